Context: an optimization exercise on an open-source flow, tuned for small area, a short achievable clock period and few clock cycles per item. The choices shown serve that exercise and are no tape-out recipe.
At most, simulation tests tie the RTL to the original design; equivalence was not proved.
Runs are listed by start time; runs that overlapped did not see each other's results, and the first one shown may already differ from the original design.
Some runs may be left out. An edit can pass the tests and still lose a function that they never use.
Function not checked in runs 1 to 3, 9 to 11 and 15 to 17: the RTL went through the layout flow alone.
No activity file was given, so power comes from the tool's default toggle rates.

==> design/flow/constraint.sdc <==
create_clock -name core_clock -period 4.0 [get_ports {clk}]
set_input_delay 0.8000 -clock core_clock [delete_from_list [all_inputs] [get_ports {clk}]]
set_output_delay 0.8000 -clock core_clock [all_outputs]
set_load 0.01 [all_outputs]
==> design/flow/run.sh <==
#!/bin/bash
# synth_recipe.tcl (not shown) runs the flow's synth.tcl, then flattens the netlist and writes it again
# the make line also repeats each setting of config.mk as NAME=value (left out here)
make -C /OpenROAD-flow-scripts/flow DESIGN_CONFIG=/design/flow/config.mk WORK_HOME=/design/flow/orfs CLKGATE_MAP_FILE= SYNTH_SCRIPT=/design/flow/synth_recipe.tcl finish
==> design/flow/design.v <==
module adder_df(sum, a, b);
    input [63:0]a;
    input [64:0]b;
    output [64:0]sum;
    assign sum = {1'd0,a} + b;
endmodule
module control(clk, reset, start, data_in, ready, wr, initial_wr, sh_right);
    input clk, reset, start;
    input data_in;
    output wr;
    output initial_wr;
    output sh_right;
    output ready;
    wire wr_check;
    wire initial_wr_check;
    wire sh_right_check;
    wire ready_check;
    reg [1:0] state;
    reg [9:0] counter;
    always @(posedge clk) begin
        if (reset) begin
            state <= 2'd0;
            counter <= 10'd0;
        end
        else begin
            case (state)
                2'b00: begin  
                    if (start == 1) state <= 2'b01;
                end
                2'b01: begin  
                    counter <= 0;
                    state <= 2'b10;
                end
                2'b10: begin  
                    if (counter == 63) state <= 2'b00;
                    counter <= counter+1;
                end
            endcase
        end
    end
    assign wr_check = (state == 2'b10) && data_in;
    assign wr = wr_check?1:0;
    assign initial_wr_check = (state == 2'b01);
    assign initial_wr = initial_wr_check?1:0;
    assign sh_right_check = (state == 2'b10);
    assign sh_right = sh_right_check?1:0;
    assign ready_check = (state == 2'b00);
    assign ready = ready_check?1:0;
endmodule
module multiplier_register(data_out, data_in, clk, reset);
    input [63:0]data_in;
    input clk, reset;
    output [63:0]data_out;
    reg [63:0]mul_reg;
    always @(posedge clk) begin  
        if (reset) mul_reg <= 64'd0;
        else mul_reg <= data_in;
    end
    assign data_out = mul_reg;
endmodule
module product_register(clk, reset, data_in, wr, initial_data_in, initial_wr, sh_right, data_out);
    input [64:0] data_in;
    input [63:0] initial_data_in;
    input clk, reset, wr, initial_wr, sh_right;
    output [128:0] data_out;
    reg [128:0] prod_reg;
    always @(posedge clk) begin
        if (reset) prod_reg <= 129'd0;
        else begin
            if (initial_wr == 1) prod_reg <= {65'd0, initial_data_in};
            else begin
                if (wr == 1) prod_reg <= {1'd0, data_in, data_out[63:1]};         
                else if (sh_right == 1) prod_reg <= {1'd0, data_out[128:1]};
            end
        end
    end
    assign data_out = prod_reg;
endmodule
module multiplication_top(a_in, b_in, result, clk, reset, start, ready);
    input [63:0] a_in, b_in;
    input clk, reset, start;
    output ready;
    output [128:0] result;
    wire [63:0]multiplier_out;
    wire [64:0]adder_out;
    wire [128:0]product_out;
    wire control_wr;
    wire control_initial_wr;
    wire control_sh_right;
    multiplier_register mru1(
        .data_out(multiplier_out), 
        .data_in(b_in), 
        .clk(clk), 
        .reset(reset));
    adder_df addu1(
        .sum(adder_out), 
        .a(multiplier_out), 
        .b(product_out[128:64]));
    product_register pru1(
        .clk(clk), 
        .reset(reset), 
        .data_in(adder_out), 
        .wr(control_wr), 
        .initial_data_in(a_in), 
        .initial_wr(control_initial_wr), 
        .data_out(product_out),
        .sh_right(control_sh_right));
    control cu1(
        .clk(clk), 
        .reset(reset), 
        .start(start), 
        .data_in(product_out[0]), 
        .ready(ready), 
        .wr(control_wr), 
        .initial_wr(control_initial_wr),
        .sh_right(control_sh_right));
    assign result = product_out;
endmodule
==> design/flow/config.mk <==
export PLATFORM = sky130hd
export DESIGN_NAME = multiplication_top
export DESIGN_NICKNAME = multiplication_top
export VERILOG_FILES = /design/flow/design.v
export SDC_FILE = /design/flow/constraint.sdc
export NUM_CORES = 4
export LEC_CHECK = 0
export CAP_MARGIN = 20
export CORE_MARGIN = 2
export CORE_UTILIZATION = 40
export SLEW_MARGIN = 20
==> impl.org, run 1 <==
** Outcome
- Run status :: finished clean

** Timing
- The number of hold-slack violations in the final timing report is 0.
- Setup skew after layout :: 0.0170 ns
- Static timing analysis puts the maximum clock frequency at 0.288 GHz.
- The worst pin sits at a relative slew slack of 30.7%.
- Min Clock Period, post-route :: 3.47 ns
- Final-layout setup total negative slack :: 0 ns
- Unrepaired setup endpoints after global routing :: false
- The number of pins with negative max-slew slack in the final report was 0.
- Setup violations remaining at the end of the flow were counted as 0.
- Dividing the final minimum period by the clock period gives 86.7%.
- Worst hold margin :: 0.498 ns
- Setup slack of the critical path after layout :: 0.531 ns
- Worst slew pin tran :: 1.04 ns

** Routing
- In this run the remaining antenna-violating nets after routing total 0.
- Wire per inst :: 17.9 um
- Summed over all layers, the routed wires come to 35.4 mm.
- Detailed router's first-iteration violation count :: 608
- After detailed routing, the number of vias per cell comes to 5.41.
- Number of optimization iterations in the first detailed-route pass :: 5
- Final routed DRC violation total :: 0
- Count of vias placed by the detailed router :: 10700

** Finish
- Flip-flop count of the largest register, all copies and words added :: 128
- Counting the fill cells in the layout gives 2722.
- Fin cells :: 1978
- The area growth from synthesis to layout is 30.3%.
- In the final layout, the share of cells above drive strength 1 is 4.71%.
- Diode insertion count for antenna repair :: 0
- For this run, the post-layout net count is 1778.

** Clock network
- TritonCTS built the clock tree.
- Clock slew seen by the registers of the worst setup and hold paths :: 0.06 ns
- Clock tree synthesis inserted a total of 25 buffers.
- Root cell of the clock tree :: sky130_fd_sc_hd__clkbuf_16
- Buffer depth of the longest clock path :: 3
- Hold repair after CTS inserted 0 buffers.
- In this run, post-CTS repair resized a total of 0 instances.
- CTS Sinks :: 204
- CTS built an H-tree with a depth of 1.
- Number of buffers added for setup after CTS :: 0
- Worst skew pair latency :: 0.54 ns

** Placement
- Prior to clock tree synthesis, the placed netlist has a worst setup slack of 0.606 ns.
- HPWL reported at the end of detailed placement :: 25.6 mm
- Input and output buffers added on the ports amount to 259.
- After detailed placement, the design holds a cell count of 1934.
- GP Congestion :: 0.884

** Global routing
- In the global route stage, met1 resource usage came out at 29.7%.
- Across every metal layer, demand over resource in global routing totals 22.3%.
- The initial antenna violation count came to 2.
- First-pass GRT wire length :: 56.3 mm
- Congestion Overflow GR :: 0
- GR peak layer :: met2
- For this run, global-route usage on met2 was measured as 35.8%.
- Entering global routing, the biggest net connects 105 pins.
- The number of global-route vias before repair was 10600.
- Met3 Resource Use GR :: 6.69%

** Floorplanning
- In this run the vertical extent of the chip is 176 um.
- Number of rows in the core area :: 62
- The floorplan step set the die width to 176 um.
- The die covers 0.0309 mm^2.
- In this run the count of I/O pins placed on the die edge is 261.
- Core outline area :: 0.0289 mm^2
- Starting Density :: 40.9%

** Worst setup path
- The worst setup path is of the reg2reg kind.
- Crit Path Max Fanout :: 5
- Depth of the worst register-to-register path :: 12
- At the worst endpoint, the arrival time is 3.88 ns.
- CP Capture Point :: pru1.prod_reg[127]
- Reg2Reg Setup Slack :: 0.53 ns
- Req. time, crit path :: 4.41 ns
- For this run, the slowest stage of the critical path takes 0.43 ns.
- Worst r2r src :: pru1.prod_reg[64]
- Most frequent cell on the critical path :: sky130_fd_sc_hd__o21ai_1
- CP Capture Type :: flip-flop
- Crit path launch :: pru1.prod_reg[64]
- The worst register-to-register path ends at pru1.prod_reg[127].
- Setup crit start kind :: flip-flop
- The signal on the critical path passes through ha_1 > fa_1 > a211oi_1 > nor2_1 > o211ai_1 > a2111oi_4 > o21ai_1 > o211ai_2 > a21oi_1 > o21ai_1 > a221oi_1 > o22ai_1.
- Standard cell with the maximum stage delay on the critical path :: sky130_fd_sc_hd__fa_1

** Yosys
- The synthesized design contains 0 enable-type register cells.
- The most used flip-flop cell after synthesis is sky130_fd_sc_hd__dfxtp_1.
- Post-synthesis sequential area ratio :: 34.6%
- Of all flip-flops after synthesis, the portion carrying an async set or reset was 0%.
- Synth Warn # :: 3
- Number of distinct standard cells referenced by the synthesized netlist :: 69
- Mean Syn Cell Area :: 8.53 um^2
- Synth Cell Area :: 0.0118 mm^2
- Syn nets :: 1585
- Flip-flop and latch count after synthesis :: 204
- Mapped Cells :: 1384

** Power and ir drop
- IR analysis of the VDD net gives a maximum drop of 0.000552 V.
- Dividing total power by cell area gives a power density of 620 mW/mm^2.
- Leakage Power :: 5.89 nW

** Worst hold path
- Hold WC Path Type :: reg2reg

** Run
- Max-cap violations in this run came to 0.
[critical path, delay by kind of cell, from the launching register on]
family          cells  cell delay [ns]
compound gates      9             2.21
fa+ha+maj           2             0.66
flops               1             0.33
simple gates        1             0.13
[cells by family after synthesis]
logic type	Yosys count	share of synthesized area (%)
AO/OA/AOI/OAI	417	23.5
XOR/XNOR	64	4.75
adder cells (fa/ha/maj)	70	7.48
buffers and inverters	125	4.33
flip-flops	204	34.6
multiplexers	107	9.09
other	1	0.0318
AND/OR/NAND/NOR	396	16.2
[cells in the final DEF, fill, tap and decap left out, types with 57 or more instances in the layout]
cell type / instances
sky130_fd_sc_hd__a21oi_1: 118
sky130_fd_sc_hd__nand2_1: 76
sky130_fd_sc_hd__a211oi_1: 90
sky130_fd_sc_hd__o21ai_0: 57
sky130_fd_sc_hd__nor2_1: 149
sky130_fd_sc_hd__dfxtp_1: 203
sky130_fd_sc_hd__nor2b_1: 74
sky130_fd_sc_hd__mux2i_1: 105
sky130_fd_sc_hd__clkdlybuf4s50_1: 258
sky130_fd_sc_hd__ha_1: 66
[stage by stage]
step,util [%],instance area (um^2),total power [mW]
floorplan,-,11800,5.64
global placement,50.5,14600,7.28
detailed placement,50.5,14600,7.31
CTS,53.3,15400,9.62
global route,53.3,15400,10.2
finish,53.3,15400,9.54
[synth_stat cells (2+ instances only)]
| cell | instances | share of area [%] |
|---|---|---|
| sky130_fd_sc_hd__a221o_1 | 2 | 0.17 |
| sky130_fd_sc_hd__a2bb2oi_1 | 2 | 0.15 |
| sky130_fd_sc_hd__o22ai_1 | 6 | 0.32 |
| sky130_fd_sc_hd__xor2_1 | 27 | 2.0 |
| sky130_fd_sc_hd__and3_1 | 10 | 0.53 |
| sky130_fd_sc_hd__o21ai_0 | 57 | 2.4 |
| sky130_fd_sc_hd__o2111ai_1 | 2 | 0.15 |
| sky130_fd_sc_hd__nand3_1 | 10 | 0.42 |
| sky130_fd_sc_hd__mux2i_1 | 105 | 8.9 |
| sky130_fd_sc_hd__o211ai_1 | 14 | 0.89 |
| sky130_fd_sc_hd__o211ai_2 | 2 | 0.21 |
| sky130_fd_sc_hd__a21oi_4 | 3 | 0.41 |
| sky130_fd_sc_hd__nor3_1 | 14 | 0.59 |
| sky130_fd_sc_hd__nand2b_1 | 5 | 0.26 |
| sky130_fd_sc_hd__nor2_1 | 150 | 4.8 |
| sky130_fd_sc_hd__a21oi_1 | 118 | 5.0 |
| sky130_fd_sc_hd__buf_1 | 14 | 0.45 |
| sky130_fd_sc_hd__buf_4 | 3 | 0.19 |
| sky130_fd_sc_hd__ha_1 | 69 | 7.3 |
| sky130_fd_sc_hd__nor2b_1 | 74 | 3.9 |
| sky130_fd_sc_hd__buf_2 | 12 | 0.51 |
| sky130_fd_sc_hd__a21o_1 | 47 | 3.0 |
| sky130_fd_sc_hd__o31ai_1 | 8 | 0.51 |
| sky130_fd_sc_hd__o21bai_1 | 15 | 0.95 |
| sky130_fd_sc_hd__nor3b_1 | 2 | 0.13 |
| sky130_fd_sc_hd__xnor2_1 | 37 | 2.7 |
| sky130_fd_sc_hd__a221oi_1 | 7 | 0.52 |
| sky130_fd_sc_hd__o21a_1 | 4 | 0.25 |
| sky130_fd_sc_hd__buf_6 | 2 | 0.19 |
| sky130_fd_sc_hd__clkbuf_1 | 71 | 2.3 |
| sky130_fd_sc_hd__nor4_1 | 4 | 0.21 |
| sky130_fd_sc_hd__nand4_1 | 28 | 1.5 |
| sky130_fd_sc_hd__a21boi_0 | 6 | 0.38 |
| sky130_fd_sc_hd__or3_1 | 12 | 0.64 |
| sky130_fd_sc_hd__or2_2 | 3 | 0.16 |
| sky130_fd_sc_hd__and4_1 | 2 | 0.15 |
| sky130_fd_sc_hd__inv_1 | 22 | 0.70 |
| sky130_fd_sc_hd__o21ai_1 | 8 | 0.34 |
| sky130_fd_sc_hd__dfxtp_1 | 204 | 35 |
| sky130_fd_sc_hd__a31oi_1 | 8 | 0.42 |
| sky130_fd_sc_hd__nand2_1 | 76 | 2.4 |
| sky130_fd_sc_hd__a31o_2 | 3 | 0.22 |
| sky130_fd_sc_hd__a211oi_1 | 90 | 5.7 |
[routing by layer]
| metal | wire, um | part of all wire [%] | up-vias |
|---|---|---|---|
| li1 | - | - | 5372 |
| met2 | 15400 | 44 | 354 |
| met3 | 3190 | 9.0 | 43 |
| met5 | 31 | 0.087 | - |
| met1 | 16200 | 46 | 4926 |
| met4 | 533 | 1.5 | 4 |
[layout make-up]
type                       instances  area [um^2]  share of cell area (%)
sequential                       204         4090                    26.6
timing repair buffer             269         2670                    17.3
tap                              384          480                    3.12
clock inverter                     5         57.6                   0.374
inverter                          22         82.6                   0.537
multi-input combinational       1055         7250                    47.1
clock buffer                      39          758                    4.93
[how the worst min path moves through the flow]
stage / end / cells after the start / slack (ns) / start
final: pru1.prod_reg[33] / 2 / 0.50 / pru1.prod_reg[33]
after global routing: pru1.prod_reg[52] / 2 / 0.51 / pru1.prod_reg[52]
after CTS: pru1.prod_reg[11] / 2 / 0.50 / pru1.prod_reg[11]
after detailed placement: pru1.prod_reg[52] / 2 / 0.49 / pru1.prod_reg[52]
after global placement: cu1.counter[1] / 2 / 0.48 / cu1.counter[1]
after floorplan: cu1.counter[1] / 2 / 0.46 / cu1.counter[1]
[power breakdown]
part	switching [mW]	internal, mW	total, mW
sequential	0.441	2.53	2.97
combinational	2.30	2.03	4.33
clock	0.884	1.36	2.24
==> run 2, diff against run 1 <==
==> design/flow/design.v (replaced) <==
module multiplication_top(a_in, b_in, result, clk, reset, start, ready);
    input [63:0] a_in, b_in;
    input clk, reset, start;
    output ready;
    output [128:0] result;
    reg rdy_q;
    reg [2:0] cnt_q;
    reg [63:0] b_q;               
    reg [69:0] lo_q;              
    reg [64:0] s_q, c_q;          
    reg [13:0] sr_q, cr_q;         
    reg [6:0] nr_q;              
    reg ca_q, cb_q;               
    reg [6:0] one_q, two_q, neg_q;
    wire last = (cnt_q == 3'd5);
    wire first = (cnt_q == 3'd0);
    wire [2:0] idx = rdy_q ? 3'd0 : cnt_q[2:0] + 3'd1;
    reg [14:0] ach;
    always @(*) begin
        case (idx)
            3'd0: ach = {a_in[13], a_in[12], a_in[11], a_in[10], a_in[9], a_in[8], a_in[7], a_in[6], a_in[5], a_in[4], a_in[3], a_in[2], a_in[1], a_in[0], 1'b0};
            3'd1: ach = {a_in[27], a_in[26], a_in[25], a_in[24], a_in[23], a_in[22], a_in[21], a_in[20], a_in[19], a_in[18], a_in[17], a_in[16], a_in[15], a_in[14], a_in[13]};
            3'd2: ach = {a_in[41], a_in[40], a_in[39], a_in[38], a_in[37], a_in[36], a_in[35], a_in[34], a_in[33], a_in[32], a_in[31], a_in[30], a_in[29], a_in[28], a_in[27]};
            3'd3: ach = {a_in[55], a_in[54], a_in[53], a_in[52], a_in[51], a_in[50], a_in[49], a_in[48], a_in[47], a_in[46], a_in[45], a_in[44], a_in[43], a_in[42], a_in[41]};
            3'd4: ach = {1'b0, 1'b0, 1'b0, 1'b0, 1'b0, 1'b0, a_in[63], a_in[62], a_in[61], a_in[60], a_in[59], a_in[58], a_in[57], a_in[56], a_in[55]};
            default: ach = 15'd0;
        endcase
    end
    wire [6:0] one_d, two_d, neg_d;
    genvar g;
    generate for (g = 0; g < 7; g = g + 1) begin : enc
        wire x0 = ach[2*g], x1 = ach[2*g+1], x2 = ach[2*g+2];
        assign one_d[g] = x1 ^ x0;
        assign two_d[g] = (x2 & ~x1 & ~x0) | (~x2 & x1 & x0);
        assign neg_d[g] = x2;
    end endgenerate
    wire [63:0] pp0 = ({64{one_q[0]}} & b_q | {64{two_q[0]}} & {b_q[62:0], 1'b0}) ^ {64{neg_q[0]}};
    wire py0 = two_q[0] & b_q[63];
    wire px0 = py0 ^ neg_q[0];
    wire pz0 = py0 & ~neg_q[0];
    wire [63:0] pp1 = ({64{one_q[1]}} & b_q | {64{two_q[1]}} & {b_q[62:0], 1'b0}) ^ {64{neg_q[1]}};
    wire py1 = two_q[1] & b_q[63];
    wire px1 = py1 ^ neg_q[1];
    wire pz1 = py1 & ~neg_q[1];
    wire [63:0] pp2 = ({64{one_q[2]}} & b_q | {64{two_q[2]}} & {b_q[62:0], 1'b0}) ^ {64{neg_q[2]}};
    wire py2 = two_q[2] & b_q[63];
    wire px2 = py2 ^ neg_q[2];
    wire pz2 = py2 & ~neg_q[2];
    wire [63:0] pp3 = ({64{one_q[3]}} & b_q | {64{two_q[3]}} & {b_q[62:0], 1'b0}) ^ {64{neg_q[3]}};
    wire py3 = two_q[3] & b_q[63];
    wire px3 = py3 ^ neg_q[3];
    wire pz3 = py3 & ~neg_q[3];
    wire [63:0] pp4 = ({64{one_q[4]}} & b_q | {64{two_q[4]}} & {b_q[62:0], 1'b0}) ^ {64{neg_q[4]}};
    wire py4 = two_q[4] & b_q[63];
    wire px4 = py4 ^ neg_q[4];
    wire pz4 = py4 & ~neg_q[4];
    wire [63:0] pp5 = ({64{one_q[5]}} & b_q | {64{two_q[5]}} & {b_q[62:0], 1'b0}) ^ {64{neg_q[5]}};
    wire py5 = two_q[5] & b_q[63];
    wire px5 = py5 ^ neg_q[5];
    wire pz5 = py5 & ~neg_q[5];
    wire [63:0] pp6 = ({64{one_q[6]}} & b_q | {64{two_q[6]}} & {b_q[62:0], 1'b0}) ^ {64{neg_q[6]}};
    wire py6 = two_q[6] & b_q[63];
    wire px6 = py6 ^ neg_q[6];
    wire pz6 = py6 & ~neg_q[6];
    wire fs1;
    wire fc2;
    wire hs3;
    wire hc4;
    wire fs5;
    wire fc6;
    wire fs7;
    wire fc8;
    wire hs9;
    wire hc10;
    wire fs11;
    wire fc12;
    wire fs13;
    wire fc14;
    wire fs15;
    wire fc16;
    wire fs17;
    wire fc18;
    wire hs19;
    wire hc20;
    wire fs21;
    wire fc22;
    wire fs23;
    wire fc24;
    wire fs25;
    wire fc26;
    wire fs27;
    wire fc28;
    wire fs29;
    wire fc30;
    wire fs31;
    wire fc32;
    wire fs33;
    wire fc34;
    wire fs35;
    wire fc36;
    wire fs37;
    wire fc38;
    wire fs39;
    wire fc40;
    wire fs41;
    wire fc42;
    wire fs43;
    wire fc44;
    wire fs45;
    wire fc46;
    wire fs47;
    wire fc48;
    wire fs49;
    wire fc50;
    wire fs51;
    wire fc52;
    wire fs53;
    wire fc54;
    wire fs55;
    wire fc56;
    wire fs57;
    wire fc58;
    wire fs59;
    wire fc60;
    wire fs61;
    wire fc62;
    wire fs63;
    wire fc64;
    wire fs65;
    wire fc66;
    wire fs67;
    wire fc68;
    wire fs69;
    wire fc70;
    wire fs71;
    wire fc72;
    wire fs73;
    wire fc74;
    wire fs75;
    wire fc76;
    wire fs77;
    wire fc78;
    wire fs79;
    wire fc80;
    wire fs81;
    wire fc82;
    wire fs83;
    wire fc84;
    wire fs85;
    wire fc86;
    wire fs87;
    wire fc88;
    wire fs89;
    wire fc90;
    wire fs91;
    wire fc92;
    wire fs93;
    wire fc94;
    wire fs95;
    wire fc96;
    wire fs97;
    wire fc98;
    wire fs99;
    wire fc100;
    wire fs101;
    wire fc102;
    wire fs103;
    wire fc104;
    wire fs105;
    wire fc106;
    wire fs107;
    wire fc108;
    wire fs109;
    wire fc110;
    wire fs111;
    wire fc112;
    wire fs113;
    wire fc114;
    wire fs115;
    wire fc116;
    wire fs117;
    wire fc118;
    wire fs119;
    wire fc120;
    wire fs121;
    wire fc122;
    wire fs123;
    wire fc124;
    wire fs125;
    wire fc126;
    wire fs127;
    wire fc128;
    wire fs129;
    wire fc130;
    wire fs131;
    wire fc132;
    wire fs133;
    wire fc134;
    wire fs135;
    wire fc136;
    wire fs137;
    wire fc138;
    wire fs139;
    wire fc140;
    wire fs141;
    wire fc142;
    wire fs143;
    wire fc144;
    wire fs145;
    wire fc146;
    wire fs147;
    wire fc148;
    wire fs149;
    wire fc150;
    wire fs151;
    wire fc152;
    wire fs153;
    wire fc154;
    wire fs155;
    wire fc156;
    wire fs157;
    wire fc158;
    wire fs159;
    wire fc160;
    wire fs161;
    wire fc162;
    wire fs163;
    wire fc164;
    wire fs165;
    wire fc166;
    wire fs167;
    wire fc168;
    wire fs169;
    wire fc170;
    wire fs171;
    wire fc172;
    wire fs173;
    wire fc174;
    wire fs175;
    wire fc176;
    wire fs177;
    wire fc178;
    wire fs179;
    wire fc180;
    wire fs181;
    wire fc182;
    wire fs183;
    wire fc184;
    wire fs185;
    wire fc186;
    wire fs187;
    wire fc188;
    wire fs189;
    wire fc190;
    wire fs191;
    wire fc192;
    wire fs193;
    wire fc194;
    wire fs195;
    wire fc196;
    wire fs197;
    wire fc198;
    wire fs199;
    wire fc200;
    wire fs201;
    wire fc202;
    wire fs203;
    wire fc204;
    wire fs205;
    wire fc206;
    wire fs207;
    wire fc208;
    wire fs209;
    wire fc210;
    wire fs211;
    wire fc212;
    wire fs213;
    wire fc214;
    wire fs215;
    wire fc216;
    wire fs217;
    wire fc218;
    wire fs219;
    wire fc220;
    wire fs221;
    wire fc222;
    wire fs223;
    wire fc224;
    wire fs225;
    wire fc226;
    wire fs227;
    wire fc228;
    wire fs229;
    wire fc230;
    wire fs231;
    wire fc232;
    wire fs233;
    wire fc234;
    wire fs235;
    wire fc236;
    wire fs237;
    wire fc238;
    wire fs239;
    wire fc240;
    wire fs241;
    wire fc242;
    wire fs243;
    wire fc244;
    wire fs245;
    wire fc246;
    wire fs247;
    wire fc248;
    wire fs249;
    wire fc250;
    wire fs251;
    wire fc252;
    wire fs253;
    wire fc254;
    wire fs255;
    wire fc256;
    wire fs257;
    wire fc258;
    wire fs259;
    wire fc260;
    wire fs261;
    wire fc262;
    wire fs263;
    wire fc264;
    wire fs265;
    wire fc266;
    wire fs267;
    wire fc268;
    wire fs269;
    wire fc270;
    wire fs271;
    wire fc272;
    wire fs273;
    wire fc274;
    wire fs275;
    wire fc276;
    wire fs277;
    wire fc278;
    wire fs279;
    wire fc280;
    wire fs281;
    wire fc282;
    wire fs283;
    wire fc284;
    wire fs285;
    wire fc286;
    wire fs287;
    wire fc288;
    wire fs289;
    wire fc290;
    wire fs291;
    wire fc292;
    wire fs293;
    wire fc294;
    wire fs295;
    wire fc296;
    wire fs297;
    wire fc298;
    wire fs299;
    wire fc300;
    wire fs301;
    wire fc302;
    wire fs303;
    wire fc304;
    wire fs305;
    wire fc306;
    wire fs307;
    wire fc308;
    wire fs309;
    wire fc310;
    wire fs311;
    wire fc312;
    wire fs313;
    wire fc314;
    wire fs315;
    wire fc316;
    wire fs317;
    wire fc318;
    wire fs319;
    wire fc320;
    wire fs321;
    wire fc322;
    wire fs323;
    wire fc324;
    wire fs325;
    wire fc326;
    wire fs327;
    wire fc328;
    wire fs329;
    wire fc330;
    wire fs331;
    wire fc332;
    wire fs333;
    wire fc334;
    wire fs335;
    wire fc336;
    wire fs337;
    wire fc338;
    wire hs339;
    wire hc340;
    wire fs341;
    wire fc342;
    wire hs343;
    wire hc344;
    wire hs345;
    wire hc346;
    wire fs347;
    wire fc348;
    wire fs349;
    wire fc350;
    wire hs351;
    wire hc352;
    wire fs353;
    wire fc354;
    wire fs355;
    wire fc356;
    wire fs357;
    wire fc358;
    wire fs359;
    wire fc360;
    wire fs361;
    wire fc362;
    wire fs363;
    wire fc364;
    wire fs365;
    wire fc366;
    wire fs367;
    wire fc368;
    wire fs369;
    wire fc370;
    wire fs371;
    wire fc372;
    wire fs373;
    wire fc374;
    wire fs375;
    wire fc376;
    wire fs377;
    wire fc378;
    wire fs379;
    wire fc380;
    wire fs381;
    wire fc382;
    wire fs383;
    wire fc384;
    wire fs385;
    wire fc386;
    wire fs387;
    wire fc388;
    wire fs389;
    wire fc390;
    wire fs391;
    wire fc392;
    wire fs393;
    wire fc394;
    wire fs395;
    wire fc396;
    wire fs397;
    wire fc398;
    wire fs399;
    wire fc400;
    wire fs401;
    wire fc402;
    wire fs403;
    wire fc404;
    wire fs405;
    wire fc406;
    wire fs407;
    wire fc408;
    wire fs409;
    wire fc410;
    wire fs411;
    wire fc412;
    wire fs413;
    wire fc414;
    wire fs415;
    wire fc416;
    wire fs417;
    wire fc418;
    wire fs419;
    wire fc420;
    wire fs421;
    wire fc422;
    wire fs423;
    wire fc424;
    wire fs425;
    wire fc426;
    wire fs427;
    wire fc428;
    wire fs429;
    wire fc430;
    wire fs431;
    wire fc432;
    wire fs433;
    wire fc434;
    wire fs435;
    wire fc436;
    wire fs437;
    wire fc438;
    wire fs439;
    wire fc440;
    wire fs441;
    wire fc442;
    wire fs443;
    wire fc444;
    wire fs445;
    wire fc446;
    wire fs447;
    wire fc448;
    wire fs449;
    wire fc450;
    wire fs451;
    wire fc452;
    wire fs453;
    wire fc454;
    wire fs455;
    wire fc456;
    wire fs457;
    wire fc458;
    wire fs459;
    wire fc460;
    wire fs461;
    wire fc462;
    wire fs463;
    wire fc464;
    wire fs465;
    wire fc466;
    wire fs467;
    wire fc468;
    wire fs469;
    wire fc470;
    wire fs471;
    wire fc472;
    wire fs473;
    wire fc474;
    wire fs475;
    wire fc476;
    wire fs477;
    wire fc478;
    wire fs479;
    wire fc480;
    wire fs481;
    wire fc482;
    wire fs483;
    wire fc484;
    wire fs485;
    wire fc486;
    wire fs487;
    wire fc488;
    wire fs489;
    wire fc490;
    wire fs491;
    wire fc492;
    wire fs493;
    wire fc494;
    wire fs495;
    wire fc496;
    wire fs497;
    wire fc498;
    wire fs499;
    wire fc500;
    wire fs501;
    wire fc502;
    wire fs503;
    wire fc504;
    wire fs505;
    wire fc506;
    wire fs507;
    wire fc508;
    wire fs509;
    wire fc510;
    wire fs511;
    wire fc512;
    wire fs513;
    wire fc514;
    wire fs515;
    wire fc516;
    wire fs517;
    wire fc518;
    wire fs519;
    wire fc520;
    wire fs521;
    wire fc522;
    wire fs523;
    wire fc524;
    wire fs525;
    wire fc526;
    wire fs527;
    wire fc528;
    wire fs529;
    wire fc530;
    wire fs531;
    wire fc532;
    wire fs533;
    wire fc534;
    wire fs535;
    wire fc536;
    wire fs537;
    wire fc538;
    wire fs539;
    wire fc540;
    wire fs541;
    wire fc542;
    wire fs543;
    wire fc544;
    wire fs545;
    wire fc546;
    wire fs547;
    wire fc548;
    wire fs549;
    wire fc550;
    wire fs551;
    wire fc552;
    wire fs553;
    wire fc554;
    wire fs555;
    wire fc556;
    wire fs557;
    wire fc558;
    wire fs559;
    wire fc560;
    wire fs561;
    wire fc562;
    wire fs563;
    wire fc564;
    wire fs565;
    wire fc566;
    wire fs567;
    wire fc568;
    wire fs569;
    wire fc570;
    wire fs571;
    wire fc572;
    wire fs573;
    wire fc574;
    wire fs575;
    wire fc576;
    wire fs577;
    wire fc578;
    wire fs579;
    wire fc580;
    wire fs581;
    wire fc582;
    wire fs583;
    wire fc584;
    wire fs585;
    wire fc586;
    wire fs587;
    wire fc588;
    wire fs589;
    wire fc590;
    wire fs591;
    wire fc592;
    wire fs593;
    wire fc594;
    wire fs595;
    wire fc596;
    wire fs597;
    wire fc598;
    wire fs599;
    wire fc600;
    wire fs601;
    wire fc602;
    wire fs603;
    wire fc604;
    wire fs605;
    wire fc606;
    wire hs607;
    wire hc608;
    wire fs609;
    wire fc610;
    wire hs611;
    wire hc612;
    wire hs613;
    wire hc614;
    wire fs615;
    wire fc616;
    wire fs617;
    wire fc618;
    wire fs619;
    wire fc620;
    wire fs621;
    wire fc622;
    wire fs623;
    wire fc624;
    wire fs625;
    wire fc626;
    wire fs627;
    wire fc628;
    wire fs629;
    wire fc630;
    wire fs631;
    wire fc632;
    wire fs633;
    wire fc634;
    wire fs635;
    wire fc636;
    wire fs637;
    wire fc638;
    wire fs639;
    wire fc640;
    wire fs641;
    wire fc642;
    wire fs643;
    wire fc644;
    wire fs645;
    wire fc646;
    wire fs647;
    wire fc648;
    wire fs649;
    wire fc650;
    wire fs651;
    wire fc652;
    wire fs653;
    wire fc654;
    wire fs655;
    wire fc656;
    wire fs657;
    wire fc658;
    wire fs659;
    wire fc660;
    wire fs661;
    wire fc662;
    wire fs663;
    wire fc664;
    wire fs665;
    wire fc666;
    wire fs667;
    wire fc668;
    wire fs669;
    wire fc670;
    wire fs671;
    wire fc672;
    wire fs673;
    wire fc674;
    wire fs675;
    wire fc676;
    wire fs677;
    wire fc678;
    wire fs679;
    wire fc680;
    wire fs681;
    wire fc682;
    wire fs683;
    wire fc684;
    wire fs685;
    wire fc686;
    wire fs687;
    wire fc688;
    wire fs689;
    wire fc690;
    wire fs691;
    wire fc692;
    wire fs693;
    wire fc694;
    wire fs695;
    wire fc696;
    wire fs697;
    wire fc698;
    wire fs699;
    wire fc700;
    wire fs701;
    wire fc702;
    wire fs703;
    wire fc704;
    wire fs705;
    wire fc706;
    wire fs707;
    wire fc708;
    wire fs709;
    wire fc710;
    wire fs711;
    wire fc712;
    wire fs713;
    wire fc714;
    wire fs715;
    wire fc716;
    wire fs717;
    wire fc718;
    wire fs719;
    wire fc720;
    wire fs721;
    wire fc722;
    wire fs723;
    wire fc724;
    wire fs725;
    wire fc726;
    wire fs727;
    wire fc728;
    wire fs729;
    wire fc730;
    wire fs731;
    wire fc732;
    wire fs733;
    wire fc734;
    wire fs735;
    wire fc736;
    wire fs737;
    wire fc738;
    wire fs739;
    wire fc740;
    wire fs741;
    wire fc742;
    wire fs743;
    wire fc744;
    wire fs745;
    wire fc746;
    wire fs747;
    wire fc748;
    wire fs749;
    wire fc750;
    wire fs751;
    wire fc752;
    wire fs753;
    wire fc754;
    wire fs755;
    wire fc756;
    wire fs757;
    wire fc758;
    wire hs759;
    wire hc760;
    wire hs761;
    wire hc762;
    wire fs763;
    wire fc764;
    wire fs765;
    wire fc766;
    wire fs767;
    wire fc768;
    wire fs769;
    wire fc770;
    wire fs771;
    wire fc772;
    wire fs773;
    wire fc774;
    wire fs775;
    wire fc776;
    wire fs777;
    wire fc778;
    wire fs779;
    wire fc780;
    wire fs781;
    wire fc782;
    wire fs783;
    wire fc784;
    wire fs785;
    wire fc786;
    wire fs787;
    wire fc788;
    wire fs789;
    wire fc790;
    wire fs791;
    wire fc792;
    wire fs793;
    wire fc794;
    wire fs795;
    wire fc796;
    wire fs797;
    wire fc798;
    wire fs799;
    wire fc800;
    wire fs801;
    wire fc802;
    wire fs803;
    wire fc804;
    wire fs805;
    wire fc806;
    wire fs807;
    wire fc808;
    wire fs809;
    wire fc810;
    wire fs811;
    wire fc812;
    wire fs813;
    wire fc814;
    wire fs815;
    wire fc816;
    wire fs817;
    wire fc818;
    wire fs819;
    wire fc820;
    wire fs821;
    wire fc822;
    wire fs823;
    wire fc824;
    wire fs825;
    wire fc826;
    wire fs827;
    wire fc828;
    wire fs829;
    wire fc830;
    wire fs831;
    wire fc832;
    wire fs833;
    wire fc834;
    wire fs835;
    wire fc836;
    wire fs837;
    wire fc838;
    wire fs839;
    wire fc840;
    wire fs841;
    wire fc842;
    wire fs843;
    wire fc844;
    wire fs845;
    wire fc846;
    wire fs847;
    wire fc848;
    wire fs849;
    wire fc850;
    wire fs851;
    wire fc852;
    wire fs853;
    wire fc854;
    wire fs855;
    wire fc856;
    wire fs857;
    wire fc858;
    wire fs859;
    wire fc860;
    wire fs861;
    wire fc862;
    wire fs863;
    wire fc864;
    wire fs865;
    wire fc866;
    wire fs867;
    wire fc868;
    wire fs869;
    wire fc870;
    wire fs871;
    wire fc872;
    wire fs873;
    wire fc874;
    wire fs875;
    wire fc876;
    wire fs877;
    wire fc878;
    wire fs879;
    wire fc880;
    wire fs881;
    wire fc882;
    wire fs883;
    wire fc884;
    wire fs885;
    wire fc886;
    wire fs887;
    wire fc888;
    wire fs889;
    wire fc890;
    wire fs891;
    wire fc892;
    wire fs893;
    wire fc894;
    wire fs895;
    wire fc896;
    wire fs897;
    wire fc898;
    wire fs899;
    wire fc900;
    wire fs901;
    wire fc902;
    wire fs903;
    wire fc904;
    wire fs905;
    wire fc906;
    wire fs907;
    wire fc908;
    wire fs909;
    wire fc910;
    wire hs911;
    wire hc912;
    assign fs1 = s_q[0] ^ c_q[0] ^ pp0[0];
    assign fc2 = (s_q[0] & c_q[0]) | (pp0[0] & (s_q[0] ^ c_q[0]));
    assign hs3 = s_q[8] ^ c_q[8];
    assign hc4 = s_q[8] & c_q[8];
    assign fs5 = s_q[9] ^ c_q[9] ^ pp0[9];
    assign fc6 = (s_q[9] & c_q[9]) | (pp0[9] & (s_q[9] ^ c_q[9]));
    assign fs7 = s_q[10] ^ c_q[10] ^ pp0[10];
    assign fc8 = (s_q[10] & c_q[10]) | (pp0[10] & (s_q[10] ^ c_q[10]));
    assign hs9 = pp1[8] ^ pp2[6];
    assign hc10 = pp1[8] & pp2[6];
    assign fs11 = s_q[11] ^ c_q[11] ^ pp0[11];
    assign fc12 = (s_q[11] & c_q[11]) | (pp0[11] & (s_q[11] ^ c_q[11]));
    assign fs13 = pp1[9] ^ pp2[7] ^ pp3[5];
    assign fc14 = (pp1[9] & pp2[7]) | (pp3[5] & (pp1[9] ^ pp2[7]));
    assign fs15 = s_q[12] ^ c_q[12] ^ pp0[12];
    assign fc16 = (s_q[12] & c_q[12]) | (pp0[12] & (s_q[12] ^ c_q[12]));
    assign fs17 = pp1[10] ^ pp2[8] ^ pp3[6];
    assign fc18 = (pp1[10] & pp2[8]) | (pp3[6] & (pp1[10] ^ pp2[8]));
    assign hs19 = pp4[4] ^ pp5[2];
    assign hc20 = pp4[4] & pp5[2];
    assign fs21 = s_q[13] ^ c_q[13] ^ pp0[13];
    assign fc22 = (s_q[13] & c_q[13]) | (pp0[13] & (s_q[13] ^ c_q[13]));
    assign fs23 = pp1[11] ^ pp2[9] ^ pp3[7];
    assign fc24 = (pp1[11] & pp2[9]) | (pp3[7] & (pp1[11] ^ pp2[9]));
    assign fs25 = pp4[5] ^ pp5[3] ^ pp6[1];
    assign fc26 = (pp4[5] & pp5[3]) | (pp6[1] & (pp4[5] ^ pp5[3]));
    assign fs27 = s_q[14] ^ c_q[14] ^ pp0[14];
    assign fc28 = (s_q[14] & c_q[14]) | (pp0[14] & (s_q[14] ^ c_q[14]));
    assign fs29 = pp1[12] ^ pp2[10] ^ pp3[8];
    assign fc30 = (pp1[12] & pp2[10]) | (pp3[8] & (pp1[12] ^ pp2[10]));
    assign fs31 = pp4[6] ^ pp5[4] ^ pp6[2];
    assign fc32 = (pp4[6] & pp5[4]) | (pp6[2] & (pp4[6] ^ pp5[4]));
    assign fs33 = s_q[15] ^ c_q[15] ^ pp0[15];
    assign fc34 = (s_q[15] & c_q[15]) | (pp0[15] & (s_q[15] ^ c_q[15]));
    assign fs35 = pp1[13] ^ pp2[11] ^ pp3[9];
    assign fc36 = (pp1[13] & pp2[11]) | (pp3[9] & (pp1[13] ^ pp2[11]));
    assign fs37 = pp4[7] ^ pp5[5] ^ pp6[3];
    assign fc38 = (pp4[7] & pp5[5]) | (pp6[3] & (pp4[7] ^ pp5[5]));
    assign fs39 = s_q[16] ^ c_q[16] ^ pp0[16];
    assign fc40 = (s_q[16] & c_q[16]) | (pp0[16] & (s_q[16] ^ c_q[16]));
    assign fs41 = pp1[14] ^ pp2[12] ^ pp3[10];
    assign fc42 = (pp1[14] & pp2[12]) | (pp3[10] & (pp1[14] ^ pp2[12]));
    assign fs43 = pp4[8] ^ pp5[6] ^ pp6[4];
    assign fc44 = (pp4[8] & pp5[6]) | (pp6[4] & (pp4[8] ^ pp5[6]));
    assign fs45 = s_q[17] ^ c_q[17] ^ pp0[17];
    assign fc46 = (s_q[17] & c_q[17]) | (pp0[17] & (s_q[17] ^ c_q[17]));
    assign fs47 = pp1[15] ^ pp2[13] ^ pp3[11];
    assign fc48 = (pp1[15] & pp2[13]) | (pp3[11] & (pp1[15] ^ pp2[13]));
    assign fs49 = pp4[9] ^ pp5[7] ^ pp6[5];
    assign fc50 = (pp4[9] & pp5[7]) | (pp6[5] & (pp4[9] ^ pp5[7]));
    assign fs51 = s_q[18] ^ c_q[18] ^ pp0[18];
    assign fc52 = (s_q[18] & c_q[18]) | (pp0[18] & (s_q[18] ^ c_q[18]));
    assign fs53 = pp1[16] ^ pp2[14] ^ pp3[12];
    assign fc54 = (pp1[16] & pp2[14]) | (pp3[12] & (pp1[16] ^ pp2[14]));
    assign fs55 = pp4[10] ^ pp5[8] ^ pp6[6];
    assign fc56 = (pp4[10] & pp5[8]) | (pp6[6] & (pp4[10] ^ pp5[8]));
    assign fs57 = s_q[19] ^ c_q[19] ^ pp0[19];
    assign fc58 = (s_q[19] & c_q[19]) | (pp0[19] & (s_q[19] ^ c_q[19]));
    assign fs59 = pp1[17] ^ pp2[15] ^ pp3[13];
    assign fc60 = (pp1[17] & pp2[15]) | (pp3[13] & (pp1[17] ^ pp2[15]));
    assign fs61 = pp4[11] ^ pp5[9] ^ pp6[7];
    assign fc62 = (pp4[11] & pp5[9]) | (pp6[7] & (pp4[11] ^ pp5[9]));
    assign fs63 = s_q[20] ^ c_q[20] ^ pp0[20];
    assign fc64 = (s_q[20] & c_q[20]) | (pp0[20] & (s_q[20] ^ c_q[20]));
    assign fs65 = pp1[18] ^ pp2[16] ^ pp3[14];
    assign fc66 = (pp1[18] & pp2[16]) | (pp3[14] & (pp1[18] ^ pp2[16]));
    assign fs67 = pp4[12] ^ pp5[10] ^ pp6[8];
    assign fc68 = (pp4[12] & pp5[10]) | (pp6[8] & (pp4[12] ^ pp5[10]));
    assign fs69 = s_q[21] ^ c_q[21] ^ pp0[21];
    assign fc70 = (s_q[21] & c_q[21]) | (pp0[21] & (s_q[21] ^ c_q[21]));
    assign fs71 = pp1[19] ^ pp2[17] ^ pp3[15];
    assign fc72 = (pp1[19] & pp2[17]) | (pp3[15] & (pp1[19] ^ pp2[17]));
    assign fs73 = pp4[13] ^ pp5[11] ^ pp6[9];
    assign fc74 = (pp4[13] & pp5[11]) | (pp6[9] & (pp4[13] ^ pp5[11]));
    assign fs75 = s_q[22] ^ c_q[22] ^ pp0[22];
    assign fc76 = (s_q[22] & c_q[22]) | (pp0[22] & (s_q[22] ^ c_q[22]));
    assign fs77 = pp1[20] ^ pp2[18] ^ pp3[16];
    assign fc78 = (pp1[20] & pp2[18]) | (pp3[16] & (pp1[20] ^ pp2[18]));
    assign fs79 = pp4[14] ^ pp5[12] ^ pp6[10];
    assign fc80 = (pp4[14] & pp5[12]) | (pp6[10] & (pp4[14] ^ pp5[12]));
    assign fs81 = s_q[23] ^ c_q[23] ^ pp0[23];
    assign fc82 = (s_q[23] & c_q[23]) | (pp0[23] & (s_q[23] ^ c_q[23]));
    assign fs83 = pp1[21] ^ pp2[19] ^ pp3[17];
    assign fc84 = (pp1[21] & pp2[19]) | (pp3[17] & (pp1[21] ^ pp2[19]));
    assign fs85 = pp4[15] ^ pp5[13] ^ pp6[11];
    assign fc86 = (pp4[15] & pp5[13]) | (pp6[11] & (pp4[15] ^ pp5[13]));
    assign fs87 = s_q[24] ^ c_q[24] ^ pp0[24];
    assign fc88 = (s_q[24] & c_q[24]) | (pp0[24] & (s_q[24] ^ c_q[24]));
    assign fs89 = pp1[22] ^ pp2[20] ^ pp3[18];
    assign fc90 = (pp1[22] & pp2[20]) | (pp3[18] & (pp1[22] ^ pp2[20]));
    assign fs91 = pp4[16] ^ pp5[14] ^ pp6[12];
    assign fc92 = (pp4[16] & pp5[14]) | (pp6[12] & (pp4[16] ^ pp5[14]));
    assign fs93 = s_q[25] ^ c_q[25] ^ pp0[25];
    assign fc94 = (s_q[25] & c_q[25]) | (pp0[25] & (s_q[25] ^ c_q[25]));
    assign fs95 = pp1[23] ^ pp2[21] ^ pp3[19];
    assign fc96 = (pp1[23] & pp2[21]) | (pp3[19] & (pp1[23] ^ pp2[21]));
    assign fs97 = pp4[17] ^ pp5[15] ^ pp6[13];
    assign fc98 = (pp4[17] & pp5[15]) | (pp6[13] & (pp4[17] ^ pp5[15]));
    assign fs99 = s_q[26] ^ c_q[26] ^ pp0[26];
    assign fc100 = (s_q[26] & c_q[26]) | (pp0[26] & (s_q[26] ^ c_q[26]));
    assign fs101 = pp1[24] ^ pp2[22] ^ pp3[20];
    assign fc102 = (pp1[24] & pp2[22]) | (pp3[20] & (pp1[24] ^ pp2[22]));
    assign fs103 = pp4[18] ^ pp5[16] ^ pp6[14];
    assign fc104 = (pp4[18] & pp5[16]) | (pp6[14] & (pp4[18] ^ pp5[16]));
    assign fs105 = s_q[27] ^ c_q[27] ^ pp0[27];
    assign fc106 = (s_q[27] & c_q[27]) | (pp0[27] & (s_q[27] ^ c_q[27]));
    assign fs107 = pp1[25] ^ pp2[23] ^ pp3[21];
    assign fc108 = (pp1[25] & pp2[23]) | (pp3[21] & (pp1[25] ^ pp2[23]));
    assign fs109 = pp4[19] ^ pp5[17] ^ pp6[15];
    assign fc110 = (pp4[19] & pp5[17]) | (pp6[15] & (pp4[19] ^ pp5[17]));
    assign fs111 = s_q[28] ^ c_q[28] ^ pp0[28];
    assign fc112 = (s_q[28] & c_q[28]) | (pp0[28] & (s_q[28] ^ c_q[28]));
    assign fs113 = pp1[26] ^ pp2[24] ^ pp3[22];
    assign fc114 = (pp1[26] & pp2[24]) | (pp3[22] & (pp1[26] ^ pp2[24]));
    assign fs115 = pp4[20] ^ pp5[18] ^ pp6[16];
    assign fc116 = (pp4[20] & pp5[18]) | (pp6[16] & (pp4[20] ^ pp5[18]));
    assign fs117 = s_q[29] ^ c_q[29] ^ pp0[29];
    assign fc118 = (s_q[29] & c_q[29]) | (pp0[29] & (s_q[29] ^ c_q[29]));
    assign fs119 = pp1[27] ^ pp2[25] ^ pp3[23];
    assign fc120 = (pp1[27] & pp2[25]) | (pp3[23] & (pp1[27] ^ pp2[25]));
    assign fs121 = pp4[21] ^ pp5[19] ^ pp6[17];
    assign fc122 = (pp4[21] & pp5[19]) | (pp6[17] & (pp4[21] ^ pp5[19]));
    assign fs123 = s_q[30] ^ c_q[30] ^ pp0[30];
    assign fc124 = (s_q[30] & c_q[30]) | (pp0[30] & (s_q[30] ^ c_q[30]));
    assign fs125 = pp1[28] ^ pp2[26] ^ pp3[24];
    assign fc126 = (pp1[28] & pp2[26]) | (pp3[24] & (pp1[28] ^ pp2[26]));
    assign fs127 = pp4[22] ^ pp5[20] ^ pp6[18];
    assign fc128 = (pp4[22] & pp5[20]) | (pp6[18] & (pp4[22] ^ pp5[20]));
    assign fs129 = s_q[31] ^ c_q[31] ^ pp0[31];
    assign fc130 = (s_q[31] & c_q[31]) | (pp0[31] & (s_q[31] ^ c_q[31]));
    assign fs131 = pp1[29] ^ pp2[27] ^ pp3[25];
    assign fc132 = (pp1[29] & pp2[27]) | (pp3[25] & (pp1[29] ^ pp2[27]));
    assign fs133 = pp4[23] ^ pp5[21] ^ pp6[19];
    assign fc134 = (pp4[23] & pp5[21]) | (pp6[19] & (pp4[23] ^ pp5[21]));
    assign fs135 = s_q[32] ^ c_q[32] ^ pp0[32];
    assign fc136 = (s_q[32] & c_q[32]) | (pp0[32] & (s_q[32] ^ c_q[32]));
    assign fs137 = pp1[30] ^ pp2[28] ^ pp3[26];
    assign fc138 = (pp1[30] & pp2[28]) | (pp3[26] & (pp1[30] ^ pp2[28]));
    assign fs139 = pp4[24] ^ pp5[22] ^ pp6[20];
    assign fc140 = (pp4[24] & pp5[22]) | (pp6[20] & (pp4[24] ^ pp5[22]));
    assign fs141 = s_q[33] ^ c_q[33] ^ pp0[33];
    assign fc142 = (s_q[33] & c_q[33]) | (pp0[33] & (s_q[33] ^ c_q[33]));
    assign fs143 = pp1[31] ^ pp2[29] ^ pp3[27];
    assign fc144 = (pp1[31] & pp2[29]) | (pp3[27] & (pp1[31] ^ pp2[29]));
    assign fs145 = pp4[25] ^ pp5[23] ^ pp6[21];
    assign fc146 = (pp4[25] & pp5[23]) | (pp6[21] & (pp4[25] ^ pp5[23]));
    assign fs147 = s_q[34] ^ c_q[34] ^ pp0[34];
    assign fc148 = (s_q[34] & c_q[34]) | (pp0[34] & (s_q[34] ^ c_q[34]));
    assign fs149 = pp1[32] ^ pp2[30] ^ pp3[28];
    assign fc150 = (pp1[32] & pp2[30]) | (pp3[28] & (pp1[32] ^ pp2[30]));
    assign fs151 = pp4[26] ^ pp5[24] ^ pp6[22];
    assign fc152 = (pp4[26] & pp5[24]) | (pp6[22] & (pp4[26] ^ pp5[24]));
    assign fs153 = s_q[35] ^ c_q[35] ^ pp0[35];
    assign fc154 = (s_q[35] & c_q[35]) | (pp0[35] & (s_q[35] ^ c_q[35]));
    assign fs155 = pp1[33] ^ pp2[31] ^ pp3[29];
    assign fc156 = (pp1[33] & pp2[31]) | (pp3[29] & (pp1[33] ^ pp2[31]));
    assign fs157 = pp4[27] ^ pp5[25] ^ pp6[23];
    assign fc158 = (pp4[27] & pp5[25]) | (pp6[23] & (pp4[27] ^ pp5[25]));
    assign fs159 = s_q[36] ^ c_q[36] ^ pp0[36];
    assign fc160 = (s_q[36] & c_q[36]) | (pp0[36] & (s_q[36] ^ c_q[36]));
    assign fs161 = pp1[34] ^ pp2[32] ^ pp3[30];
    assign fc162 = (pp1[34] & pp2[32]) | (pp3[30] & (pp1[34] ^ pp2[32]));
    assign fs163 = pp4[28] ^ pp5[26] ^ pp6[24];
    assign fc164 = (pp4[28] & pp5[26]) | (pp6[24] & (pp4[28] ^ pp5[26]));
    assign fs165 = s_q[37] ^ c_q[37] ^ pp0[37];
    assign fc166 = (s_q[37] & c_q[37]) | (pp0[37] & (s_q[37] ^ c_q[37]));
    assign fs167 = pp1[35] ^ pp2[33] ^ pp3[31];
    assign fc168 = (pp1[35] & pp2[33]) | (pp3[31] & (pp1[35] ^ pp2[33]));
    assign fs169 = pp4[29] ^ pp5[27] ^ pp6[25];
    assign fc170 = (pp4[29] & pp5[27]) | (pp6[25] & (pp4[29] ^ pp5[27]));
    assign fs171 = s_q[38] ^ c_q[38] ^ pp0[38];
    assign fc172 = (s_q[38] & c_q[38]) | (pp0[38] & (s_q[38] ^ c_q[38]));
    assign fs173 = pp1[36] ^ pp2[34] ^ pp3[32];
    assign fc174 = (pp1[36] & pp2[34]) | (pp3[32] & (pp1[36] ^ pp2[34]));
    assign fs175 = pp4[30] ^ pp5[28] ^ pp6[26];
    assign fc176 = (pp4[30] & pp5[28]) | (pp6[26] & (pp4[30] ^ pp5[28]));
    assign fs177 = s_q[39] ^ c_q[39] ^ pp0[39];
    assign fc178 = (s_q[39] & c_q[39]) | (pp0[39] & (s_q[39] ^ c_q[39]));
    assign fs179 = pp1[37] ^ pp2[35] ^ pp3[33];
    assign fc180 = (pp1[37] & pp2[35]) | (pp3[33] & (pp1[37] ^ pp2[35]));
    assign fs181 = pp4[31] ^ pp5[29] ^ pp6[27];
    assign fc182 = (pp4[31] & pp5[29]) | (pp6[27] & (pp4[31] ^ pp5[29]));
    assign fs183 = s_q[40] ^ c_q[40] ^ pp0[40];
    assign fc184 = (s_q[40] & c_q[40]) | (pp0[40] & (s_q[40] ^ c_q[40]));
    assign fs185 = pp1[38] ^ pp2[36] ^ pp3[34];
    assign fc186 = (pp1[38] & pp2[36]) | (pp3[34] & (pp1[38] ^ pp2[36]));
    assign fs187 = pp4[32] ^ pp5[30] ^ pp6[28];
    assign fc188 = (pp4[32] & pp5[30]) | (pp6[28] & (pp4[32] ^ pp5[30]));
    assign fs189 = s_q[41] ^ c_q[41] ^ pp0[41];
    assign fc190 = (s_q[41] & c_q[41]) | (pp0[41] & (s_q[41] ^ c_q[41]));
    assign fs191 = pp1[39] ^ pp2[37] ^ pp3[35];
    assign fc192 = (pp1[39] & pp2[37]) | (pp3[35] & (pp1[39] ^ pp2[37]));
    assign fs193 = pp4[33] ^ pp5[31] ^ pp6[29];
    assign fc194 = (pp4[33] & pp5[31]) | (pp6[29] & (pp4[33] ^ pp5[31]));
    assign fs195 = s_q[42] ^ c_q[42] ^ pp0[42];
    assign fc196 = (s_q[42] & c_q[42]) | (pp0[42] & (s_q[42] ^ c_q[42]));
    assign fs197 = pp1[40] ^ pp2[38] ^ pp3[36];
    assign fc198 = (pp1[40] & pp2[38]) | (pp3[36] & (pp1[40] ^ pp2[38]));
    assign fs199 = pp4[34] ^ pp5[32] ^ pp6[30];
    assign fc200 = (pp4[34] & pp5[32]) | (pp6[30] & (pp4[34] ^ pp5[32]));
    assign fs201 = s_q[43] ^ c_q[43] ^ pp0[43];
    assign fc202 = (s_q[43] & c_q[43]) | (pp0[43] & (s_q[43] ^ c_q[43]));
    assign fs203 = pp1[41] ^ pp2[39] ^ pp3[37];
    assign fc204 = (pp1[41] & pp2[39]) | (pp3[37] & (pp1[41] ^ pp2[39]));
    assign fs205 = pp4[35] ^ pp5[33] ^ pp6[31];
    assign fc206 = (pp4[35] & pp5[33]) | (pp6[31] & (pp4[35] ^ pp5[33]));
    assign fs207 = s_q[44] ^ c_q[44] ^ pp0[44];
    assign fc208 = (s_q[44] & c_q[44]) | (pp0[44] & (s_q[44] ^ c_q[44]));
    assign fs209 = pp1[42] ^ pp2[40] ^ pp3[38];
    assign fc210 = (pp1[42] & pp2[40]) | (pp3[38] & (pp1[42] ^ pp2[40]));
    assign fs211 = pp4[36] ^ pp5[34] ^ pp6[32];
    assign fc212 = (pp4[36] & pp5[34]) | (pp6[32] & (pp4[36] ^ pp5[34]));
    assign fs213 = s_q[45] ^ c_q[45] ^ pp0[45];
    assign fc214 = (s_q[45] & c_q[45]) | (pp0[45] & (s_q[45] ^ c_q[45]));
    assign fs215 = pp1[43] ^ pp2[41] ^ pp3[39];
    assign fc216 = (pp1[43] & pp2[41]) | (pp3[39] & (pp1[43] ^ pp2[41]));
    assign fs217 = pp4[37] ^ pp5[35] ^ pp6[33];
    assign fc218 = (pp4[37] & pp5[35]) | (pp6[33] & (pp4[37] ^ pp5[35]));
    assign fs219 = s_q[46] ^ c_q[46] ^ pp0[46];
    assign fc220 = (s_q[46] & c_q[46]) | (pp0[46] & (s_q[46] ^ c_q[46]));
    assign fs221 = pp1[44] ^ pp2[42] ^ pp3[40];
    assign fc222 = (pp1[44] & pp2[42]) | (pp3[40] & (pp1[44] ^ pp2[42]));
    assign fs223 = pp4[38] ^ pp5[36] ^ pp6[34];
    assign fc224 = (pp4[38] & pp5[36]) | (pp6[34] & (pp4[38] ^ pp5[36]));
    assign fs225 = s_q[47] ^ c_q[47] ^ pp0[47];
    assign fc226 = (s_q[47] & c_q[47]) | (pp0[47] & (s_q[47] ^ c_q[47]));
    assign fs227 = pp1[45] ^ pp2[43] ^ pp3[41];
    assign fc228 = (pp1[45] & pp2[43]) | (pp3[41] & (pp1[45] ^ pp2[43]));
    assign fs229 = pp4[39] ^ pp5[37] ^ pp6[35];
    assign fc230 = (pp4[39] & pp5[37]) | (pp6[35] & (pp4[39] ^ pp5[37]));
    assign fs231 = s_q[48] ^ c_q[48] ^ pp0[48];
    assign fc232 = (s_q[48] & c_q[48]) | (pp0[48] & (s_q[48] ^ c_q[48]));
    assign fs233 = pp1[46] ^ pp2[44] ^ pp3[42];
    assign fc234 = (pp1[46] & pp2[44]) | (pp3[42] & (pp1[46] ^ pp2[44]));
    assign fs235 = pp4[40] ^ pp5[38] ^ pp6[36];
    assign fc236 = (pp4[40] & pp5[38]) | (pp6[36] & (pp4[40] ^ pp5[38]));
    assign fs237 = s_q[49] ^ c_q[49] ^ pp0[49];
    assign fc238 = (s_q[49] & c_q[49]) | (pp0[49] & (s_q[49] ^ c_q[49]));
    assign fs239 = pp1[47] ^ pp2[45] ^ pp3[43];
    assign fc240 = (pp1[47] & pp2[45]) | (pp3[43] & (pp1[47] ^ pp2[45]));
    assign fs241 = pp4[41] ^ pp5[39] ^ pp6[37];
    assign fc242 = (pp4[41] & pp5[39]) | (pp6[37] & (pp4[41] ^ pp5[39]));
    assign fs243 = s_q[50] ^ c_q[50] ^ pp0[50];
    assign fc244 = (s_q[50] & c_q[50]) | (pp0[50] & (s_q[50] ^ c_q[50]));
    assign fs245 = pp1[48] ^ pp2[46] ^ pp3[44];
    assign fc246 = (pp1[48] & pp2[46]) | (pp3[44] & (pp1[48] ^ pp2[46]));
    assign fs247 = pp4[42] ^ pp5[40] ^ pp6[38];
    assign fc248 = (pp4[42] & pp5[40]) | (pp6[38] & (pp4[42] ^ pp5[40]));
    assign fs249 = s_q[51] ^ c_q[51] ^ pp0[51];
    assign fc250 = (s_q[51] & c_q[51]) | (pp0[51] & (s_q[51] ^ c_q[51]));
    assign fs251 = pp1[49] ^ pp2[47] ^ pp3[45];
    assign fc252 = (pp1[49] & pp2[47]) | (pp3[45] & (pp1[49] ^ pp2[47]));
    assign fs253 = pp4[43] ^ pp5[41] ^ pp6[39];
    assign fc254 = (pp4[43] & pp5[41]) | (pp6[39] & (pp4[43] ^ pp5[41]));
    assign fs255 = s_q[52] ^ c_q[52] ^ pp0[52];
    assign fc256 = (s_q[52] & c_q[52]) | (pp0[52] & (s_q[52] ^ c_q[52]));
    assign fs257 = pp1[50] ^ pp2[48] ^ pp3[46];
    assign fc258 = (pp1[50] & pp2[48]) | (pp3[46] & (pp1[50] ^ pp2[48]));
    assign fs259 = pp4[44] ^ pp5[42] ^ pp6[40];
    assign fc260 = (pp4[44] & pp5[42]) | (pp6[40] & (pp4[44] ^ pp5[42]));
    assign fs261 = s_q[53] ^ c_q[53] ^ pp0[53];
    assign fc262 = (s_q[53] & c_q[53]) | (pp0[53] & (s_q[53] ^ c_q[53]));
    assign fs263 = pp1[51] ^ pp2[49] ^ pp3[47];
    assign fc264 = (pp1[51] & pp2[49]) | (pp3[47] & (pp1[51] ^ pp2[49]));
    assign fs265 = pp4[45] ^ pp5[43] ^ pp6[41];
    assign fc266 = (pp4[45] & pp5[43]) | (pp6[41] & (pp4[45] ^ pp5[43]));
    assign fs267 = s_q[54] ^ c_q[54] ^ pp0[54];
    assign fc268 = (s_q[54] & c_q[54]) | (pp0[54] & (s_q[54] ^ c_q[54]));
    assign fs269 = pp1[52] ^ pp2[50] ^ pp3[48];
    assign fc270 = (pp1[52] & pp2[50]) | (pp3[48] & (pp1[52] ^ pp2[50]));
    assign fs271 = pp4[46] ^ pp5[44] ^ pp6[42];
    assign fc272 = (pp4[46] & pp5[44]) | (pp6[42] & (pp4[46] ^ pp5[44]));
    assign fs273 = s_q[55] ^ c_q[55] ^ pp0[55];
    assign fc274 = (s_q[55] & c_q[55]) | (pp0[55] & (s_q[55] ^ c_q[55]));
    assign fs275 = pp1[53] ^ pp2[51] ^ pp3[49];
    assign fc276 = (pp1[53] & pp2[51]) | (pp3[49] & (pp1[53] ^ pp2[51]));
    assign fs277 = pp4[47] ^ pp5[45] ^ pp6[43];
    assign fc278 = (pp4[47] & pp5[45]) | (pp6[43] & (pp4[47] ^ pp5[45]));
    assign fs279 = s_q[56] ^ c_q[56] ^ pp0[56];
    assign fc280 = (s_q[56] & c_q[56]) | (pp0[56] & (s_q[56] ^ c_q[56]));
    assign fs281 = pp1[54] ^ pp2[52] ^ pp3[50];
    assign fc282 = (pp1[54] & pp2[52]) | (pp3[50] & (pp1[54] ^ pp2[52]));
    assign fs283 = pp4[48] ^ pp5[46] ^ pp6[44];
    assign fc284 = (pp4[48] & pp5[46]) | (pp6[44] & (pp4[48] ^ pp5[46]));
    assign fs285 = s_q[57] ^ c_q[57] ^ pp0[57];
    assign fc286 = (s_q[57] & c_q[57]) | (pp0[57] & (s_q[57] ^ c_q[57]));
    assign fs287 = pp1[55] ^ pp2[53] ^ pp3[51];
    assign fc288 = (pp1[55] & pp2[53]) | (pp3[51] & (pp1[55] ^ pp2[53]));
    assign fs289 = pp4[49] ^ pp5[47] ^ pp6[45];
    assign fc290 = (pp4[49] & pp5[47]) | (pp6[45] & (pp4[49] ^ pp5[47]));
    assign fs291 = s_q[58] ^ c_q[58] ^ pp0[58];
    assign fc292 = (s_q[58] & c_q[58]) | (pp0[58] & (s_q[58] ^ c_q[58]));
    assign fs293 = pp1[56] ^ pp2[54] ^ pp3[52];
    assign fc294 = (pp1[56] & pp2[54]) | (pp3[52] & (pp1[56] ^ pp2[54]));
    assign fs295 = pp4[50] ^ pp5[48] ^ pp6[46];
    assign fc296 = (pp4[50] & pp5[48]) | (pp6[46] & (pp4[50] ^ pp5[48]));
    assign fs297 = s_q[59] ^ c_q[59] ^ pp0[59];
    assign fc298 = (s_q[59] & c_q[59]) | (pp0[59] & (s_q[59] ^ c_q[59]));
    assign fs299 = pp1[57] ^ pp2[55] ^ pp3[53];
    assign fc300 = (pp1[57] & pp2[55]) | (pp3[53] & (pp1[57] ^ pp2[55]));
    assign fs301 = pp4[51] ^ pp5[49] ^ pp6[47];
    assign fc302 = (pp4[51] & pp5[49]) | (pp6[47] & (pp4[51] ^ pp5[49]));
    assign fs303 = s_q[60] ^ c_q[60] ^ pp0[60];
    assign fc304 = (s_q[60] & c_q[60]) | (pp0[60] & (s_q[60] ^ c_q[60]));
    assign fs305 = pp1[58] ^ pp2[56] ^ pp3[54];
    assign fc306 = (pp1[58] & pp2[56]) | (pp3[54] & (pp1[58] ^ pp2[56]));
    assign fs307 = pp4[52] ^ pp5[50] ^ pp6[48];
    assign fc308 = (pp4[52] & pp5[50]) | (pp6[48] & (pp4[52] ^ pp5[50]));
    assign fs309 = s_q[61] ^ c_q[61] ^ pp0[61];
    assign fc310 = (s_q[61] & c_q[61]) | (pp0[61] & (s_q[61] ^ c_q[61]));
    assign fs311 = pp1[59] ^ pp2[57] ^ pp3[55];
    assign fc312 = (pp1[59] & pp2[57]) | (pp3[55] & (pp1[59] ^ pp2[57]));
    assign fs313 = pp4[53] ^ pp5[51] ^ pp6[49];
    assign fc314 = (pp4[53] & pp5[51]) | (pp6[49] & (pp4[53] ^ pp5[51]));
    assign fs315 = s_q[62] ^ c_q[62] ^ pp0[62];
    assign fc316 = (s_q[62] & c_q[62]) | (pp0[62] & (s_q[62] ^ c_q[62]));
    assign fs317 = pp1[60] ^ pp2[58] ^ pp3[56];
    assign fc318 = (pp1[60] & pp2[58]) | (pp3[56] & (pp1[60] ^ pp2[58]));
    assign fs319 = pp4[54] ^ pp5[52] ^ pp6[50];
    assign fc320 = (pp4[54] & pp5[52]) | (pp6[50] & (pp4[54] ^ pp5[52]));
    assign fs321 = s_q[63] ^ c_q[63] ^ pp0[63];
    assign fc322 = (s_q[63] & c_q[63]) | (pp0[63] & (s_q[63] ^ c_q[63]));
    assign fs323 = pp1[61] ^ pp2[59] ^ pp3[57];
    assign fc324 = (pp1[61] & pp2[59]) | (pp3[57] & (pp1[61] ^ pp2[59]));
    assign fs325 = pp4[55] ^ pp5[53] ^ pp6[51];
    assign fc326 = (pp4[55] & pp5[53]) | (pp6[51] & (pp4[55] ^ pp5[53]));
    assign fs327 = s_q[64] ^ c_q[64] ^ ~px0;
    assign fc328 = (s_q[64] & c_q[64]) | (~px0 & (s_q[64] ^ c_q[64]));
    assign fs329 = pp1[62] ^ pp2[60] ^ pp3[58];
    assign fc330 = (pp1[62] & pp2[60]) | (pp3[58] & (pp1[62] ^ pp2[60]));
    assign fs331 = pp4[56] ^ pp5[54] ^ pp6[52];
    assign fc332 = (pp4[56] & pp5[54]) | (pp6[52] & (pp4[56] ^ pp5[54]));
    assign fs333 = ~py0 ^ pp1[63] ^ pp2[61];
    assign fc334 = (~py0 & pp1[63]) | (pp2[61] & (~py0 ^ pp1[63]));
    assign fs335 = pp3[59] ^ pp4[57] ^ pp5[55];
    assign fc336 = (pp3[59] & pp4[57]) | (pp5[55] & (pp3[59] ^ pp4[57]));
    assign fs337 = pz0 ^ ~px1 ^ pp2[62];
    assign fc338 = (pz0 & ~px1) | (pp2[62] & (pz0 ^ ~px1));
    assign hs339 = pp3[60] ^ pp4[58];
    assign hc340 = pp3[60] & pp4[58];
    assign fs341 = ~py1 ^ pp2[63] ^ pp3[61];
    assign fc342 = (~py1 & pp2[63]) | (pp3[61] & (~py1 ^ pp2[63]));
    assign hs343 = pz1 ^ ~px2;
    assign hc344 = pz1 & ~px2;
    assign hs345 = s_q[4] ^ c_q[4];
    assign hc346 = s_q[4] & c_q[4];
    assign fs347 = s_q[5] ^ c_q[5] ^ pp0[5];
    assign fc348 = (s_q[5] & c_q[5]) | (pp0[5] & (s_q[5] ^ c_q[5]));
    assign fs349 = s_q[6] ^ c_q[6] ^ pp0[6];
    assign fc350 = (s_q[6] & c_q[6]) | (pp0[6] & (s_q[6] ^ c_q[6]));
    assign hs351 = pp1[4] ^ pp2[2];
    assign hc352 = pp1[4] & pp2[2];
    assign fs353 = s_q[7] ^ c_q[7] ^ pp0[7];
    assign fc354 = (s_q[7] & c_q[7]) | (pp0[7] & (s_q[7] ^ c_q[7]));
    assign fs355 = pp1[5] ^ pp2[3] ^ pp3[1];
    assign fc356 = (pp1[5] & pp2[3]) | (pp3[1] & (pp1[5] ^ pp2[3]));
    assign fs357 = hs3 ^ pp0[8] ^ pp1[6];
    assign fc358 = (hs3 & pp0[8]) | (pp1[6] & (hs3 ^ pp0[8]));
    assign fs359 = pp2[4] ^ pp3[2] ^ pp4[0];
    assign fc360 = (pp2[4] & pp3[2]) | (pp4[0] & (pp2[4] ^ pp3[2]));
    assign fs361 = hc4 ^ pp1[7] ^ pp2[5];
    assign fc362 = (hc4 & pp1[7]) | (pp2[5] & (hc4 ^ pp1[7]));
    assign fs363 = pp3[3] ^ pp4[1] ^ fs5;
    assign fc364 = (pp3[3] & pp4[1]) | (fs5 & (pp3[3] ^ pp4[1]));
    assign fs365 = pp3[4] ^ pp4[2] ^ pp5[0];
    assign fc366 = (pp3[4] & pp4[2]) | (pp5[0] & (pp3[4] ^ pp4[2]));
    assign fs367 = fc6 ^ fs7 ^ hs9;
    assign fc368 = (fc6 & fs7) | (hs9 & (fc6 ^ fs7));
    assign fs369 = pp4[3] ^ pp5[1] ^ fc8;
    assign fc370 = (pp4[3] & pp5[1]) | (fc8 & (pp4[3] ^ pp5[1]));
    assign fs371 = hc10 ^ fs11 ^ fs13;
    assign fc372 = (hc10 & fs11) | (fs13 & (hc10 ^ fs11));
    assign fs373 = pp6[0] ^ fc12 ^ fc14;
    assign fc374 = (pp6[0] & fc12) | (fc14 & (pp6[0] ^ fc12));
    assign fs375 = fs15 ^ fs17 ^ hs19;
    assign fc376 = (fs15 & fs17) | (hs19 & (fs15 ^ fs17));
    assign fs377 = fc16 ^ fc18 ^ hc20;
    assign fc378 = (fc16 & fc18) | (hc20 & (fc16 ^ fc18));
    assign fs379 = fs21 ^ fs23 ^ fs25;
    assign fc380 = (fs21 & fs23) | (fs25 & (fs21 ^ fs23));
    assign fs381 = fc22 ^ fc24 ^ fc26;
    assign fc382 = (fc22 & fc24) | (fc26 & (fc22 ^ fc24));
    assign fs383 = fs27 ^ fs29 ^ fs31;
    assign fc384 = (fs27 & fs29) | (fs31 & (fs27 ^ fs29));
    assign fs385 = fc28 ^ fc30 ^ fc32;
    assign fc386 = (fc28 & fc30) | (fc32 & (fc28 ^ fc30));
    assign fs387 = fs33 ^ fs35 ^ fs37;
    assign fc388 = (fs33 & fs35) | (fs37 & (fs33 ^ fs35));
    assign fs389 = fc34 ^ fc36 ^ fc38;
    assign fc390 = (fc34 & fc36) | (fc38 & (fc34 ^ fc36));
    assign fs391 = fs39 ^ fs41 ^ fs43;
    assign fc392 = (fs39 & fs41) | (fs43 & (fs39 ^ fs41));
    assign fs393 = fc40 ^ fc42 ^ fc44;
    assign fc394 = (fc40 & fc42) | (fc44 & (fc40 ^ fc42));
    assign fs395 = fs45 ^ fs47 ^ fs49;
    assign fc396 = (fs45 & fs47) | (fs49 & (fs45 ^ fs47));
    assign fs397 = fc46 ^ fc48 ^ fc50;
    assign fc398 = (fc46 & fc48) | (fc50 & (fc46 ^ fc48));
    assign fs399 = fs51 ^ fs53 ^ fs55;
    assign fc400 = (fs51 & fs53) | (fs55 & (fs51 ^ fs53));
    assign fs401 = fc52 ^ fc54 ^ fc56;
    assign fc402 = (fc52 & fc54) | (fc56 & (fc52 ^ fc54));
    assign fs403 = fs57 ^ fs59 ^ fs61;
    assign fc404 = (fs57 & fs59) | (fs61 & (fs57 ^ fs59));
    assign fs405 = fc58 ^ fc60 ^ fc62;
    assign fc406 = (fc58 & fc60) | (fc62 & (fc58 ^ fc60));
    assign fs407 = fs63 ^ fs65 ^ fs67;
    assign fc408 = (fs63 & fs65) | (fs67 & (fs63 ^ fs65));
    assign fs409 = fc64 ^ fc66 ^ fc68;
    assign fc410 = (fc64 & fc66) | (fc68 & (fc64 ^ fc66));
    assign fs411 = fs69 ^ fs71 ^ fs73;
    assign fc412 = (fs69 & fs71) | (fs73 & (fs69 ^ fs71));
    assign fs413 = fc70 ^ fc72 ^ fc74;
    assign fc414 = (fc70 & fc72) | (fc74 & (fc70 ^ fc72));
    assign fs415 = fs75 ^ fs77 ^ fs79;
    assign fc416 = (fs75 & fs77) | (fs79 & (fs75 ^ fs77));
    assign fs417 = fc76 ^ fc78 ^ fc80;
    assign fc418 = (fc76 & fc78) | (fc80 & (fc76 ^ fc78));
    assign fs419 = fs81 ^ fs83 ^ fs85;
    assign fc420 = (fs81 & fs83) | (fs85 & (fs81 ^ fs83));
    assign fs421 = fc82 ^ fc84 ^ fc86;
    assign fc422 = (fc82 & fc84) | (fc86 & (fc82 ^ fc84));
    assign fs423 = fs87 ^ fs89 ^ fs91;
    assign fc424 = (fs87 & fs89) | (fs91 & (fs87 ^ fs89));
    assign fs425 = fc88 ^ fc90 ^ fc92;
    assign fc426 = (fc88 & fc90) | (fc92 & (fc88 ^ fc90));
    assign fs427 = fs93 ^ fs95 ^ fs97;
    assign fc428 = (fs93 & fs95) | (fs97 & (fs93 ^ fs95));
    assign fs429 = fc94 ^ fc96 ^ fc98;
    assign fc430 = (fc94 & fc96) | (fc98 & (fc94 ^ fc96));
    assign fs431 = fs99 ^ fs101 ^ fs103;
    assign fc432 = (fs99 & fs101) | (fs103 & (fs99 ^ fs101));
    assign fs433 = fc100 ^ fc102 ^ fc104;
    assign fc434 = (fc100 & fc102) | (fc104 & (fc100 ^ fc102));
    assign fs435 = fs105 ^ fs107 ^ fs109;
    assign fc436 = (fs105 & fs107) | (fs109 & (fs105 ^ fs107));
    assign fs437 = fc106 ^ fc108 ^ fc110;
    assign fc438 = (fc106 & fc108) | (fc110 & (fc106 ^ fc108));
    assign fs439 = fs111 ^ fs113 ^ fs115;
    assign fc440 = (fs111 & fs113) | (fs115 & (fs111 ^ fs113));
    assign fs441 = fc112 ^ fc114 ^ fc116;
    assign fc442 = (fc112 & fc114) | (fc116 & (fc112 ^ fc114));
    assign fs443 = fs117 ^ fs119 ^ fs121;
    assign fc444 = (fs117 & fs119) | (fs121 & (fs117 ^ fs119));
    assign fs445 = fc118 ^ fc120 ^ fc122;
    assign fc446 = (fc118 & fc120) | (fc122 & (fc118 ^ fc120));
    assign fs447 = fs123 ^ fs125 ^ fs127;
    assign fc448 = (fs123 & fs125) | (fs127 & (fs123 ^ fs125));
    assign fs449 = fc124 ^ fc126 ^ fc128;
    assign fc450 = (fc124 & fc126) | (fc128 & (fc124 ^ fc126));
    assign fs451 = fs129 ^ fs131 ^ fs133;
    assign fc452 = (fs129 & fs131) | (fs133 & (fs129 ^ fs131));
    assign fs453 = fc130 ^ fc132 ^ fc134;
    assign fc454 = (fc130 & fc132) | (fc134 & (fc130 ^ fc132));
    assign fs455 = fs135 ^ fs137 ^ fs139;
    assign fc456 = (fs135 & fs137) | (fs139 & (fs135 ^ fs137));
    assign fs457 = fc136 ^ fc138 ^ fc140;
    assign fc458 = (fc136 & fc138) | (fc140 & (fc136 ^ fc138));
    assign fs459 = fs141 ^ fs143 ^ fs145;
    assign fc460 = (fs141 & fs143) | (fs145 & (fs141 ^ fs143));
    assign fs461 = fc142 ^ fc144 ^ fc146;
    assign fc462 = (fc142 & fc144) | (fc146 & (fc142 ^ fc144));
    assign fs463 = fs147 ^ fs149 ^ fs151;
    assign fc464 = (fs147 & fs149) | (fs151 & (fs147 ^ fs149));
    assign fs465 = fc148 ^ fc150 ^ fc152;
    assign fc466 = (fc148 & fc150) | (fc152 & (fc148 ^ fc150));
    assign fs467 = fs153 ^ fs155 ^ fs157;
    assign fc468 = (fs153 & fs155) | (fs157 & (fs153 ^ fs155));
    assign fs469 = fc154 ^ fc156 ^ fc158;
    assign fc470 = (fc154 & fc156) | (fc158 & (fc154 ^ fc156));
    assign fs471 = fs159 ^ fs161 ^ fs163;
    assign fc472 = (fs159 & fs161) | (fs163 & (fs159 ^ fs161));
    assign fs473 = fc160 ^ fc162 ^ fc164;
    assign fc474 = (fc160 & fc162) | (fc164 & (fc160 ^ fc162));
    assign fs475 = fs165 ^ fs167 ^ fs169;
    assign fc476 = (fs165 & fs167) | (fs169 & (fs165 ^ fs167));
    assign fs477 = fc166 ^ fc168 ^ fc170;
    assign fc478 = (fc166 & fc168) | (fc170 & (fc166 ^ fc168));
    assign fs479 = fs171 ^ fs173 ^ fs175;
    assign fc480 = (fs171 & fs173) | (fs175 & (fs171 ^ fs173));
    assign fs481 = fc172 ^ fc174 ^ fc176;
    assign fc482 = (fc172 & fc174) | (fc176 & (fc172 ^ fc174));
    assign fs483 = fs177 ^ fs179 ^ fs181;
    assign fc484 = (fs177 & fs179) | (fs181 & (fs177 ^ fs179));
    assign fs485 = fc178 ^ fc180 ^ fc182;
    assign fc486 = (fc178 & fc180) | (fc182 & (fc178 ^ fc180));
    assign fs487 = fs183 ^ fs185 ^ fs187;
    assign fc488 = (fs183 & fs185) | (fs187 & (fs183 ^ fs185));
    assign fs489 = fc184 ^ fc186 ^ fc188;
    assign fc490 = (fc184 & fc186) | (fc188 & (fc184 ^ fc186));
    assign fs491 = fs189 ^ fs191 ^ fs193;
    assign fc492 = (fs189 & fs191) | (fs193 & (fs189 ^ fs191));
    assign fs493 = fc190 ^ fc192 ^ fc194;
    assign fc494 = (fc190 & fc192) | (fc194 & (fc190 ^ fc192));
    assign fs495 = fs195 ^ fs197 ^ fs199;
    assign fc496 = (fs195 & fs197) | (fs199 & (fs195 ^ fs197));
    assign fs497 = fc196 ^ fc198 ^ fc200;
    assign fc498 = (fc196 & fc198) | (fc200 & (fc196 ^ fc198));
    assign fs499 = fs201 ^ fs203 ^ fs205;
    assign fc500 = (fs201 & fs203) | (fs205 & (fs201 ^ fs203));
    assign fs501 = fc202 ^ fc204 ^ fc206;
    assign fc502 = (fc202 & fc204) | (fc206 & (fc202 ^ fc204));
    assign fs503 = fs207 ^ fs209 ^ fs211;
    assign fc504 = (fs207 & fs209) | (fs211 & (fs207 ^ fs209));
    assign fs505 = fc208 ^ fc210 ^ fc212;
    assign fc506 = (fc208 & fc210) | (fc212 & (fc208 ^ fc210));
    assign fs507 = fs213 ^ fs215 ^ fs217;
    assign fc508 = (fs213 & fs215) | (fs217 & (fs213 ^ fs215));
    assign fs509 = fc214 ^ fc216 ^ fc218;
    assign fc510 = (fc214 & fc216) | (fc218 & (fc214 ^ fc216));
    assign fs511 = fs219 ^ fs221 ^ fs223;
    assign fc512 = (fs219 & fs221) | (fs223 & (fs219 ^ fs221));
    assign fs513 = fc220 ^ fc222 ^ fc224;
    assign fc514 = (fc220 & fc222) | (fc224 & (fc220 ^ fc222));
    assign fs515 = fs225 ^ fs227 ^ fs229;
    assign fc516 = (fs225 & fs227) | (fs229 & (fs225 ^ fs227));
    assign fs517 = fc226 ^ fc228 ^ fc230;
    assign fc518 = (fc226 & fc228) | (fc230 & (fc226 ^ fc228));
    assign fs519 = fs231 ^ fs233 ^ fs235;
    assign fc520 = (fs231 & fs233) | (fs235 & (fs231 ^ fs233));
    assign fs521 = fc232 ^ fc234 ^ fc236;
    assign fc522 = (fc232 & fc234) | (fc236 & (fc232 ^ fc234));
    assign fs523 = fs237 ^ fs239 ^ fs241;
    assign fc524 = (fs237 & fs239) | (fs241 & (fs237 ^ fs239));
    assign fs525 = fc238 ^ fc240 ^ fc242;
    assign fc526 = (fc238 & fc240) | (fc242 & (fc238 ^ fc240));
    assign fs527 = fs243 ^ fs245 ^ fs247;
    assign fc528 = (fs243 & fs245) | (fs247 & (fs243 ^ fs245));
    assign fs529 = fc244 ^ fc246 ^ fc248;
    assign fc530 = (fc244 & fc246) | (fc248 & (fc244 ^ fc246));
    assign fs531 = fs249 ^ fs251 ^ fs253;
    assign fc532 = (fs249 & fs251) | (fs253 & (fs249 ^ fs251));
    assign fs533 = fc250 ^ fc252 ^ fc254;
    assign fc534 = (fc250 & fc252) | (fc254 & (fc250 ^ fc252));
    assign fs535 = fs255 ^ fs257 ^ fs259;
    assign fc536 = (fs255 & fs257) | (fs259 & (fs255 ^ fs257));
    assign fs537 = fc256 ^ fc258 ^ fc260;
    assign fc538 = (fc256 & fc258) | (fc260 & (fc256 ^ fc258));
    assign fs539 = fs261 ^ fs263 ^ fs265;
    assign fc540 = (fs261 & fs263) | (fs265 & (fs261 ^ fs263));
    assign fs541 = fc262 ^ fc264 ^ fc266;
    assign fc542 = (fc262 & fc264) | (fc266 & (fc262 ^ fc264));
    assign fs543 = fs267 ^ fs269 ^ fs271;
    assign fc544 = (fs267 & fs269) | (fs271 & (fs267 ^ fs269));
    assign fs545 = fc268 ^ fc270 ^ fc272;
    assign fc546 = (fc268 & fc270) | (fc272 & (fc268 ^ fc270));
    assign fs547 = fs273 ^ fs275 ^ fs277;
    assign fc548 = (fs273 & fs275) | (fs277 & (fs273 ^ fs275));
    assign fs549 = fc274 ^ fc276 ^ fc278;
    assign fc550 = (fc274 & fc276) | (fc278 & (fc274 ^ fc276));
    assign fs551 = fs279 ^ fs281 ^ fs283;
    assign fc552 = (fs279 & fs281) | (fs283 & (fs279 ^ fs281));
    assign fs553 = fc280 ^ fc282 ^ fc284;
    assign fc554 = (fc280 & fc282) | (fc284 & (fc280 ^ fc282));
    assign fs555 = fs285 ^ fs287 ^ fs289;
    assign fc556 = (fs285 & fs287) | (fs289 & (fs285 ^ fs287));
    assign fs557 = fc286 ^ fc288 ^ fc290;
    assign fc558 = (fc286 & fc288) | (fc290 & (fc286 ^ fc288));
    assign fs559 = fs291 ^ fs293 ^ fs295;
    assign fc560 = (fs291 & fs293) | (fs295 & (fs291 ^ fs293));
    assign fs561 = fc292 ^ fc294 ^ fc296;
    assign fc562 = (fc292 & fc294) | (fc296 & (fc292 ^ fc294));
    assign fs563 = fs297 ^ fs299 ^ fs301;
    assign fc564 = (fs297 & fs299) | (fs301 & (fs297 ^ fs299));
    assign fs565 = fc298 ^ fc300 ^ fc302;
    assign fc566 = (fc298 & fc300) | (fc302 & (fc298 ^ fc300));
    assign fs567 = fs303 ^ fs305 ^ fs307;
    assign fc568 = (fs303 & fs305) | (fs307 & (fs303 ^ fs305));
    assign fs569 = fc304 ^ fc306 ^ fc308;
    assign fc570 = (fc304 & fc306) | (fc308 & (fc304 ^ fc306));
    assign fs571 = fs309 ^ fs311 ^ fs313;
    assign fc572 = (fs309 & fs311) | (fs313 & (fs309 ^ fs311));
    assign fs573 = fc310 ^ fc312 ^ fc314;
    assign fc574 = (fc310 & fc312) | (fc314 & (fc310 ^ fc312));
    assign fs575 = fs315 ^ fs317 ^ fs319;
    assign fc576 = (fs315 & fs317) | (fs319 & (fs315 ^ fs317));
    assign fs577 = fc316 ^ fc318 ^ fc320;
    assign fc578 = (fc316 & fc318) | (fc320 & (fc316 ^ fc318));
    assign fs579 = fs321 ^ fs323 ^ fs325;
    assign fc580 = (fs321 & fs323) | (fs325 & (fs321 ^ fs323));
    assign fs581 = fc322 ^ fc324 ^ fc326;
    assign fc582 = (fc322 & fc324) | (fc326 & (fc322 ^ fc324));
    assign fs583 = fs327 ^ fs329 ^ fs331;
    assign fc584 = (fs327 & fs329) | (fs331 & (fs327 ^ fs329));
    assign fs585 = pp6[53] ^ fc328 ^ fc330;
    assign fc586 = (pp6[53] & fc328) | (fc330 & (pp6[53] ^ fc328));
    assign fs587 = fc332 ^ fs333 ^ fs335;
    assign fc588 = (fc332 & fs333) | (fs335 & (fc332 ^ fs333));
    assign fs589 = pp5[56] ^ pp6[54] ^ fc334;
    assign fc590 = (pp5[56] & pp6[54]) | (fc334 & (pp5[56] ^ pp6[54]));
    assign fs591 = fc336 ^ fs337 ^ hs339;
    assign fc592 = (fc336 & fs337) | (hs339 & (fc336 ^ fs337));
    assign fs593 = pp4[59] ^ pp5[57] ^ pp6[55];
    assign fc594 = (pp4[59] & pp5[57]) | (pp6[55] & (pp4[59] ^ pp5[57]));
    assign fs595 = fc338 ^ hc340 ^ fs341;
    assign fc596 = (fc338 & hc340) | (fs341 & (fc338 ^ hc340));
    assign fs597 = pp3[62] ^ pp4[60] ^ pp5[58];
    assign fc598 = (pp3[62] & pp4[60]) | (pp5[58] & (pp3[62] ^ pp4[60]));
    assign fs599 = pp6[56] ^ fc342 ^ hs343;
    assign fc600 = (pp6[56] & fc342) | (hs343 & (pp6[56] ^ fc342));
    assign fs601 = ~py2 ^ pp3[63] ^ pp4[61];
    assign fc602 = (~py2 & pp3[63]) | (pp4[61] & (~py2 ^ pp3[63]));
    assign fs603 = pp5[59] ^ pp6[57] ^ hc344;
    assign fc604 = (pp5[59] & pp6[57]) | (hc344 & (pp5[59] ^ pp6[57]));
    assign fs605 = pz2 ^ ~px3 ^ pp4[62];
    assign fc606 = (pz2 & ~px3) | (pp4[62] & (pz2 ^ ~px3));
    assign hs607 = pp5[60] ^ pp6[58];
    assign hc608 = pp5[60] & pp6[58];
    assign fs609 = ~py3 ^ pp4[63] ^ pp5[61];
    assign fc610 = (~py3 & pp4[63]) | (pp5[61] & (~py3 ^ pp4[63]));
    assign hs611 = pz3 ^ ~px4;
    assign hc612 = pz3 & ~px4;
    assign hs613 = s_q[1] ^ c_q[1];
    assign hc614 = s_q[1] & c_q[1];
    assign fs615 = s_q[2] ^ c_q[2] ^ pp0[2];
    assign fc616 = (s_q[2] & c_q[2]) | (pp0[2] & (s_q[2] ^ c_q[2]));
    assign fs617 = s_q[3] ^ c_q[3] ^ pp0[3];
    assign fc618 = (s_q[3] & c_q[3]) | (pp0[3] & (s_q[3] ^ c_q[3]));
    assign fs619 = hs345 ^ pp0[4] ^ pp1[2];
    assign fc620 = (hs345 & pp0[4]) | (pp1[2] & (hs345 ^ pp0[4]));
    assign fs621 = hc346 ^ pp1[3] ^ pp2[1];
    assign fc622 = (hc346 & pp1[3]) | (pp2[1] & (hc346 ^ pp1[3]));
    assign fs623 = pp3[0] ^ fc348 ^ fs349;
    assign fc624 = (pp3[0] & fc348) | (fs349 & (pp3[0] ^ fc348));
    assign fs625 = fc350 ^ hc352 ^ fs353;
    assign fc626 = (fc350 & hc352) | (fs353 & (fc350 ^ hc352));
    assign fs627 = fc354 ^ fc356 ^ fs357;
    assign fc628 = (fc354 & fc356) | (fs357 & (fc354 ^ fc356));
    assign fs629 = fc358 ^ fc360 ^ fs361;
    assign fc630 = (fc358 & fc360) | (fs361 & (fc358 ^ fc360));
    assign fs631 = fc362 ^ fs365 ^ fc364;
    assign fc632 = (fc362 & fs365) | (fc364 & (fc362 ^ fs365));
    assign fs633 = fc366 ^ fc368 ^ fs369;
    assign fc634 = (fc366 & fc368) | (fs369 & (fc366 ^ fc368));
    assign fs635 = fc370 ^ fc372 ^ fs373;
    assign fc636 = (fc370 & fc372) | (fs373 & (fc370 ^ fc372));
    assign fs637 = fc374 ^ fc376 ^ fs377;
    assign fc638 = (fc374 & fc376) | (fs377 & (fc374 ^ fc376));
    assign fs639 = fc378 ^ fc380 ^ fs381;
    assign fc640 = (fc378 & fc380) | (fs381 & (fc378 ^ fc380));
    assign fs641 = fc382 ^ fc384 ^ fs385;
    assign fc642 = (fc382 & fc384) | (fs385 & (fc382 ^ fc384));
    assign fs643 = fc386 ^ fc388 ^ fs389;
    assign fc644 = (fc386 & fc388) | (fs389 & (fc386 ^ fc388));
    assign fs645 = fc390 ^ fc392 ^ fs393;
    assign fc646 = (fc390 & fc392) | (fs393 & (fc390 ^ fc392));
    assign fs647 = fc394 ^ fc396 ^ fs397;
    assign fc648 = (fc394 & fc396) | (fs397 & (fc394 ^ fc396));
    assign fs649 = fc398 ^ fc400 ^ fs401;
    assign fc650 = (fc398 & fc400) | (fs401 & (fc398 ^ fc400));
    assign fs651 = fc402 ^ fc404 ^ fs405;
    assign fc652 = (fc402 & fc404) | (fs405 & (fc402 ^ fc404));
    assign fs653 = fc406 ^ fc408 ^ fs409;
    assign fc654 = (fc406 & fc408) | (fs409 & (fc406 ^ fc408));
    assign fs655 = fc410 ^ fc412 ^ fs413;
    assign fc656 = (fc410 & fc412) | (fs413 & (fc410 ^ fc412));
    assign fs657 = fc414 ^ fc416 ^ fs417;
    assign fc658 = (fc414 & fc416) | (fs417 & (fc414 ^ fc416));
    assign fs659 = fc418 ^ fc420 ^ fs421;
    assign fc660 = (fc418 & fc420) | (fs421 & (fc418 ^ fc420));
    assign fs661 = fc422 ^ fc424 ^ fs425;
    assign fc662 = (fc422 & fc424) | (fs425 & (fc422 ^ fc424));
    assign fs663 = fc426 ^ fc428 ^ fs429;
    assign fc664 = (fc426 & fc428) | (fs429 & (fc426 ^ fc428));
    assign fs665 = fc430 ^ fc432 ^ fs433;
    assign fc666 = (fc430 & fc432) | (fs433 & (fc430 ^ fc432));
    assign fs667 = fc434 ^ fc436 ^ fs437;
    assign fc668 = (fc434 & fc436) | (fs437 & (fc434 ^ fc436));
    assign fs669 = fc438 ^ fc440 ^ fs441;
    assign fc670 = (fc438 & fc440) | (fs441 & (fc438 ^ fc440));
    assign fs671 = fc442 ^ fc444 ^ fs445;
    assign fc672 = (fc442 & fc444) | (fs445 & (fc442 ^ fc444));
    assign fs673 = fc446 ^ fc448 ^ fs449;
    assign fc674 = (fc446 & fc448) | (fs449 & (fc446 ^ fc448));
    assign fs675 = fc450 ^ fc452 ^ fs453;
    assign fc676 = (fc450 & fc452) | (fs453 & (fc450 ^ fc452));
    assign fs677 = fc454 ^ fc456 ^ fs457;
    assign fc678 = (fc454 & fc456) | (fs457 & (fc454 ^ fc456));
    assign fs679 = fc458 ^ fc460 ^ fs461;
    assign fc680 = (fc458 & fc460) | (fs461 & (fc458 ^ fc460));
    assign fs681 = fc462 ^ fc464 ^ fs465;
    assign fc682 = (fc462 & fc464) | (fs465 & (fc462 ^ fc464));
    assign fs683 = fc466 ^ fc468 ^ fs469;
    assign fc684 = (fc466 & fc468) | (fs469 & (fc466 ^ fc468));
    assign fs685 = fc470 ^ fc472 ^ fs473;
    assign fc686 = (fc470 & fc472) | (fs473 & (fc470 ^ fc472));
    assign fs687 = fc474 ^ fc476 ^ fs477;
    assign fc688 = (fc474 & fc476) | (fs477 & (fc474 ^ fc476));
    assign fs689 = fc478 ^ fc480 ^ fs481;
    assign fc690 = (fc478 & fc480) | (fs481 & (fc478 ^ fc480));
    assign fs691 = fc482 ^ fc484 ^ fs485;
    assign fc692 = (fc482 & fc484) | (fs485 & (fc482 ^ fc484));
    assign fs693 = fc486 ^ fc488 ^ fs489;
    assign fc694 = (fc486 & fc488) | (fs489 & (fc486 ^ fc488));
    assign fs695 = fc490 ^ fc492 ^ fs493;
    assign fc696 = (fc490 & fc492) | (fs493 & (fc490 ^ fc492));
    assign fs697 = fc494 ^ fc496 ^ fs497;
    assign fc698 = (fc494 & fc496) | (fs497 & (fc494 ^ fc496));
    assign fs699 = fc498 ^ fc500 ^ fs501;
    assign fc700 = (fc498 & fc500) | (fs501 & (fc498 ^ fc500));
    assign fs701 = fc502 ^ fc504 ^ fs505;
    assign fc702 = (fc502 & fc504) | (fs505 & (fc502 ^ fc504));
    assign fs703 = fc506 ^ fc508 ^ fs509;
    assign fc704 = (fc506 & fc508) | (fs509 & (fc506 ^ fc508));
    assign fs705 = fc510 ^ fc512 ^ fs513;
    assign fc706 = (fc510 & fc512) | (fs513 & (fc510 ^ fc512));
    assign fs707 = fc514 ^ fc516 ^ fs517;
    assign fc708 = (fc514 & fc516) | (fs517 & (fc514 ^ fc516));
    assign fs709 = fc518 ^ fc520 ^ fs521;
    assign fc710 = (fc518 & fc520) | (fs521 & (fc518 ^ fc520));
    assign fs711 = fc522 ^ fc524 ^ fs525;
    assign fc712 = (fc522 & fc524) | (fs525 & (fc522 ^ fc524));
    assign fs713 = fc526 ^ fc528 ^ fs529;
    assign fc714 = (fc526 & fc528) | (fs529 & (fc526 ^ fc528));
    assign fs715 = fc530 ^ fc532 ^ fs533;
    assign fc716 = (fc530 & fc532) | (fs533 & (fc530 ^ fc532));
    assign fs717 = fc534 ^ fc536 ^ fs537;
    assign fc718 = (fc534 & fc536) | (fs537 & (fc534 ^ fc536));
    assign fs719 = fc538 ^ fc540 ^ fs541;
    assign fc720 = (fc538 & fc540) | (fs541 & (fc538 ^ fc540));
    assign fs721 = fc542 ^ fc544 ^ fs545;
    assign fc722 = (fc542 & fc544) | (fs545 & (fc542 ^ fc544));
    assign fs723 = fc546 ^ fc548 ^ fs549;
    assign fc724 = (fc546 & fc548) | (fs549 & (fc546 ^ fc548));
    assign fs725 = fc550 ^ fc552 ^ fs553;
    assign fc726 = (fc550 & fc552) | (fs553 & (fc550 ^ fc552));
    assign fs727 = fc554 ^ fc556 ^ fs557;
    assign fc728 = (fc554 & fc556) | (fs557 & (fc554 ^ fc556));
    assign fs729 = fc558 ^ fc560 ^ fs561;
    assign fc730 = (fc558 & fc560) | (fs561 & (fc558 ^ fc560));
    assign fs731 = fc562 ^ fc564 ^ fs565;
    assign fc732 = (fc562 & fc564) | (fs565 & (fc562 ^ fc564));
    assign fs733 = fc566 ^ fc568 ^ fs569;
    assign fc734 = (fc566 & fc568) | (fs569 & (fc566 ^ fc568));
    assign fs735 = fc570 ^ fc572 ^ fs573;
    assign fc736 = (fc570 & fc572) | (fs573 & (fc570 ^ fc572));
    assign fs737 = fc574 ^ fc576 ^ fs577;
    assign fc738 = (fc574 & fc576) | (fs577 & (fc574 ^ fc576));
    assign fs739 = fc578 ^ fc580 ^ fs581;
    assign fc740 = (fc578 & fc580) | (fs581 & (fc578 ^ fc580));
    assign fs741 = fc582 ^ fc584 ^ fs585;
    assign fc742 = (fc582 & fc584) | (fs585 & (fc582 ^ fc584));
    assign fs743 = fc586 ^ fc588 ^ fs589;
    assign fc744 = (fc586 & fc588) | (fs589 & (fc586 ^ fc588));
    assign fs745 = fs593 ^ fc590 ^ fc592;
    assign fc746 = (fs593 & fc590) | (fc592 & (fs593 ^ fc590));
    assign fs747 = fc594 ^ fs597 ^ fc596;
    assign fc748 = (fc594 & fs597) | (fc596 & (fc594 ^ fs597));
    assign fs749 = fc598 ^ fs601 ^ fc600;
    assign fc750 = (fc598 & fs601) | (fc600 & (fc598 ^ fs601));
    assign fs751 = fc602 ^ fs605 ^ hs607;
    assign fc752 = (fc602 & fs605) | (hs607 & (fc602 ^ fs605));
    assign fs753 = pp6[59] ^ fc606 ^ hc608;
    assign fc754 = (pp6[59] & fc606) | (hc608 & (pp6[59] ^ fc606));
    assign fs755 = pp5[62] ^ pp6[60] ^ fc610;
    assign fc756 = (pp5[62] & pp6[60]) | (fc610 & (pp5[62] ^ pp6[60]));
    assign fs757 = ~py4 ^ pp5[63] ^ pp6[61];
    assign fc758 = (~py4 & pp5[63]) | (pp6[61] & (~py4 ^ pp5[63]));
    assign hs759 = pz4 ^ ~px5;
    assign hc760 = pz4 & ~px5;
    assign hs761 = hs613 ^ pp0[1];
    assign hc762 = hs613 & pp0[1];
    assign fs763 = hc614 ^ pp1[0] ^ fs615;
    assign fc764 = (hc614 & pp1[0]) | (fs615 & (hc614 ^ pp1[0]));
    assign fs765 = pp1[1] ^ fc616 ^ fs617;
    assign fc766 = (pp1[1] & fc616) | (fs617 & (pp1[1] ^ fc616));
    assign fs767 = pp2[0] ^ fc618 ^ fs619;
    assign fc768 = (pp2[0] & fc618) | (fs619 & (pp2[0] ^ fc618));
    assign fs769 = fc620 ^ fs621 ^ fs347;
    assign fc770 = (fc620 & fs621) | (fs347 & (fc620 ^ fs621));
    assign fs771 = fc622 ^ hs351 ^ fs623;
    assign fc772 = (fc622 & hs351) | (fs623 & (fc622 ^ hs351));
    assign fs773 = fs355 ^ fc624 ^ fs625;
    assign fc774 = (fs355 & fc624) | (fs625 & (fs355 ^ fc624));
    assign fs775 = fs359 ^ fc626 ^ fs627;
    assign fc776 = (fs359 & fc626) | (fs627 & (fs359 ^ fc626));
    assign fs777 = fc628 ^ fs629 ^ fs363;
    assign fc778 = (fc628 & fs629) | (fs363 & (fc628 ^ fs629));
    assign fs779 = fc630 ^ fs367 ^ fs631;
    assign fc780 = (fc630 & fs367) | (fs631 & (fc630 ^ fs367));
    assign fs781 = fs371 ^ fc632 ^ fs633;
    assign fc782 = (fs371 & fc632) | (fs633 & (fs371 ^ fc632));
    assign fs783 = fs375 ^ fc634 ^ fs635;
    assign fc784 = (fs375 & fc634) | (fs635 & (fs375 ^ fc634));
    assign fs785 = fs379 ^ fc636 ^ fs637;
    assign fc786 = (fs379 & fc636) | (fs637 & (fs379 ^ fc636));
    assign fs787 = fs383 ^ fc638 ^ fs639;
    assign fc788 = (fs383 & fc638) | (fs639 & (fs383 ^ fc638));
    assign fs789 = fs387 ^ fc640 ^ fs641;
    assign fc790 = (fs387 & fc640) | (fs641 & (fs387 ^ fc640));
    assign fs791 = fs391 ^ fc642 ^ fs643;
    assign fc792 = (fs391 & fc642) | (fs643 & (fs391 ^ fc642));
    assign fs793 = fs395 ^ fc644 ^ fs645;
    assign fc794 = (fs395 & fc644) | (fs645 & (fs395 ^ fc644));
    assign fs795 = fs399 ^ fc646 ^ fs647;
    assign fc796 = (fs399 & fc646) | (fs647 & (fs399 ^ fc646));
    assign fs797 = fs403 ^ fc648 ^ fs649;
    assign fc798 = (fs403 & fc648) | (fs649 & (fs403 ^ fc648));
    assign fs799 = fs407 ^ fc650 ^ fs651;
    assign fc800 = (fs407 & fc650) | (fs651 & (fs407 ^ fc650));
    assign fs801 = fs411 ^ fc652 ^ fs653;
    assign fc802 = (fs411 & fc652) | (fs653 & (fs411 ^ fc652));
    assign fs803 = fs415 ^ fc654 ^ fs655;
    assign fc804 = (fs415 & fc654) | (fs655 & (fs415 ^ fc654));
    assign fs805 = fs419 ^ fc656 ^ fs657;
    assign fc806 = (fs419 & fc656) | (fs657 & (fs419 ^ fc656));
    assign fs807 = fs423 ^ fc658 ^ fs659;
    assign fc808 = (fs423 & fc658) | (fs659 & (fs423 ^ fc658));
    assign fs809 = fs427 ^ fc660 ^ fs661;
    assign fc810 = (fs427 & fc660) | (fs661 & (fs427 ^ fc660));
    assign fs811 = fs431 ^ fc662 ^ fs663;
    assign fc812 = (fs431 & fc662) | (fs663 & (fs431 ^ fc662));
    assign fs813 = fs435 ^ fc664 ^ fs665;
    assign fc814 = (fs435 & fc664) | (fs665 & (fs435 ^ fc664));
    assign fs815 = fs439 ^ fc666 ^ fs667;
    assign fc816 = (fs439 & fc666) | (fs667 & (fs439 ^ fc666));
    assign fs817 = fs443 ^ fc668 ^ fs669;
    assign fc818 = (fs443 & fc668) | (fs669 & (fs443 ^ fc668));
    assign fs819 = fs447 ^ fc670 ^ fs671;
    assign fc820 = (fs447 & fc670) | (fs671 & (fs447 ^ fc670));
    assign fs821 = fs451 ^ fc672 ^ fs673;
    assign fc822 = (fs451 & fc672) | (fs673 & (fs451 ^ fc672));
    assign fs823 = fs455 ^ fc674 ^ fs675;
    assign fc824 = (fs455 & fc674) | (fs675 & (fs455 ^ fc674));
    assign fs825 = fs459 ^ fc676 ^ fs677;
    assign fc826 = (fs459 & fc676) | (fs677 & (fs459 ^ fc676));
    assign fs827 = fs463 ^ fc678 ^ fs679;
    assign fc828 = (fs463 & fc678) | (fs679 & (fs463 ^ fc678));
    assign fs829 = fs467 ^ fc680 ^ fs681;
    assign fc830 = (fs467 & fc680) | (fs681 & (fs467 ^ fc680));
    assign fs831 = fs471 ^ fc682 ^ fs683;
    assign fc832 = (fs471 & fc682) | (fs683 & (fs471 ^ fc682));
    assign fs833 = fs475 ^ fc684 ^ fs685;
    assign fc834 = (fs475 & fc684) | (fs685 & (fs475 ^ fc684));
    assign fs835 = fs479 ^ fc686 ^ fs687;
    assign fc836 = (fs479 & fc686) | (fs687 & (fs479 ^ fc686));
    assign fs837 = fs483 ^ fc688 ^ fs689;
    assign fc838 = (fs483 & fc688) | (fs689 & (fs483 ^ fc688));
    assign fs839 = fs487 ^ fc690 ^ fs691;
    assign fc840 = (fs487 & fc690) | (fs691 & (fs487 ^ fc690));
    assign fs841 = fs491 ^ fc692 ^ fs693;
    assign fc842 = (fs491 & fc692) | (fs693 & (fs491 ^ fc692));
    assign fs843 = fs495 ^ fc694 ^ fs695;
    assign fc844 = (fs495 & fc694) | (fs695 & (fs495 ^ fc694));
    assign fs845 = fs499 ^ fc696 ^ fs697;
    assign fc846 = (fs499 & fc696) | (fs697 & (fs499 ^ fc696));
    assign fs847 = fs503 ^ fc698 ^ fs699;
    assign fc848 = (fs503 & fc698) | (fs699 & (fs503 ^ fc698));
    assign fs849 = fs507 ^ fc700 ^ fs701;
    assign fc850 = (fs507 & fc700) | (fs701 & (fs507 ^ fc700));
    assign fs851 = fs511 ^ fc702 ^ fs703;
    assign fc852 = (fs511 & fc702) | (fs703 & (fs511 ^ fc702));
    assign fs853 = fs515 ^ fc704 ^ fs705;
    assign fc854 = (fs515 & fc704) | (fs705 & (fs515 ^ fc704));
    assign fs855 = fs519 ^ fc706 ^ fs707;
    assign fc856 = (fs519 & fc706) | (fs707 & (fs519 ^ fc706));
    assign fs857 = fs523 ^ fc708 ^ fs709;
    assign fc858 = (fs523 & fc708) | (fs709 & (fs523 ^ fc708));
    assign fs859 = fs527 ^ fc710 ^ fs711;
    assign fc860 = (fs527 & fc710) | (fs711 & (fs527 ^ fc710));
    assign fs861 = fs531 ^ fc712 ^ fs713;
    assign fc862 = (fs531 & fc712) | (fs713 & (fs531 ^ fc712));
    assign fs863 = fs535 ^ fc714 ^ fs715;
    assign fc864 = (fs535 & fc714) | (fs715 & (fs535 ^ fc714));
    assign fs865 = fs539 ^ fc716 ^ fs717;
    assign fc866 = (fs539 & fc716) | (fs717 & (fs539 ^ fc716));
    assign fs867 = fs543 ^ fc718 ^ fs719;
    assign fc868 = (fs543 & fc718) | (fs719 & (fs543 ^ fc718));
    assign fs869 = fs547 ^ fc720 ^ fs721;
    assign fc870 = (fs547 & fc720) | (fs721 & (fs547 ^ fc720));
    assign fs871 = fs551 ^ fc722 ^ fs723;
    assign fc872 = (fs551 & fc722) | (fs723 & (fs551 ^ fc722));
    assign fs873 = fs555 ^ fc724 ^ fs725;
    assign fc874 = (fs555 & fc724) | (fs725 & (fs555 ^ fc724));
    assign fs875 = fs559 ^ fc726 ^ fs727;
    assign fc876 = (fs559 & fc726) | (fs727 & (fs559 ^ fc726));
    assign fs877 = fs563 ^ fc728 ^ fs729;
    assign fc878 = (fs563 & fc728) | (fs729 & (fs563 ^ fc728));
    assign fs879 = fs567 ^ fc730 ^ fs731;
    assign fc880 = (fs567 & fc730) | (fs731 & (fs567 ^ fc730));
    assign fs881 = fs571 ^ fc732 ^ fs733;
    assign fc882 = (fs571 & fc732) | (fs733 & (fs571 ^ fc732));
    assign fs883 = fs575 ^ fc734 ^ fs735;
    assign fc884 = (fs575 & fc734) | (fs735 & (fs575 ^ fc734));
    assign fs885 = fs579 ^ fc736 ^ fs737;
    assign fc886 = (fs579 & fc736) | (fs737 & (fs579 ^ fc736));
    assign fs887 = fs583 ^ fc738 ^ fs739;
    assign fc888 = (fs583 & fc738) | (fs739 & (fs583 ^ fc738));
    assign fs889 = fs587 ^ fc740 ^ fs741;
    assign fc890 = (fs587 & fc740) | (fs741 & (fs587 ^ fc740));
    assign fs891 = fs591 ^ fc742 ^ fs743;
    assign fc892 = (fs591 & fc742) | (fs743 & (fs591 ^ fc742));
    assign fs893 = fs595 ^ fc744 ^ fs745;
    assign fc894 = (fs595 & fc744) | (fs745 & (fs595 ^ fc744));
    assign fs895 = fs599 ^ fc746 ^ fs747;
    assign fc896 = (fs599 & fc746) | (fs747 & (fs599 ^ fc746));
    assign fs897 = fs603 ^ fc748 ^ fs749;
    assign fc898 = (fs603 & fc748) | (fs749 & (fs603 ^ fc748));
    assign fs899 = fs751 ^ fc604 ^ fc750;
    assign fc900 = (fs751 & fc604) | (fc750 & (fs751 ^ fc604));
    assign fs901 = fs609 ^ fc752 ^ fs753;
    assign fc902 = (fs609 & fc752) | (fs753 & (fs609 ^ fc752));
    assign fs903 = hs611 ^ fc754 ^ fs755;
    assign fc904 = (hs611 & fc754) | (fs755 & (hs611 ^ fc754));
    assign fs905 = fs757 ^ hc612 ^ fc756;
    assign fc906 = (fs757 & hc612) | (fc756 & (fs757 ^ hc612));
    assign fs907 = pp6[62] ^ fc758 ^ hs759;
    assign fc908 = (pp6[62] & fc758) | (hs759 & (pp6[62] ^ fc758));
    assign fs909 = ~py5 ^ pp6[63] ^ hc760;
    assign fc910 = (~py5 & pp6[63]) | (hc760 & (~py5 ^ pp6[63]));
    assign hs911 = pz5 ^ ~px6;
    assign hc912 = pz5 & ~px6;
    wire [78:0] ts = {pz6, hc912, fc910, fc908, fc906, fc904, fc902, fc900, fc898, fc896, fc894, fc892, fc890, fc888, fc886, fc884, fc882, fc880, fc878, fc876, fc874, fc872, fc870, fc868, fc866, fc864, fc862, fc860, fc858, fc856, fc854, fc852, fc850, fc848, fc846, fc844, fc842, fc840, fc838, fc836, fc834, fc832, fc830, fc828, fc826, fc824, fc822, fc820, fc818, fc816, fc814, fc812, fc810, fc808, fc806, fc804, fc802, fc800, fc798, fc796, fc794, fc792, fc790, fc788, fc786, fc784, fc782, fc780, fc778, fc776, fc774, fc772, fc770, fc768, fc766, fc764, hc762, hs761, fs1};
    wire [78:0] tc = {1'b0, ~py6, hs911, fs909, fs907, fs905, fs903, fs901, fs899, fs897, fs895, fs893, fs891, fs889, fs887, fs885, fs883, fs881, fs879, fs877, fs875, fs873, fs871, fs869, fs867, fs865, fs863, fs861, fs859, fs857, fs855, fs853, fs851, fs849, fs847, fs845, fs843, fs841, fs839, fs837, fs835, fs833, fs831, fs829, fs827, fs825, fs823, fs821, fs819, fs817, fs815, fs813, fs811, fs809, fs807, fs805, fs803, fs801, fs799, fs797, fs795, fs793, fs791, fs789, fs787, fs785, fs783, fs781, fs779, fs777, fs775, fs773, fs771, fs769, fs767, fs765, fs763, fc2, 1'b0};
    wire [71:0] fp = {s_q[57:0], sr_q};
    wire [71:0] fq = {c_q[57:0], cr_q[13:1], ca_q};
    wire [71:0] fr = {58'd0, 1'b0, nr_q[6], 1'b0, nr_q[5], 1'b0, nr_q[4], 1'b0, nr_q[3], 1'b0, nr_q[2], 1'b0, nr_q[1], 1'b0, nr_q[0]};
    wire [71:0] fsum = fp ^ fq ^ fr;
    wire [71:0] fcar = (fp & fq) | (fr & (fp ^ fq));
    wire [71:0] fres = fsum + {fcar[70:0], 1'b0} + {71'd0, cb_q};
    wire cb_d = fres[14] ^ fsum[14] ^ fcar[13];
    wire ca_d = fcar[13];
    always @(posedge clk) begin
        if (reset) rdy_q <= 1'b1;
        else if (rdy_q) rdy_q <= ~start;
        else rdy_q <= last;
        cnt_q <= rdy_q ? 3'd0 : cnt_q + 3'd1;
        one_q <= one_d;
        two_q <= two_d;
        neg_q <= neg_d;
        if (!rdy_q && last) b_q[57:0] <= fres[71:14];
        else if (!rdy_q || start) b_q <= b_in;
        s_q <= rdy_q ? {1'b1, 64'd0} : ts[78:14];
        c_q <= rdy_q ? 65'd0 : tc[78:14];
        sr_q <= ts[13:0];
        cr_q <= tc[13:0];
        nr_q <= neg_q;
        ca_q <= (rdy_q || first) ? 1'b0 : ca_d;
        cb_q <= (rdy_q || first) ? 1'b0 : cb_d;
        if (!rdy_q) lo_q <= {fres[13:0], lo_q[69:14]};
    end
    assign ready = rdy_q;
    assign result = {1'b0, b_q[57:0], lo_q};
endmodule
==> run 2 against run 1 <==
  * Via count grew to 2.6 times the previous value
  * Still clean
  * Maximum frequency is 8.8% lower
  * Sequential cell count is 120 higher
  * Worst setup slack worse by 0.33 ns
  * Clock-buffer cell count is 17 higher
  * Global-route usage is 4.1 points higher
  * Sequential share of layout area is 7.3 points lower
  * Critical endpoint is now b_q[56]
  * Clock skew is 0.047 ns higher
==> impl.org, run 2 <==
** Floorplanning
- Starting Density :: 40.5% (-0.45 points)
- The number of rows created at floorplan came to 108 (+74%).
- The floorplan die height was 301 um (+71%).
- Die Wd :: 301 um (+71%)
- Ports placed on the boundary :: 261 (unchanged)
- The area inside the core boundary came to 0.0870 mm^2 (+200%).
- The area enclosed by the die boundary came to 0.0904 mm^2 (+190%).

** Clock network
- The tree is rooted in a sky130_fd_sc_hd__clkbuf_16.
- Cts bufs inserted :: 44 (+76%)
- The clock latency of the later-clocked register in the worst-skew pair was 0.62 ns (+0.08 ns).
- The post-CTS clock slew at the launch and capture registers of the worst setup and hold paths came to 0.06 ns (about the same).
- The cts-stage hold buffer count came to 0 (unchanged).
- Level count of the clock H-tree :: 2 (+1)
- CTS Sinks :: 324 (+59%)
- Clock tree from TritonCTS :: yes
- The maximum clock path buffer count came to 3 (unchanged).

** Worst hold path
- The worst hold path belongs to the class reg2reg.
- In this run the most critical hold path is launched from lo_q[62].

** Power and ir drop
- Fraction of power consumed by the clock network :: 10.0% (-13 points)
- The switching part of the total came to 48.4% (+10 points).
- Pwr Total :: 40.8 mW (+330%)
- Comb power frac :: 77.0% (+32 points)
- The power per cell area was 1000 mW/mm^2 (+61%).
- Leakage Power :: 16.8 nW (+180%)
- The total net switching power came to 19.8 mW (+450%).
- Peak supply drop :: 0.000552 V (about the same)
- Fraction of power consumed by sequential logic :: 13.0% (-18 points)
- Pint :: 21.0 mW (+260%)

** Outcome
- Run status :: finished clean

** Global routing
- The initial antenna violation count is 3 (+1).
- Via count of the first global-routing pass :: 28900 (+170%)
- Largest net degree at the start of global routing :: 88 (-16%)
- The total global routing track utilization came to 26.4% (+4.1 points).
- The final global-route overflow total is 0 (unchanged).
- First-pass GRT wire length :: 180 mm (+220%)

** Worst setup path
- The maximum fanout encountered on the critical timing path came to 3 (-2).
- The worst setup path is launched from a flip-flop.
- The worst setup path is captured at a flip-flop.
- The critical path arrival came to 4.17 ns (+0.29 ns).
- The critical path starts at ca_q.
- Worst r2r src :: ca_q
- Type of the setup path with the least slack :: reg2reg
- The required time of the critical path was 4.37 ns (-0.04 ns).

** Finish
- The flip-flop count of the largest register, all copies and words added is 70 (-45%).
- Fin cells :: 4911 (+150%)
- Most frequent cells in the layout :: sky130_fd_sc_hd__inv_1, sky130_fd_sc_hd__xnor2_1, sky130_fd_sc_hd__fa_1, sky130_fd_sc_hd__a22oi_1, sky130_fd_sc_hd__clkdlybuf4s50_1
- Most common cell after layout, fill and taps aside :: sky130_fd_sc_hd__inv_1
- Area growth from synthesis to layout :: 15.8%
- The post-route cell area was 0.0408 mm^2 (+170%).
- The share of layout cells above drive strength 1 was 7.43% (+2.7 points).
- The number of nets in the final layout is 4456 (+150%).

** Timing
- The sum of negative setup slack was 0 ns (unchanged).
- The count of final setup violators was 0 (unchanged).
- The fmax was 0.263 GHz (-8.8%).
- The pin slew with the least headroom to its limit came to 0.967 ns (-0.0726 ns).
- The number of pins with negative max-slew slack in the final report was 0 (unchanged).
- Final hold violation count :: 0 (unchanged)
- Slew margin rel. :: 35.6% (+4.8 points)
- The shortest clock period the worst path allows after layout was 3.80 ns (+0.334 ns).
- Final worst-path cycle share :: 95.1% (+8.4 points)
- The final worst clock skew is 0.0643 ns (+0.0473 ns).

** Yosys
- The register bit count reported by yosys was 324 (+59%).
- Mapped Cells :: 3618 (+160%)
- The share of the synthesized area in the top cell type came to 25.6% (-9.0 points).
- Mean Syn Cell Area :: 9.73 um^2 (+14%)
- Cell types with the highest counts after synthesis :: sky130_fd_sc_hd__inv_1, sky130_fd_sc_hd__xnor2_1, sky130_fd_sc_hd__fa_1, sky130_fd_sc_hd__a22oi_1, sky130_fd_sc_hd__clkbuf_1
- By area the synthesized netlist is led by sky130_fd_sc_hd__fa_1, sky130_fd_sc_hd__xnor2_1, sky130_fd_sc_hd__edfxtp_1.
- Multiplexer share of the synthesized area :: 0.668% (-8.4 points)
- The number of enable flip-flop cells after synthesis is 134 (+134).
- Syn nets :: 4356 (+170%)
- Adder and majority cell fraction of the synthesized area :: 31.2% (+24 points)
- Dominant combinational cell family by area after synthesis :: adder cells
- Compound-Gate Fraction of Synth Area :: 16.2% (-7.3 points)
- Most frequently used cell type in the post-synthesis netlist :: sky130_fd_sc_hd__inv_1
- Asr flop ratio synth :: 0% (unchanged)
- Synth Warn # :: 1 (-2)
- Cell type contributing the most total cell area after synthesis :: sky130_fd_sc_hd__fa_1
- Parity-gate share of the synthesized area counting xor and xnor cells :: 12.6% (+7.8 points)
- The sequential share of the synthesized area is 22.2% (-12 points).
- The post-synthesis cell type count came to 80 (+16%).
- Synth Cell Area :: 0.0352 mm^2 (+200%)
- The fraction of the mapped netlist area in simple logic gates came to 6.93% (-9.3 points).
- Among all flip-flop cells after synthesis, the most frequent one is sky130_fd_sc_hd__dfxtp_1.

** Placement
- HPWL reported at the end of detailed placement :: 85.2 mm (+230%)
- The total instance count after detailed placement is 4826 (+150%).
- The placer's final routability congestion estimate is 0.953 (+7.8%).
- The number of buffer cells added on primary ports is 259 (unchanged).
- The area after detailed placement was 0.0392 mm^2 (+170%).

** Routing
- Number of optimization iterations in the first detailed-route pass :: 6 (+1)
- The routed wire length is 119 mm (+240%).
- Number of nets still failing antenna checks after routing :: 0 (unchanged)
- Vias per Instance :: 5.61 (+3.8%)
- The number of vias after detailed routing came to 27600 (+160%).
- The number of violations reported at the end of detailed-routing iteration 0 was 2621 (+330%).
- Wire per inst :: 24.3 um (+36%)
- The number of remaining DRC errors was 0 (unchanged).

** Run
- The max-cap violation count is 0 (unchanged).
[run 2: cell types whose count changed in the layout (fill, tap and decap cells not counted), moves of 98 or more]
| cell | before | now |
|---|---|---|
| sky130_fd_sc_hd__buf_4 | 11 | 109 |
| sky130_fd_sc_hd__fa_1 | 1 | 449 |
| sky130_fd_sc_hd__edfxtp_1 | 0 | 134 |
| sky130_fd_sc_hd__xnor2_1 | 37 | 482 |
| sky130_fd_sc_hd__inv_1 | 22 | 541 |
| sky130_fd_sc_hd__a22oi_1 | 1 | 447 |
[run 2: worst paths after layout]
check / slack [ns] / cells past startpoint / to
hold reg to reg: 0.44 / 0 / lo_q[48]
hold / removal: 0.44 / 0 / lo_q[48]
setup reg to reg: 0.20 / 13 / b_q[56]
setup / recovery: 0.20 / 13 / b_q[56]
[run 2: cells by family after synthesis]
group / count (synthesis)
adders and majority gates: 607
buffers and inverters: 895
DFF: 324
other: 1
xor gates and xnor gates: 506
muxes: 22
AOI/OAI and AO/OA: 793
and+or+nand+nor: 470
[run 2: metrics by stage]
step           worst slack [ns]  hold WS [ns]  util, %
3_3_place_gp             0.0258         0.428     45.0
4_1_cts                  0.0255         0.445     46.8
6_report                  0.197         0.441     46.8
2_1_floorplan            0.0498         0.329        -
5_1_grt                 -0.0176         0.450     46.8
3_5_place_dp             0.0214         0.431     45.0
[run 2: repair_timing]
action,in CTS,in global routing
gates resized for setup,1,8
pin swaps,0,10
buffers inserted,0,1
setup endpoints to repair,2,12
[run 2: cell type report]
class                           instances  area, um^2
Antenna cell                            2        5.00
Clock buffer                           56        1230
Clock inverter                         26         268
Fill cell                            8369       46300
Inverter                              550        2070
Multi-Input combinational cell       2399       23900
Sequential cell                       324        7850
Tap cell                             1155        1450
Timing Repair Buffer                  399        4030
[run 2: worst max-delay path, cell delays in order (launching register included)]
cell and delay (ns):
sky130_fd_sc_hd__dfxtp_1 0.31, sky130_fd_sc_hd__fa_1 0.53, sky130_fd_sc_hd__ha_1 0.15, sky130_fd_sc_hd__inv_1 0.06, sky130_fd_sc_hd__fa_2 0.41, sky130_fd_sc_hd__nor2b_2 0.16
sky130_fd_sc_hd__o2111ai_2 0.20, sky130_fd_sc_hd__a21oi_4 0.26, sky130_fd_sc_hd__o211a_1 0.27, sky130_fd_sc_hd__o2111ai_4 0.15, sky130_fd_sc_hd__a21oi_4 0.27, sky130_fd_sc_hd__o2111ai_4 0.16
sky130_fd_sc_hd__o2111a_1 0.28, sky130_fd_sc_hd__or3_1 0.36
[run 2: power groups by stage]
stage               combinational (mW)  sequential (mW)  clock [mW]
CTS                               31.6             5.31        4.16
global placement                  31.2             5.36           0
detailed placement                31.3             5.37           0
floorplan                         22.1             5.12           0
global route                      36.0             5.39        4.28
finish                            31.4             5.32        4.07
[run 2: per-layer routing]
layer	part of all wire [%]	up-vias	GRT usage (%)	routed length, um
met2	46	1363	42.3	55300
li1	-	12100	-	-
met1	41	13800	35.5	48600
met5	0	-	0	0
met4	3.9	0	9.74	4610
met3	9.1	272	5.18	10900
==> run 3, diff against run 2 <==
==> design/flow/design.v (replaced) <==
module multiplication_top(a_in, b_in, result, clk, reset, start, ready);
    input [63:0] a_in, b_in;
    input clk, reset, start;
    output ready;
    output [128:0] result;
    reg rdy_q;
    reg [2:0] cnt_q;
    reg [4:0] sel_q;              
    reg [57:0] hi_q;               
    reg [69:0] lo_q;               
    reg [64:0] s_q, c_q;           
    reg [13:0] sr_q, cr_q;          
    reg [6:0] nr_q;               
    reg ca_q, cb_q;                
    reg [6:0] one_q, two_q, neg_q;
    wire last = !rdy_q && cnt_q == 3'd5;
    wire rdy_d = reset || (rdy_q ? !start : last);
    wire run = !reset && (rdy_q ? start : !last);
    wire [14:0] ach0 = {a_in[13:0], 1'b0};
    wire [14:0] ach;
    assign ach = ({15{sel_q[1]}} & {a_in[27], a_in[26], a_in[25], a_in[24], a_in[23], a_in[22], a_in[21], a_in[20], a_in[19], a_in[18], a_in[17], a_in[16], a_in[15], a_in[14], a_in[13]})
        | ({15{sel_q[2]}} & {a_in[41], a_in[40], a_in[39], a_in[38], a_in[37], a_in[36], a_in[35], a_in[34], a_in[33], a_in[32], a_in[31], a_in[30], a_in[29], a_in[28], a_in[27]})
        | ({15{sel_q[3]}} & {a_in[55], a_in[54], a_in[53], a_in[52], a_in[51], a_in[50], a_in[49], a_in[48], a_in[47], a_in[46], a_in[45], a_in[44], a_in[43], a_in[42], a_in[41]})
        | ({15{sel_q[4]}} & {1'b0, 1'b0, 1'b0, 1'b0, 1'b0, 1'b0, a_in[63], a_in[62], a_in[61], a_in[60], a_in[59], a_in[58], a_in[57], a_in[56], a_in[55]});
    wire [6:0] one0, two0, neg0, one_d, two_d, neg_d;
    genvar g;
    generate for (g = 0; g < 7; g = g + 1) begin : enc
        assign one0[g] = ach0[2*g+1] ^ ach0[2*g];
        assign two0[g] = (ach0[2*g+2] & ~ach0[2*g+1] & ~ach0[2*g]) | (~ach0[2*g+2] & ach0[2*g+1] & ach0[2*g]);
        assign neg0[g] = ach0[2*g+2];
        assign one_d[g] = ach[2*g+1] ^ ach[2*g];
        assign two_d[g] = (ach[2*g+2] & ~ach[2*g+1] & ~ach[2*g]) | (~ach[2*g+2] & ach[2*g+1] & ach[2*g]);
        assign neg_d[g] = ach[2*g+2];
    end endgenerate
    wire [6:0] one = rdy_q ? one0 : one_q;
    wire [6:0] two = rdy_q ? two0 : two_q;
    wire [6:0] neg = rdy_q ? neg0 : neg_q;
    wire [63:0] pp0 = ({64{one[0]}} & b_in | {64{two[0]}} & {b_in[62:0], 1'b0}) ^ {64{neg[0]}};
    wire py0 = two[0] & b_in[63];
    wire px0 = py0 ^ neg[0];
    wire npx0 = ~px0;
    wire npy0 = ~py0;
    wire pz0 = py0 & ~neg[0];
    wire [63:0] pp1 = ({64{one[1]}} & b_in | {64{two[1]}} & {b_in[62:0], 1'b0}) ^ {64{neg[1]}};
    wire py1 = two[1] & b_in[63];
    wire px1 = py1 ^ neg[1];
    wire npx1 = ~px1;
    wire npy1 = ~py1;
    wire pz1 = py1 & ~neg[1];
    wire [63:0] pp2 = ({64{one[2]}} & b_in | {64{two[2]}} & {b_in[62:0], 1'b0}) ^ {64{neg[2]}};
    wire py2 = two[2] & b_in[63];
    wire px2 = py2 ^ neg[2];
    wire npx2 = ~px2;
    wire npy2 = ~py2;
    wire pz2 = py2 & ~neg[2];
    wire [63:0] pp3 = ({64{one[3]}} & b_in | {64{two[3]}} & {b_in[62:0], 1'b0}) ^ {64{neg[3]}};
    wire py3 = two[3] & b_in[63];
    wire px3 = py3 ^ neg[3];
    wire npx3 = ~px3;
    wire npy3 = ~py3;
    wire pz3 = py3 & ~neg[3];
    wire [63:0] pp4 = ({64{one[4]}} & b_in | {64{two[4]}} & {b_in[62:0], 1'b0}) ^ {64{neg[4]}};
    wire py4 = two[4] & b_in[63];
    wire px4 = py4 ^ neg[4];
    wire npx4 = ~px4;
    wire npy4 = ~py4;
    wire pz4 = py4 & ~neg[4];
    wire [63:0] pp5 = ({64{one[5]}} & b_in | {64{two[5]}} & {b_in[62:0], 1'b0}) ^ {64{neg[5]}};
    wire py5 = two[5] & b_in[63];
    wire px5 = py5 ^ neg[5];
    wire npx5 = ~px5;
    wire npy5 = ~py5;
    wire pz5 = py5 & ~neg[5];
    wire [63:0] pp6 = ({64{one[6]}} & b_in | {64{two[6]}} & {b_in[62:0], 1'b0}) ^ {64{neg[6]}};
    wire py6 = two[6] & b_in[63];
    wire px6 = py6 ^ neg[6];
    wire npx6 = ~px6;
    wire npy6 = ~py6;
    wire pz6 = py6 & ~neg[6];
    wire fs1;
    wire fc2;
    wire hs3;
    wire hc4;
    wire fs5;
    wire fc6;
    wire fs7;
    wire fc8;
    wire hs9;
    wire hc10;
    wire fs11;
    wire fc12;
    wire fs13;
    wire fc14;
    wire fs15;
    wire fc16;
    wire fs17;
    wire fc18;
    wire hs19;
    wire hc20;
    wire fs21;
    wire fc22;
    wire fs23;
    wire fc24;
    wire fs25;
    wire fc26;
    wire fs27;
    wire fc28;
    wire fs29;
    wire fc30;
    wire fs31;
    wire fc32;
    wire fs33;
    wire fc34;
    wire fs35;
    wire fc36;
    wire fs37;
    wire fc38;
    wire fs39;
    wire fc40;
    wire fs41;
    wire fc42;
    wire fs43;
    wire fc44;
    wire fs45;
    wire fc46;
    wire fs47;
    wire fc48;
    wire fs49;
    wire fc50;
    wire fs51;
    wire fc52;
    wire fs53;
    wire fc54;
    wire fs55;
    wire fc56;
    wire fs57;
    wire fc58;
    wire fs59;
    wire fc60;
    wire fs61;
    wire fc62;
    wire fs63;
    wire fc64;
    wire fs65;
    wire fc66;
    wire fs67;
    wire fc68;
    wire fs69;
    wire fc70;
    wire fs71;
    wire fc72;
    wire fs73;
    wire fc74;
    wire fs75;
    wire fc76;
    wire fs77;
    wire fc78;
    wire fs79;
    wire fc80;
    wire fs81;
    wire fc82;
    wire fs83;
    wire fc84;
    wire fs85;
    wire fc86;
    wire fs87;
    wire fc88;
    wire fs89;
    wire fc90;
    wire fs91;
    wire fc92;
    wire fs93;
    wire fc94;
    wire fs95;
    wire fc96;
    wire fs97;
    wire fc98;
    wire fs99;
    wire fc100;
    wire fs101;
    wire fc102;
    wire fs103;
    wire fc104;
    wire fs105;
    wire fc106;
    wire fs107;
    wire fc108;
    wire fs109;
    wire fc110;
    wire fs111;
    wire fc112;
    wire fs113;
    wire fc114;
    wire fs115;
    wire fc116;
    wire fs117;
    wire fc118;
    wire fs119;
    wire fc120;
    wire fs121;
    wire fc122;
    wire fs123;
    wire fc124;
    wire fs125;
    wire fc126;
    wire fs127;
    wire fc128;
    wire fs129;
    wire fc130;
    wire fs131;
    wire fc132;
    wire fs133;
    wire fc134;
    wire fs135;
    wire fc136;
    wire fs137;
    wire fc138;
    wire fs139;
    wire fc140;
    wire fs141;
    wire fc142;
    wire fs143;
    wire fc144;
    wire fs145;
    wire fc146;
    wire fs147;
    wire fc148;
    wire fs149;
    wire fc150;
    wire fs151;
    wire fc152;
    wire fs153;
    wire fc154;
    wire fs155;
    wire fc156;
    wire fs157;
    wire fc158;
    wire fs159;
    wire fc160;
    wire fs161;
    wire fc162;
    wire fs163;
    wire fc164;
    wire fs165;
    wire fc166;
    wire fs167;
    wire fc168;
    wire fs169;
    wire fc170;
    wire fs171;
    wire fc172;
    wire fs173;
    wire fc174;
    wire fs175;
    wire fc176;
    wire fs177;
    wire fc178;
    wire fs179;
    wire fc180;
    wire fs181;
    wire fc182;
    wire fs183;
    wire fc184;
    wire fs185;
    wire fc186;
    wire fs187;
    wire fc188;
    wire fs189;
    wire fc190;
    wire fs191;
    wire fc192;
    wire fs193;
    wire fc194;
    wire fs195;
    wire fc196;
    wire fs197;
    wire fc198;
    wire fs199;
    wire fc200;
    wire fs201;
    wire fc202;
    wire fs203;
    wire fc204;
    wire fs205;
    wire fc206;
    wire fs207;
    wire fc208;
    wire fs209;
    wire fc210;
    wire fs211;
    wire fc212;
    wire fs213;
    wire fc214;
    wire fs215;
    wire fc216;
    wire fs217;
    wire fc218;
    wire fs219;
    wire fc220;
    wire fs221;
    wire fc222;
    wire fs223;
    wire fc224;
    wire fs225;
    wire fc226;
    wire fs227;
    wire fc228;
    wire fs229;
    wire fc230;
    wire fs231;
    wire fc232;
    wire fs233;
    wire fc234;
    wire fs235;
    wire fc236;
    wire fs237;
    wire fc238;
    wire fs239;
    wire fc240;
    wire fs241;
    wire fc242;
    wire fs243;
    wire fc244;
    wire fs245;
    wire fc246;
    wire fs247;
    wire fc248;
    wire fs249;
    wire fc250;
    wire fs251;
    wire fc252;
    wire fs253;
    wire fc254;
    wire fs255;
    wire fc256;
    wire fs257;
    wire fc258;
    wire fs259;
    wire fc260;
    wire fs261;
    wire fc262;
    wire fs263;
    wire fc264;
    wire fs265;
    wire fc266;
    wire fs267;
    wire fc268;
    wire fs269;
    wire fc270;
    wire fs271;
    wire fc272;
    wire fs273;
    wire fc274;
    wire fs275;
    wire fc276;
    wire fs277;
    wire fc278;
    wire fs279;
    wire fc280;
    wire fs281;
    wire fc282;
    wire fs283;
    wire fc284;
    wire fs285;
    wire fc286;
    wire fs287;
    wire fc288;
    wire fs289;
    wire fc290;
    wire fs291;
    wire fc292;
    wire fs293;
    wire fc294;
    wire fs295;
    wire fc296;
    wire fs297;
    wire fc298;
    wire fs299;
    wire fc300;
    wire fs301;
    wire fc302;
    wire fs303;
    wire fc304;
    wire fs305;
    wire fc306;
    wire fs307;
    wire fc308;
    wire fs309;
    wire fc310;
    wire fs311;
    wire fc312;
    wire fs313;
    wire fc314;
    wire fs315;
    wire fc316;
    wire fs317;
    wire fc318;
    wire fs319;
    wire fc320;
    wire fs321;
    wire fc322;
    wire fs323;
    wire fc324;
    wire fs325;
    wire fc326;
    wire fs327;
    wire fc328;
    wire fs329;
    wire fc330;
    wire fs331;
    wire fc332;
    wire fs333;
    wire fc334;
    wire fs335;
    wire fc336;
    wire fs337;
    wire fc338;
    wire hs339;
    wire hc340;
    wire fs341;
    wire fc342;
    wire hs343;
    wire hc344;
    wire hs345;
    wire hc346;
    wire fs347;
    wire fc348;
    wire fs349;
    wire fc350;
    wire hs351;
    wire hc352;
    wire fs353;
    wire fc354;
    wire fs355;
    wire fc356;
    wire fs357;
    wire fc358;
    wire fs359;
    wire fc360;
    wire fs361;
    wire fc362;
    wire fs363;
    wire fc364;
    wire fs365;
    wire fc366;
    wire fs367;
    wire fc368;
    wire fs369;
    wire fc370;
    wire fs371;
    wire fc372;
    wire fs373;
    wire fc374;
    wire fs375;
    wire fc376;
    wire fs377;
    wire fc378;
    wire fs379;
    wire fc380;
    wire fs381;
    wire fc382;
    wire fs383;
    wire fc384;
    wire fs385;
    wire fc386;
    wire fs387;
    wire fc388;
    wire fs389;
    wire fc390;
    wire fs391;
    wire fc392;
    wire fs393;
    wire fc394;
    wire fs395;
    wire fc396;
    wire fs397;
    wire fc398;
    wire fs399;
    wire fc400;
    wire fs401;
    wire fc402;
    wire fs403;
    wire fc404;
    wire fs405;
    wire fc406;
    wire fs407;
    wire fc408;
    wire fs409;
    wire fc410;
    wire fs411;
    wire fc412;
    wire fs413;
    wire fc414;
    wire fs415;
    wire fc416;
    wire fs417;
    wire fc418;
    wire fs419;
    wire fc420;
    wire fs421;
    wire fc422;
    wire fs423;
    wire fc424;
    wire fs425;
    wire fc426;
    wire fs427;
    wire fc428;
    wire fs429;
    wire fc430;
    wire fs431;
    wire fc432;
    wire fs433;
    wire fc434;
    wire fs435;
    wire fc436;
    wire fs437;
    wire fc438;
    wire fs439;
    wire fc440;
    wire fs441;
    wire fc442;
    wire fs443;
    wire fc444;
    wire fs445;
    wire fc446;
    wire fs447;
    wire fc448;
    wire fs449;
    wire fc450;
    wire fs451;
    wire fc452;
    wire fs453;
    wire fc454;
    wire fs455;
    wire fc456;
    wire fs457;
    wire fc458;
    wire fs459;
    wire fc460;
    wire fs461;
    wire fc462;
    wire fs463;
    wire fc464;
    wire fs465;
    wire fc466;
    wire fs467;
    wire fc468;
    wire fs469;
    wire fc470;
    wire fs471;
    wire fc472;
    wire fs473;
    wire fc474;
    wire fs475;
    wire fc476;
    wire fs477;
    wire fc478;
    wire fs479;
    wire fc480;
    wire fs481;
    wire fc482;
    wire fs483;
    wire fc484;
    wire fs485;
    wire fc486;
    wire fs487;
    wire fc488;
    wire fs489;
    wire fc490;
    wire fs491;
    wire fc492;
    wire fs493;
    wire fc494;
    wire fs495;
    wire fc496;
    wire fs497;
    wire fc498;
    wire fs499;
    wire fc500;
    wire fs501;
    wire fc502;
    wire fs503;
    wire fc504;
    wire fs505;
    wire fc506;
    wire fs507;
    wire fc508;
    wire fs509;
    wire fc510;
    wire fs511;
    wire fc512;
    wire fs513;
    wire fc514;
    wire fs515;
    wire fc516;
    wire fs517;
    wire fc518;
    wire fs519;
    wire fc520;
    wire fs521;
    wire fc522;
    wire fs523;
    wire fc524;
    wire fs525;
    wire fc526;
    wire fs527;
    wire fc528;
    wire fs529;
    wire fc530;
    wire fs531;
    wire fc532;
    wire fs533;
    wire fc534;
    wire fs535;
    wire fc536;
    wire fs537;
    wire fc538;
    wire fs539;
    wire fc540;
    wire fs541;
    wire fc542;
    wire fs543;
    wire fc544;
    wire fs545;
    wire fc546;
    wire fs547;
    wire fc548;
    wire fs549;
    wire fc550;
    wire fs551;
    wire fc552;
    wire fs553;
    wire fc554;
    wire fs555;
    wire fc556;
    wire fs557;
    wire fc558;
    wire fs559;
    wire fc560;
    wire fs561;
    wire fc562;
    wire fs563;
    wire fc564;
    wire fs565;
    wire fc566;
    wire fs567;
    wire fc568;
    wire fs569;
    wire fc570;
    wire fs571;
    wire fc572;
    wire fs573;
    wire fc574;
    wire fs575;
    wire fc576;
    wire fs577;
    wire fc578;
    wire fs579;
    wire fc580;
    wire fs581;
    wire fc582;
    wire fs583;
    wire fc584;
    wire fs585;
    wire fc586;
    wire fs587;
    wire fc588;
    wire fs589;
    wire fc590;
    wire fs591;
    wire fc592;
    wire fs593;
    wire fc594;
    wire fs595;
    wire fc596;
    wire fs597;
    wire fc598;
    wire fs599;
    wire fc600;
    wire fs601;
    wire fc602;
    wire fs603;
    wire fc604;
    wire fs605;
    wire fc606;
    wire hs607;
    wire hc608;
    wire fs609;
    wire fc610;
    wire hs611;
    wire hc612;
    wire hs613;
    wire hc614;
    wire fs615;
    wire fc616;
    wire fs617;
    wire fc618;
    wire fs619;
    wire fc620;
    wire fs621;
    wire fc622;
    wire fs623;
    wire fc624;
    wire fs625;
    wire fc626;
    wire fs627;
    wire fc628;
    wire fs629;
    wire fc630;
    wire fs631;
    wire fc632;
    wire fs633;
    wire fc634;
    wire fs635;
    wire fc636;
    wire fs637;
    wire fc638;
    wire fs639;
    wire fc640;
    wire fs641;
    wire fc642;
    wire fs643;
    wire fc644;
    wire fs645;
    wire fc646;
    wire fs647;
    wire fc648;
    wire fs649;
    wire fc650;
    wire fs651;
    wire fc652;
    wire fs653;
    wire fc654;
    wire fs655;
    wire fc656;
    wire fs657;
    wire fc658;
    wire fs659;
    wire fc660;
    wire fs661;
    wire fc662;
    wire fs663;
    wire fc664;
    wire fs665;
    wire fc666;
    wire fs667;
    wire fc668;
    wire fs669;
    wire fc670;
    wire fs671;
    wire fc672;
    wire fs673;
    wire fc674;
    wire fs675;
    wire fc676;
    wire fs677;
    wire fc678;
    wire fs679;
    wire fc680;
    wire fs681;
    wire fc682;
    wire fs683;
    wire fc684;
    wire fs685;
    wire fc686;
    wire fs687;
    wire fc688;
    wire fs689;
    wire fc690;
    wire fs691;
    wire fc692;
    wire fs693;
    wire fc694;
    wire fs695;
    wire fc696;
    wire fs697;
    wire fc698;
    wire fs699;
    wire fc700;
    wire fs701;
    wire fc702;
    wire fs703;
    wire fc704;
    wire fs705;
    wire fc706;
    wire fs707;
    wire fc708;
    wire fs709;
    wire fc710;
    wire fs711;
    wire fc712;
    wire fs713;
    wire fc714;
    wire fs715;
    wire fc716;
    wire fs717;
    wire fc718;
    wire fs719;
    wire fc720;
    wire fs721;
    wire fc722;
    wire fs723;
    wire fc724;
    wire fs725;
    wire fc726;
    wire fs727;
    wire fc728;
    wire fs729;
    wire fc730;
    wire fs731;
    wire fc732;
    wire fs733;
    wire fc734;
    wire fs735;
    wire fc736;
    wire fs737;
    wire fc738;
    wire fs739;
    wire fc740;
    wire fs741;
    wire fc742;
    wire fs743;
    wire fc744;
    wire fs745;
    wire fc746;
    wire fs747;
    wire fc748;
    wire fs749;
    wire fc750;
    wire fs751;
    wire fc752;
    wire fs753;
    wire fc754;
    wire fs755;
    wire fc756;
    wire fs757;
    wire fc758;
    wire hs759;
    wire hc760;
    wire hs761;
    wire hc762;
    wire fs763;
    wire fc764;
    wire fs765;
    wire fc766;
    wire fs767;
    wire fc768;
    wire fs769;
    wire fc770;
    wire fs771;
    wire fc772;
    wire fs773;
    wire fc774;
    wire fs775;
    wire fc776;
    wire fs777;
    wire fc778;
    wire fs779;
    wire fc780;
    wire fs781;
    wire fc782;
    wire fs783;
    wire fc784;
    wire fs785;
    wire fc786;
    wire fs787;
    wire fc788;
    wire fs789;
    wire fc790;
    wire fs791;
    wire fc792;
    wire fs793;
    wire fc794;
    wire fs795;
    wire fc796;
    wire fs797;
    wire fc798;
    wire fs799;
    wire fc800;
    wire fs801;
    wire fc802;
    wire fs803;
    wire fc804;
    wire fs805;
    wire fc806;
    wire fs807;
    wire fc808;
    wire fs809;
    wire fc810;
    wire fs811;
    wire fc812;
    wire fs813;
    wire fc814;
    wire fs815;
    wire fc816;
    wire fs817;
    wire fc818;
    wire fs819;
    wire fc820;
    wire fs821;
    wire fc822;
    wire fs823;
    wire fc824;
    wire fs825;
    wire fc826;
    wire fs827;
    wire fc828;
    wire fs829;
    wire fc830;
    wire fs831;
    wire fc832;
    wire fs833;
    wire fc834;
    wire fs835;
    wire fc836;
    wire fs837;
    wire fc838;
    wire fs839;
    wire fc840;
    wire fs841;
    wire fc842;
    wire fs843;
    wire fc844;
    wire fs845;
    wire fc846;
    wire fs847;
    wire fc848;
    wire fs849;
    wire fc850;
    wire fs851;
    wire fc852;
    wire fs853;
    wire fc854;
    wire fs855;
    wire fc856;
    wire fs857;
    wire fc858;
    wire fs859;
    wire fc860;
    wire fs861;
    wire fc862;
    wire fs863;
    wire fc864;
    wire fs865;
    wire fc866;
    wire fs867;
    wire fc868;
    wire fs869;
    wire fc870;
    wire fs871;
    wire fc872;
    wire fs873;
    wire fc874;
    wire fs875;
    wire fc876;
    wire fs877;
    wire fc878;
    wire fs879;
    wire fc880;
    wire fs881;
    wire fc882;
    wire fs883;
    wire fc884;
    wire fs885;
    wire fc886;
    wire fs887;
    wire fc888;
    wire fs889;
    wire fc890;
    wire fs891;
    wire fc892;
    wire fs893;
    wire fc894;
    wire fs895;
    wire fc896;
    wire fs897;
    wire fc898;
    wire fs899;
    wire fc900;
    wire fs901;
    wire fc902;
    wire fs903;
    wire fc904;
    wire fs905;
    wire fc906;
    wire fs907;
    wire fc908;
    wire fs909;
    wire fc910;
    wire hs911;
    wire hc912;
    assign {fc2, fs1} = s_q[0] + c_q[0] + pp0[0];
    assign {hc4, hs3} = s_q[8] + c_q[8];
    assign {fc6, fs5} = s_q[9] + c_q[9] + pp0[9];
    assign {fc8, fs7} = s_q[10] + c_q[10] + pp0[10];
    assign {hc10, hs9} = pp1[8] + pp2[6];
    assign {fc12, fs11} = s_q[11] + c_q[11] + pp0[11];
    assign {fc14, fs13} = pp1[9] + pp2[7] + pp3[5];
    assign {fc16, fs15} = s_q[12] + c_q[12] + pp0[12];
    assign {fc18, fs17} = pp1[10] + pp2[8] + pp3[6];
    assign {hc20, hs19} = pp4[4] + pp5[2];
    assign {fc22, fs21} = s_q[13] + c_q[13] + pp0[13];
    assign {fc24, fs23} = pp1[11] + pp2[9] + pp3[7];
    assign {fc26, fs25} = pp4[5] + pp5[3] + pp6[1];
    assign {fc28, fs27} = s_q[14] + c_q[14] + pp0[14];
    assign {fc30, fs29} = pp1[12] + pp2[10] + pp3[8];
    assign {fc32, fs31} = pp4[6] + pp5[4] + pp6[2];
    assign {fc34, fs33} = s_q[15] + c_q[15] + pp0[15];
    assign {fc36, fs35} = pp1[13] + pp2[11] + pp3[9];
    assign {fc38, fs37} = pp4[7] + pp5[5] + pp6[3];
    assign {fc40, fs39} = s_q[16] + c_q[16] + pp0[16];
    assign {fc42, fs41} = pp1[14] + pp2[12] + pp3[10];
    assign {fc44, fs43} = pp4[8] + pp5[6] + pp6[4];
    assign {fc46, fs45} = s_q[17] + c_q[17] + pp0[17];
    assign {fc48, fs47} = pp1[15] + pp2[13] + pp3[11];
    assign {fc50, fs49} = pp4[9] + pp5[7] + pp6[5];
    assign {fc52, fs51} = s_q[18] + c_q[18] + pp0[18];
    assign {fc54, fs53} = pp1[16] + pp2[14] + pp3[12];
    assign {fc56, fs55} = pp4[10] + pp5[8] + pp6[6];
    assign {fc58, fs57} = s_q[19] + c_q[19] + pp0[19];
    assign {fc60, fs59} = pp1[17] + pp2[15] + pp3[13];
    assign {fc62, fs61} = pp4[11] + pp5[9] + pp6[7];
    assign {fc64, fs63} = s_q[20] + c_q[20] + pp0[20];
    assign {fc66, fs65} = pp1[18] + pp2[16] + pp3[14];
    assign {fc68, fs67} = pp4[12] + pp5[10] + pp6[8];
    assign {fc70, fs69} = s_q[21] + c_q[21] + pp0[21];
    assign {fc72, fs71} = pp1[19] + pp2[17] + pp3[15];
    assign {fc74, fs73} = pp4[13] + pp5[11] + pp6[9];
    assign {fc76, fs75} = s_q[22] + c_q[22] + pp0[22];
    assign {fc78, fs77} = pp1[20] + pp2[18] + pp3[16];
    assign {fc80, fs79} = pp4[14] + pp5[12] + pp6[10];
    assign {fc82, fs81} = s_q[23] + c_q[23] + pp0[23];
    assign {fc84, fs83} = pp1[21] + pp2[19] + pp3[17];
    assign {fc86, fs85} = pp4[15] + pp5[13] + pp6[11];
    assign {fc88, fs87} = s_q[24] + c_q[24] + pp0[24];
    assign {fc90, fs89} = pp1[22] + pp2[20] + pp3[18];
    assign {fc92, fs91} = pp4[16] + pp5[14] + pp6[12];
    assign {fc94, fs93} = s_q[25] + c_q[25] + pp0[25];
    assign {fc96, fs95} = pp1[23] + pp2[21] + pp3[19];
    assign {fc98, fs97} = pp4[17] + pp5[15] + pp6[13];
    assign {fc100, fs99} = s_q[26] + c_q[26] + pp0[26];
    assign {fc102, fs101} = pp1[24] + pp2[22] + pp3[20];
    assign {fc104, fs103} = pp4[18] + pp5[16] + pp6[14];
    assign {fc106, fs105} = s_q[27] + c_q[27] + pp0[27];
    assign {fc108, fs107} = pp1[25] + pp2[23] + pp3[21];
    assign {fc110, fs109} = pp4[19] + pp5[17] + pp6[15];
    assign {fc112, fs111} = s_q[28] + c_q[28] + pp0[28];
    assign {fc114, fs113} = pp1[26] + pp2[24] + pp3[22];
    assign {fc116, fs115} = pp4[20] + pp5[18] + pp6[16];
    assign {fc118, fs117} = s_q[29] + c_q[29] + pp0[29];
    assign {fc120, fs119} = pp1[27] + pp2[25] + pp3[23];
    assign {fc122, fs121} = pp4[21] + pp5[19] + pp6[17];
    assign {fc124, fs123} = s_q[30] + c_q[30] + pp0[30];
    assign {fc126, fs125} = pp1[28] + pp2[26] + pp3[24];
    assign {fc128, fs127} = pp4[22] + pp5[20] + pp6[18];
    assign {fc130, fs129} = s_q[31] + c_q[31] + pp0[31];
    assign {fc132, fs131} = pp1[29] + pp2[27] + pp3[25];
    assign {fc134, fs133} = pp4[23] + pp5[21] + pp6[19];
    assign {fc136, fs135} = s_q[32] + c_q[32] + pp0[32];
    assign {fc138, fs137} = pp1[30] + pp2[28] + pp3[26];
    assign {fc140, fs139} = pp4[24] + pp5[22] + pp6[20];
    assign {fc142, fs141} = s_q[33] + c_q[33] + pp0[33];
    assign {fc144, fs143} = pp1[31] + pp2[29] + pp3[27];
    assign {fc146, fs145} = pp4[25] + pp5[23] + pp6[21];
    assign {fc148, fs147} = s_q[34] + c_q[34] + pp0[34];
    assign {fc150, fs149} = pp1[32] + pp2[30] + pp3[28];
    assign {fc152, fs151} = pp4[26] + pp5[24] + pp6[22];
    assign {fc154, fs153} = s_q[35] + c_q[35] + pp0[35];
    assign {fc156, fs155} = pp1[33] + pp2[31] + pp3[29];
    assign {fc158, fs157} = pp4[27] + pp5[25] + pp6[23];
    assign {fc160, fs159} = s_q[36] + c_q[36] + pp0[36];
    assign {fc162, fs161} = pp1[34] + pp2[32] + pp3[30];
    assign {fc164, fs163} = pp4[28] + pp5[26] + pp6[24];
    assign {fc166, fs165} = s_q[37] + c_q[37] + pp0[37];
    assign {fc168, fs167} = pp1[35] + pp2[33] + pp3[31];
    assign {fc170, fs169} = pp4[29] + pp5[27] + pp6[25];
    assign {fc172, fs171} = s_q[38] + c_q[38] + pp0[38];
    assign {fc174, fs173} = pp1[36] + pp2[34] + pp3[32];
    assign {fc176, fs175} = pp4[30] + pp5[28] + pp6[26];
    assign {fc178, fs177} = s_q[39] + c_q[39] + pp0[39];
    assign {fc180, fs179} = pp1[37] + pp2[35] + pp3[33];
    assign {fc182, fs181} = pp4[31] + pp5[29] + pp6[27];
    assign {fc184, fs183} = s_q[40] + c_q[40] + pp0[40];
    assign {fc186, fs185} = pp1[38] + pp2[36] + pp3[34];
    assign {fc188, fs187} = pp4[32] + pp5[30] + pp6[28];
    assign {fc190, fs189} = s_q[41] + c_q[41] + pp0[41];
    assign {fc192, fs191} = pp1[39] + pp2[37] + pp3[35];
    assign {fc194, fs193} = pp4[33] + pp5[31] + pp6[29];
    assign {fc196, fs195} = s_q[42] + c_q[42] + pp0[42];
    assign {fc198, fs197} = pp1[40] + pp2[38] + pp3[36];
    assign {fc200, fs199} = pp4[34] + pp5[32] + pp6[30];
    assign {fc202, fs201} = s_q[43] + c_q[43] + pp0[43];
    assign {fc204, fs203} = pp1[41] + pp2[39] + pp3[37];
    assign {fc206, fs205} = pp4[35] + pp5[33] + pp6[31];
    assign {fc208, fs207} = s_q[44] + c_q[44] + pp0[44];
    assign {fc210, fs209} = pp1[42] + pp2[40] + pp3[38];
    assign {fc212, fs211} = pp4[36] + pp5[34] + pp6[32];
    assign {fc214, fs213} = s_q[45] + c_q[45] + pp0[45];
    assign {fc216, fs215} = pp1[43] + pp2[41] + pp3[39];
    assign {fc218, fs217} = pp4[37] + pp5[35] + pp6[33];
    assign {fc220, fs219} = s_q[46] + c_q[46] + pp0[46];
    assign {fc222, fs221} = pp1[44] + pp2[42] + pp3[40];
    assign {fc224, fs223} = pp4[38] + pp5[36] + pp6[34];
    assign {fc226, fs225} = s_q[47] + c_q[47] + pp0[47];
    assign {fc228, fs227} = pp1[45] + pp2[43] + pp3[41];
    assign {fc230, fs229} = pp4[39] + pp5[37] + pp6[35];
    assign {fc232, fs231} = s_q[48] + c_q[48] + pp0[48];
    assign {fc234, fs233} = pp1[46] + pp2[44] + pp3[42];
    assign {fc236, fs235} = pp4[40] + pp5[38] + pp6[36];
    assign {fc238, fs237} = s_q[49] + c_q[49] + pp0[49];
    assign {fc240, fs239} = pp1[47] + pp2[45] + pp3[43];
    assign {fc242, fs241} = pp4[41] + pp5[39] + pp6[37];
    assign {fc244, fs243} = s_q[50] + c_q[50] + pp0[50];
    assign {fc246, fs245} = pp1[48] + pp2[46] + pp3[44];
    assign {fc248, fs247} = pp4[42] + pp5[40] + pp6[38];
    assign {fc250, fs249} = s_q[51] + c_q[51] + pp0[51];
    assign {fc252, fs251} = pp1[49] + pp2[47] + pp3[45];
    assign {fc254, fs253} = pp4[43] + pp5[41] + pp6[39];
    assign {fc256, fs255} = s_q[52] + c_q[52] + pp0[52];
    assign {fc258, fs257} = pp1[50] + pp2[48] + pp3[46];
    assign {fc260, fs259} = pp4[44] + pp5[42] + pp6[40];
    assign {fc262, fs261} = s_q[53] + c_q[53] + pp0[53];
    assign {fc264, fs263} = pp1[51] + pp2[49] + pp3[47];
    assign {fc266, fs265} = pp4[45] + pp5[43] + pp6[41];
    assign {fc268, fs267} = s_q[54] + c_q[54] + pp0[54];
    assign {fc270, fs269} = pp1[52] + pp2[50] + pp3[48];
    assign {fc272, fs271} = pp4[46] + pp5[44] + pp6[42];
    assign {fc274, fs273} = s_q[55] + c_q[55] + pp0[55];
    assign {fc276, fs275} = pp1[53] + pp2[51] + pp3[49];
    assign {fc278, fs277} = pp4[47] + pp5[45] + pp6[43];
    assign {fc280, fs279} = s_q[56] + c_q[56] + pp0[56];
    assign {fc282, fs281} = pp1[54] + pp2[52] + pp3[50];
    assign {fc284, fs283} = pp4[48] + pp5[46] + pp6[44];
    assign {fc286, fs285} = s_q[57] + c_q[57] + pp0[57];
    assign {fc288, fs287} = pp1[55] + pp2[53] + pp3[51];
    assign {fc290, fs289} = pp4[49] + pp5[47] + pp6[45];
    assign {fc292, fs291} = s_q[58] + c_q[58] + pp0[58];
    assign {fc294, fs293} = pp1[56] + pp2[54] + pp3[52];
    assign {fc296, fs295} = pp4[50] + pp5[48] + pp6[46];
    assign {fc298, fs297} = s_q[59] + c_q[59] + pp0[59];
    assign {fc300, fs299} = pp1[57] + pp2[55] + pp3[53];
    assign {fc302, fs301} = pp4[51] + pp5[49] + pp6[47];
    assign {fc304, fs303} = s_q[60] + c_q[60] + pp0[60];
    assign {fc306, fs305} = pp1[58] + pp2[56] + pp3[54];
    assign {fc308, fs307} = pp4[52] + pp5[50] + pp6[48];
    assign {fc310, fs309} = s_q[61] + c_q[61] + pp0[61];
    assign {fc312, fs311} = pp1[59] + pp2[57] + pp3[55];
    assign {fc314, fs313} = pp4[53] + pp5[51] + pp6[49];
    assign {fc316, fs315} = s_q[62] + c_q[62] + pp0[62];
    assign {fc318, fs317} = pp1[60] + pp2[58] + pp3[56];
    assign {fc320, fs319} = pp4[54] + pp5[52] + pp6[50];
    assign {fc322, fs321} = s_q[63] + c_q[63] + pp0[63];
    assign {fc324, fs323} = pp1[61] + pp2[59] + pp3[57];
    assign {fc326, fs325} = pp4[55] + pp5[53] + pp6[51];
    assign {fc328, fs327} = s_q[64] + c_q[64] + npx0;
    assign {fc330, fs329} = pp1[62] + pp2[60] + pp3[58];
    assign {fc332, fs331} = pp4[56] + pp5[54] + pp6[52];
    assign {fc334, fs333} = npy0 + pp1[63] + pp2[61];
    assign {fc336, fs335} = pp3[59] + pp4[57] + pp5[55];
    assign {fc338, fs337} = pz0 + npx1 + pp2[62];
    assign {hc340, hs339} = pp3[60] + pp4[58];
    assign {fc342, fs341} = npy1 + pp2[63] + pp3[61];
    assign {hc344, hs343} = pz1 + npx2;
    assign {hc346, hs345} = s_q[4] + c_q[4];
    assign {fc348, fs347} = s_q[5] + c_q[5] + pp0[5];
    assign {fc350, fs349} = s_q[6] + c_q[6] + pp0[6];
    assign {hc352, hs351} = pp1[4] + pp2[2];
    assign {fc354, fs353} = s_q[7] + c_q[7] + pp0[7];
    assign {fc356, fs355} = pp1[5] + pp2[3] + pp3[1];
    assign {fc358, fs357} = hs3 + pp0[8] + pp1[6];
    assign {fc360, fs359} = pp2[4] + pp3[2] + pp4[0];
    assign {fc362, fs361} = hc4 + pp1[7] + pp2[5];
    assign {fc364, fs363} = pp3[3] + pp4[1] + fs5;
    assign {fc366, fs365} = pp3[4] + pp4[2] + pp5[0];
    assign {fc368, fs367} = fc6 + fs7 + hs9;
    assign {fc370, fs369} = pp4[3] + pp5[1] + fc8;
    assign {fc372, fs371} = hc10 + fs11 + fs13;
    assign {fc374, fs373} = pp6[0] + fc12 + fc14;
    assign {fc376, fs375} = fs15 + fs17 + hs19;
    assign {fc378, fs377} = fc16 + fc18 + hc20;
    assign {fc380, fs379} = fs21 + fs23 + fs25;
    assign {fc382, fs381} = fc22 + fc24 + fc26;
    assign {fc384, fs383} = fs27 + fs29 + fs31;
    assign {fc386, fs385} = fc28 + fc30 + fc32;
    assign {fc388, fs387} = fs33 + fs35 + fs37;
    assign {fc390, fs389} = fc34 + fc36 + fc38;
    assign {fc392, fs391} = fs39 + fs41 + fs43;
    assign {fc394, fs393} = fc40 + fc42 + fc44;
    assign {fc396, fs395} = fs45 + fs47 + fs49;
    assign {fc398, fs397} = fc46 + fc48 + fc50;
    assign {fc400, fs399} = fs51 + fs53 + fs55;
    assign {fc402, fs401} = fc52 + fc54 + fc56;
    assign {fc404, fs403} = fs57 + fs59 + fs61;
    assign {fc406, fs405} = fc58 + fc60 + fc62;
    assign {fc408, fs407} = fs63 + fs65 + fs67;
    assign {fc410, fs409} = fc64 + fc66 + fc68;
    assign {fc412, fs411} = fs69 + fs71 + fs73;
    assign {fc414, fs413} = fc70 + fc72 + fc74;
    assign {fc416, fs415} = fs75 + fs77 + fs79;
    assign {fc418, fs417} = fc76 + fc78 + fc80;
    assign {fc420, fs419} = fs81 + fs83 + fs85;
    assign {fc422, fs421} = fc82 + fc84 + fc86;
    assign {fc424, fs423} = fs87 + fs89 + fs91;
    assign {fc426, fs425} = fc88 + fc90 + fc92;
    assign {fc428, fs427} = fs93 + fs95 + fs97;
    assign {fc430, fs429} = fc94 + fc96 + fc98;
    assign {fc432, fs431} = fs99 + fs101 + fs103;
    assign {fc434, fs433} = fc100 + fc102 + fc104;
    assign {fc436, fs435} = fs105 + fs107 + fs109;
    assign {fc438, fs437} = fc106 + fc108 + fc110;
    assign {fc440, fs439} = fs111 + fs113 + fs115;
    assign {fc442, fs441} = fc112 + fc114 + fc116;
    assign {fc444, fs443} = fs117 + fs119 + fs121;
    assign {fc446, fs445} = fc118 + fc120 + fc122;
    assign {fc448, fs447} = fs123 + fs125 + fs127;
    assign {fc450, fs449} = fc124 + fc126 + fc128;
    assign {fc452, fs451} = fs129 + fs131 + fs133;
    assign {fc454, fs453} = fc130 + fc132 + fc134;
    assign {fc456, fs455} = fs135 + fs137 + fs139;
    assign {fc458, fs457} = fc136 + fc138 + fc140;
    assign {fc460, fs459} = fs141 + fs143 + fs145;
    assign {fc462, fs461} = fc142 + fc144 + fc146;
    assign {fc464, fs463} = fs147 + fs149 + fs151;
    assign {fc466, fs465} = fc148 + fc150 + fc152;
    assign {fc468, fs467} = fs153 + fs155 + fs157;
    assign {fc470, fs469} = fc154 + fc156 + fc158;
    assign {fc472, fs471} = fs159 + fs161 + fs163;
    assign {fc474, fs473} = fc160 + fc162 + fc164;
    assign {fc476, fs475} = fs165 + fs167 + fs169;
    assign {fc478, fs477} = fc166 + fc168 + fc170;
    assign {fc480, fs479} = fs171 + fs173 + fs175;
    assign {fc482, fs481} = fc172 + fc174 + fc176;
    assign {fc484, fs483} = fs177 + fs179 + fs181;
    assign {fc486, fs485} = fc178 + fc180 + fc182;
    assign {fc488, fs487} = fs183 + fs185 + fs187;
    assign {fc490, fs489} = fc184 + fc186 + fc188;
    assign {fc492, fs491} = fs189 + fs191 + fs193;
    assign {fc494, fs493} = fc190 + fc192 + fc194;
    assign {fc496, fs495} = fs195 + fs197 + fs199;
    assign {fc498, fs497} = fc196 + fc198 + fc200;
    assign {fc500, fs499} = fs201 + fs203 + fs205;
    assign {fc502, fs501} = fc202 + fc204 + fc206;
    assign {fc504, fs503} = fs207 + fs209 + fs211;
    assign {fc506, fs505} = fc208 + fc210 + fc212;
    assign {fc508, fs507} = fs213 + fs215 + fs217;
    assign {fc510, fs509} = fc214 + fc216 + fc218;
    assign {fc512, fs511} = fs219 + fs221 + fs223;
    assign {fc514, fs513} = fc220 + fc222 + fc224;
    assign {fc516, fs515} = fs225 + fs227 + fs229;
    assign {fc518, fs517} = fc226 + fc228 + fc230;
    assign {fc520, fs519} = fs231 + fs233 + fs235;
    assign {fc522, fs521} = fc232 + fc234 + fc236;
    assign {fc524, fs523} = fs237 + fs239 + fs241;
    assign {fc526, fs525} = fc238 + fc240 + fc242;
    assign {fc528, fs527} = fs243 + fs245 + fs247;
    assign {fc530, fs529} = fc244 + fc246 + fc248;
    assign {fc532, fs531} = fs249 + fs251 + fs253;
    assign {fc534, fs533} = fc250 + fc252 + fc254;
    assign {fc536, fs535} = fs255 + fs257 + fs259;
    assign {fc538, fs537} = fc256 + fc258 + fc260;
    assign {fc540, fs539} = fs261 + fs263 + fs265;
    assign {fc542, fs541} = fc262 + fc264 + fc266;
    assign {fc544, fs543} = fs267 + fs269 + fs271;
    assign {fc546, fs545} = fc268 + fc270 + fc272;
    assign {fc548, fs547} = fs273 + fs275 + fs277;
    assign {fc550, fs549} = fc274 + fc276 + fc278;
    assign {fc552, fs551} = fs279 + fs281 + fs283;
    assign {fc554, fs553} = fc280 + fc282 + fc284;
    assign {fc556, fs555} = fs285 + fs287 + fs289;
    assign {fc558, fs557} = fc286 + fc288 + fc290;
    assign {fc560, fs559} = fs291 + fs293 + fs295;
    assign {fc562, fs561} = fc292 + fc294 + fc296;
    assign {fc564, fs563} = fs297 + fs299 + fs301;
    assign {fc566, fs565} = fc298 + fc300 + fc302;
    assign {fc568, fs567} = fs303 + fs305 + fs307;
    assign {fc570, fs569} = fc304 + fc306 + fc308;
    assign {fc572, fs571} = fs309 + fs311 + fs313;
    assign {fc574, fs573} = fc310 + fc312 + fc314;
    assign {fc576, fs575} = fs315 + fs317 + fs319;
    assign {fc578, fs577} = fc316 + fc318 + fc320;
    assign {fc580, fs579} = fs321 + fs323 + fs325;
    assign {fc582, fs581} = fc322 + fc324 + fc326;
    assign {fc584, fs583} = fs327 + fs329 + fs331;
    assign {fc586, fs585} = pp6[53] + fc328 + fc330;
    assign {fc588, fs587} = fc332 + fs333 + fs335;
    assign {fc590, fs589} = pp5[56] + pp6[54] + fc334;
    assign {fc592, fs591} = fc336 + fs337 + hs339;
    assign {fc594, fs593} = pp4[59] + pp5[57] + pp6[55];
    assign {fc596, fs595} = fc338 + hc340 + fs341;
    assign {fc598, fs597} = pp3[62] + pp4[60] + pp5[58];
    assign {fc600, fs599} = pp6[56] + fc342 + hs343;
    assign {fc602, fs601} = npy2 + pp3[63] + pp4[61];
    assign {fc604, fs603} = pp5[59] + pp6[57] + hc344;
    assign {fc606, fs605} = pz2 + npx3 + pp4[62];
    assign {hc608, hs607} = pp5[60] + pp6[58];
    assign {fc610, fs609} = npy3 + pp4[63] + pp5[61];
    assign {hc612, hs611} = pz3 + npx4;
    assign {hc614, hs613} = s_q[1] + c_q[1];
    assign {fc616, fs615} = s_q[2] + c_q[2] + pp0[2];
    assign {fc618, fs617} = s_q[3] + c_q[3] + pp0[3];
    assign {fc620, fs619} = hs345 + pp0[4] + pp1[2];
    assign {fc622, fs621} = hc346 + pp1[3] + pp2[1];
    assign {fc624, fs623} = pp3[0] + fc348 + fs349;
    assign {fc626, fs625} = fc350 + hc352 + fs353;
    assign {fc628, fs627} = fc354 + fc356 + fs357;
    assign {fc630, fs629} = fc358 + fc360 + fs361;
    assign {fc632, fs631} = fc362 + fs365 + fc364;
    assign {fc634, fs633} = fc366 + fc368 + fs369;
    assign {fc636, fs635} = fc370 + fc372 + fs373;
    assign {fc638, fs637} = fc374 + fc376 + fs377;
    assign {fc640, fs639} = fc378 + fc380 + fs381;
    assign {fc642, fs641} = fc382 + fc384 + fs385;
    assign {fc644, fs643} = fc386 + fc388 + fs389;
    assign {fc646, fs645} = fc390 + fc392 + fs393;
    assign {fc648, fs647} = fc394 + fc396 + fs397;
    assign {fc650, fs649} = fc398 + fc400 + fs401;
    assign {fc652, fs651} = fc402 + fc404 + fs405;
    assign {fc654, fs653} = fc406 + fc408 + fs409;
    assign {fc656, fs655} = fc410 + fc412 + fs413;
    assign {fc658, fs657} = fc414 + fc416 + fs417;
    assign {fc660, fs659} = fc418 + fc420 + fs421;
    assign {fc662, fs661} = fc422 + fc424 + fs425;
    assign {fc664, fs663} = fc426 + fc428 + fs429;
    assign {fc666, fs665} = fc430 + fc432 + fs433;
    assign {fc668, fs667} = fc434 + fc436 + fs437;
    assign {fc670, fs669} = fc438 + fc440 + fs441;
    assign {fc672, fs671} = fc442 + fc444 + fs445;
    assign {fc674, fs673} = fc446 + fc448 + fs449;
    assign {fc676, fs675} = fc450 + fc452 + fs453;
    assign {fc678, fs677} = fc454 + fc456 + fs457;
    assign {fc680, fs679} = fc458 + fc460 + fs461;
    assign {fc682, fs681} = fc462 + fc464 + fs465;
    assign {fc684, fs683} = fc466 + fc468 + fs469;
    assign {fc686, fs685} = fc470 + fc472 + fs473;
    assign {fc688, fs687} = fc474 + fc476 + fs477;
    assign {fc690, fs689} = fc478 + fc480 + fs481;
    assign {fc692, fs691} = fc482 + fc484 + fs485;
    assign {fc694, fs693} = fc486 + fc488 + fs489;
    assign {fc696, fs695} = fc490 + fc492 + fs493;
    assign {fc698, fs697} = fc494 + fc496 + fs497;
    assign {fc700, fs699} = fc498 + fc500 + fs501;
    assign {fc702, fs701} = fc502 + fc504 + fs505;
    assign {fc704, fs703} = fc506 + fc508 + fs509;
    assign {fc706, fs705} = fc510 + fc512 + fs513;
    assign {fc708, fs707} = fc514 + fc516 + fs517;
    assign {fc710, fs709} = fc518 + fc520 + fs521;
    assign {fc712, fs711} = fc522 + fc524 + fs525;
    assign {fc714, fs713} = fc526 + fc528 + fs529;
    assign {fc716, fs715} = fc530 + fc532 + fs533;
    assign {fc718, fs717} = fc534 + fc536 + fs537;
    assign {fc720, fs719} = fc538 + fc540 + fs541;
    assign {fc722, fs721} = fc542 + fc544 + fs545;
    assign {fc724, fs723} = fc546 + fc548 + fs549;
    assign {fc726, fs725} = fc550 + fc552 + fs553;
    assign {fc728, fs727} = fc554 + fc556 + fs557;
    assign {fc730, fs729} = fc558 + fc560 + fs561;
    assign {fc732, fs731} = fc562 + fc564 + fs565;
    assign {fc734, fs733} = fc566 + fc568 + fs569;
    assign {fc736, fs735} = fc570 + fc572 + fs573;
    assign {fc738, fs737} = fc574 + fc576 + fs577;
    assign {fc740, fs739} = fc578 + fc580 + fs581;
    assign {fc742, fs741} = fc582 + fc584 + fs585;
    assign {fc744, fs743} = fc586 + fc588 + fs589;
    assign {fc746, fs745} = fs593 + fc590 + fc592;
    assign {fc748, fs747} = fc594 + fs597 + fc596;
    assign {fc750, fs749} = fc598 + fs601 + fc600;
    assign {fc752, fs751} = fc602 + fs605 + hs607;
    assign {fc754, fs753} = pp6[59] + fc606 + hc608;
    assign {fc756, fs755} = pp5[62] + pp6[60] + fc610;
    assign {fc758, fs757} = npy4 + pp5[63] + pp6[61];
    assign {hc760, hs759} = pz4 + npx5;
    assign {hc762, hs761} = hs613 + pp0[1];
    assign {fc764, fs763} = hc614 + pp1[0] + fs615;
    assign {fc766, fs765} = pp1[1] + fc616 + fs617;
    assign {fc768, fs767} = pp2[0] + fc618 + fs619;
    assign {fc770, fs769} = fc620 + fs621 + fs347;
    assign {fc772, fs771} = fc622 + hs351 + fs623;
    assign {fc774, fs773} = fs355 + fc624 + fs625;
    assign {fc776, fs775} = fs359 + fc626 + fs627;
    assign {fc778, fs777} = fc628 + fs629 + fs363;
    assign {fc780, fs779} = fc630 + fs367 + fs631;
    assign {fc782, fs781} = fs371 + fc632 + fs633;
    assign {fc784, fs783} = fs375 + fc634 + fs635;
    assign {fc786, fs785} = fs379 + fc636 + fs637;
    assign {fc788, fs787} = fs383 + fc638 + fs639;
    assign {fc790, fs789} = fs387 + fc640 + fs641;
    assign {fc792, fs791} = fs391 + fc642 + fs643;
    assign {fc794, fs793} = fs395 + fc644 + fs645;
    assign {fc796, fs795} = fs399 + fc646 + fs647;
    assign {fc798, fs797} = fs403 + fc648 + fs649;
    assign {fc800, fs799} = fs407 + fc650 + fs651;
    assign {fc802, fs801} = fs411 + fc652 + fs653;
    assign {fc804, fs803} = fs415 + fc654 + fs655;
    assign {fc806, fs805} = fs419 + fc656 + fs657;
    assign {fc808, fs807} = fs423 + fc658 + fs659;
    assign {fc810, fs809} = fs427 + fc660 + fs661;
    assign {fc812, fs811} = fs431 + fc662 + fs663;
    assign {fc814, fs813} = fs435 + fc664 + fs665;
    assign {fc816, fs815} = fs439 + fc666 + fs667;
    assign {fc818, fs817} = fs443 + fc668 + fs669;
    assign {fc820, fs819} = fs447 + fc670 + fs671;
    assign {fc822, fs821} = fs451 + fc672 + fs673;
    assign {fc824, fs823} = fs455 + fc674 + fs675;
    assign {fc826, fs825} = fs459 + fc676 + fs677;
    assign {fc828, fs827} = fs463 + fc678 + fs679;
    assign {fc830, fs829} = fs467 + fc680 + fs681;
    assign {fc832, fs831} = fs471 + fc682 + fs683;
    assign {fc834, fs833} = fs475 + fc684 + fs685;
    assign {fc836, fs835} = fs479 + fc686 + fs687;
    assign {fc838, fs837} = fs483 + fc688 + fs689;
    assign {fc840, fs839} = fs487 + fc690 + fs691;
    assign {fc842, fs841} = fs491 + fc692 + fs693;
    assign {fc844, fs843} = fs495 + fc694 + fs695;
    assign {fc846, fs845} = fs499 + fc696 + fs697;
    assign {fc848, fs847} = fs503 + fc698 + fs699;
    assign {fc850, fs849} = fs507 + fc700 + fs701;
    assign {fc852, fs851} = fs511 + fc702 + fs703;
    assign {fc854, fs853} = fs515 + fc704 + fs705;
    assign {fc856, fs855} = fs519 + fc706 + fs707;
    assign {fc858, fs857} = fs523 + fc708 + fs709;
    assign {fc860, fs859} = fs527 + fc710 + fs711;
    assign {fc862, fs861} = fs531 + fc712 + fs713;
    assign {fc864, fs863} = fs535 + fc714 + fs715;
    assign {fc866, fs865} = fs539 + fc716 + fs717;
    assign {fc868, fs867} = fs543 + fc718 + fs719;
    assign {fc870, fs869} = fs547 + fc720 + fs721;
    assign {fc872, fs871} = fs551 + fc722 + fs723;
    assign {fc874, fs873} = fs555 + fc724 + fs725;
    assign {fc876, fs875} = fs559 + fc726 + fs727;
    assign {fc878, fs877} = fs563 + fc728 + fs729;
    assign {fc880, fs879} = fs567 + fc730 + fs731;
    assign {fc882, fs881} = fs571 + fc732 + fs733;
    assign {fc884, fs883} = fs575 + fc734 + fs735;
    assign {fc886, fs885} = fs579 + fc736 + fs737;
    assign {fc888, fs887} = fs583 + fc738 + fs739;
    assign {fc890, fs889} = fs587 + fc740 + fs741;
    assign {fc892, fs891} = fs591 + fc742 + fs743;
    assign {fc894, fs893} = fs595 + fc744 + fs745;
    assign {fc896, fs895} = fs599 + fc746 + fs747;
    assign {fc898, fs897} = fs603 + fc748 + fs749;
    assign {fc900, fs899} = fs751 + fc604 + fc750;
    assign {fc902, fs901} = fs609 + fc752 + fs753;
    assign {fc904, fs903} = hs611 + fc754 + fs755;
    assign {fc906, fs905} = fs757 + hc612 + fc756;
    assign {fc908, fs907} = pp6[62] + fc758 + hs759;
    assign {fc910, fs909} = npy5 + pp6[63] + hc760;
    assign {hc912, hs911} = pz5 + npx6;
    wire [78:0] ts = {pz6, hc912, fc910, fc908, fc906, fc904, fc902, fc900, fc898, fc896, fc894, fc892, fc890, fc888, fc886, fc884, fc882, fc880, fc878, fc876, fc874, fc872, fc870, fc868, fc866, fc864, fc862, fc860, fc858, fc856, fc854, fc852, fc850, fc848, fc846, fc844, fc842, fc840, fc838, fc836, fc834, fc832, fc830, fc828, fc826, fc824, fc822, fc820, fc818, fc816, fc814, fc812, fc810, fc808, fc806, fc804, fc802, fc800, fc798, fc796, fc794, fc792, fc790, fc788, fc786, fc784, fc782, fc780, fc778, fc776, fc774, fc772, fc770, fc768, fc766, fc764, hc762, hs761, fs1};
    wire [78:0] tc = {1'b0, npy6, hs911, fs909, fs907, fs905, fs903, fs901, fs899, fs897, fs895, fs893, fs891, fs889, fs887, fs885, fs883, fs881, fs879, fs877, fs875, fs873, fs871, fs869, fs867, fs865, fs863, fs861, fs859, fs857, fs855, fs853, fs851, fs849, fs847, fs845, fs843, fs841, fs839, fs837, fs835, fs833, fs831, fs829, fs827, fs825, fs823, fs821, fs819, fs817, fs815, fs813, fs811, fs809, fs807, fs805, fs803, fs801, fs799, fs797, fs795, fs793, fs791, fs789, fs787, fs785, fs783, fs781, fs779, fs777, fs775, fs773, fs771, fs769, fs767, fs765, fs763, fc2, 1'b0};
    wire [71:0] fp = {s_q[57:0], sr_q};
    wire [71:0] fq = {c_q[57:0], cr_q[13:1], ca_q};
    wire [71:0] fr = {58'd0, 1'b0, nr_q[6], 1'b0, nr_q[5], 1'b0, nr_q[4], 1'b0, nr_q[3], 1'b0, nr_q[2], 1'b0, nr_q[1], 1'b0, nr_q[0]};
    wire [71:0] fsum, fcar;
    generate for (g = 0; g < 72; g = g + 1) begin : csa
        assign {fcar[g], fsum[g]} = fp[g] + fq[g] + fr[g];
    end endgenerate
    wire [71:0] fres = fsum + {fcar[70:0], 1'b0} + {71'd0, cb_q};
    wire cb_d = fres[14] ^ fsum[14] ^ fcar[13];
    wire ca_d = fcar[13];
    always @(posedge clk) begin
        rdy_q <= rdy_d;
        cnt_q <= rdy_q ? 3'd1 : cnt_q + 3'd1;
        sel_q <= rdy_d ? 5'd2 : {sel_q[3:0], 1'b0};
        one_q <= one_d;
        two_q <= two_d;
        neg_q <= neg_d;
        s_q <= run ? ts[78:14] : {1'b1, 64'd0};
        c_q <= run ? tc[78:14] : 65'd0;
        sr_q <= ts[13:0];
        cr_q <= tc[13:0];
        nr_q <= neg;
        ca_q <= rdy_q ? 1'b0 : ca_d;
        cb_q <= rdy_q ? 1'b0 : cb_d;
        if (!rdy_q) lo_q <= {fres[13:0], lo_q[69:14]};
        if (last) hi_q <= fres[71:14];
    end
    assign ready = rdy_q;
    assign result = {1'b0, hi_q, lo_q};
endmodule
==> run 3 against run 2 <==
  * Still clean
  * Non-clock buffer count is 259 higher
  * Combinational power is 23% lower
  * Critical path depth is 1 lower
  * Clock-buffer cell count is 1 lower
==> impl.org, run 3 <==
** Finish
- Area of all placed cells without fillers :: 0.0424 mm^2 (+4.1%)
- The filler cell count in the final layout was 7058 (-16%).
- Area occupied by multi-input gates :: 0.0236 mm^2 (-1.1%)
- FF+latch area :: 0.00773 mm^2 (-1.5%)
- Area growth from synthesis to layout :: 31.1%
- The antenna diode count was 0 (-2).
- The top cell types in the final layout, fill and taps aside, are sky130_fd_sc_hd__xnor2_1, sky130_fd_sc_hd__a22oi_1, sky130_fd_sc_hd__fa_1, sky130_fd_sc_hd__buf_4, sky130_fd_sc_hd__clkdlybuf4s50_1.
- Most common cell after layout, fill and taps aside :: sky130_fd_sc_hd__xnor2_1
- Fraction of final layout cells sized beyond drive strength 1 :: 17.6% (+10 points)
- The flip-flop count of the largest register, all copies and words added was 70 (unchanged).
- Layout net count :: 4276 (-4.0%)

** Timing
- The headroom to the max-slew limit is 39.9% (+4.4 points).
- The number of pins with negative max-slew slack in the final report came to 0 (unchanged).
- Worst slew pin tran :: 0.901 ns (-0.0656 ns)
- Setup repair after global routing could not meet its margin everywhere.
- The fmax was 0.252 GHz (-4.0%).
- The worst path setup slack after routing came to 0.0378 ns (-0.159 ns).
- The final worst clock skew was 0.0223 ns (-0.0420 ns).
- Final hold violation count :: 0 (unchanged)
- The count of final setup violators is 0 (unchanged).
- Final worst-path cycle share :: 99.1% (+4.0 points)
- The shortest clock period the worst path allows after layout was 3.96 ns (+0.159 ns).

** Worst setup path
- Standard cell with the maximum stage delay on the critical path :: sky130_fd_sc_hd__fa_1
- The required time of the critical path was 4.45 ns (+0.08 ns).
- The delay of the slowest critical-path stage was 0.53 ns (about the same).
- The cell that appears most often on the critical path is sky130_fd_sc_hd__fa_1.
- Crit Path Max Fanout :: 16 (+13)
- STA classifies the critical path startpoint as a flip-flop.
- The register-to-register path setup slack came to 0.04 ns (-0.16 ns).
- STA classifies the critical path endpoint as a flip-flop.
- The worst register-to-register path ends at c_q[5].
- Buffers & Inverters on Critical Path :: 4 (+3)
- Worst r2r src :: rdy_q
- The signal on the critical path passes through buf_4 > clkinvlp_4 > o2bb2ai_4 > buf_12 > buf_12 > a22oi_1 > xnor2_1 > fa_1 > fa_1 > fa_1 > fa_1 > nor2_1.
- Broken down by cell family, the worst path's largest delay share belongs to adder cells.
- Crit path launch :: rdy_q
- Data arrival, critical path :: 4.41 ns (+0.24 ns)
- The depth of the worst register-to-register path is 12 (-1).
- By startpoint and endpoint, the worst setup path is classified as reg2reg.

** Placement
- The worst slack at placement is -0.775 ns (-0.796 ns).
- The HPWL reported at the end of detailed placement was 86.0 mm (+0.92%).
- The area after detailed placement is 0.0400 mm^2 (+2.0%).
- The placer's final routability congestion estimate came to 0.910 (-4.5%).
- The number of buffer cells added on primary ports came to 259 (unchanged).

** Power and ir drop
- The power per cell area is 786 mW/mm^2 (-21%).
- The static leakage is 17.0 nW (+1.4%).
- Pwr Total :: 33.4 mW (-18%)
- Peak supply drop :: 0.000437 V (-21%)

** Floorplanning
- Ports placed on the boundary :: 261 (unchanged)
- The area inside the core boundary was 0.0803 mm^2 (-7.7%).
- Starting Density :: 40.3% (-0.16 points)
- The horizontal die dimension was 288 um (-4.1%).
- Number of rows in the core area :: 104 (-3.7%)
- Vertical die dimension :: 288 um (-4.1%)
- Total die area :: 0.0832 mm^2 (-8.0%)

** Yosys
- Number of enable flip-flop cells after synthesis :: 128 (-4.5%)
- Main flop type after synthesis :: sky130_fd_sc_hd__dfxtp_1
- The number of nets in the synthesized netlist is 3822 (-12%).
- Synth Warn # :: 1 (unchanged)
- The post-synthesis average cell area came to 10.5 um^2 (+7.8%).
- Post-synthesis sequential area ratio :: 23.9% (+1.6 points)
- Most frequently used cell type in the post-synthesis netlist :: sky130_fd_sc_hd__xnor2_1
- Cell types with the highest counts after synthesis :: sky130_fd_sc_hd__xnor2_1, sky130_fd_sc_hd__a22oi_1, sky130_fd_sc_hd__fa_1, sky130_fd_sc_hd__inv_1, sky130_fd_sc_hd__clkbuf_1
- Cell type contributing the most total cell area after synthesis :: sky130_fd_sc_hd__fa_1
- Synth area leaders :: sky130_fd_sc_hd__fa_1, sky130_fd_sc_hd__xnor2_1, sky130_fd_sc_hd__dfxtp_1
- Synth Cell Area :: 0.0324 mm^2 (-8.1%)
- The register bit count reported by yosys is 322 (-0.62%).
- The post-synthesis cell count was 3085 (-15%).
- The share of synthesized registers carrying an async set or reset was 0% (unchanged).
- The post-synthesis cell type count is 75 (-6.3%).
- Top cell type's share of synthesized area :: 27.8% (+2.2 points)

** Routing
- Detailed router's first-iteration violation count :: 2847 (+8.6%)
- Number of nets still failing antenna checks after routing :: 0 (unchanged)
- The number of vias after detailed routing came to 26000 (-5.7%).
- The detailed-route vias per instance is 5.61 (about the same).
- Final routed DRC violation total :: 0 (unchanged)
- The average wire per cell in the routed design came to 24.1 um (-1.0%).
- Total detailed-routing wirelength :: 111 mm (-6.7%)
- Number of optimization iterations in the first detailed-route pass :: 6 (unchanged)

** Global routing
- The number of global-route vias before repair came to 26400 (-8.7%).
- The initial antenna violation count is 3 (unchanged).
- First-pass GRT wire length :: 165 mm (-8.7%)
- Congestion Overflow GR :: 0 (unchanged)
- Largest net degree at the start of global routing :: 73 (-17%)
- GRT Util Overall :: 26.2% (-0.21 points)

** Clock network
- Level count of the clock H-tree :: 2 (unchanged)
- The root buffer cell chosen for the clock tree is sky130_fd_sc_hd__clkbuf_16.
- The maximum clock path buffer count is 3 (unchanged).
- Worst skew pair latency :: 0.58 ns (-0.04 ns)
- The clock sink count is 322 (-0.62%).
- The number of buffers created by CTS is 41 (-6.8%).
- The post-CTS clock slew at the launch and capture registers of the worst setup and hold paths was 0.06 ns (about the same).
- The cts-stage hold buffer count came to 0 (unchanged).
- Clock tree from TritonCTS :: yes

** Run
- The max-cap violation count came to 0 (unchanged).

** Worst hold path
- The cell count of the worst hold path was 1 (+1).
- The min-delay analysis places its worst path in the category reg2reg.
- Beginning of the worst hold path :: cnt_q[0]
- For hold timing, the worst endpoint is cnt_q[0].

** Outcome
- Run status :: finished clean
-- run 3: changes by cell type after synthesis, moves of 12 or more --
cell / delta
sky130_fd_sc_hd__nand3_1: -17
sky130_fd_sc_hd__xor2_1: +14
sky130_fd_sc_hd__nor2b_1: -126
sky130_fd_sc_hd__buf_1: -24
sky130_fd_sc_hd__nand4_1: -15
sky130_fd_sc_hd__inv_1: -330
sky130_fd_sc_hd__nor2_1: +146
sky130_fd_sc_hd__a22oi_1: +12
sky130_fd_sc_hd__nand2_1: -38
sky130_fd_sc_hd__o21ai_0: -27
sky130_fd_sc_hd__buf_4: -58
sky130_fd_sc_hd__a21oi_1: +20
-- run 3: what timing repair did --
action                                 CTS  global route
buffers inserted                        11            20
endpoints found under the hold margin    0             0
gates resized for setup                 40            65
gates cloned                             5             8
setup endpoints to repair               91           106
pin swaps                               48            83
-- run 3: area by class of cell --
type	instances	area share, %
Multi-Input combinational cell	2299	55.6
Sequential cell	322	18.2
Timing Repair Buffer	658	17.7
Tap cell	1060	3.13
Clock buffer	55	2.69
Inverter	217	1.95
Clock inverter	21	0.699
-- run 3: how the worst max path moves through the flow --
stage	cells after the start	to	slack (ns)
finish	12	c_q[5]	0.04
floorplan	10	c_q[10]	-0.21
detailed placement	12	c_q[37]	-0.77
global route	12	c_q[5]	-0.06
CTS	14	c_q[3]	0.02
global placement	12	c_q[7]	-0.76
-- run 3: per-stage QoR --
| stage | setup TNS [ns] | std cells | utilization (%) | hold WS [ns] |
|---|---|---|---|---|
| 2_1_floorplan | -15.00 | 3085 | - | 0.388 |
| 3_5_place_dp | -81.69 | 4514 | 49.8 | 0.407 |
| 4_1_cts | 0 | 4606 | 52.1 | 0.420 |
| 3_3_place_gp | -77.66 | 4514 | 49.8 | 0.402 |
| 6_report | 0 | 4632 | 52.9 | 0.420 |
| 5_1_grt | -0.175 | 4632 | 52.9 | 0.425 |
-- run 3: cells by family (layout without fill, tap and decap cells) --
| logic type | Yosys count | count (layout) | synth area share, % |
|---|---|---|---|
| fa+ha+maj | 606 | 606 | 33.8 |
| buf+inv | 464 | 951 | 5.40 |
| other cells | 1 | 1 | 0.0116 |
| xor+xnor | 531 | 531 | 14.4 |
| simple gates | 404 | 404 | 5.56 |
| compound gates | 748 | 748 | 16.7 |
| mux | 9 | 9 | 0.282 |
| flops | 322 | 322 | 23.9 |
-- run 3: power breakdown --
group	internal (mW)	switching [mW]
registers	4.61	0.645
clock network	2.41	1.56
logic	11.3	12.8
-- run 3: metal layers --
metal	wire length (um)	up-vias	share of wire (%)	global-route usage, %
met5	27	-	0.024	0
met4	5250	4	4.7	9.68
met3	10300	267	9.2	4.64
met2	51200	1355	46	42.7
met1	44700	12900	40	34.9
li1	-	11500	-	-
==> run 4, diff against run 3 <==
--- a/design/flow/design.v
+++ b/design/flow/design.v
@@ -1450,13 +1450,10 @@
     wire [71:0] fp = {s_q[57:0], sr_q};
     wire [71:0] fq = {c_q[57:0], cr_q[13:1], ca_q};
     wire [71:0] fr = {58'd0, 1'b0, nr_q[6], 1'b0, nr_q[5], 1'b0, nr_q[4], 1'b0, nr_q[3], 1'b0, nr_q[2], 1'b0, nr_q[1], 1'b0, nr_q[0]};
-    wire [71:0] fsum, fcar;
-    generate for (g = 0; g < 72; g = g + 1) begin : csa
-        assign {fcar[g], fsum[g]} = fp[g] + fq[g] + fr[g];
-    end endgenerate
-    wire [71:0] fres = fsum + {fcar[70:0], 1'b0} + {71'd0, cb_q};
-    wire cb_d = fres[14] ^ fsum[14] ^ fcar[13];
-    wire ca_d = fcar[13];
+    wire [71:0] fres = fp + fq + fr + {71'd0, cb_q};
+    wire [15:0] lsum = fp[13:0] + fq[13:0] + fr[13:0] + {15'd0, cb_q};
+    wire ca_d = lsum[15];
+    wire cb_d = lsum[15] | lsum[14];
     always @(posedge clk) begin
         rdy_q <= rdy_d;
         cnt_q <= rdy_q ? 3'd1 : cnt_q + 3'd1;
--- a/design/flow/config.mk
+++ b/design/flow/config.mk
@@ -8,4 +8,5 @@
 export CAP_MARGIN = 20
 export CORE_MARGIN = 2
 export CORE_UTILIZATION = 40
+export SETUP_SLACK_MARGIN = 0.6
 export SLEW_MARGIN = 20
==> run 4 against run 3 <==
  * Area after synthesis grew 0.44%
  * Non-clock buffer count is 43 higher
  * Total power increased by 5.0%
  * Largest power group unchanged
  * Utilization is 3.0 points higher
  * Sequential cell count is the same
  * Largest cell class unchanged
  * Critical path depth up 3
==> impl.org, run 4 <==
** Timing
- The number of pins with negative max-slew slack in the final report came to 0 (unchanged).
- The worst slack on hold paths came to 0.407 ns (-0.0132 ns).
- The pin slew with the least headroom to its limit is 1.12 ns (+0.215 ns).
- Setup slack of the critical path after layout :: 0.195 ns (+0.157 ns)
- The shortest clock period the worst path allows after layout came to 3.81 ns (-0.157 ns).
- Setup repair after global routing could not meet its margin everywhere.
- The number of hold-slack violations in the final timing report is 0 (unchanged).
- Slew margin rel. :: 25.6% (-14 points)
- Achievable frequency :: 0.263 GHz (+4.1%)
- Final worst-path cycle share :: 95.1% (-3.9 points)
- Final setup violation count :: 0 (unchanged)
- The final worst clock skew is 0.0311 ns (+0.00882 ns).

** Worst setup path
- In this run the worst setup path begins at rdy_q.
- Crit Path Max Fanout :: 7 (-9)
- The register-to-register path setup slack was 0.19 ns (+0.16 ns).
- The critical path is of the reg2reg type.
- The critical path ends at c_q[3].
- The depth of the worst register-to-register path was 15 (+3).
- Worst r2r src :: rdy_q
- Req. time, crit path :: 4.47 ns (+0.02 ns)
- STA classifies the critical path endpoint as a flip-flop.
- Data arrival, critical path :: 4.27 ns (-0.14 ns)
- Endpoint of the worst-slack reg-to-reg timing path :: c_q[3]
- The worst setup path is launched from a flip-flop.

** Floorplanning
- Ports placed on the boundary :: 261 (unchanged)
- Core outline area :: 0.0805 mm^2 (+0.32%)
- Total die area :: 0.0836 mm^2 (+0.43%)
- The floorplan die height was 289 um (+0.21%).
- Die Wd :: 289 um (+0.21%)
- The starting density of the core is 40.4% (+0.045 points).
- Number of rows in the core area :: 104 (unchanged)

** Yosys
- The number of enable flip-flop cells after synthesis is 128 (unchanged).
- Asr flop ratio synth :: 0% (unchanged)
- Number of distinct standard cells referenced by the synthesized netlist :: 77 (+2.7%)
- The number of synthesis warnings was 1 (unchanged).
- The number of nets in the synthesized netlist was 3854 (+0.84%).
- The commonest cells after synthesis are sky130_fd_sc_hd__xnor2_1, sky130_fd_sc_hd__a22oi_1, sky130_fd_sc_hd__fa_1, sky130_fd_sc_hd__inv_1, sky130_fd_sc_hd__dfxtp_1.
- Synth Cell Area :: 0.0325 mm^2 (+0.44%)
- sky130_fd_sc_hd__xnor2_1 is the most common cell in the netlist.
- Synth area leaders :: sky130_fd_sc_hd__fa_1, sky130_fd_sc_hd__xnor2_1, sky130_fd_sc_hd__dfxtp_1
- The sequential share of the synthesized area was 23.8% (-0.10 points).
- Mapped Cells :: 3118 (+1.1%)
- Top cell type's share of synthesized area :: 27.7% (-0.12 points)
- Cell type contributing the most total cell area after synthesis :: sky130_fd_sc_hd__fa_1
- The post-synthesis average cell area came to 10.4 um^2 (-0.63%).
- Flip-flop and latch count after synthesis :: 322 (unchanged)
- Among all flip-flop cells after synthesis, the most frequent one is sky130_fd_sc_hd__dfxtp_1.

** Routing
- Final routed DRC violation total :: 0 (unchanged)
- The number of vias after detailed routing was 26700 (+2.5%).
- The routed wire length is 116 mm (+4.0%).
- Wire per inst :: 24.7 um (+2.7%)
- The residual antenna-violating net count after detailed routing was 0 (unchanged).
- The detailed-route vias per instance is 5.68 (+1.2%).
- The total iterations of the first detailed-routing run is 7 (+1).
- The number of violations reported at the end of detailed-routing iteration 0 came to 2870 (+0.81%).

** Run
- Number of max-capacitance violations reported :: 0 (unchanged)

** Placement
- HPWL reported at the end of detailed placement :: 82.2 mm (-4.5%)
- GP Congestion :: 0.915 (+0.52%)
- The total instance count after detailed placement came to 4496 (-0.40%).
- The number of buffer cells added on primary ports is 259 (unchanged).
- Post-Place Worst Slack :: -1.04 ns (-0.269 ns)

** Global routing
- Largest net degree at the start of global routing :: 82 (+12%)
- Congestion Overflow GR :: 0 (unchanged)
- First-pass GRT wire length :: 168 mm (+1.8%)
- Number of antenna violations at the first check in global routing :: 2 (-1)
- GRT Util Overall :: 26.7% (+0.48 points)
- Via count of the first global-routing pass :: 26500 (+0.67%)

** Clock network
- The cts-stage hold buffer count came to 0 (unchanged).
- Root cell of the clock tree :: sky130_fd_sc_hd__clkbuf_16
- CTS Sinks :: 322 (unchanged)
- Level count of the clock H-tree :: 2 (unchanged)
- The clock latency of the later-clocked register in the worst-skew pair was 0.61 ns (+0.03 ns).
- Clock slew seen by the registers of the worst setup and hold paths :: 0.07 ns (about the same)
- The number of buffers created by CTS was 41 (unchanged).
- TritonCTS built the clock tree.
- The maximum clock path buffer count is 3 (unchanged).

** Power and ir drop
- The cell-internal power is 19.1 mW (+4.1%).
- The switching part of the total was 45.5% (+0.48 points).
- Fraction of power consumed by sequential logic :: 14.6% (-1.2 points)
- The power share of the clock group is 10.6% (-1.3 points).
- The total net switching power came to 16.0 mW (+6.1%).
- Pwr per Cell Area :: 779 mW/mm^2 (-0.88%)
- Peak supply drop :: 0.000423 V (-3.0%)
- Comb power frac :: 74.8% (+2.4 points)
- Leakage Power :: 17.2 nW (+1.3%)

** Worst hold path
- Hold WC Path Type :: reg2reg

** Finish
- Fin cells :: 4692 (+1.3%)
- The library cells used most frequently in the layout, excluding fill and tap cells, are sky130_fd_sc_hd__xnor2_1, sky130_fd_sc_hd__a22oi_1, sky130_fd_sc_hd__buf_4, sky130_fd_sc_hd__clkdlybuf4s50_1, sky130_fd_sc_hd__fa_2.
- Fraction of final layout cells sized beyond drive strength 1 :: 28.9% (+11 points)
- Most common cell after layout, fill and taps aside :: sky130_fd_sc_hd__xnor2_1
- The flip-flop count of the largest register, all copies and words added came to 70 (unchanged).
- Diode insertion count for antenna repair :: 0 (unchanged)
- Area growth from synthesis to layout :: 38.3%
- The number of nets in the final layout came to 4336 (+1.4%).

** Outcome
- Run status :: finished clean
## run 4: changes by cell type after synthesis, sizes merged, moves of 4 or more
cell	previous run	this run
nand3	13	25
nand2	95	103
inv	215	222
o211a	4	0
nor2	198	182
clkbuf	210	194
nand4	17	27
a21oi	99	104
a211oi	11	5
buf	37	68
## run 4: per-stage QoR
step | area [um^2] | TNS [ns] | util (%) | power (mW)
4_1_cts | 43600 | 0 | 54.1 | 34.0
3_3_place_gp | 39800 | -110.51 | 49.4 | 28.6
2_1_floorplan | 33100 | -14.83 | - | 21.4
6_report | 45000 | 0 | 55.8 | 35.0
5_1_grt | 45000 | 0 | 55.8 | 38.3
3_5_place_dp | 39800 | -109.70 | 49.4 | 28.9
## run 4: critical path, cell delays in order (launching register included)
cell,delay [ns]
sky130_fd_sc_hd__dfxtp_4,0.39
sky130_fd_sc_hd__buf_12,0.13
sky130_fd_sc_hd__buf_8,0.12
sky130_fd_sc_hd__nand2_4,0.06
sky130_fd_sc_hd__buf_6,0.11
sky130_fd_sc_hd__a21boi_4,0.13
sky130_fd_sc_hd__buf_12,0.16
sky130_fd_sc_hd__buf_12,0.13
sky130_fd_sc_hd__buf_16,0.14
sky130_fd_sc_hd__buf_4,0.15
sky130_fd_sc_hd__xnor2_2,0.12
sky130_fd_sc_hd__fa_2,0.42
sky130_fd_sc_hd__fa_2,0.56
sky130_fd_sc_hd__fa_2,0.45
sky130_fd_sc_hd__fa_2,0.54
sky130_fd_sc_hd__nor2_1,0.04
## run 4: final cells by class
class / instances / area [um^2]
tap: 1060 / 1330
sequential: 322 / 7740
timing repair buffer: 701 / 8360
clock buffer: 59 / 1140
multi-input combinational: 2310 / 25400
clock inverter: 16 / 169
inverter: 224 / 850
fill: 6723 / 35600
## run 4: how the worst min path moves through the flow
| stage | from | endpoint | slack (ns) | cells after the start |
|---|---|---|---|---|
| after floorplan | cnt_q[0] | cnt_q[0] | 0.38 | 1 |
| after global placement | cnt_q[0] | cnt_q[0] | 0.39 | 1 |
| after detailed placement | cnt_q[0] | cnt_q[0] | 0.40 | 1 |
| after CTS | cnt_q[0] | cnt_q[0] | 0.42 | 1 |
| after global routing | cnt_q[0] | cnt_q[0] | 0.43 | 1 |
| final | cnt_q[0] | cnt_q[0] | 0.41 | 1 |
## run 4: routing by layer
layer / routed length (um) / vias up / track usage, %
met5: 13 / - / 0
met3: 10700 / 317 / 4.91
li1: - / 11700 / -
met4: 6270 / 2 / 11.5
met2: 53200 / 1341 / 42.2
met1: 45800 / 13300 / 35.9
## run 4: what timing repair did
item                                    CTS  global route
gates resized for setup                 305           225
endpoints found under the setup margin  173           175
pin swaps                               241           172
setup buffers                            59            28
gates cloned                             24            10
## run 4: power groups by stage
| stage | clock, mW | sequential (mW) | combinational (mW) |
|---|---|---|---|
| 5_1_grt | 3.89 | 5.19 | 29.2 |
| 3_5_place_dp | 0 | 5.19 | 23.7 |
| 2_1_floorplan | 0 | 5.01 | 16.4 |
| 6_report | 3.71 | 5.13 | 26.2 |
| 3_3_place_gp | 0 | 5.18 | 23.5 |
| 4_1_cts | 3.77 | 5.12 | 25.1 |
## run 4: logic make-up after synthesis
group	synth area share (%)
other	0.0115
adder cells (fa/ha/maj)	33.7
XOR/XNOR	14.3
AO/OA/AOI/OAI	16.4
AND/OR/NAND/NOR	5.83
flip-flops	23.8
buffers and inverters	5.74
multiplexers	0.250
Testbench counts for the RTL of run 4, summed over its fixed seeds: cycles 9,608, items 1,600.
==> run 5, diff against run 4 <==
--- a/design/flow/config.mk
+++ b/design/flow/config.mk
@@ -8,5 +8,5 @@
 export CAP_MARGIN = 20
 export CORE_MARGIN = 2
 export CORE_UTILIZATION = 40
-export SETUP_SLACK_MARGIN = 0.6
+export SETUP_SLACK_MARGIN = 1.2
 export SLEW_MARGIN = 20
==> run 5 against run 4 <==
  * Die area unchanged
  * Combinational power about the same
  * Worst setup slack improved by 0.0075 ns
  * Non-clock buffer count increased by 2
  * Still clean
  * Critical endpoint is now c_q[7]
  * Largest power group unchanged
==> impl.org, run 5 <==
** Worst setup path
- STA classifies the critical path startpoint as an input port.
- Most frequent cell on the critical path :: sky130_fd_sc_hd__fa_2
- Crit Path Max Fanout :: 9 (+2)
- Type of the setup path with the least slack :: in2reg
- Among all stages on the critical path, the largest delay is contributed by sky130_fd_sc_hd__fa_2.
- The depth of the worst register-to-register path is 15 (unchanged).
- Worst r2r src :: rdy_q
- The critical path starts at a_in[2].
- Data arrival, critical path :: 4.26 ns (about the same)
- The signal on the critical path passes through clkdlybuf4s15_1 > buf_6 > xnor2_4 > a21oi_4 > buf_12 > buf_4 > clkbuf_16 > a22oi_1 > xnor2_1 > fa_1 > fa_2 > fa_2 > fa_2 > nor2_1.
- The delay of the slowest critical-path stage is 0.55 ns (about the same).
- Req. time, crit path :: 4.46 ns (about the same)
- CP Capture Type :: flip-flop

** Yosys
- The sequential share of the synthesized area is 23.8% (unchanged).
- By count the netlist is led by sky130_fd_sc_hd__xnor2_1, sky130_fd_sc_hd__a22oi_1, sky130_fd_sc_hd__fa_1, sky130_fd_sc_hd__inv_1, sky130_fd_sc_hd__dfxtp_1.
- The number of synthesis warnings was 1 (unchanged).
- The number of enable flip-flop cells after synthesis was 128 (unchanged).
- The share of synthesized registers carrying an async set or reset is 0% (unchanged).
- Ranked by total cell area, the synthesized netlist is headed by sky130_fd_sc_hd__fa_1, sky130_fd_sc_hd__xnor2_1, sky130_fd_sc_hd__dfxtp_1.
- Flip-flop and latch count after synthesis :: 322 (unchanged)
- Number of distinct standard cells referenced by the synthesized netlist :: 77 (unchanged)
- Summed over all instances, the cell type with the most area after synthesis is sky130_fd_sc_hd__fa_1.
- The netlist area before placement was 0.0325 mm^2 (unchanged).
- The post-synthesis average cell area is 10.4 um^2 (unchanged).
- Main flop type after synthesis :: sky130_fd_sc_hd__dfxtp_1
- sky130_fd_sc_hd__xnor2_1 is the most common cell in the netlist.
- Syn nets :: 3854 (unchanged)
- Top cell type's share of synthesized area :: 27.7% (unchanged)
- The post-synthesis cell count came to 3118 (unchanged).

** Floorplanning
- The horizontal die dimension came to 289 um (unchanged).
- Core outline area :: 0.0805 mm^2 (unchanged)
- Ports placed on the boundary :: 261 (unchanged)
- Starting Density :: 40.4% (unchanged)
- The area enclosed by the die boundary came to 0.0836 mm^2 (unchanged).
- The number of rows created at floorplan is 104 (unchanged).
- Vertical die dimension :: 289 um (unchanged)

** Timing
- The count of final setup violators is 0 (unchanged).
- The final worst clock skew was 0.0328 ns (+0.00168 ns).
- The headroom to the max-slew limit is 25.6% (-0.047 points).
- Final worst-path cycle share :: 95.0% (-0.19 points)
- Number of max-slew violations in the final report :: 0 (unchanged)
- The shortest clock period the worst path allows after layout came to 3.80 ns (-0.00747 ns).
- Unrepaired setup endpoints after global routing :: true
- The fmax came to 0.263 GHz (+0.20%).
- Final hold violation count :: 0 (unchanged)
- The pin slew with the least headroom to its limit is 1.12 ns (+0.000705 ns).

** Global routing
- First-pass GRT wire length :: 168 mm (unchanged)
- Congestion Overflow GR :: 0 (unchanged)
- Global routing met1 resource utilization :: 35.9% (unchanged)
- The number of global-route vias before repair is 26500 (unchanged).
- GR peak layer :: met2
- Met3 Resource Use GR :: 4.91% (unchanged)
- Number of antenna violations at the first check in global routing :: 2 (unchanged)
- GRT Util Overall :: 26.7% (unchanged)
- Largest net degree at the start of global routing :: 82 (unchanged)
- Met2 demand-to-capacity share in global routing :: 42.2% (unchanged)

** Power and ir drop
- The cell-internal power came to 19.2 mW (+0.85%).
- The power share of the clock group is 10.5% (about the same).
- The switching part of the total came to 45.5% (-0.081 points).
- Pwr per Cell Area :: 782 mW/mm^2 (+0.31%)
- The static leakage came to 17.3 nW (+0.22%).
- The total net switching power came to 16.0 mW (+0.52%).
- The sequential share of power is 14.6% (about the same).
- The worst voltage drop across the vdd grid is 0.000427 V (+0.86%).
- Comb power frac :: 74.9% (about the same)

** Clock network
- The number of buffers created by CTS is 41 (unchanged).
- CTS Sinks :: 322 (unchanged)
- Root cell of the clock tree :: sky130_fd_sc_hd__clkbuf_16
- Worst skew pair latency :: 0.61 ns (about the same)
- TritonCTS built the clock tree.
- Clock slew seen by the registers of the worst setup and hold paths :: 0.06 ns (about the same)
- The maximum clock path buffer count was 3 (unchanged).
- Post-CTS Hold Fix Bufs :: 0 (unchanged)
- The H-tree depth reported by CTS is 2 (unchanged).

** Routing
- The number of vias after detailed routing came to 26700 (+0.31%).
- The residual antenna-violating net count after detailed routing was 0 (unchanged).
- Detailed router's first-iteration violation count :: 2786 (-2.9%)
- Final routed DRC violation total :: 0 (unchanged)
- Total detailed-routing wirelength :: 116 mm (+0.11%)
- The total iterations of the first detailed-routing run was 8 (+1).
- The average wire per cell in the routed design was 24.7 um (about the same).
- Vias per Instance :: 5.70 (+0.26%)

** Finish
- Leaving out fill and tap cells, the most frequent cell in the layout is sky130_fd_sc_hd__xnor2_1.
- The number of nets in the final layout came to 4338 (+0.046%).
- The flip-flop count of the largest register, all copies and words added was 70 (unchanged).
- From synthesis to final layout, the design area changed by 38.8%.
- Diode insertion count for antenna repair :: 0 (unchanged)
- Most frequent cells in the layout :: sky130_fd_sc_hd__xnor2_1, sky130_fd_sc_hd__a22oi_1, sky130_fd_sc_hd__buf_4, sky130_fd_sc_hd__clkdlybuf4s50_1, sky130_fd_sc_hd__fa_2
- Fraction of final layout cells sized beyond drive strength 1 :: 29.4% (+0.51 points)
- The number of standard cells in the layout, taps in and fillers out is 4694 (+0.043%).
- The filler cell count in the final layout was 6703 (-0.30%).
- The final design utilization came to 56.0% (+0.21 points).

** Worst hold path
- Beginning of the worst hold path :: cnt_q[0]
- The worst hold path belongs to the class reg2reg.
- Number of cells on the worst hold path :: 1 (unchanged)

** Placement
- The HPWL reported at the end of detailed placement was 82.2 mm (unchanged).
- The placer's final routability congestion estimate was 0.915 (unchanged).
- Number of cells after detailed placement :: 4496 (unchanged)
- The number of buffer cells added on primary ports is 259 (unchanged).

** Outcome
- The run finished with no timing, DRC or antenna violations.

** Run
- Number of max-capacitance violations reported :: 0 (unchanged)
run 5: changes by cell type in the layout (fill, tap and decap cells not counted), moves of 2 or more:
cell | before | now
sky130_fd_sc_hd__ha_1 | 139 | 131
sky130_fd_sc_hd__ha_4 | 7 | 14
sky130_fd_sc_hd__buf_4 | 248 | 250
sky130_fd_sc_hd__dfxtp_1 | 182 | 180
sky130_fd_sc_hd__o21ai_1 | 13 | 11
sky130_fd_sc_hd__o21ai_2 | 2 | 4
run 5: power by group through the flow:
stage | logic [mW] | registers (mW) | clock network [mW]
floorplan | 16.4 | 5.01 | 0
global placement | 23.5 | 5.18 | 0
detailed placement | 23.7 | 5.19 | 0
CTS | 25.1 | 5.12 | 3.77
global route | 29.4 | 5.20 | 3.88
finish | 26.4 | 5.14 | 3.71
run 5: logic make-up (layout without fill, tap and decap cells):
family,count (synthesis),in the layout,synth area share [%]
adders and majority gates,605,605,33.7
DFF,322,322,23.8
buffers and inverters,486,1002,5.74
muxes,8,8,0.250
and+or+nand+nor,420,420,5.83
AOI/OAI and AO/OA,745,745,16.4
other,1,1,0.0115
xor gates and xnor gates,531,531,14.3
run 5: layout make-up:
cell class	count	area, um^2	area share, %
clock buffer	59	1140	2.52
clock inverter	16	169	0.374
inverter	224	850	1.88
multi-input combinational	2310	25500	56.6
sequential	322	7750	17.2
tap	1060	1330	2.94
timing repair buffer	703	8370	18.6
run 5: worst paths after layout:
check	to	slack [ns]
setup / recovery	c_q[7]	0.20
hold reg to reg	cnt_q[0]	0.41
setup reg to reg	c_q[3]	0.21
hold / removal	cnt_q[0]	0.41
run 5: per-stage QoR:
step / setup WS (ns) / instance area (um^2) / total power [mW] / TNS (ns) / hold slack, ns
6_report: 0.202 / 45100 / 35.3 / 0 / 0.407
5_1_grt: 0.0862 / 45100 / 38.5 / 0 / 0.434
4_1_cts: 0.175 / 43600 / 34.0 / 0 / 0.416
3_5_place_dp: -1.04 / 39800 / 28.9 / -109.70 / 0.402
3_3_place_gp: -1.05 / 39800 / 28.6 / -110.51 / 0.393
2_1_floorplan: -0.226 / 33100 / 21.4 / -14.83 / 0.380
run 5: timing repair:
item,CTS,global route
resized for setup,305,253
cloned,24,10
setup buffers,59,30
setup endpoints to repair,257,262
pin swaps,241,177
run 5: metal layers:
layer | vias up | routed length, um | share of wire [%]
met3 | 335 | 10700 | 9.2
met2 | 1351 | 53100 | 46
li1 | 11700 | - | -
met1 | 13400 | 45800 | 39
met5 | - | 13 | 0.011
met4 | 2 | 6410 | 5.5
run 5: critical path: cells and delay by family:
family	cells	cell delay (ns)
buf+inv	5	0.81
simple gates	1	0.05
xor+xnor	2	0.29
fa+ha+maj	4	1.99
compound gates	2	0.30
==> run 6, diff against run 5 <==
--- a/design/flow/config.mk
+++ b/design/flow/config.mk
@@ -8,5 +8,4 @@
 export CAP_MARGIN = 20
 export CORE_MARGIN = 2
 export CORE_UTILIZATION = 40
-export SETUP_SLACK_MARGIN = 1.2
 export SLEW_MARGIN = 20
==> run 6 against run 5 <==
  * Largest cell class unchanged
  * Clock power rose by 1%
  * Worst setup slack got worse by 0.13 ns
  * Still clean
  * Utilization down 3.6 points
  * Via count is 3.3% lower
  * Critical endpoint is now c_q[34]
==> impl.org, run 6 <==
** Finish
- Area growth from synthesis to layout :: 30.0%
- The share of layout cells above drive strength 1 was 18.2% (-11 points).
- Area occupied by multi-input gates :: 0.0239 mm^2 (-6.4%)
- In the layout the commonest cells are sky130_fd_sc_hd__xnor2_1, sky130_fd_sc_hd__a22oi_1, sky130_fd_sc_hd__fa_1, sky130_fd_sc_hd__clkdlybuf4s50_1, sky130_fd_sc_hd__inv_1.
- The final design utilization was 52.5% (-3.6 points).
- The post-route cell area is 0.0423 mm^2 (-6.4%).
- Diode insertion count for antenna repair :: 0 (unchanged)
- The flip-flop count of the largest register, all copies and words added was 70 (unchanged).
- The library cell used most frequently in the layout, excluding fill and tap cells, is sky130_fd_sc_hd__xnor2_1.
- The number of nets in the final layout is 4241 (-2.2%).
- The area taken by flip-flops and latches is 0.00773 mm^2 (-0.24%).
- The filler cell count in the final layout is 7163 (+6.9%).
- Fin cells :: 4597 (-2.1%)

** Power and ir drop
- The power per cell area is 788 mW/mm^2 (+0.77%).
- The worst voltage drop across the vdd grid is 0.000413 V (-3.2%).
- The static leakage is 16.4 nW (-5.2%).
- The final total power came to 33.3 mW (-5.7%).

** Yosys
- The most used flip-flop cell after synthesis is sky130_fd_sc_hd__dfxtp_1.
- The share of synthesized registers carrying an async set or reset came to 0% (unchanged).
- The most common cell in the synthesized netlist is sky130_fd_sc_hd__xnor2_1.
- The netlist area before placement was 0.0325 mm^2 (unchanged).
- Mean Syn Cell Area :: 10.4 um^2 (unchanged)
- The sequential share of the synthesized area is 23.8% (unchanged).
- The share of the synthesized area in the top cell type was 27.7% (unchanged).
- The number of nets in the synthesized netlist was 3854 (unchanged).
- Ranked by instance count, the synthesized netlist is headed by sky130_fd_sc_hd__xnor2_1, sky130_fd_sc_hd__a22oi_1, sky130_fd_sc_hd__fa_1, sky130_fd_sc_hd__inv_1, sky130_fd_sc_hd__dfxtp_1.
- Mapped Cells :: 3118 (unchanged)
- Synth Warn # :: 1 (unchanged)
- The register bit count reported by yosys came to 322 (unchanged).
- Yosys attributes the largest share of cell area to sky130_fd_sc_hd__fa_1, sky130_fd_sc_hd__xnor2_1, sky130_fd_sc_hd__dfxtp_1.
- Number of distinct standard cells referenced by the synthesized netlist :: 77 (unchanged)
- The biggest area contributor in the post-synthesis netlist is sky130_fd_sc_hd__fa_1.
- Number of enable flip-flop cells after synthesis :: 128 (unchanged)

** Clock network
- Buffer depth of the longest clock path :: 3 (unchanged)
- The cell sitting at the root of the clock tree is a sky130_fd_sc_hd__clkbuf_16.
- CTS Sinks :: 322 (unchanged)
- The number of buffers created by CTS was 40 (-2.4%).
- The post-CTS clock slew at the launch and capture registers of the worst setup and hold paths is 0.06 ns (about the same).
- Post-CTS Hold Fix Bufs :: 0 (unchanged)
- The H-tree depth reported by CTS was 2 (unchanged).
- Clock tree from TritonCTS :: yes
- The clock latency of the later-clocked register in the worst-skew pair was 0.61 ns (about the same).

** Worst hold path
- The tightest min-delay check is of the reg2reg type.

** Worst setup path
- Walking the worst path, the cells encountered are dlygate4sd2_1 > or3b_4 > a31oi_4 > buf_12 > buf_12 > buf_4 > a22oi_2 > xnor2_1 > fa_1 > fa_2 > fa_1 > fa_1 > nor2_1.
- By startpoint and endpoint, the worst setup path is classified as in2reg.
- Buffers & Inverters on Critical Path :: 4 (-1)
- The required time of the critical path came to 4.43 ns (-0.03 ns).
- Data arrival, critical path :: 4.35 ns (+0.09 ns)
- The maximum fanout encountered on the critical timing path came to 8 (-1).
- The delay of the slowest critical-path stage is 0.50 ns (-0.05 ns).
- The slowest stage of the critical path is the sky130_fd_sc_hd__fa_1 cell.
- Most frequent cell on the critical path :: sky130_fd_sc_hd__fa_1
- Setup crit start kind :: input port
- CP delay by family, top :: adder cells
- CP Capture Type :: flip-flop

** Routing
- Final routed DRC violation total :: 0 (unchanged)
- The routed wire length was 110 mm (-5.4%).
- The detailed-route vias per instance came to 5.63 (-1.2%).
- The residual antenna-violating net count after detailed routing came to 0 (unchanged).
- Count of vias placed by the detailed router :: 25900 (-3.3%)
- The average wire per cell in the routed design was 23.9 um (-3.4%).
- The number of violations reported at the end of detailed-routing iteration 0 came to 2557 (-8.2%).
- The total iterations of the first detailed-routing run is 6 (-2).

** Timing
- Worst slew pin tran :: 0.895 ns (-0.222 ns)
- Min Clock Period, post-route :: 3.93 ns (+0.127 ns)
- The fmax came to 0.255 GHz (-3.2%).
- The count of final setup violators was 0 (unchanged).
- Final worst-path cycle share :: 98.1% (+3.2 points)
- Setup repair after global routing left no endpoint under its margin.
- Number of max-slew violations in the final report :: 0 (unchanged)
- The final worst clock skew came to 0.0359 ns (+0.00312 ns).
- Slew margin rel. :: 40.3% (+15 points)
- The number of hold-slack violations in the final timing report is 0 (unchanged).

** Global routing
- The final global-route overflow total was 0 (unchanged).
- The initial antenna violation count came to 2 (unchanged).
- The first-pass GRT wire length came to 162 mm (-3.5%).
- The largest net degree at the start of global routing is 71 (-13%).
- GRT Util Overall :: 25.7% (-0.95 points)
- Via count of the first global-routing pass :: 25900 (-2.5%)

** Placement
- The total instance count after detailed placement is 4476 (-0.44%).
- The number of buffer cells added on primary ports is 259 (unchanged).
- HPWL reported at the end of detailed placement :: 82.0 mm (-0.14%)
- The placer's final routability congestion estimate came to 0.900 (-1.6%).
- The area after detailed placement is 0.0399 mm^2 (+0.26%).

** Outcome
- The run finished with no timing, DRC or antenna violations.

** Floorplanning
- The starting density of the core came to 40.4% (unchanged).
- The floorplan die height was 289 um (unchanged).
- Die Wd :: 289 um (unchanged)
- The number of rows created at floorplan was 104 (unchanged).
- Core outline area :: 0.0805 mm^2 (unchanged)
- The area enclosed by the die boundary was 0.0836 mm^2 (unchanged).
- The I/O pin total is 261 (unchanged).

** Run
- Number of max-capacitance violations reported :: 0 (unchanged)
## run 6: cells by family after synthesis
family | count (synthesis) | synth area share, %
simple gates | 420 | 5.83
mux | 8 | 0.250
fa+ha+maj | 605 | 33.7
buf+inv | 486 | 5.74
flops | 322 | 23.8
other cells | 1 | 0.0115
xor+xnor | 531 | 14.3
compound gates | 745 | 16.4
## run 6: metrics by stage
step | TNS (ns) | worst slack (ns) | hold slack [ns]
finish | 0 | 0.0749 | 0.411
global placement | -82.45 | -0.811 | 0.392
detailed placement | -86.97 | -0.853 | 0.397
CTS | -0.289 | -0.0397 | 0.411
floorplan | -14.65 | -0.226 | 0.380
global route | 0 | 0.00838 | 0.437
## run 6: metal layers
metal	global-route usage (%)	routed length [um]
met5	0	28
met4	9.15	4440
met3	4.42	9380
met2	40.7	50700
met1	35.6	45300
## run 6: power by group
group | total (mW) | switching, mW | leakage [nW] | internal, mW
registers | 5.13 | 0.516 | 2.81 | 4.61
logic | 24.4 | 13.1 | 12.9 | 11.3
clock network | 3.75 | 1.58 | 0.643 | 2.17
## run 6: cell type report
type / count / area share (%)
Multi-Input combinational cell: 2310 / 56.5
Sequential cell: 322 / 18.3
Timing Repair Buffer: 607 / 16.9
Tap cell: 1060 / 3.14
Clock buffer: 51 / 2.52
Inverter: 224 / 2.00
Clock inverter: 23 / 0.643
## run 6: final timing paths
kind | startpoint | depth (start not counted) | slack, ns | end
max | a_in[6] | 13 | 0.07 | c_q[34]
min | cnt_q[0] | 1 | 0.41 | cnt_q[0]
max reg2reg | rdy_q | 13 | 0.18 | s_q[42]
min reg2reg | cnt_q[0] | 1 | 0.41 | cnt_q[0]
## run 6: repair_timing
action,4_1_cts,5_1_grt
setup buffers,11,33
gates cloned,6,4
gates resized for setup,41,76
pin swaps,30,95
endpoints found under the setup margin,101,90
==> run 7, diff against run 6 <==
==> design/flow/flow/run.sh (new file) <==
#!/bin/bash
# The standard layout (standard.sh: standard synthesis, floorplan, place,
# CTS, route), except that the ports are buffered with plain sky130 buf_1
# cells instead of the delay buffers buffer_ports picks by default.
# make's full output goes to flow_make.log here; ORFS's per-step logs are
# under orfs/logs/.
set -euo pipefail
bash standard.sh "BUFFER_PORTS_ARGS=-buffer_cell sky130_fd_sc_hd__buf_1" finish > flow_make.log 2>&1
==> design/flow/standard.sh (new file) <==
#!/bin/bash
# synth_recipe.tcl (not shown) runs the flow's synth.tcl, then flattens the netlist and writes it again
# the make line also repeats each setting of config.mk as NAME=value (left out here)
make -C /OpenROAD-flow-scripts/flow DESIGN_CONFIG=/design/flow/config.mk WORK_HOME=/design/flow/orfs CLKGATE_MAP_FILE= SYNTH_SCRIPT=/design/flow/synth_recipe.tcl "${@:-finish}"
removed: design/flow/run.sh
==> run 7 against run 6 <==
  * Largest power group unchanged
  * Utilization down 4.2 points
  * Non-clock buffer count down 81
  * Still clean on timing, DRC and antenna
  * Sequential cell count unchanged
  * Critical path depth unchanged
  * Clock skew down 0.013 ns
  * Total power down 1.7%
==> impl.org, run 7 <==
** Timing
- The pin slew with the least headroom to its limit came to 0.972 ns (+0.0772 ns).
- The final critical-path share of the clock period was 97.3% (-0.86 points).
- Final setup violation count :: 0 (unchanged)
- Slew margin rel. :: 35.2% (-5.1 points)
- Min Clock Period, post-route :: 3.89 ns (-0.0345 ns)
- Final hold violation count :: 0 (unchanged)
- The number of pins with negative max-slew slack in the final report is 0 (unchanged).
- The sum of negative setup slack is 0 ns (unchanged).
- The fmax came to 0.257 GHz (+0.89%).
- The final worst clock skew came to 0.0230 ns (-0.0129 ns).

** Floorplanning
- The horizontal die dimension was 289 um (unchanged).
- The area enclosed by the die boundary is 0.0836 mm^2 (unchanged).
- The starting density of the core is 40.4% (unchanged).
- Ports placed on the boundary :: 261 (unchanged)
- The floorplan die height is 289 um (unchanged).
- The area inside the core boundary came to 0.0805 mm^2 (unchanged).
- The number of rows created at floorplan is 104 (unchanged).

** Power and ir drop
- Leakage Power :: 14.9 nW (-9.1%)
- Pint :: 17.7 mW (-2.2%)
- Comb power frac :: 72.0% (-1.3 points)
- Peak supply drop :: 0.000399 V (-3.4%)
- Fraction of power consumed by sequential logic :: 15.7% (+0.3 points)
- Pwr per Cell Area :: 842 mW/mm^2 (+6.8%)
- The final total power was 32.7 mW (-1.7%).
- The total net switching power was 15.1 mW (-1.1%).
- The switching part of the total came to 46.0% (+0.28 points).
- The power share of the clock group was 12.3% (+1.0 points).

** Finish
- Area of all placed cells without fillers :: 0.0389 mm^2 (-8.0%)
- Fraction of the core area covered by cells at the end of the flow :: 48.3% (-4.2 points)
- Layout net count :: 4162 (-1.9%)
- Most frequent cells in the layout :: sky130_fd_sc_hd__xnor2_1, sky130_fd_sc_hd__a22oi_1, sky130_fd_sc_hd__fa_1, sky130_fd_sc_hd__buf_1, sky130_fd_sc_hd__inv_1
- Fin cells :: 4519 (-1.7%)
- Flip-flop count of the largest register, all copies and words added :: 70 (unchanged)
- The antenna diode count was 0 (unchanged).
- Fraction of final layout cells sized beyond drive strength 1 :: 14.4% (-3.9 points)
- Relative to the synthesized area, the layout overhead comes to 19.6%.
- Most common cell after layout, fill and taps aside :: sky130_fd_sc_hd__xnor2_1

** Yosys
- Flip-flop and latch count after synthesis :: 322 (unchanged)
- The share of the synthesized area in the top cell type is 27.7% (unchanged).
- Main flop type after synthesis :: sky130_fd_sc_hd__dfxtp_1
- Number of distinct standard cells referenced by the synthesized netlist :: 77 (unchanged)
- The share of synthesized registers carrying an async set or reset came to 0% (unchanged).
- The fraction of the mapped netlist area in simple logic gates is 5.83% (unchanged).
- Number of enable flip-flop cells after synthesis :: 128 (unchanged)
- Post-synthesis sequential area ratio :: 23.8% (unchanged)
- Compound-Gate Fraction of Synth Area :: 16.4% (unchanged)
- The post-synthesis average cell area is 10.4 um^2 (unchanged).
- The post-synthesis cell count came to 3118 (unchanged).
- The number of synthesis warnings is 1 (unchanged).
- Ranked by total cell area, the synthesized netlist is headed by sky130_fd_sc_hd__fa_1, sky130_fd_sc_hd__xnor2_1, sky130_fd_sc_hd__dfxtp_1.
- Multiplexer share of the synthesized area :: 0.250% (unchanged)
- The arithmetic-cell share of the synthesized area counting full adders, half adders and majority gates is 33.7% (unchanged).
- Most frequently used cell type in the post-synthesis netlist :: sky130_fd_sc_hd__xnor2_1
- The netlist area before placement was 0.0325 mm^2 (unchanged).
- Parity-gate share of the synthesized area counting xor and xnor cells :: 14.3% (unchanged)
- The biggest area contributor in the post-synthesis netlist is sky130_fd_sc_hd__fa_1.
- Cell types with the highest counts after synthesis :: sky130_fd_sc_hd__xnor2_1, sky130_fd_sc_hd__a22oi_1, sky130_fd_sc_hd__fa_1, sky130_fd_sc_hd__inv_1, sky130_fd_sc_hd__dfxtp_1
- The number of nets in the synthesized netlist was 3854 (unchanged).
- Dominant combinational cell family by area after synthesis :: adder cells

** Routing
- The detailed-route vias per instance was 5.65 (+0.43%).
- The number of remaining DRC errors was 0 (unchanged).
- Number of nets still failing antenna checks after routing :: 0 (unchanged)
- Wire per inst :: 23.6 um (-1.4%)
- The number of violations reported at the end of detailed-routing iteration 0 was 2763 (+8.1%).
- The total iterations of the first detailed-routing run was 6 (unchanged).
- The number of vias after detailed routing was 25500 (-1.3%).
- Total detailed-routing wirelength :: 106 mm (-3.0%)

** Clock network
- The clock sink count came to 322 (unchanged).
- In this run the clock root is driven by a sky130_fd_sc_hd__clkbuf_16.
- The cts-stage hold buffer count was 0 (unchanged).
- Clock tree from TritonCTS :: yes
- Worst skew pair latency :: 0.59 ns (-0.02 ns)
- Level count of the clock H-tree :: 2 (unchanged)
- Buffer depth of the longest clock path :: 3 (unchanged)
- The number of buffers created by CTS came to 42 (+5.0%).
- Clock slew seen by the registers of the worst setup and hold paths :: 0.06 ns (about the same)

** Outcome
- Run status :: finished clean

** Placement
- HPWL reported at the end of detailed placement :: 81.3 mm (-0.89%)
- The total instance count after detailed placement came to 4433 (-0.96%).
- Area post-placement :: 0.0372 mm^2 (-6.7%)
- GP Congestion :: 0.900 (unchanged)
- The number of buffer cells added on primary ports came to 259 (unchanged).

** Global routing
- The first-pass GRT wire length is 159 mm (-1.7%).
- The largest net degree at the start of global routing was 77 (+8.5%).
- The total global routing track utilization was 25.2% (-0.56 points).
- The initial antenna violation count came to 2 (unchanged).
- Congestion Overflow GR :: 0 (unchanged)
- The number of global-route vias before repair was 25500 (-1.5%).

** Worst setup path
- Data arrival, critical path :: 4.37 ns (+0.02 ns)
- The critical path is of the reg2reg type.
- The maximum fanout encountered on the critical timing path is 23 (+15).
- The startpoint identified for the worst register-to-register timing path is rdy_q.
- CP Capture Type :: flip-flop
- The register-to-register path setup slack is 0.11 ns (-0.07 ns).
- The required time of the critical path was 4.48 ns (+0.05 ns).
- Crit path launch :: rdy_q
- Setup crit start kind :: flip-flop

** Worst hold path
- Hold WC Path Type :: reg2reg
- Beginning of the worst hold path :: cnt_q[0]

** Run
- Number of max-capacitance violations reported :: 0 (unchanged)
-- run 7: changes by cell type in the layout (fill, tap and decap cells not counted), sizes merged, moves of 2 or more --
cell	before	now
buf	342	520
bufinv	4	6
clkbuf	60	57
clkdlybuf4s50	246	0
clkinv	15	12
clkinvlp	4	7
dlygate4sd2	5	0
dlymetal6s2s	4	0
-- run 7: logic make-up after synthesis --
logic type / after synthesis
muxes: 8
other: 1
adders and majority gates: 605
DFF: 322
and+or+nand+nor: 420
AOI/OAI and AO/OA: 745
xor gates and xnor gates: 531
buffers and inverters: 486
-- run 7: layout make-up --
| type | instances | area, um^2 |
|---|---|---|
| Clock buffer | 51 | 1140 |
| Multi-Input combinational cell | 2310 | 23500 |
| Timing Repair Buffer | 526 | 3960 |
| Tap cell | 1060 | 1330 |
| Sequential cell | 322 | 7730 |
| Clock inverter | 26 | 333 |
| Inverter | 224 | 847 |
| Fill cell | 7395 | 41700 |
-- run 7: path summary, 6_finish.rpt --
| check | cells after the start | to |
|---|---|---|
| setup / recovery | 13 | c_q[2] |
| hold / removal | 1 | cnt_q[0] |
| setup reg to reg | 13 | c_q[2] |
| hold reg to reg | 1 | cnt_q[0] |
-- run 7: routing by layer --
layer	vias up	GRT usage, %	part of all wire, %
met2	1134	39.9	47
li1	11300	-	-
met5	-	0	0.024
met3	232	4.49	8.0
met4	4	9.18	3.8
met1	12800	34.5	41
-- run 7: worst max-delay path: stages (launching register included) --
cell,delay (ns)
sky130_fd_sc_hd__dfxtp_4,0.40
sky130_fd_sc_hd__buf_12,0.16
sky130_fd_sc_hd__buf_4,0.16
sky130_fd_sc_hd__buf_4,0.15
sky130_fd_sc_hd__a21oi_4,0.14
sky130_fd_sc_hd__buf_4,0.20
sky130_fd_sc_hd__clkbuf_16,0.24
sky130_fd_sc_hd__a22oi_1,0.10
sky130_fd_sc_hd__xnor2_1,0.16
sky130_fd_sc_hd__fa_1,0.40
sky130_fd_sc_hd__fa_1,0.46
sky130_fd_sc_hd__fa_1,0.59
sky130_fd_sc_hd__fa_1,0.42
sky130_fd_sc_hd__nor2_1,0.21
-- run 7: what timing repair did --
action / 4_1_cts / 5_1_grt
endpoints found under the setup margin: 0 / 17
gates resized for setup: 0 / 4
setup buffers: 0 / 4
-- run 7: metrics by stage --
| stage | hold WS, ns | setup WS [ns] |
|---|---|---|
| 6_report | 0.409 | 0.109 |
| 5_1_grt | 0.424 | -0.00230 |
| 4_1_cts | 0.413 | 0.0303 |
| 3_5_place_dp | 0.400 | -0.491 |
| 3_3_place_gp | 0.392 | -0.482 |
| 2_1_floorplan | 0.380 | -0.226 |
-- run 7: power by group through the flow --
stage | Combinational [mW] | Clock [mW] | Sequential [mW]
after floorplan | 16.3 | 0 | 5.01
after global placement | 23.1 | 0 | 5.19
after detailed placement | 23.5 | 0 | 5.19
after CTS | 23.6 | 4.13 | 5.13
after global routing | 26.5 | 4.26 | 5.20
final | 23.6 | 4.04 | 5.13
==> run 8, diff against run 7 <==
--- a/design/flow/design.v
+++ b/design/flow/design.v
@@ -10,8 +10,7 @@
     reg [69:0] lo_q;               
     reg [64:0] s_q, c_q;           
     reg [13:0] sr_q, cr_q;          
-    reg [6:0] nr_q;               
-    reg ca_q, cb_q;                
+    reg cb_q;                      
     reg [6:0] one_q, two_q, neg_q;
     wire last = !rdy_q && cnt_q == 3'd5;
     wire rdy_d = reset || (rdy_q ? !start : last);
@@ -77,6 +76,12 @@
     wire npx6 = ~px6;
     wire npy6 = ~py6;
     wire pz6 = py6 & ~neg[6];
+    wire [63:0] negs;
+    generate for (g = 0; g < 32; g = g + 1) begin : ng
+        assign negs[2*g] = a_in[2*g+1];
+        assign negs[2*g+1] = 1'b0;
+    end endgenerate
+    wire [64:0] ci_t = rdy_q ? {1'b0, negs} : c_q;
     wire fs1;
     wire fc2;
     wire hs3;
@@ -989,170 +994,170 @@
     wire fc910;
     wire hs911;
     wire hc912;
-    assign {fc2, fs1} = s_q[0] + c_q[0] + pp0[0];
-    assign {hc4, hs3} = s_q[8] + c_q[8];
-    assign {fc6, fs5} = s_q[9] + c_q[9] + pp0[9];
-    assign {fc8, fs7} = s_q[10] + c_q[10] + pp0[10];
+    assign {fc2, fs1} = s_q[0] + ci_t[0] + pp0[0];
+    assign {hc4, hs3} = s_q[8] + ci_t[8];
+    assign {fc6, fs5} = s_q[9] + ci_t[9] + pp0[9];
+    assign {fc8, fs7} = s_q[10] + ci_t[10] + pp0[10];
     assign {hc10, hs9} = pp1[8] + pp2[6];
-    assign {fc12, fs11} = s_q[11] + c_q[11] + pp0[11];
+    assign {fc12, fs11} = s_q[11] + ci_t[11] + pp0[11];
     assign {fc14, fs13} = pp1[9] + pp2[7] + pp3[5];
-    assign {fc16, fs15} = s_q[12] + c_q[12] + pp0[12];
+    assign {fc16, fs15} = s_q[12] + ci_t[12] + pp0[12];
     assign {fc18, fs17} = pp1[10] + pp2[8] + pp3[6];
     assign {hc20, hs19} = pp4[4] + pp5[2];
-    assign {fc22, fs21} = s_q[13] + c_q[13] + pp0[13];
+    assign {fc22, fs21} = s_q[13] + ci_t[13] + pp0[13];
     assign {fc24, fs23} = pp1[11] + pp2[9] + pp3[7];
     assign {fc26, fs25} = pp4[5] + pp5[3] + pp6[1];
-    assign {fc28, fs27} = s_q[14] + c_q[14] + pp0[14];
+    assign {fc28, fs27} = s_q[14] + ci_t[14] + pp0[14];
     assign {fc30, fs29} = pp1[12] + pp2[10] + pp3[8];
     assign {fc32, fs31} = pp4[6] + pp5[4] + pp6[2];
-    assign {fc34, fs33} = s_q[15] + c_q[15] + pp0[15];
+    assign {fc34, fs33} = s_q[15] + ci_t[15] + pp0[15];
     assign {fc36, fs35} = pp1[13] + pp2[11] + pp3[9];
     assign {fc38, fs37} = pp4[7] + pp5[5] + pp6[3];
-    assign {fc40, fs39} = s_q[16] + c_q[16] + pp0[16];
+    assign {fc40, fs39} = s_q[16] + ci_t[16] + pp0[16];
     assign {fc42, fs41} = pp1[14] + pp2[12] + pp3[10];
     assign {fc44, fs43} = pp4[8] + pp5[6] + pp6[4];
-    assign {fc46, fs45} = s_q[17] + c_q[17] + pp0[17];
+    assign {fc46, fs45} = s_q[17] + ci_t[17] + pp0[17];
     assign {fc48, fs47} = pp1[15] + pp2[13] + pp3[11];
     assign {fc50, fs49} = pp4[9] + pp5[7] + pp6[5];
-    assign {fc52, fs51} = s_q[18] + c_q[18] + pp0[18];
+    assign {fc52, fs51} = s_q[18] + ci_t[18] + pp0[18];
     assign {fc54, fs53} = pp1[16] + pp2[14] + pp3[12];
     assign {fc56, fs55} = pp4[10] + pp5[8] + pp6[6];
-    assign {fc58, fs57} = s_q[19] + c_q[19] + pp0[19];
+    assign {fc58, fs57} = s_q[19] + ci_t[19] + pp0[19];
     assign {fc60, fs59} = pp1[17] + pp2[15] + pp3[13];
     assign {fc62, fs61} = pp4[11] + pp5[9] + pp6[7];
-    assign {fc64, fs63} = s_q[20] + c_q[20] + pp0[20];
+    assign {fc64, fs63} = s_q[20] + ci_t[20] + pp0[20];
     assign {fc66, fs65} = pp1[18] + pp2[16] + pp3[14];
     assign {fc68, fs67} = pp4[12] + pp5[10] + pp6[8];
-    assign {fc70, fs69} = s_q[21] + c_q[21] + pp0[21];
+    assign {fc70, fs69} = s_q[21] + ci_t[21] + pp0[21];
     assign {fc72, fs71} = pp1[19] + pp2[17] + pp3[15];
     assign {fc74, fs73} = pp4[13] + pp5[11] + pp6[9];
-    assign {fc76, fs75} = s_q[22] + c_q[22] + pp0[22];
+    assign {fc76, fs75} = s_q[22] + ci_t[22] + pp0[22];
     assign {fc78, fs77} = pp1[20] + pp2[18] + pp3[16];
     assign {fc80, fs79} = pp4[14] + pp5[12] + pp6[10];
-    assign {fc82, fs81} = s_q[23] + c_q[23] + pp0[23];
+    assign {fc82, fs81} = s_q[23] + ci_t[23] + pp0[23];
     assign {fc84, fs83} = pp1[21] + pp2[19] + pp3[17];
     assign {fc86, fs85} = pp4[15] + pp5[13] + pp6[11];
-    assign {fc88, fs87} = s_q[24] + c_q[24] + pp0[24];
+    assign {fc88, fs87} = s_q[24] + ci_t[24] + pp0[24];
     assign {fc90, fs89} = pp1[22] + pp2[20] + pp3[18];
     assign {fc92, fs91} = pp4[16] + pp5[14] + pp6[12];
-    assign {fc94, fs93} = s_q[25] + c_q[25] + pp0[25];
+    assign {fc94, fs93} = s_q[25] + ci_t[25] + pp0[25];
     assign {fc96, fs95} = pp1[23] + pp2[21] + pp3[19];
     assign {fc98, fs97} = pp4[17] + pp5[15] + pp6[13];
-    assign {fc100, fs99} = s_q[26] + c_q[26] + pp0[26];
+    assign {fc100, fs99} = s_q[26] + ci_t[26] + pp0[26];
     assign {fc102, fs101} = pp1[24] + pp2[22] + pp3[20];
     assign {fc104, fs103} = pp4[18] + pp5[16] + pp6[14];
-    assign {fc106, fs105} = s_q[27] + c_q[27] + pp0[27];
+    assign {fc106, fs105} = s_q[27] + ci_t[27] + pp0[27];
     assign {fc108, fs107} = pp1[25] + pp2[23] + pp3[21];
     assign {fc110, fs109} = pp4[19] + pp5[17] + pp6[15];
-    assign {fc112, fs111} = s_q[28] + c_q[28] + pp0[28];
+    assign {fc112, fs111} = s_q[28] + ci_t[28] + pp0[28];
     assign {fc114, fs113} = pp1[26] + pp2[24] + pp3[22];
     assign {fc116, fs115} = pp4[20] + pp5[18] + pp6[16];
-    assign {fc118, fs117} = s_q[29] + c_q[29] + pp0[29];
+    assign {fc118, fs117} = s_q[29] + ci_t[29] + pp0[29];
     assign {fc120, fs119} = pp1[27] + pp2[25] + pp3[23];
     assign {fc122, fs121} = pp4[21] + pp5[19] + pp6[17];
-    assign {fc124, fs123} = s_q[30] + c_q[30] + pp0[30];
+    assign {fc124, fs123} = s_q[30] + ci_t[30] + pp0[30];
     assign {fc126, fs125} = pp1[28] + pp2[26] + pp3[24];
     assign {fc128, fs127} = pp4[22] + pp5[20] + pp6[18];
-    assign {fc130, fs129} = s_q[31] + c_q[31] + pp0[31];
+    assign {fc130, fs129} = s_q[31] + ci_t[31] + pp0[31];
     assign {fc132, fs131} = pp1[29] + pp2[27] + pp3[25];
     assign {fc134, fs133} = pp4[23] + pp5[21] + pp6[19];
-    assign {fc136, fs135} = s_q[32] + c_q[32] + pp0[32];
+    assign {fc136, fs135} = s_q[32] + ci_t[32] + pp0[32];
     assign {fc138, fs137} = pp1[30] + pp2[28] + pp3[26];
     assign {fc140, fs139} = pp4[24] + pp5[22] + pp6[20];
-    assign {fc142, fs141} = s_q[33] + c_q[33] + pp0[33];
+    assign {fc142, fs141} = s_q[33] + ci_t[33] + pp0[33];
     assign {fc144, fs143} = pp1[31] + pp2[29] + pp3[27];
     assign {fc146, fs145} = pp4[25] + pp5[23] + pp6[21];
-    assign {fc148, fs147} = s_q[34] + c_q[34] + pp0[34];
+    assign {fc148, fs147} = s_q[34] + ci_t[34] + pp0[34];
     assign {fc150, fs149} = pp1[32] + pp2[30] + pp3[28];
     assign {fc152, fs151} = pp4[26] + pp5[24] + pp6[22];
-    assign {fc154, fs153} = s_q[35] + c_q[35] + pp0[35];
+    assign {fc154, fs153} = s_q[35] + ci_t[35] + pp0[35];
     assign {fc156, fs155} = pp1[33] + pp2[31] + pp3[29];
     assign {fc158, fs157} = pp4[27] + pp5[25] + pp6[23];
-    assign {fc160, fs159} = s_q[36] + c_q[36] + pp0[36];
+    assign {fc160, fs159} = s_q[36] + ci_t[36] + pp0[36];
     assign {fc162, fs161} = pp1[34] + pp2[32] + pp3[30];
     assign {fc164, fs163} = pp4[28] + pp5[26] + pp6[24];
-    assign {fc166, fs165} = s_q[37] + c_q[37] + pp0[37];
+    assign {fc166, fs165} = s_q[37] + ci_t[37] + pp0[37];
     assign {fc168, fs167} = pp1[35] + pp2[33] + pp3[31];
     assign {fc170, fs169} = pp4[29] + pp5[27] + pp6[25];
-    assign {fc172, fs171} = s_q[38] + c_q[38] + pp0[38];
+    assign {fc172, fs171} = s_q[38] + ci_t[38] + pp0[38];
     assign {fc174, fs173} = pp1[36] + pp2[34] + pp3[32];
     assign {fc176, fs175} = pp4[30] + pp5[28] + pp6[26];
-    assign {fc178, fs177} = s_q[39] + c_q[39] + pp0[39];
+    assign {fc178, fs177} = s_q[39] + ci_t[39] + pp0[39];
     assign {fc180, fs179} = pp1[37] + pp2[35] + pp3[33];
     assign {fc182, fs181} = pp4[31] + pp5[29] + pp6[27];
-    assign {fc184, fs183} = s_q[40] + c_q[40] + pp0[40];
+    assign {fc184, fs183} = s_q[40] + ci_t[40] + pp0[40];
     assign {fc186, fs185} = pp1[38] + pp2[36] + pp3[34];
     assign {fc188, fs187} = pp4[32] + pp5[30] + pp6[28];
-    assign {fc190, fs189} = s_q[41] + c_q[41] + pp0[41];
+    assign {fc190, fs189} = s_q[41] + ci_t[41] + pp0[41];
     assign {fc192, fs191} = pp1[39] + pp2[37] + pp3[35];
     assign {fc194, fs193} = pp4[33] + pp5[31] + pp6[29];
-    assign {fc196, fs195} = s_q[42] + c_q[42] + pp0[42];
+    assign {fc196, fs195} = s_q[42] + ci_t[42] + pp0[42];
     assign {fc198, fs197} = pp1[40] + pp2[38] + pp3[36];
     assign {fc200, fs199} = pp4[34] + pp5[32] + pp6[30];
-    assign {fc202, fs201} = s_q[43] + c_q[43] + pp0[43];
+    assign {fc202, fs201} = s_q[43] + ci_t[43] + pp0[43];
     assign {fc204, fs203} = pp1[41] + pp2[39] + pp3[37];
     assign {fc206, fs205} = pp4[35] + pp5[33] + pp6[31];
-    assign {fc208, fs207} = s_q[44] + c_q[44] + pp0[44];
+    assign {fc208, fs207} = s_q[44] + ci_t[44] + pp0[44];
     assign {fc210, fs209} = pp1[42] + pp2[40] + pp3[38];
     assign {fc212, fs211} = pp4[36] + pp5[34] + pp6[32];
-    assign {fc214, fs213} = s_q[45] + c_q[45] + pp0[45];
+    assign {fc214, fs213} = s_q[45] + ci_t[45] + pp0[45];
     assign {fc216, fs215} = pp1[43] + pp2[41] + pp3[39];
     assign {fc218, fs217} = pp4[37] + pp5[35] + pp6[33];
-    assign {fc220, fs219} = s_q[46] + c_q[46] + pp0[46];
+    assign {fc220, fs219} = s_q[46] + ci_t[46] + pp0[46];
     assign {fc222, fs221} = pp1[44] + pp2[42] + pp3[40];
     assign {fc224, fs223} = pp4[38] + pp5[36] + pp6[34];
-    assign {fc226, fs225} = s_q[47] + c_q[47] + pp0[47];
+    assign {fc226, fs225} = s_q[47] + ci_t[47] + pp0[47];
     assign {fc228, fs227} = pp1[45] + pp2[43] + pp3[41];
     assign {fc230, fs229} = pp4[39] + pp5[37] + pp6[35];
-    assign {fc232, fs231} = s_q[48] + c_q[48] + pp0[48];
+    assign {fc232, fs231} = s_q[48] + ci_t[48] + pp0[48];
     assign {fc234, fs233} = pp1[46] + pp2[44] + pp3[42];
     assign {fc236, fs235} = pp4[40] + pp5[38] + pp6[36];
-    assign {fc238, fs237} = s_q[49] + c_q[49] + pp0[49];
+    assign {fc238, fs237} = s_q[49] + ci_t[49] + pp0[49];
     assign {fc240, fs239} = pp1[47] + pp2[45] + pp3[43];
     assign {fc242, fs241} = pp4[41] + pp5[39] + pp6[37];
-    assign {fc244, fs243} = s_q[50] + c_q[50] + pp0[50];
+    assign {fc244, fs243} = s_q[50] + ci_t[50] + pp0[50];
     assign {fc246, fs245} = pp1[48] + pp2[46] + pp3[44];
     assign {fc248, fs247} = pp4[42] + pp5[40] + pp6[38];
-    assign {fc250, fs249} = s_q[51] + c_q[51] + pp0[51];
+    assign {fc250, fs249} = s_q[51] + ci_t[51] + pp0[51];
     assign {fc252, fs251} = pp1[49] + pp2[47] + pp3[45];
     assign {fc254, fs253} = pp4[43] + pp5[41] + pp6[39];
-    assign {fc256, fs255} = s_q[52] + c_q[52] + pp0[52];
+    assign {fc256, fs255} = s_q[52] + ci_t[52] + pp0[52];
     assign {fc258, fs257} = pp1[50] + pp2[48] + pp3[46];
     assign {fc260, fs259} = pp4[44] + pp5[42] + pp6[40];
-    assign {fc262, fs261} = s_q[53] + c_q[53] + pp0[53];
+    assign {fc262, fs261} = s_q[53] + ci_t[53] + pp0[53];
     assign {fc264, fs263} = pp1[51] + pp2[49] + pp3[47];
     assign {fc266, fs265} = pp4[45] + pp5[43] + pp6[41];
-    assign {fc268, fs267} = s_q[54] + c_q[54] + pp0[54];
+    assign {fc268, fs267} = s_q[54] + ci_t[54] + pp0[54];
     assign {fc270, fs269} = pp1[52] + pp2[50] + pp3[48];
     assign {fc272, fs271} = pp4[46] + pp5[44] + pp6[42];
-    assign {fc274, fs273} = s_q[55] + c_q[55] + pp0[55];
+    assign {fc274, fs273} = s_q[55] + ci_t[55] + pp0[55];
     assign {fc276, fs275} = pp1[53] + pp2[51] + pp3[49];
     assign {fc278, fs277} = pp4[47] + pp5[45] + pp6[43];
-    assign {fc280, fs279} = s_q[56] + c_q[56] + pp0[56];
+    assign {fc280, fs279} = s_q[56] + ci_t[56] + pp0[56];
     assign {fc282, fs281} = pp1[54] + pp2[52] + pp3[50];
     assign {fc284, fs283} = pp4[48] + pp5[46] + pp6[44];
-    assign {fc286, fs285} = s_q[57] + c_q[57] + pp0[57];
+    assign {fc286, fs285} = s_q[57] + ci_t[57] + pp0[57];
     assign {fc288, fs287} = pp1[55] + pp2[53] + pp3[51];
     assign {fc290, fs289} = pp4[49] + pp5[47] + pp6[45];
-    assign {fc292, fs291} = s_q[58] + c_q[58] + pp0[58];
+    assign {fc292, fs291} = s_q[58] + ci_t[58] + pp0[58];
     assign {fc294, fs293} = pp1[56] + pp2[54] + pp3[52];
     assign {fc296, fs295} = pp4[50] + pp5[48] + pp6[46];
-    assign {fc298, fs297} = s_q[59] + c_q[59] + pp0[59];
+    assign {fc298, fs297} = s_q[59] + ci_t[59] + pp0[59];
     assign {fc300, fs299} = pp1[57] + pp2[55] + pp3[53];
     assign {fc302, fs301} = pp4[51] + pp5[49] + pp6[47];
-    assign {fc304, fs303} = s_q[60] + c_q[60] + pp0[60];
+    assign {fc304, fs303} = s_q[60] + ci_t[60] + pp0[60];
     assign {fc306, fs305} = pp1[58] + pp2[56] + pp3[54];
     assign {fc308, fs307} = pp4[52] + pp5[50] + pp6[48];
-    assign {fc310, fs309} = s_q[61] + c_q[61] + pp0[61];
+    assign {fc310, fs309} = s_q[61] + ci_t[61] + pp0[61];
     assign {fc312, fs311} = pp1[59] + pp2[57] + pp3[55];
     assign {fc314, fs313} = pp4[53] + pp5[51] + pp6[49];
-    assign {fc316, fs315} = s_q[62] + c_q[62] + pp0[62];
+    assign {fc316, fs315} = s_q[62] + ci_t[62] + pp0[62];
     assign {fc318, fs317} = pp1[60] + pp2[58] + pp3[56];
     assign {fc320, fs319} = pp4[54] + pp5[52] + pp6[50];
-    assign {fc322, fs321} = s_q[63] + c_q[63] + pp0[63];
+    assign {fc322, fs321} = s_q[63] + ci_t[63] + pp0[63];
     assign {fc324, fs323} = pp1[61] + pp2[59] + pp3[57];
     assign {fc326, fs325} = pp4[55] + pp5[53] + pp6[51];
-    assign {fc328, fs327} = s_q[64] + c_q[64] + npx0;
+    assign {fc328, fs327} = s_q[64] + ci_t[64] + npx0;
     assign {fc330, fs329} = pp1[62] + pp2[60] + pp3[58];
     assign {fc332, fs331} = pp4[56] + pp5[54] + pp6[52];
     assign {fc334, fs333} = npy0 + pp1[63] + pp2[61];
@@ -1161,11 +1166,11 @@
     assign {hc340, hs339} = pp3[60] + pp4[58];
     assign {fc342, fs341} = npy1 + pp2[63] + pp3[61];
     assign {hc344, hs343} = pz1 + npx2;
-    assign {hc346, hs345} = s_q[4] + c_q[4];
-    assign {fc348, fs347} = s_q[5] + c_q[5] + pp0[5];
-    assign {fc350, fs349} = s_q[6] + c_q[6] + pp0[6];
+    assign {hc346, hs345} = s_q[4] + ci_t[4];
+    assign {fc348, fs347} = s_q[5] + ci_t[5] + pp0[5];
+    assign {fc350, fs349} = s_q[6] + ci_t[6] + pp0[6];
     assign {hc352, hs351} = pp1[4] + pp2[2];
-    assign {fc354, fs353} = s_q[7] + c_q[7] + pp0[7];
+    assign {fc354, fs353} = s_q[7] + ci_t[7] + pp0[7];
     assign {fc356, fs355} = pp1[5] + pp2[3] + pp3[1];
     assign {fc358, fs357} = hs3 + pp0[8] + pp1[6];
     assign {fc360, fs359} = pp2[4] + pp3[2] + pp4[0];
@@ -1295,9 +1300,9 @@
     assign {hc608, hs607} = pp5[60] + pp6[58];
     assign {fc610, fs609} = npy3 + pp4[63] + pp5[61];
     assign {hc612, hs611} = pz3 + npx4;
-    assign {hc614, hs613} = s_q[1] + c_q[1];
-    assign {fc616, fs615} = s_q[2] + c_q[2] + pp0[2];
-    assign {fc618, fs617} = s_q[3] + c_q[3] + pp0[3];
+    assign {hc614, hs613} = s_q[1] + ci_t[1];
+    assign {fc616, fs615} = s_q[2] + ci_t[2] + pp0[2];
+    assign {fc618, fs617} = s_q[3] + ci_t[3] + pp0[3];
     assign {fc620, fs619} = hs345 + pp0[4] + pp1[2];
     assign {fc622, fs621} = hc346 + pp1[3] + pp2[1];
     assign {fc624, fs623} = pp3[0] + fc348 + fs349;
@@ -1448,12 +1453,9 @@
     wire [78:0] ts = {pz6, hc912, fc910, fc908, fc906, fc904, fc902, fc900, fc898, fc896, fc894, fc892, fc890, fc888, fc886, fc884, fc882, fc880, fc878, fc876, fc874, fc872, fc870, fc868, fc866, fc864, fc862, fc860, fc858, fc856, fc854, fc852, fc850, fc848, fc846, fc844, fc842, fc840, fc838, fc836, fc834, fc832, fc830, fc828, fc826, fc824, fc822, fc820, fc818, fc816, fc814, fc812, fc810, fc808, fc806, fc804, fc802, fc800, fc798, fc796, fc794, fc792, fc790, fc788, fc786, fc784, fc782, fc780, fc778, fc776, fc774, fc772, fc770, fc768, fc766, fc764, hc762, hs761, fs1};
     wire [78:0] tc = {1'b0, npy6, hs911, fs909, fs907, fs905, fs903, fs901, fs899, fs897, fs895, fs893, fs891, fs889, fs887, fs885, fs883, fs881, fs879, fs877, fs875, fs873, fs871, fs869, fs867, fs865, fs863, fs861, fs859, fs857, fs855, fs853, fs851, fs849, fs847, fs845, fs843, fs841, fs839, fs837, fs835, fs833, fs831, fs829, fs827, fs825, fs823, fs821, fs819, fs817, fs815, fs813, fs811, fs809, fs807, fs805, fs803, fs801, fs799, fs797, fs795, fs793, fs791, fs789, fs787, fs785, fs783, fs781, fs779, fs777, fs775, fs773, fs771, fs769, fs767, fs765, fs763, fc2, 1'b0};
     wire [71:0] fp = {s_q[57:0], sr_q};
-    wire [71:0] fq = {c_q[57:0], cr_q[13:1], ca_q};
-    wire [71:0] fr = {58'd0, 1'b0, nr_q[6], 1'b0, nr_q[5], 1'b0, nr_q[4], 1'b0, nr_q[3], 1'b0, nr_q[2], 1'b0, nr_q[1], 1'b0, nr_q[0]};
-    wire [71:0] fres = fp + fq + fr + {71'd0, cb_q};
-    wire [15:0] lsum = fp[13:0] + fq[13:0] + fr[13:0] + {15'd0, cb_q};
-    wire ca_d = lsum[15];
-    wire cb_d = lsum[15] | lsum[14];
+    wire [71:0] fq = {c_q[57:0], cr_q};
+    wire [71:0] fres = fp + fq + {71'd0, cb_q};
+    wire cb_d = fres[14] ^ fp[14] ^ fq[14];
     always @(posedge clk) begin
         rdy_q <= rdy_d;
         cnt_q <= rdy_q ? 3'd1 : cnt_q + 3'd1;
@@ -1465,8 +1467,6 @@
         c_q <= run ? tc[78:14] : 65'd0;
         sr_q <= ts[13:0];
         cr_q <= tc[13:0];
-        nr_q <= neg;
-        ca_q <= rdy_q ? 1'b0 : ca_d;
         cb_q <= rdy_q ? 1'b0 : cb_d;
         if (!rdy_q) lo_q <= {fres[13:0], lo_q[69:14]};
         if (last) hi_q <= fres[71:14];
==> run 8 against run 7 <==
  * Hold slack gained 0.021 ns
  * Critical path type unchanged
  * Sequential power shrank 3%
  * Clock skew grew 0.024 ns
  * Critical path depth shrank 1
  * Sequential cell count shrank 8
  * Clock power shrank 7.9%
==> impl.org, run 8 <==
** Finish
- The area growth from synthesis to layout is 18.4%.
- The number of standard cells in the layout, taps in and fillers out is 4432 (-1.9%).
- The multi-input combinational cell area is 0.0226 mm^2 (-3.9%).
- The final design utilization was 47.6% (-0.65 points).
- The filler cell count in the final layout is 7477 (+1.1%).
- The library cells used most frequently in the layout, excluding fill and tap cells, are sky130_fd_sc_hd__a22oi_1, sky130_fd_sc_hd__xnor2_1, sky130_fd_sc_hd__fa_1, sky130_fd_sc_hd__buf_1, sky130_fd_sc_hd__inv_1.
- The flip-flop count of the largest register, all copies and words added came to 70 (unchanged).
- Layout net count :: 4018 (-3.5%)
- Most common cell after layout, fill and taps aside :: sky130_fd_sc_hd__a22oi_1
- FF+latch area :: 0.00757 mm^2 (-2.1%)
- Fraction of final layout cells sized beyond drive strength 1 :: 12.0% (-2.3 points)

** Timing
- Final worst-path cycle share :: 96.9% (-0.35 points)
- Min Clock Period, post-route :: 3.88 ns (-0.0139 ns)
- Worst slew pin tran :: 0.942 ns (-0.0307 ns)
- The number of hold-slack violations in the final timing report is 0 (unchanged).
- The final worst clock skew was 0.0467 ns (+0.0237 ns).
- The fmax is 0.258 GHz (+0.36%).
- Slew margin rel. :: 37.1% (+2.0 points)
- Number of max-slew violations in the final report :: 0 (unchanged)
- Unrepaired setup endpoints after global routing :: true
- Final setup violation count :: 0 (unchanged)

** Power and ir drop
- The cell-internal power was 16.2 mW (-8.6%).
- The static leakage was 14.2 nW (-4.7%).
- The power per cell area came to 799 mW/mm^2 (-5.0%).
- The sequential share of power is 16.6% (+0.9 points).
- The combinational cell fraction of total power came to 71.0% (-1.0 points).
- The power share of the clock group was 12.4% (about the same).
- Peak supply drop :: 0.000447 V (+12%)
- Reported net switching power :: 13.8 mW (-8.6%)
- Proportion of total power due to net switching :: 46.0% (about the same)

** Yosys
- Main flop type after synthesis :: sky130_fd_sc_hd__dfxtp_1
- The post-synthesis cell count is 3043 (-2.4%).
- The number of synthesis warnings came to 1 (unchanged).
- The sequential share of the synthesized area was 23.9% (+0.17 points).
- The number of enable flip-flop cells after synthesis was 128 (unchanged).
- Flip-flop and latch count after synthesis :: 314 (-2.5%)
- Multiplexer share of the synthesized area :: 1.43% (+1.2 points)
- Number of distinct standard cells referenced by the synthesized netlist :: 71 (-7.8%)
- The fraction of the mapped netlist area in simple logic gates is 5.89% (+0.058 points).
- The share of the synthesized area in the top cell type is 28.0% (+0.34 points).
- The number of nets in the synthesized netlist came to 3711 (-3.7%).
- The largest total area in the synthesized netlist belongs to sky130_fd_sc_hd__fa_1.
- Adder and majority cell fraction of the synthesized area :: 31.8% (-1.9 points)
- The share of synthesized registers carrying an async set or reset was 0% (unchanged).
- The post-synthesis xor/xnor area fraction came to 14.7% (+0.38 points).
- Most frequently used cell type in the post-synthesis netlist :: sky130_fd_sc_hd__a22oi_1
- Synth area leaders :: sky130_fd_sc_hd__fa_1, sky130_fd_sc_hd__xnor2_1, sky130_fd_sc_hd__edfxtp_1
- Mean Syn Cell Area :: 10.4 um^2 (-0.36%)
- Compound-Gate Fraction of Synth Area :: 16.9% (+0.51 points)
- Dominant combinational cell family by area after synthesis :: adder cells
- The commonest cells after synthesis are sky130_fd_sc_hd__a22oi_1, sky130_fd_sc_hd__xnor2_1, sky130_fd_sc_hd__fa_1, sky130_fd_sc_hd__clkbuf_1, sky130_fd_sc_hd__inv_1.
- The netlist area before placement came to 0.0316 mm^2 (-2.8%).

** Worst setup path
- The required time of the critical path came to 4.44 ns (-0.04 ns).
- Crit path launch :: rdy_q
- STA classifies the critical path startpoint as a flip-flop.
- Worst r2r src :: rdy_q
- Type of the setup path with the least slack :: reg2reg
- Reg2Reg Setup Slack :: 0.12 ns (about the same)
- The maximum fanout encountered on the critical timing path was 28 (+22%).
- STA classifies the critical path endpoint as a flip-flop.
- Data arrival, critical path :: 4.32 ns (-0.05 ns)

** Floorplanning
- The starting density of the core came to 40.2% (-0.14 points).
- Total die area :: 0.0813 mm^2 (-2.7%)
- Vertical die dimension :: 285 um (-1.4%)
- The I/O pin total came to 261 (unchanged).
- Die Wd :: 285 um (-1.4%)
- Number of rows in the core area :: 103 (-0.96%)
- Core outline area :: 0.0786 mm^2 (-2.4%)

** Routing
- The average wire per cell in the routed design is 24.4 um (+3.6%).
- The number of remaining DRC errors was 0 (unchanged).
- Count of vias placed by the detailed router :: 25100 (-1.8%)
- The number of violations reported at the end of detailed-routing iteration 0 was 2584 (-6.5%).
- Number of optimization iterations in the first detailed-route pass :: 7 (+1)
- The routed wire length was 108 mm (+1.7%).
- The residual antenna-violating net count after detailed routing was 0 (unchanged).
- The detailed-route vias per instance is 5.66 (about the same).

** Clock network
- Cts bufs inserted :: 39 (-7.1%)
- The maximum clock path buffer count was 3 (unchanged).
- Clock tree from TritonCTS :: yes
- The clock sink count came to 314 (-2.5%).
- Worst skew pair latency :: 0.59 ns (about the same)
- The H-tree depth reported by CTS is 2 (unchanged).
- Root cell of the clock tree :: sky130_fd_sc_hd__clkbuf_16
- Clock slew seen by the registers of the worst setup and hold paths :: 0.06 ns (about the same)

** Run
- The max-cap violation count came to 0 (unchanged).

** Global routing
- Number of antenna violations at the first check in global routing :: 10 (+8)
- Largest net degree at the start of global routing :: 72 (-6.5%)
- The final global-route overflow total came to 0 (unchanged).
- The number of global-route vias before repair came to 25300 (-0.65%).
- First-pass GRT wire length :: 163 mm (+2.5%)
- GRT Util Overall :: 26.5% (+1.3 points)

** Placement
- Input/output buffers :: 259 (unchanged)
- Number of cells after detailed placement :: 4355 (-1.8%)
- GP Congestion :: 0.965 (+7.3%)
- HPWL reported at the end of detailed placement :: 84.7 mm (+4.2%)

** Worst hold path
- The worst hold path begins at cnt_q[0].
- In this run the worst hold path is classified as reg2reg.

** Outcome
- Run status :: finished clean
## run 8: cell types whose count changed in the layout (fill, tap and decap cells not counted), moves of 11 or more
cell                      delta
sky130_fd_sc_hd__fa_2       -66
sky130_fd_sc_hd__ha_1       -61
sky130_fd_sc_hd__fa_1       +59
sky130_fd_sc_hd__xor2_1     +44
sky130_fd_sc_hd__xnor2_1    -34
sky130_fd_sc_hd__mux2_2     +32
sky130_fd_sc_hd__inv_1      -25
sky130_fd_sc_hd__a22oi_1    +22
sky130_fd_sc_hd__a22oi_2    -22
sky130_fd_sc_hd__and2_1     +12
sky130_fd_sc_hd__nand2_1    +11
sky130_fd_sc_hd__xnor2_2    -11
## run 8: what timing repair did
item,in CTS,in global routing
gates resized for setup,0,12
setup endpoints to repair,0,64
hold endpoints to repair,0,0
setup buffers,0,4
hold buffers,0,0
## run 8: layer usage
layer | GRT usage (%) | routed length, um | vias to the layer above
li1 | - | - | 11100
met1 | 36.8 | 45100 | 12500
met2 | 40.7 | 48500 | 1258
met3 | 6.41 | 10900 | 198
met4 | 8.65 | 3650 | 14
met5 | 0 | 83 | -
## run 8: kinds of logic after synthesis
kind of cell | Yosys count
AND/OR/NAND/NOR | 416
multiplexers | 41
buffers and inverters | 450
other | 1
flip-flops | 314
adder cells (fa/ha/maj) | 537
XOR/XNOR | 530
AO/OA/AOI/OAI | 754
## run 8: worst max-delay path, stage by stage, from the launching register on
cell and delay [ns]:
sky130_fd_sc_hd__dfxtp_4 0.40, sky130_fd_sc_hd__buf_12 0.18, sky130_fd_sc_hd__buf_4 0.17, sky130_fd_sc_hd__a21oi_4 0.17, sky130_fd_sc_hd__buf_12 0.23, sky130_fd_sc_hd__buf_12 0.19, sky130_fd_sc_hd__a22oi_1 0.08, sky130_fd_sc_hd__xnor2_1 0.20
sky130_fd_sc_hd__fa_1 0.52, sky130_fd_sc_hd__fa_1 0.51, sky130_fd_sc_hd__fa_1 0.51, sky130_fd_sc_hd__fa_1 0.53, sky130_fd_sc_hd__nor2_1 0.04
## run 8: worst paths after layout
| check | end | cells past startpoint |
|---|---|---|
| worst max-delay path | c_q[13] | 12 |
| worst min-delay path | cnt_q[0] | 1 |
| worst max register to register | c_q[13] | 12 |
| worst min register to register | cnt_q[0] | 1 |
## run 8: stage by stage
step / hold slack (ns) / cell area, um^2 / setup TNS, ns / power [mW] / worst slack, ns
2_1_floorplan: 0.388 / 31900 / -0.114 / 19.5 / -0.0214
4_1_cts: 0.433 / 37400 / 0 / 30.1 / 0.0772
3_5_place_dp: 0.419 / 36000 / -48.23 / 26.2 / -0.527
3_3_place_gp: 0.413 / 36000 / -43.95 / 25.9 / -0.458
5_1_grt: 0.442 / 37400 / -0.0132 / 32.8 / -0.0132
6_report: 0.430 / 37400 / 0 / 29.9 / 0.123
## run 8: power by group through the flow
stage | Combinational, mW | Clock, mW | Sequential (mW)
after floorplan | 14.6 | 0 | 4.85
after global placement | 20.9 | 0 | 5.01
after detailed placement | 21.2 | 0 | 5.02
after CTS | 21.3 | 3.79 | 4.96
after global routing | 23.9 | 3.91 | 5.02
final | 21.2 | 3.72 | 4.96
## run 8: layout make-up
| cell class | instances | share of cell area [%] |
|---|---|---|
| diodes | 2 | 0.0134 |
| well taps | 1050 | 3.51 |
| inverters | 197 | 1.99 |
| flip-flops and latches | 314 | 20.2 |
| repair buffers | 519 | 10.3 |
| multi-input cells | 2279 | 60.4 |
| clock buffers | 48 | 2.89 |
| clock inverters | 23 | 0.692 |
Testbench counts for the RTL of run 8, summed over its fixed seeds: cycles 9,608, items 1,600.
==> run 9, diff against run 8 <==
--- a/design/flow/design.v
+++ b/design/flow/design.v
@@ -1453,8 +1453,8 @@
     wire [78:0] ts = {pz6, hc912, fc910, fc908, fc906, fc904, fc902, fc900, fc898, fc896, fc894, fc892, fc890, fc888, fc886, fc884, fc882, fc880, fc878, fc876, fc874, fc872, fc870, fc868, fc866, fc864, fc862, fc860, fc858, fc856, fc854, fc852, fc850, fc848, fc846, fc844, fc842, fc840, fc838, fc836, fc834, fc832, fc830, fc828, fc826, fc824, fc822, fc820, fc818, fc816, fc814, fc812, fc810, fc808, fc806, fc804, fc802, fc800, fc798, fc796, fc794, fc792, fc790, fc788, fc786, fc784, fc782, fc780, fc778, fc776, fc774, fc772, fc770, fc768, fc766, fc764, hc762, hs761, fs1};
     wire [78:0] tc = {1'b0, npy6, hs911, fs909, fs907, fs905, fs903, fs901, fs899, fs897, fs895, fs893, fs891, fs889, fs887, fs885, fs883, fs881, fs879, fs877, fs875, fs873, fs871, fs869, fs867, fs865, fs863, fs861, fs859, fs857, fs855, fs853, fs851, fs849, fs847, fs845, fs843, fs841, fs839, fs837, fs835, fs833, fs831, fs829, fs827, fs825, fs823, fs821, fs819, fs817, fs815, fs813, fs811, fs809, fs807, fs805, fs803, fs801, fs799, fs797, fs795, fs793, fs791, fs789, fs787, fs785, fs783, fs781, fs779, fs777, fs775, fs773, fs771, fs769, fs767, fs765, fs763, fc2, 1'b0};
     wire [71:0] fp = {s_q[57:0], sr_q};
-    wire [71:0] fq = {c_q[57:0], cr_q};
-    wire [71:0] fres = fp + fq + {71'd0, cb_q};
+    wire [71:0] fq = {c_q[57:0], cr_q[13:1], cb_q};
+    wire [71:0] fres = fp + fq;
     wire cb_d = fres[14] ^ fp[14] ^ fq[14];
     always @(posedge clk) begin
         rdy_q <= rdy_d;
--- a/design/flow/config.mk
+++ b/design/flow/config.mk
@@ -8,4 +8,5 @@
 export CAP_MARGIN = 20
 export CORE_MARGIN = 2
 export CORE_UTILIZATION = 40
+export SETUP_SLACK_MARGIN = 0.15
 export SLEW_MARGIN = 20
==> run 9 against run 8 <==
  * Still clean
  * Critical endpoint is now c_q[42]
  * Sequential share of layout area decreased by 1.1 points
  * Largest power group unchanged
  * Non-clock buffer count rose by 152
  * Cell area up 5.5%
  * Combinational power rose by 4%
  * Register-to-register slack improved by 0.02 ns
  * Sequential power grew 2%
==> impl.org, run 9 <==
** Yosys
- The netlist area before placement was 0.0317 mm^2 (+0.12%).
- sky130_fd_sc_hd__fa_1 takes more of the synthesized area than any other cell.
- Synth area leaders :: sky130_fd_sc_hd__fa_1, sky130_fd_sc_hd__xnor2_1, sky130_fd_sc_hd__edfxtp_1
- The share of the synthesized area in the top cell type was 28.0% (-0.034 points).
- In the post-synthesis netlist, the cell with the most instances is sky130_fd_sc_hd__a22oi_1.
- Number of distinct standard cells referenced by the synthesized netlist :: 74 (+4.2%)
- The sequential share of the synthesized area was 23.9% (-0.029 points).
- Mean Syn Cell Area :: 10.4 um^2 (+0.35%)
- The number of nets in the synthesized netlist is 3704 (-0.19%).
- Synth Warn # :: 1 (unchanged)
- Flip-flop and latch count after synthesis :: 314 (unchanged)
- The number of enable flip-flop cells after synthesis came to 128 (unchanged).
- Cell types with the highest counts after synthesis :: sky130_fd_sc_hd__a22oi_1, sky130_fd_sc_hd__xnor2_1, sky130_fd_sc_hd__fa_1, sky130_fd_sc_hd__clkbuf_1, sky130_fd_sc_hd__dfxtp_1
- Among all flip-flop cells after synthesis, the most frequent one is sky130_fd_sc_hd__dfxtp_1.
- The post-synthesis cell count came to 3036 (-0.23%).
- Asr flop ratio synth :: 0% (unchanged)

** Floorplanning
- The number of rows created at floorplan was 103 (unchanged).
- Starting Density :: 40.3% (+0.049 points)
- The floorplan die height was 285 um (about the same).
- The horizontal die dimension came to 285 um (about the same).
- The area enclosed by the die boundary came to 0.0814 mm^2 (+0.12%).
- Core outline area :: 0.0786 mm^2 (unchanged)
- Ports placed on the boundary :: 261 (unchanged)

** Worst setup path
- Worst r2r src :: rdy_q
- In this run the worst setup path begins at a_in[3].
- The most critical setup path has its endpoint at c_q[42].
- Logic depth of the worst setup path including buffers :: 13 (+1)
- The largest individual stage delay along the critical path comes from the cell sky130_fd_sc_hd__fa_1.
- Most frequent cell on the critical path :: sky130_fd_sc_hd__fa_1
- Data arrival, critical path :: 4.36 ns (+0.04 ns)
- Crit Path Max Fanout :: 7 (-75%)
- Type of the setup path with the least slack :: in2reg
- Buffers & Inverters on Critical Path :: 4 (unchanged)
- The required time of the critical path came to 4.47 ns (+0.03 ns).
- The worst setup path is captured at a flip-flop.
- The depth of the worst register-to-register path came to 12 (unchanged).
- Setup crit start kind :: input port
- Cells traversed along the worst timing path :: buf_1 > or3b_4 > a31oi_4 > buf_6 > buf_12 > buf_4 > a22oi_1 > xnor2_1 > fa_1 > fa_1 > fa_1 > fa_1 > nor2_1
- On the critical path the largest part of the delay comes from adder cells.
- The register-to-register path setup slack is 0.14 ns (+0.02 ns).
- In this run the critical register-to-register path is captured at c_q[28].
- CP peak stage delay :: 0.55 ns (+0.02 ns)

** Routing
- Number of optimization iterations in the first detailed-route pass :: 8 (+1)
- The number of violations reported at the end of detailed-routing iteration 0 came to 3045 (+18%).
- The residual antenna-violating net count after detailed routing came to 0 (unchanged).
- Count of vias placed by the detailed router :: 26000 (+3.7%)
- The number of remaining DRC errors is 0 (unchanged).
- Vias per Instance :: 5.69 (+0.55%)
- Wire per inst :: 25.2 um (+3.4%)
- Total detailed-routing wirelength :: 115 mm (+6.6%)

** Global routing
- The final global-route overflow total came to 0 (unchanged).
- Via count of the first global-routing pass :: 26100 (+3.0%)
- The largest net degree at the start of global routing was 73 (+1.4%).
- Number of antenna violations at the first check in global routing :: 6 (-4)
- The first-pass GRT wire length came to 168 mm (+2.9%).
- GRT Util Overall :: 27.4% (+0.85 points)

** Run
- The max-cap violation count was 0 (unchanged).

** Outcome
- The flow ran to the end and the layout has no timing, DRC or antenna violations.

** Power and ir drop
- The power per cell area was 779 mW/mm^2 (-2.5%).
- The combinational cell fraction of total power is 71.5% (+0.5 points).
- The sequential share of power was 16.4% (-0.2 points).
- The cell-internal power was 16.7 mW (+3.3%).
- Reported net switching power :: 14.1 mW (+2.5%)
- The worst voltage drop across the vdd grid came to 0.000467 V (+4.5%).
- The switching part of the total is 45.8% (-0.19 points).
- Fraction of power consumed by the clock network :: 12.1% (-0.3 points)
- The final total power was 30.8 mW (+2.9%).
- Leakage Power :: 15.2 nW (+7.0%)

** Timing
- The number of pins with negative max-slew slack in the final report is 0 (unchanged).
- Setup skew after layout :: 0.0311 ns (-0.0156 ns)
- The shortest clock period the worst path allows after layout is 3.88 ns (+0.00532 ns).
- Final hold violation count :: 0 (unchanged)
- The fmax is 0.258 GHz (-0.14%).
- Slew margin rel. :: 37.6% (+0.42 points)
- Setup slack of the critical path after layout :: 0.118 ns (-0.00532 ns)
- Setup repair after global routing could not meet its margin everywhere.
- Worst slew pin tran :: 0.937 ns (-0.00495 ns)
- The final critical-path share of the clock period came to 97.0% (+0.13 points).
- The sum of negative setup slack is 0 ns (unchanged).
- Final setup violation count :: 0 (unchanged)

** Worst hold path
- Hold WC Path Type :: reg2reg

** Clock network
- In this run the clock root is driven by a sky130_fd_sc_hd__clkbuf_16.
- The maximum clock path buffer count is 3 (unchanged).
- Worst skew pair latency :: 0.59 ns (about the same)
- TritonCTS built the clock tree.
- The cts-stage hold buffer count is 0 (unchanged).
- Cts bufs inserted :: 41 (+5.1%)
- The H-tree depth reported by CTS is 2 (unchanged).
- The clock sink count is 314 (unchanged).
- The post-CTS clock slew at the launch and capture registers of the worst setup and hold paths is 0.06 ns (about the same).

** Finish
- The filler cell count in the final layout was 7244 (-3.1%).
- Flip-flop count of the largest register, all copies and words added :: 70 (unchanged)
- The area growth from synthesis to layout is 24.8%.
- Layout net count :: 4153 (+3.4%)
- Most frequent cells in the layout :: sky130_fd_sc_hd__a22oi_1, sky130_fd_sc_hd__xnor2_1, sky130_fd_sc_hd__fa_1, sky130_fd_sc_hd__buf_4, sky130_fd_sc_hd__buf_1
- Fraction of the core area covered by cells at the end of the flow :: 50.2% (+2.6 points)
- The share of layout cells above drive strength 1 came to 20.0% (+8.0 points).
- Leaving out fill and tap cells, the most frequent cell in the layout is sky130_fd_sc_hd__a22oi_1.

** Placement
- HPWL reported at the end of detailed placement :: 87.0 mm (+2.6%)
- The number of buffer cells added on primary ports is 259 (unchanged).
- The placer's final routability congestion estimate was 0.938 (-2.9%).
- Post-Place Worst Slack :: -0.617 ns (-0.0893 ns)
run 9: changes by cell type after synthesis, moves of 8 or more:
| cell | previous run | this run |
|---|---|---|
| sky130_fd_sc_hd__xnor2_1 | 451 | 443 |
| sky130_fd_sc_hd__nand4_1 | 17 | 27 |
| sky130_fd_sc_hd__xor2_1 | 79 | 92 |
| sky130_fd_sc_hd__buf_6 | 0 | 8 |
| sky130_fd_sc_hd__nor3_1 | 4 | 13 |
| sky130_fd_sc_hd__inv_1 | 196 | 184 |
| sky130_fd_sc_hd__clkbuf_1 | 211 | 202 |
run 9: layout make-up:
class	instances	area (um^2)	share of cell area [%]
tap	1050	1310	3.33
timing repair buffer	671	5470	13.9
clock buffer	53	1190	3.01
multi-input combinational	2272	23100	58.4
antenna	2	5.00	0.0127
inverter	185	698	1.77
sequential	314	7570	19.2
clock inverter	22	174	0.440
run 9: worst register-to-register path, cell delays in order (launching register included):
cell and delay (ns):
sky130_fd_sc_hd__dfxtp_4 0.39, sky130_fd_sc_hd__buf_4 0.15, sky130_fd_sc_hd__buf_4 0.17, sky130_fd_sc_hd__a21oi_4 0.15, sky130_fd_sc_hd__buf_12 0.25, sky130_fd_sc_hd__buf_4 0.24
sky130_fd_sc_hd__a22oi_1 0.10, sky130_fd_sc_hd__xnor2_1 0.17, sky130_fd_sc_hd__fa_1 0.49, sky130_fd_sc_hd__fa_1 0.55, sky130_fd_sc_hd__fa_1 0.44, sky130_fd_sc_hd__fa_1 0.50
sky130_fd_sc_hd__nor2_1 0.18
run 9: cells by family (layout without fill, tap and decap cells):
family	count (synthesis)	after routing	synth area share, %
xor+xnor	535	535	14.8
compound gates	738	738	16.7
mux	38	38	1.32
fa+ha+maj	537	537	31.7
flops	314	314	23.9
buf+inv	450	931	5.60
simple gates	423	423	5.98
other cells	1	3	0.0118
run 9: routing by layer:
| layer | up-vias | part of all wire, % | routed length, um | global-route usage, % |
|---|---|---|---|---|
| met3 | 247 | 10 | 11900 | 5.40 |
| li1 | 11300 | - | - | - |
| met2 | 1381 | 45 | 51600 | 42.1 |
| met4 | 10 | 3.7 | 4320 | 9.49 |
| met1 | 13000 | 41 | 47400 | 38.4 |
| met5 | - | 0.052 | 60 | 0 |
run 9: worst min-delay path by stage:
stage,startpoint,end,slack [ns],cells after the start
final,cnt_q[0],cnt_q[0],0.43,1
after global routing,cnt_q[0],cnt_q[0],0.45,1
after CTS,cnt_q[0],cnt_q[0],0.43,1
after detailed placement,cnt_q[0],cnt_q[0],0.41,1
after global placement,cnt_q[0],cnt_q[0],0.40,1
after floorplan,cnt_q[0],cnt_q[0],0.39,1
run 9: power groups by stage:
stage	clock network, mW	registers (mW)	logic [mW]
finish	3.73	5.05	22.0
global route	3.90	5.09	24.8
CTS	3.79	5.03	21.7
detailed placement	0	5.10	21.5
global placement	0	5.09	21.2
floorplan	0	4.86	15.0
run 9: repair_timing:
action,4_1_cts,5_1_grt
resized for setup,6,59
gates cloned,2,11
endpoints found under the hold margin,0,0
setup buffers,9,21
setup endpoints to repair,81,70
pin swaps,7,55
run 9: through the flow:
| stage | hold slack, ns | area, um^2 | instances |
|---|---|---|---|
| 2_1_floorplan | 0.388 | 32300 | 3036 |
| 5_1_grt | 0.453 | 39500 | 4568 |
| 3_5_place_dp | 0.414 | 37200 | 4450 |
| 3_3_place_gp | 0.401 | 37200 | 4450 |
| 4_1_cts | 0.427 | 38800 | 4536 |
| 6_report | 0.428 | 39500 | 4569 |
==> run 10, diff against run 9 <==
--- a/design/flow/design.v
+++ b/design/flow/design.v
@@ -4,36 +4,29 @@
     output ready;
     output [128:0] result;
     reg rdy_q;
-    reg [2:0] cnt_q;
-    reg [4:0] sel_q;              
+    reg [6:0] sel_q;              
     reg [57:0] hi_q;               
     reg [69:0] lo_q;               
     reg [64:0] s_q, c_q;           
     reg [13:0] sr_q, cr_q;          
     reg cb_q;                      
-    reg [6:0] one_q, two_q, neg_q;
-    wire last = !rdy_q && cnt_q == 3'd5;
+    reg [14:0] ach_q;              
+    wire last = !rdy_q && sel_q[6];
     wire rdy_d = reset || (rdy_q ? !start : last);
-    wire run = !reset && (rdy_q ? start : !last);
     wire [14:0] ach0 = {a_in[13:0], 1'b0};
-    wire [14:0] ach;
-    assign ach = ({15{sel_q[1]}} & {a_in[27], a_in[26], a_in[25], a_in[24], a_in[23], a_in[22], a_in[21], a_in[20], a_in[19], a_in[18], a_in[17], a_in[16], a_in[15], a_in[14], a_in[13]})
+    wire [14:0] ach_d;
+    assign ach_d = ({15{sel_q[1]}} & {a_in[27], a_in[26], a_in[25], a_in[24], a_in[23], a_in[22], a_in[21], a_in[20], a_in[19], a_in[18], a_in[17], a_in[16], a_in[15], a_in[14], a_in[13]})
         | ({15{sel_q[2]}} & {a_in[41], a_in[40], a_in[39], a_in[38], a_in[37], a_in[36], a_in[35], a_in[34], a_in[33], a_in[32], a_in[31], a_in[30], a_in[29], a_in[28], a_in[27]})
         | ({15{sel_q[3]}} & {a_in[55], a_in[54], a_in[53], a_in[52], a_in[51], a_in[50], a_in[49], a_in[48], a_in[47], a_in[46], a_in[45], a_in[44], a_in[43], a_in[42], a_in[41]})
         | ({15{sel_q[4]}} & {1'b0, 1'b0, 1'b0, 1'b0, 1'b0, 1'b0, a_in[63], a_in[62], a_in[61], a_in[60], a_in[59], a_in[58], a_in[57], a_in[56], a_in[55]});
-    wire [6:0] one0, two0, neg0, one_d, two_d, neg_d;
+    wire [14:0] ach = rdy_q ? ach0 : ach_q;
+    wire [6:0] one, two, neg;
     genvar g;
     generate for (g = 0; g < 7; g = g + 1) begin : enc
-        assign one0[g] = ach0[2*g+1] ^ ach0[2*g];
-        assign two0[g] = (ach0[2*g+2] & ~ach0[2*g+1] & ~ach0[2*g]) | (~ach0[2*g+2] & ach0[2*g+1] & ach0[2*g]);
-        assign neg0[g] = ach0[2*g+2];
-        assign one_d[g] = ach[2*g+1] ^ ach[2*g];
-        assign two_d[g] = (ach[2*g+2] & ~ach[2*g+1] & ~ach[2*g]) | (~ach[2*g+2] & ach[2*g+1] & ach[2*g]);
-        assign neg_d[g] = ach[2*g+2];
+        assign one[g] = ach[2*g+1] ^ ach[2*g];
+        assign two[g] = (ach[2*g+2] & ~ach[2*g+1] & ~ach[2*g]) | (~ach[2*g+2] & ach[2*g+1] & ach[2*g]);
+        assign neg[g] = ach[2*g+2];
     end endgenerate
-    wire [6:0] one = rdy_q ? one0 : one_q;
-    wire [6:0] two = rdy_q ? two0 : two_q;
-    wire [6:0] neg = rdy_q ? neg0 : neg_q;
     wire [63:0] pp0 = ({64{one[0]}} & b_in | {64{two[0]}} & {b_in[62:0], 1'b0}) ^ {64{neg[0]}};
     wire py0 = two[0] & b_in[63];
     wire px0 = py0 ^ neg[0];
@@ -81,6 +74,7 @@
         assign negs[2*g] = a_in[2*g+1];
         assign negs[2*g+1] = 1'b0;
     end endgenerate
+    wire [64:0] si_t = rdy_q ? {1'b1, 64'd0} : s_q;
     wire [64:0] ci_t = rdy_q ? {1'b0, negs} : c_q;
     wire fs1;
     wire fc2;
@@ -994,170 +988,170 @@
     wire fc910;
     wire hs911;
     wire hc912;
-    assign {fc2, fs1} = s_q[0] + ci_t[0] + pp0[0];
-    assign {hc4, hs3} = s_q[8] + ci_t[8];
-    assign {fc6, fs5} = s_q[9] + ci_t[9] + pp0[9];
-    assign {fc8, fs7} = s_q[10] + ci_t[10] + pp0[10];
+    assign {fc2, fs1} = si_t[0] + ci_t[0] + pp0[0];
+    assign {hc4, hs3} = si_t[8] + ci_t[8];
+    assign {fc6, fs5} = si_t[9] + ci_t[9] + pp0[9];
+    assign {fc8, fs7} = si_t[10] + ci_t[10] + pp0[10];
     assign {hc10, hs9} = pp1[8] + pp2[6];
-    assign {fc12, fs11} = s_q[11] + ci_t[11] + pp0[11];
+    assign {fc12, fs11} = si_t[11] + ci_t[11] + pp0[11];
     assign {fc14, fs13} = pp1[9] + pp2[7] + pp3[5];
-    assign {fc16, fs15} = s_q[12] + ci_t[12] + pp0[12];
+    assign {fc16, fs15} = si_t[12] + ci_t[12] + pp0[12];
     assign {fc18, fs17} = pp1[10] + pp2[8] + pp3[6];
     assign {hc20, hs19} = pp4[4] + pp5[2];
-    assign {fc22, fs21} = s_q[13] + ci_t[13] + pp0[13];
+    assign {fc22, fs21} = si_t[13] + ci_t[13] + pp0[13];
     assign {fc24, fs23} = pp1[11] + pp2[9] + pp3[7];
     assign {fc26, fs25} = pp4[5] + pp5[3] + pp6[1];
-    assign {fc28, fs27} = s_q[14] + ci_t[14] + pp0[14];
+    assign {fc28, fs27} = si_t[14] + ci_t[14] + pp0[14];
     assign {fc30, fs29} = pp1[12] + pp2[10] + pp3[8];
     assign {fc32, fs31} = pp4[6] + pp5[4] + pp6[2];
-    assign {fc34, fs33} = s_q[15] + ci_t[15] + pp0[15];
+    assign {fc34, fs33} = si_t[15] + ci_t[15] + pp0[15];
     assign {fc36, fs35} = pp1[13] + pp2[11] + pp3[9];
     assign {fc38, fs37} = pp4[7] + pp5[5] + pp6[3];
-    assign {fc40, fs39} = s_q[16] + ci_t[16] + pp0[16];
+    assign {fc40, fs39} = si_t[16] + ci_t[16] + pp0[16];
     assign {fc42, fs41} = pp1[14] + pp2[12] + pp3[10];
     assign {fc44, fs43} = pp4[8] + pp5[6] + pp6[4];
-    assign {fc46, fs45} = s_q[17] + ci_t[17] + pp0[17];
+    assign {fc46, fs45} = si_t[17] + ci_t[17] + pp0[17];
     assign {fc48, fs47} = pp1[15] + pp2[13] + pp3[11];
     assign {fc50, fs49} = pp4[9] + pp5[7] + pp6[5];
-    assign {fc52, fs51} = s_q[18] + ci_t[18] + pp0[18];
+    assign {fc52, fs51} = si_t[18] + ci_t[18] + pp0[18];
     assign {fc54, fs53} = pp1[16] + pp2[14] + pp3[12];
     assign {fc56, fs55} = pp4[10] + pp5[8] + pp6[6];
-    assign {fc58, fs57} = s_q[19] + ci_t[19] + pp0[19];
+    assign {fc58, fs57} = si_t[19] + ci_t[19] + pp0[19];
     assign {fc60, fs59} = pp1[17] + pp2[15] + pp3[13];
     assign {fc62, fs61} = pp4[11] + pp5[9] + pp6[7];
-    assign {fc64, fs63} = s_q[20] + ci_t[20] + pp0[20];
+    assign {fc64, fs63} = si_t[20] + ci_t[20] + pp0[20];
     assign {fc66, fs65} = pp1[18] + pp2[16] + pp3[14];
     assign {fc68, fs67} = pp4[12] + pp5[10] + pp6[8];
-    assign {fc70, fs69} = s_q[21] + ci_t[21] + pp0[21];
+    assign {fc70, fs69} = si_t[21] + ci_t[21] + pp0[21];
     assign {fc72, fs71} = pp1[19] + pp2[17] + pp3[15];
     assign {fc74, fs73} = pp4[13] + pp5[11] + pp6[9];
-    assign {fc76, fs75} = s_q[22] + ci_t[22] + pp0[22];
+    assign {fc76, fs75} = si_t[22] + ci_t[22] + pp0[22];
     assign {fc78, fs77} = pp1[20] + pp2[18] + pp3[16];
     assign {fc80, fs79} = pp4[14] + pp5[12] + pp6[10];
-    assign {fc82, fs81} = s_q[23] + ci_t[23] + pp0[23];
+    assign {fc82, fs81} = si_t[23] + ci_t[23] + pp0[23];
     assign {fc84, fs83} = pp1[21] + pp2[19] + pp3[17];
     assign {fc86, fs85} = pp4[15] + pp5[13] + pp6[11];
-    assign {fc88, fs87} = s_q[24] + ci_t[24] + pp0[24];
+    assign {fc88, fs87} = si_t[24] + ci_t[24] + pp0[24];
     assign {fc90, fs89} = pp1[22] + pp2[20] + pp3[18];
     assign {fc92, fs91} = pp4[16] + pp5[14] + pp6[12];
-    assign {fc94, fs93} = s_q[25] + ci_t[25] + pp0[25];
+    assign {fc94, fs93} = si_t[25] + ci_t[25] + pp0[25];
     assign {fc96, fs95} = pp1[23] + pp2[21] + pp3[19];
     assign {fc98, fs97} = pp4[17] + pp5[15] + pp6[13];
-    assign {fc100, fs99} = s_q[26] + ci_t[26] + pp0[26];
+    assign {fc100, fs99} = si_t[26] + ci_t[26] + pp0[26];
     assign {fc102, fs101} = pp1[24] + pp2[22] + pp3[20];
     assign {fc104, fs103} = pp4[18] + pp5[16] + pp6[14];
-    assign {fc106, fs105} = s_q[27] + ci_t[27] + pp0[27];
+    assign {fc106, fs105} = si_t[27] + ci_t[27] + pp0[27];
     assign {fc108, fs107} = pp1[25] + pp2[23] + pp3[21];
     assign {fc110, fs109} = pp4[19] + pp5[17] + pp6[15];
-    assign {fc112, fs111} = s_q[28] + ci_t[28] + pp0[28];
+    assign {fc112, fs111} = si_t[28] + ci_t[28] + pp0[28];
     assign {fc114, fs113} = pp1[26] + pp2[24] + pp3[22];
     assign {fc116, fs115} = pp4[20] + pp5[18] + pp6[16];
-    assign {fc118, fs117} = s_q[29] + ci_t[29] + pp0[29];
+    assign {fc118, fs117} = si_t[29] + ci_t[29] + pp0[29];
     assign {fc120, fs119} = pp1[27] + pp2[25] + pp3[23];
     assign {fc122, fs121} = pp4[21] + pp5[19] + pp6[17];
-    assign {fc124, fs123} = s_q[30] + ci_t[30] + pp0[30];
+    assign {fc124, fs123} = si_t[30] + ci_t[30] + pp0[30];
     assign {fc126, fs125} = pp1[28] + pp2[26] + pp3[24];
     assign {fc128, fs127} = pp4[22] + pp5[20] + pp6[18];
-    assign {fc130, fs129} = s_q[31] + ci_t[31] + pp0[31];
+    assign {fc130, fs129} = si_t[31] + ci_t[31] + pp0[31];
     assign {fc132, fs131} = pp1[29] + pp2[27] + pp3[25];
     assign {fc134, fs133} = pp4[23] + pp5[21] + pp6[19];
-    assign {fc136, fs135} = s_q[32] + ci_t[32] + pp0[32];
+    assign {fc136, fs135} = si_t[32] + ci_t[32] + pp0[32];
     assign {fc138, fs137} = pp1[30] + pp2[28] + pp3[26];
     assign {fc140, fs139} = pp4[24] + pp5[22] + pp6[20];
-    assign {fc142, fs141} = s_q[33] + ci_t[33] + pp0[33];
+    assign {fc142, fs141} = si_t[33] + ci_t[33] + pp0[33];
     assign {fc144, fs143} = pp1[31] + pp2[29] + pp3[27];
     assign {fc146, fs145} = pp4[25] + pp5[23] + pp6[21];
-    assign {fc148, fs147} = s_q[34] + ci_t[34] + pp0[34];
+    assign {fc148, fs147} = si_t[34] + ci_t[34] + pp0[34];
     assign {fc150, fs149} = pp1[32] + pp2[30] + pp3[28];
     assign {fc152, fs151} = pp4[26] + pp5[24] + pp6[22];
-    assign {fc154, fs153} = s_q[35] + ci_t[35] + pp0[35];
+    assign {fc154, fs153} = si_t[35] + ci_t[35] + pp0[35];
     assign {fc156, fs155} = pp1[33] + pp2[31] + pp3[29];
     assign {fc158, fs157} = pp4[27] + pp5[25] + pp6[23];
-    assign {fc160, fs159} = s_q[36] + ci_t[36] + pp0[36];
+    assign {fc160, fs159} = si_t[36] + ci_t[36] + pp0[36];
     assign {fc162, fs161} = pp1[34] + pp2[32] + pp3[30];
     assign {fc164, fs163} = pp4[28] + pp5[26] + pp6[24];
-    assign {fc166, fs165} = s_q[37] + ci_t[37] + pp0[37];
+    assign {fc166, fs165} = si_t[37] + ci_t[37] + pp0[37];
     assign {fc168, fs167} = pp1[35] + pp2[33] + pp3[31];
     assign {fc170, fs169} = pp4[29] + pp5[27] + pp6[25];
-    assign {fc172, fs171} = s_q[38] + ci_t[38] + pp0[38];
+    assign {fc172, fs171} = si_t[38] + ci_t[38] + pp0[38];
     assign {fc174, fs173} = pp1[36] + pp2[34] + pp3[32];
     assign {fc176, fs175} = pp4[30] + pp5[28] + pp6[26];
-    assign {fc178, fs177} = s_q[39] + ci_t[39] + pp0[39];
+    assign {fc178, fs177} = si_t[39] + ci_t[39] + pp0[39];
     assign {fc180, fs179} = pp1[37] + pp2[35] + pp3[33];
     assign {fc182, fs181} = pp4[31] + pp5[29] + pp6[27];
-    assign {fc184, fs183} = s_q[40] + ci_t[40] + pp0[40];
+    assign {fc184, fs183} = si_t[40] + ci_t[40] + pp0[40];
     assign {fc186, fs185} = pp1[38] + pp2[36] + pp3[34];
     assign {fc188, fs187} = pp4[32] + pp5[30] + pp6[28];
-    assign {fc190, fs189} = s_q[41] + ci_t[41] + pp0[41];
+    assign {fc190, fs189} = si_t[41] + ci_t[41] + pp0[41];
     assign {fc192, fs191} = pp1[39] + pp2[37] + pp3[35];
     assign {fc194, fs193} = pp4[33] + pp5[31] + pp6[29];
-    assign {fc196, fs195} = s_q[42] + ci_t[42] + pp0[42];
+    assign {fc196, fs195} = si_t[42] + ci_t[42] + pp0[42];
     assign {fc198, fs197} = pp1[40] + pp2[38] + pp3[36];
     assign {fc200, fs199} = pp4[34] + pp5[32] + pp6[30];
-    assign {fc202, fs201} = s_q[43] + ci_t[43] + pp0[43];
+    assign {fc202, fs201} = si_t[43] + ci_t[43] + pp0[43];
     assign {fc204, fs203} = pp1[41] + pp2[39] + pp3[37];
     assign {fc206, fs205} = pp4[35] + pp5[33] + pp6[31];
-    assign {fc208, fs207} = s_q[44] + ci_t[44] + pp0[44];
+    assign {fc208, fs207} = si_t[44] + ci_t[44] + pp0[44];
     assign {fc210, fs209} = pp1[42] + pp2[40] + pp3[38];
     assign {fc212, fs211} = pp4[36] + pp5[34] + pp6[32];
-    assign {fc214, fs213} = s_q[45] + ci_t[45] + pp0[45];
+    assign {fc214, fs213} = si_t[45] + ci_t[45] + pp0[45];
     assign {fc216, fs215} = pp1[43] + pp2[41] + pp3[39];
     assign {fc218, fs217} = pp4[37] + pp5[35] + pp6[33];
-    assign {fc220, fs219} = s_q[46] + ci_t[46] + pp0[46];
+    assign {fc220, fs219} = si_t[46] + ci_t[46] + pp0[46];
     assign {fc222, fs221} = pp1[44] + pp2[42] + pp3[40];
     assign {fc224, fs223} = pp4[38] + pp5[36] + pp6[34];
-    assign {fc226, fs225} = s_q[47] + ci_t[47] + pp0[47];
+    assign {fc226, fs225} = si_t[47] + ci_t[47] + pp0[47];
     assign {fc228, fs227} = pp1[45] + pp2[43] + pp3[41];
     assign {fc230, fs229} = pp4[39] + pp5[37] + pp6[35];
-    assign {fc232, fs231} = s_q[48] + ci_t[48] + pp0[48];
+    assign {fc232, fs231} = si_t[48] + ci_t[48] + pp0[48];
     assign {fc234, fs233} = pp1[46] + pp2[44] + pp3[42];
     assign {fc236, fs235} = pp4[40] + pp5[38] + pp6[36];
-    assign {fc238, fs237} = s_q[49] + ci_t[49] + pp0[49];
+    assign {fc238, fs237} = si_t[49] + ci_t[49] + pp0[49];
     assign {fc240, fs239} = pp1[47] + pp2[45] + pp3[43];
     assign {fc242, fs241} = pp4[41] + pp5[39] + pp6[37];
-    assign {fc244, fs243} = s_q[50] + ci_t[50] + pp0[50];
+    assign {fc244, fs243} = si_t[50] + ci_t[50] + pp0[50];
     assign {fc246, fs245} = pp1[48] + pp2[46] + pp3[44];
     assign {fc248, fs247} = pp4[42] + pp5[40] + pp6[38];
-    assign {fc250, fs249} = s_q[51] + ci_t[51] + pp0[51];
+    assign {fc250, fs249} = si_t[51] + ci_t[51] + pp0[51];
     assign {fc252, fs251} = pp1[49] + pp2[47] + pp3[45];
     assign {fc254, fs253} = pp4[43] + pp5[41] + pp6[39];
-    assign {fc256, fs255} = s_q[52] + ci_t[52] + pp0[52];
+    assign {fc256, fs255} = si_t[52] + ci_t[52] + pp0[52];
     assign {fc258, fs257} = pp1[50] + pp2[48] + pp3[46];
     assign {fc260, fs259} = pp4[44] + pp5[42] + pp6[40];
-    assign {fc262, fs261} = s_q[53] + ci_t[53] + pp0[53];
+    assign {fc262, fs261} = si_t[53] + ci_t[53] + pp0[53];
     assign {fc264, fs263} = pp1[51] + pp2[49] + pp3[47];
     assign {fc266, fs265} = pp4[45] + pp5[43] + pp6[41];
-    assign {fc268, fs267} = s_q[54] + ci_t[54] + pp0[54];
+    assign {fc268, fs267} = si_t[54] + ci_t[54] + pp0[54];
     assign {fc270, fs269} = pp1[52] + pp2[50] + pp3[48];
     assign {fc272, fs271} = pp4[46] + pp5[44] + pp6[42];
-    assign {fc274, fs273} = s_q[55] + ci_t[55] + pp0[55];
+    assign {fc274, fs273} = si_t[55] + ci_t[55] + pp0[55];
     assign {fc276, fs275} = pp1[53] + pp2[51] + pp3[49];
     assign {fc278, fs277} = pp4[47] + pp5[45] + pp6[43];
-    assign {fc280, fs279} = s_q[56] + ci_t[56] + pp0[56];
+    assign {fc280, fs279} = si_t[56] + ci_t[56] + pp0[56];
     assign {fc282, fs281} = pp1[54] + pp2[52] + pp3[50];
     assign {fc284, fs283} = pp4[48] + pp5[46] + pp6[44];
-    assign {fc286, fs285} = s_q[57] + ci_t[57] + pp0[57];
+    assign {fc286, fs285} = si_t[57] + ci_t[57] + pp0[57];
     assign {fc288, fs287} = pp1[55] + pp2[53] + pp3[51];
     assign {fc290, fs289} = pp4[49] + pp5[47] + pp6[45];
-    assign {fc292, fs291} = s_q[58] + ci_t[58] + pp0[58];
+    assign {fc292, fs291} = si_t[58] + ci_t[58] + pp0[58];
     assign {fc294, fs293} = pp1[56] + pp2[54] + pp3[52];
     assign {fc296, fs295} = pp4[50] + pp5[48] + pp6[46];
-    assign {fc298, fs297} = s_q[59] + ci_t[59] + pp0[59];
+    assign {fc298, fs297} = si_t[59] + ci_t[59] + pp0[59];
     assign {fc300, fs299} = pp1[57] + pp2[55] + pp3[53];
     assign {fc302, fs301} = pp4[51] + pp5[49] + pp6[47];
-    assign {fc304, fs303} = s_q[60] + ci_t[60] + pp0[60];
+    assign {fc304, fs303} = si_t[60] + ci_t[60] + pp0[60];
     assign {fc306, fs305} = pp1[58] + pp2[56] + pp3[54];
     assign {fc308, fs307} = pp4[52] + pp5[50] + pp6[48];
-    assign {fc310, fs309} = s_q[61] + ci_t[61] + pp0[61];
+    assign {fc310, fs309} = si_t[61] + ci_t[61] + pp0[61];
     assign {fc312, fs311} = pp1[59] + pp2[57] + pp3[55];
     assign {fc314, fs313} = pp4[53] + pp5[51] + pp6[49];
-    assign {fc316, fs315} = s_q[62] + ci_t[62] + pp0[62];
+    assign {fc316, fs315} = si_t[62] + ci_t[62] + pp0[62];
     assign {fc318, fs317} = pp1[60] + pp2[58] + pp3[56];
     assign {fc320, fs319} = pp4[54] + pp5[52] + pp6[50];
-    assign {fc322, fs321} = s_q[63] + ci_t[63] + pp0[63];
+    assign {fc322, fs321} = si_t[63] + ci_t[63] + pp0[63];
     assign {fc324, fs323} = pp1[61] + pp2[59] + pp3[57];
     assign {fc326, fs325} = pp4[55] + pp5[53] + pp6[51];
-    assign {fc328, fs327} = s_q[64] + ci_t[64] + npx0;
+    assign {fc328, fs327} = si_t[64] + ci_t[64] + npx0;
     assign {fc330, fs329} = pp1[62] + pp2[60] + pp3[58];
     assign {fc332, fs331} = pp4[56] + pp5[54] + pp6[52];
     assign {fc334, fs333} = npy0 + pp1[63] + pp2[61];
@@ -1166,11 +1160,11 @@
     assign {hc340, hs339} = pp3[60] + pp4[58];
     assign {fc342, fs341} = npy1 + pp2[63] + pp3[61];
     assign {hc344, hs343} = pz1 + npx2;
-    assign {hc346, hs345} = s_q[4] + ci_t[4];
-    assign {fc348, fs347} = s_q[5] + ci_t[5] + pp0[5];
-    assign {fc350, fs349} = s_q[6] + ci_t[6] + pp0[6];
+    assign {hc346, hs345} = si_t[4] + ci_t[4];
+    assign {fc348, fs347} = si_t[5] + ci_t[5] + pp0[5];
+    assign {fc350, fs349} = si_t[6] + ci_t[6] + pp0[6];
     assign {hc352, hs351} = pp1[4] + pp2[2];
-    assign {fc354, fs353} = s_q[7] + ci_t[7] + pp0[7];
+    assign {fc354, fs353} = si_t[7] + ci_t[7] + pp0[7];
     assign {fc356, fs355} = pp1[5] + pp2[3] + pp3[1];
     assign {fc358, fs357} = hs3 + pp0[8] + pp1[6];
     assign {fc360, fs359} = pp2[4] + pp3[2] + pp4[0];
@@ -1300,9 +1294,9 @@
     assign {hc608, hs607} = pp5[60] + pp6[58];
     assign {fc610, fs609} = npy3 + pp4[63] + pp5[61];
     assign {hc612, hs611} = pz3 + npx4;
-    assign {hc614, hs613} = s_q[1] + ci_t[1];
-    assign {fc616, fs615} = s_q[2] + ci_t[2] + pp0[2];
-    assign {fc618, fs617} = s_q[3] + ci_t[3] + pp0[3];
+    assign {hc614, hs613} = si_t[1] + ci_t[1];
+    assign {fc616, fs615} = si_t[2] + ci_t[2] + pp0[2];
+    assign {fc618, fs617} = si_t[3] + ci_t[3] + pp0[3];
     assign {fc620, fs619} = hs345 + pp0[4] + pp1[2];
     assign {fc622, fs621} = hc346 + pp1[3] + pp2[1];
     assign {fc624, fs623} = pp3[0] + fc348 + fs349;
@@ -1458,13 +1452,10 @@
     wire cb_d = fres[14] ^ fp[14] ^ fq[14];
     always @(posedge clk) begin
         rdy_q <= rdy_d;
-        cnt_q <= rdy_q ? 3'd1 : cnt_q + 3'd1;
-        sel_q <= rdy_d ? 5'd2 : {sel_q[3:0], 1'b0};
-        one_q <= one_d;
-        two_q <= two_d;
-        neg_q <= neg_d;
-        s_q <= run ? ts[78:14] : {1'b1, 64'd0};
-        c_q <= run ? tc[78:14] : 65'd0;
+        sel_q <= rdy_d ? 7'd2 : {sel_q[5:0], 1'b0};
+        ach_q <= ach_d;
+        s_q <= ts[78:14];
+        c_q <= tc[78:14];
         sr_q <= ts[13:0];
         cr_q <= tc[13:0];
         cb_q <= rdy_q ? 1'b0 : cb_d;
--- a/design/flow/config.mk
+++ b/design/flow/config.mk
@@ -7,6 +7,6 @@
 export LEC_CHECK = 0
 export CAP_MARGIN = 20
 export CORE_MARGIN = 2
-export CORE_UTILIZATION = 40
-export SETUP_SLACK_MARGIN = 0.15
+export CORE_UTILIZATION = 50
+export PLACE_DENSITY = 0.65
 export SLEW_MARGIN = 20
==> run 10 against run 9 <==
  * Now fails the layout checks on negative setup slack
  * Hold slack worse by 0.0097 ns
  * Clock power down 5%
  * Via count up 36%
  * Worst setup slack worse by 0.19 ns
  * Highest routed layer unchanged
  * First-iteration DRC count up 83%
  * Wire length up 26%
  * Sequential power up 28%
  * Largest power group unchanged
  * Critical path type is now reg2reg
  * Critical endpoint is now c_q[28]
  * Die area down 9.5%
  * Register-to-register slack worse by 0.22 ns
  * Sequential share of layout area down 2.0 points
==> impl.org, run 10 <==
** Yosys
- For this run, the leading register cell type out of synthesis is sky130_fd_sc_hd__dfxtp_1.
- Top cell type's share of synthesized area :: 24.7% (-3.2 points)
- The sequential share of the synthesized area is 20.8% (-3.1 points).
- Cell type contributing the most total cell area after synthesis :: sky130_fd_sc_hd__fa_1
- The number of synthesis warnings is 1 (unchanged).
- Mean Syn Cell Area :: 8.09 um^2 (-22%)
- The number of enable flip-flop cells after synthesis was 128 (unchanged).
- Mapped Cells :: 4419 (+46%)
- Synth area leaders :: sky130_fd_sc_hd__fa_1, sky130_fd_sc_hd__edfxtp_1, sky130_fd_sc_hd__dfxtp_1
- Asr flop ratio synth :: 0% (unchanged)
- The post-synthesis cell type count came to 71 (-4.1%).
- After synthesis, the most frequently instantiated cells are sky130_fd_sc_hd__nand2_1, sky130_fd_sc_hd__clkbuf_1, sky130_fd_sc_hd__fa_1, sky130_fd_sc_hd__a21oi_1, sky130_fd_sc_hd__a22oi_1.
- Flip-flop and latch count after synthesis :: 307 (-2.2%)
- The number of nets in the synthesized netlist is 5080 (+37%).
- Synth Cell Area :: 0.0358 mm^2 (+13%)
- sky130_fd_sc_hd__nand2_1 is the most common cell in the netlist.

** Floorplanning
- Ports placed on the boundary :: 261 (unchanged)
- The starting density of the core is 50.3% (+10 points).
- Core outline area :: 0.0711 mm^2 (-9.5%)
- The area enclosed by the die boundary is 0.0737 mm^2 (-9.5%).
- The horizontal die dimension is 271 um (-4.9%).
- Vertical die dimension :: 271 um (-4.9%)
- Number of rows in the core area :: 98 (-4.9%)

** Routing
- Number of nets still failing antenna checks after routing :: 0 (unchanged)
- Detailed router's first-iteration violation count :: 5574 (+83%)
- Vias per Instance :: 6.38 (+12%)
- Number of optimization iterations in the first detailed-route pass :: 9 (+1)
- The number of remaining DRC errors is 0 (unchanged).
- The routed wire length came to 146 mm (+26%).
- The average wire per cell in the routed design was 26.2 um (+3.7%).
- Count of vias placed by the detailed router :: 35500 (+36%)

** Finish
- The library cell used most frequently in the layout, excluding fill and tap cells, is sky130_fd_sc_hd__nand2_1.
- The share of layout cells above drive strength 1 came to 16.1% (-3.9 points).
- The multi-input combinational cell area was 0.0266 mm^2 (+15%).
- Count of filler cells inserted in the layout :: 6114 (-16%)
- Layout net count :: 5241 (+26%)
- The flip-flop count of the largest register, all copies and words added was 70 (unchanged).
- Leaving out fill and tap cells, the most frequent cells in the layout are sky130_fd_sc_hd__nand2_1, sky130_fd_sc_hd__a21oi_1, sky130_fd_sc_hd__a22oi_1, sky130_fd_sc_hd__fa_1, sky130_fd_sc_hd__inv_1.
- The post-route cell area came to 0.0433 mm^2 (+9.5%).
- The final design utilization came to 60.8% (+11 points).
- Area growth from synthesis to layout :: 21.0%
- FF+latch area :: 0.00743 mm^2 (-1.9%)

** Worst setup path
- In this run the critical register-to-register path is captured at c_q[28].
- The depth of the worst register-to-register path was 15 (+3).
- Crit path launch :: rdy_q
- The register-to-register path setup slack was -0.08 ns (-0.22 ns).
- The worst setup path is launched from a flip-flop.
- The critical path arrival came to 4.54 ns (+0.18 ns).
- Crit Path Max Fanout :: 44 (+37)
- Worst r2r src :: rdy_q
- Req. time, crit path :: 4.46 ns (about the same)
- CP Capture Point :: c_q[28]
- The critical path is of the reg2reg type.
- CP Capture Type :: flip-flop

** Timing
- The headroom to the max-slew limit is 37.1% (-0.44 points).
- The final critical-path share of the clock period came to 102% (+4.9 points).
- Setup slack of the critical path after layout :: -0.0762 ns (-0.194 ns)
- Final-layout setup total negative slack :: -0.466 ns (-0.466 ns)
- Setup repair after global routing could not meet its margin everywhere.
- The count of final setup violators came to 17 (+17).
- Final hold violation count :: 0 (unchanged)
- The number of pins with negative max-slew slack in the final report was 0 (unchanged).
- The fmax is 0.245 GHz (-4.8%).
- Setup skew after layout :: 0.0174 ns (-0.0137 ns)
- Worst slew pin tran :: 0.942 ns (+0.00528 ns)
- Worst hold margin :: 0.419 ns (-0.00973 ns)
- The shortest clock period the worst path allows after layout was 4.08 ns (+0.194 ns).

** Clock network
- The maximum clock path buffer count is 3 (unchanged).
- Root cell of the clock tree :: sky130_fd_sc_hd__clkbuf_16
- The clock sink count was 307 (-2.2%).
- Clock slew seen by the registers of the worst setup and hold paths :: 0.07 ns (about the same)
- Worst skew pair latency :: 0.59 ns (about the same)
- Post-CTS Hold Fix Bufs :: 0 (unchanged)
- Cts bufs inserted :: 35 (-15%)
- TritonCTS built the clock tree.
- Level count of the clock H-tree :: 2 (unchanged)

** Outcome
- The violated checks flagged are negative setup slack.
- The run finished, with violations left.

** Placement
- The placer's final routability congestion estimate was 1.02 (+8.8%).
- The worst slack at placement is -0.526 ns (+0.0911 ns).
- Area post-placement :: 0.0407 mm^2 (+9.3%)
- Input/output buffers :: 259 (unchanged)
- The HPWL reported at the end of detailed placement came to 105 mm (+21%).

** Global routing
- Largest net degree at the start of global routing :: 59 (-19%)
- First-pass GRT wire length :: 210 mm (+25%)
- GRT Util Overall :: 37.7% (+10 points)
- Number of antenna violations at the first check in global routing :: 7 (+1)
- Congestion Overflow GR :: 0 (unchanged)
- Via count of the first global-routing pass :: 32700 (+25%)

** Power and ir drop
- The static leakage was 17.2 nW (+14%).
- Pwr per Cell Area :: 835 mW/mm^2 (+7.1%)
- The worst voltage drop across the vdd grid came to 0.000483 V (+3.4%).

** Worst hold path
- In this run the worst hold path is classified as in2reg.

** Run
- The max-cap violation count is 0 (unchanged).
==> run 10: cell types whose count changed in the layout (fill, tap and decap cells not counted), sizes merged, moves of 80 or more <==
| cell | delta |
|---|---|
| nand2 | +632 |
| xnor2 | -363 |
| a22oi | -80 |
| nor2 | +83 |
| o21ai | +306 |
| a21oi | +304 |
| inv | +100 |
==> run 10: worst min path at each step <==
stage                   from   endpoint  cells after the start
finish              a_in[24]  ach_q[11]                      3
global route        a_in[24]  ach_q[11]                      3
CTS                 a_in[24]  ach_q[11]                      3
detailed placement  sel_q[5]   sel_q[6]                      1
global placement    sel_q[5]   sel_q[6]                      1
floorplan           sel_q[5]   sel_q[6]                      1
==> run 10: power breakdown <==
part	internal [mW]	total [mW]	switching [mW]
logic	10.8	26.1	15.3
clock network	2.06	3.54	1.47
registers	5.23	6.47	1.24
total	18.1	36.1	18.0
==> run 10: cell families after synthesis <==
logic type / after synthesis / synth area share, %
compound gates: 1357 / 23.8
xor+xnor: 148 / 3.63
fa+ha+maj: 530 / 27.8
buf+inv: 789 / 8.34
flops: 307 / 20.8
mux: 39 / 1.11
other cells: 1 / 0.0105
simple gates: 1248 / 14.5
==> run 10: per-stage QoR <==
step / std cells / power (mW)
floorplan: 4419 / 22.8
finish: 5561 / 36.1
detailed placement: 5463 / 31.1
global placement: 5463 / 30.4
CTS: 5534 / 34.9
global route: 5557 / 39.0
==> run 10: per-layer routing <==
metal | track usage (%) | share of wire (%) | up-vias
li1 | - | - | 15300
met1 | 50.6 | 37 | 17000
met2 | 56.2 | 43 | 2643
met3 | 11.7 | 14 | 469
met4 | 16.3 | 5.5 | 8
met5 | 0 | 0.036 | -
==> run 10: worst max-delay path, cell delays in order, from the launching register on <==
cell and delay [ns]:
sky130_fd_sc_hd__dfxtp_4 0.39, sky130_fd_sc_hd__buf_12 0.15, sky130_fd_sc_hd__mux2i_4 0.26, sky130_fd_sc_hd__buf_6 0.16, sky130_fd_sc_hd__buf_4 0.13, sky130_fd_sc_hd__nor2_4 0.05, sky130_fd_sc_hd__buf_12 0.17, sky130_fd_sc_hd__buf_12 0.19
sky130_fd_sc_hd__nor3_1 0.19, sky130_fd_sc_hd__nor2_1 0.07, sky130_fd_sc_hd__a221oi_2 0.22, sky130_fd_sc_hd__fa_1 0.48, sky130_fd_sc_hd__fa_2 0.36, sky130_fd_sc_hd__fa_1 0.48, sky130_fd_sc_hd__fa_1 0.54, sky130_fd_sc_hd__inv_1 0.05
==> run 10: repair_timing <==
action	4_1_cts	5_1_grt
setup endpoints to repair	59	118
gates cloned	2	11
gates resized for setup	90	256
buffers inserted	5	12
pin swaps	22	65
==> run 10: cell type report <==
class | count | area share [%]
diodes | 4 | 0.0231
clock buffers | 43 | 2.21
clock inverters | 21 | 0.697
inverters | 284 | 2.47
multi-input cells | 3323 | 61.5
flip-flops and latches | 307 | 17.2
well taps | 950 | 2.75
repair buffers | 629 | 13.2
==> run 11, diff against run 10 <==
--- a/design/flow/design.v
+++ b/design/flow/design.v
@@ -10,23 +10,28 @@
     reg [64:0] s_q, c_q;           
     reg [13:0] sr_q, cr_q;          
     reg cb_q;                      
-    reg [14:0] ach_q;              
+    reg [6:0] one_q, two_q, neg_q;
     wire last = !rdy_q && sel_q[6];
     wire rdy_d = reset || (rdy_q ? !start : last);
     wire [14:0] ach0 = {a_in[13:0], 1'b0};
-    wire [14:0] ach_d;
-    assign ach_d = ({15{sel_q[1]}} & {a_in[27], a_in[26], a_in[25], a_in[24], a_in[23], a_in[22], a_in[21], a_in[20], a_in[19], a_in[18], a_in[17], a_in[16], a_in[15], a_in[14], a_in[13]})
+    wire [14:0] ach;
+    assign ach = ({15{sel_q[1]}} & {a_in[27], a_in[26], a_in[25], a_in[24], a_in[23], a_in[22], a_in[21], a_in[20], a_in[19], a_in[18], a_in[17], a_in[16], a_in[15], a_in[14], a_in[13]})
         | ({15{sel_q[2]}} & {a_in[41], a_in[40], a_in[39], a_in[38], a_in[37], a_in[36], a_in[35], a_in[34], a_in[33], a_in[32], a_in[31], a_in[30], a_in[29], a_in[28], a_in[27]})
         | ({15{sel_q[3]}} & {a_in[55], a_in[54], a_in[53], a_in[52], a_in[51], a_in[50], a_in[49], a_in[48], a_in[47], a_in[46], a_in[45], a_in[44], a_in[43], a_in[42], a_in[41]})
         | ({15{sel_q[4]}} & {1'b0, 1'b0, 1'b0, 1'b0, 1'b0, 1'b0, a_in[63], a_in[62], a_in[61], a_in[60], a_in[59], a_in[58], a_in[57], a_in[56], a_in[55]});
-    wire [14:0] ach = rdy_q ? ach0 : ach_q;
-    wire [6:0] one, two, neg;
+    wire [6:0] one0, two0, neg0, one_d, two_d, neg_d;
     genvar g;
     generate for (g = 0; g < 7; g = g + 1) begin : enc
-        assign one[g] = ach[2*g+1] ^ ach[2*g];
-        assign two[g] = (ach[2*g+2] & ~ach[2*g+1] & ~ach[2*g]) | (~ach[2*g+2] & ach[2*g+1] & ach[2*g]);
-        assign neg[g] = ach[2*g+2];
+        assign one0[g] = ach0[2*g+1] ^ ach0[2*g];
+        assign two0[g] = (ach0[2*g+2] & ~ach0[2*g+1] & ~ach0[2*g]) | (~ach0[2*g+2] & ach0[2*g+1] & ach0[2*g]);
+        assign neg0[g] = ach0[2*g+2];
+        assign one_d[g] = ach[2*g+1] ^ ach[2*g];
+        assign two_d[g] = (ach[2*g+2] & ~ach[2*g+1] & ~ach[2*g]) | (~ach[2*g+2] & ach[2*g+1] & ach[2*g]);
+        assign neg_d[g] = ach[2*g+2];
     end endgenerate
+    wire [6:0] one = rdy_q ? one0 : one_q;
+    wire [6:0] two = rdy_q ? two0 : two_q;
+    wire [6:0] neg = rdy_q ? neg0 : neg_q;
     wire [63:0] pp0 = ({64{one[0]}} & b_in | {64{two[0]}} & {b_in[62:0], 1'b0}) ^ {64{neg[0]}};
     wire py0 = two[0] & b_in[63];
     wire px0 = py0 ^ neg[0];
@@ -1453,7 +1458,9 @@
     always @(posedge clk) begin
         rdy_q <= rdy_d;
         sel_q <= rdy_d ? 7'd2 : {sel_q[5:0], 1'b0};
-        ach_q <= ach_d;
+        one_q <= one_d;
+        two_q <= two_d;
+        neg_q <= neg_d;
         s_q <= ts[78:14];
         c_q <= tc[78:14];
         sr_q <= ts[13:0];
--- a/design/flow/config.mk
+++ b/design/flow/config.mk
@@ -7,6 +7,5 @@
 export LEC_CHECK = 0
 export CAP_MARGIN = 20
 export CORE_MARGIN = 2
-export CORE_UTILIZATION = 50
-export PLACE_DENSITY = 0.65
+export CORE_UTILIZATION = 40
 export SLEW_MARGIN = 20
==> run 11 against run 10 <==
  * Now clean on timing, DRC and antenna
  * Cell count down 20%
  * Sequential power is 3.6% lower
  * Area after synthesis decreased by 12%
  * Register-to-register slack better by 0.22 ns
  * Clock-buffer cell count grew 2
  * Die area up 10%
  * Largest power group unchanged
==> impl.org, run 11 <==
** Floorplanning
- Total die area :: 0.0813 mm^2 (+10%)
- Core outline area :: 0.0786 mm^2 (+11%)
- The horizontal die dimension was 285 um (+5.0%).
- The number of rows created at floorplan is 103 (+5.1%).
- The I/O pin total came to 261 (unchanged).
- Starting Density :: 40.2% (-10 points)
- The floorplan die height is 285 um (+5.0%).

** Global routing
- The first-pass GRT wire length came to 159 mm (-24%).
- Via count of the first global-routing pass :: 25100 (-23%)
- GRT Util Overall :: 25.9% (-12 points)
- The largest net degree at the start of global routing is 76 (+29%).
- The initial antenna violation count came to 4 (-3).
- The final global-route overflow total came to 0 (unchanged).

** Timing
- Worst hold margin :: 0.423 ns (+0.00464 ns)
- The fmax came to 0.257 GHz (+4.8%).
- Setup repair after global routing left no endpoint under its margin.
- Worst slew pin tran :: 1.06 ns (+0.119 ns)
- The count of final setup violators is 0 (-17).
- Final worst-path cycle share :: 97.2% (-4.7 points)
- Final hold violation count :: 0 (unchanged)
- The worst path setup slack after routing is 0.111 ns (+0.187 ns).
- The number of pins with negative max-slew slack in the final report came to 0 (unchanged).
- The shortest clock period the worst path allows after layout came to 3.89 ns (-0.187 ns).
- The final worst clock skew was 0.0345 ns (+0.0170 ns).
- The headroom to the max-slew limit was 29.3% (-7.9 points).
- The sum of negative setup slack came to 0 ns (+0.466 ns).

** Yosys
- By area, the combinational part of the netlist is dominated by adder cells.
- The register bit count reported by yosys came to 313 (+2.0%).
- Asr flop ratio synth :: 0% (unchanged)
- The sequential share of the synthesized area is 23.9% (+3.1 points).
- The post-synthesis cell type count was 72 (+1.4%).
- Syn nets :: 3688 (-27%)
- The proportion of synthesized area in mux cells is 1.30% (+0.19 points).
- Yosys instantiated no cell more often than sky130_fd_sc_hd__a22oi_1.
- The fraction of the mapped netlist area in simple logic gates is 5.42% (-9.1 points).
- The post-synthesis cell count came to 3022 (-32%).
- Compound-Gate Fraction of Synth Area :: 16.7% (-7.1 points)
- Main flop type after synthesis :: sky130_fd_sc_hd__dfxtp_1
- Synth Cell Area :: 0.0316 mm^2 (-12%)
- Number of enable flip-flop cells after synthesis :: 128 (unchanged)
- Parity-gate share of the synthesized area counting xor and xnor cells :: 14.7% (+11 points)
- Top cell type's share of synthesized area :: 28.0% (+3.3 points)
- Cell type contributing the most total cell area after synthesis :: sky130_fd_sc_hd__fa_1
- The arithmetic-cell share of the synthesized area counting full adders, half adders and majority gates is 31.7% (+3.9 points).
- In the post-synthesis netlist, the biggest area contributors are sky130_fd_sc_hd__fa_1, sky130_fd_sc_hd__xnor2_1, sky130_fd_sc_hd__edfxtp_1.
- Mean Syn Cell Area :: 10.5 um^2 (+29%)
- Synth Warn # :: 1 (unchanged)
- Cell types with the highest counts after synthesis :: sky130_fd_sc_hd__a22oi_1, sky130_fd_sc_hd__xnor2_1, sky130_fd_sc_hd__fa_1, sky130_fd_sc_hd__inv_1, sky130_fd_sc_hd__clkbuf_1

** Placement
- Number of cells after detailed placement :: 4359 (-20%)
- Input/output buffers :: 259 (unchanged)
- Post-Place Worst Slack :: -0.514 ns (+0.0119 ns)
- The HPWL reported at the end of detailed placement is 83.8 mm (-20%).
- Area post-placement :: 0.0364 mm^2 (-11%)
- GP Congestion :: 0.925 (-9.3%)

** Clock network
- The post-CTS clock slew at the launch and capture registers of the worst setup and hold paths was 0.06 ns (about the same).
- Root cell of the clock tree :: sky130_fd_sc_hd__clkbuf_16
- TritonCTS built the clock tree.
- Worst skew pair latency :: 0.60 ns (about the same)
- The H-tree depth reported by CTS is 2 (unchanged).
- CTS Sinks :: 313 (+2.0%)
- The cts-stage hold buffer count is 0 (unchanged).
- The maximum clock path buffer count was 3 (unchanged).
- Cts bufs inserted :: 40 (+14%)

** Routing
- The total iterations of the first detailed-routing run came to 10 (+1).
- Vias per Instance :: 5.61 (-12%)
- Wire per inst :: 24.0 um (-8.3%)
- Final routed DRC violation total :: 0 (unchanged)
- The number of vias after detailed routing is 24900 (-30%).
- The residual antenna-violating net count after detailed routing came to 0 (unchanged).
- Detailed router's first-iteration violation count :: 2602 (-53%)
- The routed wire length came to 106 mm (-27%).

** Worst hold path
- Beginning of the worst hold path :: sel_q[5]
- The tightest min-delay check is of the reg2reg type.
- The path with the worst hold slack has its endpoint at sel_q[6].
- Number of cells on the worst hold path :: 1 (-2)

** Worst setup path
- The slowest stage of the critical path belongs to the cell sky130_fd_sc_hd__fa_1.
- Endpoint of the worst-slack reg-to-reg timing path :: c_q[16]
- The cell that appears most often on the critical path is sky130_fd_sc_hd__fa_1.
- Crit Path Max Fanout :: 23 (-48%)
- Worst r2r src :: rdy_q
- Reg2Reg Setup Slack :: 0.14 ns (+0.22 ns)
- The depth of the worst register-to-register path came to 12 (-3).
- Setup crit start kind :: input port
- The worst setup path is captured at a flip-flop.
- Cells traversed along the worst timing path :: buf_1 > or3b_4 > a31oi_4 > buf_4 > a22oi_1 > xnor2_1 > fa_1 > fa_1 > fa_1 > fa_1 > inv_1
- The critical path in this run is classified as in2reg.
- The critical path arrival came to 4.36 ns (-0.18 ns).
- The required time of the critical path is 4.47 ns (about the same).
- The delay of the slowest critical-path stage was 0.51 ns (-0.03 ns).

** Finish
- Count of filler cells inserted in the layout :: 7407 (+21%)
- Area of all placed cells without fillers :: 0.0378 mm^2 (-13%)
- Fraction of final layout cells sized beyond drive strength 1 :: 12.2% (-3.9 points)
- The number of standard cells in the layout, taps in and fillers out was 4434 (-20%).
- Most common cell after layout, fill and taps aside :: sky130_fd_sc_hd__a22oi_1
- Relative to the synthesized area, the layout overhead comes to 19.5%.
- Most frequent cells in the layout :: sky130_fd_sc_hd__a22oi_1, sky130_fd_sc_hd__xnor2_1, sky130_fd_sc_hd__fa_1, sky130_fd_sc_hd__inv_1, sky130_fd_sc_hd__buf_1
- The number of nets in the final layout is 4017 (-23%).
- The flip-flop count of the largest register, all copies and words added is 70 (unchanged).
- Fraction of the core area covered by cells at the end of the flow :: 48.1% (-13 points)

** Power and ir drop
- Pwr Total :: 37.1 mW (+2.8%)
- Peak supply drop :: 0.000620 V (+28%)
- The power per cell area is 982 mW/mm^2 (+18%).
- Leakage Power :: 14.8 nW (-14%)

** Run
- The max-cap violation count came to 0 (unchanged).

** Outcome
- The run finished with no timing, DRC or antenna violations.
-- run 11: how the worst max path moves through the flow --
stage | from | to | slack, ns | cells past startpoint
detailed placement | a_in[11] | c_q[42] | -0.51 | 11
global placement | a_in[11] | c_q[40] | -0.50 | 11
floorplan | a_in[7] | c_q[22] | -0.04 | 11
CTS | s_q[20] | hi_q[56] | 0.03 | 13
finish | a_in[9] | c_q[17] | 0.11 | 11
global route | s_q[20] | hi_q[56] | 0.005 | 13
-- run 11: cell families after synthesis --
kind of cell,count (synthesis)
other,1
XOR/XNOR,532
AO/OA/AOI/OAI,736
multiplexers,40
AND/OR/NAND/NOR,342
buffers and inverters,523
flip-flops,313
adder cells (fa/ha/maj),535
-- run 11: worst max-delay path, delay by kind of cell --
family / cells / cell delay [ns]
AO/OA/AOI/OAI: 2 / 0.35
AND/OR/NAND/NOR: 1 / 0.47
buffers and inverters: 3 / 0.60
XOR/XNOR: 1 / 0.23
adder cells (fa/ha/maj): 4 / 1.90
-- run 11: metal layers --
layer	vias up	track usage (%)	wire (um)
li1	11000	-	-
met1	12300	34.3	42600
met5	-	0	34
met3	258	5.68	10100
met2	1319	40.9	48500
met4	6	11.3	5110
-- run 11: area by class of cell --
class	count	area, um^2	share of cell area [%]
Multi-Input combinational cell	2186	22400	59.2
Sequential cell	313	7550	20.0
Timing Repair Buffer	542	4200	11.1
Tap cell	1050	1310	3.48
Clock buffer	45	1040	2.76
Inverter	268	1010	2.67
Clock inverter	28	297	0.785
Antenna cell	2	5.00	0.0132
-- run 11: report_power, final --
part	switching, mW	total (mW)	internal [mW]	leakage, nW
clock	1.59	3.75	2.16	0.649
combinational	15.4	27.1	11.7	11.4
sequential	0.808	6.24	5.43	2.74
total	17.8	37.1	19.3	14.8
-- run 11: timing repair --
| item | in CTS | in global routing |
|---|---|---|
| setup endpoints to repair | 0 | 27 |
| resized for setup | 0 | 4 |
| setup buffers | 0 | 0 |
==> run 12, diff against run 11 <==
==> design/flow/design.v: back to that of run 8 <==
--- a/design/flow/config.mk
+++ b/design/flow/config.mk
@@ -8,4 +8,6 @@
 export CAP_MARGIN = 20
 export CORE_MARGIN = 2
 export CORE_UTILIZATION = 40
+export CTS_CLUSTER_DIAMETER = 100
+export CTS_CLUSTER_SIZE = 30
 export SLEW_MARGIN = 20
==> run 12 against run 11 <==
  * Largest power group unchanged
  * Hold slack improved by 0.016 ns
  * Critical path type is now reg2reg
  * Synthesized cell count rose by 0.69%
  * Still clean on timing, DRC and antenna
  * Sequential share of layout area increased by 0.51 points
  * Maximum frequency up 0.53%
==> impl.org, run 12 <==
** Outcome
- Run status :: finished clean

** Yosys
- The share of the synthesized area in compound gates (AO/OA/AOI/OAI) came to 16.9% (+0.25 points).
- Most frequently used cell type in the post-synthesis netlist :: sky130_fd_sc_hd__a22oi_1
- The proportion of synthesized area in mux cells came to 1.43% (+0.13 points).
- The register bit count reported by yosys is 314 (+0.32%).
- Post-synthesis sequential area ratio :: 23.9% (+0.054 points)
- Syn nets :: 3711 (+0.62%)
- Adder and majority cell fraction of the synthesized area :: 31.8% (+0.067 points)
- Cell type contributing the most total cell area after synthesis :: sky130_fd_sc_hd__fa_1
- Number of distinct standard cells referenced by the synthesized netlist :: 71 (-1.4%)
- The share of the synthesized area in the top cell type is 28.0% (about the same).
- Asr flop ratio synth :: 0% (unchanged)
- The post-synthesis xor/xnor area fraction was 14.7% (-0.061 points).
- Cell types with the highest counts after synthesis :: sky130_fd_sc_hd__a22oi_1, sky130_fd_sc_hd__xnor2_1, sky130_fd_sc_hd__fa_1, sky130_fd_sc_hd__clkbuf_1, sky130_fd_sc_hd__inv_1
- The post-synthesis cell count is 3043 (+0.69%).
- After synthesis, the largest family of logic cells by area is adder cells.
- Synth area leaders :: sky130_fd_sc_hd__fa_1, sky130_fd_sc_hd__xnor2_1, sky130_fd_sc_hd__edfxtp_1
- Main flop type after synthesis :: sky130_fd_sc_hd__dfxtp_1
- Synth Warn # :: 1 (unchanged)
- The number of enable flip-flop cells after synthesis was 128 (unchanged).
- Synth Cell Area :: 0.0316 mm^2 (about the same)
- The post-synthesis average cell area was 10.4 um^2 (-0.65%).
- The fraction of the mapped netlist area in simple logic gates came to 5.89% (+0.47 points).

** Worst setup path
- CP delay by family, top :: adder cells
- Cells traversed along the worst timing path :: buf_12 > buf_4 > a21oi_4 > buf_12 > clkbuf_16 > a22oi_1 > xnor2_1 > fa_1 > fa_1 > fa_1 > fa_1 > nor2_1
- In this run the critical register-to-register path is launched from rdy_q.
- The number of buffer and inverter instances along the worst setup path is 4 (+1).
- The worst setup path is captured at a flip-flop.
- The critical path arrival was 4.34 ns (-0.02 ns).
- The slowest stage of the critical path is the sky130_fd_sc_hd__fa_1 cell.
- The delay of the slowest critical-path stage was 0.55 ns (+0.04 ns).
- Type of the setup path with the least slack :: reg2reg
- The maximum fanout encountered on the critical timing path came to 27 (+17%).
- Logic depth of the worst setup path including buffers :: 12 (+1)
- Most frequent cell on the critical path :: sky130_fd_sc_hd__fa_1
- STA classifies the critical path startpoint as a flip-flop.
- The required time of the critical path came to 4.47 ns (about the same).
- The depth of the worst register-to-register path is 12 (unchanged).
- In this run the worst setup path begins at rdy_q.

** Timing
- Unrepaired setup endpoints after global routing :: false
- Min Clock Period, post-route :: 3.87 ns (-0.0205 ns)
- Achievable frequency :: 0.258 GHz (+0.53%)
- Final setup violation count :: 0 (unchanged)
- Setup skew after layout :: 0.0540 ns (+0.0195 ns)
- Worst slew pin tran :: 0.960 ns (-0.101 ns)
- Setup slack of the critical path after layout :: 0.131 ns (+0.0205 ns)
- Number of max-slew violations in the final report :: 0 (unchanged)
- Final worst-path cycle share :: 96.7% (-0.51 points)
- Final hold violation count :: 0 (unchanged)
- The headroom to the max-slew limit is 36.0% (+6.7 points).

** Routing
- Number of optimization iterations in the first detailed-route pass :: 8 (-2)
- The number of violations reported at the end of detailed-routing iteration 0 came to 2626 (+0.92%).
- The detailed-route vias per instance came to 5.70 (+1.6%).
- The number of remaining DRC errors is 0 (unchanged).
- The average wire per cell in the routed design came to 24.8 um (+3.2%).
- The routed wire length came to 109 mm (+2.6%).
- The number of vias after detailed routing came to 25100 (+1.0%).
- Number of nets still failing antenna checks after routing :: 0 (unchanged)

** Placement
- The worst slack at placement came to -0.527 ns (-0.0137 ns).
- The number of buffer cells added on primary ports was 259 (unchanged).
- The HPWL reported at the end of detailed placement was 84.7 mm (+1.1%).
- GP Congestion :: 0.965 (+4.3%)
- The total instance count after detailed placement was 4355 (-0.092%).

** Global routing
- Via count of the first global-routing pass :: 25100 (+0.28%)
- The final global-route overflow total came to 0 (unchanged).
- Number of antenna violations at the first check in global routing :: 10 (+6)
- The total global routing track utilization is 26.3% (+0.37 points).
- First-pass GRT wire length :: 162 mm (+1.8%)
- Largest net degree at the start of global routing :: 72 (-5.3%)

** Finish
- FF+latch area :: 0.00757 mm^2 (+0.27%)
- Area growth from synthesis to layout :: 16.8%
- Layout net count :: 4012 (-0.12%)
- Fraction of final layout cells sized beyond drive strength 1 :: 11.6% (-0.57 points)
- Leaving out fill and tap cells, the most frequent cell in the layout is sky130_fd_sc_hd__a22oi_1.
- Flip-flop count of the largest register, all copies and words added :: 70 (unchanged)
- The number of standard cells in the layout, taps in and fillers out is 4410 (-0.54%).
- Count of filler cells inserted in the layout :: 7517 (+1.5%)
- Area occupied by multi-input gates :: 0.0226 mm^2 (+1.2%)
- Most frequent cells in the layout :: sky130_fd_sc_hd__a22oi_1, sky130_fd_sc_hd__xnor2_1, sky130_fd_sc_hd__fa_1, sky130_fd_sc_hd__buf_1, sky130_fd_sc_hd__buf_4
- The final design utilization is 47.0% (-1.1 points).

** Clock network
- The clock latency of the later-clocked register in the worst-skew pair came to 0.60 ns (about the same).
- The post-CTS clock slew at the launch and capture registers of the worst setup and hold paths was 0.10 ns (+0.04 ns).
- Clock tree from TritonCTS :: yes
- The number of buffers created by CTS is 20 (-50%).
- Level count of the clock H-tree :: 1 (-1)
- The tree is rooted in a sky130_fd_sc_hd__clkbuf_16.
- Buffer depth of the longest clock path :: 3 (unchanged)
- CTS Sinks :: 314 (+0.32%)

** Floorplanning
- Vertical die dimension :: 285 um (about the same)
- The area enclosed by the die boundary came to 0.0813 mm^2 (about the same).
- The starting density of the core was 40.2% (about the same).
- The number of rows created at floorplan came to 103 (unchanged).
- The horizontal die dimension was 285 um (about the same).
- The I/O pin total is 261 (unchanged).
- The area inside the core boundary came to 0.0786 mm^2 (unchanged).

** Worst hold path
- The worst hold path belongs to the class reg2reg.
- The cell count of the worst hold path came to 1 (unchanged).
- Beginning of the worst hold path :: cnt_q[0]

** Power and ir drop
- Leakage Power :: 13.9 nW (-6.0%)
- The power per cell area was 774 mW/mm^2 (-21%).
- The worst voltage drop across the vdd grid is 0.000499 V (-19%).

** Run
- The max-cap violation count is 0 (unchanged).
## run 12: cell types whose count changed in the layout (fill, tap and decap cells not counted), sizes merged, moves of 10 or more
cell    before  now
mux2         8   33
clkinv      14    4
nor2b       71   11
clkbuf      47   30
buf        540  526
and2        15   33
nor2        55  183
mux2i       32    8
o21ai       39   53
inv        273  204
## run 12: worst paths after layout
| path | end | slack, ns |
|---|---|---|
| min | cnt_q[0] | 0.44 |
| min reg2reg | cnt_q[0] | 0.44 |
| max | c_q[31] | 0.13 |
| max reg2reg | c_q[31] | 0.13 |
## run 12: layer usage
layer	vias to the layer above	global-route usage, %	wire length, um	share of wire (%)
met1	12700	36.8	45400	42
met5	-	0	83	0.076
met4	14	7.97	3450	3.2
met3	172	5.52	10900	10
met2	1281	40.8	49400	45
li1	11000	-	-	-
## run 12: final cells by class
| type | count | share of cell area, % |
|---|---|---|
| multi-input cells | 2279 | 61.3 |
| flip-flops and latches | 314 | 20.5 |
| repair buffers | 532 | 10.8 |
| well taps | 1050 | 3.56 |
| inverters | 197 | 2.01 |
| clock buffers | 24 | 1.40 |
| clock inverters | 12 | 0.447 |
| diodes | 2 | 0.0136 |
## run 12: worst reg2reg max path, delay by kind of cell (launching register included)
kind | cells | cell delay, ns
xor gates and xnor gates | 1 | 0.21
and+or+nand+nor | 1 | 0.05
AOI/OAI and AO/OA | 2 | 0.34
buffers and inverters | 4 | 0.70
DFF | 1 | 0.41
adders and majority gates | 4 | 2.02
## run 12: cell families (layout without fill, tap and decap cells)
kind of cell / Yosys count / after routing
AO/OA/AOI/OAI: 754 / 754
XOR/XNOR: 530 / 530
adder cells (fa/ha/maj): 537 / 537
buffers and inverters: 450 / 765
flip-flops: 314 / 314
multiplexers: 41 / 41
other: 1 / 3
AND/OR/NAND/NOR: 416 / 416
## run 12: power by group
part,switching [mW],internal [mW]
logic,11.8,9.51
clock network,1.34,1.01
registers,0.512,4.44
total,13.6,15.0
## run 12: timing repair
item / CTS / global route
endpoints found under the setup margin: 0 / 62
setup buffers: 0 / 14
gates resized for setup: 0 / 9
hold buffers: 0 / 0
## run 12: metrics by stage
stage | hold slack, ns | instance area (um^2) | setup TNS [ns] | power [mW]
after global placement | 0.413 | 36000 | -43.95 | 25.9
after floorplan | 0.388 | 31900 | -0.114 | 19.5
final | 0.439 | 36900 | 0 | 28.6
after global routing | 0.451 | 36900 | 0 | 31.4
after CTS | 0.442 | 36700 | 0 | 28.6
after detailed placement | 0.419 | 36000 | -48.23 | 26.2
Testbench counts for the RTL of run 12, summed over its fixed seeds: cycles 9,608, items 1,600.
==> run 13, diff against run 12 <==
--- a/design/flow/config.mk
+++ b/design/flow/config.mk
@@ -10,4 +10,5 @@
 export CORE_UTILIZATION = 40
 export CTS_CLUSTER_DIAMETER = 100
 export CTS_CLUSTER_SIZE = 30
+export PLACE_DENSITY = 0.72
 export SLEW_MARGIN = 20
==> run 13 against run 12 <==
  * First-iteration DRC count rose by 8.5%
  * Total power fell by 0.76%
  * Critical path depth fell by 1
  * Worst setup slack got worse by 0.042 ns
  * Hold slack got worse by 0.0088 ns
  * Cell count fell by 0.39%
  * Sequential power barely moved
  * Utilization fell by 0.16 points
==> impl.org, run 13 <==
** Routing
- The number of vias after detailed routing was 25500 (+1.6%).
- The average wire per cell in the routed design came to 24.2 um (-2.3%).
- Vias per Instance :: 5.82 (+2.0%)
- Number of optimization iterations in the first detailed-route pass :: 8 (unchanged)
- The residual antenna-violating net count after detailed routing was 0 (unchanged).
- The number of remaining DRC errors came to 0 (unchanged).
- The number of violations reported at the end of detailed-routing iteration 0 was 2850 (+8.5%).
- Total detailed-routing wirelength :: 106 mm (-2.7%)

** Timing
- Worst slew pin tran :: 1.10 ns (+0.138 ns)
- The number of hold-slack violations in the final timing report came to 0 (unchanged).
- The final critical-path share of the clock period was 97.8% (+1.0 points).
- Achievable frequency :: 0.256 GHz (-1.1%)
- The headroom to the max-slew limit came to 26.8% (-9.2 points).
- The worst slack on hold paths was 0.430 ns (-0.00877 ns).
- The sum of negative setup slack came to 0 ns (unchanged).
- Min Clock Period, post-route :: 3.91 ns (+0.0420 ns)
- Number of max-slew violations in the final report :: 0 (unchanged)
- Setup repair after global routing could not meet its margin everywhere.
- The count of final setup violators came to 0 (unchanged).
- The worst path setup slack after routing came to 0.0893 ns (-0.0420 ns).
- The final worst clock skew came to 0.0548 ns (+0.000792 ns).

** Placement
- The worst slack at placement came to -0.615 ns (-0.0873 ns).
- The area after detailed placement was 0.0359 mm^2 (-0.21%).
- The placer's final routability congestion estimate came to 0.957 (-0.90%).
- The HPWL reported at the end of detailed placement was 82.4 mm (-2.7%).
- Input/output buffers :: 259 (unchanged)

** Yosys
- The post-synthesis cell count came to 3043 (unchanged).
- Most frequently used cell type in the post-synthesis netlist :: sky130_fd_sc_hd__a22oi_1
- Number of enable flip-flop cells after synthesis :: 128 (unchanged)
- Flip-flop and latch count after synthesis :: 314 (unchanged)
- The post-synthesis average cell area came to 10.4 um^2 (unchanged).
- Synth Cell Area :: 0.0316 mm^2 (unchanged)
- Asr flop ratio synth :: 0% (unchanged)
- Syn nets :: 3711 (unchanged)
- The share of the synthesized area in the top cell type was 28.0% (unchanged).
- Synth area leaders :: sky130_fd_sc_hd__fa_1, sky130_fd_sc_hd__xnor2_1, sky130_fd_sc_hd__edfxtp_1
- Post-synthesis sequential area ratio :: 23.9% (unchanged)
- The number of synthesis warnings is 1 (unchanged).
- Number of distinct standard cells referenced by the synthesized netlist :: 71 (unchanged)
- The commonest cells after synthesis are sky130_fd_sc_hd__a22oi_1, sky130_fd_sc_hd__xnor2_1, sky130_fd_sc_hd__fa_1, sky130_fd_sc_hd__clkbuf_1, sky130_fd_sc_hd__inv_1.
- Cell type contributing the most total cell area after synthesis :: sky130_fd_sc_hd__fa_1
- The most used flip-flop cell after synthesis is sky130_fd_sc_hd__dfxtp_1.

** Run
- The max-cap violation count came to 0 (unchanged).

** Outcome
- The run finished with no timing, DRC or antenna violations.

** Clock network
- Level count of the clock H-tree :: 1 (unchanged)
- The clock latency of the later-clocked register in the worst-skew pair came to 0.59 ns (about the same).
- The maximum clock path buffer count came to 3 (unchanged).
- The cts-stage hold buffer count came to 0 (unchanged).
- Clock tree from TritonCTS :: yes
- Root cell of the clock tree :: sky130_fd_sc_hd__clkbuf_16
- The post-CTS clock slew at the launch and capture registers of the worst setup and hold paths came to 0.12 ns (+0.02 ns).
- The clock sink count came to 314 (unchanged).
- Cts bufs inserted :: 21 (+5.0%)

** Power and ir drop
- Pwr per Cell Area :: 771 mW/mm^2 (-0.42%)
- The static leakage was 13.9 nW (-0.48%).
- Pwr Total :: 28.4 mW (-0.76%)
- The worst voltage drop across the vdd grid is 0.000458 V (-8.1%).

** Floorplanning
- Vertical die dimension :: 285 um (unchanged)
- Number of rows in the core area :: 103 (unchanged)
- Core outline area :: 0.0786 mm^2 (unchanged)
- Ports placed on the boundary :: 261 (unchanged)
- The starting density of the core is 40.2% (unchanged).
- The area enclosed by the die boundary is 0.0813 mm^2 (unchanged).
- The horizontal die dimension came to 285 um (unchanged).

** Worst setup path
- The critical path arrival was 4.34 ns (about the same).
- Setup crit start kind :: flip-flop
- The required time of the critical path was 4.43 ns (-0.04 ns).
- The depth of the worst register-to-register path came to 11 (-1).
- The maximum fanout encountered on the critical timing path came to 34 (+26%).
- The critical path in this run is classified as reg2reg.
- The worst setup path is captured at a flip-flop.

** Finish
- The share of layout cells above drive strength 1 is 11.3% (-0.33 points).
- Area growth from synthesis to layout :: 16.4%
- The number of nets in the final layout is 3994 (-0.45%).
- The area taken by flip-flops and latches came to 0.00757 mm^2 (unchanged).
- The post-route cell area is 0.0368 mm^2 (-0.35%).
- Area occupied by multi-input gates :: 0.0227 mm^2 (+0.17%)
- The filler cell count in the final layout was 7268 (-3.3%).
- Most frequent cells in the layout :: sky130_fd_sc_hd__a22oi_1, sky130_fd_sc_hd__xnor2_1, sky130_fd_sc_hd__fa_1, sky130_fd_sc_hd__buf_1, sky130_fd_sc_hd__inv_1
- The flip-flop count of the largest register, all copies and words added is 70 (unchanged).
- Most common cell after layout, fill and taps aside :: sky130_fd_sc_hd__a22oi_1

** Global routing
- The number of global-route vias before repair is 25700 (+2.1%).
- The initial antenna violation count came to 10 (unchanged).
- Congestion Overflow GR :: 0 (unchanged)
- The largest net degree at the start of global routing is 118 (+64%).
- The total global routing track utilization is 25.5% (-0.79 points).
- The first-pass GRT wire length was 159 mm (-2.2%).

** Worst hold path
- Hold WC Path Type :: reg2reg
- Number of cells on the worst hold path :: 1 (unchanged)
run 13: cells by family (layout without fill, tap and decap cells):
kind of cell | count (synthesis) | after routing | synth area share [%]
compound gates | 754 | 754 | 16.9
other cells | 1 | 3 | 0.0119
fa+ha+maj | 537 | 537 | 31.8
xor+xnor | 530 | 530 | 14.7
flops | 314 | 314 | 23.9
simple gates | 416 | 416 | 5.89
buf+inv | 450 | 748 | 5.36
mux | 41 | 41 | 1.43
run 13: cell type report:
cell class / instances / share of cell area [%]
Clock inverter: 11 / 0.401
Sequential cell: 314 / 20.6
Multi-Input combinational cell: 2279 / 61.6
Tap cell: 1050 / 3.57
Inverter: 197 / 2.02
Timing Repair Buffer: 513 / 10.3
Clock buffer: 27 / 1.60
Antenna cell: 2 / 0.0136
run 13: timing repair:
action	4_1_cts	5_1_grt
resized for setup	2	13
endpoints found under the hold margin	0	0
setup buffers	0	2
gates cloned	0	1
endpoints found under the setup margin	5	46
pin swaps	0	3
run 13: path summary, 6_finish.rpt:
kind / slack (ns) / startpoint / endpoint
min reg2reg: 0.43 / cnt_q[0] / cnt_q[0]
max: 0.09 / rdy_q / c_q[45]
max reg2reg: 0.09 / rdy_q / c_q[45]
min: 0.43 / cnt_q[0] / cnt_q[0]
run 13: per-stage QoR:
| stage | cells | util, % |
|---|---|---|
| after floorplan | 3043 | - |
| after global placement | 4350 | 45.7 |
| after detailed placement | 4350 | 45.7 |
| after CTS | 4388 | 46.7 |
| after global routing | 4391 | 46.8 |
| final | 4393 | 46.8 |
run 13: per-layer routing:
metal / up-vias / wire length, um / global-route usage (%)
li1: 11000 / - / -
met1: 12600 / 41000 / 34.1
met2: 1622 / 47600 / 39.6
met3: 285 / 12500 / 6.10
met4: 16 / 5060 / 10.6
met5: - / 100 / 0
run 13: worst max-delay path: stages (launching register included):
cell and delay, ns:
sky130_fd_sc_hd__dfxtp_4 0.43, sky130_fd_sc_hd__buf_12 0.23, sky130_fd_sc_hd__nor2_1 0.11, sky130_fd_sc_hd__a21oi_4 0.25
sky130_fd_sc_hd__buf_12 0.25, sky130_fd_sc_hd__a22oi_1 0.15, sky130_fd_sc_hd__xnor2_1 0.20, sky130_fd_sc_hd__fa_1 0.47
sky130_fd_sc_hd__fa_1 0.56, sky130_fd_sc_hd__fa_1 0.46, sky130_fd_sc_hd__fa_1 0.53, sky130_fd_sc_hd__nor2_1 0.05
run 13: power breakdown:
group | switching [mW] | internal [mW] | leakage [nW] | total (mW)
combinational | 11.5 | 9.38 | 10.8 | 20.9
clock | 1.35 | 1.12 | 0.354 | 2.47
sequential | 0.535 | 4.44 | 2.74 | 4.98
==> run 14, diff against run 13 <==
--- a/design/flow/config.mk
+++ b/design/flow/config.mk
@@ -8,7 +8,6 @@
 export CAP_MARGIN = 20
 export CORE_MARGIN = 2
 export CORE_UTILIZATION = 40
-export CTS_CLUSTER_DIAMETER = 100
-export CTS_CLUSTER_SIZE = 30
-export PLACE_DENSITY = 0.72
+export CTS_CLUSTER_DIAMETER = 80
+export CTS_CLUSTER_SIZE = 20
 export SLEW_MARGIN = 20
==> run 14 against run 13 <==
  * Still clean
  * Hold slack gained 0.0052 ns
  * Utilization rose by 0.33 points
  * Synthesized cell count did not move
  * Clock power increased by 8.5%
  * Sequential power about the same
  * Die area unchanged
  * Area after synthesis unchanged
  * Critical path type unchanged
  * Highest routed layer unchanged
==> impl.org, run 14 <==
** Finish
- Fraction of final layout cells sized beyond drive strength 1 :: 11.7% (+0.41 points)
- The final design utilization is 47.1% (+0.33 points).
- Most common cell after layout, fill and taps aside :: sky130_fd_sc_hd__a22oi_1
- Flip-flop count of the largest register, all copies and words added :: 70 (unchanged)
- Area growth from synthesis to layout :: 17.2%
- Most frequent cells in the layout :: sky130_fd_sc_hd__a22oi_1, sky130_fd_sc_hd__xnor2_1, sky130_fd_sc_hd__fa_1, sky130_fd_sc_hd__buf_1, sky130_fd_sc_hd__inv_1
- The number of nets in the final layout was 4011 (+0.43%).

** Timing
- The pin slew with the least headroom to its limit came to 0.967 ns (-0.131 ns).
- Final hold violation count :: 0 (unchanged)
- The headroom to the max-slew limit came to 35.5% (+8.6 points).
- Setup slack of the critical path after layout :: 0.108 ns (+0.0187 ns)
- Final-layout setup total negative slack :: 0 ns (unchanged)
- The final critical-path share of the clock period came to 97.3% (-0.47 points).
- The number of pins with negative max-slew slack in the final report is 0 (unchanged).
- The count of final setup violators came to 0 (unchanged).
- Unrepaired setup endpoints after global routing :: true
- The shortest clock period the worst path allows after layout was 3.89 ns (-0.0187 ns).
- Achievable frequency :: 0.257 GHz (+0.48%)
- Worst hold margin :: 0.436 ns (+0.00522 ns)
- The final worst clock skew is 0.0821 ns (+0.0273 ns).

** Yosys
- The arithmetic-cell share of the synthesized area counting full adders, half adders and majority gates came to 31.8% (unchanged).
- Number of enable flip-flop cells after synthesis :: 128 (unchanged)
- Syn nets :: 3711 (unchanged)
- Flip-flop and latch count after synthesis :: 314 (unchanged)
- In the synthesized netlist the dominant register cell turns out to be sky130_fd_sc_hd__dfxtp_1.
- Asr flop ratio synth :: 0% (unchanged)
- Synth Warn # :: 1 (unchanged)
- Area share of and/or/nand/nor cells after synthesis :: 5.89% (unchanged)
- The post-synthesis xor/xnor area fraction was 14.7% (unchanged).
- The post-synthesis cell count was 3043 (unchanged).
- Synth area leaders :: sky130_fd_sc_hd__fa_1, sky130_fd_sc_hd__xnor2_1, sky130_fd_sc_hd__edfxtp_1
- Most frequently used cell type in the post-synthesis netlist :: sky130_fd_sc_hd__a22oi_1
- Top cell type's share of synthesized area :: 28.0% (unchanged)
- The post-synthesis cell type count came to 71 (unchanged).
- The sequential share of the synthesized area came to 23.9% (unchanged).
- Cell type contributing the most total cell area after synthesis :: sky130_fd_sc_hd__fa_1
- The share of the synthesized area in compound gates (AO/OA/AOI/OAI) is 16.9% (unchanged).
- After synthesis, the most frequently instantiated cells are sky130_fd_sc_hd__a22oi_1, sky130_fd_sc_hd__xnor2_1, sky130_fd_sc_hd__fa_1, sky130_fd_sc_hd__clkbuf_1, sky130_fd_sc_hd__inv_1.
- Dominant combinational cell family by area after synthesis :: adder cells
- The proportion of synthesized area in mux cells was 1.43% (unchanged).
- The netlist area before placement came to 0.0316 mm^2 (unchanged).
- Mean Syn Cell Area :: 10.4 um^2 (unchanged)

** Worst setup path
- CP Capture Type :: flip-flop
- Req. time, crit path :: 4.46 ns (+0.03 ns)
- The number of buffer and inverter instances along the worst setup path came to 3 (+1).
- CP delay by family, top :: adder cells
- Walking the worst path, the cells encountered are buf_4 > mux2_2 > buf_12 > a22oi_1 > xor2_1 > fa_1 > inv_1 > fa_1 > fa_1 > fa_1 > nor2_1.
- The delay of the slowest critical-path stage came to 0.58 ns (+0.02 ns).
- Data arrival, critical path :: 4.36 ns (+0.02 ns)
- STA classifies the critical path startpoint as a flip-flop.
- Most frequent cell on the critical path :: sky130_fd_sc_hd__fa_1
- The maximum fanout encountered on the critical timing path came to 28 (-18%).
- For this design, the slowest cell found on the critical path is sky130_fd_sc_hd__fa_1.
- Type of the setup path with the least slack :: reg2reg

** Clock network
- The cts-stage hold buffer count was 0 (unchanged).
- TritonCTS built the clock tree.
- Worst skew pair latency :: 0.64 ns (+0.05 ns)
- The H-tree depth reported by CTS is 1 (unchanged).
- The number of buffers created by CTS is 25 (+19%).
- CTS Sinks :: 314 (unchanged)
- CTS placed an instance of sky130_fd_sc_hd__clkbuf_16 at the clock tree root.
- Buffer depth of the longest clock path :: 3 (unchanged)
- Clock slew seen by the registers of the worst setup and hold paths :: 0.09 ns (-0.03 ns)

** Power and ir drop
- The worst voltage drop across the vdd grid is 0.000450 V (-1.8%).
- Leakage Power :: 14.0 nW (+0.95%)
- Pint :: 15.3 mW (+2.3%)
- Proportion of total power due to net switching :: 47.1% (-0.17 points)
- The total net switching power is 13.6 mW (+1.6%).
- Fraction of power consumed by the clock network :: 9.3% (+0.6 points)
- The sequential share of power came to 17.1% (-0.5 points).
- The combinational cell fraction of total power is 73.6% (about the same).
- Pwr per Cell Area :: 780 mW/mm^2 (+1.3%)

** Outcome
- The flow ran to the end and the layout has no timing, DRC or antenna violations.

** Placement
- Input/output buffers :: 259 (unchanged)
- The placer's final routability congestion estimate is 0.965 (+0.91%).
- Post-Place Worst Slack :: -0.527 ns (+0.0873 ns)
- HPWL reported at the end of detailed placement :: 84.7 mm (+2.8%)

** Floorplanning
- Vertical die dimension :: 285 um (unchanged)
- The number of rows created at floorplan is 103 (unchanged).
- Core outline area :: 0.0786 mm^2 (unchanged)
- Total die area :: 0.0813 mm^2 (unchanged)
- The I/O pin total is 261 (unchanged).
- The horizontal die dimension came to 285 um (unchanged).
- Starting Density :: 40.2% (unchanged)

** Routing
- The number of vias after detailed routing is 25100 (-1.8%).
- Number of optimization iterations in the first detailed-route pass :: 6 (-2)
- Total detailed-routing wirelength :: 109 mm (+2.7%)
- Number of nets still failing antenna checks after routing :: 0 (unchanged)
- Vias per Instance :: 5.68 (-2.3%)
- The number of remaining DRC errors is 0 (unchanged).
- The average wire per cell in the routed design is 24.7 um (+2.2%).
- Detailed router's first-iteration violation count :: 2587 (-9.2%)

** Run
- Number of max-capacitance violations reported :: 0 (unchanged)

** Global routing
- Number of antenna violations at the first check in global routing :: 11 (+1)
- Via count of the first global-routing pass :: 25200 (-1.7%)
- The first-pass GRT wire length came to 162 mm (+2.3%).
- The final global-route overflow total was 0 (unchanged).
- GRT Util Overall :: 26.3% (+0.79 points)
- The largest net degree at the start of global routing is 72 (-39%).

** Worst hold path
- The path class of the tightest hold or removal check is reg2reg.
## run 14: logic make-up (layout without fill, tap and decap cells)
kind of cell | Yosys count | count (layout)
multiplexers | 41 | 41
adder cells (fa/ha/maj) | 537 | 537
AO/OA/AOI/OAI | 754 | 754
buffers and inverters | 450 | 769
XOR/XNOR | 530 | 530
AND/OR/NAND/NOR | 416 | 416
flip-flops | 314 | 314
other | 1 | 4
## run 14: power by group through the flow
stage	Combinational [mW]	Clock, mW	Sequential (mW)
finish	21.3	2.68	4.96
global route	23.9	2.83	5.02
CTS	21.3	2.72	4.95
detailed placement	21.2	0	5.02
global placement	20.9	0	5.01
floorplan	14.6	0	4.85
## run 14: final cells by class
| cell class | instances | area (um^2) |
|---|---|---|
| fillers | 7483 | 41600 |
| multi-input cells | 2279 | 22600 |
| flip-flops and latches | 314 | 7570 |
| repair buffers | 526 | 3960 |
| well taps | 1050 | 1310 |
| inverters | 197 | 743 |
| clock buffers | 30 | 644 |
| clock inverters | 16 | 196 |
| diodes | 3 | 7.51 |
## run 14: path summary, 6_finish.rpt
kind / start / endpoint / slack (ns) / cells past startpoint
worst max-delay path: rdy_q / c_q[5] / 0.11 / 11
worst min-delay path: cnt_q[0] / cnt_q[0] / 0.44 / 1
worst max register to register: rdy_q / c_q[5] / 0.11 / 11
worst min register to register: cnt_q[0] / cnt_q[0] / 0.44 / 1
## run 14: repair_timing
| action | 4_1_cts | 5_1_grt |
|---|---|---|
| gates resized for setup | 0 | 8 |
| buffers inserted | 0 | 8 |
| endpoints found under the setup margin | 0 | 54 |
## run 14: metrics by stage
step,total power [mW],cell area (um^2),std cells
floorplan,19.5,31900,3043
detailed placement,26.2,36000,4355
global placement,25.9,36000,4355
finish,28.9,37100,4415
global route,31.8,37000,4412
CTS,29.0,36900,4401
## run 14: per-layer routing
metal / global-route usage [%] / share of wire, % / up-vias
met5: 0 / 0.076 / -
met4: 8.42 / 3.4 / 14
met3: 5.84 / 9.8 / 195
met2: 40.5 / 45 / 1223
met1: 36.7 / 42 / 12600
li1: - / - / 11000
==> run 15, diff against run 14 <==
--- a/design/flow/design.v
+++ b/design/flow/design.v
@@ -1453,8 +1453,8 @@
     wire [78:0] ts = {pz6, hc912, fc910, fc908, fc906, fc904, fc902, fc900, fc898, fc896, fc894, fc892, fc890, fc888, fc886, fc884, fc882, fc880, fc878, fc876, fc874, fc872, fc870, fc868, fc866, fc864, fc862, fc860, fc858, fc856, fc854, fc852, fc850, fc848, fc846, fc844, fc842, fc840, fc838, fc836, fc834, fc832, fc830, fc828, fc826, fc824, fc822, fc820, fc818, fc816, fc814, fc812, fc810, fc808, fc806, fc804, fc802, fc800, fc798, fc796, fc794, fc792, fc790, fc788, fc786, fc784, fc782, fc780, fc778, fc776, fc774, fc772, fc770, fc768, fc766, fc764, hc762, hs761, fs1};
     wire [78:0] tc = {1'b0, npy6, hs911, fs909, fs907, fs905, fs903, fs901, fs899, fs897, fs895, fs893, fs891, fs889, fs887, fs885, fs883, fs881, fs879, fs877, fs875, fs873, fs871, fs869, fs867, fs865, fs863, fs861, fs859, fs857, fs855, fs853, fs851, fs849, fs847, fs845, fs843, fs841, fs839, fs837, fs835, fs833, fs831, fs829, fs827, fs825, fs823, fs821, fs819, fs817, fs815, fs813, fs811, fs809, fs807, fs805, fs803, fs801, fs799, fs797, fs795, fs793, fs791, fs789, fs787, fs785, fs783, fs781, fs779, fs777, fs775, fs773, fs771, fs769, fs767, fs765, fs763, fc2, 1'b0};
     wire [71:0] fp = {s_q[57:0], sr_q};
-    wire [71:0] fq = {c_q[57:0], cr_q};
-    wire [71:0] fres = fp + fq + {71'd0, cb_q};
+    wire [71:0] fq = {c_q[57:0], cr_q[13:1], cb_q};
+    wire [71:0] fres = fp + fq;
     wire cb_d = fres[14] ^ fp[14] ^ fq[14];
     always @(posedge clk) begin
         rdy_q <= rdy_d;
--- a/design/flow/config.mk
+++ b/design/flow/config.mk
@@ -8,6 +8,6 @@
 export CAP_MARGIN = 20
 export CORE_MARGIN = 2
 export CORE_UTILIZATION = 40
-export CTS_CLUSTER_DIAMETER = 80
-export CTS_CLUSTER_SIZE = 20
+export CTS_CLUSTER_DIAMETER = 100
+export CTS_CLUSTER_SIZE = 30
 export SLEW_MARGIN = 20
==> run 15 against run 14 <==
  * Cell area up 1.1%
  * Clock skew fell by 0.0085 ns
  * Worst setup slack got worse by 0.048 ns
  * Utilization up 0.53 points
  * Combinational power about the same
  * Total power rose by 0.72%
  * Largest cell class unchanged
  * Area after synthesis grew 0.12%
  * Largest power group unchanged
  * Register-to-register slack worse by 0.03 ns
  * Clock-buffer cell count down 4
  * First-iteration DRC count up 13%
  * Sequential cell count unchanged
==> impl.org, run 15 <==
** Finish
- The final design utilization was 47.7% (+0.53 points).
- The area taken by flip-flops and latches came to 0.00757 mm^2 (unchanged).
- Layout net count :: 4023 (+0.30%)
- Area growth from synthesis to layout :: 18.4%
- The flip-flop count of the largest register, all copies and words added is 70 (unchanged).
- The library cell used most frequently in the layout, excluding fill and tap cells, is sky130_fd_sc_hd__a22oi_1.
- Area occupied by multi-input gates :: 0.0226 mm^2 (+0.12%)
- The filler cell count in the final layout is 7409 (-0.99%).
- Diode insertion count for antenna repair :: 0 (-3)
- In the layout the commonest cells are sky130_fd_sc_hd__a22oi_1, sky130_fd_sc_hd__xnor2_1, sky130_fd_sc_hd__fa_1, sky130_fd_sc_hd__buf_1, sky130_fd_sc_hd__buf_4.
- The number of standard cells in the layout, taps in and fillers out is 4423 (+0.18%).
- Fraction of final layout cells sized beyond drive strength 1 :: 13.1% (+1.5 points)

** Timing
- The shortest clock period the worst path allows after layout came to 3.94 ns (+0.0484 ns).
- Number of max-slew violations in the final report :: 0 (unchanged)
- Setup skew after layout :: 0.0735 ns (-0.00854 ns)
- The headroom to the max-slew limit was 37.1% (+1.7 points).
- The number of hold-slack violations in the final timing report came to 0 (unchanged).
- The pin slew with the least headroom to its limit was 0.943 ns (-0.0235 ns).
- Final setup violation count :: 0 (unchanged)
- Worst hold margin :: 0.427 ns (-0.00901 ns)
- Final-layout setup total negative slack :: 0 ns (unchanged)
- The final critical-path share of the clock period is 98.5% (+1.2 points).
- Achievable frequency :: 0.254 GHz (-1.2%)

** Clock network
- The maximum clock path buffer count was 3 (unchanged).
- The number of buffers created by CTS is 24 (-4.0%).
- The clock latency of the later-clocked register in the worst-skew pair was 0.64 ns (about the same).
- TritonCTS built the clock tree.
- The post-CTS clock slew at the launch and capture registers of the worst setup and hold paths is 0.11 ns (+0.02 ns).
- The H-tree depth reported by CTS came to 1 (unchanged).
- Root cell of the clock tree :: sky130_fd_sc_hd__clkbuf_16
- The clock sink count came to 314 (unchanged).
- The cts-stage hold buffer count came to 0 (unchanged).

** Yosys
- Cell types with the highest counts after synthesis :: sky130_fd_sc_hd__a22oi_1, sky130_fd_sc_hd__xnor2_1, sky130_fd_sc_hd__fa_1, sky130_fd_sc_hd__clkbuf_1, sky130_fd_sc_hd__dfxtp_1
- Number of enable flip-flop cells after synthesis :: 128 (unchanged)
- The sequential share of the synthesized area came to 23.9% (-0.029 points).
- The number of synthesis warnings came to 1 (unchanged).
- Mapped Cells :: 3036 (-0.23%)
- The post-synthesis average cell area came to 10.4 um^2 (+0.35%).
- The share of synthesized registers carrying an async set or reset came to 0% (unchanged).
- The netlist area before placement was 0.0317 mm^2 (+0.12%).
- The number of nets in the synthesized netlist is 3704 (-0.19%).
- Among all flip-flop cells after synthesis, the most frequent one is sky130_fd_sc_hd__dfxtp_1.
- In the post-synthesis netlist, the biggest area contributors are sky130_fd_sc_hd__fa_1, sky130_fd_sc_hd__xnor2_1, sky130_fd_sc_hd__edfxtp_1.
- Number of distinct standard cells referenced by the synthesized netlist :: 74 (+4.2%)
- Yosys instantiated no cell more often than sky130_fd_sc_hd__a22oi_1.
- The share of the synthesized area in the top cell type came to 28.0% (-0.034 points).
- The biggest area contributor in the post-synthesis netlist is sky130_fd_sc_hd__fa_1.
- Flip-flop and latch count after synthesis :: 314 (unchanged)

** Placement
- The placer's final routability congestion estimate was 0.929 (-3.8%).
- HPWL reported at the end of detailed placement :: 85.0 mm (+0.32%)
- The number of buffer cells added on primary ports came to 259 (unchanged).
- The total instance count after detailed placement was 4372 (+0.39%).

** Global routing
- The total global routing track utilization was 26.3% (about the same).
- The first-pass GRT wire length was 162 mm (-0.32%).
- Largest net degree at the start of global routing :: 73 (+1.4%)
- Number of antenna violations at the first check in global routing :: 3 (-8)
- Via count of the first global-routing pass :: 24900 (-1.3%)
- Congestion Overflow GR :: 0 (unchanged)

** Routing
- The total iterations of the first detailed-routing run came to 6 (unchanged).
- Number of nets still failing antenna checks after routing :: 0 (unchanged)
- The number of vias after detailed routing is 25200 (+0.39%).
- Final routed DRC violation total :: 0 (unchanged)
- The routed wire length came to 109 mm (-0.30%).
- The number of violations reported at the end of detailed-routing iteration 0 came to 2912 (+13%).
- Wire per inst :: 24.6 um (-0.48%)
- Vias per Instance :: 5.69 (+0.21%)

** Run
- Number of max-capacitance violations reported :: 0 (unchanged)

** Power and ir drop
- The static leakage came to 14.3 nW (+2.0%).
- The total net switching power came to 13.9 mW (+1.7%).
- Pwr Total :: 29.1 mW (+0.72%)
- The power per cell area came to 777 mW/mm^2 (-0.39%).
- Comb power frac :: 73.2% (-0.4 points)
- The switching part of the total came to 47.6% (+0.47 points).
- Pint :: 15.3 mW (-0.17%)
- The worst voltage drop across the vdd grid came to 0.000402 V (-11%).
- The sequential share of power was 17.2% (about the same).
- The power share of the clock group was 9.6% (+0.3 points).

** Worst setup path
- Req. time, crit path :: 4.48 ns (+0.02 ns)
- Crit Path Max Fanout :: 12 (-57%)
- Data arrival, critical path :: 4.42 ns (+0.06 ns)
- Type of the setup path with the least slack :: in2reg
- STA classifies the critical path endpoint as a flip-flop.
- Setup crit start kind :: input port

** Floorplanning
- The area enclosed by the die boundary came to 0.0814 mm^2 (+0.12%).
- Ports placed on the boundary :: 261 (unchanged)
- Die Wd :: 285 um (about the same)
- The starting density of the core was 40.3% (+0.049 points).
- Core outline area :: 0.0786 mm^2 (unchanged)
- Number of rows in the core area :: 103 (unchanged)
- The floorplan die height came to 285 um (about the same).

** Worst hold path
- Hold WC Path Type :: reg2reg

** Outcome
- The run finished with no timing, DRC or antenna violations.
[run 15: cell count changes after synthesis, moves of 8 or more]
cell and change:
sky130_fd_sc_hd__xor2_1 +13, sky130_fd_sc_hd__inv_1 -12, sky130_fd_sc_hd__nand4_1 +10, sky130_fd_sc_hd__clkbuf_1 -9, sky130_fd_sc_hd__nor3_1 +9, sky130_fd_sc_hd__buf_6 +8
sky130_fd_sc_hd__xnor2_1 -8
[run 15: power groups by stage]
stage          sequential (mW)  combinational, mW  clock (mW)
2_1_floorplan             4.86               14.8           0
3_3_place_gp              5.06               21.0           0
3_5_place_dp              5.07               21.2           0
4_1_cts                   5.00               21.4        2.86
5_1_grt                   5.07               23.9        2.96
6_report                  5.00               21.3        2.81
[run 15: cells by family (layout without fill, tap and decap cells)]
logic type	after synthesis	after routing	synth area share [%]
AOI/OAI and AO/OA	738	738	16.7
other	1	1	0.0118
DFF	314	314	23.9
adders and majority gates	537	537	31.7
muxes	38	38	1.32
buffers and inverters	450	787	5.60
xor gates and xnor gates	535	535	14.8
and+or+nand+nor	423	423	5.98
[run 15: final timing paths]
path / from / end / slack (ns) / cells past startpoint
min reg2reg: lo_q[67] / lo_q[53] / 0.43 / 0
max reg2reg: rdy_q / c_q[14] / 0.08 / 12
max: a_in[7] / c_q[6] / 0.06 / 12
min: lo_q[67] / lo_q[53] / 0.43 / 0
[run 15: critical path, stage by stage]
cell                        delay [ns]
sky130_fd_sc_hd__buf_1            0.15
sky130_fd_sc_hd__or3b_4           0.43
sky130_fd_sc_hd__a31oi_4          0.31
sky130_fd_sc_hd__buf_4            0.20
sky130_fd_sc_hd__clkbuf_16        0.17
sky130_fd_sc_hd__a22oi_1          0.08
sky130_fd_sc_hd__xnor2_1          0.29
sky130_fd_sc_hd__fa_2             0.53
sky130_fd_sc_hd__fa_1             0.43
sky130_fd_sc_hd__fa_1             0.47
sky130_fd_sc_hd__fa_1             0.51
sky130_fd_sc_hd__nor2_1           0.05
[run 15: cell type report]
class / count / share of cell area (%)
multi-input cells: 2272 / 60.4
flip-flops and latches: 314 / 20.2
repair buffers: 558 / 11.6
well taps: 1050 / 3.51
inverters: 185 / 1.87
clock buffers: 26 / 1.68
clock inverters: 18 / 0.678
[run 15: what timing repair did]
item                                    in CTS  in global routing
buffers inserted                             0                  5
pin swaps                                    0                  4
gates resized for setup                      1                  1
gates cloned                                 0                  2
endpoints found under the setup margin       3                 28
[run 15: routing by layer]
metal	routed length (um)	GRT usage (%)	vias up
met5	35	0	-
met4	4120	9.07	6
met3	10700	5.06	198
met2	49000	40.6	1358
met1	44900	36.9	12600
li1	-	-	11000
[run 15: stage by stage]
stage	setup WS, ns	area (um^2)
2_1_floorplan	-0.0596	32000
3_3_place_gp	-0.624	36500
3_5_place_dp	-0.665	36500
4_1_cts	0.0849	37400
5_1_grt	-0.00717	37500
6_report	0.0596	37500
==> run 16, diff against run 15 <==
--- a/design/flow/design.v
+++ b/design/flow/design.v
@@ -4,6 +4,7 @@
     output ready;
     output [128:0] result;
     reg rdy_q;
+    reg busy_q;                    
     reg [2:0] cnt_q;
     reg [4:0] sel_q;              
     reg [57:0] hi_q;               
@@ -81,7 +82,7 @@
         assign negs[2*g] = a_in[2*g+1];
         assign negs[2*g+1] = 1'b0;
     end endgenerate
-    wire [64:0] ci_t = rdy_q ? {1'b0, negs} : c_q;
+    wire [64:0] ci_t = busy_q ? c_q : {1'b0, negs};
     wire fs1;
     wire fc2;
     wire hs3;
@@ -1453,11 +1454,12 @@
     wire [78:0] ts = {pz6, hc912, fc910, fc908, fc906, fc904, fc902, fc900, fc898, fc896, fc894, fc892, fc890, fc888, fc886, fc884, fc882, fc880, fc878, fc876, fc874, fc872, fc870, fc868, fc866, fc864, fc862, fc860, fc858, fc856, fc854, fc852, fc850, fc848, fc846, fc844, fc842, fc840, fc838, fc836, fc834, fc832, fc830, fc828, fc826, fc824, fc822, fc820, fc818, fc816, fc814, fc812, fc810, fc808, fc806, fc804, fc802, fc800, fc798, fc796, fc794, fc792, fc790, fc788, fc786, fc784, fc782, fc780, fc778, fc776, fc774, fc772, fc770, fc768, fc766, fc764, hc762, hs761, fs1};
     wire [78:0] tc = {1'b0, npy6, hs911, fs909, fs907, fs905, fs903, fs901, fs899, fs897, fs895, fs893, fs891, fs889, fs887, fs885, fs883, fs881, fs879, fs877, fs875, fs873, fs871, fs869, fs867, fs865, fs863, fs861, fs859, fs857, fs855, fs853, fs851, fs849, fs847, fs845, fs843, fs841, fs839, fs837, fs835, fs833, fs831, fs829, fs827, fs825, fs823, fs821, fs819, fs817, fs815, fs813, fs811, fs809, fs807, fs805, fs803, fs801, fs799, fs797, fs795, fs793, fs791, fs789, fs787, fs785, fs783, fs781, fs779, fs777, fs775, fs773, fs771, fs769, fs767, fs765, fs763, fc2, 1'b0};
     wire [71:0] fp = {s_q[57:0], sr_q};
-    wire [71:0] fq = {c_q[57:0], cr_q[13:1], cb_q};
-    wire [71:0] fres = fp + fq;
+    wire [71:0] fq = {c_q[57:0], cr_q};
+    wire [71:0] fres = fp + fq + {71'd0, cb_q};
     wire cb_d = fres[14] ^ fp[14] ^ fq[14];
     always @(posedge clk) begin
         rdy_q <= rdy_d;
+        busy_q <= !rdy_d;
         cnt_q <= rdy_q ? 3'd1 : cnt_q + 3'd1;
         sel_q <= rdy_d ? 5'd2 : {sel_q[3:0], 1'b0};
         one_q <= one_d;
@@ -1467,8 +1469,8 @@
         c_q <= run ? tc[78:14] : 65'd0;
         sr_q <= ts[13:0];
         cr_q <= tc[13:0];
-        cb_q <= rdy_q ? 1'b0 : cb_d;
-        if (!rdy_q) lo_q <= {fres[13:0], lo_q[69:14]};
+        cb_q <= busy_q ? cb_d : 1'b0;
+        if (busy_q) lo_q <= {fres[13:0], lo_q[69:14]};
         if (last) hi_q <= fres[71:14];
     end
     assign ready = rdy_q;
==> run 16 against run 15 <==
  * Largest power group unchanged
  * Critical endpoint is now c_q[3]
  * Sequential cell count is 1 higher
  * Hold slack gained 0.0062 ns
  * Highest routed layer unchanged
  * Area after synthesis rose by 0.64%
  * Maximum frequency increased by 1.4%
  * Critical path depth down 1
  * Still clean on timing, DRC and antenna
  * Utilization grew 0.082 points
==> impl.org, run 16 <==
** Floorplanning
- Vertical die dimension :: 286 um (+0.32%)
- The number of rows created at floorplan came to 103 (unchanged).
- Starting Density :: 40.4% (+0.13 points)
- Core outline area :: 0.0789 mm^2 (+0.33%)
- Die Wd :: 286 um (+0.32%)
- The I/O pin total is 261 (unchanged).
- Total die area :: 0.0819 mm^2 (+0.63%)

** Power and ir drop
- The final total power was 29.6 mW (+1.5%).
- Fraction of power consumed by sequential logic :: 17.0% (-0.2 points)
- Peak supply drop :: 0.000446 V (+11%)
- The power share of the clock group was 9.3% (-0.3 points).
- The cell-internal power came to 15.3 mW (+0.46%).
- The total net switching power is 14.2 mW (+2.7%).
- The combinational cell fraction of total power is 73.7% (+0.5 points).
- The switching part of the total came to 48.2% (+0.56 points).
- Pwr per Cell Area :: 786 mW/mm^2 (+1.0%)
- Leakage Power :: 14.3 nW (+0.45%)

** Timing
- The fmax is 0.257 GHz (+1.4%).
- Number of max-slew violations in the final report :: 0 (unchanged)
- Setup slack of the critical path after layout :: 0.115 ns (+0.0552 ns)
- The headroom to the max-slew limit was 38.3% (+1.1 points).
- Final worst-path cycle share :: 97.1% (-1.4 points)
- Unrepaired setup endpoints after global routing :: false
- The shortest clock period the worst path allows after layout was 3.89 ns (-0.0552 ns).
- Worst hold margin :: 0.433 ns (+0.00616 ns)
- The count of final setup violators was 0 (unchanged).
- Worst slew pin tran :: 0.926 ns (-0.0172 ns)
- Setup skew after layout :: 0.0995 ns (+0.0260 ns)
- The number of hold-slack violations in the final timing report came to 0 (unchanged).

** Yosys
- Syn nets :: 3751 (+1.3%)
- Cell type contributing the most total cell area after synthesis :: sky130_fd_sc_hd__fa_1
- Post-synthesis sequential area ratio :: 23.8% (-0.089 points)
- The post-synthesis cell count came to 3083 (+1.5%).
- The number of enable flip-flop cells after synthesis came to 128 (unchanged).
- The number of synthesis warnings came to 1 (unchanged).
- Synth area leaders :: sky130_fd_sc_hd__fa_1, sky130_fd_sc_hd__xnor2_1, sky130_fd_sc_hd__edfxtp_1
- Top cell type's share of synthesized area :: 27.8% (-0.18 points)
- For this run, the leading register cell type out of synthesis is sky130_fd_sc_hd__dfxtp_1.
- Asr flop ratio synth :: 0% (unchanged)
- Flip-flop and latch count after synthesis :: 315 (+0.32%)
- The post-synthesis average cell area came to 10.3 um^2 (-0.89%).
- Most frequently used cell type in the post-synthesis netlist :: sky130_fd_sc_hd__a22oi_1
- The post-synthesis cell type count came to 77 (+4.1%).
- Cell types with the highest counts after synthesis :: sky130_fd_sc_hd__a22oi_1, sky130_fd_sc_hd__xnor2_1, sky130_fd_sc_hd__fa_1, sky130_fd_sc_hd__clkbuf_1, sky130_fd_sc_hd__inv_1
- Synth Cell Area :: 0.0319 mm^2 (+0.64%)

** Routing
- Number of optimization iterations in the first detailed-route pass :: 6 (unchanged)
- The number of violations reported at the end of detailed-routing iteration 0 was 2900 (-0.41%).
- The average wire per cell in the routed design came to 24.6 um (about the same).
- The residual antenna-violating net count after detailed routing was 0 (unchanged).
- Vias per Instance :: 5.73 (+0.61%)
- The number of remaining DRC errors was 0 (unchanged).
- Total detailed-routing wirelength :: 110 mm (+0.92%)
- The number of vias after detailed routing came to 25600 (+1.5%).

** Finish
- In the layout the commonest cells are sky130_fd_sc_hd__a22oi_1, sky130_fd_sc_hd__xnor2_1, sky130_fd_sc_hd__fa_1, sky130_fd_sc_hd__buf_1, sky130_fd_sc_hd__buf_4.
- From synthesis to final layout, the design area changed by 18.2%.
- Fraction of final layout cells sized beyond drive strength 1 :: 12.2% (-0.96 points)
- Flip-flop count of the largest register, all copies and words added :: 70 (unchanged)
- Most common cell after layout, fill and taps aside :: sky130_fd_sc_hd__a22oi_1
- The area taken by flip-flops and latches came to 0.00759 mm^2 (+0.31%).
- Count of filler cells inserted in the layout :: 7379 (-0.40%)
- Layout net count :: 4062 (+0.97%)
- Area occupied by multi-input gates :: 0.0228 mm^2 (+0.75%)

** Global routing
- GRT Util Overall :: 26.1% (-0.13 points)
- The number of global-route vias before repair is 25100 (+1.1%).
- Number of antenna violations at the first check in global routing :: 3 (unchanged)
- The first-pass GRT wire length is 162 mm (about the same).
- The largest net degree at the start of global routing was 118 (+62%).
- Congestion Overflow GR :: 0 (unchanged)

** Worst setup path
- The worst setup path is of the reg2reg kind.
- The depth of the worst register-to-register path is 11 (-1).
- Req. time, crit path :: 4.44 ns (-0.04 ns)
- Data arrival, critical path :: 4.33 ns (-0.09 ns)
- In this run the critical register-to-register path is launched from rdy_q.
- STA classifies the critical path startpoint as a flip-flop.
- Crit Path Max Fanout :: 26 (+14)
- Endpoint of the worst-slack reg-to-reg timing path :: c_q[3]
- The worst setup path is captured at a flip-flop.
- The critical path starts at rdy_q.
- The most critical setup path has its endpoint at c_q[3].
- Reg2Reg Setup Slack :: 0.11 ns (+0.03 ns)

** Worst hold path
- The startpoint identified for the worst hold timing path is cnt_q[0].
- The path class of the tightest hold or removal check is reg2reg.
- The cell count of the worst hold path came to 1 (+1).

** Clock network
- The H-tree depth reported by CTS was 1 (unchanged).
- The clock sink count came to 315 (+0.32%).
- In this run the clock root is driven by a sky130_fd_sc_hd__clkbuf_16.
- The number of buffers created by CTS came to 22 (-8.3%).
- Clock tree from TritonCTS :: yes
- Clock slew seen by the registers of the worst setup and hold paths :: 0.10 ns (about the same)
- Buffer depth of the longest clock path :: 3 (unchanged)
- Worst skew pair latency :: 0.65 ns (about the same)

** Placement
- GP Congestion :: 0.945 (+1.7%)
- The worst slack at placement came to -0.589 ns (+0.0768 ns).
- The HPWL reported at the end of detailed placement came to 86.3 mm (+1.6%).
- Input/output buffers :: 259 (unchanged)

** Outcome
- The run finished with no timing, DRC or antenna violations.

** Run
- The max-cap violation count came to 0 (unchanged).
## run 16: changes by cell type after synthesis, sizes merged, moves of 9 or more
cell / change
and2: +12
buf: -10
clkbuf: +13
nand2: +12
nor2b: -9
xor2: -12
## run 16: worst min-delay path by stage
stage	endpoint	slack, ns
after floorplan	cnt_q[0]	0.39
after global placement	cnt_q[0]	0.41
after detailed placement	cnt_q[0]	0.41
after CTS	cnt_q[0]	0.44
after global routing	cnt_q[0]	0.46
final	cnt_q[0]	0.43
## run 16: worst max-delay path: stages (launching register included)
cell and delay [ns]:
sky130_fd_sc_hd__dfxtp_4 0.43, sky130_fd_sc_hd__buf_4 0.18, sky130_fd_sc_hd__nor2_1 0.08, sky130_fd_sc_hd__a21oi_4 0.35, sky130_fd_sc_hd__buf_8 0.28, sky130_fd_sc_hd__a22oi_1 0.14, sky130_fd_sc_hd__xnor2_1 0.20, sky130_fd_sc_hd__fa_1 0.46
sky130_fd_sc_hd__fa_1 0.53, sky130_fd_sc_hd__fa_1 0.45, sky130_fd_sc_hd__fa_1 0.52, sky130_fd_sc_hd__nor2_1 0.05
## run 16: power by group through the flow
stage,clock network (mW),registers [mW],logic (mW)
3_3_place_gp,0,5.09,21.3
6_report,2.75,5.04,21.8
4_1_cts,2.80,5.03,21.7
5_1_grt,2.89,5.09,24.4
3_5_place_dp,0,5.10,21.6
2_1_floorplan,0,4.91,14.8
## run 16: timing repair
action / 4_1_cts / 5_1_grt
gates resized for setup: 2 / 11
setup endpoints to repair: 17 / 47
hold buffers: 0 / 0
cloned: 0 / 3
hold endpoints to repair: 0 / 0
pin swaps: 0 / 7
buffers inserted: 1 / 6
## run 16: kinds of logic (layout without fill, tap and decap cells)
group	count (synthesis)	after routing	share of synthesized area [%]
buffers and inverters	459	786	5.44
other	1	2	0.0118
and+or+nand+nor	442	442	6.24
xor gates and xnor gates	531	531	14.6
DFF	315	315	23.8
muxes	41	41	1.41
adders and majority gates	537	537	31.5
AOI/OAI and AO/OA	757	757	17.0
## run 16: stage by stage
stage / area, um^2 / TNS [ns] / utilization [%] / cells
final: 37700 / 0 / 47.7 / 4461
after global routing: 37700 / 0 / 47.7 / 4460
after CTS: 37500 / 0 / 47.5 / 4450
after detailed placement: 36600 / -51.35 / 46.4 / 4409
after global placement: 36600 / -49.76 / 46.4 / 4409
after floorplan: 32100 / 0 / - / 3083
## run 16: final cells by class
class,count,share of cell area [%]
Multi-Input combinational cell,2309,60.6
Sequential cell,315,20.2
Timing Repair Buffer,554,11.5
Tap cell,1050,3.49
Inverter,192,1.91
Clock buffer,24,1.48
Clock inverter,16,0.880
Antenna cell,1,0.00665
## run 16: per-layer routing
metal | global-route usage (%) | share of wire, % | up-vias
met1 | 36.5 | 41 | 12900
li1 | - | - | 11200
met2 | 42.4 | 47 | 1282
met4 | 7.40 | 3.1 | 2
met5 | 0 | 0.012 | -
met3 | 3.75 | 9.0 | 170
==> run 17, diff against run 16 <==
==> design/flow/design.v: back to that of run 9 <==
--- a/design/flow/config.mk
+++ b/design/flow/config.mk
@@ -8,6 +8,6 @@
 export CAP_MARGIN = 20
 export CORE_MARGIN = 2
 export CORE_UTILIZATION = 40
-export CTS_CLUSTER_DIAMETER = 100
-export CTS_CLUSTER_SIZE = 30
+export CTS_CLUSTER_DIAMETER = 80
+export CTS_CLUSTER_SIZE = 20
 export SLEW_MARGIN = 20
==> run 17 against run 16 <==
  * Cell count shrank 0.65%
  * Critical endpoint is now c_q[29]
  * Wire length shrank 1.6%
  * Cell area shrank 0.24%
  * Total power shrank 0.95%
==> impl.org, run 17 <==
** Finish
- Most frequent cells in the layout :: sky130_fd_sc_hd__a22oi_1, sky130_fd_sc_hd__xnor2_1, sky130_fd_sc_hd__fa_1, sky130_fd_sc_hd__buf_1, sky130_fd_sc_hd__buf_4
- The flip-flop count of the largest register, all copies and words added is 70 (unchanged).
- The final design utilization was 47.8% (about the same).
- Compared with the post-synthesis result, the final layout area differs by 18.7%.
- The post-route cell area was 0.0376 mm^2 (-0.24%).
- Fraction of final layout cells sized beyond drive strength 1 :: 13.3% (+1.1 points)
- Most common cell after layout, fill and taps aside :: sky130_fd_sc_hd__a22oi_1
- Count of filler cells inserted in the layout :: 7436 (+0.77%)
- Layout net count :: 4026 (-0.89%)

** Floorplanning
- Vertical die dimension :: 285 um (-0.31%)
- Total die area :: 0.0814 mm^2 (-0.63%)
- Number of rows in the core area :: 103 (unchanged)
- Die Wd :: 285 um (-0.31%)
- The starting density of the core came to 40.3% (-0.13 points).
- The area inside the core boundary was 0.0786 mm^2 (-0.33%).
- Ports placed on the boundary :: 261 (unchanged)

** Yosys
- The post-synthesis cell type count came to 74 (-3.9%).
- Cell type contributing the most total cell area after synthesis :: sky130_fd_sc_hd__fa_1
- Synth Warn # :: 1 (unchanged)
- Mean Syn Cell Area :: 10.4 um^2 (+0.90%)
- Synth Cell Area :: 0.0317 mm^2 (-0.64%)
- The register bit count reported by yosys came to 314 (-0.32%).
- Synth area leaders :: sky130_fd_sc_hd__fa_1, sky130_fd_sc_hd__xnor2_1, sky130_fd_sc_hd__edfxtp_1
- Cell types with the highest counts after synthesis :: sky130_fd_sc_hd__a22oi_1, sky130_fd_sc_hd__xnor2_1, sky130_fd_sc_hd__fa_1, sky130_fd_sc_hd__clkbuf_1, sky130_fd_sc_hd__dfxtp_1
- Mapped Cells :: 3036 (-1.5%)
- The sequential share of the synthesized area came to 23.9% (+0.089 points).
- Asr flop ratio synth :: 0% (unchanged)
- The share of the synthesized area in the top cell type is 28.0% (+0.18 points).
- Number of enable flip-flop cells after synthesis :: 128 (unchanged)
- Among all flip-flop cells after synthesis, the most frequent one is sky130_fd_sc_hd__dfxtp_1.
- Syn nets :: 3704 (-1.3%)
- The most common cell in the synthesized netlist is sky130_fd_sc_hd__a22oi_1.

** Clock network
- The clock latency of the later-clocked register in the worst-skew pair came to 0.63 ns (-0.02 ns).
- Root cell of the clock tree :: sky130_fd_sc_hd__clkbuf_16
- CTS Sinks :: 314 (-0.32%)
- The number of buffers created by CTS is 29 (+32%).
- The H-tree depth reported by CTS was 1 (unchanged).
- The maximum clock path buffer count is 3 (unchanged).
- The post-CTS clock slew at the launch and capture registers of the worst setup and hold paths is 0.08 ns (-0.02 ns).
- Clock tree from TritonCTS :: yes

** Routing
- The detailed-routing wirelength on met1 was 44.6 mm (-1.7%).
- The number of vias after detailed routing was 25100 (-2.0%).
- The number of remaining DRC errors is 0 (unchanged).
- Total detailed-routing wirelength :: 108 mm (-1.6%)
- The total iterations of the first detailed-routing run came to 6 (unchanged).
- The residual antenna-violating net count after detailed routing is 0 (unchanged).
- The detailed route wirelength on metal2 was 48.3 mm (-5.6%).
- Detailed router's first-iteration violation count :: 2789 (-3.8%)
- Wire per inst :: 24.4 um (-1.0%)
- The length of routed met3 wiring is 10.6 mm (+6.6%).
- Top routing layer in use :: met5
- The detailed-route vias per instance is 5.65 (-1.3%).

** Timing
- The number of pins with negative max-slew slack in the final report came to 0 (unchanged).
- Setup skew after layout :: 0.0213 ns (-0.0782 ns)
- The count of final setup violators was 0 (unchanged).
- Achievable frequency :: 0.256 GHz (-0.47%)
- Final hold violation count :: 0 (unchanged)
- Slew margin rel. :: 35.2% (-3.1 points)
- The final critical-path share of the clock period came to 97.6% (+0.46 points).
- The pin slew with the least headroom to its limit was 0.971 ns (+0.0454 ns).
- Setup slack of the critical path after layout :: 0.0965 ns (-0.0183 ns)
- The shortest clock period the worst path allows after layout was 3.90 ns (+0.0183 ns).

** Outcome
- Run status :: finished clean

** Worst setup path
- The maximum fanout encountered on the critical timing path came to 21 (-19%).
- CP peak stage delay :: 0.55 ns (+0.02 ns)
- The slowest stage of the critical path is the sky130_fd_sc_hd__fa_1 cell.
- The critical path arrival was 4.40 ns (+0.07 ns).
- STA classifies the critical path startpoint as an input port.
- Most frequent cell on the critical path :: sky130_fd_sc_hd__fa_1
- Req. time, crit path :: 4.49 ns (+0.05 ns)
- By startpoint and endpoint, the worst setup path is classified as in2reg.
- Walking the worst path, the cells encountered are buf_1 > or3b_4 > a31oi_4 > buf_12 > buf_12 > a22oi_1 > xnor2_1 > fa_1 > fa_1 > fa_1 > fa_1 > nor2_1.
- STA classifies the critical path endpoint as a flip-flop.

** Global routing
- Congestion Overflow GR :: 0 (unchanged)
- Number of antenna violations at the first check in global routing :: 4 (+1)
- First-pass GRT wire length :: 161 mm (about the same)
- The largest net degree at the start of global routing came to 73 (-38%).
- Via count of the first global-routing pass :: 25000 (-0.69%)
- GRT Util Overall :: 26.2% (+0.098 points)

** Run
- Number of max-capacitance violations reported :: 0 (unchanged)

** Worst hold path
- The tightest min-delay check is of the reg2reg type.

** Power and ir drop
- The power per cell area came to 780 mW/mm^2 (-0.72%).
- Peak supply drop :: 0.000432 V (-3.2%)
- Leakage Power :: 14.3 nW (-0.17%)

** Placement
- The placer's final routability congestion estimate was 0.929 (-1.7%).
- The HPWL reported at the end of detailed placement was 85.0 mm (-1.5%).
- Input/output buffers :: 259 (unchanged)
- The area after detailed placement is 0.0365 mm^2 (-0.26%).
- Post-Place Worst Slack :: -0.665 ns (-0.0768 ns)
[run 17: cell types whose count changed in the layout (fill, tap and decap cells not counted), moves of 6 or more]
cell	change
sky130_fd_sc_hd__fa_2	+20
sky130_fd_sc_hd__and2_1	-12
sky130_fd_sc_hd__xor2_1	+12
sky130_fd_sc_hd__o21a_1	-7
sky130_fd_sc_hd__a21o_1	-8
sky130_fd_sc_hd__inv_1	-9
sky130_fd_sc_hd__clkinv_16	-6
sky130_fd_sc_hd__fa_1	-20
sky130_fd_sc_hd__xnor2_1	-7
sky130_fd_sc_hd__nand2_1	-12
sky130_fd_sc_hd__nor2b_1	+9
[run 17: metal layers]
| metal | vias up | global-route usage [%] |
|---|---|---|
| met2 | 1266 | 40.5 |
| li1 | 11100 | - |
| met5 | - | 0 |
| met3 | 220 | 5.66 |
| met4 | 6 | 9.31 |
| met1 | 12500 | 36.4 |
[run 17: stage by stage]
stage          power, mW  hold WS [ns]  std cells  setup TNS [ns]
2_1_floorplan       19.6         0.388       3036           -1.89
3_3_place_gp        26.1         0.400       4372          -55.49
3_5_place_dp        26.3         0.407       4372          -61.50
4_1_cts             29.5         0.425       4426               0
5_1_grt             32.2         0.440       4432        -0.00402
6_report            29.3         0.427       4432               0
[run 17: power breakdown]
part / internal, mW / total [mW] / switching, mW
Clock: 1.46 / 3.06 / 1.61
Combinational: 9.52 / 21.2 / 11.7
Sequential: 4.45 / 5.00 / 0.552
[run 17: path summary, 6_finish.rpt]
check / to / cells past startpoint / slack [ns] / start
setup / recovery: c_q[29] / 12 / 0.1 / a_in[7]
hold / removal: cnt_q[0] / 1 / 0.43 / cnt_q[0]
setup reg to reg: c_q[14] / 12 / 0.13 / rdy_q
hold reg to reg: cnt_q[0] / 1 / 0.43 / cnt_q[0]
[run 17: repair_timing]
item,4_1_cts,5_1_grt
setup endpoints to repair,1,15
gates resized for setup,1,1
setup buffers,0,4
gates cloned,0,1
hold buffers,0,0
pin swaps,0,2
[run 17: kinds of logic after synthesis]
family	after synthesis	share of synthesized area, %
compound gates	738	16.7
xor+xnor	535	14.8
fa+ha+maj	537	31.7
buf+inv	450	5.60
flops	314	23.9
mux	38	1.32
other cells	1	0.0118
simple gates	423	5.98
[run 17: critical path: cells and delay by family]
family	cells	cell delay (ns)
AOI/OAI and AO/OA	2	0.39
xor gates and xnor gates	1	0.20
adders and majority gates	4	1.96
buffers and inverters	3	0.55
and+or+nand+nor	2	0.47
[run 17: layout make-up]
type / instances / area (um^2) / area share [%]
sequential: 314 / 7570 / 20.2
clock inverter: 21 / 270 / 0.719
antenna: 1 / 2.50 / 0.00666
tap: 1050 / 1310 / 3.50
timing repair buffer: 556 / 4320 / 11.5
multi-input combinational: 2272 / 22600 / 60.3
clock buffer: 33 / 741 / 1.97
inverter: 185 / 699 / 1.86
==> run 18, diff against run 17 <==
--- a/design/flow/design.v
+++ b/design/flow/design.v
@@ -1453,8 +1453,8 @@
     wire [78:0] ts = {pz6, hc912, fc910, fc908, fc906, fc904, fc902, fc900, fc898, fc896, fc894, fc892, fc890, fc888, fc886, fc884, fc882, fc880, fc878, fc876, fc874, fc872, fc870, fc868, fc866, fc864, fc862, fc860, fc858, fc856, fc854, fc852, fc850, fc848, fc846, fc844, fc842, fc840, fc838, fc836, fc834, fc832, fc830, fc828, fc826, fc824, fc822, fc820, fc818, fc816, fc814, fc812, fc810, fc808, fc806, fc804, fc802, fc800, fc798, fc796, fc794, fc792, fc790, fc788, fc786, fc784, fc782, fc780, fc778, fc776, fc774, fc772, fc770, fc768, fc766, fc764, hc762, hs761, fs1};
     wire [78:0] tc = {1'b0, npy6, hs911, fs909, fs907, fs905, fs903, fs901, fs899, fs897, fs895, fs893, fs891, fs889, fs887, fs885, fs883, fs881, fs879, fs877, fs875, fs873, fs871, fs869, fs867, fs865, fs863, fs861, fs859, fs857, fs855, fs853, fs851, fs849, fs847, fs845, fs843, fs841, fs839, fs837, fs835, fs833, fs831, fs829, fs827, fs825, fs823, fs821, fs819, fs817, fs815, fs813, fs811, fs809, fs807, fs805, fs803, fs801, fs799, fs797, fs795, fs793, fs791, fs789, fs787, fs785, fs783, fs781, fs779, fs777, fs775, fs773, fs771, fs769, fs767, fs765, fs763, fc2, 1'b0};
     wire [71:0] fp = {s_q[57:0], sr_q};
-    wire [71:0] fq = {c_q[57:0], cr_q[13:1], cb_q};
-    wire [71:0] fres = fp + fq;
+    wire [71:0] fq = {c_q[57:0], cr_q};
+    wire [71:0] fres = fp + fq + {71'd0, cb_q};
     wire cb_d = fres[14] ^ fp[14] ^ fq[14];
     always @(posedge clk) begin
         rdy_q <= rdy_d;
--- a/design/flow/config.mk
+++ b/design/flow/config.mk
@@ -5,9 +5,10 @@
 export SDC_FILE = /design/flow/constraint.sdc
 export NUM_CORES = 4
 export LEC_CHECK = 0
+export ABC_AREA = 1
 export CAP_MARGIN = 20
 export CORE_MARGIN = 2
 export CORE_UTILIZATION = 40
-export CTS_CLUSTER_DIAMETER = 80
-export CTS_CLUSTER_SIZE = 20
+export CTS_CLUSTER_DIAMETER = 100
+export CTS_CLUSTER_SIZE = 30
 export SLEW_MARGIN = 20
==> run 18 against run 17 <==
  * Synthesized cell count increased by 29%
  * Total power shrank 1.3%
  * Cell count increased by 21%
  * Combinational power hardly changed
  * Critical endpoint is now c_q[14]
  * Largest cell class unchanged
  * Highest routed layer is now met4
==> impl.org, run 18 <==
** Outcome
- Run status :: finished clean

** Clock network
- The post-CTS clock slew at the launch and capture registers of the worst setup and hold paths was 0.09 ns (about the same).
- TritonCTS built the clock tree.
- Buffer depth of the longest clock path :: 3 (unchanged)
- Worst skew pair latency :: 0.62 ns (about the same)
- The number of buffers created by CTS was 22 (-24%).
- Post-CTS Hold Fix Bufs :: 0 (unchanged)
- The H-tree depth reported by CTS was 1 (unchanged).
- Clock tree synthesis selected as its root buffer the cell sky130_fd_sc_hd__clkbuf_16.
- The clock sink count came to 314 (unchanged).

** Floorplanning
- Ports placed on the boundary :: 261 (unchanged)
- Core outline area :: 0.0836 mm^2 (+6.3%)
- Die Wd :: 294 um (+3.2%)
- The number of rows created at floorplan was 106 (+2.9%).
- Total die area :: 0.0867 mm^2 (+6.5%)
- The starting density of the core is 40.4% (+0.13 points).
- The floorplan die height was 294 um (+3.2%).

** Worst setup path
- Most frequent cell on the critical path :: sky130_fd_sc_hd__fa_1
- CP peak stage delay :: 0.52 ns (-0.03 ns)
- Cells traversed along the worst timing path :: buf_4 > buf_4 > buf_4 > o21ai_4 > buf_12 > xor2_1 > fa_1 > fa_1 > fa_1 > fa_1 > nor2_2
- Standard cell with the maximum stage delay on the critical path :: sky130_fd_sc_hd__fa_1
- Type of the setup path with the least slack :: reg2reg
- Crit Path Max Fanout :: 22 (+4.8%)
- The critical path arrival came to 4.37 ns (-0.03 ns).
- The worst setup path is launched from a flip-flop.
- Req. time, crit path :: 4.52 ns (+0.03 ns)
- CP Capture Type :: flip-flop

** Yosys
- The number of enable flip-flop cells after synthesis is 128 (unchanged).
- sky130_fd_sc_hd__nand2_1 is the most common cell in the netlist.
- Mapped Cells :: 3911 (+29%)
- Synth Warn # :: 1 (unchanged)
- The share of synthesized registers carrying an async set or reset was 0% (unchanged).
- Syn nets :: 4579 (+24%)
- Main flop type after synthesis :: sky130_fd_sc_hd__dfxtp_1
- Synth Cell Area :: 0.0338 mm^2 (+6.6%)
- Post-synthesis sequential area ratio :: 22.4% (-1.5 points)
- Cell types with the highest counts after synthesis :: sky130_fd_sc_hd__nand2_1, sky130_fd_sc_hd__inv_1, sky130_fd_sc_hd__xor2_1, sky130_fd_sc_hd__fa_1, sky130_fd_sc_hd__o22ai_1
- Ranked by total cell area, the synthesized netlist is headed by sky130_fd_sc_hd__fa_1, sky130_fd_sc_hd__xor2_1, sky130_fd_sc_hd__edfxtp_1.
- Top cell type's share of synthesized area :: 26.2% (-1.7 points)
- Mean Syn Cell Area :: 8.63 um^2 (-17%)
- The post-synthesis cell type count is 46 (-38%).
- The register bit count reported by yosys is 314 (unchanged).
- Cell type contributing the most total cell area after synthesis :: sky130_fd_sc_hd__fa_1

** Routing
- Count of vias placed by the detailed router :: 29000 (+16%)
- The routed wire length is 121 mm (+12%).
- Final routed DRC violation total :: 0 (unchanged)
- The detailed-route vias per instance came to 5.41 (-4.3%).
- The number of violations reported at the end of detailed-routing iteration 0 came to 3017 (+8.2%).
- The residual antenna-violating net count after detailed routing is 0 (unchanged).
- The average wire per cell in the routed design is 22.6 um (-7.3%).
- The total iterations of the first detailed-routing run is 6 (unchanged).

** Power and ir drop
- The static leakage is 17.2 nW (+20%).
- The worst voltage drop across the vdd grid is 0.000386 V (-11%).
- Pwr per Cell Area :: 744 mW/mm^2 (-4.6%)

** Timing
- The sum of negative setup slack came to 0 ns (unchanged).
- The number of hold-slack violations in the final timing report was 0 (unchanged).
- The headroom to the max-slew limit was 34.6% (-0.57 points).
- The final critical-path share of the clock period was 96.2% (-1.3 points).
- The fmax was 0.260 GHz (+1.4%).
- Min Clock Period, post-route :: 3.85 ns (-0.0539 ns)
- Setup skew after layout :: 0.0634 ns (+0.0422 ns)
- The worst slack on hold paths came to 0.421 ns (-0.00665 ns).
- The worst path setup slack after routing is 0.150 ns (+0.0539 ns).
- Number of max-slew violations in the final report :: 0 (unchanged)
- The count of final setup violators was 0 (unchanged).
- The pin slew with the least headroom to its limit is 0.974 ns (+0.00290 ns).

** Run
- The max-cap violation count was 0 (unchanged).

** Finish
- Count of filler cells inserted in the layout :: 8239 (+11%)
- Most common cell after layout, fill and taps aside :: sky130_fd_sc_hd__nand2_1
- Most frequent cells in the layout :: sky130_fd_sc_hd__nand2_1, sky130_fd_sc_hd__inv_1, sky130_fd_sc_hd__xor2_1, sky130_fd_sc_hd__fa_1, sky130_fd_sc_hd__o22ai_1
- Area growth from synthesis to layout :: 15.2%
- Flip-flop count of the largest register, all copies and words added :: 70 (unchanged)
- The number of standard cells in the layout, taps in and fillers out came to 5356 (+21%).
- Fraction of final layout cells sized beyond drive strength 1 :: 8.89% (-4.4 points)
- Layout net count :: 4927 (+22%)
- The post-route cell area came to 0.0389 mm^2 (+3.5%).

** Placement
- The HPWL reported at the end of detailed placement is 98.1 mm (+15%).
- Number of cells after detailed placement :: 5313 (+22%)
- The worst slack at placement was -0.436 ns (+0.229 ns).
- The number of buffer cells added on primary ports came to 259 (unchanged).
- Area post-placement :: 0.0380 mm^2 (+4.3%)
- The placer's final routability congestion estimate was 0.973 (+4.8%).

** Global routing
- The initial antenna violation count came to 0 (-4).
- The largest net degree at the start of global routing is 78 (+6.8%).
- Via count of the first global-routing pass :: 29000 (+16%)
- Congestion Overflow GR :: 0 (unchanged)
- The first-pass GRT wire length was 181 mm (+12%).
- GRT Util Overall :: 27.9% (+1.7 points)

** Worst hold path
- The tightest min-delay check is of the reg2reg type.
-- run 18: cell types whose count changed after synthesis, moves of 132 or more --
cell | previous run | this run
sky130_fd_sc_hd__a22oi_1 | 459 | 1
sky130_fd_sc_hd__clkbuf_1 | 202 | 37
sky130_fd_sc_hd__inv_1 | 184 | 559
sky130_fd_sc_hd__nand2_1 | 115 | 706
sky130_fd_sc_hd__nor2_1 | 178 | 310
sky130_fd_sc_hd__o22ai_1 | 4 | 437
sky130_fd_sc_hd__xnor2_1 | 443 | 4
sky130_fd_sc_hd__xor2_1 | 92 | 490
-- run 18: layer usage --
layer  vias up  part of all wire (%)  global-route usage, %
li1      13200                     -                      -
met3       263                    11                   7.41
met4         0                   3.8                   8.84
met2      1522                    45                   44.9
met1     14000                    41                   36.7
met5         -                     0                      0
-- run 18: where the power goes --
| group | internal [mW] | switching (mW) |
|---|---|---|
| registers | 4.47 | 0.695 |
| logic | 8.97 | 12.2 |
| clock network | 1.19 | 1.43 |
| total | 14.6 | 14.3 |
-- run 18: per-stage QoR --
step | utilization [%] | power (mW)
2_1_floorplan | - | 19.5
3_3_place_gp | 45.5 | 25.7
3_5_place_dp | 45.5 | 26.2
4_1_cts | 46.5 | 28.9
5_1_grt | 46.5 | 31.9
6_report | 46.5 | 28.9
-- run 18: layout make-up --
| class | instances | area, um^2 | area share, % |
|---|---|---|---|
| diodes | 1 | 2.50 | 0.00644 |
| clock buffers | 24 | 558 | 1.44 |
| clock inverters | 16 | 254 | 0.653 |
| inverters | 573 | 2160 | 5.55 |
| multi-input cells | 2795 | 22800 | 58.8 |
| flip-flops and latches | 314 | 7570 | 19.5 |
| well taps | 1080 | 1350 | 3.48 |
| repair buffers | 553 | 4130 | 10.6 |
-- run 18: worst max-delay path, delay by kind of cell (launching register included) --
kind / cells / cell delay [ns]
fa+ha+maj: 4 / 1.86
buf+inv: 4 / 0.77
flops: 1 / 0.39
compound gates: 1 / 0.31
xor+xnor: 1 / 0.25
simple gates: 1 / 0.19
-- run 18: repair_timing --
action	4_1_cts	5_1_grt
resized for setup	1	2
setup endpoints to repair	1	15
pin swaps	0	0
buffers inserted	0	2
-- run 18: kinds of logic (layout without fill, tap and decap cells) --
kind of cell,count (synthesis),in the layout,share of synthesized area [%]
AND/OR/NAND/NOR,1129,1129,13.1
other,1,2,0.0111
XOR/XNOR,494,494,12.8
adder cells (fa/ha/maj),537,537,29.7
flip-flops,314,314,22.4
AO/OA/AOI/OAI,634,634,11.8
buffers and inverters,802,1166,10.1
-- run 18: final timing paths --
path | slack [ns] | end | startpoint | depth (start not counted)
max | 0.15 | c_q[14] | rdy_q | 11
min | 0.42 | cnt_q[0] | cnt_q[0] | 1
max reg2reg | 0.15 | c_q[14] | rdy_q | 11
min reg2reg | 0.42 | cnt_q[0] | cnt_q[0] | 1
Testbench counts for the RTL of run 18, summed over its fixed seeds: cycles 9,608, items 1,600.

## afterwards: timing with drivers on the ports
The flow's constraints put no driver on any port. The routed layouts listed below were extracted and timed again, unchanged, in two steps.
Step 1: set_driving_cell puts a clkbuf_16 on clk and a buf_2 on each other input, an assumption about the parent block.
Step 2 moves the port delays by t, midway between the first and last clock arrival at a register: inputs arrive t later, outputs are due t later. That takes back most of the time a late clock gives input paths.
Slacks: no drivers / after step 1 / after step 2; pairs: no drivers / after step 1.
run | t, ns | slack for setup (ns) | worst register clock-pin slew, ns
run 1 | 0.577 | 0.531 / 0.531 / 0.531 | 0.06 / 0.06
run 2 | 0.657 | 0.197 / 0.197 / 0.197 | 0.07 / 0.07
run 3 | 0.641 | 0.038 / 0.038 / -0.506 | 0.07 / 0.07
run 4 | 0.655 | 0.195 / 0.195 / -0.421 | 0.07 / 0.07
run 5 | 0.655 | 0.202 / 0.207 / -0.419 | 0.07 / 0.07
run 6 | 0.649 | 0.075 / 0.068 / -0.581 | 0.06 / 0.06
run 7 | 0.647 | 0.109 / 0.109 / -0.471 | 0.07 / 0.07
run 8 | 0.631 | 0.123 / 0.123 / -0.453 | 0.06 / 0.06
run 9 | 0.645 | 0.118 / 0.135 / -0.482 | 0.07 / 0.07
run 10 | 0.645 | -0.076 / -0.076 / -0.494 | 0.07 / 0.07
run 11 | 0.648 | 0.111 / 0.139 / -0.494 | 0.07 / 0.07
run 12 | 0.633 | 0.131 / 0.131 / -0.460 | 0.11 / 0.11
run 13 | 0.635 | 0.089 / 0.089 / -0.476 | 0.12 / 0.12
run 14 | 0.667 | 0.108 / 0.108 / -0.492 | 0.09 / 0.09
run 15 | 0.673 | 0.060 / 0.078 / -0.568 | 0.11 / 0.11
run 16 | 0.663 | 0.115 / 0.115 / -0.475 | 0.12 / 0.12
run 17 | 0.691 | 0.096 / 0.133 / -0.545 | 0.09 / 0.09
run 18 | 0.659 | 0.150 / 0.150 / -0.388 | 0.11 / 0.11
With both steps, setup timing fails in 15 of these runs, where it was met with ideal ports. The setup slack of run 6, which loses most, moves by -0.007 ns with the drivers and by -0.656 ns with both steps.
